Background: an optimization exercise with open tools, aiming at small area, a short achievable clock period and few clock cycles per item. Do not read the settings as production practice.
Where RTL was checked, it was by simulation tests only, not by an equivalence proof against the original.
Runs are listed by start time; runs that overlapped did not see each other's results, and the first one shown may already differ from the original design.
Not every run is shown, and edits may drop behaviour that the tests do not exercise.
No functional check of the RTL was part of runs 11, 14, 21, 22, 25, 26, 29, 31 and 36.

`config.mk`:
```
export PLATFORM = sky130hd
export DESIGN_NAME = onp_calc
export DESIGN_NICKNAME = onp_calc
export VERILOG_FILES = /design/flow/design.v
export SDC_FILE = /design/flow/constraint.sdc
export NUM_CORES = 4
export LEC_CHECK = 0
export CAP_MARGIN = 20
export CORE_MARGIN = 2
export CORE_UTILIZATION = 40
export SLEW_MARGIN = 20
```
`constraint.sdc`:
```
create_clock -name core_clock -period 9.0 [get_ports {clk}]
set_input_delay 1.8000 -clock core_clock [delete_from_list [all_inputs] [get_ports {clk}]]
set_output_delay 1.8000 -clock core_clock [all_outputs]
set_load 0.01 [all_outputs]
```
`design.v`:
```
module fifo	
#(								  	
parameter WIDTH = 8
)
(                               
input  wire        CLK,         
input  wire        RST,         							
input  wire              FI_STB,      
input  wire  [WIDTH-1:0] FI_DAT,      
output wire              FI_BSY,                           
output wire              FO_STB,      
input  wire              FO_ACK,      
output wire  [WIDTH-1:0] FO_DAT    
);                              
reg   [WIDTH-1:0] ff_dat [0:15];
reg   [3:0] ff_sel;
wire		ff_in_busy;
reg         ff_out_stb;
integer     ff_state;
assign FI_BSY     = ff_in_busy;
assign FO_STB     = ff_out_stb;
assign ff_in_busy = (ff_state==4);
always @(posedge CLK or posedge RST)
 if(RST) 
    begin
		ff_state     <= 0;
		ff_sel       <= 4'hF;
		ff_out_stb   <= 1'b0;
	end	
 else casex(ff_state)
0:  begin
	 ff_sel      <=                  4'hF;
	 ff_out_stb  <=                  1'b0;
	 ff_state    <=                     1;
    end
1: if(FI_STB) 		  
	begin
	 ff_sel      <=         ff_sel + 1'b1;
	 ff_out_stb  <=                  1'b1;
	 ff_state    <=                     2;
    end
2: if(FI_STB && FO_ACK) 		  
	begin
	 ff_sel      <=                ff_sel;
	 ff_out_stb  <=                  1'b1;
	 ff_state    <=                     2;
    end
   else if(FI_STB)	
	begin
	 ff_sel      <=         ff_sel + 1'b1;
	 ff_out_stb  <=                  1'b1;
	 ff_state    <=                     3;
    end
   else if(FO_ACK)	
	begin
	 ff_sel      <=         ff_sel - 1'b1;
	 ff_out_stb  <=                  1'b0;
	 ff_state    <=                     1;
    end
3: if(FI_STB && FO_ACK) 		  
	begin
	 ff_sel      <=                ff_sel;
	 ff_out_stb  <=                  1'b1;
	 ff_state    <=                     3;
    end
   else if(FI_STB)	
	begin
	 ff_sel      <=         ff_sel + 1'b1;
	 ff_out_stb  <=                  1'b1;
	 ff_state    <= (ff_sel>=14)? 4:3;
    end
   else if(FO_ACK)	
	begin
	 ff_sel      <=         ff_sel - 1'b1;
	 ff_out_stb  <=                  1'b1;
	 ff_state    <= (ff_sel<=1)?      2:3;
    end
4: if(FI_STB && FO_ACK) 		  
	begin
	 ff_sel      <=                ff_sel;
	 ff_out_stb  <=                  1'b1;
	 ff_state    <=                     4;
    end
   else if(FO_ACK)	
	begin
	 ff_sel      <=         ff_sel - 1'b1;
	 ff_out_stb  <=                  1'b1;
	 ff_state    <= (ff_sel>=14)? 4:3;
    end
default: ff_state <= 0;
endcase
always @(posedge CLK)
 if(FI_STB & ~ff_in_busy) begin 
	                   ff_dat[4'h0] <= FI_DAT;
	                   ff_dat[4'h1] <= ff_dat[4'h0];
	                   ff_dat[4'h2] <= ff_dat[4'h1];
	                   ff_dat[4'h3] <= ff_dat[4'h2];
	                   ff_dat[4'h4] <= ff_dat[4'h3];
	                   ff_dat[4'h5] <= ff_dat[4'h4];
	                   ff_dat[4'h6] <= ff_dat[4'h5];
	                   ff_dat[4'h7] <= ff_dat[4'h6];
	                   ff_dat[4'h8] <= ff_dat[4'h7];
	                   ff_dat[4'h9] <= ff_dat[4'h8];
	                   ff_dat[4'hA] <= ff_dat[4'h9];
	                   ff_dat[4'hB] <= ff_dat[4'hA];
	                   ff_dat[4'hC] <= ff_dat[4'hB];
	                   ff_dat[4'hD] <= ff_dat[4'hC];
	                   ff_dat[4'hE] <= ff_dat[4'hD];
	                   ff_dat[4'hF] <= ff_dat[4'hE];
                      end					   
assign                FO_DAT = ff_dat[ff_sel];
endmodule
module stack
(
	input	wire				CLK,
	input	wire				RST,
	input	wire				PUSH_STB,
	input	wire [31:0]	PUSH_DAT,
	output	wire				PUSH_ACK,
	output	wire				POP_STB,
	output	wire [31:0]	POP_DAT,
	input	wire				POP_ACK
);
reg	[4:0] push_ptr;
reg [31:0]	RAM[0:15];
wire full	= push_ptr[4];
always@(posedge CLK or posedge RST)
	if(RST)
	begin
	push_ptr <= 4'h0;
	end
  else if(PUSH_STB & ~full) 
	begin
	push_ptr <= push_ptr + 4'd1;
	RAM[push_ptr] <= PUSH_DAT;
	end
  else if(POP_STB)
	begin
	push_ptr <= push_ptr - 4'd1;
	end
assign POP_STB		=	POP_ACK;
assign	POP_DAT		=	RAM[push_ptr-1];
assign	PUSH_ACK	=	PUSH_STB & ~full;
endmodule
module M1_ONP(
    input clk, rst,
    input [3:0] in_data,             
    input wr_data,                  
    input rd_data_fifo,             
    output wire ready_fifo,
    output wire [3:0] o_data_fifo
    );
    parameter addition  = 4'hA;          
    parameter subtraction  = 4'hB;        
    parameter multiplication  = 4'hC;           
    parameter equal  = 4'hD;            
    parameter left_bracket  = 4'hE;        
    parameter right_bracket  = 4'hF;       
    parameter idle = 3'd0, out_queue = 3'd1, stack_queue = 3'd2, push_stack = 3'd3, pop_stack = 3'd4; 
    reg [3:0] counter;                    
    reg [2:0] state;  
    reg [2:0] next_state;
	reg [3:0] dane;
    reg [3:0] stos [0:15];
    reg wr_fifo;
    reg [3:0] dane_fifo;
    wire we_fifo_ready;
    reg we_fifo_rd;
    wire [3:0] we_fifo_data;
    reg brackets;    
    always@(posedge clk or posedge rst) begin
        if (rst)
            brackets = 0;
        else if (we_fifo_rd && dane == right_bracket)    
            brackets = 1;
        else if (state == pop_stack)
                if (stos[counter-1] == left_bracket)    
                    brackets = 0;                     
     end
    wire pop_stack_operator = (brackets) || ( 
                                (counter > 0) && ( stos[counter-1] !=left_bracket) && (stos[counter-1][3:1] >= dane[3:1] &&  (dane >= addition || dane <= multiplication) ||  
                                (dane == equal)));
    always@(posedge clk or posedge rst) begin
        if (rst)
            state <= idle;
        else
            state <= next_state;
    end
    always@(posedge clk or posedge rst) begin
        if (rst)
            counter <= 4'd0;
        else
            if (state == push_stack)
                counter <= counter + 1;
            else if(state == pop_stack)
                counter <= counter - 1;
    end
    integer k;   
    always@(posedge clk or posedge rst) begin
        if (rst)
            for(k = 0; k < 16 ; k = k+1)
                stos[k] <= 0;
        else if (state == push_stack) 
            stos[counter] <= dane;
    end
    always@* begin
        case (state)
            idle : 
                if (we_fifo_rd)
                    if (dane < 4'hA)
                        next_state = out_queue;                 
                    else
                        next_state = stack_queue;               
                else
                    next_state = idle;
            out_queue :
                next_state = idle;
            stack_queue :
                if (pop_stack_operator) 
                    next_state = pop_stack;
                else
                    if (dane == equal)
                        next_state = out_queue;
                    else
                        next_state = push_stack;
            push_stack :
                next_state = idle;
            pop_stack :
                if (stos[counter-1] == left_bracket)
                    next_state = idle;
                else
                    next_state = stack_queue;
            default : next_state = idle;
        endcase
    end
    always @(posedge clk or posedge rst) begin
        if (rst)
            wr_fifo <= 0;
        else if (state==out_queue) begin
            dane_fifo <= dane;
            wr_fifo <= 1;
        end
        else if (state==pop_stack) begin
            if (stos[counter-1] != left_bracket) begin
                dane_fifo <= stos[counter-1];
                wr_fifo <= 1;
            end
        end
        else
            wr_fifo <= 0;
    end
    always@(posedge clk or posedge rst) begin
        if (rst) 
            we_fifo_rd <= 0;
        else if (state == idle && next_state == idle && we_fifo_ready) begin
            we_fifo_rd <= 1;
            dane <= we_fifo_data;
        end
        else
            we_fifo_rd <= 0;
    end
fifo 
    #(								  
     .WIDTH(4)
    ) 
    FIFO_WE (
     .CLK(clk),
     .RST(rst),
     .FI_STB(wr_data),
     .FI_DAT(in_data),
     .FI_BSY(),
     .FO_STB(we_fifo_ready),
     .FO_ACK(we_fifo_rd),
     .FO_DAT(we_fifo_data)
    );
fifo 
    #(								  
     .WIDTH(4)
    ) 
    FIFO_WY (
     .CLK(clk),
     .RST(rst),
     .FI_STB(wr_fifo),
     .FI_DAT(dane_fifo),
     .FI_BSY(),
     .FO_STB(ready_fifo),
     .FO_ACK(rd_data_fifo),
     .FO_DAT(o_data_fifo)
    );
endmodule
module M2_ALU(
    input  clk, rst,
    input wire [3:0] i_data,                 
    input wire i_data_ready,                 
    output wire ack_data,                    
    output signed[31:0] o_result,
    output o_result_ready
    );
    parameter addition  = 4'hA;          
    parameter subtraction  = 4'hB;        
    parameter multiplication  = 4'hC;           
    parameter equal  = 4'hD;            
    reg [3:0] actual_operator; 
    reg push_stb_stack ;
	reg pop_ack_stack;
    reg [31:0] push_data_stack;
    wire push_ack_stack;
    wire pop_stb_stack;
    wire [31:0] pop_data_stack;
    parameter sprawdzenie = 3'd0, push_stack = 3'd1, push_stack_ready = 3'd2, pop_stack = 3'd3, pop_stack_ready = 3'd4, calculate = 3'd5;
    reg [2:0] state ;
    reg [2:0] next_state ;
    parameter POP_RESULT = 2'd1, POP_DATA = 2'd2;
    reg [1:0] POP_TYPE;     
    reg [1:0] COUNTER ;
    reg wynik_gotowy; 
    reg signed [31:0] data_a_q, data_b;
    wire signed [31:0] data_a;
    reg signed [31:0] wynik ;
    assign o_result = data_a;
    assign o_result_ready = wynik_gotowy;
    always@(posedge clk or posedge rst) begin
        if (rst)
            state <= sprawdzenie;
        else
            state <= next_state;
    end
    reg ack_fifo; 
    assign ack_data = ack_fifo;
    always@(posedge clk or posedge rst) begin
        if (rst) 
            ack_fifo <= 0;
        else if (state == sprawdzenie && i_data_ready)
            ack_fifo <= 1;
        else
            ack_fifo <= 0;
    end
    always@(posedge clk or posedge rst) begin
        if (rst) begin
            actual_operator <= 4'd0;
            POP_TYPE <= 2'd0;
        end
        else if (state == sprawdzenie && i_data_ready) begin
            if (i_data < addition)
                ;
            else if (i_data < equal) begin
                actual_operator <= i_data;
                POP_TYPE <= POP_DATA;
            end
            else if (i_data == equal)
                POP_TYPE <= POP_RESULT;
        end
    end
    always@* begin
        next_state = state;
        wynik_gotowy = 0;
        case (state)
            sprawdzenie : begin
                if (i_data_ready) begin
                    if (i_data < addition)                       
                        next_state = push_stack;
                    else if ( i_data < equal )begin             
                        next_state = pop_stack;
                    end
                    else if (i_data == equal) begin             
                        next_state = pop_stack;
                    end
                end
            end
            pop_stack :
                next_state = pop_stack_ready;
            pop_stack_ready :
                if (pop_stb_stack)begin                             
                    if (COUNTER == POP_TYPE) begin                  
                        if (POP_TYPE == POP_DATA)                  
                            next_state = calculate;
                        else begin                                
                            wynik_gotowy = 1;
                            next_state = sprawdzenie;
                        end
                    end
                    else
                        next_state = pop_stack;
                end
            push_stack :
                    next_state = push_stack_ready;
            push_stack_ready :
                if (push_ack_stack)
                    next_state = sprawdzenie;
           calculate :
                next_state = push_stack;
            default :
                next_state = sprawdzenie;
        endcase
    end
    always@(posedge clk or posedge rst) begin
        if (rst)
            push_stb_stack <= 0;
        else if (state == push_stack)
            push_stb_stack <= 1;
        else
            push_stb_stack <= 0;
    end
    always@(posedge clk or posedge rst) begin
        if (rst) begin
            COUNTER <= 0;
            pop_ack_stack <= 0;
        end 
        else if (state == pop_stack || state == pop_stack_ready) begin
            if (state == pop_stack) begin
                COUNTER <= COUNTER + 1;
                pop_ack_stack <= 1;
            end
            else
                pop_ack_stack <= 0;
        end
        else begin
            COUNTER <= 0;
            pop_ack_stack <= 0;
        end
    end
    always@(posedge clk) begin
        if (COUNTER == 2'd1 && pop_ack_stack)
            data_a_q <= pop_data_stack;
        else if (COUNTER == 2'd2 && pop_ack_stack) 
            data_b <= pop_data_stack;
    end
    assign data_a = (COUNTER == 2'd1 && pop_ack_stack) ? pop_data_stack : data_a_q;
    always@* begin
        case (actual_operator)
            addition:
                wynik = data_b + data_a_q;
            subtraction :
                wynik = data_b - data_a_q;
            multiplication :
                wynik = data_b * data_a_q;
            default :
                wynik = 0;
        endcase
    end
    always@(posedge clk) begin
        if ( state == sprawdzenie)            
            push_data_stack <= i_data;
        else if ( state == calculate)        
            push_data_stack <= wynik;
     end
    stack stack_inst
        (
         .CLK(clk),
         .RST(rst),
         .PUSH_STB(push_stb_stack),
         .PUSH_DAT(push_data_stack),
         .PUSH_ACK(push_ack_stack),
         .POP_STB(pop_stb_stack),
         .POP_DAT(pop_data_stack),
         .POP_ACK(pop_ack_stack)
        );
endmodule
module onp_calc(
    input clk,
    input rst,
    input [3:0] in_data,
    input wr_data,
    output [31:0] result,
    output result_ready
    );
    wire ready_fifo;
    wire [3:0] onp_data;
    wire rd_data_fifo;
    M1_ONP M1
        (.clk(clk),
         .rst(rst),
         .in_data(in_data),
         .wr_data(wr_data),
         .rd_data_fifo(rd_data_fifo),
         .ready_fifo(ready_fifo),
         .o_data_fifo(onp_data)
        );
    M2_ALU M2
        (.clk(clk),
         .rst(rst),
         .i_data(onp_data),
         .i_data_ready(ready_fifo),
         .ack_data(rd_data_fifo),
         .o_result(result),
         .o_result_ready(result_ready)
        );
endmodule
```
`run.sh`:
```
#!/bin/bash
# synth_recipe.tcl (not shown) runs the flow's synth.tcl, then flattens the netlist and writes it again
# the make line also repeats each setting of config.mk as NAME=value (left out here)
make -C /OpenROAD-flow-scripts/flow DESIGN_CONFIG=/design/flow/config.mk WORK_HOME=/design/flow/orfs CLKGATE_MAP_FILE= SYNTH_SCRIPT=/design/flow/synth_recipe.tcl finish
```
==> summary.txt, run 1 <==
status -> complete, no violations
commonest non-fill, non-tap cell in the layout -> edfxtp_1
# hold bufs at CTS -> 0
Detailed Route WL -> 143000 µm
Max Slew Vio Count -> 0
global placement routability congestion -> 0.890
CP max-delay cell -> dfxtp_1
#FFs+latches synth -> 853
CP Launch Type -> register
layout cells sized above 1 -> 0.0895
Period Utilization, post-route -> 0.846
FFs w/ async S/R, synth -> 0.128
CTS tree -> done
cts repair resizes -> 0
die width -> 363 µm
DRT antenna net count -> 0
Clk Latency, worst-skew pair -> 0.65 ns
crit path DAT -> 8.12 ns
Syn Area/Cell -> 12.1 µm²
EDFF count, synth -> 684
Worst setup EP type -> register
Fin. Hold Viols -> 0
crit path time final -> 7.61 ns
most frequent cells in the layout -> 684 x edfxtp_1, 461 x inv_1, 410 x fa_1, 360 x and2_1, 298 x nand2_1
setup_tns -> 0 ns
# clock sinks -> 853
Fill cells -> 11600
vias per cell -> 5.64
mean routed wirelength per cell -> 24.0 µm
Final Instance Area -> 0.0568 mm²
I/O Buffers -> 39
die span in y -> 363 µm
initial core utilization -> 0.403
Worst path max stage delay -> 0.89 ns
grt total ovfl -> 0
H-tree depth -> 3
first-pass GRT wire length -> 216000 µm
Total Die Area -> 0.131 mm²
largest net degree at the start of global routing -> 65
# rows -> 131
Max Freq -> 131 MHz
Detailed Place HPWL -> 93200 µm
post-synthesis cell count -> 4256
Max Cap Viol -> 0
crit-path cells -> buf_4, and2_1, fa_1, fa_1, fa_1, inv_1, fa_1, inv_1, fa_1, fa_1, fa_1, fa_1, ha_1, a21oi_1, o21bai_1, a21oi_1, nor4b_1, o31ai_1, a31oi_1, xor2_1, o21ai_1
CTS Buffer Depth -> 3
relative slew slack -> 0.313
Vias -> 33600
sequential cell area -> 0.0245 mm²
DRT Pass-1 Iters -> 5
Worst Path Required -> 9.51 ns
RSZ-0062 raised after global routing -> false
Clock Skew -> 0.0228 ns
vias in the first global route -> 34200
Num CTS Buffers -> 88
worst slew pin tran -> 1.03 ns
Area Growth Syn to Fin -> 10.5%
synthesized area -> 0.0514 mm²
Global Route Usage Sum -> 0.218
worst hold path type -> register to register
DP Area -> 0.0538 mm²
crit-path max FO -> 20
root buf cell -> clkbuf_16
cell mode on critical path -> fa_1
Syn Nets -> 4880
critical path class -> register to register
post-CTS setup buffers -> 0
Synth Flop Type -> edfxtp_1
Final nets -> 4849
Multi-input gate area -> 0.0245 mm²
Netlist cell types -> 91
Final Setup Violations -> 0
Core Area -> 0.128 mm²
initial antenna violation count -> 5
1st-iter DRT viols -> 3558
Worst-path clk slew -> 0.07 ns
I/O pin cnt -> 40
drt drc -> 0
YS warnings -> 7
Seq/Total Area, Yosys -> 0.476
[synthesized netlist by cell type, types with 60 or more instances]
master / n / area [µm²]
a21oi_1: 154 / 771
a22oi_1: 204 / 1530
and2_1: 360 / 2250
clkbuf_1: 221 / 830
dfrtp_1: 101 / 2530
dfxtp_1: 60 / 1200
edfxtp_1: 684 / 20500
fa_1: 410 / 8210
ha_1: 207 / 2590
inv_1: 462 / 1730
mux2_2: 92 / 1040
nand2_1: 299 / 1120
nand3_1: 65 / 325
nor2_1: 141 / 529
o21ai_0: 78 / 390
xnor2_1: 109 / 955
[worst max-delay path: cells and delay by family, from the launching register on]
family | cells | cell delay, ns
AO/OA/AOI/OAI | 6 | 1.13
XOR/XNOR | 1 | 0.20
adder cells (fa/ha/maj) | 9 | 4.27
buffers and inverters | 3 | 0.40
flip-flops | 1 | 0.89
AND/OR/NAND/NOR | 2 | 0.58
[kinds of logic after synthesis]
| kind of cell | Yosys count | share of synthesized area |
|---|---|---|
| AOI/OAI and AO/OA | 772 | 0.106 |
| adders and majority gates | 617 | 0.210 |
| xor gates and xnor gates | 148 | 0.0255 |
| and+or+nand+nor | 1054 | 0.106 |
| DFF | 853 | 0.476 |
| buffers and inverters | 704 | 0.0518 |
| muxes | 108 | 0.0245 |
[sequential cells by signal (all words and copies together), names as in the netlist, 5 cells and up]
name	flops
M2.stack_inst.RAM	512
M1.FIFO_WE.ff_dat	64
M1.FIFO_WY.ff_dat	64
M1.stos	64
M2.data_a_q	32
M2.data_b	32
M2.push_data_stack	32
M2.stack_inst.push_ptr	5
[cell type report]
| class | count | area share |
|---|---|---|
| flip-flops and latches | 853 | 0.431 |
| multi-input cells | 2699 | 0.432 |
| diodes | 2 | 0.0000881 |
| clock inverters | 46 | 0.00941 |
| clock buffers | 111 | 0.0428 |
| inverters | 462 | 0.0306 |
| well taps | 1662 | 0.0366 |
| repair buffers | 121 | 0.0177 |
[metrics by stage]
step	cells	worst slack [ns]	utilization	hold WS (ns)
3_5_place_dp	5797	1.48	0.422	0.405
6_report	5956	1.39	0.445	0.417
2_1_floorplan	4256	0.669	-	0.400
5_1_grt	5954	1.06	0.445	0.429
3_3_place_gp	5797	1.59	0.422	0.403
4_1_cts	5954	1.47	0.445	0.419
[per-layer routing]
layer  share of wire  track usage
met5         0.00016            0
met4           0.027       0.0613
met3           0.069       0.0325
met2            0.46        0.347
met1            0.44        0.311
[path summary, 6_finish.rpt]
path | startpoint | end | slack (ns) | cells after the start
max in group asynchronous | rst | M1.stos[10][0] | 5.98 | 4
min reg2reg | M1.dane_fifo[1] | M1.FIFO_WY.ff_dat[0][1] | 0.42 | 0
min in group asynchronous | rst | M1.counter[2] | 1.65 | 2
min | M1.dane_fifo[1] | M1.FIFO_WY.ff_dat[0][1] | 0.42 | 0
max | M2.data_a_q[6] | M2.push_data_stack[30] | 1.39 | 21
max reg2reg | M2.data_a_q[6] | M2.push_data_stack[30] | 1.39 | 21
Testbench counts, summed over its fixed seeds: cycles 147,341, exprs 2,400.
Power of run 1 is not shown: the default activity estimate is doubtful for this run.
==> inputs of run 2 (changes only) <==
==> design.v (replaced) <==
module onp_calc(
    input clk,
    input rst,
    input [3:0] in_data,
    input wr_data,
    output [31:0] result,
    output result_ready
    );
    reg       tv;
    reg [3:0] tok;
    always @(posedge clk or posedge rst)
        if (rst) tv <= 1'b0;
        else     tv <= wr_data;
    always @(posedge clk)
        tok <= in_data;
    wire t_dig = tv & (tok <= 4'd9);
    wire t_pm  = tv & (tok == 4'hA || tok == 4'hB);
    wire t_mul = tv & (tok == 4'hC);
    wire t_eq  = tv & (tok == 4'hD);
    wire t_lp  = tv & (tok == 4'hE);
    wire t_rp  = tv & (tok == 4'hF);
    reg  [23:0] P;
    reg         ps;
    reg  [20:0] S;
    reg  [16:0] M;
    reg         ms;
    reg         szero;    
    reg         mone;     
    reg         pmul;     
    reg         rdy;
    reg         init;
    wire clr = rdy | init;
    reg  [23:0] X, Y;
    reg         cin;
    always @* begin
        X = {{3{S[20]}}, S};
        Y = ps ? ~P : P;
        cin = ps;
        if (t_dig) begin
            cin = 1'b0;
            case (tok)
                4'd0: begin X = 24'd0;             Y = 24'd0; end
                4'd1: begin X = 24'd0;             Y = P; end
                4'd2: begin X = {P[22:0], 1'b0};   Y = 24'd0; end
                4'd3: begin X = {P[22:0], 1'b0};   Y = P; end
                4'd4: begin X = {P[21:0], 2'b0};   Y = 24'd0; end
                4'd5: begin X = {P[21:0], 2'b0};   Y = P; end
                4'd6: begin X = {P[21:0], 2'b0};   Y = {P[22:0], 1'b0}; end
                4'd7: begin X = {P[20:0], 3'b0};   Y = ~P; cin = 1'b1; end
                4'd8: begin X = {P[20:0], 3'b0};   Y = 24'd0; end
                default: begin X = {P[20:0], 3'b0}; Y = P; end
            endcase
        end
    end
    wire [23:0] sum = X + Y + {23'd0, cin};
    reg [3:0] fst [0:5];
    wire inh = ~pmul;
    wire [3:0] ftop = fst[0];
    wire f_szero = ftop[3], f_inh = ftop[2], f_mone = ftop[1], f_ms = ftop[0];
    integer i;
    always @(posedge clk)
        if (t_lp) begin
            fst[0] <= {szero, inh, mone, ms};
            for (i = 1; i < 6; i = i + 1) fst[i] <= fst[i-1];
        end else if (t_rp) begin
            for (i = 0; i < 5; i = i + 1) fst[i] <= fst[i+1];
        end
    reg [16:0] v0;
    reg [10:0] v1;
    reg [4:0]  v2;
    reg [1:0]  vc;
    wire push_s = t_lp & ~szero;
    wire push_m = t_lp & ~inh & ~mone;
    wire pop_m  = t_rp & ~f_inh & ~f_mone;
    wire pop_s  = t_rp & ~f_szero;
    wire [1:0] m_at = vc + {1'b0, push_s};
    always @(posedge clk) begin
        if (push_s && vc == 2'd0) v0 <= S[16:0];
        if (push_m && m_at == 2'd0) v0 <= M;
        if (push_s && vc == 2'd1) v1 <= S[10:0];
        if (push_m && m_at == 2'd1) v1 <= M[10:0];
        if (push_s && vc == 2'd2) v2 <= S[4:0];
        if (push_m && m_at == 2'd2) v2 <= M[4:0];
    end
    function [16:0] rd;
        input [1:0] k;
        case (k)
            2'd0: rd = v0;
            2'd1: rd = {{6{v1[10]}}, v1};
            default: rd = {{12{v2[4]}}, v2};
        endcase
    endfunction
    wire [16:0] top1 = rd(vc - 2'd1);
    wire [16:0] top2 = rd(vc - 2'd2);
    wire [16:0] pop_mv = top1;
    wire [16:0] pop_sv = pop_m ? top2 : top1;
    always @(posedge clk or posedge rst)
        if (rst) vc <= 2'd0;
        else if (clr) vc <= 2'd0;
        else if (t_lp) vc <= vc + {1'b0, push_s} + {1'b0, push_m};
        else if (t_rp) vc <= vc - {1'b0, pop_s} - {1'b0, pop_m};
    always @(posedge clk or posedge rst)
        if (rst) begin
            rdy <= 1'b0;
            init <= 1'b1;
            szero <= 1'b1;
            mone <= 1'b1;
            pmul <= 1'b0;
        end else begin
            init <= 1'b0;
            rdy <= t_eq;
            if (clr) begin
                szero <= 1'b1;
                mone <= 1'b1;
                pmul <= 1'b0;
            end else if (tv) begin
                pmul <= t_mul;
                if (t_pm) szero <= 1'b0;
                if (t_lp) begin
                    szero <= 1'b1;
                    if (~inh) mone <= 1'b0;
                end
                if (t_rp) begin
                    szero <= f_szero;
                    if (~f_inh) mone <= f_mone;
                end
            end
        end
    always @(posedge clk) begin
        if (clr) begin
            P <= 24'd1;
            ps <= 1'b0;
            S <= 21'd0;
            M <= 17'd1;
            ms <= 1'b0;
        end else begin
            if (t_dig) P <= sum;
            if (t_rp | t_eq) begin
                P <= sum;
                ps <= 1'b0;
            end
            if (t_pm) begin
                S <= sum[20:0];
                P <= {{7{M[16]}}, M};
                ps <= ms ^ tok[0];
            end
            if (t_lp) begin
                S <= 21'd0;
                if (~inh) M <= P[16:0];
                ms <= ps;
            end
            if (t_rp) begin
                S <= f_szero ? 21'd0 : {{4{pop_sv[16]}}, pop_sv};
                ms <= f_ms;
                if (~f_inh) M <= f_mone ? 17'd1 : pop_mv;
            end
        end
    end
    assign result = {{8{P[23]}}, P};
    assign result_ready = rdy;
endmodule
==> summary.txt, run 2 <==
Worst-path clk slew -> 0.07 ns (about the same)
DP Area -> 0.00940 mm² (-83%)
Period Utilization, post-route -> 0.488 (-0.358)
Max Slew Vio Count -> 0 (unchanged)
Synth Flop Type -> dfxtp_1
vias per cell -> 6.07 (+7.7%)
vias in the first global route -> 7482 (-78%)
worst slew pin tran -> 1.08 ns (+0.0476 ns)
CTS tree -> done
global placement routability congestion -> 0.870 (-2.3%)
crit path DAT -> 4.71 ns (-3.41 ns)
most frequent cell after synthesis -> nand2_1
initial antenna violation count -> 0 (-5)
most frequent cells in the layout -> 137 x nand2_1, 116 x a21oi_1, 88 x o21ai_0, 86 x nor2_1, 68 x dfxtp_1
largest net degree at the start of global routing -> 42 (-35%)
Total Die Area -> 0.0235 mm² (-82%)
grt total ovfl -> 0 (unchanged)
Antenna diodes -> 0 (-2)
R2R Path Start -> tok[0]
Detailed Route WL -> 27300 µm (-81%)
crit path time final -> 4.39 ns (-3.22 ns)
Fin. Hold Viols -> 0 (unchanged)
Largest regs -> P x24, fst x24, S x21
R2R Path End -> P[20]
die width -> 153 µm (-58%)
# hold bufs at CTS -> 0 (unchanged)
initial core utilization -> 0.408 (+0.00465)
RSZ-0062 raised after global routing -> false
post-CTS setup buffers -> 0 (unchanged)
H-tree depth -> 4 (+1)
pre-CTS setup slack -> 4.63 ns (+3.15 ns)
Syn Area/Cell -> 8.48 µm² (-30%)
EDFF count, synth -> 57 (-92%)
die span in y -> 153 µm (-58%)
GR peak layer -> met2
Final Setup Violations -> 0 (unchanged)
cell taking the most area after synthesis -> edfxtp_1
mean routed wirelength per cell -> 20.6 µm (-14%)
DRT Pass-1 Iters -> 5 (unchanged)
sequential cell area -> 0.00328 mm² (-87%)
CP Launch Type -> register
Final Instance Area -> 0.00998 mm² (-82%)
Final nets -> 1071 (-78%)
1st-iter DRT viols -> 695 (-80%)
synth cell count leaders -> 137 x nand2_1, 116 x a21oi_1, 89 x nor2_1
relative slew slack -> 0.279 (-0.0338)
Seq/Total Area, Yosys -> 0.368 (-0.108)
critical path class -> register to register
Max Freq -> 228 MHz (+73%)
status -> complete, no violations
Vias -> 8035 (-76%)
commonest non-fill, non-tap cell in the layout -> nand2_1
drt drc -> 0 (unchanged)
# rows -> 54 (-59%)
Multi-input gate area -> 0.00518 mm² (-79%)
FFs w/ async S/R, synth -> 0.0602 (-0.0676)
synthesized area -> 0.00890 mm² (-83%)
root buf cell -> clkbuf_16
first-pass GRT wire length -> 43000 µm (-80%)
Global Route Usage Sum -> 0.231 (+0.0129)
Worst setup EP type -> register
Num CTS Buffers -> 17 (-81%)
crit-path max FO -> 24 (+20%)
Syn Nets -> 1091 (-78%)
post-synth top area share -> 0.192 (-0.207)
CP Launch Point -> tok[0]
I/O pin cnt -> 40 (unchanged)
Clk Latency, worst-skew pair -> 0.43 ns (-0.22 ns)
CTS Buffer Depth -> 2 (-1)
cts repair resizes -> 0 (unchanged)
DRT antenna net count -> 0 (unchanged)
Max Cap Viol -> 0 (unchanged)
grt met1 use -> 0.321 (+0.0103)
post-synthesis cell count -> 1050 (-75%)
Final WS setup -> 4.61 ns (+3.22 ns)
GR Util met3 -> 0.0414 (+0.00891)
Fill cells -> 2139 (-81%)
worst setup path endpoint -> P[20]
worst reg2reg path depth -> 14 (-33%)
Worst Path Required -> 9.32 ns (-0.19 ns)
layout cells sized above 1 -> 0.108 (+0.0189)
YS warnings -> 2 (-5)
# clock sinks -> 133 (-84%)
#FFs+latches synth -> 133 (-84%)
worst hold path type -> register to register
Detailed Place HPWL -> 19300 µm (-79%)
top post-synthesis cells by area -> edfxtp_1 19%, dfxtp_1 15%, a21oi_1 6.5%, nand2_1 5.8%, o21ai_0 4.9%
GR Layer Usage met2 -> 0.366 (+0.0191)
Area Growth Syn to Fin -> 12.1%
Core Area -> 0.0218 mm² (-83%)
I/O Buffers -> 39 (unchanged)
Netlist cell types -> 80 (-12%)
Worst R2R Setup Slack -> 4.61 ns (+3.22 ns)
setup_tns -> 0 ns (unchanged)
Clock Skew -> 0.00963 ns (-0.0132 ns)
## run 2: cell count changes after synthesis, moves of 162 or more
cell / previous run / this run
nand2_1: 299 / 137
and2_1: 360 / 8
edfxtp_1: 684 / 57
a22oi_1: 204 / 37
ha_1: 207 / 31
fa_1: 410 / 3
inv_1: 462 / 16
## run 2: stage by stage
stage               hold slack (ns)   util  std cells
global placement              0.429  0.431       1291
global route                  0.466  0.457       1323
CTS                           0.448  0.457       1323
finish                        0.448  0.457       1323
detailed placement            0.442  0.431       1291
floorplan                     0.422      -       1050
## run 2: layout make-up
cell class	instances	area share
clock inverters	15	0.0159
flip-flops and latches	133	0.328
repair buffers	56	0.0519
clock buffers	17	0.0426
inverters	19	0.00714
well taps	280	0.0351
multi-input cells	803	0.519
## run 2: worst max-delay path, stage by stage, from the launching register on
cell       delay [ns]
dfxtp_1          0.72
inv_1            0.30
a32oi_1          0.24
nor2b_2          0.15
buf_4            0.31
o21ai_0          0.17
fa_1             0.46
fa_1             0.43
nor2b_1          0.19
o2111ai_1        0.19
a21oi_2          0.25
a211oi_1         0.12
o21ai_1          0.31
xnor2_1          0.11
a2111oi_1        0.32
## run 2: metal layers
layer / wire length [µm] / vias to the layer above / share of wire
met5: 0 / - / 0
met4: 614 / 0 / 0.022
met3: 1750 / 45 / 0.064
met2: 12700 / 314 / 0.47
met1: 12200 / 3853 / 0.45
li1: - / 3823 / -
## run 2: cell families after synthesis
| group | after synthesis | share of synthesized area |
|---|---|---|
| flops | 133 | 0.368 |
| simple gates | 300 | 0.152 |
| xor+xnor | 24 | 0.0236 |
| fa+ha+maj | 34 | 0.0503 |
| other cells | 1 | 0.000421 |
| buf+inv | 114 | 0.0545 |
| mux | 56 | 0.0724 |
| compound gates | 388 | 0.279 |
## run 2: worst min-delay path by stage
stage / start / end / slack (ns) / cells after the start
after CTS: fst[4][2] / fst[5][2] / 0.45 / 0
after global routing: fst[4][2] / fst[5][2] / 0.47 / 0
after floorplan: fst[4][0] / fst[5][0] / 0.42 / 0
after global placement: fst[4][3] / fst[5][3] / 0.43 / 0
final: fst[4][2] / fst[5][2] / 0.45 / 0
after detailed placement: fst[4][1] / fst[5][1] / 0.44 / 0
Testbench counts for the RTL of run 2, summed over its fixed seeds: cycles 30,450, exprs 2,400.
Power of run 2 is not shown: the default activity estimate is doubtful for this run.
==> inputs of run 3 (changes only) <==
--- a/design.v
+++ b/design.v
@@ -7,17 +7,4 @@
     output result_ready
     );
-    reg       tv;
-    reg [3:0] tok;
-    always @(posedge clk or posedge rst)
-        if (rst) tv <= 1'b0;
-        else     tv <= wr_data;
-    always @(posedge clk)
-        tok <= in_data;
-    wire t_dig = tv & (tok <= 4'd9);
-    wire t_pm  = tv & (tok == 4'hA || tok == 4'hB);
-    wire t_mul = tv & (tok == 4'hC);
-    wire t_eq  = tv & (tok == 4'hD);
-    wire t_lp  = tv & (tok == 4'hE);
-    wire t_rp  = tv & (tok == 4'hF);
     reg  [23:0] P;
     reg         ps;
@@ -30,28 +17,8 @@
     reg         rdy;
     reg         init;
+    reg t_dig, t_pm, t_sub, t_mul, t_eq, t_lp, t_rp;
+    reg x2, x4, x8, xs, y1, y2, yn;
     wire clr = rdy | init;
-    reg  [23:0] X, Y;
-    reg         cin;
-    always @* begin
-        X = {{3{S[20]}}, S};
-        Y = ps ? ~P : P;
-        cin = ps;
-        if (t_dig) begin
-            cin = 1'b0;
-            case (tok)
-                4'd0: begin X = 24'd0;             Y = 24'd0; end
-                4'd1: begin X = 24'd0;             Y = P; end
-                4'd2: begin X = {P[22:0], 1'b0};   Y = 24'd0; end
-                4'd3: begin X = {P[22:0], 1'b0};   Y = P; end
-                4'd4: begin X = {P[21:0], 2'b0};   Y = 24'd0; end
-                4'd5: begin X = {P[21:0], 2'b0};   Y = P; end
-                4'd6: begin X = {P[21:0], 2'b0};   Y = {P[22:0], 1'b0}; end
-                4'd7: begin X = {P[20:0], 3'b0};   Y = ~P; cin = 1'b1; end
-                4'd8: begin X = {P[20:0], 3'b0};   Y = 24'd0; end
-                default: begin X = {P[20:0], 3'b0}; Y = P; end
-            endcase
-        end
-    end
-    wire [23:0] sum = X + Y + {23'd0, cin};
+    wire tv  = t_dig | t_pm | t_mul | t_eq | t_lp | t_rp;
     reg [3:0] fst [0:5];
     wire inh = ~pmul;
@@ -66,4 +33,45 @@
             for (i = 0; i < 5; i = i + 1) fst[i] <= fst[i+1];
         end
+    reg ps_nx;
+    always @* begin
+        ps_nx = ps;
+        if (clr | t_rp | t_eq) ps_nx = 1'b0;
+        else if (t_pm) ps_nx = ms ^ t_sub;
+    end
+    wire [3:0] d = in_data;
+    wire w_dig = wr_data & ~(d[3] & (d[2] | d[1]));
+    wire w_as  = wr_data & (d == 4'hA || d == 4'hB || d == 4'hD || d == 4'hF);
+    always @(posedge clk or posedge rst)
+        if (rst) begin
+            t_dig <= 1'b0; t_pm <= 1'b0; t_mul <= 1'b0; t_eq <= 1'b0;
+            t_lp <= 1'b0; t_rp <= 1'b0;
+            x2 <= 1'b0; x4 <= 1'b0; x8 <= 1'b0; xs <= 1'b0;
+            y1 <= 1'b0; y2 <= 1'b0; yn <= 1'b0;
+        end else begin
+            t_dig <= w_dig;
+            t_pm  <= wr_data & (d == 4'hA || d == 4'hB);
+            t_mul <= wr_data & (d == 4'hC);
+            t_eq  <= wr_data & (d == 4'hD);
+            t_lp  <= wr_data & (d == 4'hE);
+            t_rp  <= wr_data & (d == 4'hF);
+            x2 <= w_dig & (d == 4'd2 || d == 4'd3);
+            x4 <= w_dig & (d == 4'd4 || d == 4'd5 || d == 4'd6);
+            x8 <= w_dig & (d == 4'd7 || d == 4'd8 || d == 4'd9);
+            xs <= w_as;
+            y1 <= (w_dig & (d == 4'd1 || d == 4'd3 || d == 4'd5 || d == 4'd9)) | (w_as & ~ps_nx);
+            y2 <= w_dig & (d == 4'd6);
+            yn <= (w_dig & (d == 4'd7)) | (w_as & ps_nx);
+        end
+    always @(posedge clk)
+        t_sub <= d[0];
+    wire [23:0] X = ({24{x2}} & {P[22:0], 1'b0})
+                  | ({24{x4}} & {P[21:0], 2'b0})
+                  | ({24{x8}} & {P[20:0], 3'b0})
+                  | ({24{xs}} & {{3{S[20]}}, S});
+    wire [23:0] Y = ({24{y1}} & P)
+                  | ({24{y2}} & {P[22:0], 1'b0})
+                  | ({24{yn}} & ~P);
+    wire [24:0] sum1 = {X, 1'b1} + {Y, yn};
+    wire [23:0] sum = sum1[24:1];
     reg [16:0] v0;
     reg [10:0] v1;
@@ -128,20 +136,15 @@
         end
     always @(posedge clk) begin
+        ps <= ps_nx;
         if (clr) begin
             P <= 24'd1;
-            ps <= 1'b0;
             S <= 21'd0;
             M <= 17'd1;
             ms <= 1'b0;
         end else begin
-            if (t_dig) P <= sum;
-            if (t_rp | t_eq) begin
-                P <= sum;
-                ps <= 1'b0;
-            end
+            if (t_dig | t_rp | t_eq) P <= sum;
             if (t_pm) begin
                 S <= sum[20:0];
                 P <= {{7{M[16]}}, M};
-                ps <= ms ^ tok[0];
             end
             if (t_lp) begin
==> summary.txt, run 3 <==
R2R Path Start -> t_lp
post-CTS setup buffers -> 0 (unchanged)
Max Freq -> 269 MHz (+18%)
YS warnings -> 2 (unchanged)
Fin. Hold Viols -> 0 (unchanged)
Worst-path clk slew -> 0.07 ns (about the same)
Detailed Route WL -> 26900 µm (-1.6%)
drt drc -> 0 (unchanged)
Synth Flop Type -> dfxtp_1
Num CTS Buffers -> 17 (unchanged)
vias per cell -> 6.22 (+2.4%)
die span in y -> 154 µm (+0.38%)
cell taking the most area after synthesis -> edfxtp_1
crit-path cells -> buf_4, nand2_1, nor3_1, nand2_1, nand2_1
synth cell count leaders -> 107 x nand2_1, 105 x a21oi_1, 85 x a22oi_1
critical path class -> register to register
Final Setup Violations -> 0 (unchanged)
post-synth top area share -> 0.191 (-0.00147)
post-synthesis mux area share -> 0.0810 (+0.00865)
Finished Layout Cells -> 1282 (-3.1%)
vias in the first global route -> 7419 (-0.84%)
Post-Synth Adder-Cell Area -> 0.0491 (-0.00122)
Post-Synth XOR/XNOR Area -> 0.0234 (-0.000181)
1st-iter DRT viols -> 853 (+23%)
Worst setup EP type -> register
RSZ-0062 raised after global routing -> false
first-pass GRT wire length -> 42000 µm (-2.2%)
Max Slew Vio Count -> 0 (unchanged)
I/O Buffers -> 39 (unchanged)
H-tree depth -> 4 (unchanged)
complex-gate fraction of the synthesized area -> 0.268 (-0.0112)
Worst Path Required -> 9.06 ns (-0.26 ns)
Syn Nets -> 1050 (-3.8%)
global placement routability congestion -> 0.882 (+1.4%)
largest net degree at the start of global routing -> 40 (-4.8%)
CP Launch Point -> t_lp
Global Route Usage Sum -> 0.224 (-0.00685)
Multi-input gate area -> 0.00498 mm² (-3.9%)
# rows -> 54 (unchanged)
CP Launch Type -> register
Netlist cell types -> 70 (-13%)
status -> complete, no violations
Final nets -> 1030 (-3.8%)
EDFF count, synth -> 57 (unchanged)
I/O pin cnt -> 40 (unchanged)
relative slew slack -> 0.281 (+0.00160)
FFs w/ async S/R, synth -> 0.141 (+0.0807)
post-synthesis cell count -> 1009 (-3.9%)
simple-gate share of the synthesized area -> 0.132 (-0.0193)
Clock Skew -> 0.0105 ns (+0.000899 ns)
die width -> 154 µm (+0.38%)
largest family of logic cells by synthesized area -> compound AO/OA/AOI/OAI gates
top post-synthesis cells by area -> edfxtp_1 19%, dfxtp_1 15%, a22oi_1 7.1%, mux2_2 6.7%, a21oi_1 5.9%
initial core utilization -> 0.410 (+0.00188)
Period Utilization, post-route -> 0.413 (-0.0755)
worst hold path type -> register to register
commonest non-fill, non-tap cell in the layout -> nand2_1
Fill cells -> 2131 (-0.37%)
placed cells -> 1250 (-3.2%)
most frequent cell after synthesis -> nand2_1
mean routed wirelength per cell -> 21.0 µm (+1.6%)
DRT antenna net count -> 0 (unchanged)
setup_tns -> 0 ns (unchanged)
Detailed Place HPWL -> 17800 µm (-7.6%)
Largest regs -> P x24, fst x24, S x21
root buf cell -> clkbuf_16
synthesized area -> 0.00897 mm² (+0.77%)
Seq/Total Area, Yosys -> 0.392 (+0.0240)
grt total ovfl -> 0 (unchanged)
#FFs+latches synth -> 142 (+6.8%)
Antenna diodes -> 0 (unchanged)
Core Area -> 0.0219 mm² (+0.31%)
initial antenna violation count -> 0 (unchanged)
CTS tree -> done
cell mode on critical path -> nand2_1
CP max-delay cell -> nand2_1
sequential cell area -> 0.00352 mm² (+7.3%)
Syn Area/Cell -> 8.89 µm² (+4.9%)
# clock sinks -> 142 (+6.8%)
Area Growth Syn to Fin -> 11.0%
# hold bufs at CTS -> 0 (unchanged)
Total Die Area -> 0.0236 mm² (+0.75%)
crit path DAT -> 3.77 ns (-0.94 ns)
CTS Buffer Depth -> 2 (unchanged)
Hold Crit Start -> fst[4][0]
crit path time final -> 3.71 ns (-0.680 ns)
Vias -> 7970 (-0.81%)
worst slew pin tran -> 1.07 ns (-0.00270 ns)
Clk Latency, worst-skew pair -> 0.44 ns (about the same)
most frequent cells in the layout -> 107 x nand2_1, 105 x a21oi_1, 85 x a22oi_1, 77 x nor2_1, 68 x o21ai_0
layout cells sized above 1 -> 0.119 (+0.0104)
cts repair resizes -> 0 (unchanged)
crit-path max FO -> 33 (+38%)
DRT Pass-1 Iters -> 8 (+3)
Worst path max stage delay -> 0.88 ns (+0.16 ns)
Max Cap Viol -> 0 (unchanged)
==> run 3: cell types whose count changed in the layout (fill, tap and decap cells not counted), moves of 17 or more <==
| cell | delta |
|---|---|
| mux2_2 | +23 |
| nand2_1 | -30 |
| o21ai_0 | -20 |
| a221o_1 | -22 |
| a22oi_1 | +49 |
| mux2_1 | -17 |
==> run 3: worst max-delay path: cells and delay by family (launching register included) <==
| kind | cells | cell delay (ns) |
|---|---|---|
| buffers and inverters | 1 | 0.34 |
| AND/OR/NAND/NOR | 4 | 2.65 |
| flip-flops | 1 | 0.32 |
==> run 3: layout make-up <==
| cell class | instances | area share |
|---|---|---|
| multi-input cells | 758 | 0.500 |
| flip-flops and latches | 142 | 0.353 |
| well taps | 280 | 0.0352 |
| repair buffers | 53 | 0.0497 |
| clock buffers | 17 | 0.0427 |
| inverters | 17 | 0.00641 |
| clock inverters | 15 | 0.0127 |
==> run 3: path summary, 6_finish.rpt <==
kind | cells past startpoint | endpoint | slack [ns]
setup / recovery | 5 | v0[1] | 5.29
hold / removal | 0 | fst[5][0] | 0.45
setup reg to reg | 5 | v0[1] | 5.29
hold reg to reg | 0 | fst[5][0] | 0.45
max in group asynchronous | 2 | yn | 6.65
min in group asynchronous | 2 | t_lp | 1.83
==> run 3: kinds of logic after synthesis <==
logic type | after synthesis
AND/OR/NAND/NOR | 264
XOR/XNOR | 24
other | 1
multiplexers | 66
flip-flops | 142
buffers and inverters | 109
AO/OA/AOI/OAI | 369
adder cells (fa/ha/maj) | 34
==> run 3: metrics by stage <==
step | util | setup slack, ns | instance area, µm² | hold slack, ns
floorplan | - | 6.21 | 8970 | 0.405
global placement | 0.430 | 5.45 | 9410 | 0.427
detailed placement | 0.430 | 5.39 | 9410 | 0.427
CTS | 0.455 | 5.36 | 9960 | 0.449
global route | 0.455 | 5.00 | 9960 | 0.457
finish | 0.455 | 5.29 | 9960 | 0.446
==> run 3: metal layers <==
metal  vias to the layer above  GRT usage  share of wire
met3                        43     0.0347          0.071
met1                      3831      0.322           0.45
met5                         -          0              0
met2                       374      0.350           0.45
li1                       3722          -              -
met4                         0     0.0651          0.020
Testbench counts for the RTL of run 3, summed over its fixed seeds: cycles 30,450, exprs 2,400.
Power of run 3 is not shown: the default activity estimate is doubtful for this run.
==> inputs of run 4 (changes only) <==
--- a/config.mk
+++ b/config.mk
@@ -6,4 +6,5 @@
 export NUM_CORES = 4
 export LEC_CHECK = 0
+export ABC_AREA = 1
 export CAP_MARGIN = 20
 export CORE_MARGIN = 2
==> summary.txt, run 4 <==
DRT Pass-1 Iters -> 7 (-1)
Worst Path Required -> 9.30 ns (+0.24 ns)
crit-path max FO -> 27 (-18%)
RSZ-0062 raised after global routing -> false
EDFF count, synth -> 57 (unchanged)
Core Area -> 0.0235 mm² (+7.5%)
Max Cap Viol -> 0 (unchanged)
Max Freq -> 285 MHz (+5.8%)
global placement routability congestion -> 0.930 (+5.4%)
YS warnings -> 2 (unchanged)
initial core utilization -> 0.408 (-0.00228)
Syn Area/Cell -> 6.74 µm² (-24%)
# clock sinks -> 142 (unchanged)
H-tree depth -> 4 (unchanged)
Period Utilization, post-route -> 0.390 (-0.0225)
layout cells sized above 1 -> 0.0442 (-0.0746)
Vias -> 9228 (+16%)
CTS Buffer Depth -> 2 (unchanged)
first-pass GRT wire length -> 46700 µm (+11%)
Antenna diodes -> 0 (unchanged)
root buf cell -> clkbuf_16
die span in y -> 159 µm (+3.3%)
Post-Synth XOR/XNOR Area -> 0.00913 (-0.0143)
I/O pin cnt -> 40 (unchanged)
DRT antenna net count -> 0 (unchanged)
Worst setup EP type -> register
post-synthesis cell count -> 1423 (+41%)
DRT met1 WL -> 14100 µm (+15%)
simple-gate share of the synthesized area -> 0.282 (+0.149)
synth cell count leaders -> 468 x nand2_1, 170 x inv_1, 130 x o21ai_0
die width -> 159 µm (+3.3%)
post-CTS setup buffers -> 0 (unchanged)
WL met2 -> 13300 µm (+8.7%)
Top Metal Used -> met4
relative slew slack -> 0.340 (+0.0590)
vias in the first global route -> 8627 (+16%)
critical path class -> register to register
setup_tns -> 0 ns (unchanged)
Met3 Wirelength -> 1440 µm (-24%)
cell taking the most area after synthesis -> nand2_1
Worst path top cell family by delay -> simple AND/OR/NAND/NOR gates
crit path DAT -> 3.82 ns (+0.05 ns)
most frequent cells in the layout -> 468 x nand2_1, 170 x inv_1, 130 x o21ai_0, 109 x a21oi_1, 87 x nand3_1
worst slew pin tran -> 0.990 ns (-0.0837 ns)
Detailed Place HPWL -> 21100 µm (+18%)
Largest regs -> P x24, fst x24, S x21
Clk Latency, worst-skew pair -> 0.44 ns (about the same)
FFs w/ async S/R, synth -> 0.141 (unchanged)
Worst R2R Setup Slack -> 5.49 ns (+0.20 ns)
mean routed wirelength per cell -> 16.8 µm (-20%)
top post-synthesis cells by area -> nand2_1 18%, edfxtp_1 18%, dfxtp_1 14%, o21ai_0 6.8%, inv_1 6.7%
Area Growth Syn to Fin -> 11.0% (about the same)
CTS tree -> done
Num CTS Buffers -> 17 (unchanged)
I/O Buffers -> 39 (unchanged)
Clock Skew -> 0.0167 ns (+0.00617 ns)
CP Launch Type -> register
CP max-delay cell -> nor2_1
Total Die Area -> 0.0252 mm² (+6.8%)
# rows -> 56 (+3.7%)
crit-path cells -> buf_4, nor2_4, inv_1, nor2_1, inv_2, o21ai_0, a21oi_1
drt drc -> 0 (unchanged)
# hold bufs at CTS -> 0 (unchanged)
Final nets -> 1453 (+41%)
post-synthesis mux area share -> 0.00222 (-0.0788)
initial antenna violation count -> 0 (unchanged)
Syn Nets -> 1464 (+39%)
Fin. Hold Viols -> 0 (unchanged)
grt total ovfl -> 0 (unchanged)
Worst-path clk slew -> 0.06 ns (about the same)
commonest non-fill, non-tap cell in the layout -> nand2_1
complex-gate fraction of the synthesized area -> 0.188 (-0.0800)
Final Setup Violations -> 0 (unchanged)
Post-Synth Adder-Cell Area -> 0.0459 (-0.00319)
worst hold path type -> register to register
post-synth top area share -> 0.183 (-0.00770)
vias per cell -> 5.29 (-15%)
Netlist cell types -> 51 (-27%)
status -> complete, no violations
#FFs+latches synth -> 142 (unchanged)
most frequent cell after synthesis -> nand2_1
crit path time final -> 3.51 ns (-0.202 ns)
Max Slew Vio Count -> 0 (unchanged)
Worst path max stage delay -> 0.81 ns (-0.07 ns)
largest net degree at the start of global routing -> 55 (+38%)
synthesized area -> 0.00959 mm² (+6.9%)
Detailed Route WL -> 29300 µm (+9.2%)
Synth Flop Type -> dfxtp_1
Global Route Usage Sum -> 0.231 (+0.00632)
1st-iter DRT viols -> 764 (-10%)
largest family of logic cells by synthesized area -> simple AND/OR/NAND/NOR gates
Worst Path Buf+Inv -> 3 (+2)
Seq/Total Area, Yosys -> 0.367 (-0.0255)
cts repair resizes -> 0 (unchanged)
[run 4: changes by cell type in the layout (fill, tap and decap cells not counted), moves of 10 or more]
cell      delta
nand3_1     +73
o21ai_0     +62
a22oi_1     -85
mux2_2      -52
nand2_1    +361
inv_1      +155
mux2i_1     -12
a21o_1      -12
o22ai_1     +21
o211ai_1    +14
buf_4       -10
[run 4: stage by stage]
stage / hold WS, ns / utilization / worst slack [ns] / cells / area [µm²]
after global routing: 0.415 / 0.452 / 5.03 / 1744 / 10700
after floorplan: 0.355 / - / 6.43 / 1423 / 9590
after global placement: 0.389 / 0.428 / 5.51 / 1712 / 10100
after CTS: 0.404 / 0.452 / 5.45 / 1744 / 10700
after detailed placement: 0.390 / 0.428 / 5.49 / 1712 / 10100
final: 0.395 / 0.452 / 5.49 / 1744 / 10700
[run 4: cell type report]
type                            count  area, µm²
Multi-Input combinational cell   1030       5060
Sequential cell                   142       3520
Clock inverter                     12        135
Inverter                          178        673
Tap cell                          319        399
Clock buffer                       20        447
Timing Repair Buffer               43        420
Fill cell                        2521      12900
[run 4: per-layer routing]
metal  global-route usage  up-vias
met5                    0        -
met4               0.0678        0
met3               0.0321       39
met2                0.370      285
met1                0.324     4249
li1                     -     4655
[run 4: kinds of logic (layout without fill, tap and decap cells)]
group	Yosys count	after routing
AND/OR/NAND/NOR	661	661
AO/OA/AOI/OAI	322	322
buffers and inverters	251	253
flip-flops	142	142
adder cells (fa/ha/maj)	34	34
XOR/XNOR	10	10
multiplexers	2	2
other	1	1
[run 4: final timing paths]
path	from	end	cells after the start
max in group asynchronous	rst	pmul	2
min in group asynchronous	rst	rdy	2
max	t_lp	S[15]	7
min reg2reg	t_eq	rdy	0
max reg2reg	t_lp	S[15]	7
min	t_eq	rdy	0
Power of run 4 is not shown: the default activity estimate is doubtful for this run.
==> inputs of run 5 (changes only) <==
--- a/config.mk
+++ b/config.mk
@@ -6,7 +6,6 @@
 export NUM_CORES = 4
 export LEC_CHECK = 0
-export ABC_AREA = 1
 export CAP_MARGIN = 20
 export CORE_MARGIN = 2
 export CORE_UTILIZATION = 40
-export SLEW_MARGIN = 20
+export SLEW_MARGIN = 70
==> summary.txt, run 5 <==
cts repair resizes -> 0 (unchanged)
global placement routability congestion -> 0.882 (-5.1%)
Worst setup EP type -> primary output
Max Cap Viol -> 0 (unchanged)
# rows -> 54 (-3.6%)
Worst Path Required -> 7.20 ns (-2.10 ns)
vias per cell -> 6.17 (+17%)
grt met1 use -> 0.322 (-0.00198)
setup_tns -> 0 ns (unchanged)
DRT antenna net count -> 0 (unchanged)
most frequent cells in the layout -> 103 x a21oi_1, 103 x nand2_1, 85 x a22oi_1, 75 x nor2_1
RSZ-0062 raised after global routing -> false
I/O pin cnt -> 40 (unchanged)
Clk Latency, worst-skew pair -> 0.43 ns (about the same)
# hold bufs at CTS -> 0 (unchanged)
FFs w/ async S/R, synth -> 0.141 (unchanged)
H-tree depth -> 4 (unchanged)
die width -> 154 µm (-3.2%)
top post-synthesis cells by area -> edfxtp_1 19%, dfxtp_1 15%, a22oi_1 7.1%, mux2_2 6.7%, a21oi_1 5.9%
first-pass GRT wire length -> 42300 µm (-9.2%)
vias in the first global route -> 7448 (-14%)
Final nets -> 1035 (-29%)
Fin. Hold Viols -> 0 (unchanged)
drt drc -> 0 (unchanged)
Core Area -> 0.0219 mm² (-7.0%)
Max Slew Vio Count -> 0 (unchanged)
1st-iter DRT viols -> 671 (-12%)
post-CTS setup buffers -> 0 (unchanged)
layout cells sized above 1 -> 0.160 (+0.116)
Worst Path Buf+Inv -> 1 (-2)
CP max-delay cell -> clkdlybuf4s50_1
Syn Nets -> 1050 (-28%)
crit path time final -> 3.45 ns (-0.0604 ns)
crit-path cells -> clkdlybuf4s50_1
Max Freq -> 290 MHz (+1.8%)
die span in y -> 154 µm (-3.2%)
Detailed Place HPWL -> 18100 µm (-14%)
CTS Buffer Depth -> 2 (unchanged)
Period Utilization, post-route -> 0.384 (-0.00671)
status -> complete, no violations
Fill cells -> 2135 (-15%)
Netlist cell types -> 70 (+37%)
EDFF count, synth -> 57 (unchanged)
root buf cell -> clkbuf_16
CTS tree -> done
post-synth top area share -> 0.191 (+0.00770)
crit-path max FO -> 9 (-67%)
cell taking the most area after synthesis -> edfxtp_1
grt total ovfl -> 0 (unchanged)
critical path class -> register to primary output
GR Layer Usage met2 -> 0.353 (-0.0172)
Total Die Area -> 0.0236 mm² (-6.3%)
mean routed wirelength per cell -> 21.0 µm (+25%)
GR peak layer -> met2
WHS Path Cells -> 0 (unchanged)
largest net degree at the start of global routing -> 40 (-27%)
CP Depth -> 1 (-6)
I/O Buffers -> 39 (unchanged)
DRT Pass-1 Iters -> 6 (-1)
Clock Skew -> 0.00927 ns (-0.00743 ns)
Detailed Route WL -> 27000 µm (-8.0%)
Global Route Usage Sum -> 0.226 (-0.00430)
worst hold path type -> register to register
YS warnings -> 2 (unchanged)
Largest regs -> P x24, fst x24, S x21
crit path DAT -> 1.65 ns (-2.17 ns)
synth cell count leaders -> 107 x nand2_1, 105 x a21oi_1, 85 x a22oi_1
#FFs+latches synth -> 142 (unchanged)
Seq/Total Area, Yosys -> 0.392 (+0.0255)
Synth Flop Type -> dfxtp_1
CP Launch Type -> register
synthesized area -> 0.00897 mm² (-6.5%)
initial antenna violation count -> 0 (unchanged)
Final Setup Violations -> 0 (unchanged)
Num CTS Buffers -> 17 (unchanged)
initial core utilization -> 0.410 (+0.00228)
post-synthesis cell count -> 1009 (-29%)
Area Growth Syn to Fin -> 14.1%
Vias -> 7947 (-14%)
Antenna diodes -> 0 (unchanged)
# clock sinks -> 142 (unchanged)
Worst path max stage delay -> 0.63 ns (-0.18 ns)
most frequent cell after synthesis -> nand2_1
worst reg2reg path depth -> 11 (+4)
Worst path top cell family by delay -> buffers and inverters
Worst-path clk slew -> 0.07 ns (about the same)
GR Util met3 -> 0.0392 (+0.00705)
Syn Area/Cell -> 8.89 µm² (+32%)
run 5: worst paths after layout:
kind / startpoint / end / slack (ns)
max reg2reg: x2 / S[16] / 5.76
max: P[11] / result[11] / 5.55
min: fst[4][3] / fst[5][3] / 0.45
max in group asynchronous: rst / mone / 7.05
min in group asynchronous: rst / x4 / 1.67
min reg2reg: fst[4][3] / fst[5][3] / 0.45
run 5: area by class of cell:
cell class              count  area (µm²)  area share
clock buffers              17         425      0.0416
flip-flops and latches    142        3540       0.346
repair buffers             58         572      0.0559
multi-input cells         758        5130       0.501
clock inverters            15         153      0.0149
well taps                 280         350      0.0342
inverters                  17        68.8     0.00672
run 5: cells by family after synthesis:
family	synth area share
AOI/OAI and AO/OA	0.268
xor gates and xnor gates	0.0234
adders and majority gates	0.0491
buffers and inverters	0.0538
DFF	0.392
muxes	0.0810
other	0.000418
and+or+nand+nor	0.132
run 5: stage by stage:
step | utilization | setup slack, ns | hold slack, ns | std cells | instance area, µm²
floorplan | - | 6.21 | 0.405 | 1009 | 8970
global placement | 0.430 | 5.45 | 0.427 | 1250 | 9410
detailed placement | 0.438 | 5.82 | 0.433 | 1254 | 9580
CTS | 0.464 | 5.56 | 0.449 | 1286 | 10200
global route | 0.468 | 5.52 | 0.460 | 1287 | 10200
finish | 0.468 | 5.55 | 0.447 | 1287 | 10200
run 5: per-layer routing:
layer	share of wire	vias to the layer above
li1	-	3743
met1	0.45	3846
met2	0.46	323
met3	0.066	35
met4	0.019	0
met5	0	-
Power of run 5 is not shown: the default activity estimate is doubtful for this run.
==> inputs of run 6 (changes only) <==
--- a/config.mk
+++ b/config.mk
@@ -9,3 +9,4 @@
 export CORE_MARGIN = 2
 export CORE_UTILIZATION = 40
-export SLEW_MARGIN = 70
+export SETUP_SLACK_MARGIN = 5
+export SLEW_MARGIN = 50
==> summary.txt, run 6 <==
status -> complete, no violations
Max Cap Viol -> 0 (unchanged)
worst hold path type -> register to register
CP max-delay cell -> clkdlybuf4s50_1
Antenna diodes -> 0 (unchanged)
Max Slew Vio Count -> 0 (unchanged)
cell taking the most area after synthesis -> edfxtp_1
die width -> 154 µm (unchanged)
initial core utilization -> 0.410 (unchanged)
sequential cell area -> 0.00352 mm² (-0.42%)
Global Route Usage Sum -> 0.222 (-0.00380)
synth cell count leaders -> 107 x nand2_1, 105 x a21oi_1, 85 x a22oi_1
global placement routability congestion -> 0.882 (unchanged)
post-CTS setup buffers -> 0 (unchanged)
Core Area -> 0.0219 mm² (unchanged)
Worst Path Required -> 7.20 ns (about the same)
CP Launch Type -> register
Fin. Hold Viols -> 0 (unchanged)
layout cells sized above 1 -> 0.134 (-0.0261)
#FFs+latches synth -> 142 (unchanged)
synthesized area -> 0.00897 mm² (unchanged)
post-synth top area share -> 0.191 (unchanged)
1st-iter DRT viols -> 720 (+7.3%)
post-layout util -> 0.457 (-0.0105)
Area Growth Syn to Fin -> 11.5%
Seq/Total Area, Yosys -> 0.392 (unchanged)
most frequent cells in the layout -> 105 x a21oi_1, 104 x nand2_1, 85 x a22oi_1, 77 x nor2_1, 68 x o21ai_0
Worst path max stage delay -> 0.62 ns (about the same)
setup_tns -> 0 ns (unchanged)
H-tree depth -> 4 (unchanged)
worst slew pin tran -> 0.654 ns
top post-synthesis cells by area -> edfxtp_1 19%, dfxtp_1 15%, a22oi_1 7.1%, mux2_2 6.7%, a21oi_1 5.9%
crit path time final -> 3.45 ns (+0.00247 ns)
EDFF count, synth -> 57 (unchanged)
DRT Pass-1 Iters -> 8 (+2)
crit path DAT -> 1.65 ns (about the same)
Detailed Place HPWL -> 17800 µm (-1.4%)
drt drc -> 0 (unchanged)
CTS tree -> done
Num CTS Buffers -> 17 (unchanged)
Worst Path Buf+Inv -> 1 (unchanged)
grt total ovfl -> 0 (unchanged)
Worst path top cell family by delay -> buffers and inverters
Final Setup Violations -> 0 (unchanged)
Clock Skew -> 0.0152 ns (+0.00590 ns)
vias per cell -> 6.20 (+0.47%)
Multi-input gate area -> 0.00502 mm² (-2.1%)
first-pass GRT wire length -> 41500 µm (-2.0%)
FFs w/ async S/R, synth -> 0.141 (unchanged)
Netlist cell types -> 70 (unchanged)
I/O pin cnt -> 40 (unchanged)
relative slew slack -> 0.564
Syn Nets -> 1050 (unchanged)
die span in y -> 154 µm (unchanged)
critical path class -> register to primary output
Worst-path clk slew -> 0.06 ns (about the same)
most frequent cell after synthesis -> nand2_1
YS warnings -> 2 (unchanged)
# rows -> 54 (unchanged)
Period Utilization, post-route -> 0.384 (about the same)
Fill cells -> 2165 (+1.4%)
Total Die Area -> 0.0236 mm² (unchanged)
crit-path cells -> clkdlybuf4s50_1
DRT antenna net count -> 0 (unchanged)
I/O Buffers -> 39 (unchanged)
root buf cell -> clkbuf_16
CTS Buffer Depth -> 2 (unchanged)
Syn Area/Cell -> 8.89 µm² (unchanged)
post-synthesis cell count -> 1009 (unchanged)
# hold bufs at CTS -> 0 (unchanged)
Vias -> 7953 (+0.076%)
cts repair resizes -> 0 (unchanged)
initial antenna violation count -> 0 (unchanged)
Clk Latency, worst-skew pair -> 0.44 ns (about the same)
crit-path max FO -> 9 (unchanged)
Synth Flop Type -> dfxtp_1
mean routed wirelength per cell -> 20.8 µm (-0.59%)
largest net degree at the start of global routing -> 40 (unchanged)
vias in the first global route -> 7347 (-1.4%)
Final nets -> 1030 (-0.48%)
Max Freq -> 290 MHz (about the same)
Detailed Route WL -> 26700 µm (-0.97%)
Worst setup EP type -> primary output
RSZ-0062 raised after global routing -> false
# clock sinks -> 142 (unchanged)
commonest non-fill, non-tap cell in the layout -> a21oi_1
Largest regs -> P x24, fst x24, S x21
## run 6: layer usage
| layer | global-route usage | vias up | wire length (µm) | part of all wire |
|---|---|---|---|---|
| met5 | 0 | - | 0 | 0 |
| met4 | 0.0769 | 0 | 624 | 0.023 |
| met3 | 0.0397 | 43 | 1990 | 0.074 |
| met2 | 0.343 | 373 | 12200 | 0.46 |
| li1 | - | 3727 | - | - |
| met1 | 0.314 | 3810 | 11900 | 0.44 |
## run 6: path summary, 6_finish.rpt
check                      startpoint         end  slack (ns)  depth (start not counted)
setup / recovery                P[15]  result[15]        5.55                          1
hold / removal                   t_eq         rdy        0.44                          0
setup reg to reg                vc[1]       S[17]        5.75                          9
hold reg to reg                  t_eq         rdy        0.44                          0
max in group asynchronous         rst          xs        6.95                          2
min in group asynchronous         rst          y1        1.69                          2
## run 6: through the flow
step | instance area [µm²] | instances | hold WS (ns) | setup WS (ns)
2_1_floorplan | 8970 | 1009 | 0.405 | 6.21
3_3_place_gp | 9410 | 1250 | 0.427 | 5.45
3_5_place_dp | 9430 | 1250 | 0.427 | 5.68
4_1_cts | 9990 | 1282 | 0.448 | 5.54
5_1_grt | 10000 | 1282 | 0.456 | 5.50
6_report | 10000 | 1282 | 0.443 | 5.55
## run 6: area by class of cell
type / count / area share
Clock buffer: 17 / 0.0425
Clock inverter: 15 / 0.0130
Inverter: 17 / 0.00638
Multi-Input combinational cell: 758 / 0.501
Sequential cell: 142 / 0.352
Tap cell: 280 / 0.0350
Timing Repair Buffer: 53 / 0.0495
## run 6: cell families (layout without fill, tap and decap cells)
family / Yosys count / count (layout) / share of synthesized area
AOI/OAI and AO/OA: 369 / 369 / 0.268
other: 1 / 1 / 0.000418
DFF: 142 / 142 / 0.392
xor gates and xnor gates: 24 / 24 / 0.0234
muxes: 66 / 66 / 0.0810
and+or+nand+nor: 264 / 264 / 0.132
buffers and inverters: 109 / 102 / 0.0538
adders and majority gates: 34 / 34 / 0.0491
Power of run 6 is not shown: the default activity estimate is doubtful for this run.
==> inputs of run 7 (changes only) <==
==> flow/run.sh (new file) <==
#!/bin/bash
set -euo pipefail
bash standard.sh synth > synth.log 2>&1
bash standard.sh SETUP_SLACK_MARGIN=6.0 "BUFFER_PORTS_ARGS=-buffer_cell sky130_fd_sc_hd__buf_2" finish > layout.log 2>&1
==> standard.sh (new file) <==
#!/bin/bash
# synth_recipe.tcl (not shown) runs the flow's synth.tcl, then flattens the netlist and writes it again
# the make line also repeats each setting of config.mk as NAME=value (left out here)
make -C /OpenROAD-flow-scripts/flow DESIGN_CONFIG=/design/flow/config.mk WORK_HOME=/design/flow/orfs CLKGATE_MAP_FILE= SYNTH_SCRIPT=/design/flow/synth_recipe.tcl "${@:-finish}"
--- a/config.mk
+++ b/config.mk
@@ -9,4 +9,3 @@
 export CORE_MARGIN = 2
 export CORE_UTILIZATION = 40
-export SETUP_SLACK_MARGIN = 5
-export SLEW_MARGIN = 50
+export SLEW_MARGIN = 20
removed: run.sh
==> summary.txt, run 7 <==
Largest regs -> P x24, fst x24, S x21
layout cells sized above 1 -> 0.275 (+0.141)
GR Util met3 -> 0.0389 (-0.000846)
Global Route Usage Sum -> 0.234 (+0.0120)
Hold WS -> 0.450 ns (+0.00727 ns)
H-tree depth -> 4 (unchanged)
YS warnings -> 2 (unchanged)
relative slew slack -> 0.417 (-0.147)
root buf cell -> clkbuf_16
DP Area -> 0.00923 mm² (-2.2%)
Worst-path clk slew -> 0.08 ns (+0.02 ns)
Clock Skew -> 0.0201 ns (+0.00494 ns)
status -> complete, no violations
Vias -> 8326 (+4.7%)
Worst Path Required -> 9.30 ns (+2.10 ns)
Detailed Route WL -> 29200 µm (+9.4%)
Area Growth Syn to Fin -> 19.3%
worst reg2reg path depth -> 11 (+2)
Synth Flop Type -> dfxtp_1
Syn Area/Cell -> 8.89 µm² (unchanged)
Detailed Place HPWL -> 17800 µm (-0.14%)
Worst R2R Setup Slack -> 5.93 ns (+0.18 ns)
die span in y -> 154 µm (unchanged)
cell taking the most area after synthesis -> edfxtp_1
vias per cell -> 6.29 (+1.4%)
Max Freq -> 326 MHz (+13%)
synth cell count leaders -> 107 x nand2_1, 105 x a21oi_1, 85 x a22oi_1
top post-synthesis cells by area -> edfxtp_1 19%, dfxtp_1 15%, a22oi_1 7.1%, mux2_2 6.7%, a21oi_1 5.9%
vias in the first global route -> 7633 (+3.9%)
Seq/Total Area, Yosys -> 0.392 (unchanged)
GR Layer Usage met2 -> 0.368 (+0.0243)
crit-path max FO -> 12 (+3)
post-synthesis cell count -> 1009 (unchanged)
crit path time final -> 3.07 ns (-0.388 ns)
DRT Pass-1 Iters -> 6 (-2)
setup_tns -> 0 ns (unchanged)
Total Die Area -> 0.0236 mm² (unchanged)
most frequent cell after synthesis -> nand2_1
1st-iter DRT viols -> 934 (+30%)
post-synth top area share -> 0.191 (unchanged)
FFs w/ async S/R, synth -> 0.141 (unchanged)
initial core utilization -> 0.410 (unchanged)
#FFs+latches synth -> 142 (unchanged)
grt total ovfl -> 0 (unchanged)
# hold bufs at CTS -> 0 (unchanged)
critical path class -> register to register
# rows -> 54 (unchanged)
Worst setup EP type -> register
Core Area -> 0.0219 mm² (unchanged)
global placement routability congestion -> 0.883 (+0.15%)
Final Setup Violations -> 0 (unchanged)
grt met1 use -> 0.333 (+0.0185)
largest net degree at the start of global routing -> 36 (-10%)
Antenna diodes -> 0 (unchanged)
# clock sinks -> 142 (unchanged)
Fin. Hold Viols -> 0 (unchanged)
Clk Latency, worst-skew pair -> 0.45 ns (about the same)
Final Instance Area -> 0.0107 mm² (+7.0%)
CTS tree -> done
Num CTS Buffers -> 17 (unchanged)
synthesized area -> 0.00897 mm² (unchanged)
initial antenna violation count -> 0 (unchanged)
Final nets -> 1072 (+4.1%)
drt drc -> 0 (unchanged)
WHS Path Cells -> 0 (unchanged)
worst slew pin tran -> 0.875 ns (+0.221 ns)
CP Launch Type -> register
die width -> 154 µm (unchanged)
I/O Buffers -> 39 (unchanged)
Fill cells -> 2064 (-4.7%)
worst hold path type -> register to register
RSZ-0062 raised after global routing -> true
Netlist cell types -> 70 (unchanged)
most frequent cells in the layout -> 102 x nand2_1, 95 x a21oi_1, 83 x a22oi_1, 77 x nor2_1, 60 x o21ai_0
Syn Nets -> 1050 (unchanged)
Max Cap Viol -> 0 (unchanged)
Period Utilization, post-route -> 0.341 (-0.0431)
mean routed wirelength per cell -> 22.1 µm (+6.0%)
crit path DAT -> 3.37 ns (+1.72 ns)
DRT antenna net count -> 0 (unchanged)
CTS Buffer Depth -> 2 (unchanged)
commonest non-fill, non-tap cell in the layout -> nand2_1
Max Slew Vio Count -> 0 (unchanged)
I/O pin cnt -> 40 (unchanged)
EDFF count, synth -> 57 (unchanged)
GR peak layer -> met2
first-pass GRT wire length -> 43500 µm (+4.9%)
-- run 7: cell types whose count changed in the layout (fill, tap and decap cells not counted), moves of 15 or more --
cell             change
dfxtp_1             -15
clkdlybuf4s50_1     -39
buf_4               +31
buf_2               +39
ha_1                -16
dfxtp_2             +15
-- run 7: final timing paths --
| path | to | start |
|---|---|---|
| worst max-delay path | P[16] | y1 |
| worst min-delay path | rdy | t_eq |
| worst max register to register | P[16] | y1 |
| worst min register to register | rdy | t_eq |
| max in group asynchronous | xs | rst |
| min in group asynchronous | y1 | rst |
-- run 7: what timing repair did --
| item | CTS | global route |
|---|---|---|
| pin swaps | 9 | 37 |
| hold endpoints to repair | 0 | 0 |
| endpoints found under the setup margin | 99 | 51 |
| gates resized for setup | 46 | 82 |
| gates cloned | 1 | 3 |
| setup buffers | 11 | 25 |
-- run 7: final cells by class --
| cell class | count | area, µm² | share of cell area |
|---|---|---|---|
| well taps | 280 | 350 | 0.0327 |
| multi-input cells | 758 | 5400 | 0.505 |
| repair buffers | 94 | 711 | 0.0664 |
| repair inverters | 1 | 7.51 | 0.000702 |
| clock buffers | 17 | 425 | 0.0398 |
| clock inverters | 15 | 184 | 0.0172 |
| flip-flops and latches | 142 | 3550 | 0.332 |
| inverters | 17 | 68.8 | 0.00643 |
-- run 7: kinds of logic (layout without fill, tap and decap cells) --
kind of cell / after synthesis / after routing / share of synthesized area
AO/OA/AOI/OAI: 369 / 369 / 0.268
AND/OR/NAND/NOR: 264 / 264 / 0.132
flip-flops: 142 / 142 / 0.392
buffers and inverters: 109 / 144 / 0.0538
multiplexers: 66 / 66 / 0.0810
adder cells (fa/ha/maj): 34 / 34 / 0.0491
XOR/XNOR: 24 / 24 / 0.0234
other: 1 / 1 / 0.000418
-- run 7: worst max-delay path: stages (launching register included) --
cell,delay (ns)
dfrtp_4,0.51
buf_6,0.17
a22oi_1,0.19
o21ai_1,0.14
ha_4,0.27
and2_4,0.14
a221o_2,0.39
o211ai_4,0.28
o31ai_4,0.14
a41oi_2,0.35
xor2_1,0.22
a31oi_1,0.10
-- run 7: per-stage QoR --
stage / instances / setup slack, ns / utilization
floorplan: 1009 / 6.21 / -
global placement: 1252 / 5.37 / 0.421
detailed placement: 1252 / 5.31 / 0.421
CTS: 1296 / 6.00 / 0.461
global route: 1324 / 5.88 / 0.489
finish: 1324 / 5.93 / 0.489
-- run 7: layer usage --
metal | vias to the layer above | wire (µm) | part of all wire
met4 | 0 | 578 | 0.020
met3 | 52 | 2740 | 0.094
met2 | 444 | 13500 | 0.46
li1 | 3817 | - | -
met5 | - | 0 | 0
met1 | 4013 | 12500 | 0.43
Power of run 7 is not shown: the default activity estimate is doubtful for this run.
==> inputs of run 8 (changes only) <==
==> flow/run.sh (replaced) <==
#!/bin/bash
# Standard synthesis, then the standard layout with repair_timing aiming for
# 6 ns of setup slack (the clock and constraints are the design's own).
set -euo pipefail
bash standard.sh synth > synth.log 2>&1
bash standard.sh SETUP_SLACK_MARGIN=6.0 finish > layout.log 2>&1
==> summary.txt, run 8 <==
status -> complete, no violations
initial antenna violation count -> 0 (unchanged)
root buf cell -> clkbuf_16
R2R Path End -> P[20]
YS warnings -> 2 (unchanged)
Worst Path Buf+Inv -> 3 (+2)
Detailed Route WL -> 29500 µm (+1.0%)
die width -> 154 µm (unchanged)
commonest non-fill, non-tap cell in the layout -> nand2_1
synth cell count leaders -> 107 x nand2_1, 105 x a21oi_1, 85 x a22oi_1
Multi-input gate area -> 0.00534 mm² (-1.1%)
CP Launch Point -> xs
#FFs+latches synth -> 142 (unchanged)
crit-path cells -> buf_12, a222oi_1, inv_1, ha_4, and2_4, a221o_2, o211ai_4, buf_6, o31ai_4, a31oi_1, mux2_2, a21oi_2
CTS Buffer Depth -> 2 (unchanged)
Num CTS Buffers -> 17 (unchanged)
DRT antenna net count -> 0 (unchanged)
# rows -> 54 (unchanged)
first-pass GRT wire length -> 44200 µm (+1.4%)
synthesized area -> 0.00897 mm² (unchanged)
Largest regs -> P x24, fst x24, S x21
Detailed Place HPWL -> 17800 µm (+0.26%)
mean routed wirelength per cell -> 22.2 µm (+0.47%)
crit path DAT -> 3.44 ns (+0.07 ns)
Antenna diodes -> 0 (unchanged)
worst slew pin tran -> 1.06 ns (+0.183 ns)
H-tree depth -> 4 (unchanged)
largest net degree at the start of global routing -> 40 (+11%)
Worst Path Required -> 9.37 ns (+0.07 ns)
sequential cell area -> 0.00362 mm² (+1.8%)
initial core utilization -> 0.410 (unchanged)
I/O Buffers -> 39 (unchanged)
setup_tns -> 0 ns (unchanged)
Max Slew Vio Count -> 0 (unchanged)
Vias -> 8309 (-0.20%)
CP Depth -> 12 (+1)
most frequent cell after synthesis -> nand2_1
Period Utilization, post-route -> 0.341 (+0.000540)
1st-iter DRT viols -> 891 (-4.6%)
Final nets -> 1079 (+0.65%)
CTS tree -> done
DP Area -> 0.00941 mm² (+2.0%)
global placement routability congestion -> 0.882 (-0.15%)
Clock Skew -> 0.0123 ns (-0.00776 ns)
Seq/Total Area, Yosys -> 0.392 (unchanged)
Finished Layout Cells -> 1331 (+0.53%)
placed cells -> 1250 (-0.16%)
Worst path top cell family by delay -> compound AO/OA/AOI/OAI gates
Syn Nets -> 1050 (unchanged)
Clk Latency, worst-skew pair -> 0.43 ns (-0.02 ns)
Max Freq -> 326 MHz (-0.16%)
critical path class -> register to register
Fin. Hold Viols -> 0 (unchanged)
crit path time final -> 3.07 ns (+0.00486 ns)
relative slew slack -> 0.292 (-0.125)
Final Instance Area -> 0.0108 mm² (+1.3%)
Netlist cell types -> 70 (unchanged)
Syn Area/Cell -> 8.89 µm² (unchanged)
CP Launch Type -> register
layout cells sized above 1 -> 0.250 (-0.0247)
post-layout util -> 0.495 (+0.00657)
I/O pin cnt -> 40 (unchanged)
EDFF count, synth -> 57 (unchanged)
RSZ-0062 raised after global routing -> true
post-synth top area share -> 0.191 (unchanged)
worst hold path type -> register to register
# hold bufs at CTS -> 0 (unchanged)
worst reg2reg path depth -> 12 (+1)
vias in the first global route -> 7703 (+0.92%)
drt drc -> 0 (unchanged)
Global Route Usage Sum -> 0.238 (+0.00357)
CP max-delay cell -> dfrtp_4
worst setup path endpoint -> P[20]
DRT Pass-1 Iters -> 6 (unchanged)
grt total ovfl -> 0 (unchanged)
Fill cells -> 2088 (+1.2%)
Core Area -> 0.0219 mm² (unchanged)
cell taking the most area after synthesis -> edfxtp_1
Synth Flop Type -> dfxtp_1
R2R Path Start -> xs
most frequent cells in the layout -> 101 x nand2_1, 97 x a21oi_1, 84 x a22oi_1, 76 x nor2_1, 60 x o21ai_0
Worst path max stage delay -> 0.50 ns (about the same)
Worst R2R Setup Slack -> 5.93 ns (about the same)
die span in y -> 154 µm (unchanged)
vias per cell -> 6.24 (-0.73%)
Max Cap Viol -> 0 (unchanged)
Final Setup Violations -> 0 (unchanged)
Total Die Area -> 0.0236 mm² (unchanged)
crit-path max FO -> 6 (-6)
Worst-path clk slew -> 0.07 ns (about the same)
top post-synthesis cells by area -> edfxtp_1 19%, dfxtp_1 15%, a22oi_1 7.1%, mux2_2 6.7%, a21oi_1 5.9%
post-synthesis cell count -> 1009 (unchanged)
Worst setup EP type -> register
FFs w/ async S/R, synth -> 0.141 (unchanged)
Area Growth Syn to Fin -> 20.9%
# clock sinks -> 142 (unchanged)
[run 8: cell count changes in the layout (fill, tap and decap cells not counted), moves of 3 or more]
cell,delta
dlygate4sd2_1,+33
buf_6,+4
inv_6,+5
buf_2,-39
buf_4,+7
dfxtp_1,-9
clkdlybuf4s50_1,+6
inv_8,-5
clkinv_8,-5
dfxtp_2,-11
clkinvlp_4,+3
dfxtp_4,+20
[run 8: worst reg2reg max path, stage by stage (launching register included)]
cell and delay, ns:
dfrtp_4 0.50, buf_12 0.15, a222oi_1 0.26, inv_1 0.13, ha_4 0.26, and2_4 0.14, a221o_2 0.37, o211ai_4 0.24
buf_6 0.15, o31ai_4 0.10, a31oi_1 0.25, mux2_2 0.37, a21oi_2 0.11
[run 8: cells by family (layout without fill, tap and decap cells)]
group,count (synthesis),in the layout,share of synthesized area
compound gates,369,369,0.268
other cells,1,1,0.000418
xor+xnor,24,24,0.0234
simple gates,264,264,0.132
buf+inv,109,151,0.0538
mux,66,66,0.0810
fa+ha+maj,34,34,0.0491
flops,142,142,0.392
[run 8: through the flow]
| step | hold WS (ns) | setup WS [ns] |
|---|---|---|
| 2_1_floorplan | 0.405 | 6.21 |
| 3_3_place_gp | 0.427 | 5.45 |
| 3_5_place_dp | 0.427 | 5.39 |
| 4_1_cts | 0.449 | 5.96 |
| 5_1_grt | 0.457 | 5.84 |
| 6_report | 0.446 | 5.93 |
[run 8: how the worst min path moves through the flow]
stage | startpoint | end | cells after the start
finish | fst[4][0] | fst[5][0] | 0
global route | fst[4][0] | fst[5][0] | 0
CTS | fst[4][3] | fst[5][3] | 0
detailed placement | t_eq | rdy | 0
global placement | fst[4][1] | fst[5][1] | 0
floorplan | t_eq | rdy | 0
[run 8: what timing repair did]
action	in CTS	in global routing
cloned	2	1
setup buffers	25	21
pin swaps	14	33
setup endpoints to repair	121	61
resized for setup	123	60
[run 8: layout make-up]
cell class / count / share of cell area
inverter: 17 / 0.00635
timing repair inverter: 1 / 0.000692
clock buffer: 17 / 0.0392
clock inverter: 15 / 0.0117
timing repair buffer: 101 / 0.0838
tap: 280 / 0.0323
multi-input combinational: 758 / 0.492
sequential: 142 / 0.334
[run 8: routing by layer]
layer,routed length (µm),global-route usage,share of wire,up-vias
met4,531,0.0673,0.018,0
met1,12800,0.340,0.43,4044
li1,-,-,-,3819
met2,13600,0.374,0.46,394
met3,2580,0.0380,0.087,52
met5,0,0,0,-
Power of run 8 is not shown: the default activity estimate is doubtful for this run.
==> inputs of run 9 (changes only) <==
--- a/design.v
+++ b/design.v
@@ -10,8 +10,8 @@
     reg         ps;
     reg  [20:0] S;
-    reg  [16:0] M;
+    reg  [13:0] M;
     reg         ms;
     reg         szero;    
-    reg         mone;     
+    reg   [1:0] nic;      
     reg         pmul;     
     reg         rdy;
@@ -21,12 +21,12 @@
     wire clr = rdy | init;
     wire tv  = t_dig | t_pm | t_mul | t_eq | t_lp | t_rp;
-    reg [3:0] fst [0:5];
+    reg [2:0] fst [0:5];
     wire inh = ~pmul;
-    wire [3:0] ftop = fst[0];
-    wire f_szero = ftop[3], f_inh = ftop[2], f_mone = ftop[1], f_ms = ftop[0];
+    wire [2:0] ftop = fst[0];
+    wire f_szero = ftop[2], f_inh = ftop[1], f_ms = ftop[0];
     integer i;
     always @(posedge clk)
         if (t_lp) begin
-            fst[0] <= {szero, inh, mone, ms};
+            fst[0] <= {szero, inh, ms};
             for (i = 1; i < 6; i = i + 1) fst[i] <= fst[i-1];
         end else if (t_rp) begin
@@ -74,38 +74,23 @@
     wire [24:0] sum1 = {X, 1'b1} + {Y, yn};
     wire [23:0] sum = sum1[24:1];
-    reg [16:0] v0;
-    reg [10:0] v1;
-    reg [4:0]  v2;
-    reg [1:0]  vc;
+    reg [16:0] s0;
+    reg [10:0] s1;
+    reg [4:0]  s2;
+    reg [1:0]  sc;
+    reg [7:0]  msave;
     wire push_s = t_lp & ~szero;
-    wire push_m = t_lp & ~inh & ~mone;
-    wire pop_m  = t_rp & ~f_inh & ~f_mone;
     wire pop_s  = t_rp & ~f_szero;
-    wire [1:0] m_at = vc + {1'b0, push_s};
     always @(posedge clk) begin
-        if (push_s && vc == 2'd0) v0 <= S[16:0];
-        if (push_m && m_at == 2'd0) v0 <= M;
-        if (push_s && vc == 2'd1) v1 <= S[10:0];
-        if (push_m && m_at == 2'd1) v1 <= M[10:0];
-        if (push_s && vc == 2'd2) v2 <= S[4:0];
-        if (push_m && m_at == 2'd2) v2 <= M[4:0];
+        if (push_s && sc == 2'd0) s0 <= S[16:0];
+        if (push_s && sc == 2'd1) s1 <= S[10:0];
+        if (push_s && sc == 2'd2) s2 <= S[4:0];
+        if (t_lp & ~inh) msave <= M[7:0];
     end
-    function [16:0] rd;
-        input [1:0] k;
-        case (k)
-            2'd0: rd = v0;
-            2'd1: rd = {{6{v1[10]}}, v1};
-            default: rd = {{12{v2[4]}}, v2};
-        endcase
-    endfunction
-    wire [16:0] top1 = rd(vc - 2'd1);
-    wire [16:0] top2 = rd(vc - 2'd2);
-    wire [16:0] pop_mv = top1;
-    wire [16:0] pop_sv = pop_m ? top2 : top1;
+    wire [16:0] pop_sv = sc == 2'd1 ? s0 : sc == 2'd2 ? {{6{s1[10]}}, s1} : {{12{s2[4]}}, s2};
     always @(posedge clk or posedge rst)
-        if (rst) vc <= 2'd0;
-        else if (clr) vc <= 2'd0;
-        else if (t_lp) vc <= vc + {1'b0, push_s} + {1'b0, push_m};
-        else if (t_rp) vc <= vc - {1'b0, pop_s} - {1'b0, pop_m};
+        if (rst) sc <= 2'd0;
+        else if (clr) sc <= 2'd0;
+        else if (push_s) sc <= sc + 2'd1;
+        else if (pop_s) sc <= sc - 2'd1;
     always @(posedge clk or posedge rst)
         if (rst) begin
@@ -113,5 +98,5 @@
             init <= 1'b1;
             szero <= 1'b1;
-            mone <= 1'b1;
+            nic <= 2'd0;
             pmul <= 1'b0;
         end else begin
@@ -120,5 +105,5 @@
             if (clr) begin
                 szero <= 1'b1;
-                mone <= 1'b1;
+                nic <= 2'd0;
                 pmul <= 1'b0;
             end else if (tv) begin
@@ -127,9 +112,9 @@
                 if (t_lp) begin
                     szero <= 1'b1;
-                    if (~inh) mone <= 1'b0;
+                    if (~inh) nic <= nic + 2'd1;
                 end
                 if (t_rp) begin
                     szero <= f_szero;
-                    if (~f_inh) mone <= f_mone;
+                    if (~f_inh) nic <= nic - 2'd1;
                 end
             end
@@ -140,5 +125,5 @@
             P <= 24'd1;
             S <= 21'd0;
-            M <= 17'd1;
+            M <= 14'd1;
             ms <= 1'b0;
         end else begin
@@ -146,9 +131,9 @@
             if (t_pm) begin
                 S <= sum[20:0];
-                P <= {{7{M[16]}}, M};
+                P <= {{10{M[13]}}, M};
             end
             if (t_lp) begin
                 S <= 21'd0;
-                if (~inh) M <= P[16:0];
+                if (~inh) M <= P[13:0];
                 ms <= ps;
             end
@@ -156,5 +141,5 @@
                 S <= f_szero ? 21'd0 : {{4{pop_sv[16]}}, pop_sv};
                 ms <= f_ms;
-                if (~f_inh) M <= f_mone ? 17'd1 : pop_mv;
+                if (~f_inh) M <= (nic == 2'd1) ? 14'd1 : {{6{msave[7]}}, msave};
             end
         end
==> flow/run.sh (replaced) <==
#!/bin/bash
set -euo pipefail
bash standard.sh synth > synth.log 2>&1
bash standard.sh SETUP_SLACK_MARGIN=6.0 finish > layout.log 2>&1
==> summary.txt, run 9 <==
crit path DAT -> 3.25 ns (-0.19 ns)
Netlist cell types -> 68 (-2.9%)
Seq/Total Area, Yosys -> 0.452 (+0.0599)
# hold bufs at CTS -> 0 (unchanged)
Worst Path Required -> 9.29 ns (-0.08 ns)
GR Layer Usage met2 -> 0.338 (-0.0354)
worst slew pin tran -> 0.909 ns (-0.148 ns)
Detailed Place HPWL -> 14300 µm (-20%)
Antenna diodes -> 0 (unchanged)
Largest regs -> P x24, S x21, fst x18
CP Launch Type -> register
vias per cell -> 5.97 (-4.3%)
Max Slew Vio Count -> 0 (unchanged)
initial core utilization -> 0.405 (-0.00458)
die width -> 144 µm (-6.4%)
# clock sinks -> 142 (unchanged)
layout cells sized above 1 -> 0.161 (-0.0897)
Max Freq -> 339 MHz (+4.0%)
post-synthesis cell count -> 857 (-15%)
Core Area -> 0.0193 mm² (-12%)
vias in the first global route -> 6295 (-18%)
mean routed wirelength per cell -> 19.5 µm (-12%)
Worst path max stage delay -> 0.58 ns (+0.08 ns)
Synth Flop Type -> dfxtp_1
CTS Buffer Depth -> 2 (unchanged)
initial antenna violation count -> 0 (unchanged)
Top reg by flops -> P
setup_tns -> 0 ns (unchanged)
relative slew slack -> 0.392 (+0.101)
DRT antenna net count -> 0 (unchanged)
Multi-input gate area -> 0.00398 mm² (-25%)
Vias -> 6790 (-18%)
Detailed Route WL -> 22200 µm (-25%)
most frequent cells in the layout -> 103 x nand2_1, 91 x o21ai_0, 72 x a21oi_1, 63 x a22oi_1, 59 x edfxtp_1
GR peak layer -> met2
Fin. Hold Viols -> 0 (unchanged)
#FFs+latches synth -> 142 (unchanged)
Worst-path clk slew -> 0.07 ns (about the same)
Final Setup Violations -> 0 (unchanged)
die span in y -> 144 µm (-6.4%)
crit-path cells -> a22oi_1, nand2_1, ha_1, o211ai_1, nor3_1, a211oi_2, a21oi_1, xor2_1, a221oi_1, nor2_1
Final nets -> 894 (-17%)
# rows -> 51 (-5.6%)
RSZ-0062 raised after global routing -> true
EDFF count, synth -> 59 (+3.5%)
largest net degree at the start of global routing -> 37 (-7.5%)
1st-iter DRT viols -> 562 (-37%)
Worst setup EP type -> register
FFs w/ async S/R, synth -> 0.148 (+0.00704)
Period Utilization, post-route -> 0.328 (-0.0131)
DRT Pass-1 Iters -> 5 (-1)
crit path time final -> 2.95 ns (-0.118 ns)
global placement routability congestion -> 0.949 (+7.6%)
crit-path max FO -> 21 (+15)
Max Cap Viol -> 0 (unchanged)
commonest non-fill, non-tap cell in the layout -> nand2_1
first-pass GRT wire length -> 34600 µm (-22%)
grt total ovfl -> 0 (unchanged)
GR Util met3 -> 0.0430 (+0.00494)
I/O Buffers -> 39 (unchanged)
root buf cell -> clkbuf_16
max FFs per register -> 24
cell taking the most area after synthesis -> edfxtp_1
H-tree depth -> 4 (unchanged)
placed cells -> 1091 (-13%)
CP max-delay cell -> dfrtp_2
Total Die Area -> 0.0207 mm² (-12%)
Num CTS Buffers -> 17 (unchanged)
status -> complete, no violations
YS warnings -> 2 (unchanged)
drt drc -> 0 (unchanged)
Clock Skew -> 0.00788 ns (-0.00447 ns)
Clk Latency, worst-skew pair -> 0.42 ns (about the same)
post-synth top area share -> 0.226 (+0.0353)
Syn Nets -> 892 (-15%)
synthesized area -> 0.00784 mm² (-13%)
Area Growth Syn to Fin -> 16.9%
Global Route Usage Sum -> 0.217 (-0.0209)
top post-synthesis cells by area -> edfxtp_1 23%, dfxtp_1 16%, dfrtp_1 6.1%, a22oi_1 6.0%, o21ai_0 5.9%
CTS tree -> done
I/O pin cnt -> 40 (unchanged)
worst hold path type -> register to register
Fill cells -> 1856 (-11%)
Syn Area/Cell -> 9.14 µm² (+2.8%)
most frequent cell after synthesis -> nand2_1
Finished Layout Cells -> 1137 (-15%)
sequential cell area -> 0.00363 mm² (+0.31%)
synth cell count leaders -> 103 x nand2_1, 92 x o21ai_0, 75 x a21oi_1
critical path class -> register to register
grt met1 use -> 0.299 (-0.0411)
[run 9: cell types whose count changed after synthesis, moves of 5 or more]
cell and change:
a22oi_1 -22, a21oi_1 -30, o21ai_0 +24, nor2_1 -32, o22a_1 -7, a31oi_1 +6, ha_1 -5, buf_1 -5
a311oi_1 +5, nand4_1 +5, mux2i_1 -5, clkbuf_1 -7, o221a_2 -6, mux2_2 -38
[run 9: per-stage QoR]
stage               hold slack, ns  utilization  setup slack (ns)  area (µm²)
floorplan                    0.422            -              6.31        7840
global placement             0.428        0.428              5.65        8280
detailed placement           0.438        0.428              5.67        8280
CTS                          0.453        0.463              5.78        8950
global route                 0.464        0.474              5.86        9160
finish                       0.449        0.474              6.05        9160
[run 9: cells by family (layout without fill, tap and decap cells)]
logic type               Yosys count  after routing  synth area share
other                              1              1          0.000479
buffers and inverters             95            110            0.0516
flip-flops                       142            142             0.452
XOR/XNOR                          24             24            0.0268
AO/OA/AOI/OAI                    327            327             0.267
AND/OR/NAND/NOR                  217            217             0.125
adder cells (fa/ha/maj)           28             28            0.0457
multiplexers                      23             23            0.0318
[run 9: path summary, 6_finish.rpt]
| kind | startpoint | end | slack (ns) | cells past startpoint |
|---|---|---|---|---|
| setup / recovery | x8 | P[16] | 6.05 | 10 |
| max in group asynchronous | rst | y1 | 6.58 | 2 |
| min in group asynchronous | rst | t_rp | 1.83 | 2 |
| hold reg to reg | fst[4][2] | fst[5][2] | 0.45 | 0 |
| hold / removal | fst[4][2] | fst[5][2] | 0.45 | 0 |
| setup reg to reg | x8 | P[16] | 6.05 | 10 |
[run 9: final cells by class]
class                           instances  share of cell area
Timing Repair inverter                  1            0.000820
Timing Repair Buffer                   59              0.0583
Inverter                               18             0.00779
Sequential cell                       142               0.396
Tap cell                              265              0.0362
Clock inverter                         15              0.0190
Multi-Input combinational cell        620               0.435
Clock buffer                           17              0.0465
[run 9: worst max-delay path, delay by kind of cell, from the launching register on]
kind	cells	cell delay, ns
compound gates	5	1.39
xor+xnor	1	0.18
fa+ha+maj	1	0.41
flops	1	0.58
simple gates	3	0.25
[run 9: per-layer routing]
| metal | vias to the layer above | wire length (µm) |
|---|---|---|
| li1 | 3169 | - |
| met1 | 3302 | 10100 |
| met2 | 272 | 10000 |
| met3 | 47 | 1340 |
| met4 | 0 | 704 |
| met5 | - | 0 |
[run 9: repair_timing]
item                       in CTS  in global routing
cloned                          1                  0
resized for setup              82                 31
setup endpoints to repair      63                 34
pin swaps                       0                  8
setup buffers                   3                 10
Testbench counts for the RTL of run 9, summed over its fixed seeds: cycles 30,450, exprs 2,400.
Power of run 9 is not shown: the default activity estimate is doubtful for this run.
==> inputs of run 10 (changes only) <==
==> flow/run.sh (replaced) <==
#!/bin/bash
set -euo pipefail
bash standard.sh synth > synth.log 2>&1
bash standard.sh SETUP_SLACK_MARGIN=6.5 finish > layout.log 2>&1
==> summary.txt, run 10 <==
vias in the first global route -> 6844 (+8.7%)
critical path class -> register to register
H-tree depth -> 4 (unchanged)
DRT Pass-1 Iters -> 7 (+2)
Period Utilization, post-route -> 0.324 (-0.00380)
die span in y -> 144 µm (unchanged)
Detailed Place HPWL -> 14300 µm (-0.46%)
Worst Path Buf+Inv -> 3 (+3)
Top reg by flops -> P
# rows -> 51 (unchanged)
DRT antenna net count -> 0 (unchanged)
Max Slew Vio Count -> 0 (unchanged)
root buf cell -> clkbuf_16
most frequent cell after synthesis -> nand2_1
Core Area -> 0.0193 mm² (unchanged)
initial antenna violation count -> 0 (unchanged)
Clk Latency, worst-skew pair -> 0.43 ns (about the same)
Clock Skew -> 0.00850 ns (+0.000622 ns)
crit-path cells -> buf_12, buf_4, a22oi_1, nand2_1, ha_4, nand4_1, a2111oi_4, nor3_4, buf_12, a22oi_2, xnor2_1, a21oi_1
worst reg2reg path depth -> 12 (+2)
commonest non-fill, non-tap cell in the layout -> nand2_1
crit path DAT -> 3.19 ns (-0.06 ns)
status -> complete, no violations
Finished Layout Cells -> 1227 (+7.9%)
Area Growth Syn to Fin -> 37.0%
Worst Path Required -> 9.27 ns (-0.02 ns)
crit path time final -> 2.92 ns (-0.0342 ns)
Antenna diodes -> 0 (unchanged)
worst hold path type -> register to register
EDFF count, synth -> 59 (unchanged)
drt drc -> 0 (unchanged)
grt total ovfl -> 0 (unchanged)
Seq/Total Area, Yosys -> 0.452 (unchanged)
Worst path max stage delay -> 0.50 ns (-0.08 ns)
I/O Buffers -> 39 (unchanged)
Worst setup EP type -> register
Worst path top cell family by delay -> compound AO/OA/AOI/OAI gates
Hold Path Sink -> fst[5][1]
R2R Path Start -> xs
top post-synthesis cells by area -> edfxtp_1 23%, dfxtp_1 16%, dfrtp_1 6.1%, a22oi_1 6.0%, o21ai_0 5.9%
relative slew slack -> 0.308 (-0.0847)
Total Die Area -> 0.0207 mm² (unchanged)
worst slew pin tran -> 1.03 ns (+0.125 ns)
Largest regs -> P x24, S x21, fst x18
Syn Area/Cell -> 9.14 µm² (unchanged)
RSZ-0062 raised after global routing -> true
Final Setup Violations -> 0 (unchanged)
post-synth top area share -> 0.226 (unchanged)
most frequent cells in the layout -> 97 x nand2_1, 88 x buf_4, 61 x o21ai_0, 59 x edfxtp_1, 56 x a21oi_1
cell taking the most area after synthesis -> edfxtp_1
cell mode on critical path -> buf_12
CP Launch Type -> register
R2R Path End -> P[19]
crit-path max FO -> 5 (-76%)
WHS Path Cells -> 0 (unchanged)
post-synthesis cell count -> 857 (unchanged)
vias per cell -> 6.03 (+0.95%)
Detailed Route WL -> 25800 µm (+17%)
initial core utilization -> 0.405 (unchanged)
1st-iter DRT viols -> 891 (+59%)
CTS Buffer Depth -> 2 (unchanged)
Worst R2R Setup Slack -> 6.08 ns (+0.03 ns)
Syn Nets -> 892 (unchanged)
Worst-path clk slew -> 0.07 ns (about the same)
synth cell count leaders -> 103 x nand2_1, 92 x o21ai_0, 75 x a21oi_1
CTS tree -> done
FFs w/ async S/R, synth -> 0.148 (unchanged)
placed cells -> 1091 (unchanged)
#FFs+latches synth -> 142 (unchanged)
largest net degree at the start of global routing -> 37 (unchanged)
CP max-delay cell -> dfrtp_4
Num CTS Buffers -> 17 (unchanged)
Fill cells -> 1629 (-12%)
# hold bufs at CTS -> 0 (unchanged)
Final nets -> 984 (+10%)
Max Cap Viol -> 0 (unchanged)
die width -> 144 µm (unchanged)
mean routed wirelength per cell -> 21.1 µm (+8.0%)
Max Freq -> 343 MHz (+1.2%)
max FFs per register -> 24 (unchanged)
first-pass GRT wire length -> 38900 µm (+12%)
Synth Flop Type -> dfxtp_1
setup_tns -> 0 ns (unchanged)
Vias -> 7397 (+8.9%)
Global Route Usage Sum -> 0.247 (+0.0298)
Hold Crit Start -> fst[4][1]
# clock sinks -> 142 (unchanged)
I/O pin cnt -> 40 (unchanged)
synthesized area -> 0.00784 mm² (unchanged)
YS warnings -> 2 (unchanged)
Netlist cell types -> 68 (unchanged)
global placement routability congestion -> 0.918 (-3.3%)
Fin. Hold Viols -> 0 (unchanged)
layout cells sized above 1 -> 0.354 (+0.194)
## run 10: cell counts after synthesis
Identical to the previous run, type by type.
## run 10: routing by layer
| layer | vias to the layer above | GRT usage | routed length [µm] |
|---|---|---|---|
| met5 | - | 0 | 0 |
| met4 | 0 | 0.0996 | 1110 |
| li1 | 3343 | - | - |
| met3 | 90 | 0.0523 | 2230 |
| met2 | 394 | 0.376 | 11500 |
| met1 | 3570 | 0.342 | 11000 |
## run 10: cell type report
type / count / area (µm²) / share of cell area
clock buffers: 19 / 443 / 0.0413
clock inverters: 13 / 176 / 0.0164
inverters: 18 / 78.8 / 0.00734
multi-input cells: 620 / 4650 / 0.433
flip-flops and latches: 142 / 3660 / 0.341
well taps: 265 / 332 / 0.0309
repair buffers: 148 / 1390 / 0.129
repair inverters: 2 / 12.5 / 0.00117
## run 10: cells by family after synthesis
logic type / share of synthesized area
buffers and inverters: 0.0516
DFF: 0.452
AOI/OAI and AO/OA: 0.267
and+or+nand+nor: 0.125
muxes: 0.0318
adders and majority gates: 0.0457
xor gates and xnor gates: 0.0268
other: 0.000479
## run 10: worst max path at each step
stage          startpoint         end  slack [ns]  depth (start not counted)
6_report               xs       P[19]        6.08                         12
5_1_grt                x8       S[19]        5.99                         11
2_1_floorplan          x2       P[16]        6.47                         11
3_5_place_dp   in_data[2]          yn        5.66                          5
3_3_place_gp   in_data[2]          yn        5.66                          5
4_1_cts             P[23]  result[30]        6.16                          2
## run 10: per-stage QoR
stage,cell area (µm²),hold slack (ns),utilization,worst slack [ns]
2_1_floorplan,7850,0.422,-,6.47
3_3_place_gp,8270,0.431,0.428,5.66
3_5_place_dp,8300,0.436,0.429,5.66
4_1_cts,10300,0.455,0.531,6.16
5_1_grt,10700,0.457,0.555,5.99
6_report,10700,0.453,0.555,6.08
## run 10: timing repair
item / CTS / global route
hold endpoints to repair: 0 / 0
setup buffers: 79 / 22
pin swaps: 55 / 43
gates resized for setup: 351 / 67
setup endpoints to repair: 97 / 135
cloned: 2 / 1
## run 10: worst register-to-register path, delay by kind of cell, from the launching register on
kind            cells  cell delay (ns)
compound gates      4             0.93
xor+xnor            1             0.17
fa+ha+maj           1             0.31
buf+inv             3             0.44
flops               1             0.50
simple gates        3             0.42
Power of run 10 is not shown: the default activity estimate is doubtful for this run.
==> inputs of run 11 (changes only) <==
--- a/design.v
+++ b/design.v
@@ -42,25 +42,19 @@
     wire w_dig = wr_data & ~(d[3] & (d[2] | d[1]));
     wire w_as  = wr_data & (d == 4'hA || d == 4'hB || d == 4'hD || d == 4'hF);
-    always @(posedge clk or posedge rst)
-        if (rst) begin
-            t_dig <= 1'b0; t_pm <= 1'b0; t_mul <= 1'b0; t_eq <= 1'b0;
-            t_lp <= 1'b0; t_rp <= 1'b0;
-            x2 <= 1'b0; x4 <= 1'b0; x8 <= 1'b0; xs <= 1'b0;
-            y1 <= 1'b0; y2 <= 1'b0; yn <= 1'b0;
-        end else begin
-            t_dig <= w_dig;
-            t_pm  <= wr_data & (d == 4'hA || d == 4'hB);
-            t_mul <= wr_data & (d == 4'hC);
-            t_eq  <= wr_data & (d == 4'hD);
-            t_lp  <= wr_data & (d == 4'hE);
-            t_rp  <= wr_data & (d == 4'hF);
-            x2 <= w_dig & (d == 4'd2 || d == 4'd3);
-            x4 <= w_dig & (d == 4'd4 || d == 4'd5 || d == 4'd6);
-            x8 <= w_dig & (d == 4'd7 || d == 4'd8 || d == 4'd9);
-            xs <= w_as;
-            y1 <= (w_dig & (d == 4'd1 || d == 4'd3 || d == 4'd5 || d == 4'd9)) | (w_as & ~ps_nx);
-            y2 <= w_dig & (d == 4'd6);
-            yn <= (w_dig & (d == 4'd7)) | (w_as & ps_nx);
-        end
+    always @(posedge clk) begin
+        t_dig <= w_dig;
+        t_pm  <= wr_data & (d == 4'hA || d == 4'hB);
+        t_mul <= wr_data & (d == 4'hC);
+        t_eq  <= wr_data & (d == 4'hD);
+        t_lp  <= wr_data & (d == 4'hE);
+        t_rp  <= wr_data & (d == 4'hF);
+        x2 <= w_dig & (d == 4'd2 || d == 4'd3);
+        x4 <= w_dig & (d == 4'd4 || d == 4'd5 || d == 4'd6);
+        x8 <= w_dig & (d == 4'd7 || d == 4'd8 || d == 4'd9);
+        xs <= w_as;
+        y1 <= (w_dig & (d == 4'd1 || d == 4'd3 || d == 4'd5 || d == 4'd9)) | (w_as & ~ps_nx);
+        y2 <= w_dig & (d == 4'd6);
+        yn <= (w_dig & (d == 4'd7)) | (w_as & ps_nx);
+    end
     always @(posedge clk)
         t_sub <= d[0];
@@ -88,7 +82,6 @@
     end
     wire [16:0] pop_sv = sc == 2'd1 ? s0 : sc == 2'd2 ? {{6{s1[10]}}, s1} : {{12{s2[4]}}, s2};
-    always @(posedge clk or posedge rst)
-        if (rst) sc <= 2'd0;
-        else if (clr) sc <= 2'd0;
+    always @(posedge clk)
+        if (clr) sc <= 2'd0;
         else if (push_s) sc <= sc + 2'd1;
         else if (pop_s) sc <= sc - 2'd1;
@@ -97,25 +90,23 @@
             rdy <= 1'b0;
             init <= 1'b1;
+        end else begin
+            init <= 1'b0;
+            rdy <= t_eq;
+        end
+    always @(posedge clk)
+        if (clr) begin
             szero <= 1'b1;
             nic <= 2'd0;
             pmul <= 1'b0;
-        end else begin
-            init <= 1'b0;
-            rdy <= t_eq;
-            if (clr) begin
+        end else if (tv) begin
+            pmul <= t_mul;
+            if (t_pm) szero <= 1'b0;
+            if (t_lp) begin
                 szero <= 1'b1;
-                nic <= 2'd0;
-                pmul <= 1'b0;
-            end else if (tv) begin
-                pmul <= t_mul;
-                if (t_pm) szero <= 1'b0;
-                if (t_lp) begin
-                    szero <= 1'b1;
-                    if (~inh) nic <= nic + 2'd1;
-                end
-                if (t_rp) begin
-                    szero <= f_szero;
-                    if (~f_inh) nic <= nic - 2'd1;
-                end
+                if (~inh) nic <= nic + 2'd1;
+            end
+            if (t_rp) begin
+                szero <= f_szero;
+                if (~f_inh) nic <= nic - 2'd1;
             end
         end
==> flow/run.sh (replaced) <==
#!/bin/bash
set -euo pipefail
bash standard.sh synth > synth.log 2>&1
bash standard.sh SETUP_SLACK_MARGIN=6.0 "BUFFER_PORTS_ARGS=-buffer_cell sky130_fd_sc_hd__buf_2" finish > layout.log 2>&1
--- a/config.mk
+++ b/config.mk
@@ -8,4 +8,4 @@
 export CAP_MARGIN = 20
 export CORE_MARGIN = 2
-export CORE_UTILIZATION = 40
+export CORE_UTILIZATION = 60
 export SLEW_MARGIN = 20
==> summary.txt, run 11 <==
status -> complete, no violations
top post-synthesis cells by area -> edfxtp_1 23%, dfxtp_1 21%, o21ai_0 6.1%, a22oi_1 6.1%, a21oi_1 5.3%
# hold bufs at CTS -> 0 (unchanged)
Worst path max stage delay -> 0.53 ns (+0.03 ns)
RSZ-0062 raised after global routing -> true
setup_tns -> 0 ns (unchanged)
vias per cell -> 6.29 (+4.4%)
Final Setup Violations -> 0 (unchanged)
vias in the first global route -> 5791 (-15%)
crit path time final -> 2.97 ns (+0.0530 ns)
Met3 Wirelength -> 1280 µm (-43%)
CP Launch Type -> register
crit path DAT -> 1.17 ns (-2.02 ns)
DRT Pass-1 Iters -> 7 (unchanged)
Core Area -> 0.0126 mm² (-35%)
Worst setup EP type -> primary output
EDFF count, synth -> 59 (unchanged)
Worst Path Required -> 7.20 ns (-2.07 ns)
DRT antenna net count -> 0 (unchanged)
die span in y -> 117 µm (-19%)
Max Cap Viol -> 0 (unchanged)
crit-path cells -> buf_2
worst slew pin tran -> 0.945 ns (-0.0893 ns)
DRT met1 WL -> 8510 µm (-23%)
Clk Latency, worst-skew pair -> 0.44 ns (about the same)
I/O Buffers -> 39 (unchanged)
Worst path top cell family by delay -> flip-flops
# clock sinks -> 142 (unchanged)
Largest regs -> P x24, S x21, fst x18
commonest non-fill, non-tap cell in the layout -> nand2_1
#FFs+latches synth -> 142 (unchanged)
Global Route Usage Sum -> 0.300 (+0.0529)
crit-path max FO -> 8 (+3)
post-synth top area share -> 0.231 (+0.00491)
grt total ovfl -> 0 (unchanged)
YS warnings -> 2 (unchanged)
H-tree depth -> 4 (unchanged)
root buf cell -> clkbuf_16
Fin. Hold Viols -> 0 (unchanged)
layout cells sized above 1 -> 0.155 (-0.199)
Top Metal Used -> met4
global placement routability congestion -> 0.907 (-1.2%)
Syn Nets -> 893 (+0.11%)
1st-iter DRT viols -> 624 (-30%)
critical path class -> register to primary output
Top reg by flops -> P
cell taking the most area after synthesis -> edfxtp_1
Max Slew Vio Count -> 0 (unchanged)
Detailed Route WL -> 20400 µm (-21%)
initial antenna violation count -> 0 (unchanged)
most frequent cells in the layout -> 98 x nand2_1, 92 x o21ai_0, 79 x a21oi_1, 69 x dfxtp_1, 62 x a22oi_1
# rows -> 41 (-20%)
synth cell count leaders -> 98 x nand2_1, 94 x o21ai_0, 81 x a21oi_1, 81 x dfxtp_1, 62 x a22oi_1
synthesized area -> 0.00767 mm² (-2.1%)
FFs w/ async S/R, synth -> 0.0141 (-0.134)
Worst Path Buf+Inv -> 1 (-2)
max FFs per register -> 24 (unchanged)
Antenna diodes -> 0 (unchanged)
Fill cells -> 1040 (-36%)
sequential cell area -> 0.00347 mm² (-5.0%)
first-pass GRT wire length -> 31000 µm (-20%)
Worst-path clk slew -> 0.06 ns (about the same)
mean routed wirelength per cell -> 19.6 µm (-7.2%)
I/O pin cnt -> 40 (unchanged)
worst hold path type -> register to register
initial core utilization -> 0.610 (+0.205)
Clock Skew -> 0.0172 ns (+0.00869 ns)
die width -> 117 µm (-19%)
Syn Area/Cell -> 8.94 µm² (-2.2%)
Seq/Total Area, Yosys -> 0.449 (-0.00276)
Vias -> 6565 (-11%)
post-synthesis cell count -> 858 (+0.12%)
placed cells -> 999 (-8.4%)
pre-CTS setup slack -> 5.71 ns (+0.0577 ns)
Finished Layout Cells -> 1043 (-15%)
Multi-input gate area -> 0.00388 mm² (-17%)
Detailed Place HPWL -> 13800 µm (-3.7%)
Total Die Area -> 0.0137 mm² (-34%)
CTS tree -> done
CP max-delay cell -> dfxtp_1
relative slew slack -> 0.367 (+0.0598)
Netlist cell types -> 61 (-10%)
Period Utilization, post-route -> 0.330 (+0.00588)
most frequent cell after synthesis -> nand2_1
largest net degree at the start of global routing -> 45 (+22%)
Final WS setup -> 6.03 ns (-0.0530 ns)
Final nets -> 893 (-9.2%)
Synth Flop Type -> dfxtp_1
Num CTS Buffers -> 17 (unchanged)
CTS Buffer Depth -> 2 (unchanged)
Max Freq -> 337 MHz (-1.8%)
Area Growth Syn to Fin -> 12.1%
WL met2 -> 10000 µm (-13%)
drt drc -> 0 (unchanged)
[run 11: per-stage QoR]
step                      utilization  cell area, µm²  hold WS [ns]
after global placement          0.621            7810         0.368
after CTS                       0.676            8490         0.379
after global routing            0.684            8600         0.386
final                           0.684            8600         0.377
after floorplan                     -            7670         0.354
after detailed placement        0.621            7810         0.371
[run 11: timing repair]
action                                  CTS  global route
resized for setup                         9            22
gates cloned                              1             0
endpoints found under the setup margin   29            44
buffers inserted                          5             6
pin swaps                                 1            10
[run 11: final cells by class]
class                      instances  area share
sequential                       142       0.404
inverter                          17     0.00829
timing repair inverter             1    0.000873
tap                              172      0.0250
timing repair buffer              56      0.0375
multi-input combinational        623       0.451
clock buffer                      17      0.0495
clock inverter                    15      0.0233
[run 11: final timing paths]
check	start	endpoint	slack, ns	cells past startpoint
max in group asynchronous	rst	init	7.57	2
min reg2reg	t_eq	rdy	0.38	0
min in group asynchronous	rst	rdy	1.22	2
min	t_eq	rdy	0.38	0
max	P[15]	result[15]	6.03	1
max reg2reg	y1	S[15]	6.08	11
[run 11: layer usage]
metal | track usage | vias up
li1 | - | 3139
met1 | 0.378 | 3111
met2 | 0.497 | 270
met3 | 0.0597 | 45
met4 | 0.139 | 0
met5 | 0 | -
[run 11: cells by family (layout without fill, tap and decap cells)]
group,Yosys count,after routing,synth area share
AND/OR/NAND/NOR,221,221,0.127
other,1,1,0.000489
XOR/XNOR,22,22,0.0251
flip-flops,142,142,0.449
buffers and inverters,93,106,0.0499
multiplexers,22,22,0.0310
AO/OA/AOI/OAI,329,329,0.270
adder cells (fa/ha/maj),28,28,0.0467
Power of run 11 is not shown: the default activity estimate is doubtful for this run.
==> inputs of run 12 (changes only) <==
--- a/design.v
+++ b/design.v
@@ -21,5 +21,5 @@
     wire clr = rdy | init;
     wire tv  = t_dig | t_pm | t_mul | t_eq | t_lp | t_rp;
-    reg [2:0] fst [0:5];
+    reg [2:0] fst [0:4];
     wire inh = ~pmul;
     wire [2:0] ftop = fst[0];
@@ -29,7 +29,7 @@
         if (t_lp) begin
             fst[0] <= {szero, inh, ms};
-            for (i = 1; i < 6; i = i + 1) fst[i] <= fst[i-1];
+            for (i = 1; i < 5; i = i + 1) fst[i] <= fst[i-1];
         end else if (t_rp) begin
-            for (i = 0; i < 5; i = i + 1) fst[i] <= fst[i+1];
+            for (i = 0; i < 4; i = i + 1) fst[i] <= fst[i+1];
         end
     reg ps_nx;
==> flow/run.sh (replaced) <==
#!/bin/bash
set -euo pipefail
MARGIN=${MARGIN:-6.0}
bash standard.sh synth > synth.log 2>&1
bash standard.sh SETUP_SLACK_MARGIN=$MARGIN "BUFFER_PORTS_ARGS=-buffer_cell sky130_fd_sc_hd__buf_2" finish > layout.log 2>&1
--- a/config.mk
+++ b/config.mk
@@ -8,4 +8,4 @@
 export CAP_MARGIN = 20
 export CORE_MARGIN = 2
-export CORE_UTILIZATION = 60
+export CORE_UTILIZATION = 40
 export SLEW_MARGIN = 20
==> summary.txt, run 12 <==
Max Cap Viol -> 0 (unchanged)
first-pass GRT wire length -> 32000 µm (+3.3%)
Detailed Route WL -> 20500 µm (+0.44%)
vias per cell -> 5.79 (-8.0%)
Vias -> 6344 (-3.4%)
mean routed wirelength per cell -> 18.7 µm (-4.3%)
critical path class -> register to primary output
layout cells sized above 1 -> 0.153 (-0.00168)
post-synthesis cell count -> 852 (-0.70%)
most frequent cells in the layout -> 99 x nand2_1, 89 x o21ai_0, 80 x a21oi_1, 63 x dfxtp_1, 62 x a22oi_1
crit path DAT -> 1.17 ns (about the same)
synthesized area -> 0.00754 mm² (-1.7%)
Area Growth Syn to Fin -> 12.3%
crit-path cells -> buf_2
Final nets -> 883 (-1.1%)
Netlist cell types -> 60 (-1.6%)
RSZ-0062 raised after global routing -> true
placed cells -> 1057 (+5.8%)
global placement routability congestion -> 0.888 (-2.1%)
cell taking the most area after synthesis -> edfxtp_1
worst hold path type -> register to register
largest net degree at the start of global routing -> 45 (unchanged)
DRT Pass-1 Iters -> 5 (-2)
crit-path max FO -> 8 (unchanged)
crit path time final -> 2.97 ns (-0.00300 ns)
CP Depth -> 1 (unchanged)
Final WS setup -> 6.03 ns (+0.00300 ns)
pre-CTS setup slack -> 5.66 ns (-0.0501 ns)
Fin. Hold Viols -> 0 (unchanged)
Detailed Place HPWL -> 13800 µm (+0.57%)
YS warnings -> 2 (unchanged)
die width -> 141 µm (+21%)
Synth Flop Type -> dfxtp_1
relative slew slack -> 0.267 (-0.101)
synth cell count leaders -> 99 x nand2_1, 93 x o21ai_0, 81 x a21oi_1, 81 x dfxtp_1, 62 x a22oi_1
Worst R2R Setup Slack -> 6.07 ns (about the same)
setup_tns -> 0 ns (unchanged)
grt total ovfl -> 0 (unchanged)
#FFs+latches synth -> 139 (-2.1%)
commonest non-fill, non-tap cell in the layout -> nand2_1
Antenna diodes -> 0 (unchanged)
R2R Path End -> P[14]
Num CTS Buffers -> 17 (unchanged)
Worst Path Buf+Inv -> 1 (unchanged)
Clock Skew -> 0.0124 ns (-0.00475 ns)
Clk Latency, worst-skew pair -> 0.43 ns (about the same)
die span in y -> 141 µm (+21%)
Syn Nets -> 887 (-0.67%)
worst setup path endpoint -> result[15]
Worst path top cell family by delay -> flip-flops
Top reg by flops -> P
Core Area -> 0.0186 mm² (+48%)
max FFs per register -> 24 (unchanged)
CP max-delay cell -> dfxtp_1
CP Launch Type -> register
R2R Path Start -> x2
initial antenna violation count -> 0 (unchanged)
Worst path max stage delay -> 0.53 ns (about the same)
Worst-path clk slew -> 0.06 ns (about the same)
I/O pin cnt -> 40 (unchanged)
Syn Area/Cell -> 8.85 µm² (-0.97%)
CTS Buffer Depth -> 2 (unchanged)
Period Utilization, post-route -> 0.330 (-0.000333)
drt drc -> 0 (unchanged)
worst slew pin tran -> 1.10 ns (+0.151 ns)
worst reg2reg path depth -> 11 (unchanged)
H-tree depth -> 4 (unchanged)
status -> complete, no violations
Seq/Total Area, Yosys -> 0.445 (-0.00434)
# clock sinks -> 139 (-2.1%)
Worst setup EP type -> primary output
# hold bufs at CTS -> 0 (unchanged)
1st-iter DRT viols -> 624 (unchanged)
DRT antenna net count -> 0 (unchanged)
CTS tree -> done
Largest regs -> P x24, S x21, s0 x17
WHS Path Cells -> 0 (unchanged)
post-synth top area share -> 0.223 (-0.00804)
Max Slew Vio Count -> 0 (unchanged)
FFs w/ async S/R, synth -> 0.0144 (+0.000304)
CP Launch Point -> P[15]
initial core utilization -> 0.406 (-0.204)
Max Freq -> 337 MHz (+0.10%)
Worst Path Required -> 7.20 ns (about the same)
Total Die Area -> 0.0200 mm² (+46%)
vias in the first global route -> 5880 (+1.5%)
Global Route Usage Sum -> 0.207 (-0.0929)
Finished Layout Cells -> 1095 (+5.0%)
top post-synthesis cells by area -> edfxtp_1 22%, dfxtp_1 22%, o21ai_0 6.2%, a22oi_1 6.2%, a21oi_1 5.4%
I/O Buffers -> 39 (unchanged)
EDFF count, synth -> 56 (-5.1%)
root buf cell -> clkbuf_16
# rows -> 50 (+22%)
most frequent cell after synthesis -> nand2_1
Final Setup Violations -> 0 (unchanged)
[run 12: how the worst min path moves through the flow]
stage / end / startpoint
floorplan: rdy / t_eq
global placement: rdy / t_eq
detailed placement: rdy / t_eq
CTS: rdy / t_eq
global route: rdy / t_eq
finish: rdy / t_eq
[run 12: timing repair]
action,in CTS,in global routing
cloned,1,0
buffers inserted,3,2
resized for setup,9,32
pin swaps,1,4
setup endpoints to repair,30,43
[run 12: area by class of cell]
cell class / instances / area, µm²
Fill cell: 1798 / 10100
Multi-Input combinational cell: 620 / 3840
Sequential cell: 139 / 3390
Clock buffer: 22 / 485
Tap cell: 234 / 293
Timing Repair Buffer: 51 / 285
Clock inverter: 10 / 87.6
Inverter: 18 / 71.3
Timing Repair inverter: 1 / 7.51
[run 12: kinds of logic after synthesis]
group	count (synthesis)	share of synthesized area
DFF	139	0.445
and+or+nand+nor	221	0.129
xor gates and xnor gates	22	0.0256
AOI/OAI and AO/OA	329	0.275
other	1	0.000497
buffers and inverters	93	0.0506
adders and majority gates	28	0.0475
muxes	19	0.0270
[run 12: worst reg2reg max path: cells and delay by family (launching register included)]
kind / cells / cell delay [ns]
AOI/OAI and AO/OA: 6 / 1.30
xor gates and xnor gates: 1 / 0.23
adders and majority gates: 1 / 0.39
buffers and inverters: 2 / 0.29
DFF: 1 / 0.42
and+or+nand+nor: 1 / 0.19
[run 12: metal layers]
metal  up-vias  track usage  wire length [µm]
li1       3114            -                 -
met1      3038        0.279              9590
met2       155        0.323              9380
met3        37       0.0472               932
met4         0       0.0826               588
met5         -            0                 0
[run 12: stage by stage]
stage	util	hold slack, ns	area (µm²)
global placement	0.418	0.397	7770
CTS	0.452	0.402	8390
global route	0.456	0.411	8470
floorplan	-	0.354	7540
finish	0.456	0.404	8470
detailed placement	0.418	0.391	7770
Testbench counts for the RTL of run 12, summed over its fixed seeds: cycles 30,450, exprs 2,400.
Power of run 12 is not shown: the default activity estimate is doubtful for this run.
==> inputs of run 13 (changes only) <==
==> flow/run.sh (replaced) <==
#!/bin/bash
set -euo pipefail
MARGIN=6.0
bash standard.sh synth > synth.log 2>&1
bash standard.sh SETUP_SLACK_MARGIN=$MARGIN "BUFFER_PORTS_ARGS=-buffer_cell sky130_fd_sc_hd__buf_2" finish > layout.log 2>&1
--- a/config.mk
+++ b/config.mk
@@ -8,4 +8,4 @@
 export CAP_MARGIN = 20
 export CORE_MARGIN = 2
-export CORE_UTILIZATION = 40
+export CORE_UTILIZATION = 70
 export SLEW_MARGIN = 20
==> summary.txt, run 13 <==
status -> complete, no violations
Vias -> 6962 (+9.7%)
I/O pin cnt -> 40 (unchanged)
layout cells sized above 1 -> 0.181 (+0.0276)
I/O Buffers -> 39 (unchanged)
relative slew slack -> 0.372 (+0.105)
post-synth top area share -> 0.223 (unchanged)
die span in y -> 108 µm (-24%)
Detailed Place HPWL -> 13500 µm (-2.4%)
setup_tns -> 0 ns (unchanged)
EDFF count, synth -> 56 (unchanged)
Top reg by flops -> P
root buf cell -> clkbuf_8
top post-synthesis cells by area -> edfxtp_1 22%, dfxtp_1 22%, o21ai_0 6.2%, a22oi_1 6.2%, a21oi_1 5.4%
worst hold path type -> register to register
Area Growth Syn to Fin -> 12.9%
R2R Path End -> S[15]
# hold bufs at CTS -> 0 (unchanged)
Clock Skew -> 0.00723 ns (-0.00520 ns)
post-synthesis mux area share -> 0.0270 (unchanged)
synth cell count leaders -> 99 x nand2_1, 93 x o21ai_0, 81 x a21oi_1, 81 x dfxtp_1, 62 x a22oi_1
Worst Path Required -> 7.20 ns (about the same)
Max Freq -> 338 MHz (+0.30%)
most frequent cell after synthesis -> nand2_1
CP Depth -> 1 (unchanged)
die width -> 108 µm (-24%)
Post-Synth XOR/XNOR Area -> 0.0256 (unchanged)
crit path time final -> 2.96 ns (-0.00889 ns)
#FFs+latches synth -> 139 (unchanged)
Largest regs -> P x24, S x21, s0 x17
drt drc -> 0 (unchanged)
worst reg2reg path depth -> 12 (+1)
crit-path cells -> buf_2
DRT antenna net count -> 0 (unchanged)
grt total ovfl -> 0 (unchanged)
Max Cap Viol -> 0 (unchanged)
Final Instance Area -> 0.00851 mm² (+0.53%)
CTS tree -> done
DRT Pass-1 Iters -> 9 (+4)
grt met1 use -> 0.468 (+0.189)
crit-path max FO -> 8 (unchanged)
Total Die Area -> 0.0116 mm² (-42%)
vias per cell -> 6.93 (+20%)
Antenna diodes -> 0 (unchanged)
worst slew pin tran -> 0.939 ns (-0.157 ns)
initial core utilization -> 0.727 (+0.321)
first-pass GRT wire length -> 32800 µm (+2.5%)
Clk Latency, worst-skew pair -> 0.54 ns (+0.11 ns)
Core Area -> 0.0104 mm² (-44%)
GR Layer Usage met2 -> 0.586 (+0.263)
mean routed wirelength per cell -> 21.3 µm (+14%)
Global Route Usage Sum -> 0.370 (+0.163)
Worst setup EP type -> primary output
Hold WS -> 0.406 ns (+0.00217 ns)
CP max-delay cell -> dfxtp_2
Period Utilization, post-route -> 0.329 (-0.000988)
Worst path max stage delay -> 0.44 ns (-0.09 ns)
# clock sinks -> 139 (unchanged)
post-synthesis cell count -> 852 (unchanged)
global placement routability congestion -> 0.952 (+7.2%)
Max Slew Vio Count -> 0 (unchanged)
CP Launch Point -> P[15]
max FFs per register -> 24 (unchanged)
Seq/Total Area, Yosys -> 0.445 (unchanged)
GR peak layer -> met2
complex-gate fraction of the synthesized area -> 0.275 (unchanged)
Worst-path clk slew -> 0.06 ns (about the same)
Worst R2R Setup Slack -> 6.06 ns (about the same)
Worst path top cell family by delay -> flip-flops
initial antenna violation count -> 0 (unchanged)
synthesized area -> 0.00754 mm² (unchanged)
1st-iter DRT viols -> 949 (+52%)
cell taking the most area after synthesis -> edfxtp_1
Multi-input gate area -> 0.00389 mm² (+1.3%)
worst setup path endpoint -> result[15]
H-tree depth -> 4 (unchanged)
Num CTS Buffers -> 17 (unchanged)
Syn Area/Cell -> 8.85 µm² (unchanged)
Final Setup Violations -> 0 (unchanged)
CTS Buffer Depth -> 2 (unchanged)
RSZ-0062 raised after global routing -> true
vias in the first global route -> 6329 (+7.6%)
Post-Synth Adder-Cell Area -> 0.0475 (unchanged)
commonest non-fill, non-tap cell in the layout -> nand2_1
FFs w/ async S/R, synth -> 0.0144 (unchanged)
Fin. Hold Viols -> 0 (unchanged)
GR Util met3 -> 0.0914 (+0.0442)
Detailed Route WL -> 21300 µm (+4.2%)
Syn Nets -> 887 (unchanged)
R2R Path Start -> yn
DP Area -> 0.00764 mm² (-1.7%)
Final nets -> 890 (+0.79%)
largest family of logic cells by synthesized area -> compound AO/OA/AOI/OAI gates
Fill cells -> 636 (-65%)
crit path DAT -> 1.16 ns (about the same)
sequential cell area -> 0.00341 mm² (+0.55%)
post-layout util -> 0.821 (+0.365)
Worst Path Buf+Inv -> 1 (unchanged)
Synth Flop Type -> dfxtp_1
simple-gate share of the synthesized area -> 0.129 (unchanged)
YS warnings -> 2 (unchanged)
most frequent cells in the layout -> 99 x nand2_1, 90 x o21ai_0, 78 x a21oi_1, 62 x a22oi_1, 56 x edfxtp_1
largest net degree at the start of global routing -> 45 (unchanged)
# rows -> 37 (-26%)
CP Launch Type -> register
Netlist cell types -> 60 (unchanged)
critical path class -> register to primary output
run 13: cell counts after synthesis:
No cell type changed its count.
run 13: worst reg2reg max path: stages, from the launching register on:
cell        delay, ns
dfxtp_4          0.40
clkinvlp_4       0.17
buf_4            0.18
o21ai_0          0.31
ha_4             0.29
o211ai_1         0.14
a21oi_2          0.09
buf_4            0.16
a2bb2oi_2        0.18
o21ai_2          0.16
nand2_1          0.12
or4b_1           0.47
and3_1           0.17
run 13: worst min-delay path by stage:
stage,startpoint,endpoint,slack [ns],cells after the start
5_1_grt,t_eq,rdy,0.42,0
3_3_place_gp,t_eq,rdy,0.39,0
6_report,t_eq,rdy,0.41,0
4_1_cts,t_eq,rdy,0.41,0
2_1_floorplan,t_eq,rdy,0.35,0
3_5_place_dp,t_eq,rdy,0.40,0
run 13: layer usage:
metal  routed length [µm]  part of all wire
met5                    0                 0
met4                 1050             0.049
met3                 2030             0.095
met2                10100              0.47
met1                 8160              0.38
run 13: final cells by class:
cell class / instances / share of cell area
clock inverters: 13 / 0.0197
inverters: 18 / 0.00838
clock buffers: 19 / 0.0507
repair inverters: 1 / 0.000882
multi-input cells: 620 / 0.457
repair buffers: 58 / 0.0420
flip-flops and latches: 139 / 0.401
well taps: 136 / 0.0200
run 13: repair_timing:
action / 4_1_cts / 5_1_grt
gates resized for setup: 34 / 26
buffers inserted: 4 / 8
gates cloned: 1 / 0
endpoints found under the setup margin: 61 / 31
pin swaps: 1 / 11
run 13: logic make-up after synthesis:
logic type                 Yosys count
buffers and inverters               93
muxes                               19
DFF                                139
xor gates and xnor gates            22
AOI/OAI and AO/OA                  329
other                                1
adders and majority gates           28
and+or+nand+nor                    221
run 13: per-stage QoR:
| step | instances | setup WS (ns) |
|---|---|---|
| floorplan | 852 | 6.27 |
| global placement | 958 | 5.79 |
| detailed placement | 958 | 5.67 |
| CTS | 995 | 6.01 |
| global route | 1004 | 5.96 |
| finish | 1004 | 6.04 |
Power of run 13 is not shown: the default activity estimate is doubtful for this run.
==> inputs of run 14 (changes only) <==
--- a/design.v
+++ b/design.v
@@ -18,5 +18,5 @@
     reg         init;
     reg t_dig, t_pm, t_sub, t_mul, t_eq, t_lp, t_rp;
-    reg x2, x4, x8, xs, y1, y2, yn;
+    reg x4, x8, xs, y1, y2, yn;
     wire clr = rdy | init;
     wire tv  = t_dig | t_pm | t_mul | t_eq | t_lp | t_rp;
@@ -49,16 +49,14 @@
         t_lp  <= wr_data & (d == 4'hE);
         t_rp  <= wr_data & (d == 4'hF);
-        x2 <= w_dig & (d == 4'd2 || d == 4'd3);
-        x4 <= w_dig & (d == 4'd4 || d == 4'd5 || d == 4'd6);
+        x4 <= w_dig & (d == 4'd3 || d == 4'd4 || d == 4'd5 || d == 4'd6);
         x8 <= w_dig & (d == 4'd7 || d == 4'd8 || d == 4'd9);
         xs <= w_as;
-        y1 <= (w_dig & (d == 4'd1 || d == 4'd3 || d == 4'd5 || d == 4'd9)) | (w_as & ~ps_nx);
-        y2 <= w_dig & (d == 4'd6);
-        yn <= (w_dig & (d == 4'd7)) | (w_as & ps_nx);
+        y1 <= (w_dig & (d == 4'd1 || d == 4'd5 || d == 4'd9)) | (w_as & ~ps_nx);
+        y2 <= w_dig & (d == 4'd2 || d == 4'd6);
+        yn <= (w_dig & (d == 4'd3 || d == 4'd7)) | (w_as & ps_nx);
     end
     always @(posedge clk)
         t_sub <= d[0];
-    wire [23:0] X = ({24{x2}} & {P[22:0], 1'b0})
-                  | ({24{x4}} & {P[21:0], 2'b0})
+    wire [23:0] X = ({24{x4}} & {P[21:0], 2'b0})
                   | ({24{x8}} & {P[20:0], 3'b0})
                   | ({24{xs}} & {{3{S[20]}}, S});
--- a/config.mk
+++ b/config.mk
@@ -8,4 +8,4 @@
 export CAP_MARGIN = 20
 export CORE_MARGIN = 2
-export CORE_UTILIZATION = 70
+export CORE_UTILIZATION = 40
 export SLEW_MARGIN = 20
==> summary.txt, run 14 <==
synthesized area -> 0.00742 mm² (-1.6%)
first-pass GRT wire length -> 31900 µm (-2.5%)
critical path class -> register to primary output
Worst Path Buf+Inv -> 1 (unchanged)
Antenna diodes -> 0 (unchanged)
commonest non-fill, non-tap cell in the layout -> nand2_1
CTS Buffer Depth -> 2 (unchanged)
die span in y -> 140 µm (+30%)
CP Launch Type -> register
Fin. Hold Viols -> 0 (unchanged)
Largest regs -> P x24, S x21, s0 x17
EDFF count, synth -> 56 (unchanged)
DRT antenna net count -> 0 (unchanged)
max FFs per register -> 24 (unchanged)
Clk Latency, worst-skew pair -> 0.43 ns (-0.11 ns)
layout cells sized above 1 -> 0.198 (+0.0172)
Multi-input gate area -> 0.00381 mm² (-2.2%)
RSZ-0062 raised after global routing -> true
crit path time final -> 2.97 ns (+0.00630 ns)
Max Slew Vio Count -> 0 (unchanged)
worst hold path type -> register to register
Syn Area/Cell -> 9.23 µm² (+4.3%)
vias per cell -> 5.82 (-16%)
Fill cells -> 1695 (+170%)
#FFs+latches synth -> 138 (-0.72%)
most frequent cells in the layout -> 80 x nand2_1, 79 x a21oi_1, 67 x dfxtp_1, 65 x o21ai_0, 56 x edfxtp_1
I/O Buffers -> 39 (unchanged)
Max Cap Viol -> 0 (unchanged)
Worst path top cell family by delay -> flip-flops
Syn Nets -> 839 (-5.4%)
CTS tree -> done
Synth Flop Type -> dfxtp_1
cell taking the most area after synthesis -> edfxtp_1
initial core utilization -> 0.410 (-0.317)
Detailed Route WL -> 20200 µm (-5.4%)
Netlist cell types -> 72 (+20%)
worst slew pin tran -> 0.991 ns (+0.0515 ns)
post-layout util -> 0.476 (-0.345)
relative slew slack -> 0.337 (-0.0345)
vias in the first global route -> 5868 (-7.3%)
DRT Pass-1 Iters -> 5 (-4)
initial antenna violation count -> 0 (unchanged)
CP Depth -> 1 (unchanged)
worst setup path endpoint -> result[3]
WL met2 -> 9120 µm (-9.7%)
Total Die Area -> 0.0197 mm² (+69%)
Final WS setup -> 6.03 ns (-0.00630 ns)
FFs w/ async S/R, synth -> 0.0145 (+0.000104)
Vias -> 6237 (-10%)
mean routed wirelength per cell -> 18.8 µm (-11%)
1st-iter DRT viols -> 540 (-43%)
Core Area -> 0.0181 mm² (+74%)
crit-path cells -> buf_2
sequential cell area -> 0.00336 mm² (-1.5%)
YS warnings -> 2 (unchanged)
CP max-delay cell -> dfxtp_1
Top reg by flops -> P
# clock sinks -> 138 (-0.72%)
crit path DAT -> 1.17 ns (about the same)
H-tree depth -> 4 (unchanged)
Global Route Usage Sum -> 0.207 (-0.163)
global placement routability congestion -> 0.885 (-7.1%)
top post-synthesis cells by area -> edfxtp_1 23%, dfxtp_1 22%, a21oi_1 5.5%, o21ai_0 4.7%, ha_1 4.6%
Period Utilization, post-route -> 0.330 (+0.000700)
most frequent cell after synthesis -> a21oi_1
CP Launch Point -> P[3]
Clock Skew -> 0.0117 ns (+0.00447 ns)
grt total ovfl -> 0 (unchanged)
Max Freq -> 337 MHz (-0.21%)
root buf cell -> clkbuf_16
status -> complete, no violations
die width -> 140 µm (+30%)
pre-CTS setup slack -> 5.74 ns (+0.0703 ns)
I/O pin cnt -> 40 (unchanged)
Top Metal Used -> met4
Worst R2R Setup Slack -> 6.06 ns (about the same)
Area Growth Syn to Fin -> 15.9%
Worst setup EP type -> primary output
Final nets -> 865 (-2.8%)
Num CTS Buffers -> 17 (unchanged)
Worst Path Required -> 7.20 ns (about the same)
worst reg2reg path depth -> 13 (+1)
Worst-path clk slew -> 0.06 ns (about the same)
synth cell count leaders -> 82 x a21oi_1, 81 x nand2_1, 80 x dfxtp_1
# rows -> 49 (+32%)
crit-path max FO -> 8 (unchanged)
DRT met1 WL -> 9300 µm (+14%)
post-synthesis cell count -> 804 (-5.6%)
drt drc -> 0 (unchanged)
Seq/Total Area, Yosys -> 0.449 (+0.00435)
largest net degree at the start of global routing -> 39 (-13%)
Final Setup Violations -> 0 (unchanged)
Worst path max stage delay -> 0.53 ns (+0.09 ns)
post-synth top area share -> 0.227 (+0.00353)
Met3 Wirelength -> 1320 µm (-35%)
R2R Path Start -> x4
R2R Path End -> S[20]
setup_tns -> 0 ns (unchanged)
Detailed Place HPWL -> 13000 µm (-3.4%)
==> run 14: changes by cell type in the layout (fill, tap and decap cells not counted), sizes merged, moves of 4 or more <==
cell and delta:
nand2 -17, o221a +5, nor3 -5, o21ai -7, a222oi +17, nand4 -4
a21oi +4, a22oi -36, inv +26, buf +5, xnor2 +4, a21o -7
nor2 -4
==> run 14: cell families after synthesis <==
kind of cell / share of synthesized area
flip-flops: 0.449
multiplexers: 0.0261
adder cells (fa/ha/maj): 0.0482
other: 0.000505
AND/OR/NAND/NOR: 0.115
AO/OA/AOI/OAI: 0.270
buffers and inverters: 0.0597
XOR/XNOR: 0.0307
==> run 14: worst min-delay path by stage <==
stage	start	end	slack, ns	cells after the start
after detailed placement	t_eq	rdy	0.40	0
after CTS	t_eq	rdy	0.42	0
after floorplan	t_eq	rdy	0.37	0
final	t_eq	rdy	0.42	0
after global placement	t_eq	rdy	0.41	0
after global routing	t_eq	rdy	0.42	0
==> run 14: area by class of cell <==
cell class | instances | area share
inverter | 42 | 0.0192
timing repair buffer | 63 | 0.0460
timing repair inverter | 1 | 0.000872
clock inverter | 13 | 0.0156
sequential | 138 | 0.391
multi-input combinational | 567 | 0.443
clock buffer | 19 | 0.0515
tap | 229 | 0.0333
==> run 14: stage by stage <==
step                hold WS, ns  instance area, µm²  instances
floorplan                 0.367                7420        804
global placement          0.407                7700       1026
detailed placement        0.403                7700       1026
CTS                       0.416                8330       1061
global route              0.418                8600       1072
finish                    0.417                8600       1072
==> run 14: layer usage <==
| layer | global-route usage | vias up |
|---|---|---|
| met5 | 0 | - |
| met4 | 0.0803 | 0 |
| met3 | 0.0444 | 34 |
| met2 | 0.315 | 227 |
| met1 | 0.289 | 2945 |
| li1 | - | 3031 |
==> run 14: timing repair <==
item	CTS	global route
pin swaps	0	15
gates resized for setup	11	47
hold endpoints to repair	0	0
cloned	1	0
buffers inserted	2	11
hold buffers	0	0
endpoints found under the setup margin	25	33
Power of run 14 is not shown: the default activity estimate is doubtful for this run.
==> inputs of run 15 (changes only) <==
--- a/design.v
+++ b/design.v
@@ -18,5 +18,5 @@
     reg         init;
     reg t_dig, t_pm, t_sub, t_mul, t_eq, t_lp, t_rp;
-    reg x4, x8, xs, y1, y2, yn;
+    reg x2, x4, x8, xs, y1, y2, yn;
     wire clr = rdy | init;
     wire tv  = t_dig | t_pm | t_mul | t_eq | t_lp | t_rp;
@@ -49,14 +49,16 @@
         t_lp  <= wr_data & (d == 4'hE);
         t_rp  <= wr_data & (d == 4'hF);
-        x4 <= w_dig & (d == 4'd3 || d == 4'd4 || d == 4'd5 || d == 4'd6);
+        x2 <= w_dig & (d == 4'd2 || d == 4'd3);
+        x4 <= w_dig & (d == 4'd4 || d == 4'd5 || d == 4'd6);
         x8 <= w_dig & (d == 4'd7 || d == 4'd8 || d == 4'd9);
         xs <= w_as;
-        y1 <= (w_dig & (d == 4'd1 || d == 4'd5 || d == 4'd9)) | (w_as & ~ps_nx);
-        y2 <= w_dig & (d == 4'd2 || d == 4'd6);
-        yn <= (w_dig & (d == 4'd3 || d == 4'd7)) | (w_as & ps_nx);
+        y1 <= (w_dig & (d == 4'd1 || d == 4'd3 || d == 4'd5 || d == 4'd9)) | (w_as & ~ps_nx);
+        y2 <= w_dig & (d == 4'd6);
+        yn <= (w_dig & (d == 4'd7)) | (w_as & ps_nx);
     end
     always @(posedge clk)
         t_sub <= d[0];
-    wire [23:0] X = ({24{x4}} & {P[21:0], 2'b0})
+    wire [23:0] X = ({24{x2}} & {P[22:0], 1'b0})
+                  | ({24{x4}} & {P[21:0], 2'b0})
                   | ({24{x8}} & {P[20:0], 3'b0})
                   | ({24{xs}} & {{3{S[20]}}, S});
--- a/config.mk
+++ b/config.mk
@@ -9,3 +9,4 @@
 export CORE_MARGIN = 2
 export CORE_UTILIZATION = 40
+export CTS_BUF_LIST = sky130_fd_sc_hd__clkbuf_4 sky130_fd_sc_hd__clkbuf_8
 export SLEW_MARGIN = 20
==> summary.txt, run 15 <==
status -> complete, no violations
most frequent cell after synthesis -> nand2_1
vias in the first global route -> 5887 (+0.32%)
worst reg2reg path depth -> 12 (-1)
Detailed Place HPWL -> 13800 µm (+6.0%)
Detailed Route WL -> 20600 µm (+1.9%)
worst hold path type -> register to register
Seq/Total Area, Yosys -> 0.445 (-0.00435)
Final Instance Area -> 0.00833 mm² (-3.2%)
Max Cap Viol -> 0 (unchanged)
drt drc -> 0 (unchanged)
Multi-input gate area -> 0.00387 mm² (+1.5%)
Syn Nets -> 887 (+5.7%)
post-synth top area share -> 0.223 (-0.00353)
# hold bufs at CTS -> 0 (unchanged)
cell taking the most area after synthesis -> edfxtp_1
CTS tree -> done
Worst path max stage delay -> 0.48 ns (-0.05 ns)
Worst-path clk slew -> 0.08 ns (+0.02 ns)
YS warnings -> 2 (unchanged)
Finished Layout Cells -> 1096 (+2.2%)
Period Utilization, post-route -> 0.325 (-0.00415)
FFs w/ async S/R, synth -> 0.0144 (-0.000104)
pre-CTS setup slack -> 5.66 ns (-0.0727 ns)
post-synthesis cell count -> 852 (+6.0%)
Largest regs -> P x24, S x21, s0 x17
Global Route Usage Sum -> 0.205 (-0.00171)
critical path class -> register to primary output
I/O pin cnt -> 40 (unchanged)
Core Area -> 0.0186 mm² (+2.7%)
Final nets -> 884 (+2.2%)
top post-synthesis cells by area -> edfxtp_1 22%, dfxtp_1 22%, o21ai_0 6.2%, a22oi_1 6.2%, a21oi_1 5.4%
DP Area -> 0.00777 mm² (+0.84%)
max FFs per register -> 24 (unchanged)
Num CTS Buffers -> 17 (unchanged)
Syn Area/Cell -> 8.85 µm² (-4.1%)
Total Die Area -> 0.0200 mm² (+1.5%)
global placement routability congestion -> 0.888 (+0.34%)
die width -> 141 µm (+0.77%)
initial antenna violation count -> 0 (unchanged)
RSZ-0062 raised after global routing -> true
# rows -> 50 (+2.0%)
vias per cell -> 5.77 (-0.84%)
CP Launch Type -> register
die span in y -> 141 µm (+0.77%)
Worst setup EP type -> primary output
Area Growth Syn to Fin -> 10.5%
DRT antenna net count -> 0 (unchanged)
Synth Flop Type -> dfxtp_1
setup_tns -> 0 ns (unchanged)
mean routed wirelength per cell -> 18.8 µm (-0.34%)
worst slew pin tran -> 1.08 ns (+0.0891 ns)
Worst path top cell family by delay -> flip-flops
crit path time final -> 2.93 ns (-0.0374 ns)
synthesized area -> 0.00754 mm² (+1.6%)
Worst Path Buf+Inv -> 1 (unchanged)
EDFF count, synth -> 56 (unchanged)
Fill cells -> 1803 (+6.4%)
Max Freq -> 341 MHz (+1.3%)
Worst Path Required -> 7.20 ns (about the same)
crit path DAT -> 1.13 ns (-0.04 ns)
1st-iter DRT viols -> 680 (+26%)
Fin. Hold Viols -> 0 (unchanged)
crit-path cells -> buf_2
grt met1 use -> 0.277 (-0.0114)
H-tree depth -> 4 (unchanged)
GR Layer Usage met2 -> 0.323 (+0.00793)
grt total ovfl -> 0 (unchanged)
synth cell count leaders -> 99 x nand2_1, 93 x o21ai_0, 81 x a21oi_1, 81 x dfxtp_1, 62 x a22oi_1
# clock sinks -> 139 (+0.72%)
largest net degree at the start of global routing -> 45 (+15%)
I/O Buffers -> 39 (unchanged)
layout cells sized above 1 -> 0.172 (-0.0264)
GR Util met3 -> 0.0395 (-0.00496)
Antenna diodes -> 0 (unchanged)
Final Setup Violations -> 0 (unchanged)
sequential cell area -> 0.00341 mm² (+1.3%)
Final WS setup -> 6.07 ns (+0.0374 ns)
first-pass GRT wire length -> 31800 µm (-0.37%)
Hold Path Sink -> rdy
#FFs+latches synth -> 139 (+0.72%)
R2R Path Start -> x2
Hold Crit Start -> t_eq
Clock Skew -> 0.0141 ns (+0.00241 ns)
most frequent cells in the layout -> 99 x nand2_1, 89 x o21ai_0, 80 x a21oi_1, 61 x a22oi_1, 56 x edfxtp_1
Vias -> 6323 (+1.4%)
initial core utilization -> 0.406 (-0.00459)
crit-path max FO -> 8 (unchanged)
root buf cell -> clkbuf_8
R2R Path End -> S[16]
Worst R2R Setup Slack -> 6.09 ns (+0.03 ns)
Top reg by flops -> P
CP max-delay cell -> dfxtp_1
WHS Path Cells -> 0 (unchanged)
placed cells -> 1057 (+3.0%)
commonest non-fill, non-tap cell in the layout -> nand2_1
Clk Latency, worst-skew pair -> 0.47 ns (+0.04 ns)
DRT Pass-1 Iters -> 5 (unchanged)
relative slew slack -> 0.278 (-0.0596)
Max Slew Vio Count -> 0 (unchanged)
Netlist cell types -> 60 (-17%)
GR peak layer -> met2
CTS Buffer Depth -> 2 (unchanged)
[run 15: cell types whose count changed after synthesis, moves of 4 or more]
cell	before	now
a21o_1	9	18
a222oi_1	18	1
a22oi_1	26	62
clkbuf_1	40	61
inv_1	40	18
nand2_1	81	99
nand4_1	1	5
nor2_1	51	55
nor3_1	10	15
o21ai_0	69	93
o21ai_1	18	2
o221a_1	5	0
xnor2_1	16	12
[run 15: worst max-delay path by stage]
stage               start          to  slack (ns)  cells after the start
global placement       y1       S[16]        5.71                     11
floorplan              y1       S[16]        6.27                     12
finish              P[20]  result[20]        6.07                      1
CTS                  P[0]   result[0]        6.00                      1
global route           xs       P[21]        5.96                     11
detailed placement     y1       S[16]        5.66                     11
[run 15: area by class of cell]
type,count,area share
repair buffers,52,0.0351
inverters,18,0.00856
repair inverters,1,0.000901
flip-flops and latches,139,0.409
clock inverters,11,0.0141
well taps,234,0.0351
multi-input cells,620,0.464
clock buffers,21,0.0332
[run 15: logic make-up (layout without fill, tap and decap cells)]
group | after synthesis | count (layout) | synth area share
buffers and inverters | 93 | 103 | 0.0506
DFF | 139 | 139 | 0.445
xor gates and xnor gates | 22 | 22 | 0.0256
other | 1 | 1 | 0.000497
adders and majority gates | 28 | 28 | 0.0475
and+or+nand+nor | 221 | 221 | 0.129
muxes | 19 | 19 | 0.0270
AOI/OAI and AO/OA | 329 | 329 | 0.275
[run 15: what timing repair did]
action,CTS,global route
resized for setup,20,35
gates cloned,1,0
pin swaps,1,7
buffers inserted,3,3
endpoints found under the setup margin,48,35
[run 15: stage by stage]
step	utilization	hold WS, ns
4_1_cts	0.443	0.405
3_5_place_dp	0.418	0.391
2_1_floorplan	-	0.354
3_3_place_gp	0.418	0.397
5_1_grt	0.448	0.414
6_report	0.448	0.406
[run 15: layer usage]
metal	vias up	part of all wire
met5	-	0
met4	0	0.028
li1	3112	-
met2	158	0.46
met3	31	0.046
met1	3022	0.46
Testbench counts for the RTL of run 15, summed over its fixed seeds: cycles 30,450, exprs 2,400.
Power of run 15 is not shown: the default activity estimate is doubtful for this run.
==> inputs of run 16 (changes only) <==
--- a/config.mk
+++ b/config.mk
@@ -9,4 +9,6 @@
 export CORE_MARGIN = 2
 export CORE_UTILIZATION = 40
-export CTS_BUF_LIST = sky130_fd_sc_hd__clkbuf_4 sky130_fd_sc_hd__clkbuf_8
+export CTS_BUF_LIST = sky130_fd_sc_hd__clkbuf_8
+export CTS_CLUSTER_DIAMETER = 100
+export CTS_CLUSTER_SIZE = 20
 export SLEW_MARGIN = 20
==> summary.txt, run 16 <==
top post-synthesis cells by area -> edfxtp_1 22%, dfxtp_1 22%, o21ai_0 6.2%, a22oi_1 6.2%, a21oi_1 5.4%
status -> complete, no violations
DRT Pass-1 Iters -> 5 (unchanged)
Vias -> 6326 (+0.047%)
Core Area -> 0.0186 mm² (unchanged)
Num CTS Buffers -> 17 (unchanged)
worst slew pin tran -> 1.08 ns (+0.00171 ns)
Period Utilization, post-route -> 0.325 (-0.000364)
initial antenna violation count -> 0 (unchanged)
1st-iter DRT viols -> 678 (-0.29%)
critical path class -> register to primary output
crit path DAT -> 1.13 ns (about the same)
Final WS setup -> 6.07 ns (+0.00328 ns)
vias in the first global route -> 5887 (unchanged)
Seq/Total Area, Yosys -> 0.445 (unchanged)
Largest regs -> P x24, S x21, s0 x17
Fill cells -> 1807 (+0.22%)
Global Route Usage Sum -> 0.205 (unchanged)
Worst Path Required -> 7.20 ns (about the same)
CP Launch Point -> P[22]
Clock Skew -> 0.0139 ns (-0.000170 ns)
Fin. Hold Viols -> 0 (unchanged)
Max Slew Vio Count -> 0 (unchanged)
FFs w/ async S/R, synth -> 0.0144 (unchanged)
Max Freq -> 342 MHz (+0.11%)
mean routed wirelength per cell -> 18.8 µm (about the same)
Detailed Place HPWL -> 13800 µm (unchanged)
Syn Nets -> 887 (unchanged)
commonest non-fill, non-tap cell in the layout -> nand2_1
cell taking the most area after synthesis -> edfxtp_1
R2R Path Start -> x2
crit-path max FO -> 6 (-2)
die span in y -> 141 µm (unchanged)
sequential cell area -> 0.00341 mm² (unchanged)
layout cells sized above 1 -> 0.169 (-0.00232)
most frequent cells in the layout -> 99 x nand2_1, 89 x o21ai_0, 80 x a21oi_1, 61 x a22oi_1, 56 x edfxtp_1
Hold Crit Start -> t_eq
DRT antenna net count -> 0 (unchanged)
Final nets -> 884 (unchanged)
RSZ-0062 raised after global routing -> true
synth cell count leaders -> 99 x nand2_1, 93 x o21ai_0, 81 x a21oi_1, 81 x dfxtp_1, 62 x a22oi_1
max FFs per register -> 24 (unchanged)
global placement routability congestion -> 0.888 (unchanged)
H-tree depth -> 4 (unchanged)
Total Die Area -> 0.0200 mm² (unchanged)
initial core utilization -> 0.406 (unchanged)
pre-CTS setup slack -> 5.66 ns (unchanged)
most frequent cell after synthesis -> nand2_1
Top reg by flops -> P
CTS tree -> done
Synth Flop Type -> dfxtp_1
post-synthesis cell count -> 852 (unchanged)
I/O pin cnt -> 40 (unchanged)
CP max-delay cell -> dfxtp_1
Worst Path Buf+Inv -> 1 (unchanged)
Final Setup Violations -> 0 (unchanged)
crit path time final -> 2.93 ns (-0.00328 ns)
grt total ovfl -> 0 (unchanged)
CTS Buffer Depth -> 2 (unchanged)
I/O Buffers -> 39 (unchanged)
setup_tns -> 0 ns (unchanged)
Worst-path clk slew -> 0.08 ns (about the same)
Area Growth Syn to Fin -> 10.4% (about the same)
Syn Area/Cell -> 8.85 µm² (unchanged)
die width -> 141 µm (unchanged)
crit-path cells -> buf_2
# clock sinks -> 139 (unchanged)
largest net degree at the start of global routing -> 45 (unchanged)
vias per cell -> 5.77 (about the same)
YS warnings -> 2 (unchanged)
relative slew slack -> 0.276 (-0.00114)
drt drc -> 0 (unchanged)
synthesized area -> 0.00754 mm² (unchanged)
Clk Latency, worst-skew pair -> 0.47 ns (about the same)
# rows -> 50 (unchanged)
post-layout util -> 0.448 (about the same)
#FFs+latches synth -> 139 (unchanged)
Worst path max stage delay -> 0.47 ns (about the same)
Netlist cell types -> 60 (unchanged)
# hold bufs at CTS -> 0 (unchanged)
Multi-input gate area -> 0.00387 mm² (unchanged)
first-pass GRT wire length -> 31800 µm (unchanged)
Max Cap Viol -> 0 (unchanged)
worst hold path type -> register to register
post-synth top area share -> 0.223 (unchanged)
Worst path top cell family by delay -> flip-flops
EDFF count, synth -> 56 (unchanged)
Detailed Route WL -> 20600 µm (about the same)
CP Launch Type -> register
Worst setup EP type -> primary output
Antenna diodes -> 0 (unchanged)
root buf cell -> clkbuf_8
[run 16: cell types whose count changed in the layout (fill, tap and decap cells not counted), sizes merged]
cell,before,now
clkbuf,21,19
inv,20,22
[run 16: area by class of cell]
class,instances,share of cell area
multi-input combinational,620,0.464
inverter,18,0.00857
tap,234,0.0352
timing repair buffer,52,0.0352
sequential,139,0.409
clock inverter,13,0.0150
timing repair inverter,1,0.000902
clock buffer,19,0.0314
[run 16: logic make-up (layout without fill, tap and decap cells)]
family,Yosys count,count (layout),synth area share
AOI/OAI and AO/OA,329,329,0.275
xor gates and xnor gates,22,22,0.0256
adders and majority gates,28,28,0.0475
buffers and inverters,93,103,0.0506
DFF,139,139,0.445
muxes,19,19,0.0270
other,1,1,0.000497
and+or+nand+nor,221,221,0.129
[run 16: worst paths after layout]
kind,to,slack (ns),cells after the start
min reg2reg,rdy,0.41,0
max reg2reg,S[16],6.09,12
max,result[22],6.07,1
min in group asynchronous,rdy,1.17,2
max in group asynchronous,init,7.64,2
min,rdy,0.41,0
[run 16: metrics by stage]
stage,area (µm²),hold WS [ns],std cells
final,8320,0.406,1096
after global routing,8320,0.414,1096
after CTS,8220,0.405,1093
after detailed placement,7770,0.391,1057
after global placement,7770,0.397,1057
after floorplan,7540,0.354,852
[run 16: routing by layer]
layer  GRT usage  up-vias  part of all wire
met2       0.323      158              0.46
met4      0.0868        0             0.028
met5           0        -                 0
met3      0.0395       31             0.046
met1       0.277     3023              0.47
li1            -     3114                 -
[run 16: repair_timing]
| action | 4_1_cts | 5_1_grt |
|---|---|---|
| gates resized for setup | 20 | 35 |
| setup buffers | 3 | 3 |
| gates cloned | 1 | 0 |
| endpoints found under the setup margin | 48 | 35 |
| pin swaps | 1 | 7 |
Power of run 16 is not shown: the default activity estimate is doubtful for this run.
==> inputs of run 17 (changes only) <==
--- a/config.mk
+++ b/config.mk
@@ -10,5 +10,5 @@
 export CORE_UTILIZATION = 40
 export CTS_BUF_LIST = sky130_fd_sc_hd__clkbuf_8
-export CTS_CLUSTER_DIAMETER = 100
-export CTS_CLUSTER_SIZE = 20
+export CTS_CLUSTER_DIAMETER = 150
+export CTS_CLUSTER_SIZE = 30
 export SLEW_MARGIN = 20
==> summary.txt, run 17 <==
Num CTS Buffers -> 17 (unchanged)
# clock sinks -> 139 (unchanged)
top post-synthesis cells by area -> edfxtp_1 22%, dfxtp_1 22%, o21ai_0 6.2%, a22oi_1 6.2%, a21oi_1 5.4%
DRT antenna net count -> 0 (unchanged)
initial antenna violation count -> 0 (unchanged)
Worst setup EP type -> primary output
CP max-delay cell -> dfxtp_1
Netlist cell types -> 60 (unchanged)
FFs w/ async S/R, synth -> 0.0144 (unchanged)
RSZ-0062 raised after global routing -> true
setup_tns -> 0 ns (unchanged)
Max Slew Vio Count -> 0 (unchanged)
drt drc -> 0 (unchanged)
status -> complete, no violations
root buf cell -> clkbuf_8
worst slew pin tran -> 1.08 ns (unchanged)
Clock Skew -> 0.0139 ns (unchanged)
worst reg2reg path depth -> 12 (unchanged)
Global Route Usage Sum -> 0.205 (unchanged)
CP Launch Type -> register
Synth Flop Type -> dfxtp_1
# rows -> 50 (unchanged)
Fin. Hold Viols -> 0 (unchanged)
GR peak layer -> met2
I/O Buffers -> 39 (unchanged)
Detailed Route WL -> 20600 µm (unchanged)
H-tree depth -> 4 (unchanged)
largest net degree at the start of global routing -> 45 (unchanged)
worst hold path type -> register to register
CTS tree -> done
post-synthesis cell count -> 852 (unchanged)
Max Cap Viol -> 0 (unchanged)
CP Depth -> 1 (unchanged)
Period Utilization, post-route -> 0.325 (unchanged)
cell taking the most area after synthesis -> edfxtp_1
Final Setup Violations -> 0 (unchanged)
EDFF count, synth -> 56 (unchanged)
Syn Nets -> 887 (unchanged)
synth cell count leaders -> 99 x nand2_1, 93 x o21ai_0, 81 x a21oi_1, 81 x dfxtp_1, 62 x a22oi_1
Max Freq -> 342 MHz (unchanged)
GR Util met3 -> 0.0395 (unchanged)
Worst path top cell family by delay -> flip-flops
Top reg by flops -> P
die span in y -> 141 µm (unchanged)
CP Launch Point -> P[22]
Final nets -> 884 (unchanged)
Vias -> 6326 (unchanged)
worst setup path endpoint -> result[22]
crit-path cells -> buf_2
Worst Path Required -> 7.20 ns (about the same)
Syn Area/Cell -> 8.85 µm² (unchanged)
# hold bufs at CTS -> 0 (unchanged)
grt total ovfl -> 0 (unchanged)
Worst path max stage delay -> 0.47 ns (about the same)
Clk Latency, worst-skew pair -> 0.47 ns (about the same)
#FFs+latches synth -> 139 (unchanged)
Worst Path Buf+Inv -> 1 (unchanged)
global placement routability congestion -> 0.888 (unchanged)
max FFs per register -> 24 (unchanged)
crit-path max FO -> 6 (unchanged)
synthesized area -> 0.00754 mm² (unchanged)
Largest regs -> P x24, S x21, s0 x17
mean routed wirelength per cell -> 18.8 µm (unchanged)
post-synth top area share -> 0.223 (unchanged)
Worst-path clk slew -> 0.08 ns (about the same)
Area Growth Syn to Fin -> 10.4% (unchanged)
first-pass GRT wire length -> 31800 µm (unchanged)
Seq/Total Area, Yosys -> 0.445 (unchanged)
Detailed Place HPWL -> 13800 µm (unchanged)
relative slew slack -> 0.276 (unchanged)
initial core utilization -> 0.406 (unchanged)
R2R Path Start -> x2
GR Layer Usage met2 -> 0.323 (unchanged)
vias per cell -> 5.77 (unchanged)
I/O pin cnt -> 40 (unchanged)
die width -> 141 µm (unchanged)
Antenna diodes -> 0 (unchanged)
placed cells -> 1057 (unchanged)
Worst R2R Setup Slack -> 6.09 ns (about the same)
crit path time final -> 2.93 ns (unchanged)
most frequent cell after synthesis -> nand2_1
CTS Buffer Depth -> 2 (unchanged)
critical path class -> register to primary output
Finished Layout Cells -> 1096 (unchanged)
1st-iter DRT viols -> 678 (unchanged)
layout cells sized above 1 -> 0.169 (unchanged)
R2R Path End -> S[16]
YS warnings -> 2 (unchanged)
most frequent cells in the layout -> 99 x nand2_1, 89 x o21ai_0, 80 x a21oi_1, 61 x a22oi_1, 56 x edfxtp_1
Total Die Area -> 0.0200 mm² (unchanged)
crit path DAT -> 1.13 ns (about the same)
grt met1 use -> 0.277 (unchanged)
commonest non-fill, non-tap cell in the layout -> nand2_1
DRT Pass-1 Iters -> 5 (unchanged)
Core Area -> 0.0186 mm² (unchanged)
vias in the first global route -> 5887 (unchanged)
[run 17: cell counts after synthesis]
No cell type changed its count.
[run 17: final cells by class]
cell class / instances / area, µm²
fillers: 1807 / 10300
multi-input cells: 620 / 3870
flip-flops and latches: 139 / 3410
repair buffers: 52 / 293
well taps: 234 / 293
clock buffers: 19 / 262
clock inverters: 13 / 125
inverters: 18 / 71.3
repair inverters: 1 / 7.51
[run 17: kinds of logic after synthesis]
group	share of synthesized area
DFF	0.445
AOI/OAI and AO/OA	0.275
muxes	0.0270
buffers and inverters	0.0506
other	0.000497
adders and majority gates	0.0475
xor gates and xnor gates	0.0256
and+or+nand+nor	0.129
[run 17: how the worst min path moves through the flow]
stage,end,start,depth (start not counted),slack (ns)
2_1_floorplan,rdy,t_eq,0,0.35
3_3_place_gp,rdy,t_eq,0,0.40
3_5_place_dp,rdy,t_eq,0,0.39
4_1_cts,rdy,t_eq,0,0.40
5_1_grt,rdy,t_eq,0,0.41
6_report,rdy,t_eq,0,0.41
[run 17: routing by layer]
layer / vias to the layer above / part of all wire / wire, µm
met5: - / 0 / 0
met4: 0 / 0.028 / 575
met3: 31 / 0.046 / 937
met2: 158 / 0.46 / 9480
met1: 3023 / 0.47 / 9580
li1: 3114 / - / -
[run 17: repair_timing]
action                                  CTS  global route
cloned                                    1             0
buffers inserted                          3             3
endpoints found under the setup margin   48            35
pin swaps                                 1             7
gates resized for setup                  20            35
[run 17: stage by stage]
stage                util  cell area [µm²]  hold slack (ns)  worst slack (ns)
finish              0.448             8320            0.406              6.07
global route        0.448             8320            0.414              5.96
CTS                 0.442             8220            0.405              6.00
detailed placement  0.418             7770            0.391              5.66
global placement    0.418             7770            0.397              5.71
floorplan               -             7540            0.354              6.27
Power of run 17 is not shown: the default activity estimate is doubtful for this run.
==> inputs of run 18 (changes only) <==
==> flow/run.sh (replaced) <==
#!/bin/bash
set -euo pipefail
MARGIN=6.2
bash standard.sh synth > synth.log 2>&1
bash standard.sh SETUP_SLACK_MARGIN=$MARGIN "BUFFER_PORTS_ARGS=-buffer_cell sky130_fd_sc_hd__buf_2" finish > layout.log 2>&1
--- a/config.mk
+++ b/config.mk
@@ -10,5 +10,3 @@
 export CORE_UTILIZATION = 40
 export CTS_BUF_LIST = sky130_fd_sc_hd__clkbuf_8
-export CTS_CLUSTER_DIAMETER = 150
-export CTS_CLUSTER_SIZE = 30
 export SLEW_MARGIN = 20
==> summary.txt, run 18 <==
largest net degree at the start of global routing -> 45 (unchanged)
Final nets -> 941 (+6.4%)
#FFs+latches synth -> 139 (unchanged)
CTS Buffer Depth -> 2 (unchanged)
Synth Flop Type -> dfxtp_1
global placement routability congestion -> 0.888 (unchanged)
DRT antenna net count -> 0 (unchanged)
Core Area -> 0.0186 mm² (unchanged)
Worst Path Required -> 9.33 ns (+2.13 ns)
crit-path max FO -> 7 (+1)
FFs w/ async S/R, synth -> 0.0144 (unchanged)
synthesized area -> 0.00754 mm² (unchanged)
Fin. Hold Viols -> 0 (unchanged)
YS warnings -> 2 (unchanged)
synth cell count leaders -> 99 x nand2_1, 93 x o21ai_0, 81 x a21oi_1, 81 x dfxtp_1, 62 x a22oi_1
die width -> 141 µm (unchanged)
post-synth top area share -> 0.223 (unchanged)
I/O pin cnt -> 40 (unchanged)
crit path DAT -> 3.24 ns (+2.11 ns)
Final WS setup -> 6.09 ns (+0.0168 ns)
# clock sinks -> 139 (unchanged)
EDFF count, synth -> 56 (unchanged)
Hold WS -> 0.404 ns (-0.00248 ns)
setup_tns -> 0 ns (unchanged)
Num CTS Buffers -> 17 (unchanged)
worst slew pin tran -> 1.05 ns (-0.0267 ns)
Final Setup Violations -> 0 (unchanged)
H-tree depth -> 4 (unchanged)
commonest non-fill, non-tap cell in the layout -> nand2_1
Clock Skew -> 0.0150 ns (+0.00102 ns)
drt drc -> 0 (unchanged)
sequential cell area -> 0.00347 mm² (+1.9%)
layout cells sized above 1 -> 0.262 (+0.0929)
max FFs per register -> 24 (unchanged)
pre-CTS setup slack -> 5.66 ns (unchanged)
post-synthesis cell count -> 852 (unchanged)
Detailed Place HPWL -> 13800 µm (unchanged)
Global Route Usage Sum -> 0.215 (+0.00962)
Max Slew Vio Count -> 0 (unchanged)
CP Launch Type -> register
Detailed Route WL -> 22400 µm (+8.9%)
initial core utilization -> 0.406 (unchanged)
Max Freq -> 344 MHz (+0.58%)
Area Growth Syn to Fin -> 20.7%
I/O Buffers -> 39 (unchanged)
Netlist cell types -> 60 (unchanged)
# hold bufs at CTS -> 0 (unchanged)
CTS tree -> done
Syn Nets -> 887 (unchanged)
Seq/Total Area, Yosys -> 0.445 (unchanged)
critical path class -> register to register
cell taking the most area after synthesis -> edfxtp_1
DRT Pass-1 Iters -> 5 (unchanged)
Max Cap Viol -> 0 (unchanged)
Worst-path clk slew -> 0.08 ns (about the same)
relative slew slack -> 0.294 (+0.0179)
status -> complete, no violations
root buf cell -> clkbuf_8
# rows -> 50 (unchanged)
most frequent cell after synthesis -> nand2_1
top post-synthesis cells by area -> edfxtp_1 22%, dfxtp_1 22%, o21ai_0 6.2%, a22oi_1 6.2%, a21oi_1 5.4%
Multi-input gate area -> 0.00409 mm² (+5.7%)
die span in y -> 141 µm (unchanged)
mean routed wirelength per cell -> 19.4 µm (+3.5%)
worst hold path type -> register to register
RSZ-0062 raised after global routing -> true
first-pass GRT wire length -> 33300 µm (+4.7%)
Antenna diodes -> 0 (unchanged)
crit path time final -> 2.91 ns (-0.0168 ns)
Largest regs -> P x24, S x21, s0 x17
1st-iter DRT viols -> 681 (+0.44%)
Period Utilization, post-route -> 0.323 (-0.00187)
Worst setup EP type -> register
Vias -> 6728 (+6.4%)
vias per cell -> 5.84 (+1.1%)
grt total ovfl -> 0 (unchanged)
most frequent cells in the layout -> 98 x nand2_1, 83 x o21ai_0, 73 x a21oi_1, 65 x buf_4, 60 x a22oi_1
Total Die Area -> 0.0200 mm² (unchanged)
Syn Area/Cell -> 8.85 µm² (unchanged)
vias in the first global route -> 6149 (+4.5%)
Top reg by flops -> P
Clk Latency, worst-skew pair -> 0.48 ns (about the same)
initial antenna violation count -> 0 (unchanged)
Fill cells -> 1720 (-4.8%)
-- run 18: cell counts after synthesis --
No cell type changed its count.
-- run 18: final cells by class --
type / instances / area share
clock inverters: 13 / 0.0137
clock buffers: 19 / 0.0287
flip-flops and latches: 139 / 0.381
repair inverters: 1 / 0.000825
well taps: 234 / 0.0322
repair buffers: 109 / 0.0863
multi-input cells: 620 / 0.449
inverters: 18 / 0.00784
-- run 18: cells by family (layout without fill, tap and decap cells) --
logic type | after synthesis | after routing | share of synthesized area
AOI/OAI and AO/OA | 329 | 329 | 0.275
xor gates and xnor gates | 22 | 22 | 0.0256
adders and majority gates | 28 | 28 | 0.0475
buffers and inverters | 93 | 160 | 0.0506
DFF | 139 | 139 | 0.445
muxes | 19 | 19 | 0.0270
other | 1 | 1 | 0.000497
and+or+nand+nor | 221 | 221 | 0.129
-- run 18: per-layer routing --
layer | GRT usage | vias up | wire length, µm
li1 | - | 3224 | -
met1 | 0.288 | 3227 | 10200
met2 | 0.343 | 224 | 10200
met3 | 0.0381 | 53 | 1180
met4 | 0.0900 | 0 | 793
met5 | 0 | - | 0
-- run 18: final timing paths --
check / to / from / depth (start not counted) / slack (ns)
min reg2reg: rdy / t_eq / 0 / 0.40
max reg2reg: P[22] / P[0] / 13 / 6.09
max in group asynchronous: init / rst / 2 / 7.65
min in group asynchronous: rdy / rst / 2 / 1.15
min: rdy / t_eq / 0 / 0.40
max: P[22] / P[0] / 13 / 6.09
-- run 18: critical path, stage by stage, from the launching register on --
cell      delay (ns)
dfxtp_4         0.38
buf_4           0.14
a22oi_1         0.23
nand2_1         0.14
ha_4            0.25
a21o_1          0.23
a31oi_4         0.19
buf_4           0.15
a21oi_2         0.04
o211ai_1        0.29
o21ai_2         0.16
a31oi_2         0.26
xor2_1          0.22
a21oi_1         0.09
-- run 18: metrics by stage --
step	util	cell area [µm²]	cells
2_1_floorplan	-	7540	852
3_3_place_gp	0.418	7770	1057
3_5_place_dp	0.418	7770	1057
4_1_cts	0.464	8620	1124
5_1_grt	0.490	9100	1153
6_report	0.490	9100	1153
-- run 18: repair_timing --
action,4_1_cts,5_1_grt
pin swaps,6,38
endpoints found under the setup margin,66,41
gates cloned,1,0
buffers inserted,34,29
resized for setup,78,63
Power of run 18 is not shown: the default activity estimate is doubtful for this run.
==> inputs of run 19 (changes only) <==
==> flow/run.sh (replaced) <==
#!/bin/bash
set -euo pipefail
MARGIN=5.8
bash standard.sh synth > synth.log 2>&1
bash standard.sh SETUP_SLACK_MARGIN=$MARGIN "BUFFER_PORTS_ARGS=-buffer_cell sky130_fd_sc_hd__buf_2" finish > layout.log 2>&1
==> summary.txt, run 19 <==
status -> complete, no violations
RSZ-0062 raised after global routing -> false
Global Route Usage Sum -> 0.204 (-0.0105)
layout cells sized above 1 -> 0.130 (-0.132)
max FFs per register -> 24 (unchanged)
cell taking the most area after synthesis -> edfxtp_1
Core Area -> 0.0186 mm² (unchanged)
CTS Buffer Depth -> 2 (unchanged)
Area Growth Syn to Fin -> 9.08%
Fin. Hold Viols -> 0 (unchanged)
Worst setup EP type -> primary output
Syn Area/Cell -> 8.85 µm² (unchanged)
Final nets -> 883 (-6.2%)
1st-iter DRT viols -> 540 (-21%)
drt drc -> 0 (unchanged)
worst hold path type -> register to register
initial core utilization -> 0.406 (unchanged)
synth cell count leaders -> 99 x nand2_1, 93 x o21ai_0, 81 x a21oi_1, 81 x dfxtp_1, 62 x a22oi_1
# rows -> 50 (unchanged)
Largest regs -> P x24, S x21, s0 x17
crit-path cells -> buf_2
largest net degree at the start of global routing -> 45 (unchanged)
Worst path max stage delay -> 0.55 ns (+0.17 ns)
DRT antenna net count -> 0 (unchanged)
crit-path max FO -> 9 (+2)
initial antenna violation count -> 0 (unchanged)
post-synth top area share -> 0.223 (unchanged)
top post-synthesis cells by area -> edfxtp_1 22%, dfxtp_1 22%, o21ai_0 6.2%, a22oi_1 6.2%, a21oi_1 5.4%
Max Slew Vio Count -> 0 (unchanged)
placed cells -> 1057 (unchanged)
I/O pin cnt -> 40 (unchanged)
first-pass GRT wire length -> 31600 µm (-5.0%)
root buf cell -> clkbuf_8
vias in the first global route -> 5810 (-5.5%)
vias per cell -> 5.74 (-1.6%)
die width -> 141 µm (unchanged)
Clk Latency, worst-skew pair -> 0.47 ns (about the same)
FFs w/ async S/R, synth -> 0.0144 (unchanged)
crit path time final -> 3.02 ns (+0.111 ns)
Num CTS Buffers -> 17 (unchanged)
grt total ovfl -> 0 (unchanged)
commonest non-fill, non-tap cell in the layout -> nand2_1
CP max-delay cell -> dfxtp_1
Top reg by flops -> P
Syn Nets -> 887 (unchanged)
mean routed wirelength per cell -> 18.5 µm (-5.0%)
Antenna diodes -> 0 (unchanged)
Worst Path Buf+Inv -> 1 (-1)
Total Die Area -> 0.0200 mm² (unchanged)
Fill cells -> 1816 (+5.6%)
Vias -> 6288 (-6.5%)
Worst Path Required -> 7.20 ns (-2.13 ns)
YS warnings -> 2 (unchanged)
Worst path top cell family by delay -> flip-flops
Worst-path clk slew -> 0.07 ns (about the same)
Seq/Total Area, Yosys -> 0.445 (unchanged)
Multi-input gate area -> 0.00381 mm² (-6.7%)
setup_tns -> 0 ns (unchanged)
CTS tree -> done
sequential cell area -> 0.00337 mm² (-2.9%)
post-layout util -> 0.443 (-0.0471)
Period Utilization, post-route -> 0.335 (+0.0123)
#FFs+latches synth -> 139 (unchanged)
Final Setup Violations -> 0 (unchanged)
worst slew pin tran -> 1.02 ns (-0.0300 ns)
# clock sinks -> 139 (unchanged)
Synth Flop Type -> dfxtp_1
synthesized area -> 0.00754 mm² (unchanged)
die span in y -> 141 µm (unchanged)
DRT Pass-1 Iters -> 5 (unchanged)
critical path class -> register to primary output
global placement routability congestion -> 0.888 (unchanged)
most frequent cells in the layout -> 99 x nand2_1, 93 x o21ai_0, 80 x a21oi_1, 74 x dfxtp_1, 62 x a22oi_1
EDFF count, synth -> 56 (unchanged)
CP Launch Type -> register
H-tree depth -> 4 (unchanged)
most frequent cell after synthesis -> nand2_1
Finished Layout Cells -> 1095 (-5.0%)
Clock Skew -> 0.0166 ns (+0.00165 ns)
Max Freq -> 331 MHz (-3.7%)
Max Cap Viol -> 0 (unchanged)
I/O Buffers -> 39 (unchanged)
crit path DAT -> 1.22 ns (-2.02 ns)
Detailed Route WL -> 20200 µm (-9.8%)
Detailed Place HPWL -> 13800 µm (unchanged)
relative slew slack -> 0.314 (+0.0201)
Netlist cell types -> 60 (unchanged)
post-synthesis cell count -> 852 (unchanged)
run 19: cell counts after synthesis:
No cell type changed its count.
run 19: cell type report:
cell class,count,area share
inverters,18,0.00867
multi-input cells,620,0.463
clock buffers,19,0.0318
clock inverters,13,0.0152
flip-flops and latches,139,0.410
repair inverters,1,0.000913
repair buffers,51,0.0347
well taps,234,0.0356
run 19: per-stage QoR:
step / cell area (µm²) / setup slack [ns] / hold WS [ns]
floorplan: 7540 / 6.27 / 0.354
global placement: 7770 / 5.71 / 0.397
detailed placement: 7770 / 5.66 / 0.391
CTS: 8170 / 5.80 / 0.405
global route: 8230 / 5.79 / 0.414
finish: 8230 / 5.98 / 0.399
run 19: routing by layer:
metal | share of wire | up-vias | GRT usage | wire (µm)
met5 | 0 | - | 0 | 0
met4 | 0.028 | 0 | 0.0842 | 570
li1 | - | 3110 | - | -
met1 | 0.47 | 2997 | 0.278 | 9480
met3 | 0.042 | 31 | 0.0378 | 843
met2 | 0.46 | 150 | 0.322 | 9310
run 19: kinds of logic (layout without fill, tap and decap cells):
| family | count (synthesis) | in the layout | share of synthesized area |
|---|---|---|---|
| adder cells (fa/ha/maj) | 28 | 28 | 0.0475 |
| other | 1 | 1 | 0.000497 |
| AND/OR/NAND/NOR | 221 | 221 | 0.129 |
| AO/OA/AOI/OAI | 329 | 329 | 0.275 |
| flip-flops | 139 | 139 | 0.445 |
| multiplexers | 19 | 19 | 0.0270 |
| buffers and inverters | 93 | 102 | 0.0506 |
| XOR/XNOR | 22 | 22 | 0.0256 |
run 19: worst paths after layout:
check | from | end | slack (ns) | cells after the start
setup / recovery | P[8] | result[8] | 5.98 | 1
hold / removal | t_eq | rdy | 0.40 | 0
setup reg to reg | x2 | P[18] | 5.99 | 11
max in group asynchronous | rst | init | 7.64 | 2
hold reg to reg | t_eq | rdy | 0.40 | 0
min in group asynchronous | rst | rdy | 1.17 | 2
run 19: timing repair:
item / in CTS / in global routing
hold buffers: 0 / 0
endpoints found under the hold margin: 0 / 0
setup endpoints to repair: 10 / 29
cloned: 1 / 0
setup buffers: 0 / 5
gates resized for setup: 6 / 7
Power of run 19 is not shown: the default activity estimate is doubtful for this run.
==> inputs of run 20 (changes only) <==
==> flow/run.sh (replaced) <==
#!/bin/bash
set -euo pipefail
MARGIN=6.0
bash standard.sh synth > synth.log 2>&1
bash standard.sh SETUP_SLACK_MARGIN=$MARGIN "BUFFER_PORTS_ARGS=-buffer_cell sky130_fd_sc_hd__buf_2" finish > layout.log 2>&1
==> summary.txt, run 20 <==
post-synth top area share -> 0.223 (unchanged)
Max Slew Vio Count -> 0 (unchanged)
worst hold path type -> register to register
Num CTS Buffers -> 17 (unchanged)
Multi-input gate area -> 0.00387 mm² (+1.4%)
critical path class -> register to primary output
post-layout util -> 0.448 (+0.00532)
crit-path cells -> buf_2
drt drc -> 0 (unchanged)
placed cells -> 1057 (unchanged)
vias per cell -> 5.77 (+0.51%)
CP max-delay cell -> dfxtp_1
Vias -> 6326 (+0.60%)
Netlist cell types -> 60 (unchanged)
cell taking the most area after synthesis -> edfxtp_1
setup_tns -> 0 ns (unchanged)
Max Freq -> 342 MHz (+3.2%)
1st-iter DRT viols -> 678 (+26%)
DRT antenna net count -> 0 (unchanged)
largest net degree at the start of global routing -> 45 (unchanged)
Worst Path Required -> 7.20 ns (about the same)
# rows -> 50 (unchanged)
YS warnings -> 2 (unchanged)
Finished Layout Cells -> 1096 (+0.091%)
Period Utilization, post-route -> 0.325 (-0.0104)
RSZ-0062 raised after global routing -> true
Total Die Area -> 0.0200 mm² (unchanged)
crit path time final -> 2.93 ns (-0.0939 ns)
global placement routability congestion -> 0.888 (unchanged)
Antenna diodes -> 0 (unchanged)
crit path DAT -> 1.13 ns (-0.09 ns)
Top reg by flops -> P
EDFF count, synth -> 56 (unchanged)
die span in y -> 141 µm (unchanged)
Clk Latency, worst-skew pair -> 0.47 ns (about the same)
I/O pin cnt -> 40 (unchanged)
Fill cells -> 1807 (-0.50%)
initial antenna violation count -> 0 (unchanged)
commonest non-fill, non-tap cell in the layout -> nand2_1
Detailed Place HPWL -> 13800 µm (unchanged)
DRT Pass-1 Iters -> 5 (unchanged)
synth cell count leaders -> 99 x nand2_1, 93 x o21ai_0, 81 x a21oi_1, 81 x dfxtp_1, 62 x a22oi_1
CP Launch Type -> register
relative slew slack -> 0.276 (-0.0380)
Syn Area/Cell -> 8.85 µm² (unchanged)
post-synthesis cell count -> 852 (unchanged)
Final nets -> 884 (+0.11%)
Detailed Route WL -> 20600 µm (+1.8%)
grt total ovfl -> 0 (unchanged)
sequential cell area -> 0.00341 mm² (+1.1%)
max FFs per register -> 24 (unchanged)
CTS Buffer Depth -> 2 (unchanged)
mean routed wirelength per cell -> 18.8 µm (+1.7%)
status -> complete, no violations
Syn Nets -> 887 (unchanged)
Worst path top cell family by delay -> flip-flops
# clock sinks -> 139 (unchanged)
Final Instance Area -> 0.00832 mm² (+1.2%)
layout cells sized above 1 -> 0.169 (+0.0393)
Worst path max stage delay -> 0.47 ns (-0.08 ns)
DP Area -> 0.00777 mm² (unchanged)
vias in the first global route -> 5887 (+1.3%)
Clock Skew -> 0.0139 ns (-0.00267 ns)
Worst Path Buf+Inv -> 1 (unchanged)
top post-synthesis cells by area -> edfxtp_1 22%, dfxtp_1 22%, o21ai_0 6.2%, a22oi_1 6.2%, a21oi_1 5.4%
H-tree depth -> 4 (unchanged)
Worst-path clk slew -> 0.08 ns (about the same)
I/O Buffers -> 39 (unchanged)
root buf cell -> clkbuf_8
Largest regs -> P x24, S x21, s0 x17
Area Growth Syn to Fin -> 10.4%
Max Cap Viol -> 0 (unchanged)
most frequent cell after synthesis -> nand2_1
synthesized area -> 0.00754 mm² (unchanged)
die width -> 141 µm (unchanged)
crit-path max FO -> 6 (-3)
initial core utilization -> 0.406 (unchanged)
Seq/Total Area, Yosys -> 0.445 (unchanged)
most frequent cells in the layout -> 99 x nand2_1, 89 x o21ai_0, 80 x a21oi_1, 61 x a22oi_1, 56 x edfxtp_1
#FFs+latches synth -> 139 (unchanged)
Global Route Usage Sum -> 0.205 (+0.000924)
Final Setup Violations -> 0 (unchanged)
Synth Flop Type -> dfxtp_1
worst slew pin tran -> 1.08 ns (+0.0568 ns)
Core Area -> 0.0186 mm² (unchanged)
Fin. Hold Viols -> 0 (unchanged)
first-pass GRT wire length -> 31800 µm (+0.52%)
Worst setup EP type -> primary output
FFs w/ async S/R, synth -> 0.0144 (unchanged)
CTS tree -> done
[run 20: cell counts after synthesis]
No cell type changed its count.
[run 20: timing repair]
action	4_1_cts	5_1_grt
pin swaps	1	7
buffers inserted	3	3
hold buffers	0	0
gates cloned	1	0
setup endpoints to repair	48	35
gates resized for setup	20	35
[run 20: metal layers]
layer / global-route usage / wire, µm / up-vias
li1: - / - / 3114
met1: 0.277 / 9580 / 3023
met2: 0.323 / 9480 / 158
met3: 0.0395 / 937 / 31
met4: 0.0868 / 575 / 0
met5: 0 / 0 / -
[run 20: worst paths after layout]
kind,start,to,slack [ns],cells past startpoint
min,t_eq,rdy,0.41,0
min reg2reg,t_eq,rdy,0.41,0
max,P[22],result[22],6.07,1
max in group asynchronous,rst,init,7.64,2
min in group asynchronous,rst,rdy,1.17,2
max reg2reg,x2,S[16],6.09,12
[run 20: area by class of cell]
type	count	share of cell area
Timing Repair inverter	1	0.000902
Clock inverter	13	0.0150
Tap cell	234	0.0352
Sequential cell	139	0.409
Timing Repair Buffer	52	0.0352
Clock buffer	19	0.0314
Inverter	18	0.00857
Multi-Input combinational cell	620	0.464
[run 20: cells by family after synthesis]
logic type / synth area share
mux: 0.0270
buf+inv: 0.0506
compound gates: 0.275
other cells: 0.000497
simple gates: 0.129
flops: 0.445
xor+xnor: 0.0256
fa+ha+maj: 0.0475
[run 20: metrics by stage]
step | hold WS, ns | setup slack [ns]
after floorplan | 0.354 | 6.27
after global placement | 0.397 | 5.71
after detailed placement | 0.391 | 5.66
after global routing | 0.414 | 5.96
after CTS | 0.405 | 6.00
final | 0.406 | 6.07
Power of run 20 is not shown: the default activity estimate is doubtful for this run.
==> inputs of run 21 (changes only) <==
--- a/design.v
+++ b/design.v
@@ -17,8 +17,7 @@
     reg         rdy;
     reg         init;
-    reg t_dig, t_pm, t_sub, t_mul, t_eq, t_lp, t_rp;
-    reg x2, x4, x8, xs, y1, y2, yn;
+    reg t_ps, t_pm, t_sub, t_mul, t_eq, t_lp, t_rp;    
+    reg x4, x8, xs, y1, y2, yn;
     wire clr = rdy | init;
-    wire tv  = t_dig | t_pm | t_mul | t_eq | t_lp | t_rp;
     reg [2:0] fst [0:4];
     wire inh = ~pmul;
@@ -43,5 +42,5 @@
     wire w_as  = wr_data & (d == 4'hA || d == 4'hB || d == 4'hD || d == 4'hF);
     always @(posedge clk) begin
-        t_dig <= w_dig;
+        t_ps  <= w_dig | (wr_data & (d == 4'hD || d == 4'hF));
         t_pm  <= wr_data & (d == 4'hA || d == 4'hB);
         t_mul <= wr_data & (d == 4'hC);
@@ -49,16 +48,14 @@
         t_lp  <= wr_data & (d == 4'hE);
         t_rp  <= wr_data & (d == 4'hF);
-        x2 <= w_dig & (d == 4'd2 || d == 4'd3);
-        x4 <= w_dig & (d == 4'd4 || d == 4'd5 || d == 4'd6);
+        x4 <= w_dig & (d == 4'd3 || d == 4'd4 || d == 4'd5 || d == 4'd6);
         x8 <= w_dig & (d == 4'd7 || d == 4'd8 || d == 4'd9);
         xs <= w_as;
-        y1 <= (w_dig & (d == 4'd1 || d == 4'd3 || d == 4'd5 || d == 4'd9)) | (w_as & ~ps_nx);
-        y2 <= w_dig & (d == 4'd6);
-        yn <= (w_dig & (d == 4'd7)) | (w_as & ps_nx);
+        y1 <= (w_dig & (d == 4'd1 || d == 4'd5 || d == 4'd9)) | (w_as & ~ps_nx);
+        y2 <= w_dig & (d == 4'd2 || d == 4'd6);
+        yn <= (w_dig & (d == 4'd3 || d == 4'd7)) | (w_as & ps_nx);
     end
     always @(posedge clk)
         t_sub <= d[0];
-    wire [23:0] X = ({24{x2}} & {P[22:0], 1'b0})
-                  | ({24{x4}} & {P[21:0], 2'b0})
+    wire [23:0] X = ({24{x4}} & {P[21:0], 2'b0})
                   | ({24{x8}} & {P[20:0], 3'b0})
                   | ({24{xs}} & {{3{S[20]}}, S});
@@ -99,6 +96,7 @@
             nic <= 2'd0;
             pmul <= 1'b0;
-        end else if (tv) begin
-            pmul <= t_mul;
+        end else begin
+            if (t_mul) pmul <= 1'b1;
+            else if (t_pm | t_lp) pmul <= 1'b0;
             if (t_pm) szero <= 1'b0;
             if (t_lp) begin
@@ -119,5 +117,5 @@
             ms <= 1'b0;
         end else begin
-            if (t_dig | t_rp | t_eq) P <= sum;
+            if (t_ps) P <= sum;
             if (t_pm) begin
                 S <= sum[20:0];
==> summary.txt, run 21 <==
Syn Area/Cell -> 9.26 µm² (+4.6%)
setup_tns -> 0 ns (unchanged)
#FFs+latches synth -> 138 (-0.72%)
Largest regs -> P x24, S x21, s0 x17
I/O pin cnt -> 40 (unchanged)
Netlist cell types -> 71 (+18%)
top post-synthesis cells by area -> edfxtp_1 22%, dfxtp_1 21%, o21ai_0 5.7%, a21oi_1 5.6%, ha_1 4.5%
Period Utilization, post-route -> 0.329 (+0.00386)
Final nets -> 871 (-1.5%)
most frequent cell after synthesis -> o21ai_0
status -> complete, no violations
drt drc -> 0 (unchanged)
Worst setup EP type -> register
vias per cell -> 5.96 (+3.2%)
Detailed Place HPWL -> 13600 µm (-1.4%)
Final Setup Violations -> 0 (unchanged)
Syn Nets -> 847 (-4.5%)
Worst Path Required -> 9.39 ns (+2.19 ns)
Worst R2R Setup Slack -> 6.04 ns (-0.05 ns)
synthesized area -> 0.00752 mm² (-0.32%)
FFs w/ async S/R, synth -> 0.0145 (+0.000104)
initial antenna violation count -> 0 (unchanged)
sequential cell area -> 0.00337 mm² (-0.95%)
grt total ovfl -> 0 (unchanged)
Vias -> 6452 (+2.0%)
synth cell count leaders -> 86 x o21ai_0, 84 x a21oi_1, 80 x dfxtp_1
Hold Crit Start -> t_eq
relative slew slack -> 0.387 (+0.111)
first-pass GRT wire length -> 33100 µm (+4.2%)
critical path class -> register to register
# rows -> 50 (unchanged)
worst slew pin tran -> 0.918 ns (-0.163 ns)
R2R Path Start -> yn
Synth Flop Type -> dfxtp_1
YS warnings -> 2 (unchanged)
Worst-path clk slew -> 0.08 ns (about the same)
CP max-delay cell -> or4b_1
crit path time final -> 2.96 ns (+0.0348 ns)
root buf cell -> clkbuf_8
EDFF count, synth -> 56 (unchanged)
# hold bufs at CTS -> 0 (unchanged)
die span in y -> 141 µm (-0.16%)
Worst Path Buf+Inv -> 2 (+1)
Antenna diodes -> 0 (unchanged)
R2R Path End -> S[16]
CTS tree -> done
vias in the first global route -> 5886 (-0.017%)
post-synth top area share -> 0.224 (+0.000705)
DRT Pass-1 Iters -> 9 (+4)
crit path DAT -> 3.35 ns (+2.22 ns)
max FFs per register -> 24 (unchanged)
H-tree depth -> 4 (unchanged)
layout cells sized above 1 -> 0.197 (+0.0273)
RSZ-0062 raised after global routing -> true
CP Depth -> 10 (+9)
CP Launch Type -> register
mean routed wirelength per cell -> 19.5 µm (+3.8%)
Worst path top cell family by delay -> compound AO/OA/AOI/OAI gates
Clock Skew -> 0.0154 ns (+0.00144 ns)
Num CTS Buffers -> 17 (unchanged)
Core Area -> 0.0186 mm² (unchanged)
Max Cap Viol -> 0 (unchanged)
CP Launch Point -> yn
Detailed Route WL -> 21100 µm (+2.6%)
crit-path cells -> clkinvlp_4, buf_12, o21ai_0, ha_4, and4_4, nand3_1, a21o_1, a211o_4, or4b_1, a31oi_1
Worst path max stage delay -> 0.51 ns (+0.04 ns)
# clock sinks -> 138 (-0.72%)
global placement routability congestion -> 0.937 (+5.5%)
CTS Buffer Depth -> 2 (unchanged)
cell taking the most area after synthesis -> edfxtp_1
crit-path max FO -> 10 (+4)
Max Freq -> 338 MHz (-1.2%)
Fill cells -> 1783 (-1.3%)
Max Slew Vio Count -> 0 (unchanged)
post-synthesis cell count -> 812 (-4.7%)
Hold WS -> 0.365 ns (-0.0407 ns)
most frequent cells in the layout -> 84 x o21ai_0, 83 x a21oi_1, 74 x nand2_1, 58 x dfxtp_1, 56 x edfxtp_1
Global Route Usage Sum -> 0.211 (+0.00615)
worst reg2reg path depth -> 10 (-2)
Clk Latency, worst-skew pair -> 0.47 ns (about the same)
Seq/Total Area, Yosys -> 0.444 (-0.00126)
initial core utilization -> 0.405 (-0.00128)
largest net degree at the start of global routing -> 40 (-11%)
Top reg by flops -> P
Multi-input gate area -> 0.00392 mm² (+1.5%)
I/O Buffers -> 39 (unchanged)
die width -> 141 µm (-0.16%)
Fin. Hold Viols -> 0 (unchanged)
Total Die Area -> 0.0199 mm² (-0.31%)
worst setup path endpoint -> S[16]
Area Growth Syn to Fin -> 13.2%
commonest non-fill, non-tap cell in the layout -> o21ai_0
DRT antenna net count -> 0 (unchanged)
worst hold path type -> register to register
1st-iter DRT viols -> 683 (+0.74%)
run 21: changes by cell type in the layout (fill, tap and decap cells not counted), moves of 5 or more:
| cell | previous run | this run |
|---|---|---|
| a222oi_1 | 1 | 18 |
| a22oi_1 | 61 | 27 |
| dfxtp_1 | 53 | 58 |
| inv_1 | 19 | 38 |
| mux2_2 | 11 | 19 |
| nand2_1 | 99 | 74 |
| nor2_1 | 54 | 41 |
| nor3_1 | 15 | 7 |
| o21ai_0 | 89 | 84 |
run 21: through the flow:
| step | instance area (µm²) | std cells | util | setup slack (ns) |
|---|---|---|---|---|
| global placement | 7780 | 1035 | 0.419 | 5.41 |
| CTS | 8260 | 1071 | 0.445 | 6.00 |
| global route | 8510 | 1083 | 0.458 | 5.94 |
| finish | 8510 | 1083 | 0.458 | 6.04 |
| floorplan | 7520 | 812 | - | 6.21 |
| detailed placement | 7780 | 1035 | 0.419 | 5.58 |
run 21: cell type report:
class | instances | share of cell area
multi-input combinational | 580 | 0.461
sequential | 138 | 0.397
timing repair buffer | 59 | 0.0444
tap | 234 | 0.0344
clock buffer | 19 | 0.0307
inverter | 39 | 0.0178
clock inverter | 13 | 0.0140
timing repair inverter | 1 | 0.000882
run 21: worst register-to-register path, cell delays in order (launching register included):
cell	delay, ns
dfxtp_2	0.41
clkinvlp_4	0.14
buf_12	0.16
o21ai_0	0.32
ha_4	0.24
and4_4	0.23
nand3_1	0.10
a21o_1	0.21
a211o_4	0.39
or4b_1	0.51
a31oi_1	0.17
run 21: timing repair:
action	CTS	global route
endpoints found under the setup margin	48	29
hold endpoints to repair	0	0
cloned	1	0
pin swaps	1	6
buffers inserted	3	12
gates resized for setup	29	29
run 21: cell families after synthesis:
logic type / synth area share
mux: 0.0404
simple gates: 0.113
xor+xnor: 0.0256
fa+ha+maj: 0.0476
flops: 0.444
compound gates: 0.274
other cells: 0.000499
buf+inv: 0.0544
run 21: worst min path at each step:
| stage | cells past startpoint | end | slack (ns) |
|---|---|---|---|
| 6_report | 0 | rdy | 0.37 |
| 5_1_grt | 0 | rdy | 0.38 |
| 4_1_cts | 0 | rdy | 0.37 |
| 3_5_place_dp | 0 | rdy | 0.35 |
| 3_3_place_gp | 0 | rdy | 0.35 |
| 2_1_floorplan | 0 | rdy | 0.33 |
run 21: layer usage:
layer	track usage	share of wire
met5	0	0
met4	0.0621	0.014
met3	0.0510	0.076
met2	0.310	0.44
met1	0.308	0.46
Power of run 21 is not shown: the default activity estimate is doubtful for this run.
==> inputs of run 22 (changes only) <==
==> flow/run.sh (replaced) <==
#!/bin/bash
set -euo pipefail
MARGIN=5.9
bash standard.sh synth > synth.log 2>&1
bash standard.sh SETUP_SLACK_MARGIN=$MARGIN "BUFFER_PORTS_ARGS=-buffer_cell sky130_fd_sc_hd__buf_2" finish > layout.log 2>&1
==> summary.txt, run 22 <==
Detailed Place HPWL -> 13600 µm (unchanged)
Core Area -> 0.0186 mm² (unchanged)
Worst path top cell family by delay -> flip-flops
Seq/Total Area, Yosys -> 0.444 (unchanged)
1st-iter DRT viols -> 727 (+6.4%)
FFs w/ async S/R, synth -> 0.0145 (unchanged)
relative slew slack -> 0.400 (+0.0129)
crit-path max FO -> 8 (-2)
crit path DAT -> 1.26 ns (-2.09 ns)
Top reg by flops -> P
crit-path cells -> buf_2
CTS Buffer Depth -> 2 (unchanged)
die span in y -> 141 µm (unchanged)
max FFs per register -> 24 (unchanged)
Vias -> 6382 (-1.1%)
Synth Flop Type -> dfxtp_1
Largest regs -> P x24, S x21, s0 x17
initial antenna violation count -> 0 (unchanged)
mean routed wirelength per cell -> 19.4 µm (-0.67%)
Fill cells -> 1812 (+1.6%)
I/O Buffers -> 39 (unchanged)
CTS tree -> done
Worst-path clk slew -> 0.08 ns (about the same)
synth cell count leaders -> 86 x o21ai_0, 84 x a21oi_1, 80 x dfxtp_1
status -> complete, no violations
Final nets -> 864 (-0.80%)
Antenna diodes -> 0 (unchanged)
Worst Path Buf+Inv -> 1 (-1)
# rows -> 50 (unchanged)
Area Growth Syn to Fin -> 10.9%
Period Utilization, post-route -> 0.340 (+0.0108)
Clk Latency, worst-skew pair -> 0.48 ns (about the same)
EDFF count, synth -> 56 (unchanged)
Syn Nets -> 847 (unchanged)
initial core utilization -> 0.405 (unchanged)
DRT Pass-1 Iters -> 5 (-4)
drt drc -> 0 (unchanged)
H-tree depth -> 4 (unchanged)
Global Route Usage Sum -> 0.211 (-0.000507)
Final Setup Violations -> 0 (unchanged)
commonest non-fill, non-tap cell in the layout -> o21ai_0
top post-synthesis cells by area -> edfxtp_1 22%, dfxtp_1 21%, o21ai_0 5.7%, a21oi_1 5.6%, ha_1 4.5%
CP Launch Type -> register
post-synth top area share -> 0.224 (unchanged)
grt total ovfl -> 0 (unchanged)
first-pass GRT wire length -> 33100 µm (-0.23%)
# clock sinks -> 138 (unchanged)
layout cells sized above 1 -> 0.170 (-0.0269)
I/O pin cnt -> 40 (unchanged)
RSZ-0062 raised after global routing -> false
synthesized area -> 0.00752 mm² (unchanged)
Worst Path Required -> 7.20 ns (-2.19 ns)
global placement routability congestion -> 0.937 (unchanged)
Num CTS Buffers -> 17 (unchanged)
Fin. Hold Viols -> 0 (unchanged)
post-synthesis cell count -> 812 (unchanged)
vias in the first global route -> 5864 (-0.37%)
#FFs+latches synth -> 138 (unchanged)
# hold bufs at CTS -> 0 (unchanged)
setup_tns -> 0 ns (unchanged)
vias per cell -> 5.93 (-0.44%)
Max Freq -> 327 MHz (-3.2%)
largest net degree at the start of global routing -> 40 (unchanged)
most frequent cells in the layout -> 86 x o21ai_0, 83 x a21oi_1, 74 x nand2_1, 69 x dfxtp_1, 56 x edfxtp_1
cell taking the most area after synthesis -> edfxtp_1
CP max-delay cell -> dfxtp_1
worst slew pin tran -> 0.899 ns (-0.0193 ns)
most frequent cell after synthesis -> o21ai_0
root buf cell -> clkbuf_8
Worst setup EP type -> primary output
Syn Area/Cell -> 9.26 µm² (unchanged)
die width -> 141 µm (unchanged)
Worst path max stage delay -> 0.57 ns (+0.06 ns)
crit path time final -> 3.06 ns (+0.0973 ns)
Clock Skew -> 0.0168 ns (+0.00145 ns)
Max Slew Vio Count -> 0 (unchanged)
Netlist cell types -> 71 (unchanged)
worst hold path type -> register to register
YS warnings -> 2 (unchanged)
Total Die Area -> 0.0199 mm² (unchanged)
Max Cap Viol -> 0 (unchanged)
Detailed Route WL -> 20800 µm (-1.3%)
critical path class -> register to primary output
DRT antenna net count -> 0 (unchanged)
## run 22: changes by cell type in the layout (fill, tap and decap cells not counted), moves of 2 or more
| cell | change |
|---|---|
| buf_4 | -6 |
| dfxtp_1 | +11 |
| dfxtp_2 | -11 |
| ha_2 | +4 |
| ha_4 | -3 |
| o21ai_0 | +2 |
| o21ai_1 | -2 |
## run 22: cells by family (layout without fill, tap and decap cells)
group | after synthesis | after routing | synth area share
buf+inv | 94 | 124 | 0.0544
flops | 138 | 138 | 0.444
mux | 28 | 28 | 0.0404
xor+xnor | 22 | 22 | 0.0256
compound gates | 318 | 318 | 0.274
fa+ha+maj | 28 | 28 | 0.0476
other cells | 1 | 1 | 0.000499
simple gates | 183 | 183 | 0.113
## run 22: layout make-up
cell class,instances,area [µm²],share of cell area
multi-input cells,580,3830,0.460
clock inverters,13,119,0.0143
well taps,234,293,0.0351
flip-flops and latches,138,3360,0.403
repair buffers,52,313,0.0375
repair inverters,1,7.51,0.000901
inverters,39,150,0.0180
clock buffers,19,262,0.0314
## run 22: timing repair
action / in CTS / in global routing
cloned: 1 / 0
endpoints found under the setup margin: 26 / 23
setup buffers: 2 / 6
resized for setup: 11 / 19
pin swaps: 0 / 3
## run 22: final timing paths
| kind | start | end | slack [ns] | cells after the start |
|---|---|---|---|---|
| max in group asynchronous | rst | init | 7.65 | 2 |
| min | t_eq | rdy | 0.37 | 0 |
| max reg2reg | x4 | P[22] | 5.95 | 10 |
| min reg2reg | t_eq | rdy | 0.37 | 0 |
| max | P[9] | result[9] | 5.94 | 1 |
| min in group asynchronous | rst | rdy | 1.16 | 2 |
## run 22: layer usage
layer  track usage  vias to the layer above  wire [µm]
li1              -                     3069          -
met1         0.308                     3053       9830
met2         0.311                      225       9130
met3        0.0489                       35       1540
met4        0.0595                        0        342
met5             0                        -          0
## run 22: through the flow
step            util  cell area (µm²)  hold WS, ns  cells  worst slack, ns
2_1_floorplan      -             7520        0.332    812             6.21
3_3_place_gp   0.419             7780        0.351   1035             5.41
3_5_place_dp   0.419             7780        0.351   1035             5.58
4_1_cts        0.442             8220        0.369   1070             5.90
5_1_grt        0.449             8330        0.380   1076             5.90
6_report       0.449             8330        0.365   1076             5.94
## run 22: worst reg2reg max path, cell delays in order (launching register included)
cell and delay, ns:
dfxtp_4 0.41, buf_6 0.18, a222oi_1 0.37, inv_1 0.09, ha_1 0.41, nand3_1 0.18, a21oi_1 0.08, or4_1 0.41
a31oi_1 0.38, nor4b_2 0.34, nor4_1 0.08
Power of run 22 is not shown: the default activity estimate is doubtful for this run.
==> inputs of run 23 (changes only) <==
--- a/design.v
+++ b/design.v
@@ -17,7 +17,8 @@
     reg         rdy;
     reg         init;
-    reg t_ps, t_pm, t_sub, t_mul, t_eq, t_lp, t_rp;    
-    reg x4, x8, xs, y1, y2, yn;
+    reg t_dig, t_pm, t_sub, t_mul, t_eq, t_lp, t_rp;
+    reg x2, x4, x8, xs, y1, y2, yn;
     wire clr = rdy | init;
+    wire tv  = t_dig | t_pm | t_mul | t_eq | t_lp | t_rp;
     reg [2:0] fst [0:4];
     wire inh = ~pmul;
@@ -42,5 +43,5 @@
     wire w_as  = wr_data & (d == 4'hA || d == 4'hB || d == 4'hD || d == 4'hF);
     always @(posedge clk) begin
-        t_ps  <= w_dig | (wr_data & (d == 4'hD || d == 4'hF));
+        t_dig <= w_dig;
         t_pm  <= wr_data & (d == 4'hA || d == 4'hB);
         t_mul <= wr_data & (d == 4'hC);
@@ -48,14 +49,16 @@
         t_lp  <= wr_data & (d == 4'hE);
         t_rp  <= wr_data & (d == 4'hF);
-        x4 <= w_dig & (d == 4'd3 || d == 4'd4 || d == 4'd5 || d == 4'd6);
+        x2 <= w_dig & (d == 4'd2 || d == 4'd3);
+        x4 <= w_dig & (d == 4'd4 || d == 4'd5 || d == 4'd6);
         x8 <= w_dig & (d == 4'd7 || d == 4'd8 || d == 4'd9);
         xs <= w_as;
-        y1 <= (w_dig & (d == 4'd1 || d == 4'd5 || d == 4'd9)) | (w_as & ~ps_nx);
-        y2 <= w_dig & (d == 4'd2 || d == 4'd6);
-        yn <= (w_dig & (d == 4'd3 || d == 4'd7)) | (w_as & ps_nx);
+        y1 <= (w_dig & (d == 4'd1 || d == 4'd3 || d == 4'd5 || d == 4'd9)) | (w_as & ~ps_nx);
+        y2 <= w_dig & (d == 4'd6);
+        yn <= (w_dig & (d == 4'd7)) | (w_as & ps_nx);
     end
     always @(posedge clk)
         t_sub <= d[0];
-    wire [23:0] X = ({24{x4}} & {P[21:0], 2'b0})
+    wire [23:0] X = ({24{x2}} & {P[22:0], 1'b0})
+                  | ({24{x4}} & {P[21:0], 2'b0})
                   | ({24{x8}} & {P[20:0], 3'b0})
                   | ({24{xs}} & {{3{S[20]}}, S});
@@ -96,7 +99,6 @@
             nic <= 2'd0;
             pmul <= 1'b0;
-        end else begin
-            if (t_mul) pmul <= 1'b1;
-            else if (t_pm | t_lp) pmul <= 1'b0;
+        end else if (tv) begin
+            pmul <= t_mul;
             if (t_pm) szero <= 1'b0;
             if (t_lp) begin
@@ -117,5 +119,5 @@
             ms <= 1'b0;
         end else begin
-            if (t_ps) P <= sum;
+            if (t_dig | t_rp | t_eq) P <= sum;
             if (t_pm) begin
                 S <= sum[20:0];
==> flow/run.sh (replaced) <==
#!/bin/bash
set -euo pipefail
MARGIN=6.0
bash standard.sh synth > synth.log 2>&1
bash standard.sh SETUP_SLACK_MARGIN=$MARGIN "BUFFER_PORTS_ARGS=-buffer_cell sky130_fd_sc_hd__buf_1" finish > layout.log 2>&1
==> summary.txt, run 23 <==
Worst path top cell family by delay -> flip-flops
initial core utilization -> 0.406 (+0.00128)
Syn Area/Cell -> 8.85 µm² (-4.4%)
top post-synthesis cells by area -> edfxtp_1 22%, dfxtp_1 22%, o21ai_0 6.2%, a22oi_1 6.2%, a21oi_1 5.4%
Detailed Place HPWL -> 13500 µm (-0.77%)
CTS tree -> done
mean routed wirelength per cell -> 18.4 µm (-5.0%)
worst hold path type -> register to register
global placement routability congestion -> 0.874 (-6.7%)
Total Die Area -> 0.0200 mm² (+0.31%)
largest family of logic cells by synthesized area -> compound AO/OA/AOI/OAI gates
critical path class -> register to primary output
Hold WS -> 0.408 ns (+0.0430 ns)
crit-path max FO -> 7 (-1)
#FFs+latches synth -> 139 (+0.72%)
layout cells sized above 1 -> 0.114 (-0.0555)
DRT antenna net count -> 0 (unchanged)
Global Route Usage Sum -> 0.202 (-0.00853)
setup_tns -> 0 ns (unchanged)
post-synthesis cell count -> 852 (+4.9%)
Top reg by flops -> P
Clk Latency, worst-skew pair -> 0.47 ns (about the same)
Vias -> 6329 (-0.83%)
most frequent cell after synthesis -> nand2_1
vias in the first global route -> 5957 (+1.6%)
# clock sinks -> 139 (+0.72%)
YS warnings -> 2 (unchanged)
# hold bufs at CTS -> 0 (unchanged)
complex-gate fraction of the synthesized area -> 0.275 (+0.000794)
Area Growth Syn to Fin -> 9.56%
Worst Path Buf+Inv -> 1 (unchanged)
Max Slew Vio Count -> 0 (unchanged)
Fin. Hold Viols -> 0 (unchanged)
synth cell count leaders -> 99 x nand2_1, 93 x o21ai_0, 81 x a21oi_1, 81 x dfxtp_1, 62 x a22oi_1
worst reg2reg path depth -> 11 (+1)
WHS Path Cells -> 0 (unchanged)
1st-iter DRT viols -> 587 (-19%)
CP Depth -> 1 (unchanged)
FFs w/ async S/R, synth -> 0.0144 (-0.000104)
crit path DAT -> 1.15 ns (-0.11 ns)
I/O Buffers -> 39 (unchanged)
RSZ-0062 raised after global routing -> true
I/O pin cnt -> 40 (unchanged)
Final nets -> 888 (+2.8%)
crit path time final -> 2.95 ns (-0.111 ns)
Final Setup Violations -> 0 (unchanged)
Antenna diodes -> 0 (unchanged)
Worst setup EP type -> primary output
status -> complete, no violations
most frequent cells in the layout -> 99 x nand2_1, 92 x o21ai_0, 80 x a21oi_1, 62 x a22oi_1, 56 x edfxtp_1
Period Utilization, post-route -> 0.327 (-0.0124)
Max Freq -> 339 MHz (+3.8%)
DRT Pass-1 Iters -> 5 (unchanged)
vias per cell -> 5.75 (-3.0%)
CP max-delay cell -> dfxtp_1
Post-Synth Adder-Cell Area -> 0.0475 (-0.000150)
# rows -> 50 (unchanged)
worst slew pin tran -> 0.998 ns (+0.0995 ns)
grt total ovfl -> 0 (unchanged)
Netlist cell types -> 60 (-15%)
Worst R2R Setup Slack -> 6.10 ns (+0.15 ns)
Seq/Total Area, Yosys -> 0.445 (+0.00126)
Detailed Route WL -> 20200 µm (-2.9%)
Largest regs -> P x24, S x21, s0 x17
Post-Synth XOR/XNOR Area -> 0.0256 (-0.0000808)
Fill cells -> 1825 (+0.72%)
H-tree depth -> 4 (unchanged)
Max Cap Viol -> 0 (unchanged)
first-pass GRT wire length -> 31400 µm (-5.0%)
post-synthesis mux area share -> 0.0270 (-0.0134)
simple-gate share of the synthesized area -> 0.129 (+0.0154)
Synth Flop Type -> dfxtp_1
die span in y -> 141 µm (+0.16%)
post-layout util -> 0.445 (-0.00391)
Worst-path clk slew -> 0.08 ns (about the same)
drt drc -> 0 (unchanged)
Syn Nets -> 887 (+4.7%)
max FFs per register -> 24 (unchanged)
post-synth top area share -> 0.223 (-0.000705)
EDFF count, synth -> 56 (unchanged)
Clock Skew -> 0.0227 ns (+0.00589 ns)
Core Area -> 0.0186 mm² (unchanged)
CTS Buffer Depth -> 2 (unchanged)
largest net degree at the start of global routing -> 44 (+10%)
initial antenna violation count -> 0 (unchanged)
commonest non-fill, non-tap cell in the layout -> nand2_1
root buf cell -> clkbuf_8
Num CTS Buffers -> 17 (unchanged)
synthesized area -> 0.00754 mm² (+0.32%)
die width -> 141 µm (+0.16%)
relative slew slack -> 0.332 (-0.0681)
Worst path max stage delay -> 0.49 ns (-0.08 ns)
crit-path cells -> buf_1
CP Launch Type -> register
cell taking the most area after synthesis -> edfxtp_1
Worst Path Required -> 7.20 ns (about the same)
run 23: final cells by class:
cell class	instances	area, µm²	share of cell area
Clock buffer	19	262	0.0317
Clock inverter	13	113	0.0136
Inverter	18	71.3	0.00863
Multi-Input combinational cell	620	3840	0.464
Sequential cell	139	3400	0.412
Tap cell	234	293	0.0354
Timing Repair Buffer	55	267	0.0323
Timing Repair inverter	2	15.0	0.00182
run 23: kinds of logic after synthesis:
kind of cell / Yosys count
multiplexers: 19
other: 1
AND/OR/NAND/NOR: 221
flip-flops: 139
XOR/XNOR: 22
buffers and inverters: 93
adder cells (fa/ha/maj): 28
AO/OA/AOI/OAI: 329
run 23: what timing repair did:
| action | in CTS | in global routing |
|---|---|---|
| setup buffers | 6 | 3 |
| gates cloned | 1 | 1 |
| pin swaps | 1 | 4 |
| hold endpoints to repair | 0 | 0 |
| endpoints found under the setup margin | 44 | 36 |
| resized for setup | 17 | 26 |
run 23: final timing paths:
check / from / to
max reg2reg: x2 / P[18]
max in group asynchronous: rst / init
min in group asynchronous: rst / rdy
max: P[21] / result[21]
min: t_eq / rdy
min reg2reg: t_eq / rdy
run 23: metal layers:
metal	part of all wire	global-route usage	vias to the layer above	routed length [µm]
met4	0.030	0.0895	0	600
met5	0	0	-	0
li1	-	-	3122	-
met1	0.46	0.274	2973	9270
met3	0.060	0.0408	35	1220
met2	0.45	0.314	199	9140
run 23: worst reg2reg max path, stage by stage (launching register included):
cell and delay, ns:
dfxtp_4 0.43, a222oi_1 0.35, inv_1 0.08, ha_1 0.38, nand4_1 0.23, a211oi_2 0.29, nor3_2 0.07, buf_4 0.16
a31oi_2 0.27, a21oi_1 0.12, xnor2_1 0.16, o221a_2 0.25
run 23: through the flow:
stage	setup slack (ns)	cell area, µm²	cells
floorplan	6.27	7540	852
global placement	5.70	7720	1057
detailed placement	5.68	7720	1057
CTS	6.00	8170	1096
global route	5.94	8260	1100
finish	6.05	8260	1100
Testbench counts for the RTL of run 23, summed over its fixed seeds: cycles 30,450, exprs 2,400.
Power of run 23 is not shown: the default activity estimate is doubtful for this run.
==> inputs of run 24 (changes only) <==
==> flow/run.sh (replaced) <==
#!/bin/bash
set -euo pipefail
MARGIN=6.0
bash standard.sh synth > synth.log 2>&1
bash standard.sh SETUP_SLACK_MARGIN=$MARGIN "BUFFER_PORTS_ARGS=-buffer_cell sky130_fd_sc_hd__buf_2" finish > layout.log 2>&1
--- a/config.mk
+++ b/config.mk
@@ -10,3 +10,4 @@
 export CORE_UTILIZATION = 40
 export CTS_BUF_LIST = sky130_fd_sc_hd__clkbuf_8
+export PLACE_DENSITY = 0.75
 export SLEW_MARGIN = 20
==> summary.txt, run 24 <==
status -> complete, no violations
crit-path max FO -> 6 (-1)
Worst-path clk slew -> 0.08 ns (about the same)
critical path class -> register to primary output
DRT Pass-1 Iters -> 5 (unchanged)
Clock Skew -> 0.0117 ns (-0.0111 ns)
1st-iter DRT viols -> 711 (+21%)
Area Growth Syn to Fin -> 9.79%
synth cell count leaders -> 99 x nand2_1, 93 x o21ai_0, 81 x a21oi_1, 81 x dfxtp_1, 62 x a22oi_1
Syn Area/Cell -> 8.85 µm² (unchanged)
GR Util met3 -> 0.0459 (+0.00506)
Detailed Route WL -> 20000 µm (-0.99%)
setup_tns -> 0 ns (unchanged)
commonest non-fill, non-tap cell in the layout -> nand2_1
crit path time final -> 2.96 ns (+0.0123 ns)
H-tree depth -> 4 (unchanged)
Largest regs -> P x24, S x21, s0 x17
layout cells sized above 1 -> 0.161 (+0.0467)
CP Launch Type -> register
GR Layer Usage met2 -> 0.312 (-0.00230)
# clock sinks -> 139 (unchanged)
vias in the first global route -> 5978 (+0.35%)
crit-path cells -> buf_2
initial core utilization -> 0.406 (unchanged)
FFs w/ async S/R, synth -> 0.0144 (unchanged)
CTS tree -> done
Worst setup EP type -> primary output
Worst path top cell family by delay -> flip-flops
YS warnings -> 2 (unchanged)
global placement routability congestion -> 0.894 (+2.2%)
Top reg by flops -> P
GR peak layer -> met2
CP max-delay cell -> dfxtp_1
grt met1 use -> 0.270 (-0.00443)
Worst path max stage delay -> 0.50 ns (about the same)
Num CTS Buffers -> 17 (unchanged)
DRT antenna net count -> 0 (unchanged)
first-pass GRT wire length -> 31100 µm (-0.84%)
most frequent cells in the layout -> 99 x nand2_1, 90 x o21ai_0, 79 x a21oi_1, 62 x a22oi_1, 56 x edfxtp_1
Seq/Total Area, Yosys -> 0.445 (unchanged)
Core Area -> 0.0186 mm² (unchanged)
Worst R2R Setup Slack -> 6.07 ns (-0.03 ns)
Syn Nets -> 887 (unchanged)
Worst Path Required -> 7.20 ns (about the same)
RSZ-0062 raised after global routing -> true
die width -> 141 µm (unchanged)
die span in y -> 141 µm (unchanged)
Total Die Area -> 0.0200 mm² (unchanged)
vias per cell -> 6.00 (+4.4%)
cell taking the most area after synthesis -> edfxtp_1
largest net degree at the start of global routing -> 44 (unchanged)
Max Cap Viol -> 0 (unchanged)
worst hold path type -> register to register
most frequent cell after synthesis -> nand2_1
drt drc -> 0 (unchanged)
Fin. Hold Viols -> 0 (unchanged)
Vias -> 6587 (+4.1%)
initial antenna violation count -> 0 (unchanged)
Detailed Place HPWL -> 13300 µm (-1.5%)
Max Slew Vio Count -> 0 (unchanged)
Synth Flop Type -> dfxtp_1
I/O pin cnt -> 40 (unchanged)
grt total ovfl -> 0 (unchanged)
I/O Buffers -> 39 (unchanged)
top post-synthesis cells by area -> edfxtp_1 22%, dfxtp_1 22%, o21ai_0 6.2%, a22oi_1 6.2%, a21oi_1 5.4%
Netlist cell types -> 60 (unchanged)
# rows -> 50 (unchanged)
CTS Buffer Depth -> 2 (unchanged)
relative slew slack -> 0.376 (+0.0442)
Global Route Usage Sum -> 0.199 (-0.00376)
Final nets -> 885 (-0.34%)
Clk Latency, worst-skew pair -> 0.46 ns (about the same)
Antenna diodes -> 0 (unchanged)
Final Setup Violations -> 0 (unchanged)
mean routed wirelength per cell -> 18.3 µm (-0.72%)
synthesized area -> 0.00754 mm² (unchanged)
worst slew pin tran -> 0.932 ns (-0.0661 ns)
Worst Path Buf+Inv -> 1 (unchanged)
max FFs per register -> 24 (unchanged)
root buf cell -> clkbuf_8
EDFF count, synth -> 56 (unchanged)
Max Freq -> 338 MHz (-0.42%)
post-synthesis cell count -> 852 (unchanged)
crit path DAT -> 1.16 ns (about the same)
post-synth top area share -> 0.223 (unchanged)
Period Utilization, post-route -> 0.329 (+0.00137)
#FFs+latches synth -> 139 (unchanged)
[run 24: cell types whose count changed in the layout (fill, tap and decap cells not counted), moves of 2 or more]
cell / delta
buf_1: -39
buf_2: +39
buf_4: -3
bufinv_16: -2
clkbuf_8: +2
o21ai_0: -2
[run 24: stage by stage]
stage               instances  setup WS, ns  instance area [µm²]  hold slack [ns]   util
floorplan                 852          6.27                 7540            0.354      -
global placement         1057          5.76                 7770            0.391  0.418
detailed placement       1057          5.75                 7770            0.384  0.418
CTS                      1095          6.01                 8190            0.400  0.441
global route             1097          5.92                 8280            0.415  0.446
finish                   1097          6.04                 8280            0.403  0.446
[run 24: kinds of logic after synthesis]
family                   count (synthesis)  synth area share
other                                    1          0.000497
XOR/XNOR                                22            0.0256
flip-flops                             139             0.445
multiplexers                            19            0.0270
buffers and inverters                   93            0.0506
AO/OA/AOI/OAI                          329             0.275
AND/OR/NAND/NOR                        221             0.129
adder cells (fa/ha/maj)                 28            0.0475
[run 24: layer usage]
| metal | routed length, µm | share of wire |
|---|---|---|
| met3 | 1360 | 0.068 |
| met5 | 0 | 0 |
| met4 | 471 | 0.024 |
| met2 | 9230 | 0.46 |
| met1 | 8970 | 0.45 |
[run 24: cell type report]
type	instances	area, µm²
fill	1794	10300
multi-input combinational	620	3860
sequential	139	3400
timing repair buffer	52	293
tap	234	293
clock buffer	21	289
inverter	18	71.3
clock inverter	11	57.6
timing repair inverter	2	12.5
[run 24: worst paths after layout]
kind | cells after the start | startpoint | endpoint
setup / recovery | 1 | P[22] | result[22]
hold / removal | 0 | t_eq | rdy
setup reg to reg | 11 | yn | S[15]
hold reg to reg | 0 | t_eq | rdy
max in group asynchronous | 2 | rst | init
min in group asynchronous | 2 | rst | rdy
[run 24: repair_timing]
action	CTS	global route
gates cloned	2	0
gates resized for setup	20	27
endpoints found under the setup margin	37	41
pin swaps	1	7
buffers inserted	4	2
hold buffers	0	0
Power of run 24 is not shown: the default activity estimate is doubtful for this run.
==> inputs of run 25 (changes only) <==
--- a/design.v
+++ b/design.v
@@ -17,8 +17,7 @@
     reg         rdy;
     reg         init;
-    reg t_dig, t_pm, t_sub, t_mul, t_eq, t_lp, t_rp;
+    reg t_ps, t_pm, t_sub, t_mul, t_eq, t_lp, t_rp;    
     reg x2, x4, x8, xs, y1, y2, yn;
     wire clr = rdy | init;
-    wire tv  = t_dig | t_pm | t_mul | t_eq | t_lp | t_rp;
     reg [2:0] fst [0:4];
     wire inh = ~pmul;
@@ -43,5 +42,5 @@
     wire w_as  = wr_data & (d == 4'hA || d == 4'hB || d == 4'hD || d == 4'hF);
     always @(posedge clk) begin
-        t_dig <= w_dig;
+        t_ps  <= w_dig | (wr_data & (d == 4'hD || d == 4'hF));
         t_pm  <= wr_data & (d == 4'hA || d == 4'hB);
         t_mul <= wr_data & (d == 4'hC);
@@ -99,6 +98,7 @@
             nic <= 2'd0;
             pmul <= 1'b0;
-        end else if (tv) begin
-            pmul <= t_mul;
+        end else begin
+            if (t_mul) pmul <= 1'b1;
+            else if (t_pm | t_lp) pmul <= 1'b0;
             if (t_pm) szero <= 1'b0;
             if (t_lp) begin
@@ -119,5 +119,5 @@
             ms <= 1'b0;
         end else begin
-            if (t_dig | t_rp | t_eq) P <= sum;
+            if (t_ps) P <= sum;
             if (t_pm) begin
                 S <= sum[20:0];
==> flow/run.sh (replaced) <==
#!/bin/bash
set -euo pipefail
MARGIN=6.0
bash standard.sh synth > synth.log 2>&1
bash standard.sh SETUP_SLACK_MARGIN=$MARGIN "BUFFER_PORTS_ARGS=-buffer_cell sky130_fd_sc_hd__buf_1" finish > layout.log 2>&1
--- a/config.mk
+++ b/config.mk
@@ -10,4 +10,3 @@
 export CORE_UTILIZATION = 40
 export CTS_BUF_LIST = sky130_fd_sc_hd__clkbuf_8
-export PLACE_DENSITY = 0.75
 export SLEW_MARGIN = 20
==> summary.txt, run 25 <==
Antenna diodes -> 0 (unchanged)
Clk Latency, worst-skew pair -> 0.46 ns (about the same)
Num CTS Buffers -> 17 (unchanged)
Top reg by flops -> P
synthesized area -> 0.00780 mm² (+3.4%)
Hold Crit Start -> t_eq
FFs w/ async S/R, synth -> 0.0144 (unchanged)
largest net degree at the start of global routing -> 35 (-20%)
I/O Buffers -> 39 (unchanged)
max FFs per register -> 24 (unchanged)
YS warnings -> 2 (unchanged)
Period Utilization, post-route -> 0.328 (-0.000376)
crit path DAT -> 1.16 ns (about the same)
Core Area -> 0.0193 mm² (+3.7%)
setup_tns -> 0 ns (unchanged)
layout cells sized above 1 -> 0.154 (-0.00696)
# rows -> 51 (+2.0%)
Vias -> 6667 (+1.2%)
Worst Path Required -> 7.20 ns (about the same)
vias in the first global route -> 6029 (+0.85%)
Seq/Total Area, Yosys -> 0.430 (-0.0146)
Largest regs -> P x24, S x21, s0 x17
Fin. Hold Viols -> 0 (unchanged)
Syn Area/Cell -> 9.20 µm² (+3.9%)
initial core utilization -> 0.405 (-0.00124)
status -> complete, no violations
post-synth top area share -> 0.216 (-0.00734)
crit-path max FO -> 8 (+2)
Worst path top cell family by delay -> flip-flops
H-tree depth -> 4 (unchanged)
Multi-input gate area -> 0.00415 mm² (+7.4%)
die width -> 144 µm (+1.6%)
drt drc -> 0 (unchanged)
Global Route Usage Sum -> 0.213 (+0.0142)
Post-Synth XOR/XNOR Area -> 0.0180 (-0.00758)
Final nets -> 898 (+1.5%)
synth cell count leaders -> 89 x nand2_1, 81 x dfxtp_1, 67 x o21ai_0
1st-iter DRT viols -> 527 (-26%)
# clock sinks -> 139 (unchanged)
worst slew pin tran -> 0.965 ns (+0.0329 ns)
grt total ovfl -> 0 (unchanged)
relative slew slack -> 0.350 (-0.0265)
Total Die Area -> 0.0206 mm² (+3.3%)
RSZ-0062 raised after global routing -> true
Max Cap Viol -> 0 (unchanged)
Fill cells -> 1922 (+7.1%)
Final Setup Violations -> 0 (unchanged)
first-pass GRT wire length -> 33900 µm (+8.8%)
die span in y -> 144 µm (+1.6%)
most frequent cells in the layout -> 89 x nand2_1, 67 x o21ai_0, 63 x a21oi_1, 59 x a22oi_1, 56 x edfxtp_1
critical path class -> register to primary output
Post-Synth Adder-Cell Area -> 0.0459 (-0.00156)
Synth Flop Type -> dfxtp_1
simple-gate share of the synthesized area -> 0.124 (-0.00504)
CP Launch Type -> register
complex-gate fraction of the synthesized area -> 0.287 (+0.0120)
Syn Nets -> 883 (-0.45%)
DRT antenna net count -> 0 (unchanged)
worst hold path type -> register to register
CP Launch Point -> P[16]
Worst Path Buf+Inv -> 1 (unchanged)
post-synthesis mux area share -> 0.0443 (+0.0172)
commonest non-fill, non-tap cell in the layout -> nand2_1
sequential cell area -> 0.00340 mm² (unchanged)
Worst setup EP type -> primary output
initial antenna violation count -> 0 (unchanged)
I/O pin cnt -> 40 (unchanged)
Worst path max stage delay -> 0.51 ns (about the same)
largest family of logic cells by synthesized area -> compound AO/OA/AOI/OAI gates
root buf cell -> clkbuf_8
CTS Buffer Depth -> 2 (unchanged)
top post-synthesis cells by area -> edfxtp_1 22%, dfxtp_1 21%, a22oi_1 5.7%, ha_1 4.3%, o21ai_0 4.3%
most frequent cell after synthesis -> nand2_1
post-synthesis cell count -> 848 (-0.47%)
Clock Skew -> 0.0141 ns (+0.00244 ns)
Detailed Route WL -> 22000 µm (+9.7%)
EDFF count, synth -> 56 (unchanged)
crit-path cells -> buf_1
CP max-delay cell -> dfxtp_1
Max Slew Vio Count -> 0 (unchanged)
R2R Path Start -> y1
Area Growth Syn to Fin -> 12.3%
global placement routability congestion -> 0.890 (-0.36%)
crit path time final -> 2.96 ns (-0.00338 ns)
Max Freq -> 338 MHz (+0.11%)
#FFs+latches synth -> 139 (unchanged)
mean routed wirelength per cell -> 19.3 µm (+5.4%)
Detailed Place HPWL -> 14400 µm (+8.3%)
CTS tree -> done
cell taking the most area after synthesis -> edfxtp_1
Netlist cell types -> 74 (+23%)
vias per cell -> 5.84 (-2.7%)
DRT Pass-1 Iters -> 6 (+1)
Worst-path clk slew -> 0.08 ns (about the same)
Worst R2R Setup Slack -> 6.08 ns (about the same)
[run 25: cell count changes after synthesis, sizes merged, moves of 7 or more]
cell / previous run / this run
o21ai: 95 / 73
a21oi: 82 / 65
nor2: 55 / 39
mux2i: 8 / 21
nand2: 99 / 89
o221a: 1 / 9
o31ai: 1 / 9
clkbuf: 62 / 55
[run 25: metrics by stage]
stage	area (µm²)	worst slack, ns	util	hold WS, ns	std cells
floorplan	7800	6.10	-	0.332	848
global placement	8050	5.52	0.418	0.343	1090
detailed placement	8050	5.43	0.418	0.341	1090
CTS	8540	5.95	0.443	0.353	1129
global route	8750	5.92	0.454	0.362	1141
finish	8750	6.04	0.454	0.352	1141
[run 25: per-layer routing]
| metal | up-vias | global-route usage | wire [µm] |
|---|---|---|---|
| met2 | 255 | 0.341 | 10200 |
| li1 | 3207 | - | - |
| met5 | - | 0 | 0 |
| met4 | 0 | 0.0666 | 335 |
| met3 | 27 | 0.0363 | 1400 |
| met1 | 3178 | 0.294 | 10100 |
[run 25: cells by family after synthesis]
family / Yosys count
xor+xnor: 16
compound gates: 325
simple gates: 210
other cells: 1
mux: 33
buf+inv: 96
flops: 139
fa+ha+maj: 28
[run 25: worst paths after layout]
check,endpoint,cells after the start
worst max-delay path,result[16],1
worst min-delay path,rdy,0
worst max register to register,P[21],12
worst min register to register,rdy,0
max in group asynchronous,init,2
min in group asynchronous,rdy,2
[run 25: cell type report]
type / instances / share of cell area
clock inverter: 14 / 0.0141
inverter: 25 / 0.0111
multi-input combinational: 613 / 0.474
tap: 265 / 0.0379
timing repair buffer: 66 / 0.0454
sequential: 139 / 0.389
clock buffer: 18 / 0.0283
timing repair inverter: 1 / 0.000858
[run 25: what timing repair did]
action,in CTS,in global routing
cloned,1,1
endpoints found under the setup margin,56,27
pin swaps,4,13
gates resized for setup,28,29
endpoints found under the hold margin,0,0
buffers inserted,6,11
hold buffers,0,0
Power of run 25 is not shown: the default activity estimate is doubtful for this run.
==> inputs of run 26 (changes only) <==
==> design.v (replaced) <==
module onp_calc(
    input clk,
    input rst,
    input [3:0] in_data,
    input wr_data,
    output [31:0] result,
    output result_ready
    );
    reg  [23:0] P;
    reg         ps;
    reg  [20:0] S;
    reg         snz;      
    reg         szero;    
    reg         spush;    
    reg  [13:0] M;
    reg         ms;
    reg   [1:0] nic;      
    reg         pmul;     
    reg         rdy;
    reg         init;
    reg t_dig, t_pm, t_sub, t_mul, t_eq, t_lp, t_rp;
    reg x2, x4, x8, xs, y1, y2, yn;
    wire clr = rdy | init;
    wire tv  = t_dig | t_pm | t_mul | t_eq | t_lp | t_rp;
    reg [3:0] fst [0:4];
    wire inh = ~pmul;
    wire [3:0] ftop = fst[0];
    wire f_szero = ftop[3], f_spush = ftop[2], f_inh = ftop[1], f_ms = ftop[0];
    integer i;
    always @(posedge clk)
        if (t_lp) begin
            fst[0] <= {szero, spush, inh, ms};
            for (i = 1; i < 5; i = i + 1) fst[i] <= fst[i-1];
        end else if (t_rp) begin
            for (i = 0; i < 4; i = i + 1) fst[i] <= fst[i+1];
        end
    reg ps_nx, szero_nx;
    always @* begin
        ps_nx = ps;
        if (clr | t_rp | t_eq) ps_nx = 1'b0;
        else if (t_pm) ps_nx = ms ^ t_sub;
        szero_nx = szero;
        if (clr | t_lp) szero_nx = 1'b1;
        else if (t_pm) szero_nx = 1'b0;
        else if (t_rp) szero_nx = f_szero;
    end
    wire [3:0] d = in_data;
    wire w_dig = wr_data & ~(d[3] & (d[2] | d[1]));
    wire w_as  = wr_data & (d == 4'hA || d == 4'hB || d == 4'hD || d == 4'hF);
    always @(posedge clk) begin
        t_dig <= w_dig;
        t_pm  <= wr_data & (d == 4'hA || d == 4'hB);
        t_mul <= wr_data & (d == 4'hC);
        t_eq  <= wr_data & (d == 4'hD);
        t_lp  <= wr_data & (d == 4'hE);
        t_rp  <= wr_data & (d == 4'hF);
        x2 <= w_dig & (d == 4'd2 || d == 4'd3);
        x4 <= w_dig & (d == 4'd4 || d == 4'd5 || d == 4'd6);
        x8 <= w_dig & (d == 4'd7 || d == 4'd8 || d == 4'd9);
        xs <= w_as & ~szero_nx;
        y1 <= (w_dig & (d == 4'd1 || d == 4'd3 || d == 4'd5 || d == 4'd9)) | (w_as & ~ps_nx);
        y2 <= w_dig & (d == 4'd6);
        yn <= (w_dig & (d == 4'd7)) | (w_as & ps_nx);
    end
    always @(posedge clk)
        t_sub <= d[0];
    wire [23:0] X = ({24{x2}} & {P[22:0], 1'b0})
                  | ({24{x4}} & {P[21:0], 2'b0})
                  | ({24{x8}} & {P[20:0], 3'b0})
                  | ({24{xs}} & {{3{S[20]}}, S});
    wire [23:0] Y = ({24{y1}} & P)
                  | ({24{y2}} & {P[22:0], 1'b0})
                  | ({24{yn}} & ~P);
    wire [24:0] sum1 = {X, 1'b1} + {Y, yn};
    wire [23:0] sum = sum1[24:1];
    reg [13:0] s0;
    reg [7:0]  s1;
    reg [7:0]  msave;
    wire push_s = t_pm & szero & snz;
    wire pop_s  = t_rp & ~szero & spush;
    always @(posedge clk) begin
        if (push_s) begin
            s0 <= S[13:0];
            s1 <= s0[7:0];
        end else if (pop_s) begin
            s0 <= {{6{s1[7]}}, s1};
        end
        if (t_lp & ~inh) msave <= M[7:0];
    end
    always @(posedge clk or posedge rst)
        if (rst) begin
            rdy <= 1'b0;
            init <= 1'b1;
        end else begin
            init <= 1'b0;
            rdy <= t_eq;
        end
    always @(posedge clk) begin
        szero <= szero_nx;
        if (clr) begin
            snz <= 1'b0;
            spush <= 1'b0;
            nic <= 2'd0;
            pmul <= 1'b0;
        end else if (tv) begin
            pmul <= t_mul;
            if (t_pm) begin
                snz <= 1'b1;
                if (szero) spush <= snz;
            end
            if (t_lp) begin
                spush <= 1'b0;
                if (~inh) nic <= nic + 2'd1;
            end
            if (t_rp) begin
                if (~szero) snz <= spush;
                spush <= f_spush;
                if (~f_inh) nic <= nic - 2'd1;
            end
        end
    end
    always @(posedge clk) begin
        ps <= ps_nx;
        if (clr) begin
            P <= 24'd1;
            S <= 21'd0;
            M <= 14'd1;
            ms <= 1'b0;
        end else begin
            if (t_dig | t_rp | t_eq) P <= sum;
            if (t_pm) begin
                S <= sum[20:0];
                P <= {{10{M[13]}}, M};
            end
            if (t_lp) begin
                if (~inh) M <= P[13:0];
                ms <= ps;
            end
            if (t_rp) begin
                if (~szero) S <= spush ? {{7{s0[13]}}, s0} : 21'd0;
                ms <= f_ms;
                if (~f_inh) M <= (nic == 2'd1) ? 14'd1 : {{6{msave[7]}}, msave};
            end
        end
    end
    assign result = {{8{P[23]}}, P};
    assign result_ready = rdy;
endmodule
==> summary.txt, run 26 <==
Clock Skew -> 0.0134 ns (-0.000749 ns)
Area Growth Syn to Fin -> 10.2%
die width -> 140 µm (-2.4%)
1st-iter DRT viols -> 665 (+26%)
global placement routability congestion -> 0.946 (+6.2%)
crit path time final -> 2.96 ns (+0.00983 ns)
vias per cell -> 5.83 (-0.17%)
most frequent cell after synthesis -> nand2_1
Num CTS Buffers -> 17 (unchanged)
Detailed Place HPWL -> 13300 µm (-8.1%)
root buf cell -> clkbuf_8
worst hold path type -> register to register
Max Cap Viol -> 0 (unchanged)
DRT Pass-1 Iters -> 22 (+16)
initial antenna violation count -> 0 (unchanged)
Total Die Area -> 0.0196 mm² (-4.8%)
Global Route Usage Sum -> 0.202 (-0.0107)
Detailed Route WL -> 20100 µm (-8.6%)
Final Setup Violations -> 0 (unchanged)
first-pass GRT wire length -> 31300 µm (-7.7%)
# hold bufs at CTS -> 0 (unchanged)
post-synth top area share -> 0.219 (+0.00311)
relative slew slack -> 0.279 (-0.0704)
CP Launch Type -> register
synth cell count leaders -> 115 x nand2_1, 81 x dfxtp_1, 76 x a21oi_1
setup_tns -> 0 ns (unchanged)
Syn Area/Cell -> 9.12 µm² (-0.85%)
Seq/Total Area, Yosys -> 0.428 (-0.00194)
I/O pin cnt -> 40 (unchanged)
Top reg by flops -> P
Worst setup EP type -> primary output
Worst-path clk slew -> 0.08 ns (about the same)
# clock sinks -> 133 (-4.3%)
EDFF count, synth -> 50 (-11%)
FFs w/ async S/R, synth -> 0.0150 (+0.000649)
Worst Path Buf+Inv -> 1 (unchanged)
mean routed wirelength per cell -> 19.0 µm (-1.2%)
# rows -> 49 (-3.9%)
status -> complete, no violations
Period Utilization, post-route -> 0.329 (+0.00109)
CP max-delay cell -> dfxtp_1
Fill cells -> 1748 (-9.1%)
cell taking the most area after synthesis -> dfxtp_1
I/O Buffers -> 39 (unchanged)
synthesized area -> 0.00741 mm² (-4.9%)
DRT antenna net count -> 0 (unchanged)
Netlist cell types -> 65 (-12%)
Fin. Hold Viols -> 0 (unchanged)
H-tree depth -> 4 (unchanged)
Core Area -> 0.0181 mm² (-6.1%)
top post-synthesis cells by area -> dfxtp_1 22%, edfxtp_1 20%, nand2_1 5.8%, a21oi_1 5.1%, ha_1 4.1%
CTS tree -> done
most frequent cells in the layout -> 115 x nand2_1, 73 x a21oi_1, 54 x dfxtp_1, 50 x edfxtp_1, 46 x nor2_1
crit-path max FO -> 11 (+3)
crit path DAT -> 1.16 ns (about the same)
drt drc -> 0 (unchanged)
vias in the first global route -> 5666 (-6.0%)
placed cells -> 1021 (-6.3%)
Vias -> 6154 (-7.7%)
Syn Nets -> 845 (-4.3%)
die span in y -> 140 µm (-2.4%)
max FFs per register -> 24 (unchanged)
Worst path top cell family by delay -> flip-flops
worst slew pin tran -> 1.08 ns (+0.116 ns)
CTS Buffer Depth -> 2 (unchanged)
post-synthesis cell count -> 813 (-4.1%)
Max Slew Vio Count -> 0 (unchanged)
grt total ovfl -> 0 (unchanged)
initial core utilization -> 0.410 (+0.00520)
commonest non-fill, non-tap cell in the layout -> nand2_1
Largest regs -> P x24, S x21, fst x20
YS warnings -> 2 (unchanged)
largest net degree at the start of global routing -> 49 (+40%)
Final nets -> 845 (-5.9%)
Synth Flop Type -> dfxtp_1
Antenna diodes -> 0 (unchanged)
Worst path max stage delay -> 0.52 ns (about the same)
#FFs+latches synth -> 133 (-4.3%)
Worst Path Required -> 7.20 ns (about the same)
critical path class -> register to primary output
RSZ-0062 raised after global routing -> true
crit-path cells -> buf_1
Max Freq -> 337 MHz (-0.33%)
Clk Latency, worst-skew pair -> 0.45 ns (about the same)
layout cells sized above 1 -> 0.144 (-0.0100)
Finished Layout Cells -> 1055 (-7.5%)
run 26: cell count changes after synthesis, sizes merged, moves of 8 or more:
cell    previous run  this run
a211oi            12        20
a21oi             65        77
a221o              0        23
a22oi             59        38
a31oi             18         9
mux2              12        24
nand2             89       115
nor2b             10        31
o211ai            15         4
o21ai             73        36
run 26: path summary, 6_finish.rpt:
| path | endpoint | start | slack, ns | cells past startpoint |
|---|---|---|---|---|
| max | result[31] | P[23] | 6.04 | 1 |
| min reg2reg | rdy | t_eq | 0.40 | 0 |
| min | rdy | t_eq | 0.40 | 0 |
| max in group asynchronous | init | rst | 7.64 | 2 |
| max reg2reg | P[23] | yn | 6.06 | 12 |
| min in group asynchronous | rdy | rst | 1.17 | 2 |
run 26: layout make-up:
cell class / count / area [µm²] / share of cell area
clock buffers: 18 / 248 / 0.0303
clock inverters: 14 / 161 / 0.0198
multi-input cells: 595 / 3970 / 0.485
repair buffers: 48 / 214 / 0.0262
well taps: 229 / 287 / 0.0351
flip-flops and latches: 133 / 3230 / 0.395
inverters: 18 / 67.6 / 0.00827
run 26: cells by family after synthesis:
logic type / synth area share
adders and majority gates: 0.0432
muxes: 0.0554
xor gates and xnor gates: 0.0260
AOI/OAI and AO/OA: 0.249
and+or+nand+nor: 0.150
other: 0.000506
DFF: 0.428
buffers and inverters: 0.0476
run 26: stage by stage:
| step | worst slack, ns | hold slack, ns | area, µm² | utilization |
|---|---|---|---|---|
| after global placement | 5.75 | 0.398 | 7610 | 0.421 |
| after detailed placement | 5.76 | 0.392 | 7610 | 0.421 |
| after global routing | 5.91 | 0.420 | 8170 | 0.452 |
| after floorplan | 6.25 | 0.363 | 7410 | - |
| after CTS | 6.00 | 0.400 | 8060 | 0.446 |
| final | 6.04 | 0.403 | 8170 | 0.452 |
run 26: repair_timing:
action	4_1_cts	5_1_grt
pin swaps	0	7
gates resized for setup	21	31
hold endpoints to repair	0	0
endpoints found under the setup margin	31	40
gates cloned	0	0
setup buffers	0	2
run 26: routing by layer:
metal	track usage	up-vias	part of all wire	wire, µm
met4	0.0712	0	0.020	403
met1	0.284	2955	0.48	9630
li1	-	2992	-	-
met2	0.296	178	0.43	8650
met3	0.0609	29	0.069	1380
met5	0	-	0	0
Power of run 26 is not shown: the default activity estimate is doubtful for this run.
==> inputs of run 27 (changes only) <==
--- a/design.v
+++ b/design.v
@@ -10,7 +10,6 @@
     reg         ps;
     reg  [20:0] S;
-    reg         snz;      
     reg         szero;    
-    reg         spush;    
+    reg   [1:0] nzc;      
     reg  [13:0] M;
     reg         ms;
@@ -23,12 +22,12 @@
     wire clr = rdy | init;
     wire tv  = t_dig | t_pm | t_mul | t_eq | t_lp | t_rp;
-    reg [3:0] fst [0:4];
+    reg [2:0] fst [0:4];
     wire inh = ~pmul;
-    wire [3:0] ftop = fst[0];
-    wire f_szero = ftop[3], f_spush = ftop[2], f_inh = ftop[1], f_ms = ftop[0];
+    wire [2:0] ftop = fst[0];
+    wire f_szero = ftop[2], f_inh = ftop[1], f_ms = ftop[0];
     integer i;
     always @(posedge clk)
         if (t_lp) begin
-            fst[0] <= {szero, spush, inh, ms};
+            fst[0] <= {szero, inh, ms};
             for (i = 1; i < 5; i = i + 1) fst[i] <= fst[i-1];
         end else if (t_rp) begin
@@ -77,6 +76,7 @@
     reg [7:0]  s1;
     reg [7:0]  msave;
-    wire push_s = t_pm & szero & snz;
-    wire pop_s  = t_rp & ~szero & spush;
+    wire held   = (nzc != 2'd0);
+    wire push_s = t_pm & szero & held;
+    wire pop_s  = t_rp & ~szero & held;
     always @(posedge clk) begin
         if (push_s) begin
@@ -99,21 +99,15 @@
         szero <= szero_nx;
         if (clr) begin
-            snz <= 1'b0;
-            spush <= 1'b0;
+            nzc <= 2'd0;
             nic <= 2'd0;
             pmul <= 1'b0;
         end else if (tv) begin
             pmul <= t_mul;
-            if (t_pm) begin
-                snz <= 1'b1;
-                if (szero) spush <= snz;
-            end
             if (t_lp) begin
-                spush <= 1'b0;
+                if (~szero) nzc <= nzc + 2'd1;
                 if (~inh) nic <= nic + 2'd1;
             end
             if (t_rp) begin
-                if (~szero) snz <= spush;
-                spush <= f_spush;
+                if (~f_szero) nzc <= nzc - 2'd1;
                 if (~f_inh) nic <= nic - 2'd1;
             end
@@ -138,5 +132,5 @@
             end
             if (t_rp) begin
-                if (~szero) S <= spush ? {{7{s0[13]}}, s0} : 21'd0;
+                if (~szero) S <= held ? {{7{s0[13]}}, s0} : 21'd0;
                 ms <= f_ms;
                 if (~f_inh) M <= (nic == 2'd1) ? 14'd1 : {{6{msave[7]}}, msave};
==> summary.txt, run 27 <==
die span in y -> 139 µm (-0.67%)
status -> complete, no violations
Netlist cell types -> 68 (+4.6%)
first-pass GRT wire length -> 32300 µm (+3.5%)
top post-synthesis cells by area -> dfxtp_1 22%, edfxtp_1 18%, a21oi_1 5.3%, nand2_1 4.4%, ha_1 4.3%
Top reg by flops -> P
Final Setup Violations -> 0 (unchanged)
DRT antenna net count -> 0 (unchanged)
simple-gate share of the synthesized area -> 0.144 (-0.00579)
setup_tns -> 0 ns (unchanged)
RSZ-0062 raised after global routing -> true
#FFs+latches synth -> 128 (-3.8%)
post-layout util -> 0.442 (-0.00925)
Worst R2R Setup Slack -> 6.16 ns (+0.10 ns)
most frequent cells in the layout -> 86 x nand2_1, 76 x a21oi_1, 55 x dfxtp_1, 45 x edfxtp_1
CTS tree -> done
Synth Flop Type -> dfxtp_1
post-synthesis mux area share -> 0.0551 (-0.000259)
crit-path max FO -> 9 (-2)
Clock Skew -> 0.0177 ns (+0.00431 ns)
pre-CTS setup slack -> 5.89 ns (+0.134 ns)
most frequent cell after synthesis -> nand2_1
Largest regs -> P x24, S x21, fst x15
largest family of logic cells by synthesized area -> compound AO/OA/AOI/OAI gates
Worst Path Required -> 7.20 ns (about the same)
DP Area -> 0.00753 mm² (-1.1%)
CP Launch Type -> register
crit path DAT -> 1.16 ns (about the same)
Worst-path clk slew -> 0.08 ns (about the same)
largest net degree at the start of global routing -> 45 (-8.2%)
Clk Latency, worst-skew pair -> 0.46 ns (about the same)
Max Freq -> 337 MHz (about the same)
EDFF count, synth -> 45 (-10%)
worst hold path type -> register to register
Max Slew Vio Count -> 0 (unchanged)
initial antenna violation count -> 0 (unchanged)
post-synthesis cell count -> 795 (-2.2%)
DRT Pass-1 Iters -> 5 (-77%)
Final nets -> 829 (-1.9%)
Final WS setup -> 6.04 ns (+0.000920 ns)
Post-Synth Adder-Cell Area -> 0.0455 (+0.00231)
Post-Synth XOR/XNOR Area -> 0.0288 (+0.00276)
Syn Area/Cell -> 9.20 µm² (+0.87%)
# hold bufs at CTS -> 0 (unchanged)
Max Cap Viol -> 0 (unchanged)
1st-iter DRT viols -> 532 (-20%)
initial core utilization -> 0.407 (-0.00284)
layout cells sized above 1 -> 0.142 (-0.00192)
Seq/Total Area, Yosys -> 0.414 (-0.0146)
grt total ovfl -> 0 (unchanged)
H-tree depth -> 4 (unchanged)
Fill cells -> 1746 (-0.11%)
CP max-delay cell -> dfxtp_1
max FFs per register -> 24 (unchanged)
synthesized area -> 0.00731 mm² (-1.4%)
crit path time final -> 2.96 ns (-0.000920 ns)
Area Growth Syn to Fin -> 8.69%
Worst Path Buf+Inv -> 1 (unchanged)
Detailed Place HPWL -> 13500 µm (+1.9%)
commonest non-fill, non-tap cell in the layout -> nand2_1
synth cell count leaders -> 86 x nand2_1, 81 x dfxtp_1, 77 x a21oi_1
Worst path top cell family by delay -> flip-flops
crit-path cells -> buf_1
Detailed Route WL -> 20000 µm (-0.32%)
critical path class -> register to primary output
vias in the first global route -> 5796 (+2.3%)
drt drc -> 0 (unchanged)
Num CTS Buffers -> 17 (unchanged)
mean routed wirelength per cell -> 19.3 µm (+1.3%)
# clock sinks -> 128 (-3.8%)
root buf cell -> clkbuf_8
vias per cell -> 5.87 (+0.61%)
Global Route Usage Sum -> 0.211 (+0.00854)
worst slew pin tran -> 0.991 ns (-0.0905 ns)
Worst path max stage delay -> 0.52 ns (about the same)
YS warnings -> 2 (unchanged)
CTS Buffer Depth -> 2 (unchanged)
cell taking the most area after synthesis -> dfxtp_1
I/O Buffers -> 39 (unchanged)
Core Area -> 0.0180 mm² (-0.68%)
die width -> 139 µm (-0.67%)
Period Utilization, post-route -> 0.329 (about the same)
Fin. Hold Viols -> 0 (unchanged)
Worst setup EP type -> primary output
Total Die Area -> 0.0194 mm² (-1.3%)
I/O pin cnt -> 40 (unchanged)
Syn Nets -> 828 (-2.0%)
Final Instance Area -> 0.00795 mm² (-2.7%)
Antenna diodes -> 0 (unchanged)
relative slew slack -> 0.340 (+0.0603)
post-synth top area share -> 0.222 (+0.00303)
FFs w/ async S/R, synth -> 0.0156 (+0.000587)
Vias -> 6092 (-1.0%)
# rows -> 49 (unchanged)
complex-gate fraction of the synthesized area -> 0.263 (+0.0137)
global placement routability congestion -> 0.865 (-8.6%)
## run 27: cell count changes in the layout (fill, tap and decap cells not counted), moves of 4 or more
| cell | change |
|---|---|
| nand2_1 | -29 |
| edfxtp_1 | -5 |
| or3_1 | +4 |
| nor3_1 | +4 |
| a21o_1 | +10 |
| inv_6 | +5 |
| nor2_1 | -7 |
| dfxtp_4 | -4 |
| o21ai_0 | +4 |
| ha_1 | +5 |
| o31ai_1 | -4 |
| a211oi_1 | -6 |
## run 27: stage by stage
stage,hold slack (ns),cells
final,0.451,1038
after global placement,0.429,1005
after CTS,0.453,1037
after global routing,0.465,1038
after detailed placement,0.437,1005
after floorplan,0.372,795
## run 27: logic make-up (layout without fill, tap and decap cells)
logic type | count (synthesis) | after routing
AOI/OAI and AO/OA | 274 | 274
xor gates and xnor gates | 24 | 24
adders and majority gates | 26 | 26
buffers and inverters | 85 | 99
DFF | 128 | 128
muxes | 37 | 37
other | 1 | 1
and+or+nand+nor | 220 | 220
## run 27: worst paths after layout
kind | startpoint | endpoint | cells past startpoint
setup / recovery | P[3] | result[3] | 1
hold / removal | fst[3][1] | fst[4][1] | 0
setup reg to reg | yn | S[12] | 10
hold reg to reg | fst[3][1] | fst[4][1] | 0
max in group asynchronous | rst | init | 2
min in group asynchronous | rst | rdy | 2
## run 27: per-layer routing
layer / vias to the layer above / global-route usage / wire length [µm] / part of all wire
li1: 2959 / - / - / -
met1: 2941 / 0.311 / 9920 / 0.50
met3: 21 / 0.0435 / 1170 / 0.058
met2: 171 / 0.314 / 8710 / 0.44
met4: 0 / 0.0537 / 206 / 0.010
met5: - / 0 / 0 / 0
## run 27: area by class of cell
class	count	area [µm²]	share of cell area
multi-input cells	582	3960	0.498
flip-flops and latches	128	3060	0.386
well taps	229	287	0.0361
clock buffers	17	234	0.0294
repair buffers	50	229	0.0288
clock inverters	15	109	0.0137
inverters	17	63.8	0.00803
## run 27: what timing repair did
action | 4_1_cts | 5_1_grt
setup buffers | 0 | 1
gates resized for setup | 13 | 20
pin swaps | 0 | 1
setup endpoints to repair | 39 | 41
Testbench counts for the RTL of run 27, summed over its fixed seeds: cycles 30,450, exprs 2,400.
Power of run 27 is not shown: the default activity estimate is doubtful for this run.
==> inputs of run 28 (changes only) <==
--- a/design.v
+++ b/design.v
@@ -19,5 +19,5 @@
     reg         init;
     reg t_dig, t_pm, t_sub, t_mul, t_eq, t_lp, t_rp;
-    reg x2, x4, x8, xs, y1, y2, yn;
+    reg x4, x8, xs, y1, y2, yn;
     wire clr = rdy | init;
     wire tv  = t_dig | t_pm | t_mul | t_eq | t_lp | t_rp;
@@ -54,16 +54,14 @@
         t_lp  <= wr_data & (d == 4'hE);
         t_rp  <= wr_data & (d == 4'hF);
-        x2 <= w_dig & (d == 4'd2 || d == 4'd3);
-        x4 <= w_dig & (d == 4'd4 || d == 4'd5 || d == 4'd6);
+        x4 <= w_dig & (d == 4'd3 || d == 4'd4 || d == 4'd5 || d == 4'd6);
         x8 <= w_dig & (d == 4'd7 || d == 4'd8 || d == 4'd9);
         xs <= w_as & ~szero_nx;
-        y1 <= (w_dig & (d == 4'd1 || d == 4'd3 || d == 4'd5 || d == 4'd9)) | (w_as & ~ps_nx);
-        y2 <= w_dig & (d == 4'd6);
-        yn <= (w_dig & (d == 4'd7)) | (w_as & ps_nx);
+        y1 <= (w_dig & (d == 4'd1 || d == 4'd5 || d == 4'd9)) | (w_as & ~ps_nx);
+        y2 <= w_dig & (d == 4'd2 || d == 4'd6);
+        yn <= (w_dig & (d == 4'd3 || d == 4'd7)) | (w_as & ps_nx);
     end
     always @(posedge clk)
         t_sub <= d[0];
-    wire [23:0] X = ({24{x2}} & {P[22:0], 1'b0})
-                  | ({24{x4}} & {P[21:0], 2'b0})
+    wire [23:0] X = ({24{x4}} & {P[21:0], 2'b0})
                   | ({24{x8}} & {P[20:0], 3'b0})
                   | ({24{xs}} & {{3{S[20]}}, S});
--- a/config.mk
+++ b/config.mk
@@ -8,5 +8,5 @@
 export CAP_MARGIN = 20
 export CORE_MARGIN = 2
-export CORE_UTILIZATION = 40
+export CORE_UTILIZATION = 55
 export CTS_BUF_LIST = sky130_fd_sc_hd__clkbuf_8
 export SLEW_MARGIN = 20
==> summary.txt, run 28 <==
status -> complete, no violations
Max Slew Vio Count -> 0 (unchanged)
YS warnings -> 2 (unchanged)
DRT antenna net count -> 0 (unchanged)
# hold bufs at CTS -> 0 (unchanged)
worst hold path type -> register to register
vias per cell -> 6.26 (+6.7%)
Worst-path clk slew -> 0.08 ns (about the same)
Max Cap Viol -> 0 (unchanged)
synthesized area -> 0.00719 mm² (-1.7%)
post-synth top area share -> 0.223 (+0.00108)
complex-gate fraction of the synthesized area -> 0.239 (-0.0235)
Global Route Usage Sum -> 0.290 (+0.0797)
Period Utilization, post-route -> 0.328 (-0.00161)
Fill cells -> 1127 (-35%)
vias in the first global route -> 5754 (-0.72%)
FFs w/ async S/R, synth -> 0.0157 (+0.000123)
#FFs+latches synth -> 127 (-0.78%)
largest family of logic cells by synthesized area -> compound AO/OA/AOI/OAI gates
crit-path max FO -> 8 (-1)
mean routed wirelength per cell -> 20.3 µm (+5.4%)
root buf cell -> clkbuf_8
Syn Nets -> 819 (-1.1%)
Synth Flop Type -> dfxtp_1
synth cell count leaders -> 82 x nand2_1, 80 x dfxtp_1, 70 x a21oi_1
Final Setup Violations -> 0 (unchanged)
first-pass GRT wire length -> 31500 µm (-2.6%)
most frequent cell after synthesis -> nand2_1
1st-iter DRT viols -> 558 (+4.9%)
Syn Area/Cell -> 9.14 µm² (-0.59%)
post-synthesis cell count -> 786 (-1.1%)
worst slew pin tran -> 1.06 ns (+0.0683 ns)
CTS tree -> done
Worst setup EP type -> primary output
drt drc -> 0 (unchanged)
Clock Skew -> 0.0148 ns (-0.00284 ns)
I/O Buffers -> 39 (unchanged)
relative slew slack -> 0.290 (-0.0494)
DRT Pass-1 Iters -> 7 (+2)
Final Instance Area -> 0.00782 mm² (-1.6%)
EDFF count, synth -> 45 (unchanged)
Final nets -> 827 (-0.24%)
Total Die Area -> 0.0140 mm² (-28%)
Finished Layout Cells -> 979 (-5.7%)
Post-Synth Adder-Cell Area -> 0.0463 (+0.000793)
Largest regs -> P x24, S x21, fst x15
crit path time final -> 2.95 ns (-0.0145 ns)
Fin. Hold Viols -> 0 (unchanged)
die span in y -> 118 µm (-15%)
cell taking the most area after synthesis -> dfxtp_1
DP Area -> 0.00736 mm² (-2.2%)
grt total ovfl -> 0 (unchanged)
top post-synthesis cells by area -> dfxtp_1 22%, edfxtp_1 19%, a21oi_1 4.9%, ha_1 4.4%, nand2_1 4.3%
Area Growth Syn to Fin -> 8.86%
I/O pin cnt -> 40 (unchanged)
critical path class -> register to primary output
Netlist cell types -> 69 (+1.5%)
Detailed Place HPWL -> 13400 µm (-0.89%)
die width -> 118 µm (-15%)
setup_tns -> 0 ns (unchanged)
Antenna diodes -> 0 (unchanged)
Post-Synth XOR/XNOR Area -> 0.0256 (-0.00316)
Worst Path Buf+Inv -> 1 (unchanged)
# rows -> 41 (-16%)
post-synthesis mux area share -> 0.0545 (-0.000608)
placed cells -> 946 (-5.9%)
H-tree depth -> 4 (unchanged)
Core Area -> 0.0127 mm² (-29%)
Seq/Total Area, Yosys -> 0.418 (+0.00442)
crit-path cells -> buf_1
max FFs per register -> 24 (unchanged)
Worst path max stage delay -> 0.51 ns (about the same)
crit path DAT -> 1.15 ns (about the same)
Num CTS Buffers -> 17 (unchanged)
Clk Latency, worst-skew pair -> 0.47 ns (about the same)
CP Launch Type -> register
Top reg by flops -> P
Met3 Wirelength -> 1730 µm (+48%)
initial antenna violation count -> 0 (unchanged)
Worst path top cell family by delay -> flip-flops
layout cells sized above 1 -> 0.134 (-0.00832)
CTS Buffer Depth -> 2 (unchanged)
DRT met1 WL -> 9300 µm (-6.2%)
WL met2 -> 8530 µm (-2.0%)
Vias -> 6129 (+0.61%)
# clock sinks -> 127 (-0.78%)
Worst Path Required -> 7.20 ns (about the same)
global placement routability congestion -> 0.923 (+6.8%)
largest net degree at the start of global routing -> 62 (+38%)
CP max-delay cell -> dfxtp_1
Top Metal Used -> met4
Max Freq -> 339 MHz (+0.49%)
initial core utilization -> 0.567 (+0.160)
most frequent cells in the layout -> 81 x nand2_1, 69 x a21oi_1, 61 x dfxtp_1, 45 x edfxtp_1, 41 x nor2_1
simple-gate share of the synthesized area -> 0.162 (+0.0177)
commonest non-fill, non-tap cell in the layout -> nand2_1
RSZ-0062 raised after global routing -> true
Detailed Route WL -> 19900 µm (-0.56%)
-- run 28: layout make-up --
| class | instances | area (µm²) | area share |
|---|---|---|---|
| Tap cell | 172 | 215 | 0.0275 |
| Multi-Input combinational cell | 566 | 3860 | 0.493 |
| Clock buffer | 18 | 248 | 0.0317 |
| Sequential cell | 127 | 3040 | 0.388 |
| Inverter | 33 | 124 | 0.0158 |
| Clock inverter | 14 | 120 | 0.0154 |
| Timing Repair Buffer | 49 | 221 | 0.0283 |
-- run 28: logic make-up (layout without fill, tap and decap cells) --
| kind of cell | after synthesis | after routing |
|---|---|---|
| compound gates | 243 | 243 |
| fa+ha+maj | 26 | 26 |
| mux | 36 | 36 |
| other cells | 1 | 1 |
| buf+inv | 93 | 114 |
| xor+xnor | 21 | 21 |
| flops | 127 | 127 |
| simple gates | 239 | 239 |
-- run 28: what timing repair did --
action / 4_1_cts / 5_1_grt
pin swaps: 0 / 5
cloned: 0 / 0
gates resized for setup: 9 / 24
setup buffers: 0 / 1
endpoints found under the setup margin: 22 / 31
-- run 28: path summary, 6_finish.rpt --
kind	start	to	slack, ns	cells after the start
max reg2reg	x4	P[20]	6.10	10
max	P[11]	result[11]	6.05	1
min reg2reg	t_eq	rdy	0.40	0
min	t_eq	rdy	0.40	0
min in group asynchronous	rst	rdy	1.14	2
max in group asynchronous	rst	init	7.66	2
-- run 28: per-stage QoR --
stage | hold slack (ns) | setup WS (ns) | util
2_1_floorplan | 0.351 | 6.32 | -
3_3_place_gp | 0.392 | 5.81 | 0.581
3_5_place_dp | 0.399 | 5.85 | 0.581
4_1_cts | 0.402 | 6.00 | 0.611
5_1_grt | 0.411 | 5.96 | 0.617
6_report | 0.404 | 6.05 | 0.617
-- run 28: routing by layer --
layer,GRT usage,vias to the layer above
met2,0.409,235
met1,0.436,2938
met4,0.104,0
li1,-,2928
met5,0,-
met3,0.0603,28
Testbench counts for the RTL of run 28, summed over its fixed seeds: cycles 30,450, exprs 2,400.
Power of run 28 is not shown: the default activity estimate is doubtful for this run.
==> inputs of run 29 (changes only) <==
--- a/design.v
+++ b/design.v
@@ -18,8 +18,7 @@
     reg         rdy;
     reg         init;
-    reg t_dig, t_pm, t_sub, t_mul, t_eq, t_lp, t_rp;
+    reg t_ps, t_pm, t_sub, t_mul, t_eq, t_lp, t_rp;    
     reg x4, x8, xs, y1, y2, yn;
     wire clr = rdy | init;
-    wire tv  = t_dig | t_pm | t_mul | t_eq | t_lp | t_rp;
     reg [2:0] fst [0:4];
     wire inh = ~pmul;
@@ -48,5 +47,5 @@
     wire w_as  = wr_data & (d == 4'hA || d == 4'hB || d == 4'hD || d == 4'hF);
     always @(posedge clk) begin
-        t_dig <= w_dig;
+        t_ps  <= w_dig | (wr_data & (d == 4'hD || d == 4'hF));
         t_pm  <= wr_data & (d == 4'hA || d == 4'hB);
         t_mul <= wr_data & (d == 4'hC);
@@ -100,6 +99,7 @@
             nic <= 2'd0;
             pmul <= 1'b0;
-        end else if (tv) begin
-            pmul <= t_mul;
+        end else begin
+            if (t_mul) pmul <= 1'b1;
+            else if (t_pm | t_lp) pmul <= 1'b0;
             if (t_lp) begin
                 if (~szero) nzc <= nzc + 2'd1;
@@ -120,5 +120,5 @@
             ms <= 1'b0;
         end else begin
-            if (t_dig | t_rp | t_eq) P <= sum;
+            if (t_ps) P <= sum;
             if (t_pm) begin
                 S <= sum[20:0];
--- a/config.mk
+++ b/config.mk
@@ -8,5 +8,5 @@
 export CAP_MARGIN = 20
 export CORE_MARGIN = 2
-export CORE_UTILIZATION = 55
+export CORE_UTILIZATION = 40
 export CTS_BUF_LIST = sky130_fd_sc_hd__clkbuf_8
 export SLEW_MARGIN = 20
==> summary.txt, run 29 <==
status -> complete, no violations
layout cells sized above 1 -> 0.162 (+0.0281)
Worst Path Buf+Inv -> 1 (unchanged)
Period Utilization, post-route -> 0.333 (+0.00495)
CTS tree -> done
die width -> 136 µm (+15%)
critical path class -> register to register
relative slew slack -> 0.389 (+0.0983)
GR Layer Usage met2 -> 0.366 (-0.0436)
vias per cell -> 5.96 (-4.7%)
Syn Area/Cell -> 9.34 µm² (+2.2%)
global placement routability congestion -> 0.952 (+3.1%)
#FFs+latches synth -> 127 (unchanged)
Seq/Total Area, Yosys -> 0.428 (+0.0101)
DRT Pass-1 Iters -> 8 (+1)
Worst path max stage delay -> 0.41 ns (-0.10 ns)
# rows -> 48 (+17%)
GR peak layer -> met2
mean routed wirelength per cell -> 19.9 µm (-2.2%)
most frequent cell after synthesis -> a21oi_1
Largest regs -> P x24, S x21, fst x15
Max Cap Viol -> 0 (unchanged)
Worst-path clk slew -> 0.09 ns (about the same)
YS warnings -> 2 (unchanged)
CP max-delay cell -> dfxtp_4
initial antenna violation count -> 0 (unchanged)
Detailed Place HPWL -> 13200 µm (-1.4%)
drt drc -> 0 (unchanged)
simple-gate share of the synthesized area -> 0.131 (-0.0310)
I/O pin cnt -> 40 (unchanged)
RSZ-0062 raised after global routing -> true
# hold bufs at CTS -> 0 (unchanged)
Netlist cell types -> 62 (-10%)
CP Launch Type -> register
Antenna diodes -> 0 (unchanged)
worst slew pin tran -> 0.911 ns (-0.148 ns)
1st-iter DRT viols -> 566 (+1.4%)
H-tree depth -> 4 (unchanged)
synthesized area -> 0.00702 mm² (-2.4%)
GR Util met3 -> 0.0425 (-0.0178)
vias in the first global route -> 5782 (+0.49%)
DRT antenna net count -> 0 (unchanged)
Detailed Route WL -> 19900 µm (+0.17%)
root buf cell -> clkbuf_8
Post-Synth XOR/XNOR Area -> 0.0350 (+0.00936)
crit path DAT -> 3.29 ns (+2.14 ns)
I/O Buffers -> 39 (unchanged)
FFs w/ async S/R, synth -> 0.0157 (unchanged)
post-synthesis mux area share -> 0.0592 (+0.00471)
die span in y -> 136 µm (+15%)
cell taking the most area after synthesis -> dfxtp_1
complex-gate fraction of the synthesized area -> 0.244 (+0.00491)
Worst setup EP type -> register
Max Slew Vio Count -> 0 (unchanged)
largest family of logic cells by synthesized area -> compound AO/OA/AOI/OAI gates
crit-path max FO -> 12 (+4)
post-synth top area share -> 0.228 (+0.00541)
Fill cells -> 1657 (+47%)
Core Area -> 0.0172 mm² (+36%)
post-synthesis cell count -> 751 (-4.5%)
Num CTS Buffers -> 17 (unchanged)
Clock Skew -> 0.0125 ns (-0.00232 ns)
Final nets -> 798 (-3.5%)
CTS Buffer Depth -> 2 (unchanged)
Global Route Usage Sum -> 0.217 (-0.0735)
Final Setup Violations -> 0 (unchanged)
Worst Path Required -> 9.29 ns (+2.09 ns)
grt total ovfl -> 0 (unchanged)
Fin. Hold Viols -> 0 (unchanged)
worst hold path type -> register to register
Clk Latency, worst-skew pair -> 0.45 ns (-0.02 ns)
Total Die Area -> 0.0186 mm² (+33%)
Top reg by flops -> P
Area Growth Syn to Fin -> 12.2%
crit path time final -> 2.99 ns (+0.0445 ns)
Max Freq -> 334 MHz (-1.5%)
synth cell count leaders -> 81 x a21oi_1, 80 x dfxtp_1, 79 x nand2_1
max FFs per register -> 24 (unchanged)
Syn Nets -> 784 (-4.3%)
first-pass GRT wire length -> 31000 µm (-1.4%)
# clock sinks -> 127 (unchanged)
initial core utilization -> 0.407 (-0.160)
EDFF count, synth -> 45 (unchanged)
top post-synthesis cells by area -> dfxtp_1 23%, edfxtp_1 19%, a21oi_1 5.8%, ha_1 4.5%, nand2_1 4.2%
grt met1 use -> 0.270 (-0.166)
most frequent cells in the layout -> 79 x nand2_1, 76 x a21oi_1, 52 x dfxtp_1, 45 x edfxtp_1, 41 x nor2_1
crit-path cells -> buf_4, a22o_1, ha_1, o211ai_1, o211ai_2, a41oi_4, o21ba_4, o21ai_4, o32ai_2, xor2_1, o22ai_1
Worst path top cell family by delay -> compound AO/OA/AOI/OAI gates
commonest non-fill, non-tap cell in the layout -> nand2_1
largest net degree at the start of global routing -> 58 (-6.5%)
setup_tns -> 0 ns (unchanged)
Post-Synth Adder-Cell Area -> 0.0474 (+0.00112)
Synth Flop Type -> dfxtp_1
Vias -> 5981 (-2.4%)
==> run 29: cell count changes after synthesis, moves of 4 or more <==
cell / before / now
a21boi_0: 1 / 5
a21o_1: 10 / 21
a21oi_1: 70 / 81
and3_1: 9 / 3
mux2i_1: 14 / 19
nand3_1: 13 / 5
nor3_1: 21 / 13
o211ai_1: 7 / 3
o21a_1: 8 / 2
o21ai_1: 12 / 5
o31ai_1: 7 / 1
or3_1: 9 / 1
xor2_1: 6 / 12
==> run 29: cells by family (layout without fill, tap and decap cells) <==
| family | after synthesis | after routing |
|---|---|---|
| AO/OA/AOI/OAI | 242 | 242 |
| AND/OR/NAND/NOR | 197 | 197 |
| flip-flops | 127 | 127 |
| buffers and inverters | 91 | 118 |
| multiplexers | 39 | 39 |
| XOR/XNOR | 28 | 28 |
| adder cells (fa/ha/maj) | 26 | 26 |
| other | 1 | 1 |
==> run 29: what timing repair did <==
| item | 4_1_cts | 5_1_grt |
|---|---|---|
| setup buffers | 0 | 6 |
| pin swaps | 0 | 6 |
| setup endpoints to repair | 38 | 44 |
| resized for setup | 18 | 36 |
==> run 29: final timing paths <==
| check | from | end | slack (ns) | cells after the start |
|---|---|---|---|---|
| worst max-delay path | x4 | P[21] | 6.01 | 11 |
| worst min-delay path | t_eq | rdy | 0.39 | 0 |
| worst max register to register | x4 | P[21] | 6.01 | 11 |
| worst min register to register | t_eq | rdy | 0.39 | 0 |
| max in group asynchronous | rst | init | 7.64 | 2 |
| min in group asynchronous | rst | rdy | 1.16 | 2 |
==> run 29: per-layer routing <==
layer / vias to the layer above / wire length [µm]
met5: - / 0
met4: 0 / 702
met3: 43 / 1000
met2: 220 / 9780
met1: 2923 / 8440
li1: 2795 / -
==> run 29: layout make-up <==
type                    count  area [µm²]  share of cell area
multi-input cells         533        3720               0.473
flip-flops and latches    127        3050               0.388
well taps                 225         282              0.0358
repair buffers             53         259              0.0329
clock buffers              17         234              0.0297
clock inverters            15         196              0.0250
inverters                  33         128              0.0162
==> run 29: metrics by stage <==
| stage | instances | area [µm²] | hold WS [ns] | utilization | setup slack, ns |
|---|---|---|---|---|---|
| 3_5_place_dp | 965 | 7250 | 0.363 | 0.421 | 5.64 |
| 2_1_floorplan | 751 | 7020 | 0.329 | - | 6.29 |
| 6_report | 1003 | 7870 | 0.388 | 0.457 | 6.01 |
| 3_3_place_gp | 965 | 7250 | 0.365 | 0.420 | 5.61 |
| 4_1_cts | 997 | 7720 | 0.393 | 0.448 | 5.93 |
| 5_1_grt | 1003 | 7870 | 0.391 | 0.457 | 5.89 |
Power of run 29 is not shown: the default activity estimate is doubtful for this run.
==> inputs of run 30 (changes only) <==
--- a/design.v
+++ b/design.v
@@ -18,7 +18,8 @@
     reg         rdy;
     reg         init;
-    reg t_ps, t_pm, t_sub, t_mul, t_eq, t_lp, t_rp;    
+    reg t_dig, t_pm, t_sub, t_mul, t_eq, t_lp, t_rp;
     reg x4, x8, xs, y1, y2, yn;
     wire clr = rdy | init;
+    wire tv  = t_dig | t_pm | t_mul | t_eq | t_lp | t_rp;
     reg [2:0] fst [0:4];
     wire inh = ~pmul;
@@ -47,5 +48,5 @@
     wire w_as  = wr_data & (d == 4'hA || d == 4'hB || d == 4'hD || d == 4'hF);
     always @(posedge clk) begin
-        t_ps  <= w_dig | (wr_data & (d == 4'hD || d == 4'hF));
+        t_dig <= w_dig;
         t_pm  <= wr_data & (d == 4'hA || d == 4'hB);
         t_mul <= wr_data & (d == 4'hC);
@@ -99,7 +100,6 @@
             nic <= 2'd0;
             pmul <= 1'b0;
-        end else begin
-            if (t_mul) pmul <= 1'b1;
-            else if (t_pm | t_lp) pmul <= 1'b0;
+        end else if (tv) begin
+            pmul <= t_mul;
             if (t_lp) begin
                 if (~szero) nzc <= nzc + 2'd1;
@@ -120,5 +120,5 @@
             ms <= 1'b0;
         end else begin
-            if (t_ps) P <= sum;
+            if (t_dig | t_rp | t_eq) P <= sum;
             if (t_pm) begin
                 S <= sum[20:0];
==> flow/run.sh (replaced) <==
#!/bin/bash
set -euo pipefail
MARGIN=6.1
bash standard.sh synth > synth.log 2>&1
bash standard.sh SETUP_SLACK_MARGIN=$MARGIN "BUFFER_PORTS_ARGS=-buffer_cell sky130_fd_sc_hd__buf_1" finish > layout.log 2>&1
==> summary.txt, run 30 <==
drt drc -> 0 (unchanged)
post-layout util -> 0.454 (-0.00227)
status -> complete, no violations
first-pass GRT wire length -> 31100 µm (about the same)
Detailed Route WL -> 19400 µm (-2.5%)
pre-CTS setup slack -> 5.91 ns (+0.270 ns)
Total Die Area -> 0.0191 mm² (+2.4%)
# clock sinks -> 127 (unchanged)
worst slew pin tran -> 0.824 ns (-0.0869 ns)
1st-iter DRT viols -> 608 (+7.4%)
EDFF count, synth -> 45 (unchanged)
CP Launch Type -> register
I/O pin cnt -> 40 (unchanged)
Global Route Usage Sum -> 0.203 (-0.0133)
grt total ovfl -> 0 (unchanged)
Largest regs -> P x24, S x21, fst x15
relative slew slack -> 0.450 (+0.0614)
Max Slew Vio Count -> 0 (unchanged)
Hold WS -> 0.401 ns (+0.0132 ns)
mean routed wirelength per cell -> 18.6 µm (-6.3%)
critical path class -> register to register
H-tree depth -> 4 (unchanged)
initial antenna violation count -> 0 (unchanged)
CTS tree -> done
synth cell count leaders -> 82 x nand2_1, 80 x dfxtp_1, 70 x a21oi_1
Worst Path Required -> 9.39 ns (+0.10 ns)
FFs w/ async S/R, synth -> 0.0157 (unchanged)
post-synthesis cell count -> 786 (+4.7%)
Num CTS Buffers -> 17 (unchanged)
YS warnings -> 2 (unchanged)
Core Area -> 0.0178 mm² (+3.2%)
max FFs per register -> 24 (unchanged)
Clock Skew -> 0.0169 ns (+0.00443 ns)
Worst-path clk slew -> 0.08 ns (about the same)
vias per cell -> 5.85 (-1.9%)
initial core utilization -> 0.404 (-0.00286)
Syn Area/Cell -> 9.14 µm² (-2.1%)
# hold bufs at CTS -> 0 (unchanged)
Clk Latency, worst-skew pair -> 0.46 ns (about the same)
Final Setup Violations -> 0 (unchanged)
cell taking the most area after synthesis -> dfxtp_1
Max Cap Viol -> 0 (unchanged)
synthesized area -> 0.00719 mm² (+2.4%)
Final WS setup -> 6.11 ns (+0.106 ns)
crit-path max FO -> 22 (+10)
layout cells sized above 1 -> 0.178 (+0.0162)
Seq/Total Area, Yosys -> 0.418 (-0.0101)
CP max-delay cell -> dfxtp_4
most frequent cell after synthesis -> nand2_1
crit path time final -> 2.89 ns (-0.106 ns)
most frequent cells in the layout -> 81 x nand2_1, 66 x a21oi_1, 49 x dfxtp_1, 45 x edfxtp_1, 41 x nor2_1
global placement routability congestion -> 0.840 (-12%)
I/O Buffers -> 39 (unchanged)
top post-synthesis cells by area -> dfxtp_1 22%, edfxtp_1 19%, a21oi_1 4.9%, ha_1 4.4%, nand2_1 4.3%
RSZ-0062 raised after global routing -> true
Max Freq -> 346 MHz (+3.7%)
CTS Buffer Depth -> 2 (unchanged)
Antenna diodes -> 0 (unchanged)
Worst path max stage delay -> 0.42 ns (about the same)
Fin. Hold Viols -> 0 (unchanged)
crit path DAT -> 3.27 ns (-0.02 ns)
Worst setup EP type -> register
Area Growth Syn to Fin -> 12.4%
post-synth top area share -> 0.223 (-0.00541)
#FFs+latches synth -> 127 (unchanged)
Final nets -> 834 (+4.5%)
commonest non-fill, non-tap cell in the layout -> nand2_1
die width -> 138 µm (+1.2%)
setup_tns -> 0 ns (unchanged)
vias in the first global route -> 5521 (-4.5%)
cell mode on critical path -> o31ai_4
Synth Flop Type -> dfxtp_1
crit-path cells -> a222oi_1, inv_1, ha_4, nand3_1, or2_1, a21oi_4, o31ai_4, buf_4, o31ai_4, mux2_1, nor3_2
DRT antenna net count -> 0 (unchanged)
Netlist cell types -> 69 (+11%)
root buf cell -> clkbuf_8
worst hold path type -> register to register
Period Utilization, post-route -> 0.321 (-0.0118)
DRT Pass-1 Iters -> 6 (-2)
# rows -> 49 (+2.1%)
largest net degree at the start of global routing -> 63 (+8.6%)
Vias -> 6099 (+2.0%)
Top reg by flops -> P
die span in y -> 138 µm (+1.2%)
Detailed Place HPWL -> 13000 µm (-1.2%)
Syn Nets -> 819 (+4.5%)
==> run 30: changes by cell type after synthesis, sizes merged, moves of 7 or more <==
cell | before | now
nand3 | 5 | 13
a21o | 21 | 10
a21oi | 84 | 71
or3 | 1 | 9
o21a | 2 | 9
o31ai | 1 | 9
nor3 | 13 | 24
o21ai | 23 | 33
==> run 30: through the flow <==
stage / area [µm²] / cells
after global routing: 8080 / 1043
after global placement: 7440 / 1005
after detailed placement: 7440 / 1005
after CTS: 7900 / 1038
final: 8080 / 1043
after floorplan: 7190 / 786
==> run 30: cells by family after synthesis <==
group / after synthesis / share of synthesized area
other: 1 / 0.000522
and+or+nand+nor: 239 / 0.162
adders and majority gates: 26 / 0.0463
AOI/OAI and AO/OA: 243 / 0.239
DFF: 127 / 0.418
xor gates and xnor gates: 21 / 0.0256
buffers and inverters: 93 / 0.0538
muxes: 36 / 0.0545
==> run 30: cell type report <==
class / count / area [µm²]
Timing Repair Buffer: 56 / 279
Clock inverter: 13 / 125
Inverter: 33 / 124
Tap cell: 229 / 287
Fill cell: 1731 / 9700
Sequential cell: 127 / 3070
Multi-Input combinational cell: 566 / 3940
Clock buffer: 19 / 262
==> run 30: repair_timing <==
item                                    4_1_cts  5_1_grt
endpoints found under the setup margin       58       41
gates resized for setup                      36       39
setup buffers                                 1        5
cloned                                        0        0
pin swaps                                     2        8
==> run 30: final timing paths <==
kind / from / endpoint / slack [ns] / cells past startpoint
hold / removal: t_eq / rdy / 0.40 / 0
setup reg to reg: x4 / P[16] / 6.11 / 11
setup / recovery: x4 / P[16] / 6.11 / 11
max in group asynchronous: rst / init / 7.62 / 2
min in group asynchronous: rst / rdy / 1.17 / 2
hold reg to reg: t_eq / rdy / 0.40 / 0
==> run 30: critical path: cells and delay by family (launching register included) <==
kind | cells | cell delay, ns
AND/OR/NAND/NOR | 3 | 0.49
adder cells (fa/ha/maj) | 1 | 0.31
buffers and inverters | 2 | 0.31
flip-flops | 1 | 0.42
AO/OA/AOI/OAI | 4 | 0.89
multiplexers | 1 | 0.36
==> run 30: routing by layer <==
layer  routed length [µm]  vias up  share of wire  global-route usage
met1                 9350     2930           0.48               0.302
li1                     -     2940              -                   -
met2                 8440      197           0.43               0.292
met5                    0        -              0                   0
met3                 1300       32          0.067              0.0464
met4                  333        0          0.017              0.0671
Testbench counts for the RTL of run 30, summed over its fixed seeds: cycles 30,450, exprs 2,400.
Power of run 30 is not shown: the default activity estimate is doubtful for this run.
==> inputs of run 31 (changes only) <==
--- a/design.v
+++ b/design.v
@@ -18,8 +18,7 @@
     reg         rdy;
     reg         init;
-    reg t_dig, t_pm, t_sub, t_mul, t_eq, t_lp, t_rp;
+    reg t_ps, t_pm, t_sub, t_mul, t_eq, t_lp, t_rp;    
     reg x4, x8, xs, y1, y2, yn;
     wire clr = rdy | init;
-    wire tv  = t_dig | t_pm | t_mul | t_eq | t_lp | t_rp;
     reg [2:0] fst [0:4];
     wire inh = ~pmul;
@@ -48,5 +47,5 @@
     wire w_as  = wr_data & (d == 4'hA || d == 4'hB || d == 4'hD || d == 4'hF);
     always @(posedge clk) begin
-        t_dig <= w_dig;
+        t_ps  <= w_dig | (wr_data & (d == 4'hD || d == 4'hF));
         t_pm  <= wr_data & (d == 4'hA || d == 4'hB);
         t_mul <= wr_data & (d == 4'hC);
@@ -100,6 +99,7 @@
             nic <= 2'd0;
             pmul <= 1'b0;
-        end else if (tv) begin
-            pmul <= t_mul;
+        end else begin
+            if (t_mul) pmul <= 1'b1;
+            else if (t_pm | t_lp) pmul <= 1'b0;
             if (t_lp) begin
                 if (~szero) nzc <= nzc + 2'd1;
@@ -120,5 +120,5 @@
             ms <= 1'b0;
         end else begin
-            if (t_dig | t_rp | t_eq) P <= sum;
+            if (t_ps) P <= sum;
             if (t_pm) begin
                 S <= sum[20:0];
==> summary.txt, run 31 <==
RSZ-0062 raised after global routing -> true
Detailed Route WL -> 20200 µm (+4.0%)
I/O Buffers -> 39 (unchanged)
# rows -> 48 (-2.0%)
Worst path max stage delay -> 0.41 ns (about the same)
Detailed Place HPWL -> 13200 µm (+1.3%)
die span in y -> 136 µm (-1.2%)
Area Growth Syn to Fin -> 15.4%
Netlist cell types -> 62 (-10%)
most frequent cell after synthesis -> a21oi_1
Synth Flop Type -> dfxtp_1
drt drc -> 0 (unchanged)
largest net degree at the start of global routing -> 58 (-7.9%)
Syn Area/Cell -> 9.34 µm² (+2.2%)
CTS tree -> done
#FFs+latches synth -> 127 (unchanged)
crit-path cells -> buf_4, a22o_1, ha_4, o211ai_1, o211ai_2, a41oi_4, o21ba_4, o21ai_4, o32ai_2, xor2_1, o22ai_1
Worst setup EP type -> register
most frequent cells in the layout -> 78 x nand2_1, 74 x a21oi_1, 49 x dfxtp_1, 45 x edfxtp_1, 41 x nor2_1
crit path time final -> 2.90 ns (+0.00878 ns)
post-synthesis cell count -> 751 (-4.5%)
CP max-delay cell -> dfxtp_4
initial antenna violation count -> 0 (unchanged)
DRT antenna net count -> 0 (unchanged)
Core Area -> 0.0172 mm² (-3.1%)
critical path class -> register to register
crit path DAT -> 3.18 ns (-0.09 ns)
Max Cap Viol -> 0 (unchanged)
Final nets -> 801 (-4.0%)
I/O pin cnt -> 40 (unchanged)
post-layout util -> 0.470 (+0.0150)
Syn Nets -> 784 (-4.3%)
FFs w/ async S/R, synth -> 0.0157 (unchanged)
post-synth top area share -> 0.228 (+0.00541)
max FFs per register -> 24 (unchanged)
Seq/Total Area, Yosys -> 0.428 (+0.0101)
Period Utilization, post-route -> 0.322 (+0.000976)
first-pass GRT wire length -> 31300 µm (+0.80%)
vias per cell -> 5.95 (+1.7%)
Fin. Hold Viols -> 0 (unchanged)
vias in the first global route -> 5839 (+5.8%)
H-tree depth -> 4 (unchanged)
Num CTS Buffers -> 17 (unchanged)
Final Setup Violations -> 0 (unchanged)
Total Die Area -> 0.0186 mm² (-2.3%)
Top reg by flops -> P
worst slew pin tran -> 0.979 ns (+0.155 ns)
worst hold path type -> register to register
Clock Skew -> 0.0127 ns (-0.00420 ns)
global placement routability congestion -> 0.952 (+13%)
cell taking the most area after synthesis -> dfxtp_1
Global Route Usage Sum -> 0.219 (+0.0151)
Worst Path Required -> 9.29 ns (-0.10 ns)
YS warnings -> 2 (unchanged)
synthesized area -> 0.00702 mm² (-2.4%)
layout cells sized above 1 -> 0.192 (+0.0139)
CTS Buffer Depth -> 2 (unchanged)
commonest non-fill, non-tap cell in the layout -> nand2_1
root buf cell -> clkbuf_8
relative slew slack -> 0.343 (-0.107)
Worst Path Buf+Inv -> 1 (-1)
status -> complete, no violations
Largest regs -> P x24, S x21, fst x15
# hold bufs at CTS -> 0 (unchanged)
Clk Latency, worst-skew pair -> 0.45 ns (about the same)
synth cell count leaders -> 81 x a21oi_1, 80 x dfxtp_1, 79 x nand2_1
DRT Pass-1 Iters -> 10 (+4)
Vias -> 5983 (-1.9%)
grt total ovfl -> 0 (unchanged)
Fill cells -> 1633 (-5.7%)
CP Launch Type -> register
# clock sinks -> 127 (unchanged)
top post-synthesis cells by area -> dfxtp_1 23%, edfxtp_1 19%, a21oi_1 5.8%, ha_1 4.5%, nand2_1 4.2%
EDFF count, synth -> 45 (unchanged)
initial core utilization -> 0.407 (+0.00286)
die width -> 136 µm (-1.2%)
mean routed wirelength per cell -> 20.1 µm (+7.8%)
1st-iter DRT viols -> 561 (-7.7%)
setup_tns -> 0 ns (unchanged)
Max Slew Vio Count -> 0 (unchanged)
Antenna diodes -> 0 (unchanged)
Worst path top cell family by delay -> compound AO/OA/AOI/OAI gates
crit-path max FO -> 12 (-45%)
Max Freq -> 345 MHz (-0.30%)
Worst-path clk slew -> 0.09 ns (about the same)
## run 31: cell count changes in the layout (fill, tap and decap cells not counted), moves of 6 or more
cell,before,now
a21oi_1,66,74
dfxtp_2,21,11
o31ai_1,7,1
ha_4,3,10
xor2_1,5,11
or3_1,9,1
nand3_1,13,5
dfxtp_4,10,20
o21ai_0,19,13
o21a_1,8,2
a21o_1,10,21
nor3_1,19,13
## run 31: cell type report
class,instances,area [µm²],share of cell area
Clock buffer,17,234,0.0289
Tap cell,225,282,0.0348
Clock inverter,15,196,0.0243
Sequential cell,127,3090,0.382
Inverter,33,128,0.0158
Multi-Input combinational cell,533,3880,0.479
Timing Repair Buffer,56,282,0.0348
## run 31: metrics by stage
step | std cells | setup slack (ns) | hold WS [ns] | cell area (µm²)
2_1_floorplan | 751 | 6.29 | 0.329 | 7020
3_3_place_gp | 965 | 5.61 | 0.365 | 7250
3_5_place_dp | 965 | 5.64 | 0.363 | 7250
4_1_cts | 999 | 6.00 | 0.393 | 7780
5_1_grt | 1006 | 5.99 | 0.391 | 8090
6_report | 1006 | 6.10 | 0.387 | 8090
## run 31: path summary, 6_finish.rpt
path | start | endpoint | slack (ns) | cells after the start
max | x4 | P[21] | 6.10 | 11
min | t_eq | rdy | 0.39 | 0
max reg2reg | x4 | P[21] | 6.10 | 11
min reg2reg | t_eq | rdy | 0.39 | 0
max in group asynchronous | rst | init | 7.64 | 2
min in group asynchronous | rst | rdy | 1.16 | 2
## run 31: cell families (layout without fill, tap and decap cells)
logic type / Yosys count / after routing / share of synthesized area
AOI/OAI and AO/OA: 242 / 242 / 0.244
xor gates and xnor gates: 28 / 28 / 0.0350
adders and majority gates: 26 / 26 / 0.0474
buffers and inverters: 91 / 121 / 0.0546
DFF: 127 / 127 / 0.428
muxes: 39 / 39 / 0.0592
other: 1 / 1 / 0.000535
and+or+nand+nor: 197 / 197 / 0.131
## run 31: timing repair
item,in CTS,in global routing
resized for setup,41,55
pin swaps,3,11
setup buffers,2,7
setup endpoints to repair,67,70
## run 31: routing by layer
metal	wire (µm)	GRT usage
met1	8570	0.274
met2	9920	0.365
met3	972	0.0425
met4	742	0.0961
met5	0	0
## run 31: worst reg2reg max path, stage by stage (launching register included)
cell and delay [ns]:
dfxtp_4 0.41, buf_4 0.21, a22o_1 0.28, ha_4 0.27
o211ai_1 0.25, o211ai_2 0.19, a41oi_4 0.34, o21ba_4 0.20
o21ai_4 0.08, o32ai_2 0.23, xor2_1 0.19, o22ai_1 0.10
Power of run 31 is not shown: the default activity estimate is doubtful for this run.
==> inputs of run 32 (changes only) <==
--- a/design.v
+++ b/design.v
@@ -18,7 +18,8 @@
     reg         rdy;
     reg         init;
-    reg t_ps, t_pm, t_sub, t_mul, t_eq, t_lp, t_rp;    
+    reg t_dig, t_pm, t_sub, t_mul, t_eq, t_lp, t_rp;
     reg x4, x8, xs, y1, y2, yn;
     wire clr = rdy | init;
+    wire tv  = t_dig | t_pm | t_mul | t_eq | t_lp | t_rp;
     reg [2:0] fst [0:4];
     wire inh = ~pmul;
@@ -47,5 +48,5 @@
     wire w_as  = wr_data & (d == 4'hA || d == 4'hB || d == 4'hD || d == 4'hF);
     always @(posedge clk) begin
-        t_ps  <= w_dig | (wr_data & (d == 4'hD || d == 4'hF));
+        t_dig <= w_dig;
         t_pm  <= wr_data & (d == 4'hA || d == 4'hB);
         t_mul <= wr_data & (d == 4'hC);
@@ -99,7 +100,6 @@
             nic <= 2'd0;
             pmul <= 1'b0;
-        end else begin
-            if (t_mul) pmul <= 1'b1;
-            else if (t_pm | t_lp) pmul <= 1'b0;
+        end else if (tv) begin
+            pmul <= t_mul;
             if (t_lp) begin
                 if (~szero) nzc <= nzc + 2'd1;
@@ -120,5 +120,5 @@
             ms <= 1'b0;
         end else begin
-            if (t_ps) P <= sum;
+            if (t_dig | t_rp | t_eq) P <= sum;
             if (t_pm) begin
                 S <= sum[20:0];
==> flow/run.sh (replaced) <==
#!/bin/bash
set -euo pipefail
MARGIN=5.9
bash standard.sh synth > synth.log 2>&1
bash standard.sh SETUP_SLACK_MARGIN=$MARGIN "BUFFER_PORTS_ARGS=-buffer_cell sky130_fd_sc_hd__buf_1" finish > layout.log 2>&1
==> summary.txt, run 32 <==
status -> complete, no violations
most frequent cell after synthesis -> nand2_1
Worst-path clk slew -> 0.08 ns (about the same)
CP Launch Type -> register
Final nets -> 830 (+3.6%)
CTS tree -> done
Core Area -> 0.0178 mm² (+3.2%)
1st-iter DRT viols -> 622 (+11%)
Worst path top cell family by delay -> flip-flops
#FFs+latches synth -> 127 (unchanged)
CP max-delay cell -> dfxtp_1
initial core utilization -> 0.404 (-0.00286)
# clock sinks -> 127 (unchanged)
# hold bufs at CTS -> 0 (unchanged)
vias in the first global route -> 5517 (-5.5%)
crit-path max FO -> 8 (-4)
Fill cells -> 1745 (+6.9%)
mean routed wirelength per cell -> 18.4 µm (-8.3%)
Syn Area/Cell -> 9.14 µm² (-2.1%)
DRT Pass-1 Iters -> 8 (-2)
H-tree depth -> 4 (unchanged)
Multi-input gate area -> 0.00381 mm² (-1.7%)
largest net degree at the start of global routing -> 63 (+8.6%)
Clock Skew -> 0.0171 ns (+0.00432 ns)
Netlist cell types -> 69 (+11%)
Seq/Total Area, Yosys -> 0.418 (-0.0101)
die span in y -> 138 µm (+1.2%)
Top reg by flops -> P
Period Utilization, post-route -> 0.336 (+0.0138)
worst hold path type -> register to register
# rows -> 49 (+2.1%)
I/O pin cnt -> 40 (unchanged)
post-synth top area share -> 0.223 (-0.00541)
Vias -> 6052 (+1.2%)
WHS Path Cells -> 0 (unchanged)
top post-synthesis cells by area -> dfxtp_1 22%, edfxtp_1 19%, a21oi_1 4.9%, ha_1 4.4%, nand2_1 4.3%
Final WS setup -> 5.98 ns (-0.124 ns)
Antenna diodes -> 0 (unchanged)
EDFF count, synth -> 45 (unchanged)
Detailed Route WL -> 19100 µm (-5.3%)
crit path time final -> 3.02 ns (+0.124 ns)
global placement routability congestion -> 0.840 (-12%)
Largest regs -> P x24, S x21, fst x15
FFs w/ async S/R, synth -> 0.0157 (unchanged)
crit path DAT -> 1.22 ns (-1.96 ns)
worst reg2reg path depth -> 10 (-1)
initial antenna violation count -> 0 (unchanged)
Hold WS -> 0.402 ns (+0.0152 ns)
root buf cell -> clkbuf_8
Synth Flop Type -> dfxtp_1
die width -> 138 µm (+1.2%)
layout cells sized above 1 -> 0.112 (-0.0797)
sequential cell area -> 0.00302 mm² (-2.5%)
Syn Nets -> 819 (+4.5%)
synthesized area -> 0.00719 mm² (+2.4%)
CTS Buffer Depth -> 2 (unchanged)
post-synthesis cell count -> 786 (+4.7%)
Worst Path Buf+Inv -> 1 (unchanged)
pre-CTS setup slack -> 5.91 ns (+0.270 ns)
Final Setup Violations -> 0 (unchanged)
Clk Latency, worst-skew pair -> 0.46 ns (about the same)
setup_tns -> 0 ns (unchanged)
crit-path cells -> buf_1
Fin. Hold Viols -> 0 (unchanged)
commonest non-fill, non-tap cell in the layout -> nand2_1
Worst path max stage delay -> 0.54 ns (+0.13 ns)
RSZ-0062 raised after global routing -> true
vias per cell -> 5.82 (-2.1%)
Detailed Place HPWL -> 13000 µm (-1.2%)
Max Cap Viol -> 0 (unchanged)
critical path class -> register to primary output
cell taking the most area after synthesis -> dfxtp_1
max FFs per register -> 24 (unchanged)
relative slew slack -> 0.443 (+0.100)
Worst setup EP type -> primary output
Global Route Usage Sum -> 0.203 (-0.0154)
most frequent cells in the layout -> 82 x nand2_1, 71 x dfxtp_1, 70 x a21oi_1, 45 x edfxtp_1, 42 x nor2_1
post-layout util -> 0.443 (-0.0269)
YS warnings -> 2 (unchanged)
DRT antenna net count -> 0 (unchanged)
worst slew pin tran -> 0.834 ns (-0.145 ns)
first-pass GRT wire length -> 31000 µm (-1.0%)
Max Slew Vio Count -> 0 (unchanged)
CP Depth -> 1 (-10)
Num CTS Buffers -> 17 (unchanged)
I/O Buffers -> 39 (unchanged)
synth cell count leaders -> 82 x nand2_1, 80 x dfxtp_1, 70 x a21oi_1
grt total ovfl -> 0 (unchanged)
Worst Path Required -> 7.20 ns (-2.09 ns)
Max Freq -> 331 MHz (-4.1%)
Total Die Area -> 0.0191 mm² (+2.4%)
Area Growth Syn to Fin -> 9.51%
drt drc -> 0 (unchanged)
run 32: cell types whose count changed in the layout (fill, tap and decap cells not counted), moves of 9 or more:
cell	change
ha_1	+15
a21oi_2	-9
a21o_1	-11
dfxtp_1	+22
dfxtp_4	-20
ha_4	-10
run 32: area by class of cell:
class / instances / share of cell area
multi-input combinational: 566 / 0.484
tap: 229 / 0.0364
sequential: 127 / 0.383
clock inverter: 13 / 0.0159
timing repair buffer: 52 / 0.0310
inverter: 33 / 0.0157
clock buffer: 19 / 0.0332
run 32: kinds of logic (layout without fill, tap and decap cells):
logic type                 Yosys count  count (layout)  synth area share
muxes                               36              36            0.0545
DFF                                127             127             0.418
xor gates and xnor gates            21              21            0.0256
other                                1               1          0.000522
adders and majority gates           26              26            0.0463
and+or+nand+nor                    239             239             0.162
buffers and inverters               93             117            0.0538
AOI/OAI and AO/OA                  243             243             0.239
run 32: what timing repair did:
item / 4_1_cts / 5_1_grt
resized for setup: 1 / 10
endpoints found under the setup margin: 2 / 29
setup buffers: 0 / 2
pin swaps: 0 / 1
gates cloned: 0 / 0
run 32: per-stage QoR:
stage / instances / instance area [µm²]
global route: 1039 / 7870
floorplan: 786 / 7190
CTS: 1037 / 7830
global placement: 1005 / 7440
detailed placement: 1005 / 7440
finish: 1039 / 7870
run 32: per-layer routing:
layer	GRT usage	wire [µm]	vias to the layer above
met5	0	0	-
met4	0.0671	292	0
met3	0.0464	1110	29
met2	0.293	8270	182
met1	0.300	9470	2910
li1	-	-	2931
run 32: worst paths after layout:
path | from | to | slack, ns
min | t_eq | rdy | 0.40
min reg2reg | t_eq | rdy | 0.40
max reg2reg | x4 | P[10] | 6.05
max in group asynchronous | rst | init | 7.61
min in group asynchronous | rst | rdy | 1.18
max | P[7] | result[7] | 5.98
Testbench counts for the RTL of run 32, summed over its fixed seeds: cycles 30,450, exprs 2,400.
Power of run 32 is not shown: the default activity estimate is doubtful for this run.
==> inputs of run 33 (changes only) <==
==> flow/run.sh (replaced) <==
#!/bin/bash
set -euo pipefail
MARGIN=6.0
bash standard.sh synth > synth.log 2>&1
bash standard.sh SETUP_SLACK_MARGIN=$MARGIN "BUFFER_PORTS_ARGS=-buffer_cell sky130_fd_sc_hd__buf_1" finish > layout.log 2>&1
==> summary.txt, run 33 <==
Worst Path Required -> 7.20 ns (about the same)
# rows -> 49 (unchanged)
Multi-input gate area -> 0.00383 mm² (+0.56%)
crit-path cells -> buf_1
I/O Buffers -> 39 (unchanged)
Core Area -> 0.0178 mm² (unchanged)
Max Slew Vio Count -> 0 (unchanged)
Num CTS Buffers -> 17 (unchanged)
Vias -> 6009 (-0.71%)
DRT Pass-1 Iters -> 5 (-3)
CTS Buffer Depth -> 2 (unchanged)
YS warnings -> 2 (unchanged)
Seq/Total Area, Yosys -> 0.418 (unchanged)
1st-iter DRT viols -> 628 (+0.96%)
commonest non-fill, non-tap cell in the layout -> nand2_1
DP Area -> 0.00744 mm² (unchanged)
crit-path max FO -> 7 (-1)
Fin. Hold Viols -> 0 (unchanged)
largest net degree at the start of global routing -> 63 (unchanged)
Largest regs -> P x24, S x21, fst x15
WHS Path Cells -> 0 (unchanged)
#FFs+latches synth -> 127 (unchanged)
Worst Path Buf+Inv -> 1 (unchanged)
most frequent cell after synthesis -> nand2_1
grt total ovfl -> 0 (unchanged)
Hold Path Sink -> rdy
Max Freq -> 340 MHz (+2.7%)
die width -> 138 µm (unchanged)
post-synthesis cell count -> 786 (unchanged)
Hold Crit Start -> t_eq
synth cell count leaders -> 82 x nand2_1, 80 x dfxtp_1, 70 x a21oi_1
layout cells sized above 1 -> 0.131 (+0.0185)
Global Route Usage Sum -> 0.203 (+0.000207)
Worst setup EP type -> primary output
Fill cells -> 1739 (-0.34%)
top post-synthesis cells by area -> dfxtp_1 22%, edfxtp_1 19%, a21oi_1 4.9%, ha_1 4.4%, nand2_1 4.3%
H-tree depth -> 4 (unchanged)
Period Utilization, post-route -> 0.327 (-0.00879)
root buf cell -> clkbuf_8
die span in y -> 138 µm (unchanged)
vias in the first global route -> 5519 (+0.036%)
Final Instance Area -> 0.00791 mm² (+0.57%)
# clock sinks -> 127 (unchanged)
CP Launch Type -> register
global placement routability congestion -> 0.840 (unchanged)
EDFF count, synth -> 45 (unchanged)
Worst path max stage delay -> 0.49 ns (-0.05 ns)
max FFs per register -> 24 (unchanged)
Syn Area/Cell -> 9.14 µm² (unchanged)
R2R Path End -> P[19]
Final Setup Violations -> 0 (unchanged)
post-layout util -> 0.445 (+0.00253)
critical path class -> register to primary output
R2R Path Start -> x4
sequential cell area -> 0.00304 mm² (+0.79%)
relative slew slack -> 0.432 (-0.0107)
setup_tns -> 0 ns (unchanged)
Area Growth Syn to Fin -> 10.1%
Hold WS -> 0.403 ns (+0.000925 ns)
Netlist cell types -> 69 (unchanged)
worst slew pin tran -> 0.846 ns (+0.0113 ns)
initial core utilization -> 0.404 (unchanged)
crit path time final -> 2.94 ns (-0.0792 ns)
Detailed Route WL -> 19100 µm (-0.30%)
worst hold path type -> register to register
worst reg2reg path depth -> 10 (unchanged)
initial antenna violation count -> 0 (unchanged)
crit path DAT -> 1.14 ns (-0.08 ns)
Syn Nets -> 819 (unchanged)
Max Cap Viol -> 0 (unchanged)
synthesized area -> 0.00719 mm² (unchanged)
Antenna diodes -> 0 (unchanged)
Detailed Place HPWL -> 13000 µm (unchanged)
most frequent cells in the layout -> 82 x nand2_1, 68 x a21oi_1, 60 x dfxtp_1, 45 x edfxtp_1, 41 x nor2_1
Top reg by flops -> P
CP max-delay cell -> dfxtp_1
Final nets -> 830 (unchanged)
drt drc -> 0 (unchanged)
CTS tree -> done
RSZ-0062 raised after global routing -> true
DRT antenna net count -> 0 (unchanged)
first-pass GRT wire length -> 31000 µm (+0.15%)
Worst-path clk slew -> 0.08 ns (about the same)
I/O pin cnt -> 40 (unchanged)
Total Die Area -> 0.0191 mm² (unchanged)
Worst R2R Setup Slack -> 6.18 ns (+0.13 ns)
post-synth top area share -> 0.223 (unchanged)
Clock Skew -> 0.0187 ns (+0.00161 ns)
Worst path top cell family by delay -> flip-flops
Clk Latency, worst-skew pair -> 0.46 ns (about the same)
Synth Flop Type -> dfxtp_1
mean routed wirelength per cell -> 18.4 µm (-0.30%)
cell taking the most area after synthesis -> dfxtp_1
status -> complete, no violations
FFs w/ async S/R, synth -> 0.0157 (unchanged)
vias per cell -> 5.78 (-0.71%)
run 33: repair_timing:
item / CTS / global route
pin swaps: 0 / 3
buffers inserted: 0 / 2
endpoints found under the setup margin: 14 / 42
hold buffers: 0 / 0
hold endpoints to repair: 0 / 0
resized for setup: 7 / 25
run 33: how the worst max path moves through the flow:
stage          depth (start not counted)   from         end  slack [ns]
2_1_floorplan                         11     yn       P[16]        6.32
3_3_place_gp                           9     y1       P[21]        5.92
3_5_place_dp                           9     y1       P[21]        5.91
4_1_cts                                1  P[11]  result[11]        6.01
5_1_grt                               10     yn       P[21]        5.96
6_report                               1  P[15]  result[15]        6.06
run 33: cell type report:
class,instances,share of cell area
Clock buffer,19,0.0330
Clock inverter,13,0.0158
Inverter,33,0.0157
Multi-Input combinational cell,566,0.484
Sequential cell,127,0.384
Tap cell,229,0.0362
Timing Repair Buffer,52,0.0308
run 33: stage by stage:
step	setup slack (ns)	instances
floorplan	6.32	786
global placement	5.92	1005
detailed placement	5.91	1005
CTS	6.01	1037
global route	5.96	1039
finish	6.06	1039
run 33: kinds of logic (layout without fill, tap and decap cells):
group	Yosys count	count (layout)	share of synthesized area
other cells	1	1	0.000522
fa+ha+maj	26	26	0.0463
compound gates	243	243	0.239
xor+xnor	21	21	0.0256
buf+inv	93	117	0.0538
flops	127	127	0.418
simple gates	239	239	0.162
mux	36	36	0.0545
run 33: per-layer routing:
layer	track usage	vias to the layer above	part of all wire	wire [µm]
li1	-	2935	-	-
met1	0.301	2888	0.49	9400
met2	0.293	162	0.43	8260
met3	0.0464	24	0.061	1160
met4	0.0671	0	0.014	265
met5	0	-	0	0
Power of run 33 is not shown: the default activity estimate is doubtful for this run.
==> inputs of run 34 (changes only) <==
--- a/config.mk
+++ b/config.mk
@@ -10,3 +10,4 @@
 export CORE_UTILIZATION = 40
 export CTS_BUF_LIST = sky130_fd_sc_hd__clkbuf_8
+export GPL_TIMING_DRIVEN = 0
 export SLEW_MARGIN = 20
==> summary.txt, run 34 <==
synthesized area -> 0.00719 mm² (unchanged)
Max Slew Vio Count -> 0 (unchanged)
relative slew slack -> 0.415 (-0.0177)
Global Route Usage Sum -> 0.220 (+0.0168)
CP Launch Type -> register
1st-iter DRT viols -> 615 (-2.1%)
Worst path top cell family by delay -> flip-flops
post-synth top area share -> 0.223 (unchanged)
Fin. Hold Viols -> 0 (unchanged)
mean routed wirelength per cell -> 19.6 µm (+6.5%)
commonest non-fill, non-tap cell in the layout -> nand2_1
top post-synthesis cells by area -> dfxtp_1 22%, edfxtp_1 19%, a21oi_1 4.9%, ha_1 4.4%, nand2_1 4.3%
crit-path max FO -> 7 (unchanged)
Syn Nets -> 819 (unchanged)
vias in the first global route -> 5883 (+6.6%)
Largest regs -> P x24, S x21, fst x15
Max Freq -> 338 MHz (-0.64%)
Seq/Total Area, Yosys -> 0.418 (unchanged)
CP Launch Point -> P[15]
post-synthesis cell count -> 786 (unchanged)
most frequent cells in the layout -> 81 x nand2_1, 64 x a21oi_1, 63 x dfxtp_1, 45 x edfxtp_1, 43 x buf_1
# rows -> 49 (unchanged)
Detailed Route WL -> 21400 µm (+12%)
CTS tree -> done
max FFs per register -> 24 (unchanged)
status -> complete, no violations
Clock Skew -> 0.0131 ns (-0.00559 ns)
Fill cells -> 1740 (+0.058%)
R2R Path Start -> xs
DRT antenna net count -> 0 (unchanged)
CTS Buffer Depth -> 2 (unchanged)
worst reg2reg path depth -> 11 (+1)
worst setup path endpoint -> result[15]
Final nets -> 884 (+6.5%)
initial core utilization -> 0.404 (unchanged)
most frequent cell after synthesis -> nand2_1
# clock sinks -> 127 (unchanged)
FFs w/ async S/R, synth -> 0.0157 (unchanged)
grt total ovfl -> 0 (unchanged)
Syn Area/Cell -> 9.14 µm² (unchanged)
YS warnings -> 2 (unchanged)
DRT Pass-1 Iters -> 7 (+2)
crit path time final -> 2.96 ns (+0.0191 ns)
largest net degree at the start of global routing -> 18 (-71%)
Total Die Area -> 0.0191 mm² (unchanged)
synth cell count leaders -> 82 x nand2_1, 80 x dfxtp_1, 70 x a21oi_1
global placement routability congestion -> 0.906 (+7.9%)
CP Depth -> 1 (unchanged)
vias per cell -> 5.77 (-0.24%)
crit path DAT -> 1.16 ns (+0.02 ns)
Num CTS Buffers -> 17 (unchanged)
Worst-path clk slew -> 0.08 ns (about the same)
#FFs+latches synth -> 127 (unchanged)
Synth Flop Type -> dfxtp_1
layout cells sized above 1 -> 0.178 (+0.0474)
Antenna diodes -> 0 (unchanged)
R2R Path End -> S[18]
critical path class -> register to primary output
die span in y -> 138 µm (unchanged)
root buf cell -> clkbuf_8
Top reg by flops -> P
Clk Latency, worst-skew pair -> 0.44 ns (-0.02 ns)
Worst Path Required -> 7.20 ns (about the same)
Vias -> 6306 (+4.9%)
H-tree depth -> 4 (unchanged)
Detailed Place HPWL -> 15700 µm (+21%)
Netlist cell types -> 69 (unchanged)
I/O Buffers -> 37 (-5.1%)
worst slew pin tran -> 0.878 ns (+0.0322 ns)
cell taking the most area after synthesis -> dfxtp_1
die width -> 138 µm (unchanged)
Worst path max stage delay -> 0.52 ns (+0.03 ns)
Max Cap Viol -> 0 (unchanged)
Period Utilization, post-route -> 0.329 (+0.00212)
# hold bufs at CTS -> 0 (unchanged)
Worst setup EP type -> primary output
worst hold path type -> register to register
crit-path cells -> buf_1
Worst Path Buf+Inv -> 1 (unchanged)
Area Growth Syn to Fin -> 17.1%
first-pass GRT wire length -> 33300 µm (+7.4%)
I/O pin cnt -> 40 (unchanged)
Worst R2R Setup Slack -> 6.05 ns (-0.13 ns)
drt drc -> 0 (unchanged)
setup_tns -> 0 ns (unchanged)
initial antenna violation count -> 0 (unchanged)
EDFF count, synth -> 45 (unchanged)
Final Setup Violations -> 0 (unchanged)
CP max-delay cell -> dfxtp_1
Core Area -> 0.0178 mm² (unchanged)
RSZ-0062 raised after global routing -> true
-- run 34: cell counts after synthesis --
Identical to the previous run, type by type.
-- run 34: timing repair --
item | in CTS | in global routing
setup buffers | 5 | 4
gates resized for setup | 42 | 54
setup endpoints to repair | 34 | 44
pin swaps | 6 | 20
-- run 34: area by class of cell --
cell class	instances	area, µm²	area share
multi-input combinational	566	4050	0.482
timing repair buffer	46	210	0.0250
clock inverter	13	136	0.0162
buffer	60	307	0.0364
tap	229	287	0.0341
inverter	33	124	0.0147
clock buffer	19	262	0.0311
sequential	127	3030	0.361
-- run 34: per-layer routing --
layer  GRT usage  part of all wire  vias up
met3      0.0513             0.066       24
met2       0.349              0.47      214
met4      0.0548             0.013        0
met1       0.306              0.45     3032
met5           0                 0        -
li1            -                 -     3036
-- run 34: cells by family (layout without fill, tap and decap cells) --
group                    after synthesis  count (layout)  synth area share
AO/OA/AOI/OAI                        243             243             0.239
XOR/XNOR                              21              21            0.0256
adder cells (fa/ha/maj)               26              26            0.0463
buffers and inverters                 93             171            0.0538
flip-flops                           127             127             0.418
multiplexers                          36              36            0.0545
other                                  1               1          0.000522
AND/OR/NAND/NOR                      239             239             0.162
-- run 34: stage by stage --
step | hold WS (ns) | cells | setup WS (ns) | util | area, µm²
final | 0.391 | 1093 | 6.04 | 0.473 | 8410
after global routing | 0.400 | 1093 | 5.92 | 0.473 | 8410
after CTS | 0.393 | 1089 | 6.00 | 0.462 | 8210
after detailed placement | 0.382 | 1052 | 5.67 | 0.428 | 7610
after global placement | 0.383 | 1052 | 5.66 | 0.428 | 7610
after floorplan | 0.351 | 786 | 6.32 | - | 7190
-- run 34: worst min path at each step --
stage / endpoint / start / slack [ns] / cells after the start
global route: rdy / t_eq / 0.40 / 0
global placement: rdy / t_eq / 0.38 / 0
finish: rdy / t_eq / 0.39 / 0
CTS: rdy / t_eq / 0.39 / 0
detailed placement: rdy / t_eq / 0.38 / 0
floorplan: rdy / t_eq / 0.35 / 0
Power of run 34 is not shown: the default activity estimate is doubtful for this run.
==> inputs of run 35 (changes only) <==
--- a/config.mk
+++ b/config.mk
@@ -10,4 +10,4 @@
 export CORE_UTILIZATION = 40
 export CTS_BUF_LIST = sky130_fd_sc_hd__clkbuf_8
-export GPL_TIMING_DRIVEN = 0
+export PLACE_DENSITY = 0.5
 export SLEW_MARGIN = 20
==> summary.txt, run 35 <==
cell taking the most area after synthesis -> dfxtp_1
Synth Flop Type -> dfxtp_1
Max Freq -> 338 MHz (+0.14%)
vias in the first global route -> 5776 (-1.8%)
largest net degree at the start of global routing -> 63 (+45)
Clk Latency, worst-skew pair -> 0.46 ns (+0.02 ns)
Core Area -> 0.0178 mm² (unchanged)
Worst path top cell family by delay -> flip-flops
Worst Path Required -> 7.20 ns (about the same)
worst hold path type -> register to register
# rows -> 49 (unchanged)
initial core utilization -> 0.404 (unchanged)
Largest regs -> P x24, S x21, fst x15
Worst-path clk slew -> 0.09 ns (about the same)
sequential cell area -> 0.00305 mm² (+0.45%)
FFs w/ async S/R, synth -> 0.0157 (unchanged)
Seq/Total Area, Yosys -> 0.418 (unchanged)
drt drc -> 0 (unchanged)
Period Utilization, post-route -> 0.328 (-0.000474)
commonest non-fill, non-tap cell in the layout -> nand2_1
CP Launch Type -> register
die span in y -> 138 µm (unchanged)
Max Slew Vio Count -> 0 (unchanged)
root buf cell -> clkbuf_8
Worst R2R Setup Slack -> 6.07 ns (+0.02 ns)
grt total ovfl -> 0 (unchanged)
I/O Buffers -> 39 (+5.4%)
most frequent cells in the layout -> 82 x nand2_1, 67 x a21oi_1, 56 x dfxtp_1, 45 x edfxtp_1, 41 x nor2_1
DRT antenna net count -> 0 (unchanged)
die width -> 138 µm (unchanged)
Syn Nets -> 819 (unchanged)
# clock sinks -> 127 (unchanged)
Detailed Place HPWL -> 14000 µm (-11%)
setup_tns -> 0 ns (unchanged)
synthesized area -> 0.00719 mm² (unchanged)
CTS Buffer Depth -> 2 (unchanged)
#FFs+latches synth -> 127 (unchanged)
Vias -> 6108 (-3.1%)
Final nets -> 830 (-6.1%)
DRT Pass-1 Iters -> 7 (unchanged)
top post-synthesis cells by area -> dfxtp_1 22%, edfxtp_1 19%, a21oi_1 4.9%, ha_1 4.4%, nand2_1 4.3%
Worst Path Buf+Inv -> 1 (unchanged)
Fin. Hold Viols -> 0 (unchanged)
global placement routability congestion -> 0.919 (+1.5%)
Area Growth Syn to Fin -> 11.3%
max FFs per register -> 24 (unchanged)
Final Setup Violations -> 0 (unchanged)
Num CTS Buffers -> 17 (unchanged)
Worst path max stage delay -> 0.51 ns (about the same)
mean routed wirelength per cell -> 20.0 µm (+2.2%)
most frequent cell after synthesis -> nand2_1
relative slew slack -> 0.312 (-0.103)
H-tree depth -> 4 (unchanged)
crit path time final -> 2.96 ns (-0.00427 ns)
YS warnings -> 2 (unchanged)
1st-iter DRT viols -> 533 (-13%)
Netlist cell types -> 69 (unchanged)
Max Cap Viol -> 0 (unchanged)
CP max-delay cell -> dfxtp_1
Syn Area/Cell -> 9.14 µm² (unchanged)
Total Die Area -> 0.0191 mm² (unchanged)
CTS tree -> done
Antenna diodes -> 0 (unchanged)
synth cell count leaders -> 82 x nand2_1, 80 x dfxtp_1, 70 x a21oi_1
worst slew pin tran -> 1.03 ns (+0.154 ns)
Worst setup EP type -> primary output
post-synth top area share -> 0.223 (unchanged)
crit path DAT -> 1.16 ns (about the same)
crit-path cells -> buf_1
# hold bufs at CTS -> 0 (unchanged)
Clock Skew -> 0.0182 ns (+0.00512 ns)
critical path class -> register to primary output
crit-path max FO -> 6 (-1)
Global Route Usage Sum -> 0.215 (-0.00519)
RSZ-0062 raised after global routing -> true
layout cells sized above 1 -> 0.147 (-0.0313)
Multi-input gate area -> 0.00386 mm² (-4.8%)
status -> complete, no violations
first-pass GRT wire length -> 32800 µm (-1.6%)
EDFF count, synth -> 45 (unchanged)
Top reg by flops -> P
initial antenna violation count -> 0 (unchanged)
I/O pin cnt -> 40 (unchanged)
Detailed Route WL -> 20800 µm (-2.9%)
post-synthesis cell count -> 786 (unchanged)
Fill cells -> 1767 (+1.6%)
vias per cell -> 5.88 (+1.9%)
[run 35: cell counts after synthesis]
Identical to the previous run, type by type.
[run 35: area by class of cell]
cell class,count,share of cell area
repair buffers,52,0.0313
inverters,33,0.0160
multi-input cells,566,0.482
clock inverters,14,0.0227
well taps,229,0.0358
clock buffers,18,0.0310
flip-flops and latches,127,0.381
[run 35: path summary, 6_finish.rpt]
| path | from | endpoint | cells after the start |
|---|---|---|---|
| max in group asynchronous | rst | init | 2 |
| min in group asynchronous | rst | rdy | 2 |
| hold reg to reg | t_eq | rdy | 0 |
| setup reg to reg | x4 | S[16] | 11 |
| hold / removal | t_eq | rdy | 0 |
| setup / recovery | P[21] | result[21] | 1 |
[run 35: cells by family (layout without fill, tap and decap cells)]
group / Yosys count / count (layout) / synth area share
compound gates: 243 / 243 / 0.239
fa+ha+maj: 26 / 26 / 0.0463
buf+inv: 93 / 117 / 0.0538
flops: 127 / 127 / 0.418
mux: 36 / 36 / 0.0545
other cells: 1 / 1 / 0.000522
xor+xnor: 21 / 21 / 0.0256
simple gates: 239 / 239 / 0.162
[run 35: per-layer routing]
| metal | up-vias | routed length (µm) | track usage |
|---|---|---|---|
| met5 | - | 0 | 0 |
| met4 | 0 | 258 | 0.0553 |
| met3 | 21 | 1320 | 0.0447 |
| met2 | 183 | 8990 | 0.312 |
| met1 | 2967 | 10200 | 0.325 |
| li1 | 2937 | - | - |
[run 35: what timing repair did]
| item | in CTS | in global routing |
|---|---|---|
| pin swaps | 0 | 6 |
| gates resized for setup | 21 | 21 |
| endpoints found under the hold margin | 0 | 0 |
| endpoints found under the setup margin | 44 | 36 |
| buffers inserted | 0 | 5 |
[run 35: per-stage QoR]
| stage | utilization | hold slack [ns] | area (µm²) | std cells | setup WS [ns] |
|---|---|---|---|---|---|
| floorplan | - | 0.351 | 7190 | 786 | 6.32 |
| global placement | 0.417 | 0.393 | 7420 | 1002 | 5.86 |
| detailed placement | 0.417 | 0.392 | 7420 | 1002 | 5.83 |
| CTS | 0.443 | 0.401 | 7890 | 1034 | 6.01 |
| global route | 0.450 | 0.406 | 8000 | 1039 | 5.96 |
| finish | 0.450 | 0.389 | 8000 | 1039 | 6.04 |
Power of run 35 is not shown: the default activity estimate is doubtful for this run.
==> inputs of run 36 (changes only) <==
--- a/design.v
+++ b/design.v
@@ -69,6 +69,30 @@
                   | ({24{y2}} & {P[22:0], 1'b0})
                   | ({24{yn}} & ~P);
-    wire [24:0] sum1 = {X, 1'b1} + {Y, yn};
-    wire [23:0] sum = sum1[24:1];
+    wire [23:0] ag = X & Y, ap = X ^ Y;
+    reg  [23:0] cg, cp, ng, np;
+    integer lv, b;
+    always @* begin
+        cg = ag;
+        cp = ap;
+        cg[0] = ag[0] | (ap[0] & yn);
+        for (b = 1; b < 24; b = b + 2) begin
+            cg[b] = ag[b] | (ap[b] & cg[b-1]);
+            cp[b] = ap[b] & ap[b-1];
+        end
+        for (lv = 1; lv < 5; lv = lv + 1) begin
+            ng = cg;
+            np = cp;
+            for (b = 1; b < 24; b = b + 2)
+                if (b >= (1 << lv) + 1) begin
+                    ng[b] = cg[b] | (cp[b] & cg[b - (1 << lv)]);
+                    np[b] = cp[b] & cp[b - (1 << lv)];
+                end
+            cg = ng;
+            cp = np;
+        end
+        for (b = 2; b < 24; b = b + 2)
+            cg[b] = ag[b] | (ap[b] & cg[b-1]);
+    end
+    wire [23:0] sum = ap ^ {cg[22:0], yn};
     reg [13:0] s0;
     reg [7:0]  s1;
--- a/config.mk
+++ b/config.mk
@@ -10,4 +10,3 @@
 export CORE_UTILIZATION = 40
 export CTS_BUF_LIST = sky130_fd_sc_hd__clkbuf_8
-export PLACE_DENSITY = 0.5
 export SLEW_MARGIN = 20
==> summary.txt, run 36 <==
CTS Buffer Depth -> 2 (unchanged)
Total Die Area -> 0.0179 mm² (-5.9%)
worst hold path type -> register to register
#FFs+latches synth -> 127 (unchanged)
worst reg2reg path depth -> 16 (+5)
Hold Path Sink -> rdy
Clk Latency, worst-skew pair -> 0.47 ns (about the same)
Fill cells -> 1540 (-13%)
global placement routability congestion -> 0.875 (-4.8%)
Synth Flop Type -> dfxtp_1
Final Setup Violations -> 0 (unchanged)
crit path time final -> 3.44 ns (+0.488 ns)
post-synthesis cell count -> 717 (-8.8%)
H-tree depth -> 4 (unchanged)
synth cell count leaders -> 109 x nand2_1, 80 x dfxtp_1, 60 x a21oi_1
vias per cell -> 5.78 (-1.7%)
post-layout util -> 0.485 (+0.0349)
Worst R2R Setup Slack -> 5.56 ns (-0.51 ns)
first-pass GRT wire length -> 29400 µm (-10%)
EDFF count, synth -> 45 (unchanged)
FFs w/ async S/R, synth -> 0.0157 (unchanged)
Syn Nets -> 759 (-7.3%)
YS warnings -> 2 (unchanged)
DRT antenna net count -> 0 (unchanged)
Clock Skew -> 0.0123 ns (-0.00586 ns)
die width -> 134 µm (-3.0%)
CTS tree -> done
# rows -> 47 (-4.1%)
I/O Buffers -> 39 (unchanged)
Vias -> 5772 (-5.5%)
mean routed wirelength per cell -> 19.2 µm (-3.7%)
max FFs per register -> 24 (unchanged)
commonest non-fill, non-tap cell in the layout -> nand2_1
RSZ-0062 raised after global routing -> true
Worst setup EP type -> register
root buf cell -> clkbuf_8
Syn Area/Cell -> 9.41 µm² (+2.9%)
Max Freq -> 290 MHz (-14%)
largest net degree at the start of global routing -> 50 (-21%)
Final nets -> 808 (-2.7%)
Netlist cell types -> 54 (-22%)
Num CTS Buffers -> 17 (unchanged)
layout cells sized above 1 -> 0.211 (+0.0636)
Global Route Usage Sum -> 0.213 (-0.00226)
initial antenna violation count -> 0 (unchanged)
grt total ovfl -> 0 (unchanged)
vias in the first global route -> 5653 (-2.1%)
1st-iter DRT viols -> 532 (-0.19%)
Core Area -> 0.0165 mm² (-7.1%)
most frequent cell after synthesis -> nand2_1
crit path DAT -> 3.75 ns (+2.59 ns)
synthesized area -> 0.00675 mm² (-6.1%)
R2R Path End -> P[23]
Hold Crit Start -> t_eq
DRT Pass-1 Iters -> 8 (+1)
drt drc -> 0 (unchanged)
Worst Path Required -> 9.31 ns (+2.11 ns)
Area Growth Syn to Fin -> 18.7%
# clock sinks -> 127 (unchanged)
relative slew slack -> 0.256 (-0.0560)
top post-synthesis cells by area -> dfxtp_1 24%, edfxtp_1 20%, nand2_1 6.1%, a21oi_1 4.5%, ha_1 4.1%
Antenna diodes -> 0 (unchanged)
I/O pin cnt -> 40 (unchanged)
Max Slew Vio Count -> 0 (unchanged)
Fin. Hold Viols -> 0 (unchanged)
Hold WS -> 0.403 ns (+0.0140 ns)
setup_tns -> 0 ns (unchanged)
Seq/Total Area, Yosys -> 0.445 (+0.0272)
CP Launch Type -> register
Period Utilization, post-route -> 0.383 (+0.0543)
status -> complete, no violations
WHS Path Cells -> 0 (unchanged)
Top reg by flops -> P
Worst-path clk slew -> 0.08 ns (about the same)
crit-path max FO -> 6 (unchanged)
Detailed Place HPWL -> 10900 µm (-22%)
initial core utilization -> 0.408 (+0.00412)
Max Cap Viol -> 0 (unchanged)
Detailed Route WL -> 19200 µm (-7.4%)
post-synth top area share -> 0.237 (+0.0145)
critical path class -> register to register
worst slew pin tran -> 1.10 ns (+0.0724 ns)
Largest regs -> P x24, S x21, fst x15
R2R Path Start -> x4
cell taking the most area after synthesis -> dfxtp_1
die span in y -> 134 µm (-3.0%)
most frequent cells in the layout -> 108 x nand2_1, 60 x dfxtp_1, 51 x a21oi_1, 48 x nor2_1, 45 x edfxtp_1
run 36: layout make-up:
class,count,area (µm²),share of cell area
Multi-Input combinational cell,500,3620,0.452
Clock inverter,15,160,0.0200
Inverter,36,139,0.0173
Timing Repair inverter,1,5.00,0.000625
Sequential cell,127,3050,0.380
Tap cell,220,275,0.0344
Clock buffer,17,234,0.0292
Timing Repair Buffer,83,527,0.0658
run 36: worst max-delay path by stage:
stage,slack (ns),to,startpoint,cells past startpoint
after floorplan,5.77,P[23],yn,17
after global placement,5.24,P[23],y2,14
after detailed placement,5.16,P[21],y2,13
after CTS,5.61,P[23],yn,17
after global routing,5.33,P[23],x4,16
final,5.56,P[23],x4,16
run 36: repair_timing:
| item | CTS | global route |
|---|---|---|
| gates resized for setup | 36 | 42 |
| hold buffers | 0 | 0 |
| pin swaps | 27 | 29 |
| setup buffers | 29 | 9 |
| endpoints found under the setup margin | 50 | 48 |
| cloned | 0 | 1 |
run 36: critical path: stages (launching register included):
cell	delay, ns
dfxtp_4	0.39
buf_4	0.15
a222oi_1	0.49
inv_1	0.10
ha_1	0.21
a21oi_2	0.17
nand2_1	0.11
o21ai_4	0.19
o21ai_2	0.10
a221oi_4	0.36
o21ai_2	0.09
fa_2	0.33
xor2_1	0.17
xnor2_1	0.18
nand2_1	0.06
o21ai_1	0.09
a21oi_1	0.07
run 36: metal layers:
metal  vias to the layer above  track usage  routed length (µm)
met5                         -            0                   0
met1                      2807        0.271                8050
met3                        47       0.0412                1360
met2                       251        0.341                9270
li1                       2667            -                   -
met4                         0        0.116                 545
run 36: metrics by stage:
stage / worst slack [ns] / instance area (µm²) / instances
2_1_floorplan: 5.77 / 6850 / 717
3_3_place_gp: 5.24 / 7040 / 928
3_5_place_dp: 5.16 / 7040 / 928
4_1_cts: 5.61 / 7780 / 989
5_1_grt: 5.33 / 8010 / 999
6_report: 5.56 / 8010 / 999
run 36: cells by family after synthesis:
group,Yosys count,synth area share
buffers and inverters,90,0.0560
xor gates and xnor gates,16,0.0208
DFF,127,0.445
other,1,0.000556
and+or+nand+nor,231,0.156
AOI/OAI and AO/OA,193,0.203
adders and majority gates,35,0.0794
muxes,24,0.0386
Power of run 36 is not shown: the default activity estimate is doubtful for this run.
==> inputs of run 37 (changes only) <==
--- a/design.v
+++ b/design.v
@@ -69,30 +69,6 @@
                   | ({24{y2}} & {P[22:0], 1'b0})
                   | ({24{yn}} & ~P);
-    wire [23:0] ag = X & Y, ap = X ^ Y;
-    reg  [23:0] cg, cp, ng, np;
-    integer lv, b;
-    always @* begin
-        cg = ag;
-        cp = ap;
-        cg[0] = ag[0] | (ap[0] & yn);
-        for (b = 1; b < 24; b = b + 2) begin
-            cg[b] = ag[b] | (ap[b] & cg[b-1]);
-            cp[b] = ap[b] & ap[b-1];
-        end
-        for (lv = 1; lv < 5; lv = lv + 1) begin
-            ng = cg;
-            np = cp;
-            for (b = 1; b < 24; b = b + 2)
-                if (b >= (1 << lv) + 1) begin
-                    ng[b] = cg[b] | (cp[b] & cg[b - (1 << lv)]);
-                    np[b] = cp[b] & cp[b - (1 << lv)];
-                end
-            cg = ng;
-            cp = np;
-        end
-        for (b = 2; b < 24; b = b + 2)
-            cg[b] = ag[b] | (ap[b] & cg[b-1]);
-    end
-    wire [23:0] sum = ap ^ {cg[22:0], yn};
+    wire [24:0] sum1 = {X, 1'b1} + {Y, yn};
+    wire [23:0] sum = sum1[24:1];
     reg [13:0] s0;
     reg [7:0]  s1;
--- a/config.mk
+++ b/config.mk
@@ -6,4 +6,5 @@
 export NUM_CORES = 4
 export LEC_CHECK = 0
+export ABC_AREA = 1
 export CAP_MARGIN = 20
 export CORE_MARGIN = 2
==> summary.txt, run 37 <==
worst hold path type -> register to register
FFs w/ async S/R, synth -> 0.0157 (unchanged)
Final Setup Violations -> 0 (unchanged)
synth cell count leaders -> 364 x nand2_1, 187 x inv_1, 80 x dfxtp_1
vias per cell -> 5.15 (-11%)
Top Metal Used -> met4
Worst setup EP type -> primary output
synthesized area -> 0.00777 mm² (+15%)
die width -> 143 µm (+7.1%)
drt drc -> 0 (unchanged)
grt total ovfl -> 0 (unchanged)
1st-iter DRT viols -> 638 (+20%)
largest net degree at the start of global routing -> 42 (-16%)
I/O Buffers -> 39 (unchanged)
Finished Layout Cells -> 1424 (+43%)
Final nets -> 1184 (+47%)
placed cells -> 1386 (+49%)
CP Launch Type -> register
Antenna diodes -> 0 (unchanged)
crit path DAT -> 1.15 ns (-2.60 ns)
DRT Pass-1 Iters -> 6 (-2)
Detailed Place HPWL -> 17100 µm (+57%)
Worst path max stage delay -> 0.51 ns (+0.02 ns)
crit-path cells -> buf_1
relative slew slack -> 0.323 (+0.0668)
Final Instance Area -> 0.00857 mm² (+6.9%)
H-tree depth -> 4 (unchanged)
Worst Path Buf+Inv -> 1 (-1)
initial antenna violation count -> 0 (unchanged)
top post-synthesis cells by area -> dfxtp_1 21%, nand2_1 18%, edfxtp_1 17%, inv_1 9.0%, a21oi_1 4.3%
Syn Nets -> 1161 (+53%)
commonest non-fill, non-tap cell in the layout -> nand2_1
YS warnings -> 2 (unchanged)
Synth Flop Type -> dfxtp_1
Period Utilization, post-route -> 0.327 (-0.0553)
most frequent cell after synthesis -> nand2_1
Netlist cell types -> 43 (-20%)
Worst Path Required -> 7.20 ns (-2.11 ns)
Clock Skew -> 0.0131 ns (+0.000781 ns)
cell taking the most area after synthesis -> dfxtp_1
Max Cap Viol -> 0 (unchanged)
vias in the first global route -> 6872 (+22%)
#FFs+latches synth -> 127 (unchanged)
Max Freq -> 339 MHz (+17%)
Worst-path clk slew -> 0.08 ns (about the same)
Worst path top cell family by delay -> flip-flops
Core Area -> 0.0189 mm² (+14%)
setup_tns -> 0 ns (unchanged)
Largest regs -> P x24, S x21, fst x15
# hold bufs at CTS -> 0 (unchanged)
WL met2 -> 10600 µm (+14%)
DRT antenna net count -> 0 (unchanged)
Met3 Wirelength -> 1430 µm (+5.4%)
max FFs per register -> 24 (unchanged)
post-synth top area share -> 0.206 (-0.0313)
Top reg by flops -> P
Vias -> 7329 (+27%)
critical path class -> register to primary output
Fill cells -> 1986 (+29%)
CTS tree -> done
Syn Area/Cell -> 6.89 µm² (-27%)
I/O pin cnt -> 40 (unchanged)
CP max-delay cell -> dfxtp_1
root buf cell -> clkbuf_8
mean routed wirelength per cell -> 16.5 µm (-14%)
worst slew pin tran -> 1.01 ns (-0.0899 ns)
Fin. Hold Viols -> 0 (unchanged)
crit path time final -> 2.95 ns (-0.498 ns)
DP Area -> 0.00806 mm² (+14%)
EDFF count, synth -> 45 (unchanged)
most frequent cells in the layout -> 364 x nand2_1, 188 x inv_1, 67 x dfxtp_1, 65 x a21oi_1, 62 x o21ai_0
crit-path max FO -> 7 (+1)
global placement routability congestion -> 0.910 (+4.0%)
Total Die Area -> 0.0206 mm² (+15%)
Detailed Route WL -> 23500 µm (+22%)
first-pass GRT wire length -> 36900 µm (+25%)
# rows -> 50 (+6.4%)
RSZ-0062 raised after global routing -> true
status -> complete, no violations
Global Route Usage Sum -> 0.234 (+0.0217)
Num CTS Buffers -> 17 (unchanged)
Area Growth Syn to Fin -> 10.2%
die span in y -> 143 µm (+7.1%)
initial core utilization -> 0.411 (+0.00306)
post-layout util -> 0.453 (-0.0314)
layout cells sized above 1 -> 0.0739 (-0.137)
Clk Latency, worst-skew pair -> 0.45 ns (-0.02 ns)
# clock sinks -> 127 (unchanged)
CTS Buffer Depth -> 2 (unchanged)
post-synthesis cell count -> 1128 (+57%)
DRT met1 WL -> 10800 µm (+34%)
Max Slew Vio Count -> 0 (unchanged)
Seq/Total Area, Yosys -> 0.387 (-0.0587)
-- run 37: changes by cell type after synthesis, moves of 12 or more --
cell / previous run / this run
o211ai_1: 10 / 37
o221ai_1: 0 / 12
a221o_1: 21 / 0
nand3_1: 5 / 56
mux2_2: 16 / 0
inv_1: 36 / 187
xnor2_1: 13 / 1
fa_1: 13 / 1
nand2_1: 109 / 364
o21ai_0: 21 / 63
nor2b_1: 30 / 0
nor3b_1: 12 / 0
clkbuf_1: 36 / 22
a222oi_1: 18 / 0
-- run 37: stage by stage --
step	hold WS (ns)	setup WS (ns)
4_1_cts	0.371	6.00
6_report	0.372	6.05
3_3_place_gp	0.368	5.71
5_1_grt	0.369	5.98
2_1_floorplan	0.332	6.52
3_5_place_dp	0.368	6.04
-- run 37: area by class of cell --
type | count | area (µm²) | area share
Clock buffer | 19 | 262 | 0.0305
Timing Repair Buffer | 48 | 214 | 0.0250
Multi-Input combinational cell | 765 | 3840 | 0.448
Timing Repair inverter | 1 | 7.51 | 0.000876
Sequential cell | 127 | 3020 | 0.353
Clock inverter | 13 | 170 | 0.0199
Inverter | 191 | 728 | 0.0850
Tap cell | 260 | 325 | 0.0380
-- run 37: per-layer routing --
layer	global-route usage	up-vias
li1	-	3676
met1	0.315	3335
met2	0.368	265
met3	0.0457	53
met4	0.100	0
met5	0	-
-- run 37: final timing paths --
check	start	end	slack [ns]	depth (start not counted)
max	P[11]	result[11]	6.05	1
min	t_eq	rdy	0.37	0
max reg2reg	xs	P[21]	6.15	13
min reg2reg	t_eq	rdy	0.37	0
max in group asynchronous	rst	init	7.66	2
min in group asynchronous	rst	rdy	1.15	2
-- run 37: cells by family (layout without fill, tap and decap cells) --
group | Yosys count | after routing | share of synthesized area
xor+xnor | 10 | 10 | 0.0113
flops | 127 | 127 | 0.387
fa+ha+maj | 26 | 26 | 0.0428
simple gates | 519 | 519 | 0.279
other cells | 1 | 1 | 0.000483
buf+inv | 236 | 272 | 0.120
compound gates | 209 | 209 | 0.159
-- run 37: timing repair --
item / 4_1_cts / 5_1_grt
endpoints found under the setup margin: 3 / 66
pin swaps: 0 / 1
gates cloned: 0 / 1
gates resized for setup: 3 / 14
setup buffers: 0 / 5
Testbench counts for the RTL of run 37, summed over its fixed seeds: cycles 30,450, exprs 2,400.
Power of run 37 is not shown: the default activity estimate is doubtful for this run.
==> inputs of run 38 (changes only) <==
==> flow/run.sh (replaced) <==
#!/bin/bash
set -euo pipefail
MARGIN=6.3
bash standard.sh synth > synth.log 2>&1
bash standard.sh SETUP_SLACK_MARGIN=$MARGIN "BUFFER_PORTS_ARGS=-buffer_cell sky130_fd_sc_hd__buf_1" finish > layout.log 2>&1
==> summary.txt, run 38 <==
Detailed Place HPWL -> 17100 µm (unchanged)
I/O Buffers -> 39 (unchanged)
Post-Synth Adder-Cell Area -> 0.0428 (unchanged)
critical path class -> register to primary output
initial antenna violation count -> 0 (unchanged)
root buf cell -> clkbuf_8
Worst path max stage delay -> 0.39 ns (-0.12 ns)
Detailed Route WL -> 24400 µm (+3.6%)
Synth Flop Type -> dfxtp_1
Global Route Usage Sum -> 0.244 (+0.00993)
status -> complete, no violations
grt total ovfl -> 0 (unchanged)
commonest non-fill, non-tap cell in the layout -> nand2_1
Core Area -> 0.0189 mm² (unchanged)
worst slew pin tran -> 0.831 ns (-0.183 ns)
die width -> 143 µm (unchanged)
Worst setup EP type -> primary output
Worst R2R Setup Slack -> 6.44 ns (+0.29 ns)
CP Depth -> 1 (unchanged)
Max Slew Vio Count -> 0 (unchanged)
GR Layer Usage met2 -> 0.395 (+0.0273)
R2R Path End -> P[21]
max FFs per register -> 24 (unchanged)
Max Freq -> 360 MHz (+6.1%)
cell taking the most area after synthesis -> dfxtp_1
Worst-path clk slew -> 0.08 ns (about the same)
grt met1 use -> 0.320 (+0.00563)
YS warnings -> 2 (unchanged)
Final Setup Violations -> 0 (unchanged)
crit-path max FO -> 10 (+3)
1st-iter DRT viols -> 637 (-0.16%)
drt drc -> 0 (unchanged)
simple-gate share of the synthesized area -> 0.279 (unchanged)
global placement routability congestion -> 0.910 (unchanged)
H-tree depth -> 4 (unchanged)
Fill cells -> 1929 (-2.9%)
Fin. Hold Viols -> 0 (unchanged)
GR Util met3 -> 0.0447 (-0.00100)
relative slew slack -> 0.446 (+0.123)
most frequent cell after synthesis -> nand2_1
crit path DAT -> 0.98 ns (-0.17 ns)
setup_tns -> 0 ns (unchanged)
I/O pin cnt -> 40 (unchanged)
vias in the first global route -> 7087 (+3.1%)
most frequent cells in the layout -> 363 x nand2_1, 187 x inv_1, 64 x a21oi_1, 62 x o21ai_0, 56 x nor2_1
Clk Latency, worst-skew pair -> 0.46 ns (about the same)
Total Die Area -> 0.0206 mm² (unchanged)
layout cells sized above 1 -> 0.143 (+0.0691)
crit-path cells -> buf_2
synthesized area -> 0.00777 mm² (unchanged)
Vias -> 7478 (+2.0%)
Antenna diodes -> 0 (unchanged)
Worst Path Required -> 7.20 ns (about the same)
post-synthesis cell count -> 1128 (unchanged)
DRT Pass-1 Iters -> 5 (-1)
largest net degree at the start of global routing -> 42 (unchanged)
#FFs+latches synth -> 127 (unchanged)
# rows -> 50 (unchanged)
CP Launch Type -> register
worst hold path type -> register to register
FFs w/ async S/R, synth -> 0.0157 (unchanged)
Num CTS Buffers -> 17 (unchanged)
Final nets -> 1216 (+2.7%)
worst setup path endpoint -> result[28]
Hold Crit Start -> t_eq
R2R Path Start -> P[14]
top post-synthesis cells by area -> dfxtp_1 21%, nand2_1 18%, edfxtp_1 17%, inv_1 9.0%, a21oi_1 4.3%
Period Utilization, post-route -> 0.309 (-0.0189)
DRT antenna net count -> 0 (unchanged)
Syn Nets -> 1161 (unchanged)
Syn Area/Cell -> 6.89 µm² (unchanged)
post-synth top area share -> 0.206 (unchanged)
Max Cap Viol -> 0 (unchanged)
vias per cell -> 5.14 (-0.21%)
largest family of logic cells by synthesized area -> simple AND/OR/NAND/NOR gates
CP Launch Point -> P[23]
Seq/Total Area, Yosys -> 0.387 (unchanged)
Post-Synth XOR/XNOR Area -> 0.0113 (unchanged)
Worst path top cell family by delay -> flip-flops
Largest regs -> P x24, S x21, fst x15
post-synthesis mux area share -> 0 (unchanged)
Area Growth Syn to Fin -> 16.9%
EDFF count, synth -> 45 (unchanged)
initial core utilization -> 0.411 (unchanged)
# clock sinks -> 127 (unchanged)
first-pass GRT wire length -> 38300 µm (+3.9%)
RSZ-0062 raised after global routing -> true
die span in y -> 143 µm (unchanged)
Top reg by flops -> P
complex-gate fraction of the synthesized area -> 0.159 (unchanged)
Clock Skew -> 0.0159 ns (+0.00277 ns)
GR peak layer -> met2
Worst Path Buf+Inv -> 1 (unchanged)
synth cell count leaders -> 364 x nand2_1, 187 x inv_1, 80 x dfxtp_1
CP max-delay cell -> dfxtp_4
mean routed wirelength per cell -> 16.7 µm (+1.3%)
Netlist cell types -> 43 (unchanged)
CTS Buffer Depth -> 2 (unchanged)
worst reg2reg path depth -> 14 (+1)
crit path time final -> 2.78 ns (-0.170 ns)
CTS tree -> done
-- run 38: cell counts after synthesis --
Identical to the previous run, type by type.
-- run 38: how the worst min path moves through the flow --
| stage | to | cells after the start |
|---|---|---|
| 6_report | rdy | 0 |
| 5_1_grt | rdy | 0 |
| 4_1_cts | rdy | 0 |
| 3_5_place_dp | rdy | 0 |
| 3_3_place_gp | rdy | 0 |
| 2_1_floorplan | rdy | 0 |
-- run 38: logic make-up (layout without fill, tap and decap cells) --
group,after synthesis,in the layout
and+or+nand+nor,519,519
AOI/OAI and AO/OA,209,209
other,1,1
buffers and inverters,236,304
xor gates and xnor gates,10,10
DFF,127,127
adders and majority gates,26,26
-- run 38: cell type report --
| class | count | area (µm²) | area share |
|---|---|---|---|
| Tap cell | 260 | 325 | 0.0358 |
| Timing Repair inverter | 1 | 7.51 | 0.000826 |
| Clock buffer | 19 | 262 | 0.0288 |
| Clock inverter | 13 | 170 | 0.0187 |
| Multi-Input combinational cell | 765 | 3850 | 0.424 |
| Sequential cell | 127 | 3100 | 0.341 |
| Inverter | 191 | 731 | 0.0804 |
| Timing Repair Buffer | 80 | 639 | 0.0704 |
-- run 38: metal layers --
metal | vias to the layer above | part of all wire
met5 | - | 0
met1 | 3423 | 0.46
met4 | 0 | 0.031
met2 | 257 | 0.46
li1 | 3749 | -
met3 | 49 | 0.052
-- run 38: repair_timing --
action | 4_1_cts | 5_1_grt
setup buffers | 34 | 3
pin swaps | 1 | 0
cloned | 1 | 0
setup endpoints to repair | 89 | 72
hold endpoints to repair | 0 | 0
hold buffers | 0 | 0
gates resized for setup | 109 | 11
-- run 38: metrics by stage --
stage               cell area, µm²  cells  worst slack, ns  utilization  hold WS, ns
floorplan                     7770   1128             6.52            -        0.332
global placement              8060   1386             5.71        0.426        0.368
detailed placement            8060   1386             6.04        0.427        0.368
CTS                           9030   1453             6.16        0.478        0.371
global route                  9090   1456             6.17        0.481        0.369
finish                        9090   1456             6.22        0.481        0.374
Power of run 38 is not shown: the default activity estimate is doubtful for this run.
==> inputs of run 39 (changes only) <==
==> flow/run.sh (replaced) <==
#!/bin/bash
set -euo pipefail
MARGIN=6.0
bash standard.sh synth > synth.log 2>&1
bash standard.sh SETUP_SLACK_MARGIN=$MARGIN "BUFFER_PORTS_ARGS=-buffer_cell sky130_fd_sc_hd__buf_1" finish > layout.log 2>&1
--- a/config.mk
+++ b/config.mk
@@ -6,8 +6,7 @@
 export NUM_CORES = 4
 export LEC_CHECK = 0
-export ABC_AREA = 1
 export CAP_MARGIN = 20
 export CORE_MARGIN = 2
 export CORE_UTILIZATION = 40
-export CTS_BUF_LIST = sky130_fd_sc_hd__clkbuf_8
+export CTS_BUF_LIST = sky130_fd_sc_hd__clkbuf_2 sky130_fd_sc_hd__clkbuf_8
 export SLEW_MARGIN = 20
==> summary.txt, run 39 <==
status -> complete, no violations
max FFs per register -> 24 (unchanged)
Seq/Total Area, Yosys -> 0.418 (+0.0315)
initial antenna violation count -> 0 (unchanged)
Area Growth Syn to Fin -> 10.2%
critical path class -> register to primary output
crit-path cells -> buf_1
Clk Latency, worst-skew pair -> 0.46 ns (about the same)
worst setup path endpoint -> result[2]
post-synth top area share -> 0.223 (+0.0168)
crit-path max FO -> 8 (-2)
# rows -> 49 (-2.0%)
vias in the first global route -> 5519 (-22%)
drt drc -> 0 (unchanged)
Antenna diodes -> 0 (unchanged)
Syn Nets -> 819 (-29%)
worst hold path type -> register to register
commonest non-fill, non-tap cell in the layout -> nand2_1
DRT antenna net count -> 0 (unchanged)
Detailed Place HPWL -> 13000 µm (-24%)
Max Slew Vio Count -> 0 (unchanged)
layout cells sized above 1 -> 0.136 (-0.00717)
Post-Synth Adder-Cell Area -> 0.0463 (+0.00349)
Worst path max stage delay -> 0.50 ns (+0.11 ns)
die width -> 138 µm (-3.7%)
#FFs+latches synth -> 127 (unchanged)
post-synthesis mux area share -> 0.0545 (+0.0545)
Syn Area/Cell -> 9.14 µm² (+33%)
Netlist cell types -> 69 (+60%)
I/O pin cnt -> 40 (unchanged)
EDFF count, synth -> 45 (unchanged)
global placement routability congestion -> 0.840 (-7.7%)
complex-gate fraction of the synthesized area -> 0.239 (+0.0800)
Final nets -> 830 (-32%)
relative slew slack -> 0.434 (-0.0120)
R2R Path Start -> x4
first-pass GRT wire length -> 31000 µm (-19%)
post-synthesis cell count -> 786 (-30%)
R2R Path End -> P[19]
mean routed wirelength per cell -> 18.5 µm (+10%)
Max Freq -> 340 MHz (-5.5%)
Worst path top cell family by delay -> flip-flops
Worst Path Required -> 7.20 ns (about the same)
Global Route Usage Sum -> 0.203 (-0.0409)
CTS tree -> done
FFs w/ async S/R, synth -> 0.0157 (unchanged)
RSZ-0062 raised after global routing -> true
I/O Buffers -> 39 (unchanged)
Synth Flop Type -> dfxtp_1
CTS Buffer Depth -> 2 (unchanged)
largest family of logic cells by synthesized area -> compound AO/OA/AOI/OAI gates
Total Die Area -> 0.0191 mm² (-7.3%)
CP Launch Type -> register
Final Setup Violations -> 0 (unchanged)
Worst setup EP type -> primary output
crit path DAT -> 1.14 ns (+0.16 ns)
Max Cap Viol -> 0 (unchanged)
Vias -> 6031 (-19%)
Core Area -> 0.0178 mm² (-5.9%)
Fin. Hold Viols -> 0 (unchanged)
largest net degree at the start of global routing -> 63 (+50%)
top post-synthesis cells by area -> dfxtp_1 22%, edfxtp_1 19%, a21oi_1 4.9%, ha_1 4.4%, nand2_1 4.3%
worst reg2reg path depth -> 10 (-4)
setup_tns -> 0 ns (unchanged)
worst slew pin tran -> 0.843 ns (+0.0124 ns)
Post-Synth XOR/XNOR Area -> 0.0256 (+0.0143)
Top reg by flops -> P
initial core utilization -> 0.404 (-0.00717)
die span in y -> 138 µm (-3.7%)
grt total ovfl -> 0 (unchanged)
vias per cell -> 5.80 (+13%)
root buf cell -> clkbuf_8
Worst R2R Setup Slack -> 6.17 ns (-0.27 ns)
Detailed Route WL -> 19200 µm (-21%)
Period Utilization, post-route -> 0.326 (+0.0179)
# clock sinks -> 127 (unchanged)
CP Depth -> 1 (unchanged)
synth cell count leaders -> 82 x nand2_1, 80 x dfxtp_1, 70 x a21oi_1
crit path time final -> 2.94 ns (+0.161 ns)
1st-iter DRT viols -> 626 (-1.7%)
YS warnings -> 2 (unchanged)
Largest regs -> P x24, S x21, fst x15
cell taking the most area after synthesis -> dfxtp_1
synthesized area -> 0.00719 mm² (-7.5%)
most frequent cell after synthesis -> nand2_1
most frequent cells in the layout -> 82 x nand2_1, 68 x a21oi_1, 60 x dfxtp_1, 45 x edfxtp_1, 41 x nor2_1
Worst-path clk slew -> 0.08 ns (about the same)
simple-gate share of the synthesized area -> 0.162 (-0.117)
H-tree depth -> 4 (unchanged)
Num CTS Buffers -> 17 (unchanged)
CP Launch Point -> P[2]
Worst Path Buf+Inv -> 1 (unchanged)
Clock Skew -> 0.0159 ns (+0.0000497 ns)
CP max-delay cell -> dfxtp_1
DRT Pass-1 Iters -> 9 (+4)
[run 39: cell count changes in the layout (fill, tap and decap cells not counted), moves of 18 or more]
cell	previous run	this run
nand2_1	363	82
inv_1	187	32
o21ai_0	62	19
nand3_1	55	13
buf_1	6	39
nor2b_1	0	33
o211ai_1	37	7
buf_4	41	13
a221o_1	0	23
buf_6	23	0
dfxtp_4	25	4
mux2_2	0	19
a222oi_1	0	18
[run 39: metal layers]
metal	wire length (µm)	track usage	vias up
met5	0	0	-
met4	275	0.0671	0
met3	1160	0.0464	26
met2	8260	0.293	182
met1	9480	0.301	2892
li1	-	-	2931
[run 39: worst min path at each step]
| stage | depth (start not counted) | from | slack, ns | end |
|---|---|---|---|---|
| floorplan | 0 | t_eq | 0.35 | rdy |
| global placement | 0 | t_eq | 0.39 | rdy |
| detailed placement | 0 | t_eq | 0.39 | rdy |
| CTS | 0 | t_eq | 0.41 | rdy |
| global route | 0 | t_eq | 0.42 | rdy |
| finish | 0 | t_eq | 0.40 | rdy |
[run 39: final cells by class]
type / instances / area, µm²
Fill cell: 1735 / 9860
Clock buffer: 23 / 282
Clock inverter: 9 / 110
Timing Repair Buffer: 52 / 244
Tap cell: 229 / 287
Multi-Input combinational cell: 566 / 3830
Inverter: 33 / 124
Sequential cell: 127 / 3040
[run 39: cell families after synthesis]
group,count (synthesis)
multiplexers,36
other,1
flip-flops,127
buffers and inverters,93
adder cells (fa/ha/maj),26
XOR/XNOR,21
AND/OR/NAND/NOR,239
AO/OA/AOI/OAI,243
[run 39: metrics by stage]
stage               hold WS [ns]   util  cells  setup slack [ns]  cell area, µm²
global placement           0.391  0.419   1005              5.92            7440
CTS                        0.409  0.441   1037              6.01            7850
finish                     0.403  0.445   1039              6.06            7920
floorplan                  0.351      -    786              6.32            7190
detailed placement         0.393  0.419   1005              5.91            7440
global route               0.421  0.445   1039              5.96            7920
[run 39: what timing repair did]
item                       CTS  global route
setup endpoints to repair   14            42
resized for setup            7            25
cloned                       0             0
hold buffers                 0             0
pin swaps                    0             3
setup buffers                0             2
Power of run 39 is not shown: the default activity estimate is doubtful for this run.
==> inputs of run 40 (changes only) <==
--- a/config.mk
+++ b/config.mk
@@ -8,5 +8,5 @@
 export CAP_MARGIN = 20
 export CORE_MARGIN = 2
-export CORE_UTILIZATION = 40
-export CTS_BUF_LIST = sky130_fd_sc_hd__clkbuf_2 sky130_fd_sc_hd__clkbuf_8
+export CORE_UTILIZATION = 70
+export CTS_BUF_LIST = sky130_fd_sc_hd__clkbuf_4
 export SLEW_MARGIN = 20
==> summary.txt, run 40 <==
status -> complete, no violations
Netlist cell types -> 69 (unchanged)
mean routed wirelength per cell -> 20.4 µm (+11%)
max FFs per register -> 24 (unchanged)
Max Freq -> 340 MHz (about the same)
Hold WS -> 0.387 ns (-0.0167 ns)
initial core utilization -> 0.728 (+0.324)
vias per cell -> 6.81 (+17%)
Worst Path Buf+Inv -> 1 (unchanged)
CTS tree -> done
Fin. Hold Viols -> 0 (unchanged)
#FFs+latches synth -> 127 (unchanged)
CP max-delay cell -> dfxtp_2
Detailed Route WL -> 19100 µm (-0.14%)
post-synthesis cell count -> 786 (unchanged)
Seq/Total Area, Yosys -> 0.418 (unchanged)
Fill cells -> 649 (-63%)
post-synth top area share -> 0.223 (unchanged)
Worst-path clk slew -> 0.11 ns (+0.03 ns)
Final Setup Violations -> 0 (unchanged)
CTS Buffer Depth -> 2 (unchanged)
Top reg by flops -> P
grt total ovfl -> 0 (unchanged)
first-pass GRT wire length -> 30400 µm (-2.2%)
Num CTS Buffers -> 17 (unchanged)
Antenna diodes -> 0 (unchanged)
top post-synthesis cells by area -> dfxtp_1 22%, edfxtp_1 19%, a21oi_1 4.9%, ha_1 4.4%, nand2_1 4.3%
1st-iter DRT viols -> 816 (+30%)
Period Utilization, post-route -> 0.327 (about the same)
setup_tns -> 0 ns (unchanged)
die span in y -> 105 µm (-24%)
Worst Path Required -> 7.20 ns (about the same)
EDFF count, synth -> 45 (unchanged)
Total Die Area -> 0.0111 mm² (-42%)
global placement routability congestion -> 0.983 (+17%)
initial antenna violation count -> 0 (unchanged)
layout cells sized above 1 -> 0.147 (+0.0108)
Clk Latency, worst-skew pair -> 0.55 ns (+0.09 ns)
placed cells -> 906 (-9.9%)
Syn Nets -> 819 (unchanged)
crit path time final -> 2.94 ns (+0.00191 ns)
Synth Flop Type -> dfxtp_1
synth cell count leaders -> 82 x nand2_1, 80 x dfxtp_1, 70 x a21oi_1
Clock Skew -> 0.0193 ns (+0.00339 ns)
# clock sinks -> 127 (unchanged)
vias in the first global route -> 5927 (+7.4%)
Area Growth Syn to Fin -> 7.80%
DRT Pass-1 Iters -> 13 (+4)
H-tree depth -> 4 (unchanged)
# rows -> 36 (-27%)
Worst path top cell family by delay -> flip-flops
CP Launch Type -> register
Core Area -> 0.00986 mm² (-45%)
most frequent cells in the layout -> 81 x nand2_1, 67 x a21oi_1, 49 x dfxtp_1, 45 x edfxtp_1, 42 x nor2_1
FFs w/ async S/R, synth -> 0.0157 (unchanged)
Multi-input gate area -> 0.00383 mm² (about the same)
commonest non-fill, non-tap cell in the layout -> nand2_1
cell taking the most area after synthesis -> dfxtp_1
Detailed Place HPWL -> 12800 µm (-1.5%)
root buf cell -> clkbuf_4
Final WS setup -> 6.06 ns (-0.00191 ns)
crit-path cells -> buf_1
Max Slew Vio Count -> 0 (unchanged)
Max Cap Viol -> 0 (unchanged)
worst hold path type -> register to register
largest net degree at the start of global routing -> 62 (-1.6%)
Syn Area/Cell -> 9.14 µm² (unchanged)
RSZ-0062 raised after global routing -> true
Worst path max stage delay -> 0.43 ns (-0.07 ns)
DRT antenna net count -> 0 (unchanged)
die width -> 105 µm (-24%)
Largest regs -> P x24, S x21, fst x15
Final nets -> 825 (-0.60%)
Finished Layout Cells -> 938 (-9.7%)
critical path class -> register to primary output
pre-CTS setup slack -> 5.88 ns (-0.0293 ns)
relative slew slack -> 0.269 (-0.165)
Global Route Usage Sum -> 0.350 (+0.146)
worst slew pin tran -> 1.10 ns (+0.254 ns)
crit path DAT -> 1.14 ns (about the same)
synthesized area -> 0.00719 mm² (unchanged)
I/O Buffers -> 39 (unchanged)
sequential cell area -> 0.00309 mm² (+1.5%)
crit-path max FO -> 7 (-1)
Worst setup EP type -> primary output
YS warnings -> 2 (unchanged)
most frequent cell after synthesis -> nand2_1
I/O pin cnt -> 40 (unchanged)
drt drc -> 0 (unchanged)
Vias -> 6390 (+6.0%)
[run 40: cell counts after synthesis]
Identical to the previous run, type by type.
[run 40: path summary, 6_finish.rpt]
check                           startpoint          to  slack [ns]  cells after the start
worst max-delay path                 P[15]  result[15]        6.06                      1
worst min-delay path                  t_eq         rdy        0.39                      0
worst max register to register          yn       P[21]        6.08                     10
worst min register to register        t_eq         rdy        0.39                      0
max in group asynchronous              rst        init        7.76                      2
min in group asynchronous              rst         rdy        1.05                      2
[run 40: repair_timing]
item | in CTS | in global routing
buffers inserted | 0 | 0
resized for setup | 33 | 26
hold buffers | 0 | 0
setup endpoints to repair | 41 | 40
pin swaps | 0 | 1
[run 40: cell families (layout without fill, tap and decap cells)]
group / count (synthesis) / in the layout / synth area share
AO/OA/AOI/OAI: 243 / 243 / 0.239
AND/OR/NAND/NOR: 239 / 239 / 0.162
flip-flops: 127 / 127 / 0.418
buffers and inverters: 93 / 112 / 0.0538
multiplexers: 36 / 36 / 0.0545
adder cells (fa/ha/maj): 26 / 26 / 0.0463
XOR/XNOR: 21 / 21 / 0.0256
other: 1 / 1 / 0.000522
[run 40: final cells by class]
type / count / area share
multi-input combinational: 566 / 0.495
clock buffer: 21 / 0.0204
clock inverter: 11 / 0.0215
tap: 133 / 0.0215
inverter: 33 / 0.0160
timing repair buffer: 47 / 0.0273
sequential: 127 / 0.398
[run 40: through the flow]
step / cell area (µm²) / utilization
after floorplan: 7190 / -
after global placement: 7300 / 0.740
after detailed placement: 7300 / 0.740
after CTS: 7670 / 0.778
after global routing: 7750 / 0.785
final: 7750 / 0.785
[run 40: metal layers]
metal  vias up  share of wire  global-route usage
met5         -              0                   0
met4         0          0.022               0.151
met3        48           0.12              0.0884
met2       400           0.45               0.518
met1      3011           0.40               0.486
li1       2931              -                   -
[run 40: worst register-to-register path: stages, from the launching register on]
cell and delay [ns]:
dfxtp_2 0.45, nor2b_1 0.19, a221o_1 0.26, ha_1 0.36, a211oi_2 0.28, o211ai_1 0.19
a21boi_2 0.31, a21oi_1 0.19, o221ai_1 0.23, mux2i_1 0.22, o311a_1 0.19
Power of run 40 is not shown: the default activity estimate is doubtful for this run.

==> separate check: timing with driven ports <==
How much do the figures lean on ideal ports? The routed layouts below were timed once more, with nothing changed but the port constraints. Step 1 assumes that a clkbuf_16 drives the clock port and a buf_2 every other input. Step 2 times the ports against the registers' clock, not the clock port: input delays grow and output delays shrink by t, the midpoint of the rising clock arrivals with the driver on. a / b / c = ideal ports / drivers / drivers and shift; a / b = the first two.
run | t (ns) | slack for setup (ns) | worst register clock-pin slew, ns
run 1 | 0.700 | 1.387 / 1.387 / 1.387 | 0.07 / 0.07
run 2 | 0.472 | 4.606 / 4.606 / 4.606 | 0.07 / 0.07
run 3 | 0.474 | 5.286 / 5.286 / 5.286 | 0.07 / 0.07
run 4 | 0.475 | 5.488 / 5.488 / 5.488 | 0.07 / 0.07
run 5 | 0.473 | 5.548 / 5.505 / 5.765 | 0.07 / 0.07
run 6 | 0.480 | 5.546 / 5.500 / 5.746 | 0.07 / 0.07
run 7 | 0.482 | 5.934 / 5.934 / 5.934 | 0.08 / 0.08
run 8 | 0.470 | 5.929 / 5.929 / 5.847 | 0.07 / 0.07
run 9 | 0.467 | 6.047 / 6.008 / 5.865 | 0.07 / 0.07
run 10 | 0.466 | 6.081 / 6.081 / 6.081 | 0.07 / 0.07
run 11 | 0.471 | 6.028 / 5.985 / 6.081 | 0.07 / 0.07
run 12 | 0.472 | 6.031 / 5.988 / 6.072 | 0.06 / 0.06
run 13 | 0.579 | 6.040 / 6.003 / 6.057 | 0.06 / 0.06
run 14 | 0.466 | 6.034 / 5.994 / 6.056 | 0.07 / 0.07
run 15 | 0.498 | 6.071 / 6.032 / 6.090 | 0.09 / 0.09
run 16 | 0.498 | 6.075 / 6.035 / 6.090 | 0.09 / 0.09
run 17 | 0.498 | 6.075 / 6.035 / 6.090 | 0.09 / 0.09
run 18 | 0.512 | 6.091 / 6.082 / 6.091 | 0.09 / 0.09
run 19 | 0.502 | 5.981 / 5.942 / 5.995 | 0.09 / 0.09
run 20 | 0.498 | 6.075 / 6.035 / 6.090 | 0.09 / 0.09
run 21 | 0.500 | 6.040 / 6.012 / 6.040 | 0.09 / 0.09
run 22 | 0.506 | 5.942 / 5.904 / 5.955 | 0.09 / 0.09
run 23 | 0.502 | 6.054 / 6.014 / 6.065 | 0.09 / 0.09
run 24 | 0.489 | 6.042 / 6.001 / 6.067 | 0.08 / 0.08
run 25 | 0.492 | 6.045 / 6.003 / 6.076 | 0.09 / 0.09
run 26 | 0.479 | 6.035 / 5.998 / 6.060 | 0.08 / 0.08
run 27 | 0.489 | 6.036 / 5.997 / 6.112 | 0.09 / 0.09
run 28 | 0.495 | 6.051 / 6.012 / 6.102 | 0.08 / 0.08
run 29 | 0.477 | 6.006 / 6.006 / 6.006 | 0.09 / 0.09
run 30 | 0.496 | 6.112 / 6.099 / 6.015 | 0.08 / 0.08
run 31 | 0.476 | 6.104 / 6.089 / 6.104 | 0.09 / 0.09
run 32 | 0.488 | 5.979 / 5.941 / 6.013 | 0.08 / 0.08
run 33 | 0.491 | 6.059 / 6.019 / 6.026 | 0.08 / 0.08
run 34 | 0.469 | 6.040 / 6.004 / 6.054 | 0.08 / 0.08
run 35 | 0.486 | 6.044 / 6.006 / 6.042 | 0.09 / 0.09
run 36 | 0.498 | 5.555 / 5.555 / 5.555 | 0.08 / 0.08
run 37 | 0.481 | 6.053 / 6.016 / 5.998 | 0.08 / 0.08
run 38 | 0.487 | 6.223 / 6.185 / 5.988 | 0.08 / 0.08
run 39 | 0.490 | 6.062 / 6.022 / 6.028 | 0.08 / 0.08
run 40 | 0.575 | 6.060 / 6.025 / 6.076 | 0.12 / 0.12
After both steps every run listed still meets setup and hold. The setup slack of run 38, which loses most, moves by -0.038 ns with the drivers and by -0.235 ns with both steps.
